This is an optimization exercise on Yosys and OpenROAD, whose aim is small area, a short achievable clock period and few clock cycles per item, not a production implementation.
At most, simulation tests tie the RTL to the original design; equivalence was not proved.
Order is by start time. A run may have started before the one above it ended, and the first run may already hold edits.
Some runs may be left out. An edit can pass the tests and still lose a function that they never use.
Only the layout flow was run in runs 4, 5, 12 and 17; the RTL was not checked for function there.

==> design.v <==
module sha256_1(
						input 	wire 			CLK,
						input	wire			RST,
						input	wire			write_en,
						input	wire	[639:0]	block_in,
						input	wire	[255:0]	digest_in,
						output	wire	[255:0]	digest_out_1,
						output	wire	[255:0]	digest_out_2,
						output  wire            valid_out
);
	wire [31:0] d0_256;
	wire [31:0] d1_256;
	wire 	[31:0]  w_i;
	wire 	[31:0]  w1;
	wire 	[31:0]  w2;
	wire 	[31:0]  w3;
	wire 	[31:0]  w4;
	wire 	[31:0]  w5;
	wire 	[31:0]  w6;
	wire 	[31:0]  w7;
	wire 	[31:0]  w8;
	wire 	[31:0]  w9;
	wire 	[31:0]  w10;
	wire 	[31:0]  w11;
	wire 	[31:0]  w12;
	wire 	[31:0]  w13;
	wire 	[31:0]  w14;
	wire 	[31:0]  w15;
	wire 	[31:0]  w16;
	reg  [31:0] K;
	wire [31:0] K_i;
	wire [511:0] block_out_wire;
	wire [255:0] digest_out_wire;
	reg [255:0] digest_out_1_reg;
	reg [255:0] digest_out_2_reg;
	reg [511:0] block_in_reg;
	reg [127:0] block_in_2_reg;
	reg [6:0] counter_reg;
	wire [5:0] counter_w_reg;
	reg [255:0] digest_in_reg;
	reg [255:0] digest_initial_reg;
	reg        valid_out_reg;
	assign w1 = block_in_reg[511:480];
	assign w2 = block_in_reg[479:448];
	assign w3 = block_in_reg[447:416];
	assign w4 = block_in_reg[415:384];
	assign w5 = block_in_reg[383:352];
	assign w6 = block_in_reg[351:320];
	assign w7 = block_in_reg[319:288];
	assign w8 = block_in_reg[287:256];
	assign w9 = block_in_reg[255:224];
	assign w10 = block_in_reg[223:192];
	assign w11 = block_in_reg[191:160];
	assign w12 = block_in_reg[159:128];
	assign w13 = block_in_reg[127:96];
	assign w14 = block_in_reg[95:64];
	assign w15 = block_in_reg[63:32];
	assign w16 = block_in_reg[31:0];
	assign d0_256 = {w2[6:0],w2[31:7],w2[6:0],w2[31:7]}^{w2[17:0],w2[31:18],w2[17:0],w2[31:18]}^{3'b000,w2[31:3],3'b000,w2[31:3]};
	assign d1_256 = {w15[16:0],w15[31:17],w15[16:0],w15[31:17]}^{w15[18:0],w15[31:19],w15[18:0],w15[31:19]}^{10'b0000000000,w15[31:10],10'b0000000000,w15[31:10]};
	assign w_i = 	(counter_w_reg==0) ?   w1: 
					(counter_w_reg==1) ?   w2:
					(counter_w_reg==2) ?   w3:
					(counter_w_reg==3) ?   w4:
					(counter_w_reg==4) ?   w5:
					(counter_w_reg==5) ?   w6:
					(counter_w_reg==6) ?   w7:
					(counter_w_reg==7) ?   w8:
					(counter_w_reg==8) ?   w9:
					(counter_w_reg==9) ?   w10:
					(counter_w_reg==10) ?   w11:
					(counter_w_reg==11) ?   w12:
					(counter_w_reg==12) ?   w13:
					(counter_w_reg==13) ?   w14:
					(counter_w_reg==14) ?   w15:
					(counter_w_reg==15) ?   w16: d0_256 + w10 + d1_256 + w1;  
	assign block_out_wire = {w2,w3,w4,w5,w6,w7,w8,w9,w10,w11,w12,w13,w14,w15,w16,w_i};
	always @(posedge CLK or negedge RST) 
	begin
		if(RST == 1'b0) begin
			block_in_reg <= 512'b0;
			block_in_2_reg <= 128'b0;
		end
		else begin
			if(write_en == 1'b1 && counter_reg >= 65 && counter_reg <= 69) begin
				block_in_reg <= {block_in_2_reg,384'b0};
			end
			else if(write_en == 1'b1 && counter_reg > 16 && counter_reg <= 65) begin
				block_in_reg <= block_out_wire;
				block_in_2_reg <= block_in_2_reg;
			end
			else if(write_en == 1'b1 && counter_reg== 0) begin
				block_in_reg <= block_in[639:128];
				block_in_2_reg <= block_in[127:0];
			end
			else begin
				block_in_reg <= block_in_reg;
				block_in_2_reg <= block_in_2_reg;
			end
		end
	end
	wire 	[31:0]  a;
	wire 	[31:0]  b;
	wire 	[31:0]  c;
	wire 	[31:0]  d;
	wire 	[31:0]  e;
	wire 	[31:0]  f;
	wire 	[31:0]  g;
	wire 	[31:0]  h;
	wire 	[31:0]  updated_a;
	wire 	[31:0]  updated_b;
	wire 	[31:0]  updated_c;
	wire 	[31:0]  updated_d;
	wire 	[31:0]  updated_e;
	wire 	[31:0]  updated_f;
	wire 	[31:0]  updated_g;
	wire 	[31:0]  updated_h;
	wire 	[31:0]  sum_0;
	wire 	[31:0]  sum_1;
	wire	[31:0]  ch;
	wire	[31:0]  maj;
	wire	[31:0]  T1;
	wire	[31:0]  T2;
	assign a = digest_in_reg[255:224];
	assign b = digest_in_reg[223:192];
	assign c = digest_in_reg[191:160];
	assign d = digest_in_reg[159:128];
	assign e = digest_in_reg[127:96];
	assign f = digest_in_reg[95:64];
	assign g = digest_in_reg[63:32];
	assign h = digest_in_reg[31:0];
	assign sum_1 = {e[5:0],e[31:6]} ^ {e[10:0], e[31:11]} ^ {e[24:0], e[31:25]};
	assign sum_0 = {a[1:0], a[31:2]} ^ {a[12:0], a[31:13]} ^ {a[21:0], a[31:22]};
	assign ch    = (e & f) ^ ((~e) & g);
	assign maj	 = (a & b) ^ (a & c) ^ (b & c);
	assign T1 = h + sum_1 + ch + K_i + w_i;
	assign T2 = sum_0 + maj;  
	assign updated_a = T1 + T2;  
	assign updated_e = d + T1;  
	assign updated_b = a;
	assign updated_c = b;
	assign updated_d = c;
	assign updated_f = e;
	assign updated_g = f;
	assign updated_h = g;
	assign digest_out_wire = {updated_a,updated_b,updated_c,updated_d,updated_e,updated_f,updated_g,updated_h};
  	always @(posedge CLK or negedge RST) 
	begin
		if(RST == 1'b0) begin
			counter_reg <= 6'b0;
			valid_out_reg <= 1'b0;
			digest_out_1_reg <= 256'b0;
			digest_out_2_reg <= 256'b0;
		end
		else begin
			if(write_en == 1'b1 && counter_reg == 69) begin
                        counter_reg <= 0;
                        valid_out_reg <= 1'b1;
						digest_out_2_reg[255:224] <=  updated_a;
						digest_out_2_reg[223:192] <= updated_b;
						digest_out_2_reg[191:160] <= updated_c;
						digest_out_2_reg[159:128] <= updated_d;
						digest_out_2_reg[127:96] <= updated_e;
						digest_out_2_reg[95:64] <= updated_f;
						digest_out_2_reg[63:32] <= updated_g;
						digest_out_2_reg[31:0] <= updated_h;
            end
			else if(write_en == 1'b1 && counter_reg == 66) begin
                        counter_reg <= counter_reg + 1;
						digest_out_1_reg <= digest_in_reg;					
            end
			else if(write_en == 1'b1) begin
				counter_reg <= counter_reg + 1;
				valid_out_reg <= 1'b0;
				digest_out_1_reg <= digest_out_1_reg;
				digest_out_2_reg <= digest_out_2_reg;
			end
            else begin
                counter_reg <= 0;
                valid_out_reg <= 1'b0;  
				digest_out_1_reg <= digest_out_1_reg;
                digest_out_2_reg <= digest_out_2_reg;
            end
		end
	end
    assign valid_out = valid_out_reg;
	assign digest_out_1 = digest_out_1_reg;
    assign digest_out_2 = digest_out_2_reg;
	always @(posedge CLK or negedge RST) 
	begin
		if(RST == 1'b0) begin
			digest_in_reg <= 256'b0;
			digest_initial_reg<= 256'b0;
		end
		else begin
			if(write_en == 1'b1 && counter_reg== 0) begin
				digest_in_reg <= digest_in;
				digest_initial_reg <= digest_in;
			end
			else if(write_en == 1'b1 && counter_reg == 65) begin
						digest_in_reg[255:224] <=  digest_initial_reg[255:224] + a;
						digest_in_reg[223:192] <= digest_initial_reg[223:192] + b;
						digest_in_reg[191:160] <= digest_initial_reg[191:160] + c;
						digest_in_reg[159:128] <= digest_initial_reg[159:128] + d;
						digest_in_reg[127:96] <= digest_initial_reg[127:96] + e;
						digest_in_reg[95:64] <= digest_initial_reg[95:64] + f;
						digest_in_reg[63:32] <= digest_initial_reg[63:32] + g;
						digest_in_reg[31:0] <= digest_initial_reg[31:0] + h;
            end
			else begin
						digest_in_reg <= digest_out_wire;
			end
		end
	end
	assign K_i = (counter_reg==0)? 0: K;
	assign counter_w_reg = (counter_reg<65) ? counter_reg -1 : 
						   (counter_reg==65) ? 0 : 
						   (counter_reg==66) ? 0 : counter_reg-66;
	always @*
    begin 
      case(counter_w_reg)
        00: K = 32'h428a2f98;
        01: K = 32'h71374491;
        02: K = 32'hb5c0fbcf;
        03: K = 32'he9b5dba5;
        04: K = 32'h3956c25b;
        05: K = 32'h59f111f1;
        06: K = 32'h923f82a4;
        07: K = 32'hab1c5ed5;
        08: K = 32'hd807aa98;
        09: K = 32'h12835b01;
        10: K = 32'h243185be;
        11: K = 32'h550c7dc3;
        12: K = 32'h72be5d74;
        13: K = 32'h80deb1fe;
        14: K = 32'h9bdc06a7;
        15: K = 32'hc19bf174;
        16: K = 32'he49b69c1;
        17: K = 32'hefbe4786;
        18: K = 32'h0fc19dc6;
        19: K = 32'h240ca1cc;
        20: K = 32'h2de92c6f;
        21: K = 32'h4a7484aa;
        22: K = 32'h5cb0a9dc;
        23: K = 32'h76f988da;
        24: K = 32'h983e5152;
        25: K = 32'ha831c66d;
        26: K = 32'hb00327c8;
        27: K = 32'hbf597fc7;
        28: K = 32'hc6e00bf3;
        29: K = 32'hd5a79147;
        30: K = 32'h06ca6351;
        31: K = 32'h14292967;
        32: K = 32'h27b70a85;
        33: K = 32'h2e1b2138;
        34: K = 32'h4d2c6dfc;
        35: K = 32'h53380d13;
        36: K = 32'h650a7354;
        37: K = 32'h766a0abb;
        38: K = 32'h81c2c92e;
        39: K = 32'h92722c85;
        40: K = 32'ha2bfe8a1;
        41: K = 32'ha81a664b;
        42: K = 32'hc24b8b70;
        43: K = 32'hc76c51a3;
        44: K = 32'hd192e819;
        45: K = 32'hd6990624;
        46: K = 32'hf40e3585;
        47: K = 32'h106aa070;
        48: K = 32'h19a4c116;
        49: K = 32'h1e376c08;
        50: K = 32'h2748774c;
        51: K = 32'h34b0bcb5;
        52: K = 32'h391c0cb3;
        53: K = 32'h4ed8aa4a;
        54: K = 32'h5b9cca4f;
        55: K = 32'h682e6ff3;
        56: K = 32'h748f82ee;
        57: K = 32'h78a5636f;
        58: K = 32'h84c87814;
        59: K = 32'h8cc70208;
        60: K = 32'h90befffa;
        61: K = 32'ha4506ceb;
        62: K = 32'hbef9a3f7;
        63: K = 32'hc67178f2;
      endcase
    end
endmodule
==> run.sh <==
#!/bin/bash
# synth_recipe.tcl (not shown) runs the flow's synth.tcl, then flattens the netlist and writes it again
# the make line also repeats each setting of config.mk as NAME=value (left out here)
make -C /OpenROAD-flow-scripts/flow DESIGN_CONFIG=/design/flow/config.mk WORK_HOME=/design/flow/orfs CLKGATE_MAP_FILE= SYNTH_SCRIPT=/design/flow/synth_recipe.tcl finish
==> config.mk <==
export PLATFORM = sky130hd
export DESIGN_NAME = sha256_1
export DESIGN_NICKNAME = sha256_1
export VERILOG_FILES = /design/flow/design.v
export SDC_FILE = /design/flow/constraint.sdc
export NUM_CORES = 4
export LEC_CHECK = 0
export CAP_MARGIN = 20
export CORE_MARGIN = 2
export CORE_UTILIZATION = 40
export PLACE_DENSITY = 0.6
export SLEW_MARGIN = 20
==> constraint.sdc <==
create_clock -name core_clock -period 15.0 [get_ports {CLK}]
set_input_delay 3.0000 -clock core_clock [delete_from_list [all_inputs] [get_ports {CLK}]]
set_output_delay 3.0000 -clock core_clock [all_outputs]
set_load 0.01 [all_outputs]
==> results.txt, run 1 <==
# TYPE chip_impl_metric gauge
chip_impl_info{name="rsz0062_at_grt",value="false"} 1
chip_impl_metric{name="synth.cell_area",unit="sq um"} 102000
chip_impl_metric{name="cts.repair_timing.setup_buffer_count",unit=""} 0
chip_impl_info{name="critPathKind",value="reg2reg"} 1
chip_impl_info{name="tritoncts",value="built"} 1
chip_impl_info{name="crit_start",value="counter_reg[2]$_DFF_PN0_"} 1
chip_impl_metric{name="dp_hpwl",unit="microns"} 465000
chip_impl_metric{name="hold_viol",unit=""} 0
chip_impl_metric{name="critical_path.max_stage_delay",unit="ns"} 0.67
chip_impl_metric{name="fin_nets",unit=""} 14170
chip_impl_metric{name="cts_resized",unit=""} 0
chip_impl_metric{name="fill_cells",unit=""} 23848
chip_impl_metric{name="synth-edff-count",unit=""} 0
chip_impl_metric{name="cts.path.max_buffers",unit=""} 3
chip_impl_metric{name="ctsHtreeMaxLevel",unit=""} 4
chip_impl_info{name="critical_path.most_common_cell",value="a21o_1"} 1
chip_impl_info{name="timing.critical_path.to_type",value="flop"} 1
chip_impl_metric{name="grt_pass1_wl",unit="microns"} 797000
chip_impl_metric{name="timing.critical_path.buf_inv",unit=""} 6
chip_impl_metric{name="path_depth",unit=""} 43
chip_impl_metric{name="grt_pass1_vias",unit=""} 96191
chip_impl_metric{name="io_buffers",unit=""} 1411
chip_impl_metric{name="start_util",unit="%"} 40.2
chip_impl_metric{name="finalInstanceArea",unit="sq um"} 126000
chip_impl_info{name="worstHoldPathType",value="reg2reg"} 1
chip_impl_metric{name="num_io_pins",unit=""} 1412
chip_impl_metric{name="grt_use_total",unit="%"} 44.3
chip_impl_metric{name="finalWorstPathRequiredPeriod",unit="ns"} 14.09
chip_impl_metric{name="detailed_router_iteration_count_before_antenna_repair",unit=""} 6
chip_impl_metric{name="critPathArrivalTime",unit="ns"} 14.84
chip_impl_metric{name="die_w",unit="microns"} 509
chip_impl_metric{name="initialDrtViolationCount",unit=""} 14258
chip_impl_metric{name="critical_path.max_fanout",unit=""} 22
chip_impl_metric{name="drcViolationCount",unit=""} 0
chip_impl_metric{name="synth-seq-area-share",unit="%"} 41.0
chip_impl_metric{name="cp_data_required_time",unit="ns"} 15.76
chip_impl_metric{name="clock_sink_count",unit=""} 1672
chip_impl_metric{name="drv.max_cap_violation_count",unit=""} 0
chip_impl_metric{name="report.final.slew_viol_count",unit=""} 0
chip_impl_metric{name="async_flop_share",unit="%"} 100
chip_impl_metric{name="timing.slew.headroom",unit="%"} 10.7
chip_impl_info{name="cpLargestDelayFamily",value="compound AO/OA/AOI/OAI gates"} 1
chip_impl_info{name="cpMaxStageDelayCell",value="nand2_1"} 1
chip_impl_metric{name="global_route.overflow_total",unit=""} 0
chip_impl_info{name="clock_tree.root_cell",value="clkbuf_16"} 1
chip_impl_info{name="timing.critical_path.from_type",value="flop"} 1
chip_impl_info{name="critical_path.endpoint",value="digest_out_2_reg[252]$_DFFE_PN0P_"} 1
chip_impl_metric{name="placement.cell_area",unit="sq um"} 119000
chip_impl_metric{name="antenna_violating_nets_post_route",unit=""} 0
chip_impl_info{name="outcome",value="finished clean"} 1
chip_impl_metric{name="number_of_flip_flops_in_the_largest_register",unit=""} 512
chip_impl_metric{name="synthToLayoutAreaGrowth",unit="%"} 23.7
chip_impl_metric{name="reg2regPathDepth",unit=""} 43
chip_impl_metric{name="timing.final.setup_violations",unit=""} 0
chip_impl_metric{name="grt_antenna_before_repair",unit=""} 115
chip_impl_metric{name="mean_cell_area_of_the_mapped_netlist",unit="sq um"} 8.76
chip_impl_metric{name="post_route_cells_drive_above_1_share",unit="%"} 8.49
chip_impl_metric{name="vias_per_cell",unit=""} 6.19
chip_impl_metric{name="gp_congestion",unit=""} 1.08
chip_impl_metric{name="synth-seq-cells",unit=""} 1672
chip_impl_metric{name="setup.reg_to_reg.worst_slack",unit="ns"} 0.91
chip_impl_metric{name="vias",unit=""} 100616
chip_impl_metric{name="synth_warnings",unit=""} 1
chip_impl_metric{name="dieHeight",unit="microns"} 509
chip_impl_metric{name="yosys.cell_types.count",unit=""} 98
chip_impl_metric{name="maxClockFrequency",unit="GHz"} 0.0710
chip_impl_metric{name="postSynthCellCount",unit=""} 11655
chip_impl_info{name="worst_r2r_startpoint",value="counter_reg[2]$_DFF_PN0_"} 1
chip_impl_metric{name="die_footprint",unit="sq um"} 259000
chip_impl_metric{name="grt_start_max_net_pins",unit=""} 258
chip_impl_metric{name="final.hold.worst_slack",unit="ns"} 0.474
chip_impl_metric{name="skew",unit="ns"} 0.105
chip_impl_metric{name="wl_per_cell",unit="microns"} 36.3
chip_impl_metric{name="cts.clk_slew.worst_paths",unit="ns"} 0.06
chip_impl_metric{name="fraction_of_the_cycle_the_final_worst_path_needs",unit="%"} 93.9
chip_impl_metric{name="core-area",unit="sq um"} 254000
chip_impl_metric{name="synth_nets",unit=""} 13148
chip_impl_info{name="timing.rr.end",value="digest_out_2_reg[252]$_DFFE_PN0P_"} 1
chip_impl_metric{name="cts_hold_buffers",unit=""} 0
chip_impl_metric{name="insertion_delay",unit="ns"} 0.93
chip_impl_metric{name="route.final.wire_length",unit="microns"} 591000
chip_impl_metric{name="tritoncts.num_buffers",unit=""} 190
chip_impl_info{name="leading_register_cell_type_out_of_synthesis",value="dfrtp_1"} 1
chip_impl_metric{name="max_slew.worst_pin.slew",unit="ns"} 1.33
chip_impl_metric{name="min_delay_path_depth",unit=""} 2
chip_impl_metric{name="rows",unit=""} 185
chip_impl_metric{name="setup_tns",unit="ns"} 0
==> worst min-delay path, cell delays in order, from the launching register on <==
cell and delay, ns:
dfrtp_1 0.34, nand2_1 0.05, nand2_1 0.05
==> cells in the final DEF, fill, tap and decap left out, types with 44 or more instances in the layout <==
cell type / n
a31oi_1: 88
a221oi_1: 57
a21oi_1: 862
inv_1: 371
nand2_1: 2705
a311oi_1: 379
ha_1: 399
o21ai_0: 644
dfrtp_1: 1672
clkbuf_16: 191
o22ai_1: 60
xnor2_1: 377
fa_1: 195
nand3_1: 160
clkdlybuf4s50_1: 1410
xor2_1: 163
nor3_1: 130
o21bai_1: 45
mux2i_1: 64
mux2_2: 489
nor2_1: 885
nor2b_1: 44
o21a_1: 84
clkbuf_1: 50
nand2b_1: 62
diode_2: 62
o211ai_1: 91
buf_4: 206
a21o_1: 171
a211oi_1: 67
==> worst min-delay path by stage <==
stage | from | endpoint | slack, ns
after floorplan | block_in_2_reg[0]$_DFFE_PN0P_ | block_in_2_reg[0]$_DFFE_PN0P_ | 0.45
after global placement | block_in_2_reg[70]$_DFFE_PN0P_ | block_in_2_reg[70]$_DFFE_PN0P_ | 0.46
after detailed placement | block_in_2_reg[8]$_DFFE_PN0P_ | block_in_2_reg[8]$_DFFE_PN0P_ | 0.46
after CTS | block_in_2_reg[8]$_DFFE_PN0P_ | block_in_2_reg[8]$_DFFE_PN0P_ | 0.48
after global routing | block_in_2_reg[26]$_DFFE_PN0P_ | block_in_2_reg[26]$_DFFE_PN0P_ | 0.49
final | block_in_2_reg[78]$_DFFE_PN0P_ | block_in_2_reg[78]$_DFFE_PN0P_ | 0.47
==> layer usage <==
metal	track usage [%]	vias to the layer above	wire length, microns	share of wire (%)
met5	0	-	338	0.057
met4	33.8	50	54700	9.3
met3	10.1	1516	55900	9.5
met2	65.4	6177	253000	43
met1	56.2	50396	227000	38
li1	-	42477	-	-
==> metrics by stage <==
step / instances / setup WS, ns / util [%]
2_1_floorplan: 11655 / 3.85 / -
3_3_place_gp: 15847 / 1.47 / 47.0
3_5_place_dp: 15849 / 1.29 / 47.0
4_1_cts: 16198 / 1.28 / 49.6
5_1_grt: 16228 / 0.203 / 49.7
6_report: 16262 / 0.914 / 49.7
==> synth_stat cells, types with 22 or more instances <==
library cell     n  area share [%]
nand2_1       2706              10
dfrtp_1       1672              41
nor2_1         891             3.3
a21oi_1        863             4.2
clkbuf_1       733             2.7
o21ai_0        644             3.2
mux2_2         489             5.4
ha_1           399             4.9
xnor2_1        380             3.3
a311oi_1       379             3.3
inv_1          371             1.4
fa_1           195             3.8
a21o_1         171             1.3
xor2_1         163             1.4
nand3_1        162            0.79
nor3_1         131            0.64
o211ai_1        91            0.67
a31oi_1         89            0.55
o21a_1          84            0.62
a211oi_1        69            0.51
mux2i_1         64            0.63
nand2b_1        62            0.38
o22ai_1         60            0.37
a221oi_1        57            0.49
buf_1           47            0.17
and3_1          45            0.28
o21bai_1        45            0.33
nor2b_1         44            0.27
nor4_1          37            0.23
o221ai_1        32            0.27
nand4_1         30            0.18
or3_1           30            0.18
and2_1          26            0.16
o31ai_1         26            0.19
buf_2           23            0.11
a21boi_0        22            0.16
==> final cells by class <==
cell class	count	area (sq um)	share of cell area, %
multi-input cells	8799	55900	44.3
flip-flops and latches	1672	41800	33.1
repair buffers	1639	16100	12.8
clock buffers	279	5490	4.35
well taps	3366	4210	3.34
inverters	375	1410	1.12
clock inverters	70	1130	0.897
diodes	62	155	0.123
==> kinds of logic (layout without fill, tap and decap cells) <==
| group | Yosys count | count (layout) | share of synthesized area (%) |
|---|---|---|---|
| and+or+nand+nor | 4234 | 4234 | 16.9 |
| AOI/OAI and AO/OA | 2852 | 2852 | 18.0 |
| DFF | 1672 | 1672 | 41.0 |
| buffers and inverters | 1184 | 2363 | 4.41 |
| adders and majority gates | 614 | 614 | 8.91 |
| muxes | 555 | 555 | 6.05 |
| xor gates and xnor gates | 544 | 544 | 4.68 |
| other | 0 | 62 | 0 |
Testbench counts, summed over its fixed seeds: cycles 13,440, items 192.
Power of run 1 is not shown: default switching activity piles up to over one toggle a cycle in this logic, so the estimate is an artifact.
==> run 2, diff against run 1 <==
==> design.v (replaced) <==
module sha256_1(
	input  wire         CLK,
	input  wire         RST,
	input  wire         write_en,
	input  wire [639:0] block_in,
	input  wire [255:0] digest_in,
	output wire [255:0] digest_out_1,
	output wire [255:0] digest_out_2,
	output wire         valid_out
);
	localparam [6:0] LAST = 7'd75;
	reg  [6:0]  cnt;
	reg         valid_r;
	reg  [31:0] a, b, c, d, e, f, g, h;
	reg  [31:0] wr [0:15];
	reg  [31:0] pk;
	reg  [31:0] kr;
	function [31:0] add32(input [31:0] x, input [31:0] y);
		reg [31:0] gg, pp;
		integer l, i, k;
		begin
			gg = x & y;
			pp = x ^ y;
			for (l = 0; l < 5; l = l + 1)
				for (i = 0; i < 32; i = i + 1)
					if ((i >> l) & 1) begin
						k = ((i >> l) << l) - 1;
						gg[i] = gg[i] | (pp[i] & gg[k]);
						pp[i] = pp[i] & pp[k];
					end
			add32 = x ^ y ^ {gg[30:0], 1'b0};
		end
	endfunction
	always @(posedge CLK or negedge RST) begin
		if (!RST) begin
			cnt     <= 7'd0;
			valid_r <= 1'b0;
		end else if (!write_en) begin
			cnt     <= 7'd0;
			valid_r <= 1'b0;
		end else if (cnt == LAST) begin
			cnt     <= 7'd0;
			valid_r <= 1'b1;
		end else begin
			cnt     <= cnt + 7'd1;
			valid_r <= 1'b0;
		end
	end
	wire ldc  = (cnt < 7'd4);
	wire ffc  = (cnt >= 7'd68) && (cnt < 7'd72);
	wire capc = (cnt >= 7'd72);
	wire [31:0] s0w = {wr[1][6:0], wr[1][31:7]} ^ {wr[1][17:0], wr[1][31:18]} ^ (wr[1] >> 3);
	wire [31:0] s1w = {wr[14][16:0], wr[14][31:17]} ^ {wr[14][18:0], wr[14][31:19]} ^ (wr[14] >> 10);
	wire [31:0] ws0 = s1w ^ wr[9] ^ s0w;
	wire [31:0] wc0 = ((s1w & wr[9]) | (s1w & s0w) | (wr[9] & s0w)) << 1;
	wire [31:0] ws1 = ws0 ^ wc0 ^ wr[0];
	wire [31:0] wc1 = ((ws0 & wc0) | (ws0 & wr[0]) | (wc0 & wr[0])) << 1;
	wire [31:0] wsum = add32(ws1, wc1);
	reg  [31:0] bw;
	always @* begin
		case (cnt)
		7'd2: bw = block_in[639:608];
		7'd3: bw = block_in[607:576];
		7'd4: bw = block_in[575:544];
		7'd5: bw = block_in[543:512];
		7'd6: bw = block_in[511:480];
		7'd7: bw = block_in[479:448];
		7'd8: bw = block_in[447:416];
		7'd9: bw = block_in[415:384];
		7'd10: bw = block_in[383:352];
		7'd11: bw = block_in[351:320];
		7'd12: bw = block_in[319:288];
		7'd13: bw = block_in[287:256];
		7'd14: bw = block_in[255:224];
		7'd15: bw = block_in[223:192];
		7'd16: bw = block_in[191:160];
		7'd17: bw = block_in[159:128];
		7'd70: bw = block_in[127:96];
		7'd71: bw = block_in[95:64];
		7'd72: bw = block_in[63:32];
		7'd73: bw = block_in[31:0];
		default: bw = wsum;
		endcase
	end
	reg [31:0] kv;    
	always @* begin
		case (cnt)
		7'd2: kv = 32'h428a2f98;
		7'd3: kv = 32'h71374491;
		7'd4: kv = 32'hb5c0fbcf;
		7'd5: kv = 32'he9b5dba5;
		7'd6: kv = 32'h3956c25b;
		7'd7: kv = 32'h59f111f1;
		7'd8: kv = 32'h923f82a4;
		7'd9: kv = 32'hab1c5ed5;
		7'd10: kv = 32'hd807aa98;
		7'd11: kv = 32'h12835b01;
		7'd12: kv = 32'h243185be;
		7'd13: kv = 32'h550c7dc3;
		7'd14: kv = 32'h72be5d74;
		7'd15: kv = 32'h80deb1fe;
		7'd16: kv = 32'h9bdc06a7;
		7'd17: kv = 32'hc19bf174;
		7'd18: kv = 32'he49b69c1;
		7'd19: kv = 32'hefbe4786;
		7'd20: kv = 32'h0fc19dc6;
		7'd21: kv = 32'h240ca1cc;
		7'd22: kv = 32'h2de92c6f;
		7'd23: kv = 32'h4a7484aa;
		7'd24: kv = 32'h5cb0a9dc;
		7'd25: kv = 32'h76f988da;
		7'd26: kv = 32'h983e5152;
		7'd27: kv = 32'ha831c66d;
		7'd28: kv = 32'hb00327c8;
		7'd29: kv = 32'hbf597fc7;
		7'd30: kv = 32'hc6e00bf3;
		7'd31: kv = 32'hd5a79147;
		7'd32: kv = 32'h06ca6351;
		7'd33: kv = 32'h14292967;
		7'd34: kv = 32'h27b70a85;
		7'd35: kv = 32'h2e1b2138;
		7'd36: kv = 32'h4d2c6dfc;
		7'd37: kv = 32'h53380d13;
		7'd38: kv = 32'h650a7354;
		7'd39: kv = 32'h766a0abb;
		7'd40: kv = 32'h81c2c92e;
		7'd41: kv = 32'h92722c85;
		7'd42: kv = 32'ha2bfe8a1;
		7'd43: kv = 32'ha81a664b;
		7'd44: kv = 32'hc24b8b70;
		7'd45: kv = 32'hc76c51a3;
		7'd46: kv = 32'hd192e819;
		7'd47: kv = 32'hd6990624;
		7'd48: kv = 32'hf40e3585;
		7'd49: kv = 32'h106aa070;
		7'd50: kv = 32'h19a4c116;
		7'd51: kv = 32'h1e376c08;
		7'd52: kv = 32'h2748774c;
		7'd53: kv = 32'h34b0bcb5;
		7'd54: kv = 32'h391c0cb3;
		7'd55: kv = 32'h4ed8aa4a;
		7'd56: kv = 32'h5b9cca4f;
		7'd57: kv = 32'h682e6ff3;
		7'd58: kv = 32'h748f82ee;
		7'd59: kv = 32'h78a5636f;
		7'd60: kv = 32'h84c87814;
		7'd61: kv = 32'h8cc70208;
		7'd62: kv = 32'h90befffa;
		7'd63: kv = 32'ha4506ceb;
		7'd64: kv = 32'hbef9a3f7;
		7'd65: kv = 32'hc67178f2;
		7'd70: kv = 32'h428a2f98;
		7'd71: kv = 32'h71374491;
		7'd72: kv = 32'hb5c0fbcf;
		7'd73: kv = 32'he9b5dba5;
		default: kv = 32'h00000000;
		endcase
	end
	wire [31:0] S1  = {e[5:0], e[31:6]} ^ {e[10:0], e[31:11]} ^ {e[24:0], e[31:25]};
	wire [31:0] S0  = {a[1:0], a[31:2]} ^ {a[12:0], a[31:13]} ^ {a[21:0], a[31:22]};
	wire [31:0] CH  = (e & f) ^ (~e & g);
	wire [31:0] MAJ = (a & b) | (a & c) | (b & c);
	wire [31:0] xs = pk ^ S1 ^ CH;
	wire [31:0] xc = ((pk & S1) | (pk & CH) | (S1 & CH)) << 1;
	wire [31:0] zs = xs ^ xc ^ S0;
	wire [31:0] zc = ((xs & xc) | (xs & S0) | (xc & S0)) << 1;
	wire [31:0] os = zs ^ zc ^ MAJ;
	wire [31:0] oc = ((zs & zc) | (zs & MAJ) | (zc & MAJ)) << 1;
	wire [31:0] anew = add32(os, oc);
	wire [31:0] qs = xs ^ xc ^ d;
	wire [31:0] qc = ((xs & xc) | (xs & d) | (xc & d)) << 1;
	wire [31:0] enew = add32(qs, qc);
	wire [1:0] hs = cnt[1:0] + {1'b0, cnt[6]};
	reg  [31:0] ha, he;
	always @* begin
		case (hs)
		2'd0: begin ha = digest_in[159:128]; he = digest_in[31:0];   end
		2'd1: begin ha = digest_in[191:160]; he = digest_in[63:32];  end
		2'd2: begin ha = digest_in[223:192]; he = digest_in[95:64];  end
		default: begin ha = digest_in[255:224]; he = digest_in[127:96]; end
		endcase
	end
	reg  [31:0] hra, hre;
	wire [31:0] ffa = add32(d, hra);
	wire [31:0] ffe = add32(h, hre);
	integer i;
	always @(posedge CLK) begin
		for (i = 0; i < 15; i = i + 1) wr[i] <= wr[i+1];
		wr[15] <= bw;
		if (capc) begin
			wr[7] <= d;
			wr[3] <= h;
		end
		hra <= ha;
		hre <= he;
		kr <= kv;
		pk <= add32(g ^ kr ^ wr[15], ((g & kr) | (g & wr[15]) | (kr & wr[15])) << 1);
		a <= ldc ? ha : ffc ? ffa : anew;
		b <= a; c <= b; d <= c;
		e <= ldc ? he : ffc ? ffe : enew;
		f <= e; g <= f; h <= g;
	end
	assign valid_out = valid_r;
	assign digest_out_2 = {a, b, c, d, e, f, g, h};
	assign digest_out_1 = {wr[7], wr[6], wr[5], wr[4], wr[3], wr[2], wr[1], wr[0]};
endmodule
==> run 2 against run 1 <==
Compared with the run above: the run now fails in I/O pin placement (3_2_place_iop); synthesized area decreased by 58%; synthesized cell count decreased by 66%.
==> results.txt, run 2 <==
# TYPE chip_impl_metric gauge
chip_impl_metric{name="synth-edff-count",unit=""} 0
chip_impl_metric{name="synth_nets",unit=""} 5335
chip_impl_metric{name="synth-seq-cells",unit=""} 904
chip_impl_info{name="haltStage",value="I/O pin placement (3_2_place_iop)"} 1
chip_impl_metric{name="synth_top_cell_area_share",unit="%"} 41.5
chip_impl_metric{name="start_util",unit="%"} 40.3
chip_impl_info{name="post_synth_main_area_contributors",value="dfxtp_1 41%, fa_1 10%, xnor2_1 5.9%"} 1
chip_impl_metric{name="die_w",unit="microns"} 333
chip_impl_info{name="synth_top_cells_by_count",value="896 x dfxtp_1, 293 x xnor2_1, 225 x fa_1"} 1
chip_impl_metric{name="postSynthCellCount",unit=""} 4007
chip_impl_info{name="post-synth-top-count-cell",value="dfxtp_1"} 1
chip_impl_metric{name="async_flop_share",unit="%"} 0.885
chip_impl_info{name="yosys.area.top_type",value="dfxtp_1"} 1
chip_impl_metric{name="dieHeight",unit="microns"} 333
chip_impl_metric{name="synth_warnings",unit=""} 2
chip_impl_metric{name="mean_cell_area_of_the_mapped_netlist",unit="sq um"} 10.8
chip_impl_metric{name="synth-seq-area-share",unit="%"} 41.9
chip_impl_info{name="outcome",value="stopped before the end"} 1
chip_impl_metric{name="yosys.cell_types.count",unit=""} 84
chip_impl_info{name="leading_register_cell_type_out_of_synthesis",value="dfxtp_1"} 1
chip_impl_metric{name="rows",unit=""} 120
chip_impl_info{name="toolErrorMsg",value="[ERROR PPL-0024] Number of IO pins (1412) exceeds maximum number of available positions (1202). Increase the die perimeter from 1331.36um to 1920.32um."} 1
chip_impl_metric{name="synth.cell_area",unit="sq um"} 43300
## run 2: changes by cell type after synthesis, sizes merged, moves of 118 or more
| cell | before | now |
|---|---|---|
| nand2 | 2708 | 196 |
| dfrtp | 1672 | 8 |
| dfxtp | 0 | 896 |
| nor2 | 894 | 218 |
| a21oi | 863 | 193 |
| clkbuf | 733 | 161 |
| o21ai | 652 | 194 |
| mux2 | 490 | 63 |
| a311oi | 379 | 9 |
| inv | 372 | 161 |
| ha | 399 | 204 |
| a22oi | 20 | 180 |
| nand3 | 163 | 45 |
## run 2: logic make-up after synthesis
family	Yosys count	synth area share, %
fa+ha+maj	460	17.0
mux	168	6.07
compound gates	991	15.7
simple gates	710	7.66
buf+inv	358	3.16
flops	904	41.9
xor+xnor	416	8.42
Testbench counts for the RTL of run 2, summed over its fixed seeds: cycles 14,592, items 192.
==> run 3, diff against run 2 <==
--- a/design.v
+++ b/design.v
@@ -81,2 +81,3 @@
 		7'd73: bw = block_in[31:0];
+		7'd66, 7'd67, 7'd68, 7'd69: bw = he;
 		default: bw = wsum;
@@ -172,15 +173,21 @@
 	wire [31:0] enew = add32(qs, qc);
-	wire [1:0] hs = cnt[1:0] + {1'b0, cnt[6]};
+	wire [1:0] hsa = cnt[1:0] + {1'b0, cnt[6]};
+	wire [1:0] hse = cnt[1:0] + {cnt[6], 1'b0};
 	reg  [31:0] ha, he;
 	always @* begin
-		case (hs)
-		2'd0: begin ha = digest_in[159:128]; he = digest_in[31:0];   end
-		2'd1: begin ha = digest_in[191:160]; he = digest_in[63:32];  end
-		2'd2: begin ha = digest_in[223:192]; he = digest_in[95:64];  end
-		default: begin ha = digest_in[255:224]; he = digest_in[127:96]; end
-		endcase
-	end
-	reg  [31:0] hra, hre;
+		case (hsa)
+		2'd0: ha = digest_in[159:128];
+		2'd1: ha = digest_in[191:160];
+		2'd2: ha = digest_in[223:192];
+		default: ha = digest_in[255:224];
+		endcase
+		case (hse)
+		2'd0: he = digest_in[31:0];
+		2'd1: he = digest_in[63:32];
+		2'd2: he = digest_in[95:64];
+		default: he = digest_in[127:96];
+		endcase
+	end
+	reg  [31:0] hra;
 	wire [31:0] ffa = add32(d, hra);
-	wire [31:0] ffe = add32(h, hre);
 	integer i;
@@ -194,3 +201,2 @@
 		hra <= ha;
-		hre <= he;
 		kr <= kv;
@@ -199,3 +205,3 @@
 		b <= a; c <= b; d <= c;
-		e <= ldc ? he : ffc ? ffe : enew;
+		e <= ldc ? he : ffc ? pk : enew;
 		f <= e; g <= f; h <= g;
--- a/config.mk
+++ b/config.mk
@@ -8,4 +8,4 @@
 export CAP_MARGIN = 20
-export CORE_MARGIN = 2
-export CORE_UTILIZATION = 40
+export CORE_AREA = 5 5 485 485
+export DIE_AREA = 0 0 490 490
 export PLACE_DENSITY = 0.6
==> run 3 against run 2 <==
Compared with the run above: now clean on timing, DRC and antenna; synthesized area shrank 3.6%; synthesized cell count shrank 3.3%.
==> results.txt, run 3 <==
# TYPE chip_impl_metric gauge
chip_impl_info{name="outcome",value="finished clean"} 1
chip_impl_metric{name="die_footprint",unit="sq um"} 240000
chip_impl_info{name="synth_top_cells_by_count",value="864 x dfxtp_1, 290 x xnor2_1, 221 x nand2_1"} 1
chip_impl_metric{name="cts.clk_slew.worst_paths",unit="ns"} 0.06
chip_impl_metric{name="vias",unit=""} 41010
chip_impl_metric{name="detailed_router_iteration_count_before_antenna_repair",unit=""} 11
chip_impl_metric{name="grt_use_total",unit="%"} 29.1
chip_impl_info{name="crit_start",value="e[27]$_DFF_P_"} 1
chip_impl_info{name="timing.critical_path.to_type",value="flop"} 1
chip_impl_metric{name="timing.final.setup_violations",unit=""} 0
chip_impl_metric{name="cts_hold_buffers",unit=""} 0
chip_impl_info{name="worstHoldPathType",value="reg2reg"} 1
chip_impl_metric{name="synth-edff-count",unit=""} 0
chip_impl_metric{name="global_route.overflow_total",unit=""} 0
chip_impl_metric{name="async_flop_share",unit="%"} 0.917
chip_impl_metric{name="wl_per_cell",unit="microns"} 43.1
chip_impl_info{name="commonest_non_fill_non_tap_cell_in_the_layout",value="clkdlybuf4s50_1"} 1
chip_impl_metric{name="synth.cell_area",unit="sq um"} 41700
chip_impl_metric{name="ctsHtreeMaxLevel",unit=""} 3
chip_impl_info{name="timing.rr.end",value="a[17]$_DFF_P_"} 1
chip_impl_metric{name="tritoncts.num_buffers",unit=""} 104
chip_impl_metric{name="placed_cells_incl_taps",unit=""} 8181
chip_impl_metric{name="synth_top_cell_area_share",unit="%"} 41.5
chip_impl_metric{name="drv.max_cap_violation_count",unit=""} 0
chip_impl_info{name="leading_register_cell_type_out_of_synthesis",value="dfxtp_1"} 1
chip_impl_info{name="timing.critical_path.from_type",value="flop"} 1
chip_impl_metric{name="fin_nets",unit=""} 6554
chip_impl_metric{name="synthToLayoutAreaGrowth",unit="%"} 52.5
chip_impl_info{name="rsz0062_at_grt",value="false"} 1
chip_impl_metric{name="hold_viol",unit=""} 0
chip_impl_metric{name="vias_per_cell",unit=""} 4.84
chip_impl_metric{name="fraction_of_the_cycle_the_final_worst_path_needs",unit="%"} 38.0
chip_impl_info{name="yosys.area.top_type",value="dfxtp_1"} 1
chip_impl_metric{name="cts.path.max_buffers",unit=""} 3
chip_impl_info{name="tritoncts",value="built"} 1
chip_impl_metric{name="route.final.wire_length",unit="microns"} 365000
chip_impl_metric{name="dieHeight",unit="microns"} 490
chip_impl_metric{name="dp_hpwl",unit="microns"} 315000
chip_impl_metric{name="initialDrtViolationCount",unit=""} 5000
chip_impl_metric{name="setup.reg_to_reg.worst_slack",unit="ns"} 9.30
chip_impl_metric{name="synth-seq-cells",unit=""} 872
chip_impl_metric{name="final-instance-count-excl-fill",unit=""} 8471
chip_impl_metric{name="cts.repair_timing.setup_buffer_count",unit=""} 0
chip_impl_metric{name="synth-seq-area-share",unit="%"} 42.0
chip_impl_info{name="critical_path.endpoint",value="a[17]$_DFF_P_"} 1
chip_impl_metric{name="io_buffers",unit=""} 1411
chip_impl_metric{name="critPathArrivalTime",unit="ns"} 6.30
chip_impl_info{name="post-synth-top-count-cell",value="dfxtp_1"} 1
chip_impl_metric{name="maxClockFrequency",unit="GHz"} 0.175
chip_impl_metric{name="reg2regPathDepth",unit=""} 16
chip_impl_metric{name="grt_antenna_before_repair",unit=""} 185
chip_impl_metric{name="clock_sink_count",unit=""} 872
chip_impl_metric{name="core-area",unit="sq um"} 230000
chip_impl_metric{name="postSynthCellCount",unit=""} 3874
chip_impl_metric{name="timing.slew.headroom",unit="%"} 12.9
chip_impl_metric{name="skew",unit="ns"} 0.124
chip_impl_metric{name="synth_warnings",unit=""} 2
chip_impl_metric{name="report.final.slew_viol_count",unit=""} 0
chip_impl_metric{name="synth_nets",unit=""} 5167
chip_impl_metric{name="antenna_violating_nets_post_route",unit=""} 0
chip_impl_metric{name="critical_path.max_fanout",unit=""} 6
chip_impl_metric{name="grt_pass1_wl",unit="microns"} 456000
chip_impl_metric{name="drcViolationCount",unit=""} 0
chip_impl_metric{name="grt_start_max_net_pins",unit=""} 61
chip_impl_metric{name="gp_congestion",unit=""} 1.05
chip_impl_metric{name="die_w",unit="microns"} 490
chip_impl_metric{name="start_util",unit="%"} 18.2
chip_impl_metric{name="yosys.cell_types.count",unit=""} 74
chip_impl_info{name="post_synth_main_area_contributors",value="dfxtp_1 41%, fa_1 11%, xnor2_1 6.1%"} 1
chip_impl_metric{name="number_of_flip_flops_in_the_largest_register",unit=""} 512
chip_impl_metric{name="max_slew.worst_pin.slew",unit="ns"} 1.29
chip_impl_metric{name="insertion_delay",unit="ns"} 0.82
chip_impl_metric{name="grt_pass1_vias",unit=""} 40699
chip_impl_metric{name="finalWorstPathRequiredPeriod",unit="ns"} 5.70
chip_impl_metric{name="rows",unit=""} 176
chip_impl_metric{name="post_route_cells_drive_above_1_share",unit="%"} 8.36
chip_impl_metric{name="min_delay_path_depth",unit=""} 0
chip_impl_metric{name="num_io_pins",unit=""} 1412
chip_impl_info{name="clock_tree.root_cell",value="clkbuf_16"} 1
chip_impl_info{name="layout_common_cells",value="1,411 x clkdlybuf4s50_1, 864 x dfxtp_1, 289 x xnor2_1"} 1
chip_impl_metric{name="cts_resized",unit=""} 0
chip_impl_metric{name="cp_data_required_time",unit="ns"} 15.60
chip_impl_info{name="worst_r2r_startpoint",value="e[27]$_DFF_P_"} 1
chip_impl_metric{name="setup_tns",unit="ns"} 0
chip_impl_info{name="critPathKind",value="reg2reg"} 1
chip_impl_metric{name="mean_cell_area_of_the_mapped_netlist",unit="sq um"} 10.8
## run 3: changes by cell type after synthesis, sizes merged, moves of 12 or more
cell,delta
a211oi,+16
a222oi,+21
a22oi,-12
and3,+13
buf,+13
dfxtp,-32
ha,-30
nand2,+25
nor2,-37
nor2b,-20
xor2,-20
## run 3: cells by family (layout without fill, tap and decap cells)
kind of cell               count (synthesis)  count (layout)  share of synthesized area (%)
AOI/OAI and AO/OA                        977             977                           16.0
xor gates and xnor gates                 393             393                           8.25
adders and majority gates                425             425                           16.5
buffers and inverters                    366            1840                           3.41
DFF                                      872             872                           42.0
muxes                                    171             171                           6.37
other                                      0              97                              0
and+or+nand+nor                          670             670                           7.48
## run 3: worst max-delay path: stages, from the launching register on
cell      delay (ns)
dfxtp_1         0.60
xor2_1          0.14
xnor2_1         0.44
fa_1            0.58
xnor2_1         0.31
xor2_1          0.22
fa_1            0.46
ha_1            0.31
a211oi_1        0.34
o211ai_1        0.25
a41o_1          0.33
a31oi_1         0.59
inv_1           0.15
fa_1            0.45
xor2_1          0.15
a21oi_1         0.15
o21ai_0         0.09
## run 3: final cells by class
type,instances,area [sq um]
antenna,97,243
clock buffer,135,2950
clock inverter,58,887
fill,24067,166000
inverter,164,616
multi-input combinational,2636,23000
sequential,872,17500
tap,3026,3790
timing repair buffer,1483,14700
## run 3: through the flow
step                      hold WS [ns]  util (%)  worst slack (ns)  instance area, sq um
final                            0.264      27.7              9.30                 63600
after global routing             0.295      27.6              9.15                 63500
after CTS                        0.264      27.6              9.47                 63400
after detailed placement         0.312      25.9              9.28                 59500
after global placement           0.310      25.9              8.25                 59500
after floorplan                  0.310         -             10.57                 41700
## run 3: worst min path at each step
stage,endpoint,startpoint,slack (ns)
4_1_cts,wr[9][11]$_DFF_P_,wr[10][11]$_DFF_P_,0.26
6_report,wr[9][11]$_DFF_P_,wr[10][11]$_DFF_P_,0.26
3_3_place_gp,wr[10][29]$_DFF_P_,wr[11][29]$_DFF_P_,0.31
5_1_grt,wr[10][0]$_DFF_P_,wr[11][0]$_DFF_P_,0.30
3_5_place_dp,wr[10][20]$_DFF_P_,wr[11][20]$_DFF_P_,0.31
2_1_floorplan,wr[10][0]$_DFF_P_,wr[11][0]$_DFF_P_,0.31
## run 3: per-layer routing
layer	GRT usage (%)	wire length (microns)	part of all wire, %
met3	13.7	44900	12
met1	35.3	144000	39
met4	15.4	22200	6.1
met5	0	678	0.19
met2	42.7	153000	42
Testbench counts for the RTL of run 3, summed over its fixed seeds: cycles 14,592, items 192.
Power of run 3 is left out for the same reason.
==> run 4, diff against run 3 <==
==> design.v (replaced) <==
module sha256_1(
	input  wire         CLK,
	input  wire         RST,
	input  wire         write_en,
	input  wire [639:0] block_in,
	input  wire [255:0] digest_in,
	output wire [255:0] digest_out_1,
	output wire [255:0] digest_out_2,
	output wire         valid_out
);
	localparam [6:0] LAST = 7'd73;
	reg  [6:0]  cnt;
	reg         valid_r;
	reg  [31:0] a, b, c, d, e, f, g, h;
	reg  [31:0] wr [0:15];
	reg  [31:0] pk;
	reg  [31:0] kr;
	reg  [31:0] hra;
	function [31:0] add32(input [31:0] x, input [31:0] y);
		reg [31:0] gg, pp;
		integer l, i, k;
		begin
			gg = x & y;
			pp = x ^ y;
			for (l = 0; l < 5; l = l + 1)
				for (i = 0; i < 32; i = i + 1)
					if ((i >> l) & 1) begin
						k = ((i >> l) << l) - 1;
						gg[i] = gg[i] | (pp[i] & gg[k]);
						pp[i] = pp[i] & pp[k];
					end
			add32 = x ^ y ^ {gg[30:0], 1'b0};
		end
	endfunction
	always @(posedge CLK or negedge RST) begin
		if (!RST) begin
			cnt     <= 7'd0;
			valid_r <= 1'b0;
		end else if (!write_en) begin
			cnt     <= 7'd0;
			valid_r <= 1'b0;
		end else if (cnt == LAST) begin
			cnt     <= 7'd0;
			valid_r <= 1'b1;
		end else begin
			cnt     <= cnt + 7'd1;
			valid_r <= 1'b0;
		end
	end
	wire ldc  = (cnt < 7'd2);
	wire ffc  = (cnt >= 7'd66) && (cnt <= 7'd69);
	wire capc = (cnt >= 7'd70);
	wire [1:0] sa = cnt[1:0] + {cnt[6], cnt[6]};
	wire [1:0] se = cnt[1:0];
	wire [31:0] al = sa[0] ? digest_in[255:224] : digest_in[223:192];
	wire [31:0] ah = sa[0] ? digest_in[191:160] : digest_in[159:128];
	wire [31:0] ha = sa[1] ? al : ah;
	wire [31:0] el = se[0] ? digest_in[127:96] : digest_in[95:64];
	wire [31:0] eh = se[0] ? digest_in[63:32]  : digest_in[31:0];
	wire [31:0] he = se[1] ? el : eh;
	wire [31:0] s0w = {wr[1][6:0], wr[1][31:7]} ^ {wr[1][17:0], wr[1][31:18]} ^ (wr[1] >> 3);
	wire [31:0] s1w = {wr[14][16:0], wr[14][31:17]} ^ {wr[14][18:0], wr[14][31:19]} ^ (wr[14] >> 10);
	wire [31:0] ws0 = s1w ^ wr[9] ^ s0w;
	wire [31:0] wc0 = ((s1w & wr[9]) | (s1w & s0w) | (wr[9] & s0w)) << 1;
	wire [31:0] ws1 = ws0 ^ wc0 ^ wr[0];
	wire [31:0] wc1 = ((ws0 & wc0) | (ws0 & wr[0]) | (wc0 & wr[0])) << 1;
	wire [31:0] wsum = add32(ffc ? d : ws1, ffc ? hra : wc1);
	reg  [31:0] bw;
	always @* begin
		case (cnt)
		7'd0: bw = block_in[639:608];
		7'd1: bw = block_in[607:576];
		7'd2: bw = block_in[575:544];
		7'd3: bw = block_in[543:512];
		7'd4: bw = block_in[511:480];
		7'd5: bw = block_in[479:448];
		7'd6: bw = block_in[447:416];
		7'd7: bw = block_in[415:384];
		7'd8: bw = block_in[383:352];
		7'd9: bw = block_in[351:320];
		7'd10: bw = block_in[319:288];
		7'd11: bw = block_in[287:256];
		7'd12: bw = block_in[255:224];
		7'd13: bw = block_in[223:192];
		7'd14: bw = block_in[191:160];
		7'd15: bw = block_in[159:128];
		7'd64, 7'd65, 7'd66, 7'd67: bw = he;
		7'd68: bw = block_in[127:96];
		7'd69: bw = block_in[95:64];
		7'd70: bw = block_in[63:32];
		7'd71: bw = block_in[31:0];
		default: bw = wsum;
		endcase
	end
	reg [31:0] kv;
	always @* begin
		case (cnt)
		7'd0: kv = 32'h428a2f98;
		7'd1: kv = 32'h71374491;
		7'd2: kv = 32'hb5c0fbcf;
		7'd3: kv = 32'he9b5dba5;
		7'd4: kv = 32'h3956c25b;
		7'd5: kv = 32'h59f111f1;
		7'd6: kv = 32'h923f82a4;
		7'd7: kv = 32'hab1c5ed5;
		7'd8: kv = 32'hd807aa98;
		7'd9: kv = 32'h12835b01;
		7'd10: kv = 32'h243185be;
		7'd11: kv = 32'h550c7dc3;
		7'd12: kv = 32'h72be5d74;
		7'd13: kv = 32'h80deb1fe;
		7'd14: kv = 32'h9bdc06a7;
		7'd15: kv = 32'hc19bf174;
		7'd16: kv = 32'he49b69c1;
		7'd17: kv = 32'hefbe4786;
		7'd18: kv = 32'h0fc19dc6;
		7'd19: kv = 32'h240ca1cc;
		7'd20: kv = 32'h2de92c6f;
		7'd21: kv = 32'h4a7484aa;
		7'd22: kv = 32'h5cb0a9dc;
		7'd23: kv = 32'h76f988da;
		7'd24: kv = 32'h983e5152;
		7'd25: kv = 32'ha831c66d;
		7'd26: kv = 32'hb00327c8;
		7'd27: kv = 32'hbf597fc7;
		7'd28: kv = 32'hc6e00bf3;
		7'd29: kv = 32'hd5a79147;
		7'd30: kv = 32'h06ca6351;
		7'd31: kv = 32'h14292967;
		7'd32: kv = 32'h27b70a85;
		7'd33: kv = 32'h2e1b2138;
		7'd34: kv = 32'h4d2c6dfc;
		7'd35: kv = 32'h53380d13;
		7'd36: kv = 32'h650a7354;
		7'd37: kv = 32'h766a0abb;
		7'd38: kv = 32'h81c2c92e;
		7'd39: kv = 32'h92722c85;
		7'd40: kv = 32'ha2bfe8a1;
		7'd41: kv = 32'ha81a664b;
		7'd42: kv = 32'hc24b8b70;
		7'd43: kv = 32'hc76c51a3;
		7'd44: kv = 32'hd192e819;
		7'd45: kv = 32'hd6990624;
		7'd46: kv = 32'hf40e3585;
		7'd47: kv = 32'h106aa070;
		7'd48: kv = 32'h19a4c116;
		7'd49: kv = 32'h1e376c08;
		7'd50: kv = 32'h2748774c;
		7'd51: kv = 32'h34b0bcb5;
		7'd52: kv = 32'h391c0cb3;
		7'd53: kv = 32'h4ed8aa4a;
		7'd54: kv = 32'h5b9cca4f;
		7'd55: kv = 32'h682e6ff3;
		7'd56: kv = 32'h748f82ee;
		7'd57: kv = 32'h78a5636f;
		7'd58: kv = 32'h84c87814;
		7'd59: kv = 32'h8cc70208;
		7'd60: kv = 32'h90befffa;
		7'd61: kv = 32'ha4506ceb;
		7'd62: kv = 32'hbef9a3f7;
		7'd63: kv = 32'hc67178f2;
		7'd68: kv = 32'h428a2f98;
		7'd69: kv = 32'h71374491;
		7'd70: kv = 32'hb5c0fbcf;
		7'd71: kv = 32'he9b5dba5;
		default: kv = 32'h00000000;
		endcase
	end
	wire [31:0] S1  = {e[5:0], e[31:6]} ^ {e[10:0], e[31:11]} ^ {e[24:0], e[31:25]};
	wire [31:0] S0  = {a[1:0], a[31:2]} ^ {a[12:0], a[31:13]} ^ {a[21:0], a[31:22]};
	wire [31:0] CH  = (e & f) ^ (~e & g);
	wire [31:0] MAJ = (a & b) | (a & c) | (b & c);
	wire [31:0] xs = pk ^ S1 ^ CH;
	wire [31:0] xc = ((pk & S1) | (pk & CH) | (S1 & CH)) << 1;
	wire [31:0] zs = xs ^ xc ^ S0;
	wire [31:0] zc = ((xs & xc) | (xs & S0) | (xc & S0)) << 1;
	wire [31:0] os = zs ^ zc ^ MAJ;
	wire [31:0] oc = ((zs & zc) | (zs & MAJ) | (zc & MAJ)) << 1;
	wire [31:0] anew = add32(os, oc);
	wire [31:0] qs = xs ^ xc ^ d;
	wire [31:0] qc = ((xs & xc) | (xs & d) | (xc & d)) << 1;
	wire [31:0] enew = add32(qs, qc);
	integer i;
	always @(posedge CLK) begin
		for (i = 0; i < 15; i = i + 1) wr[i] <= wr[i+1];
		wr[15] <= bw;
		if (capc) begin
			wr[7] <= d;
			wr[3] <= h;
		end
		hra <= ha;
		kr  <= kv;
		pk  <= add32(g ^ kr ^ wr[15], ((g & kr) | (g & wr[15]) | (kr & wr[15])) << 1);
		a <= ldc ? al : ffc ? wsum : anew;
		b <= a;
		c <= ldc ? ah : b;
		d <= c;
		e <= ldc ? el : ffc ? pk : enew;
		f <= e;
		g <= ldc ? eh : f;
		h <= g;
	end
	assign valid_out = valid_r;
	assign digest_out_2 = {a, b, c, d, e, f, g, h};
	assign digest_out_1 = {wr[7], wr[6], wr[5], wr[4], wr[3], wr[2], wr[1], wr[0]};
endmodule
==> flow/run.sh (new file) <==
#!/bin/bash
# Standard layout, with the port buffers made of the smallest buffer cell.
set -euo pipefail
export BUFFER_PORTS_ARGS="-buffer_cell sky130_fd_sc_hd__buf_1"
bash standard.sh > standard_flow.log 2>&1
==> standard.sh (new file) <==
#!/bin/bash
# synth_recipe.tcl (not shown) runs the flow's synth.tcl, then flattens the netlist and writes it again
# the make line also repeats each setting of config.mk as NAME=value (left out here)
make -C /OpenROAD-flow-scripts/flow DESIGN_CONFIG=/design/flow/config.mk WORK_HOME=/design/flow/orfs CLKGATE_MAP_FILE= SYNTH_SCRIPT=/design/flow/synth_recipe.tcl "${@:-finish}"
removed: run.sh
==> run 4 against run 3 <==
Compared with the run above: first-iteration DRC count is 27% lower; synthesized area rose by 3.4%; design area is 12% lower; register-to-register slack got worse by 0.87 ns; sequential share of layout area grew 3.8 points; final cell count grew 3.9%; critical endpoint is now wr[15][30]$_DFF_P_; still clean on timing, DRC and antenna.
==> results.txt, run 4 <==
# TYPE chip_impl_metric gauge
chip_impl_info{name="outcome",value="finished clean"} 1
chip_impl_metric{name="timing.critical_path.buf_inv",unit=""} 6
chip_impl_info{name="tritoncts",value="built"} 1
chip_impl_metric{name="cts_resized",unit=""} 0
chip_impl_metric{name="vias_per_cell",unit=""} 4.82
chip_impl_metric{name="fraction_of_the_cycle_the_final_worst_path_needs",unit="%"} 43.8
chip_impl_metric{name="timing.slew.headroom",unit="%"} 17.6
chip_impl_metric{name="placed_cells_incl_taps",unit=""} 8573
chip_impl_metric{name="rows",unit=""} 176
chip_impl_metric{name="synth_top_cell_area_share",unit="%"} 40.1
chip_impl_info{name="critical_path.most_common_cell",value="buf_4"} 1
chip_impl_metric{name="wl_per_cell",unit="microns"} 40.6
chip_impl_metric{name="critical_path.max_fanout",unit=""} 126
chip_impl_metric{name="synth-seq-cells",unit=""} 872
chip_impl_metric{name="number_of_flip_flops_in_the_largest_register",unit=""} 512
chip_impl_metric{name="dp_hpwl",unit="microns"} 306000
chip_impl_info{name="layout_common_cells",value="1,411 x buf_1, 864 x dfxtp_1, 438 x nand2_1"} 1
chip_impl_info{name="post_synth_main_area_contributors",value="dfxtp_1 40%, fa_1 10%, xnor2_1 5.5%"} 1
chip_impl_metric{name="grt_antenna_before_repair",unit=""} 200
chip_impl_metric{name="synth-edff-count",unit=""} 0
chip_impl_metric{name="synth.cell_area",unit="sq um"} 43100
chip_impl_info{name="hold_start",value="wr[12][6]$_DFF_P_"} 1
chip_impl_metric{name="reg2regPathDepth",unit=""} 23
chip_impl_metric{name="die_w",unit="microns"} 490
chip_impl_metric{name="grt_pass1_wl",unit="microns"} 454000
chip_impl_info{name="commonest_non_fill_non_tap_cell_in_the_layout",value="buf_1"} 1
chip_impl_metric{name="setup_tns",unit="ns"} 0
chip_impl_metric{name="skew",unit="ns"} 0.0622
chip_impl_metric{name="finalWorstPathRequiredPeriod",unit="ns"} 6.57
chip_impl_metric{name="dieHeight",unit="microns"} 490
chip_impl_metric{name="finalWorstSetupSlack",unit="ns"} 8.43
chip_impl_metric{name="timing.final.setup_violations",unit=""} 0
chip_impl_metric{name="postSynthCellCount",unit=""} 4247
chip_impl_metric{name="min_delay_path_depth",unit=""} 0
chip_impl_metric{name="final-instance-count-excl-fill",unit=""} 8801
chip_impl_info{name="worst_r2r_startpoint",value="cnt[1]$_DFF_PN0_"} 1
chip_impl_metric{name="ctsHtreeMaxLevel",unit=""} 3
chip_impl_metric{name="vias",unit=""} 42377
chip_impl_metric{name="critPathArrivalTime",unit="ns"} 7.16
chip_impl_metric{name="io_buffers",unit=""} 1411
chip_impl_metric{name="cts.repair_timing.setup_buffer_count",unit=""} 0
chip_impl_metric{name="cp_data_required_time",unit="ns"} 15.59
chip_impl_metric{name="global_route.overflow_total",unit=""} 0
chip_impl_info{name="min_to",value="wr[11][6]$_DFF_P_"} 1
chip_impl_info{name="post-synth-top-count-cell",value="dfxtp_1"} 1
chip_impl_metric{name="antenna_violating_nets_post_route",unit=""} 0
chip_impl_metric{name="synthToLayoutAreaGrowth",unit="%"} 29.5
chip_impl_info{name="crit_chain",value="clkinv_1 > buf_4 > ha_1 > buf_4 > inv_1 > nor2_4 > buf_4 > o211ai_1 > buf_12 > nand2_1 > nand2_1 > ha_1 > fa_1 > a211oi_1 > o211ai_1 > a41oi_1 > o21ai_1 > a211oi_2 > a21oi_1 > a211o_1 > xor2_1 > nor2_1 > a21oi_1"} 1
chip_impl_info{name="timing.critical_path.to_type",value="flop"} 1
chip_impl_info{name="critPathKind",value="reg2reg"} 1
chip_impl_metric{name="clock_sink_count",unit=""} 872
chip_impl_metric{name="start_util",unit="%"} 18.8
chip_impl_metric{name="gp_congestion",unit=""} 1.03
chip_impl_metric{name="mean_cell_area_of_the_mapped_netlist",unit="sq um"} 10.2
chip_impl_info{name="leading_register_cell_type_out_of_synthesis",value="dfxtp_1"} 1
chip_impl_metric{name="max_slew.worst_pin.slew",unit="ns"} 1.20
chip_impl_info{name="synth_top_cells_by_count",value="864 x dfxtp_1, 440 x nand2_1, 273 x xnor2_1"} 1
chip_impl_metric{name="detailed_router_iteration_count_before_antenna_repair",unit=""} 6
chip_impl_info{name="rsz0062_at_grt",value="false"} 1
chip_impl_metric{name="drv.max_cap_violation_count",unit=""} 0
chip_impl_metric{name="cts_hold_buffers",unit=""} 0
chip_impl_metric{name="num_io_pins",unit=""} 1412
chip_impl_metric{name="report.final.slew_viol_count",unit=""} 0
chip_impl_metric{name="route.final.wire_length",unit="microns"} 357000
chip_impl_metric{name="drcViolationCount",unit=""} 0
chip_impl_metric{name="fin_nets",unit=""} 6899
chip_impl_metric{name="setup.reg_to_reg.worst_slack",unit="ns"} 8.43
chip_impl_metric{name="tritoncts.num_buffers",unit=""} 93
chip_impl_metric{name="synth_nets",unit=""} 5504
chip_impl_info{name="worstHoldPathType",value="reg2reg"} 1
chip_impl_info{name="timing.rr.end",value="wr[15][30]$_DFF_P_"} 1
chip_impl_metric{name="synth-seq-area-share",unit="%"} 40.6
chip_impl_metric{name="cts.path.max_buffers",unit=""} 3
chip_impl_metric{name="die_footprint",unit="sq um"} 240000
chip_impl_metric{name="cts.clk_slew.worst_paths",unit="ns"} 0.06
chip_impl_metric{name="critical_path.max_stage_delay",unit="ns"} 0.59
chip_impl_info{name="cpLargestDelayFamily",value="compound AO/OA/AOI/OAI gates"} 1
chip_impl_metric{name="fill_cells",unit=""} 25270
chip_impl_info{name="timing.critical_path.from_type",value="flop"} 1
chip_impl_metric{name="yosys.cell_types.count",unit=""} 81
chip_impl_metric{name="grt_pass1_vias",unit=""} 42626
chip_impl_metric{name="post_route_cells_drive_above_1_share",unit="%"} 8.19
chip_impl_info{name="yosys.area.top_type",value="dfxtp_1"} 1
chip_impl_metric{name="async_flop_share",unit="%"} 0.917
chip_impl_metric{name="grt_start_max_net_pins",unit=""} 127
chip_impl_metric{name="grt_use_total",unit="%"} 28.6
chip_impl_info{name="cpMaxStageDelayCell",value="a41oi_1"} 1
chip_impl_metric{name="synth_warnings",unit=""} 2
chip_impl_info{name="clock_tree.root_cell",value="clkbuf_16"} 1
chip_impl_metric{name="initialDrtViolationCount",unit=""} 3665
chip_impl_metric{name="hold_viol",unit=""} 0
chip_impl_metric{name="core-area",unit="sq um"} 230000
chip_impl_metric{name="place_worst_setup_slack",unit="ns"} 8.46
chip_impl_metric{name="insertion_delay",unit="ns"} 0.74
chip_impl_metric{name="maxClockFrequency",unit="GHz"} 0.152
## run 4: through the flow
step           instance area, sq um  util, %  hold slack [ns]
4_1_cts                       55700     24.2            0.316
6_report                      55800     24.3            0.307
3_5_place_dp                  52600     22.9            0.312
2_1_floorplan                 43100        -            0.310
5_1_grt                       55800     24.3            0.326
3_3_place_gp                  52500     22.9            0.310
## run 4: cell type report
class                   instances  area, sq um  share of cell area (%)
inverters                     166          623                    1.12
well taps                    3026         3790                    6.78
repair buffers               1544         6320                    11.3
multi-input cells            2965        24300                    43.6
clock inverters                41          505                   0.905
flip-flops and latches        872        17500                    31.4
diodes                         62          155                   0.278
clock buffers                 125         2610                    4.67
## run 4: cell families after synthesis
group	Yosys count	share of synthesized area, %
mux	277	7.95
xor+xnor	373	7.58
fa+ha+maj	389	14.9
simple gates	894	8.91
compound gates	1032	16.5
flops	872	40.6
buf+inv	410	3.58
## run 4: worst reg2reg max path, cell delays in order (launching register included)
cell and delay [ns]:
dfrtp_2 0.40, clkinv_1 0.16, buf_4 0.39, ha_1 0.24
buf_4 0.28, inv_1 0.15, nor2_4 0.12, buf_4 0.28
o211ai_1 0.21, buf_12 0.30, nand2_1 0.27, nand2_1 0.07
ha_1 0.21, fa_1 0.48, a211oi_1 0.35, o211ai_1 0.21
a41oi_1 0.59, o21ai_1 0.30, a211oi_2 0.39, a21oi_1 0.22
a211o_1 0.34, xor2_1 0.23, nor2_1 0.07, a21oi_1 0.17
## run 4: layer usage
layer  vias to the layer above  part of all wire, %  track usage [%]
met5                         -                 0.14                0
met4                        72                  6.4             15.3
met3                       689                  6.7             6.21
met2                      2402                   49             49.5
met1                     21230                   38             32.7
li1                      17984                    -                -
## run 4: worst max-delay path by stage
stage | start | end | slack, ns | depth (start not counted)
6_report | cnt[1]$_DFF_PN0_ | wr[15][30]$_DFF_P_ | 8.43 | 23
5_1_grt | cnt[1]$_DFF_PN0_ | a[30]$_DFF_P_ | 8.20 | 23
2_1_floorplan | cnt[1]$_DFF_PN0_ | wr[15][31]$_DFF_P_ | 9.39 | 24
4_1_cts | cnt[1]$_DFF_PN0_ | a[30]$_DFF_P_ | 8.41 | 23
3_3_place_gp | cnt[1]$_DFF_PN0_ | wr[15][31]$_DFF_P_ | 8.44 | 23
3_5_place_dp | cnt[1]$_DFF_PN0_ | a[30]$_DFF_P_ | 8.46 | 23
Power of run 4 is left out for the same reason.
==> run 5, diff against run 4 <==
--- a/flow/run.sh
+++ b/flow/run.sh
@@ -4,2 +4,3 @@
 export BUFFER_PORTS_ARGS="-buffer_cell sky130_fd_sc_hd__buf_1"
+export SETUP_SLACK_MARGIN=10.5
 bash standard.sh > standard_flow.log 2>&1
==> run 5 against run 4 <==
Compared with the run above: global-route usage up 0.23 points; final cell count up 1.4%; worst hold slack better by 0.013 ns; worst setup slack better by 1.8 ns; synthesized area unchanged; core utilization up 1.4 points; largest cell class unchanged; highest routed layer unchanged.
==> results.txt, run 5 <==
# TYPE chip_impl_metric gauge
chip_impl_info{name="outcome",value="finished clean"} 1
chip_impl_metric{name="critical_path.max_stage_delay",unit="ns"} 0.56
chip_impl_metric{name="timing.final.setup_violations",unit=""} 0
chip_impl_metric{name="placed_cells_incl_taps",unit=""} 8568
chip_impl_metric{name="initialDrtViolationCount",unit=""} 4005
chip_impl_info{name="synth_top_cells_by_count",value="864 x dfxtp_1, 440 x nand2_1, 273 x xnor2_1"} 1
chip_impl_metric{name="synth.cell_area",unit="sq um"} 43100
chip_impl_metric{name="gp_congestion",unit=""} 1.02
chip_impl_metric{name="synth_nets",unit=""} 5504
chip_impl_metric{name="synth-seq-area-share",unit="%"} 40.6
chip_impl_metric{name="global_route.overflow_total",unit=""} 0
chip_impl_metric{name="dieHeight",unit="microns"} 490
chip_impl_metric{name="timing.critical_path.buf_inv",unit=""} 4
chip_impl_metric{name="synthToLayoutAreaGrowth",unit="%"} 37.2
chip_impl_metric{name="synth-edff-count",unit=""} 0
chip_impl_metric{name="fill_cells",unit=""} 24858
chip_impl_metric{name="vias_per_cell",unit=""} 4.85
chip_impl_info{name="tritoncts",value="built"} 1
chip_impl_metric{name="max_slew.worst_pin.slew",unit="ns"} 1.34
chip_impl_metric{name="die_w",unit="microns"} 490
chip_impl_metric{name="vias",unit=""} 43331
chip_impl_metric{name="setup_tns",unit="ns"} 0
chip_impl_metric{name="insertion_delay",unit="ns"} 0.73
chip_impl_metric{name="ctsHtreeMaxLevel",unit=""} 3
chip_impl_info{name="crit_chain",value="buf_16 > ha_4 > nand2b_4 > a21oi_4 > o211ai_1 > buf_4 > clkbuf_16 > buf_16 > nand2_4 > nand2_4 > ha_4 > fa_2 > a211oi_2 > o211ai_1 > a41oi_2 > o21ai_4 > a211oi_4 > a21oi_2 > a211o_1 > xor2_2 > o22ai_1 > a21oi_1"} 1
chip_impl_metric{name="dp_hpwl",unit="microns"} 305000
chip_impl_metric{name="cts.path.max_buffers",unit=""} 3
chip_impl_info{name="leading_register_cell_type_out_of_synthesis",value="dfxtp_1"} 1
chip_impl_metric{name="tritoncts.num_buffers",unit=""} 94
chip_impl_metric{name="antenna_violating_nets_post_route",unit=""} 0
chip_impl_metric{name="synth_top_cell_area_share",unit="%"} 40.1
chip_impl_metric{name="mean_cell_area_of_the_mapped_netlist",unit="sq um"} 10.2
chip_impl_metric{name="drcViolationCount",unit=""} 0
chip_impl_metric{name="final_core_util",unit="%"} 25.7
chip_impl_metric{name="cts.clk_slew.worst_paths",unit="ns"} 0.07
chip_impl_metric{name="rows",unit=""} 176
chip_impl_metric{name="yosys.cell_types.count",unit=""} 81
chip_impl_info{name="critPathKind",value="reg2reg"} 1
chip_impl_metric{name="async_flop_share",unit="%"} 0.917
chip_impl_metric{name="report.final.slew_viol_count",unit=""} 0
chip_impl_info{name="timing.critical_path.from_type",value="flop"} 1
chip_impl_metric{name="wl_per_cell",unit="microns"} 40.6
chip_impl_info{name="clock_tree.root_cell",value="clkbuf_16"} 1
chip_impl_metric{name="detailed_router_iteration_count_before_antenna_repair",unit=""} 7
chip_impl_metric{name="fin_nets",unit=""} 7012
chip_impl_metric{name="critical_path.max_fanout",unit=""} 5
chip_impl_info{name="post-synth-top-count-cell",value="dfxtp_1"} 1
chip_impl_metric{name="post_route_cells_drive_above_1_share",unit="%"} 17.8
chip_impl_info{name="yosys.area.top_type",value="dfxtp_1"} 1
chip_impl_metric{name="route.final.wire_length",unit="microns"} 362000
chip_impl_metric{name="fraction_of_the_cycle_the_final_worst_path_needs",unit="%"} 31.5
chip_impl_metric{name="synth_warnings",unit=""} 2
chip_impl_metric{name="multi_input_comb_area",unit="sq um"} 25500
chip_impl_info{name="cpLargestDelayFamily",value="compound AO/OA/AOI/OAI gates"} 1
chip_impl_info{name="worstHoldPathType",value="reg2reg"} 1
chip_impl_metric{name="final-instance-count-excl-fill",unit=""} 8926
chip_impl_info{name="rsz0062_at_grt",value="true"} 1
chip_impl_metric{name="finalWorstSetupSlack",unit="ns"} 10.27
chip_impl_metric{name="grt_pass1_vias",unit=""} 43430
chip_impl_metric{name="io_buffers",unit=""} 1411
chip_impl_metric{name="hold_viol",unit=""} 0
chip_impl_metric{name="postSynthCellCount",unit=""} 4247
chip_impl_metric{name="cts_hold_buffers",unit=""} 0
chip_impl_info{name="timing.critical_path.to_type",value="flop"} 1
chip_impl_metric{name="grt_use_total",unit="%"} 28.8
chip_impl_metric{name="clock_sink_count",unit=""} 872
chip_impl_metric{name="grt_pass1_wl",unit="microns"} 457000
chip_impl_metric{name="grt_antenna_before_repair",unit=""} 183
chip_impl_metric{name="num_io_pins",unit=""} 1412
chip_impl_metric{name="die_footprint",unit="sq um"} 240000
chip_impl_info{name="layout_common_cells",value="1,297 x buf_1, 693 x dfxtp_1, 428 x nand2_1"} 1
chip_impl_info{name="cpMaxStageDelayCell",value="dfrtp_4"} 1
chip_impl_metric{name="start_util",unit="%"} 18.8
chip_impl_metric{name="timing.slew.headroom",unit="%"} 10.7
chip_impl_metric{name="core-area",unit="sq um"} 230000
chip_impl_metric{name="cp_data_required_time",unit="ns"} 15.54
chip_impl_metric{name="regArea",unit="sq um"} 17900
chip_impl_metric{name="number_of_flip_flops_in_the_largest_register",unit=""} 512
chip_impl_metric{name="grt_start_max_net_pins",unit=""} 89
chip_impl_metric{name="drv.max_cap_violation_count",unit=""} 0
chip_impl_metric{name="critPathArrivalTime",unit="ns"} 5.27
chip_impl_metric{name="place_worst_setup_slack",unit="ns"} 7.98
chip_impl_metric{name="finalWorstPathRequiredPeriod",unit="ns"} 4.73
chip_impl_metric{name="synth-seq-cells",unit=""} 872
chip_impl_info{name="commonest_non_fill_non_tap_cell_in_the_layout",value="buf_1"} 1
chip_impl_info{name="post_synth_main_area_contributors",value="dfxtp_1 40%, fa_1 10%, xnor2_1 5.5%"} 1
chip_impl_metric{name="skew",unit="ns"} 0.0382
chip_impl_metric{name="maxClockFrequency",unit="GHz"} 0.212
-- run 5: area by class of cell --
cell class | count | area share [%]
repair buffers | 1654 | 13.5
well taps | 3026 | 6.40
repair inverters | 2 | 0.0296
multi-input cells | 2965 | 43.1
clock inverters | 61 | 1.07
flip-flops and latches | 872 | 30.2
inverters | 166 | 1.11
diodes | 69 | 0.292
clock buffers | 111 | 4.27
-- run 5: metal layers --
layer	part of all wire, %	track usage [%]
met3	7.3	6.78
met4	7.5	16.7
met5	0.11	0
met1	37	32.4
met2	48	49.7
-- run 5: logic make-up after synthesis --
| kind of cell | after synthesis | synth area share [%] |
|---|---|---|
| xor gates and xnor gates | 373 | 7.58 |
| buffers and inverters | 410 | 3.58 |
| and+or+nand+nor | 894 | 8.91 |
| DFF | 872 | 40.6 |
| adders and majority gates | 389 | 14.9 |
| AOI/OAI and AO/OA | 1032 | 16.5 |
| muxes | 277 | 7.95 |
-- run 5: worst register-to-register path, stage by stage, from the launching register on --
cell,delay (ns)
dfrtp_4,0.56
buf_16,0.17
ha_4,0.16
nand2b_4,0.14
a21oi_4,0.13
o211ai_1,0.11
buf_4,0.17
clkbuf_16,0.16
buf_16,0.14
nand2_4,0.07
nand2_4,0.05
ha_4,0.16
fa_2,0.37
a211oi_2,0.29
o211ai_1,0.21
a41oi_2,0.33
o21ai_4,0.13
a211oi_4,0.29
a21oi_2,0.12
a211o_1,0.37
xor2_2,0.17
o22ai_1,0.17
a21oi_1,0.07
-- run 5: final timing paths --
kind                                    start            endpoint  slack (ns)  depth (start not counted)
min in group asynchronous                 RST   valid_r$_DFF_PN0_        2.44                          1
min reg2reg                wr[11][17]$_DFF_P_  wr[10][17]$_DFF_P_        0.32                          0
max                          cnt[2]$_DFF_PN0_       a[30]$_DFF_P_       10.27                         22
min                        wr[11][17]$_DFF_P_  wr[10][17]$_DFF_P_        0.32                          0
max in group asynchronous                 RST    cnt[0]$_DFF_PN0_       11.85                          1
max reg2reg                  cnt[2]$_DFF_PN0_       a[30]$_DFF_P_       10.27                         22
-- run 5: timing repair --
action,4_1_cts,5_1_grt
setup endpoints to repair,306,61
gates resized for setup,541,117
cloned,13,5
endpoints found under the hold margin,0,0
pin swaps,78,82
buffers inserted,57,41
-- run 5: per-stage QoR --
step | cell area, sq um | hold WS [ns]
finish | 59100 | 0.320
global route | 59100 | 0.328
CTS | 58000 | 0.320
detailed placement | 52500 | 0.312
global placement | 52500 | 0.310
floorplan | 43300 | 0.310
Power of run 5 is left out for the same reason.
==> run 6, diff against run 5 <==
--- a/design.v
+++ b/design.v
@@ -34,2 +34,4 @@
 	endfunction
+	wire [6:0] cnt_n = (!write_en || cnt == LAST) ? 7'd0 : cnt + 7'd1;
+	reg ldc, ffc, capc;
 	always @(posedge CLK or negedge RST) begin
@@ -38,16 +40,13 @@
 			valid_r <= 1'b0;
-		end else if (!write_en) begin
-			cnt     <= 7'd0;
-			valid_r <= 1'b0;
-		end else if (cnt == LAST) begin
-			cnt     <= 7'd0;
-			valid_r <= 1'b1;
+			ldc     <= 1'b1;
+			ffc     <= 1'b0;
+			capc    <= 1'b0;
 		end else begin
-			cnt     <= cnt + 7'd1;
-			valid_r <= 1'b0;
+			cnt     <= cnt_n;
+			valid_r <= write_en && cnt == LAST;
+			ldc     <= cnt_n < 7'd2;
+			ffc     <= cnt_n >= 7'd66 && cnt_n <= 7'd69;
+			capc    <= cnt_n >= 7'd70;
 		end
 	end
-	wire ldc  = (cnt < 7'd2);
-	wire ffc  = (cnt >= 7'd66) && (cnt <= 7'd69);
-	wire capc = (cnt >= 7'd70);
 	wire [1:0] sa = cnt[1:0] + {cnt[6], cnt[6]};
--- a/flow/run.sh
+++ b/flow/run.sh
@@ -4,3 +4,2 @@
 export BUFFER_PORTS_ARGS="-buffer_cell sky130_fd_sc_hd__buf_1"
-export SETUP_SLACK_MARGIN=10.5
 bash standard.sh > standard_flow.log 2>&1
--- a/config.mk
+++ b/config.mk
@@ -9,2 +9,3 @@
 export CORE_AREA = 5 5 485 485
+export CTS_BUF_LIST = sky130_fd_sc_hd__clkbuf_4 sky130_fd_sc_hd__clkbuf_8
 export DIE_AREA = 0 0 490 490
==> run 6 against run 5 <==
Compared with the run above: worst hold slack lost 0.019 ns; register-to-register slack lost 1.0 ns; synthesized area grew 1.1%; critical endpoint is now a[21]$_DFF_P_.
==> results.txt, run 6 <==
# TYPE chip_impl_metric gauge
chip_impl_metric{name="start_util",unit="%"} 19.0
chip_impl_metric{name="vias",unit=""} 42751
chip_impl_metric{name="detailed_router_iteration_count_before_antenna_repair",unit=""} 8
chip_impl_metric{name="skew",unit="ns"} 0.0454
chip_impl_metric{name="timing.slew.headroom",unit="%"} 13.0
chip_impl_metric{name="place_worst_setup_slack",unit="ns"} 8.72
chip_impl_metric{name="post_route_cells_drive_above_1_share",unit="%"} 11.7
chip_impl_metric{name="async_flop_share",unit="%"} 1.26
chip_impl_metric{name="synth_nets",unit=""} 5389
chip_impl_metric{name="insertion_delay",unit="ns"} 0.92
chip_impl_info{name="worstHoldPathType",value="reg2reg"} 1
chip_impl_metric{name="maxClockFrequency",unit="GHz"} 0.174
chip_impl_metric{name="critPathArrivalTime",unit="ns"} 6.57
chip_impl_metric{name="setup_tns",unit="ns"} 0
chip_impl_info{name="rsz0062_at_grt",value="false"} 1
chip_impl_metric{name="vias_per_cell",unit=""} 4.87
chip_impl_metric{name="wl_per_cell",unit="microns"} 40.2
chip_impl_info{name="clock_tree.root_cell",value="clkbuf_8"} 1
chip_impl_metric{name="drv.max_cap_violation_count",unit=""} 0
chip_impl_metric{name="finalWorstPathRequiredPeriod",unit="ns"} 5.74
chip_impl_metric{name="synth_warnings",unit=""} 2
chip_impl_metric{name="cts_resized",unit=""} 0
chip_impl_metric{name="tritoncts.num_buffers",unit=""} 154
chip_impl_metric{name="critical_path.max_stage_delay",unit="ns"} 0.65
chip_impl_metric{name="fin_nets",unit=""} 6818
chip_impl_metric{name="synth-edff-count",unit=""} 0
chip_impl_metric{name="critical_path.max_fanout",unit=""} 55
chip_impl_info{name="post_synth_main_area_contributors",value="dfxtp_1 40%, fa_1 9.9%, xnor2_1 5.3%"} 1
chip_impl_metric{name="number_of_flip_flops_in_the_largest_register",unit=""} 512
chip_impl_metric{name="timing.final.setup_violations",unit=""} 0
chip_impl_metric{name="dieHeight",unit="microns"} 490
chip_impl_metric{name="report.final.slew_viol_count",unit=""} 0
chip_impl_metric{name="cts.repair_timing.setup_buffer_count",unit=""} 0
chip_impl_metric{name="synth_top_cell_area_share",unit="%"} 39.7
chip_impl_info{name="leading_register_cell_type_out_of_synthesis",value="dfxtp_1"} 1
chip_impl_metric{name="synth-seq-area-share",unit="%"} 40.3
chip_impl_info{name="tritoncts",value="built"} 1
chip_impl_metric{name="route.final.wire_length",unit="microns"} 353000
chip_impl_metric{name="synthToLayoutAreaGrowth",unit="%"} 29.7
chip_impl_info{name="layout_common_cells",value="1,410 x buf_1, 864 x dfxtp_1, 259 x xnor2_1"} 1
chip_impl_metric{name="mean_cell_area_of_the_mapped_netlist",unit="sq um"} 10.6
chip_impl_metric{name="antenna_violating_nets_post_route",unit=""} 0
chip_impl_metric{name="num_io_pins",unit=""} 1412
chip_impl_metric{name="die_w",unit="microns"} 490
chip_impl_metric{name="rows",unit=""} 176
chip_impl_info{name="synth_top_cells_by_count",value="864 x dfxtp_1, 262 x xnor2_1, 245 x a21oi_1"} 1
chip_impl_info{name="commonest_non_fill_non_tap_cell_in_the_layout",value="buf_1"} 1
chip_impl_metric{name="grt_pass1_vias",unit=""} 42954
chip_impl_metric{name="cts.path.max_buffers",unit=""} 3
chip_impl_metric{name="global_route.overflow_total",unit=""} 0
chip_impl_metric{name="yosys.cell_types.count",unit=""} 87
chip_impl_info{name="post-synth-top-count-cell",value="dfxtp_1"} 1
chip_impl_metric{name="drcViolationCount",unit=""} 0
chip_impl_metric{name="cts_hold_buffers",unit=""} 0
chip_impl_metric{name="synth-seq-cells",unit=""} 875
chip_impl_metric{name="hold_viol",unit=""} 0
chip_impl_metric{name="ctsHtreeMaxLevel",unit=""} 4
chip_impl_metric{name="dp_hpwl",unit="microns"} 300000
chip_impl_metric{name="initialDrtViolationCount",unit=""} 3772
chip_impl_metric{name="die_footprint",unit="sq um"} 240000
chip_impl_metric{name="synth.cell_area",unit="sq um"} 43600
chip_impl_metric{name="grt_antenna_before_repair",unit=""} 165
chip_impl_metric{name="fraction_of_the_cycle_the_final_worst_path_needs",unit="%"} 38.2
chip_impl_metric{name="grt_start_max_net_pins",unit=""} 149
chip_impl_metric{name="grt_use_total",unit="%"} 28.2
chip_impl_metric{name="postSynthCellCount",unit=""} 4130
chip_impl_info{name="timing.critical_path.to_type",value="flop"} 1
chip_impl_metric{name="clock_sink_count",unit=""} 875
chip_impl_metric{name="max_slew.worst_pin.slew",unit="ns"} 1.30
chip_impl_metric{name="finalWorstSetupSlack",unit="ns"} 9.26
chip_impl_info{name="yosys.area.top_type",value="dfxtp_1"} 1
chip_impl_info{name="critPathKind",value="reg2reg"} 1
chip_impl_metric{name="grt_pass1_wl",unit="microns"} 448000
chip_impl_metric{name="gp_congestion",unit=""} 1.06
chip_impl_metric{name="cts.clk_slew.worst_paths",unit="ns"} 0.06
chip_impl_info{name="timing.critical_path.from_type",value="flop"} 1
chip_impl_metric{name="core-area",unit="sq um"} 230000
chip_impl_metric{name="io_buffers",unit=""} 1411
chip_impl_metric{name="cp_data_required_time",unit="ns"} 15.83
chip_impl_info{name="crit_chain",value="buf_4 > buf_4 > mux2_2 > ha_1 > fa_1 > a211oi_1 > o21a_1 > nor3_2 > o211a_1 > or3b_1 > a21oi_1 > xnor2_1 > a221oi_1 > a21oi_1"} 1
chip_impl_info{name="cpMaxStageDelayCell",value="buf_4"} 1
chip_impl_metric{name="fill_cells",unit=""} 25135
chip_impl_info{name="outcome",value="finished clean"} 1
==> run 6: per-stage QoR <==
step	hold WS [ns]	cell area [sq um]	util [%]	cells
after floorplan	0.310	43600	-	4130
after global placement	0.310	52700	22.9	8421
after detailed placement	0.312	52900	23.0	8428
after CTS	0.298	56300	24.5	8710
after global routing	0.320	56400	24.6	8746
final	0.302	56500	24.6	8773
==> run 6: worst max-delay path: cells and delay by family (launching register included) <==
kind / cells / cell delay (ns)
flops: 1 / 0.63
xor+xnor: 1 / 0.56
simple gates: 2 / 0.58
compound gates: 6 / 1.53
fa+ha+maj: 2 / 0.69
buf+inv: 2 / 1.17
mux: 1 / 0.42
==> run 6: worst paths after layout <==
path | slack [ns] | startpoint | cells past startpoint | end
worst max-delay path | 9.26 | ffc$_DFF_PN0_ | 14 | a[21]$_DFF_P_
worst min-delay path | 0.30 | wr[10][27]$_DFF_P_ | 0 | wr[9][27]$_DFF_P_
worst max register to register | 9.26 | ffc$_DFF_PN0_ | 14 | a[21]$_DFF_P_
worst min register to register | 0.30 | wr[10][27]$_DFF_P_ | 0 | wr[9][27]$_DFF_P_
max in group asynchronous | 12.53 | RST | 1 | cnt[3]$_DFF_PN0_
min in group asynchronous | 2.07 | RST | 1 | ffc$_DFF_PN0_
==> run 6: layout make-up <==
cell class | count | area [sq um] | share of cell area (%)
multi-input cells | 2837 | 24700 | 43.8
diodes | 62 | 155 | 0.275
well taps | 3026 | 3790 | 6.70
repair buffers | 1518 | 6130 | 10.8
clock buffers | 236 | 2960 | 5.24
clock inverters | 46 | 508 | 0.899
flip-flops and latches | 875 | 17600 | 31.1
inverters | 173 | 649 | 1.15
==> run 6: cells by family after synthesis <==
kind of cell    synth area share [%]
xor+xnor                        7.26
simple gates                    7.73
flops                           40.3
compound gates                  16.3
fa+ha+maj                       14.8
mux                             9.88
buf+inv                         3.74
==> run 6: routing by layer <==
| layer | wire, microns | GRT usage [%] | up-vias |
|---|---|---|---|
| met2 | 172000 | 49.0 | 2772 |
| met1 | 133000 | 32.2 | 21270 |
| li1 | - | - | 17881 |
| met4 | 20500 | 13.7 | 80 |
| met5 | 562 | 0 | - |
| met3 | 25800 | 6.85 | 748 |
Testbench counts for the RTL of run 6, summed over its fixed seeds: cycles 14,208, items 192.
Power of run 6 is left out for the same reason.
==> run 7, diff against run 6 <==
--- a/flow/run.sh
+++ b/flow/run.sh
@@ -4,2 +4,3 @@
 export BUFFER_PORTS_ARGS="-buffer_cell sky130_fd_sc_hd__buf_1"
+export SETUP_SLACK_MARGIN=10.5
 bash standard.sh > standard_flow.log 2>&1
--- a/config.mk
+++ b/config.mk
@@ -9,3 +9,2 @@
 export CORE_AREA = 5 5 485 485
-export CTS_BUF_LIST = sky130_fd_sc_hd__clkbuf_4 sky130_fd_sc_hd__clkbuf_8
 export DIE_AREA = 0 0 490 490
==> run 7 against run 6 <==
Compared with the run above: highest routed layer unchanged; core utilization is 1.9 points higher; global-route usage is 0.46 points higher; wire length is 1.9% higher; critical path depth is 4 higher.
==> results.txt, run 7 <==
# TYPE chip_impl_metric gauge
chip_impl_info{name="outcome",value="finished clean"} 1
chip_impl_metric{name="synth_top_cell_area_share",unit="%"} 39.7
chip_impl_metric{name="num_io_pins",unit=""} 1412
chip_impl_metric{name="route.final.wire_length",unit="microns"} 359000
chip_impl_metric{name="insertion_delay",unit="ns"} 0.78
chip_impl_info{name="timing.critical_path.from_type",value="flop"} 1
chip_impl_metric{name="grt_pass1_wl",unit="microns"} 455000
chip_impl_metric{name="finalWorstPathRequiredPeriod",unit="ns"} 4.69
chip_impl_info{name="leading_register_cell_type_out_of_synthesis",value="dfxtp_1"} 1
chip_impl_metric{name="tritoncts.num_buffers",unit=""} 102
chip_impl_info{name="commonest_non_fill_non_tap_cell_in_the_layout",value="buf_1"} 1
chip_impl_metric{name="antenna_violating_nets_post_route",unit=""} 0
chip_impl_metric{name="mean_cell_area_of_the_mapped_netlist",unit="sq um"} 10.6
chip_impl_metric{name="dieHeight",unit="microns"} 490
chip_impl_info{name="worstHoldPathType",value="reg2reg"} 1
chip_impl_info{name="cpMaxStageDelayCell",value="fa_2"} 1
chip_impl_metric{name="synth-seq-cells",unit=""} 875
chip_impl_info{name="synth_top_cells_by_count",value="864 x dfxtp_1, 262 x xnor2_1, 245 x a21oi_1"} 1
chip_impl_info{name="rsz0062_at_grt",value="true"} 1
chip_impl_metric{name="cts.clk_slew.worst_paths",unit="ns"} 0.06
chip_impl_metric{name="grt_pass1_vias",unit=""} 43276
chip_impl_metric{name="synth-seq-area-share",unit="%"} 40.3
chip_impl_metric{name="critical_path.max_stage_delay",unit="ns"} 0.63
chip_impl_metric{name="setup_tns",unit="ns"} 0
chip_impl_metric{name="fill_cells",unit=""} 24515
chip_impl_info{name="tritoncts",value="built"} 1
chip_impl_info{name="post_synth_main_area_contributors",value="dfxtp_1 40%, fa_1 9.9%, xnor2_1 5.3%"} 1
chip_impl_metric{name="finalWorstSetupSlack",unit="ns"} 10.31
chip_impl_metric{name="ctsHtreeMaxLevel",unit=""} 3
chip_impl_metric{name="start_util",unit="%"} 19.0
chip_impl_metric{name="timing.slew.headroom",unit="%"} 26.9
chip_impl_metric{name="final.hold.worst_slack",unit="ns"} 0.311
chip_impl_metric{name="postSynthCellCount",unit=""} 4130
chip_impl_metric{name="synthToLayoutAreaGrowth",unit="%"} 39.9
chip_impl_info{name="layout_common_cells",value="1,252 x buf_1, 632 x dfxtp_1, 254 x buf_4"} 1
chip_impl_metric{name="timing.final.setup_violations",unit=""} 0
chip_impl_metric{name="io_buffers",unit=""} 1411
chip_impl_info{name="yosys.area.top_type",value="dfxtp_1"} 1
chip_impl_metric{name="die_footprint",unit="sq um"} 240000
chip_impl_metric{name="detailed_router_iteration_count_before_antenna_repair",unit=""} 6
chip_impl_info{name="cpLargestDelayFamily",value="compound AO/OA/AOI/OAI gates"} 1
chip_impl_info{name="timing.critical_path.to_type",value="flop"} 1
chip_impl_info{name="clock_tree.root_cell",value="clkbuf_16"} 1
chip_impl_metric{name="core-area",unit="sq um"} 230000
chip_impl_metric{name="yosys.cell_types.count",unit=""} 87
chip_impl_metric{name="grt_use_total",unit="%"} 28.6
chip_impl_metric{name="synth_nets",unit=""} 5389
chip_impl_info{name="crit_chain",value="buf_4 > xor2_4 > xnor2_4 > fa_2 > xor2_2 > xor2_1 > ha_1 > a211oi_2 > o211ai_1 > a32o_2 > buf_6 > a32oi_4 > a21oi_4 > a41o_1 > buf_6 > o31ai_4 > xor2_1 > a222oi_1"} 1
chip_impl_metric{name="grt_start_max_net_pins",unit=""} 86
chip_impl_metric{name="die_w",unit="microns"} 490
chip_impl_metric{name="wl_per_cell",unit="microns"} 40.7
chip_impl_metric{name="vias",unit=""} 43106
chip_impl_metric{name="fraction_of_the_cycle_the_final_worst_path_needs",unit="%"} 31.3
chip_impl_metric{name="place_worst_setup_slack",unit="ns"} 9.05
chip_impl_metric{name="multi_input_comb_area",unit="sq um"} 26700
chip_impl_info{name="post-synth-top-count-cell",value="dfxtp_1"} 1
chip_impl_metric{name="gp_congestion",unit=""} 1.08
chip_impl_metric{name="critical_path.max_fanout",unit=""} 7
chip_impl_metric{name="regArea",unit="sq um"} 18200
chip_impl_metric{name="timing.critical_path.buf_inv",unit=""} 3
chip_impl_metric{name="skew",unit="ns"} 0.0773
chip_impl_metric{name="drv.max_cap_violation_count",unit=""} 0
chip_impl_metric{name="cts.path.max_buffers",unit=""} 3
chip_impl_metric{name="critPathArrivalTime",unit="ns"} 5.33
chip_impl_metric{name="number_of_flip_flops_in_the_largest_register",unit=""} 512
chip_impl_info{name="critPathKind",value="reg2reg"} 1
chip_impl_metric{name="global_route.overflow_total",unit=""} 0
chip_impl_metric{name="grt_antenna_before_repair",unit=""} 173
chip_impl_metric{name="clock_sink_count",unit=""} 875
chip_impl_metric{name="rows",unit=""} 176
chip_impl_metric{name="hold_viol",unit=""} 0
chip_impl_metric{name="vias_per_cell",unit=""} 4.88
chip_impl_metric{name="maxClockFrequency",unit="GHz"} 0.213
chip_impl_metric{name="dp_hpwl",unit="microns"} 301000
chip_impl_metric{name="initialDrtViolationCount",unit=""} 4293
chip_impl_metric{name="drcViolationCount",unit=""} 0
chip_impl_metric{name="synth_warnings",unit=""} 2
chip_impl_metric{name="report.final.slew_viol_count",unit=""} 0
chip_impl_metric{name="post_route_cells_drive_above_1_share",unit="%"} 23.4
chip_impl_metric{name="fin_nets",unit=""} 6913
chip_impl_metric{name="async_flop_share",unit="%"} 1.26
chip_impl_metric{name="max_slew.worst_pin.slew",unit="ns"} 1.09
chip_impl_metric{name="synth.cell_area",unit="sq um"} 43600
chip_impl_metric{name="cp_data_required_time",unit="ns"} 15.64
chip_impl_metric{name="synth-edff-count",unit=""} 0
run 7: path summary, 6_finish.rpt:
| check | from | endpoint | slack, ns | cells after the start |
|---|---|---|---|---|
| hold / removal | wr[10][23]$_DFF_P_ | wr[9][23]$_DFF_P_ | 0.31 | 0 |
| max in group asynchronous | RST | ffc$_DFF_PN0_ | 12.28 | 1 |
| min in group asynchronous | RST | cnt[4]$_DFF_PN0_ | 2.24 | 1 |
| setup / recovery | e[13]$_DFF_P_ | e[30]$_DFF_P_ | 10.31 | 18 |
| setup reg to reg | e[13]$_DFF_P_ | e[30]$_DFF_P_ | 10.31 | 18 |
| hold reg to reg | wr[10][23]$_DFF_P_ | wr[9][23]$_DFF_P_ | 0.31 | 0 |
run 7: kinds of logic (layout without fill, tap and decap cells):
family,count (synthesis),count (layout),synth area share [%]
other,0,67,0
adders and majority gates,391,391,14.8
xor gates and xnor gates,361,361,7.26
DFF,875,875,40.3
muxes,348,348,9.88
buffers and inverters,418,2024,3.74
AOI/OAI and AO/OA,1018,1018,16.3
and+or+nand+nor,719,719,7.73
run 7: stage by stage:
step | area (sq um) | util [%] | std cells
after floorplan | 43600 | - | 4130
after global placement | 52700 | 23.0 | 8426
after detailed placement | 52900 | 23.0 | 8433
after CTS | 59600 | 26.0 | 8714
after global routing | 60900 | 26.5 | 8814
final | 61000 | 26.5 | 8829
run 7: cell type report:
type,instances,area share (%)
multi-input combinational,2837,43.7
sequential,875,29.9
antenna,67,0.275
tap,3026,6.21
clock inverter,46,0.973
inverter,173,1.07
timing repair buffer,1665,13.2
clock buffer,140,4.72
run 7: timing repair:
action,in CTS,in global routing
setup endpoints to repair,342,71
resized for setup,835,158
buffers inserted,95,48
pin swaps,81,100
hold buffers,0,0
run 7: layer usage:
layer	track usage, %	part of all wire (%)	wire [microns]
met1	32.8	38	136000
met4	16.7	7.1	25400
met3	6.84	7.3	26100
met5	0	0.11	401
met2	48.5	48	171000
Power of run 7 is left out for the same reason.
==> run 8, diff against run 7 <==
--- a/config.mk
+++ b/config.mk
@@ -10,3 +10,3 @@
 export DIE_AREA = 0 0 490 490
-export PLACE_DENSITY = 0.6
+export PLACE_DENSITY = 0.75
 export SLEW_MARGIN = 20
==> run 8 against run 7 <==
Compared with the run above: still clean; via count up 1.0%; die area unchanged; clock-buffer cell count down 14; design area down 1.2%; clock skew down 0.00061 ns; wire length down 2.1%; maximum frequency down 2.5%; non-clock buffer count down 33.
==> results.txt, run 8 <==
# TYPE chip_impl_metric gauge
chip_impl_info{name="worst_r2r_startpoint",value="e[15]$_DFF_P_"} 1
chip_impl_metric{name="core-area",unit="sq um"} 230000
chip_impl_metric{name="met3RoutedLength",unit="microns"} 32300
chip_impl_info{name="outcome",value="finished clean"} 1
chip_impl_metric{name="skew",unit="ns"} 0.0767
chip_impl_info{name="min_to",value="wr[12][28]$_DFF_P_"} 1
chip_impl_info{name="critPathKind",value="in2reg"} 1
chip_impl_metric{name="insertion_delay",unit="ns"} 0.77
chip_impl_metric{name="num_io_pins",unit=""} 1412
chip_impl_metric{name="antenna_violating_nets_post_route",unit=""} 0
chip_impl_info{name="commonest_non_fill_non_tap_cell_in_the_layout",value="buf_1"} 1
chip_impl_metric{name="cp_data_required_time",unit="ns"} 15.60
chip_impl_metric{name="fraction_of_the_cycle_the_final_worst_path_needs",unit="%"} 32.1
chip_impl_metric{name="synth.cell_area",unit="sq um"} 43600
chip_impl_metric{name="max_slew.worst_pin.slew",unit="ns"} 1.15
chip_impl_info{name="synth_top_cells_by_count",value="864 x dfxtp_1, 262 x xnor2_1, 245 x a21oi_1"} 1
chip_impl_metric{name="grt_pass1_vias",unit=""} 42731
chip_impl_metric{name="grt_pass1_wl",unit="microns"} 444000
chip_impl_metric{name="maxClockFrequency",unit="GHz"} 0.208
chip_impl_metric{name="synth_nets",unit=""} 5389
chip_impl_metric{name="cts.clk_slew.worst_paths",unit="ns"} 0.06
chip_impl_info{name="rsz0062_at_grt",value="true"} 1
chip_impl_metric{name="critPathArrivalTime",unit="ns"} 5.41
chip_impl_metric{name="grt_start_max_net_pins",unit=""} 76
chip_impl_info{name="hold_start",value="wr[13][28]$_DFF_P_"} 1
chip_impl_metric{name="final_core_util",unit="%"} 26.2
chip_impl_metric{name="multi_input_comb_area",unit="sq um"} 26100
chip_impl_metric{name="gp_congestion",unit=""} 1.01
chip_impl_metric{name="grt_antenna_before_repair",unit=""} 153
chip_impl_metric{name="route.final.wire_length",unit="microns"} 352000
chip_impl_metric{name="synth-seq-cells",unit=""} 875
chip_impl_metric{name="hold_viol",unit=""} 0
chip_impl_info{name="cpMaxStageDelayCell",value="nor4_4"} 1
chip_impl_info{name="post-synth-top-count-cell",value="dfxtp_1"} 1
chip_impl_info{name="yosys.area.top_type",value="dfxtp_1"} 1
chip_impl_metric{name="wl_met2",unit="microns"} 163000
chip_impl_metric{name="yosys.cell_types.count",unit=""} 87
chip_impl_metric{name="mean_cell_area_of_the_mapped_netlist",unit="sq um"} 10.6
chip_impl_metric{name="detail_route.wirelength.met1",unit="microns"} 126000
chip_impl_metric{name="finalWorstPathRequiredPeriod",unit="ns"} 4.81
chip_impl_metric{name="synth-seq-area-share",unit="%"} 40.3
chip_impl_metric{name="synthToLayoutAreaGrowth",unit="%"} 38.3
chip_impl_metric{name="vias_per_cell",unit=""} 4.93
chip_impl_metric{name="synth_warnings",unit=""} 2
chip_impl_metric{name="drv.max_cap_violation_count",unit=""} 0
chip_impl_metric{name="synth-edff-count",unit=""} 0
chip_impl_metric{name="ctsHtreeMaxLevel",unit=""} 3
chip_impl_metric{name="cts.path.max_buffers",unit=""} 3
chip_impl_metric{name="wl_per_cell",unit="microns"} 39.9
chip_impl_metric{name="reg2regPathDepth",unit=""} 19
chip_impl_metric{name="report.final.slew_viol_count",unit=""} 0
chip_impl_info{name="worstHoldPathType",value="reg2reg"} 1
chip_impl_metric{name="tritoncts.num_buffers",unit=""} 102
chip_impl_metric{name="vias",unit=""} 43539
chip_impl_metric{name="setup_tns",unit="ns"} 0
chip_impl_metric{name="critical_path.max_stage_delay",unit="ns"} 0.78
chip_impl_metric{name="post_route_cells_drive_above_1_share",unit="%"} 22.6
chip_impl_metric{name="timing.slew.headroom",unit="%"} 23.2
chip_impl_info{name="timing.critical_path.to_type",value="flop"} 1
chip_impl_info{name="crit_chain",value="buf_1 > mux4_2 > a22oi_2 > nand4_1 > nor4_4 > a21oi_1"} 1
chip_impl_metric{name="critical_path.max_fanout",unit=""} 2
chip_impl_info{name="post_synth_main_area_contributors",value="dfxtp_1 40%, fa_1 9.9%, xnor2_1 5.3%"} 1
chip_impl_metric{name="timing.critical_path.buf_inv",unit=""} 1
chip_impl_metric{name="drcViolationCount",unit=""} 0
chip_impl_info{name="leading_register_cell_type_out_of_synthesis",value="dfxtp_1"} 1
chip_impl_metric{name="postSynthCellCount",unit=""} 4130
chip_impl_metric{name="number_of_flip_flops_in_the_largest_register",unit=""} 512
chip_impl_metric{name="global_route.overflow_total",unit=""} 0
chip_impl_metric{name="rows",unit=""} 176
chip_impl_metric{name="start_util",unit="%"} 19.0
chip_impl_metric{name="setup.reg_to_reg.worst_slack",unit="ns"} 10.25
chip_impl_metric{name="grt_use_total",unit="%"} 28.0
chip_impl_metric{name="fin_nets",unit=""} 6880
chip_impl_info{name="layout_common_cells",value="1,204 x buf_1, 653 x dfxtp_1, 236 x buf_4"} 1
chip_impl_metric{name="initialDrtViolationCount",unit=""} 4926
chip_impl_metric{name="timing.final.setup_violations",unit=""} 0
chip_impl_metric{name="async_flop_share",unit="%"} 1.26
chip_impl_metric{name="detailed_router_iteration_count_before_antenna_repair",unit=""} 9
chip_impl_metric{name="dp_hpwl",unit="microns"} 294000
chip_impl_info{name="timing.critical_path.from_type",value="primary input"} 1
chip_impl_metric{name="die_w",unit="microns"} 490
chip_impl_metric{name="synth_top_cell_area_share",unit="%"} 39.7
chip_impl_info{name="timing.rr.end",value="a[27]$_DFF_P_"} 1
chip_impl_info{name="top_signal_layer_used",value="met5"} 1
chip_impl_metric{name="clock_sink_count",unit=""} 875
chip_impl_metric{name="io_buffers",unit=""} 1411
chip_impl_metric{name="min_delay_path_depth",unit=""} 0
chip_impl_metric{name="die_footprint",unit="sq um"} 240000
chip_impl_metric{name="dieHeight",unit="microns"} 490
chip_impl_metric{name="regArea",unit="sq um"} 18200
chip_impl_info{name="cpLargestDelayFamily",value="simple AND/OR/NAND/NOR gates"} 1
chip_impl_info{name="tritoncts",value="built"} 1
chip_impl_info{name="clock_tree.root_cell",value="clkbuf_16"} 1
chip_impl_metric{name="fill_cells",unit=""} 24567
chip_impl_metric{name="cts_hold_buffers",unit=""} 0
==> run 8: cell counts after synthesis <==
No cell type changed its count.
==> run 8: logic make-up (layout without fill, tap and decap cells) <==
group / Yosys count / count (layout) / synth area share (%)
AO/OA/AOI/OAI: 1018 / 1018 / 16.3
AND/OR/NAND/NOR: 719 / 719 / 7.73
XOR/XNOR: 361 / 361 / 7.26
multiplexers: 348 / 348 / 9.88
adder cells (fa/ha/maj): 391 / 391 / 14.8
flip-flops: 875 / 875 / 40.3
buffers and inverters: 418 / 1998 / 3.74
other: 0 / 88 / 0
==> run 8: worst max path at each step <==
stage	start	end	slack, ns	depth (start not counted)
after global routing	e[15]$_DFF_P_	a[29]$_DFF_P_	10.10	19
final	digest_in[83]	wr[15][19]$_DFF_P_	10.19	6
after global placement	digest_in[114]	wr[15][18]$_DFF_P_	8.02	7
after floorplan	e[3]$_DFF_P_	a[27]$_DFF_P_	10.51	16
after detailed placement	digest_in[114]	wr[15][18]$_DFF_P_	8.75	8
after CTS	a[31]$_DFF_P_	digest_out_2[255]	10.21	1
==> run 8: through the flow <==
step                hold WS [ns]  setup slack, ns  cells  area (sq um)
floorplan                  0.310            10.51   4130         43600
global placement           0.310             8.02   8422         52700
detailed placement         0.312             8.75   8425         52800
CTS                        0.289            10.21   8703         59100
global route               0.307            10.10   8792         60200
finish                     0.296            10.19   8824         60300
==> run 8: per-layer routing <==
layer / track usage [%] / up-vias
met5: 0.476 / -
met4: 19.4 / 62
met3: 7.98 / 826
met2: 46.1 / 3175
met1: 31.2 / 21479
li1: - / 17997
==> run 8: repair_timing <==
item	4_1_cts	5_1_grt
endpoints found under the hold margin	0	0
pin swaps	48	62
cloned	0	0
endpoints found under the setup margin	348	57
gates resized for setup	762	154
buffers inserted	85	32
==> run 8: final cells by class <==
| class | count | share of cell area [%] |
|---|---|---|
| Timing Repair Buffer | 1632 | 12.8 |
| Tap cell | 3026 | 6.28 |
| Multi-Input combinational cell | 2837 | 43.3 |
| Inverter | 173 | 1.09 |
| Clock buffer | 126 | 4.53 |
| Sequential cell | 875 | 30.1 |
| Clock inverter | 67 | 1.43 |
| Antenna cell | 88 | 0.365 |
Power of run 8 is left out for the same reason.
==> run 9, diff against run 8 <==
--- a/flow/run.sh
+++ b/flow/run.sh
@@ -4,3 +4,3 @@
 export BUFFER_PORTS_ARGS="-buffer_cell sky130_fd_sc_hd__buf_1"
-export SETUP_SLACK_MARGIN=10.5
+export SETUP_SLACK_MARGIN=11.0
 bash standard.sh > standard_flow.log 2>&1
--- a/config.mk
+++ b/config.mk
@@ -10,3 +10,3 @@
 export DIE_AREA = 0 0 490 490
-export PLACE_DENSITY = 0.75
+export PLACE_DENSITY = 0.6
 export SLEW_MARGIN = 20
==> run 9 against run 8 <==
Compared with the run above: still clean on timing, DRC and antenna; clock skew fell by 0.0071 ns; maximum frequency fell by 0.97%; design area rose by 14%; via count increased by 3.2%; non-clock buffer count increased by 363; critical endpoint is now a[27]$_DFF_P_.
==> results.txt, run 9 <==
# TYPE chip_impl_metric gauge
chip_impl_metric{name="cts_hold_buffers",unit=""} 0
chip_impl_metric{name="yosys.cell_types.count",unit=""} 87
chip_impl_metric{name="drcViolationCount",unit=""} 0
chip_impl_metric{name="detailed_router_iteration_count_before_antenna_repair",unit=""} 10
chip_impl_info{name="rsz0062_at_grt",value="true"} 1
chip_impl_info{name="timing.critical_path.to_type",value="flop"} 1
chip_impl_metric{name="clock_sink_count",unit=""} 875
chip_impl_metric{name="wl_per_cell",unit="microns"} 40.3
chip_impl_metric{name="fraction_of_the_cycle_the_final_worst_path_needs",unit="%"} 32.4
chip_impl_info{name="worstHoldPathType",value="reg2reg"} 1
chip_impl_metric{name="grt_pass1_vias",unit=""} 45177
chip_impl_info{name="tritoncts",value="built"} 1
chip_impl_info{name="clock_tree.root_cell",value="clkbuf_16"} 1
chip_impl_metric{name="maxClockFrequency",unit="GHz"} 0.206
chip_impl_info{name="outcome",value="finished clean"} 1
chip_impl_metric{name="global_route.overflow_total",unit=""} 0
chip_impl_metric{name="cts.clk_slew.worst_paths",unit="ns"} 0.07
chip_impl_metric{name="hold_viol",unit=""} 0
chip_impl_metric{name="placed_cells_incl_taps",unit=""} 8417
chip_impl_metric{name="die_footprint",unit="sq um"} 240000
chip_impl_metric{name="insertion_delay",unit="ns"} 0.78
chip_impl_metric{name="dp_hpwl",unit="microns"} 302000
chip_impl_metric{name="fin_nets",unit=""} 7243
chip_impl_metric{name="ctsHtreeMaxLevel",unit=""} 3
chip_impl_info{name="critPathKind",value="reg2reg"} 1
chip_impl_metric{name="timing.slew.headroom",unit="%"} 27.2
chip_impl_metric{name="max_slew.worst_pin.slew",unit="ns"} 1.09
chip_impl_metric{name="timing.final.setup_violations",unit=""} 0
chip_impl_metric{name="synth_nets",unit=""} 5389
chip_impl_metric{name="synth_top_cell_area_share",unit="%"} 39.7
chip_impl_metric{name="setup_tns",unit="ns"} 0
chip_impl_metric{name="start_util",unit="%"} 19.0
chip_impl_metric{name="vias",unit=""} 44927
chip_impl_metric{name="core-area",unit="sq um"} 230000
chip_impl_metric{name="grt_use_total",unit="%"} 29.4
chip_impl_metric{name="route.final.wire_length",unit="microns"} 370000
chip_impl_metric{name="synth-seq-area-share",unit="%"} 40.3
chip_impl_metric{name="vias_per_cell",unit=""} 4.90
chip_impl_metric{name="final-instance-count-excl-fill",unit=""} 9173
chip_impl_metric{name="io_buffers",unit=""} 1411
chip_impl_metric{name="synth.cell_area",unit="sq um"} 43600
chip_impl_metric{name="tritoncts.num_buffers",unit=""} 101
chip_impl_metric{name="critPathArrivalTime",unit="ns"} 5.48
chip_impl_info{name="post-synth-top-count-cell",value="dfxtp_1"} 1
chip_impl_info{name="synth_top_cells_by_count",value="864 x dfxtp_1, 262 x xnor2_1, 245 x a21oi_1"} 1
chip_impl_metric{name="number_of_flip_flops_in_the_largest_register",unit=""} 512
chip_impl_info{name="layout_common_cells",value="893 x buf_1, 548 x buf_6, 481 x buf_4"} 1
chip_impl_metric{name="synth_warnings",unit=""} 2
chip_impl_info{name="timing.critical_path.from_type",value="flop"} 1
chip_impl_metric{name="report.final.slew_viol_count",unit=""} 0
chip_impl_metric{name="grt_antenna_before_repair",unit=""} 175
chip_impl_metric{name="finalWorstPathRequiredPeriod",unit="ns"} 4.86
chip_impl_metric{name="dieHeight",unit="microns"} 490
chip_impl_metric{name="mean_cell_area_of_the_mapped_netlist",unit="sq um"} 10.6
chip_impl_metric{name="synth-seq-cells",unit=""} 875
chip_impl_metric{name="synthToLayoutAreaGrowth",unit="%"} 57.7
chip_impl_metric{name="gp_congestion",unit=""} 1.04
chip_impl_metric{name="fill_cells",unit=""} 23684
chip_impl_info{name="commonest_non_fill_non_tap_cell_in_the_layout",value="buf_1"} 1
chip_impl_metric{name="post_route_cells_drive_above_1_share",unit="%"} 39.5
chip_impl_metric{name="drv.max_cap_violation_count",unit=""} 0
chip_impl_metric{name="skew",unit="ns"} 0.0696
chip_impl_metric{name="postSynthCellCount",unit=""} 4130
chip_impl_metric{name="place_worst_setup_slack",unit="ns"} 8.91
chip_impl_metric{name="multi_input_comb_area",unit="sq um"} 27100
chip_impl_metric{name="synth-edff-count",unit=""} 0
chip_impl_metric{name="antenna_violating_nets_post_route",unit=""} 0
chip_impl_metric{name="die_w",unit="microns"} 490
chip_impl_metric{name="cts.path.max_buffers",unit=""} 3
chip_impl_info{name="post_synth_main_area_contributors",value="dfxtp_1 40%, fa_1 9.9%, xnor2_1 5.3%"} 1
chip_impl_metric{name="initialDrtViolationCount",unit=""} 4395
chip_impl_metric{name="async_flop_share",unit="%"} 1.26
chip_impl_metric{name="grt_pass1_wl",unit="microns"} 469000
chip_impl_info{name="yosys.area.top_type",value="dfxtp_1"} 1
chip_impl_metric{name="regArea",unit="sq um"} 19000
chip_impl_metric{name="cp_data_required_time",unit="ns"} 15.63
chip_impl_metric{name="finalWorstSetupSlack",unit="ns"} 10.14
chip_impl_metric{name="grt_start_max_net_pins",unit=""} 78
chip_impl_info{name="leading_register_cell_type_out_of_synthesis",value="dfxtp_1"} 1
chip_impl_metric{name="num_io_pins",unit=""} 1412
chip_impl_metric{name="rows",unit=""} 176
chip_impl_metric{name="critical_path.max_fanout",unit=""} 4
## run 9: cell counts after synthesis
No cell type changed its count.
## run 9: path summary, 6_finish.rpt
path	start	endpoint	slack (ns)	cells after the start
max	e[14]$_DFF_P_	a[27]$_DFF_P_	10.14	17
min	wr[13][3]$_DFF_P_	wr[12][3]$_DFF_P_	0.29	0
max reg2reg	e[14]$_DFF_P_	a[27]$_DFF_P_	10.14	17
min reg2reg	wr[13][3]$_DFF_P_	wr[12][3]$_DFF_P_	0.29	0
max in group asynchronous	RST	cnt[4]$_DFF_PN0_	12.17	1
min in group asynchronous	RST	capc$_DFF_PN0_	2.29	1
## run 9: through the flow
step                      hold WS, ns  util [%]  area, sq um
after detailed placement        0.312      23.1        53000
after floorplan                 0.310         -        43900
after global placement          0.309      23.0        52800
after global routing            0.285      29.9        68700
final                           0.285      29.9        68700
after CTS                       0.263      29.1        66900
## run 9: repair_timing
item                                     CTS  global route
gates cloned                               2             0
resized for setup                       2351           196
buffers inserted                         400            87
endpoints found under the setup margin   601           602
pin swaps                                134           119
## run 9: area by class of cell
| cell class | instances | area share [%] |
|---|---|---|
| Tap cell | 3026 | 5.51 |
| Sequential cell | 875 | 27.6 |
| Multi-Input combinational cell | 2838 | 39.5 |
| Clock buffer | 126 | 4.06 |
| Antenna cell | 76 | 0.277 |
| Clock inverter | 64 | 1.34 |
| Timing Repair Buffer | 1995 | 20.8 |
| Inverter | 173 | 0.950 |
## run 9: cells by family after synthesis
| logic type | synth area share, % |
|---|---|
| simple gates | 7.73 |
| mux | 9.88 |
| compound gates | 16.3 |
| flops | 40.3 |
| buf+inv | 3.74 |
| xor+xnor | 7.26 |
| fa+ha+maj | 14.8 |
## run 9: critical path: stages (launching register included)
cell	delay, ns
dfxtp_4	0.42
xor2_2	0.19
xnor2_1	0.16
fa_1	0.44
inv_1	0.13
fa_1	0.45
fa_1	0.53
ha_1	0.33
nand3_1	0.09
a21oi_2	0.16
o21ai_4	0.10
or3_4	0.43
a2111oi_4	0.29
buf_4	0.20
o211ai_1	0.12
nand3b_1	0.11
or3b_1	0.36
a31oi_1	0.19
## run 9: metal layers
layer	vias to the layer above	wire [microns]	global-route usage, %
li1	18720	-	-
met1	22500	139000	33.6
met2	2735	175000	49.7
met3	892	27300	7.09
met4	80	27600	17.7
met5	-	521	0.0198
Power of run 9 is left out for the same reason.
==> run 10, diff against run 9 <==
--- a/flow/run.sh
+++ b/flow/run.sh
@@ -4,3 +4,3 @@
 export BUFFER_PORTS_ARGS="-buffer_cell sky130_fd_sc_hd__buf_1"
-export SETUP_SLACK_MARGIN=11.0
+export SETUP_SLACK_MARGIN=10.5
 bash standard.sh > standard_flow.log 2>&1
--- a/config.mk
+++ b/config.mk
@@ -9,4 +9,6 @@
 export CORE_AREA = 5 5 485 485
+export CTS_CLUSTER_DIAMETER = 80
+export CTS_CLUSTER_SIZE = 30
 export DIE_AREA = 0 0 490 490
-export PLACE_DENSITY = 0.6
+export PLACE_DENSITY = 0.75
 export SLEW_MARGIN = 20
==> run 10 against run 9 <==
Compared with the run above: wire length fell by 5.1%; core utilization fell by 3.9 points; first-iteration DRC count grew 18%; non-clock buffer count is 368 lower; via count decreased by 4.0%; final cell count fell by 4.6%; die area did not move; flip-flop and latch count unchanged; synthesized cell count stayed put; worst setup slack worse by 0.049 ns; sequential share of layout area increased by 2.8 points; still clean.
==> results.txt, run 10 <==
# TYPE chip_impl_metric gauge
chip_impl_info{name="outcome",value="finished clean"} 1
chip_impl_metric{name="grt_pass1_wl",unit="microns"} 442000
chip_impl_metric{name="cts.clk_slew.worst_paths",unit="ns"} 0.10
chip_impl_metric{name="clock_sink_count",unit=""} 875
chip_impl_metric{name="mean_cell_area_of_the_mapped_netlist",unit="sq um"} 10.6
chip_impl_metric{name="grt_antenna_before_repair",unit=""} 160
chip_impl_info{name="timing.critical_path.to_type",value="flop"} 1
chip_impl_info{name="post_synth_main_area_contributors",value="dfxtp_1 40%, fa_1 9.9%, xnor2_1 5.3%"} 1
chip_impl_metric{name="max_slew.worst_pin.slew",unit="ns"} 1.08
chip_impl_info{name="tritoncts",value="built"} 1
chip_impl_metric{name="vias",unit=""} 43116
chip_impl_info{name="critPathKind",value="in2reg"} 1
chip_impl_metric{name="drcViolationCount",unit=""} 0
chip_impl_info{name="yosys.area.top_type",value="dfxtp_1"} 1
chip_impl_metric{name="timing.final.setup_violations",unit=""} 0
chip_impl_info{name="worstHoldPathType",value="reg2reg"} 1
chip_impl_info{name="synth_top_cells_by_count",value="864 x dfxtp_1, 262 x xnor2_1, 245 x a21oi_1"} 1
chip_impl_metric{name="timing.critical_path.buf_inv",unit=""} 1
chip_impl_metric{name="fraction_of_the_cycle_the_final_worst_path_needs",unit="%"} 32.7
chip_impl_info{name="cpMaxStageDelayCell",value="nor4_4"} 1
chip_impl_metric{name="die_w",unit="microns"} 490
chip_impl_metric{name="vias_per_cell",unit=""} 4.93
chip_impl_metric{name="wl_per_cell",unit="microns"} 40.1
chip_impl_metric{name="timing.slew.headroom",unit="%"} 27.7
chip_impl_metric{name="report.final.slew_viol_count",unit=""} 0
chip_impl_metric{name="maxClockFrequency",unit="GHz"} 0.204
chip_impl_metric{name="async_flop_share",unit="%"} 1.26
chip_impl_metric{name="synth-seq-area-share",unit="%"} 40.3
chip_impl_info{name="rsz0062_at_grt",value="true"} 1
chip_impl_metric{name="setup.reg_to_reg.worst_slack",unit="ns"} 10.16
chip_impl_metric{name="synthToLayoutAreaGrowth",unit="%"} 36.9
chip_impl_metric{name="global_route.overflow_total",unit=""} 0
chip_impl_info{name="leading_register_cell_type_out_of_synthesis",value="dfxtp_1"} 1
chip_impl_metric{name="synth.cell_area",unit="sq um"} 43600
chip_impl_info{name="clock_tree.root_cell",value="clkbuf_16"} 1
chip_impl_metric{name="grt_use_total",unit="%"} 27.9
chip_impl_metric{name="synth_nets",unit=""} 5389
chip_impl_metric{name="die_footprint",unit="sq um"} 240000
chip_impl_metric{name="dieHeight",unit="microns"} 490
chip_impl_metric{name="synth-edff-count",unit=""} 0
chip_impl_metric{name="synth_warnings",unit=""} 2
chip_impl_metric{name="core-area",unit="sq um"} 230000
chip_impl_metric{name="gp_congestion",unit=""} 1.01
chip_impl_metric{name="rows",unit=""} 176
chip_impl_metric{name="cts.path.max_buffers",unit=""} 3
chip_impl_metric{name="setup_tns",unit="ns"} 0
chip_impl_metric{name="hold_viol",unit=""} 0
chip_impl_metric{name="start_util",unit="%"} 19.0
chip_impl_metric{name="antenna_violating_nets_post_route",unit=""} 0
chip_impl_metric{name="critPathArrivalTime",unit="ns"} 5.49
chip_impl_metric{name="critical_path.max_stage_delay",unit="ns"} 0.84
chip_impl_metric{name="skew",unit="ns"} 0.0604
chip_impl_metric{name="finalWorstPathRequiredPeriod",unit="ns"} 4.91
chip_impl_info{name="crit_chain",value="clkbuf_2 > mux4_2 > a22oi_2 > nand4_1 > nor4_4 > a21oi_1"} 1
chip_impl_metric{name="yosys.cell_types.count",unit=""} 87
chip_impl_metric{name="reg2regPathDepth",unit=""} 19
chip_impl_metric{name="synth_top_cell_area_share",unit="%"} 39.7
chip_impl_metric{name="postSynthCellCount",unit=""} 4130
chip_impl_info{name="min_to",value="wr[1][14]$_DFF_P_"} 1
chip_impl_metric{name="place_worst_setup_slack",unit="ns"} 8.75
chip_impl_metric{name="cp_data_required_time",unit="ns"} 15.58
chip_impl_metric{name="min_delay_path_depth",unit=""} 0
chip_impl_info{name="post-synth-top-count-cell",value="dfxtp_1"} 1
chip_impl_metric{name="post_route_cells_drive_above_1_share",unit="%"} 22.2
chip_impl_metric{name="insertion_delay",unit="ns"} 0.74
chip_impl_info{name="commonest_non_fill_non_tap_cell_in_the_layout",value="buf_1"} 1
chip_impl_metric{name="number_of_flip_flops_in_the_largest_register",unit=""} 512
chip_impl_metric{name="fin_nets",unit=""} 6844
chip_impl_info{name="layout_common_cells",value="1,217 x buf_1, 658 x dfxtp_1, 229 x a21oi_1"} 1
chip_impl_metric{name="detailed_router_iteration_count_before_antenna_repair",unit=""} 6
chip_impl_metric{name="initialDrtViolationCount",unit=""} 5178
chip_impl_metric{name="grt_pass1_vias",unit=""} 42294
chip_impl_metric{name="critical_path.max_fanout",unit=""} 2
chip_impl_metric{name="dp_hpwl",unit="microns"} 294000
chip_impl_info{name="worst_r2r_startpoint",value="e[10]$_DFF_P_"} 1
chip_impl_metric{name="tritoncts.num_buffers",unit=""} 71
chip_impl_metric{name="synth-seq-cells",unit=""} 875
chip_impl_metric{name="num_io_pins",unit=""} 1412
chip_impl_info{name="timing.rr.end",value="a[27]$_DFF_P_"} 1
chip_impl_metric{name="route.final.wire_length",unit="microns"} 351000
chip_impl_info{name="timing.critical_path.from_type",value="primary input"} 1
chip_impl_metric{name="io_buffers",unit=""} 1411
chip_impl_metric{name="drv.max_cap_violation_count",unit=""} 0
chip_impl_metric{name="finalWorstSetupSlack",unit="ns"} 10.09
chip_impl_metric{name="ctsHtreeMaxLevel",unit=""} 3
chip_impl_info{name="hold_start",value="wr[2][14]$_DFF_P_"} 1
chip_impl_info{name="cpLargestDelayFamily",value="simple AND/OR/NAND/NOR gates"} 1
chip_impl_metric{name="grt_start_max_net_pins",unit=""} 76
run 10: changes by cell type in the layout (fill, tap and decap cells not counted), moves of 21 or more:
cell,change
dfxtp_1,+327
xnor2_2,+21
dfxtp_4,-162
buf_8,-22
dfxtp_2,-165
buf_1,+324
clkbuf_16,-30
buf_6,-519
buf_2,+128
buf_4,-268
run 10: what timing repair did:
action | CTS | global route
resized for setup | 766 | 159
cloned | 0 | 0
hold buffers | 0 | 0
buffers inserted | 85 | 28
endpoints found under the setup margin | 330 | 61
pin swaps | 81 | 82
run 10: worst register-to-register path, delay by kind of cell (launching register included):
family	cells	cell delay, ns
adder cells (fa/ha/maj)	4	1.84
buffers and inverters	4	0.37
flip-flops	1	0.43
AO/OA/AOI/OAI	4	0.69
XOR/XNOR	2	0.33
AND/OR/NAND/NOR	5	1.13
run 10: kinds of logic (layout without fill, tap and decap cells):
logic type	after synthesis	count (layout)	synth area share [%]
AOI/OAI and AO/OA	1018	1018	16.3
and+or+nand+nor	719	719	7.73
other	0	86	0
muxes	348	348	9.88
DFF	875	875	40.3
adders and majority gates	391	391	14.8
buffers and inverters	418	1929	3.74
xor gates and xnor gates	361	361	7.26
run 10: metrics by stage:
step	hold WS (ns)	util, %	cells	instance area (sq um)
6_report	0.330	26.0	8753	59700
5_1_grt	0.331	26.0	8724	59600
4_1_cts	0.331	25.5	8639	58500
3_5_place_dp	0.312	23.0	8425	52800
3_3_place_gp	0.310	22.9	8422	52700
2_1_floorplan	0.310	-	4130	43600
run 10: worst max path at each step:
stage              startpoint                 end  slack [ns]  cells after the start
2_1_floorplan    e[3]$_DFF_P_       a[27]$_DFF_P_       10.51                     16
3_3_place_gp   digest_in[114]  wr[15][18]$_DFF_P_        8.02                      7
3_5_place_dp   digest_in[114]  wr[15][18]$_DFF_P_        8.75                      8
4_1_cts         e[18]$_DFF_P_       a[26]$_DFF_P_       10.22                     22
5_1_grt         e[15]$_DFF_P_       a[27]$_DFF_P_        9.99                     18
6_report        digest_in[51]  wr[15][19]$_DFF_P_       10.09                      6
run 10: final cells by class:
| class | count | area (sq um) |
|---|---|---|
| well taps | 3026 | 3790 |
| flip-flops and latches | 875 | 18200 |
| clock inverters | 56 | 978 |
| diodes | 86 | 215 |
| multi-input cells | 2837 | 26400 |
| clock buffers | 73 | 1810 |
| inverters | 173 | 657 |
| repair buffers | 1627 | 7690 |
| fillers | 24537 | 170000 |
run 10: per-layer routing:
layer | part of all wire [%] | track usage [%] | wire length, microns | vias to the layer above
met2 | 46 | 45.8 | 161000 | 3076
met3 | 9.1 | 8.28 | 32100 | 811
met1 | 36 | 30.9 | 126000 | 21252
li1 | - | - | - | 17903
met4 | 8.8 | 19.6 | 30700 | 74
met5 | 0.15 | 0 | 526 | -
Power of run 10 is left out for the same reason.
==> run 11, diff against run 10 <==
--- a/flow/run.sh
+++ b/flow/run.sh
@@ -4,3 +4,3 @@
 export BUFFER_PORTS_ARGS="-buffer_cell sky130_fd_sc_hd__buf_1"
-export SETUP_SLACK_MARGIN=10.5
+export SETUP_SLACK_MARGIN=10.0
 bash standard.sh > standard_flow.log 2>&1
--- a/config.mk
+++ b/config.mk
@@ -9,4 +9,2 @@
 export CORE_AREA = 5 5 485 485
-export CTS_CLUSTER_DIAMETER = 80
-export CTS_CLUSTER_SIZE = 30
 export DIE_AREA = 0 0 490 490
==> run 11 against run 10 <==
Compared with the run above: still clean; core utilization decreased by 1.1 points; synthesized cell count unchanged; design area down 4.4%; first-iteration DRC count is 4.4% lower; wire length shrank 3.6%; worst setup slack got worse by 0.071 ns; die area is the same; synthesized area is the same; clock skew rose by 0.015 ns; maximum frequency is 1.4% lower; sequential share of layout area is 0.63 points higher.
==> results.txt, run 11 <==
# TYPE chip_impl_metric gauge
chip_impl_metric{name="setup.reg_to_reg.worst_slack",unit="ns"} 10.08
chip_impl_info{name="post-synth-top-count-cell",value="dfxtp_1"} 1
chip_impl_metric{name="num_io_pins",unit=""} 1412
chip_impl_metric{name="grt_pass1_wl",unit="microns"} 426000
chip_impl_metric{name="number_of_flip_flops_in_the_largest_register",unit=""} 512
chip_impl_info{name="rsz0062_at_grt",value="true"} 1
chip_impl_info{name="clock_tree.root_cell",value="clkbuf_16"} 1
chip_impl_metric{name="max_slew.worst_pin.slew",unit="ns"} 1.19
chip_impl_metric{name="synth.cell_area",unit="sq um"} 43600
chip_impl_metric{name="grt_start_max_net_pins",unit=""} 91
chip_impl_metric{name="die_footprint",unit="sq um"} 240000
chip_impl_metric{name="route.final.wire_length",unit="microns"} 338000
chip_impl_metric{name="yosys.cell_types.count",unit=""} 87
chip_impl_metric{name="report.final.slew_viol_count",unit=""} 0
chip_impl_info{name="post_synth_main_area_contributors",value="dfxtp_1 40%, fa_1 9.9%, xnor2_1 5.3%"} 1
chip_impl_info{name="crit_start",value="a[10]$_DFF_P_"} 1
chip_impl_metric{name="synth-seq-cells",unit=""} 875
chip_impl_info{name="top_signal_layer_used",value="met5"} 1
chip_impl_info{name="commonest_non_fill_non_tap_cell_in_the_layout",value="buf_1"} 1
chip_impl_metric{name="synth-edff-count",unit=""} 0
chip_impl_metric{name="skew",unit="ns"} 0.0755
chip_impl_metric{name="postSynthCellCount",unit=""} 4130
chip_impl_metric{name="wl_met2",unit="microns"} 154000
chip_impl_metric{name="fin_nets",unit=""} 6774
chip_impl_info{name="critical_path.endpoint",value="digest_out_2[234]"} 1
chip_impl_metric{name="synth_warnings",unit=""} 2
chip_impl_metric{name="timing.slew.headroom",unit="%"} 20.8
chip_impl_info{name="worst_r2r_startpoint",value="wr[14][20]$_DFF_P_"} 1
chip_impl_metric{name="async_flop_share",unit="%"} 1.26
chip_impl_metric{name="clock_sink_count",unit=""} 875
chip_impl_metric{name="dieHeight",unit="microns"} 490
chip_impl_info{name="timing.critical_path.to_type",value="output port"} 1
chip_impl_metric{name="synth-simple-area-share",unit="%"} 7.73
chip_impl_metric{name="final_core_util",unit="%"} 24.9
chip_impl_metric{name="io_buffers",unit=""} 1411
chip_impl_metric{name="rows",unit=""} 176
chip_impl_metric{name="maxClockFrequency",unit="GHz"} 0.201
chip_impl_metric{name="vias",unit=""} 42631
chip_impl_metric{name="core-area",unit="sq um"} 230000
chip_impl_info{name="tritoncts",value="built"} 1
chip_impl_info{name="layout_common_cells",value="1,409 x buf_1, 796 x dfxtp_1, 245 x xnor2_1"} 1
chip_impl_metric{name="grt_antenna_before_repair",unit=""} 167
chip_impl_metric{name="place_worst_setup_slack",unit="ns"} 9.20
chip_impl_metric{name="synth_nets",unit=""} 5389
chip_impl_metric{name="wl_per_cell",unit="microns"} 38.8
chip_impl_metric{name="timing.final.setup_violations",unit=""} 0
chip_impl_metric{name="grt_use_total",unit="%"} 26.9
chip_impl_metric{name="insertion_delay",unit="ns"} 0.76
chip_impl_metric{name="synth_top_cell_area_share",unit="%"} 39.7
chip_impl_metric{name="synth-seq-area-share",unit="%"} 40.3
chip_impl_metric{name="cts.path.max_buffers",unit=""} 3
chip_impl_metric{name="critical_path.max_fanout",unit=""} 6
chip_impl_metric{name="finalWorstSetupSlack",unit="ns"} 10.02
chip_impl_metric{name="met3RoutedLength",unit="microns"} 29400
chip_impl_metric{name="finalWorstPathRequiredPeriod",unit="ns"} 4.98
chip_impl_metric{name="hold_viol",unit=""} 0
chip_impl_info{name="timing.rr.end",value="a[21]$_DFF_P_"} 1
chip_impl_metric{name="global_route.overflow_total",unit=""} 0
chip_impl_metric{name="critical_path.max_stage_delay",unit="ns"} 0.99
chip_impl_metric{name="detail_route.wirelength.met1",unit="microns"} 124000
chip_impl_metric{name="gp_congestion",unit=""} 1.01
chip_impl_metric{name="reg2regPathDepth",unit=""} 15
chip_impl_metric{name="path_depth",unit=""} 1
chip_impl_metric{name="mean_cell_area_of_the_mapped_netlist",unit="sq um"} 10.6
chip_impl_metric{name="fill_cells",unit=""} 24824
chip_impl_info{name="cpMaxStageDelayCell",value="dfxtp_1"} 1
chip_impl_metric{name="post_route_cells_drive_above_1_share",unit="%"} 12.1
chip_impl_info{name="cpLargestDelayFamily",value="flip-flops"} 1
chip_impl_metric{name="tritoncts.num_buffers",unit=""} 92
chip_impl_metric{name="detailed_router_iteration_count_before_antenna_repair",unit=""} 7
chip_impl_metric{name="yosys.area_share.xor_xnor",unit="%"} 7.26
chip_impl_info{name="worstHoldPathType",value="reg2reg"} 1
chip_impl_metric{name="ctsHtreeMaxLevel",unit=""} 3
chip_impl_metric{name="cts.clk_slew.worst_paths",unit="ns"} 0.07
chip_impl_info{name="critPathKind",value="reg2out"} 1
chip_impl_metric{name="fraction_of_the_cycle_the_final_worst_path_needs",unit="%"} 33.2
chip_impl_metric{name="initialDrtViolationCount",unit=""} 4949
chip_impl_metric{name="drcViolationCount",unit=""} 0
chip_impl_metric{name="die_w",unit="microns"} 490
chip_impl_metric{name="grt_pass1_vias",unit=""} 41436
chip_impl_metric{name="antenna_violating_nets_post_route",unit=""} 0
chip_impl_metric{name="regArea",unit="sq um"} 17700
chip_impl_metric{name="cts_hold_buffers",unit=""} 0
chip_impl_info{name="leading_register_cell_type_out_of_synthesis",value="dfxtp_1"} 1
chip_impl_metric{name="drv.max_cap_violation_count",unit=""} 0
chip_impl_metric{name="synth_compound_gate_area_share",unit="%"} 16.3
chip_impl_info{name="synth_top_cells_by_count",value="864 x dfxtp_1, 262 x xnor2_1, 245 x a21oi_1"} 1
chip_impl_metric{name="post_synth_mux_area_share",unit="%"} 9.88
chip_impl_info{name="yosys.area.top_type",value="dfxtp_1"} 1
chip_impl_metric{name="dp_hpwl",unit="microns"} 286000
chip_impl_info{name="synth_top_family_by_area",value="compound AO/OA/AOI/OAI gates"} 1
chip_impl_metric{name="timing.critical_path.buf_inv",unit=""} 1
chip_impl_metric{name="start_util",unit="%"} 19.0
chip_impl_metric{name="synthToLayoutAreaGrowth",unit="%"} 31.0
chip_impl_info{name="timing.critical_path.from_type",value="flop"} 1
chip_impl_metric{name="vias_per_cell",unit=""} 4.89
chip_impl_metric{name="cp_data_required_time",unit="ns"} 12.00
chip_impl_info{name="outcome",value="finished clean"} 1
chip_impl_info{name="crit_chain",value="buf_1"} 1
chip_impl_metric{name="critPathArrivalTime",unit="ns"} 1.98
chip_impl_metric{name="synth_adder_area_share",unit="%"} 14.8
chip_impl_metric{name="multi_input_comb_area",unit="sq um"} 25000
chip_impl_metric{name="setup_tns",unit="ns"} 0
==> run 11: cell counts after synthesis <==
Identical to the previous run, type by type.
==> run 11: logic make-up (layout without fill, tap and decap cells) <==
family	after synthesis	after routing
AO/OA/AOI/OAI	1018	1018
flip-flops	875	875
AND/OR/NAND/NOR	719	720
buffers and inverters	418	1879
adder cells (fa/ha/maj)	391	391
XOR/XNOR	361	361
multiplexers	348	348
other	0	100
==> run 11: layer usage <==
metal | global-route usage, % | vias to the layer above
li1 | - | 17821
met1 | 30.5 | 20765
met2 | 43.7 | 3098
met3 | 7.12 | 863
met4 | 19.3 | 84
met5 | 0 | -
==> run 11: worst min path at each step <==
stage | from | to | slack [ns] | cells after the start
finish | wr[13][27]$_DFF_P_ | wr[12][27]$_DFF_P_ | 0.30 | 0
global route | wr[10][10]$_DFF_P_ | wr[9][10]$_DFF_P_ | 0.31 | 0
CTS | wr[10][10]$_DFF_P_ | wr[9][10]$_DFF_P_ | 0.29 | 0
detailed placement | wr[11][25]$_DFF_P_ | wr[10][25]$_DFF_P_ | 0.31 | 0
global placement | wr[13][26]$_DFF_P_ | wr[12][26]$_DFF_P_ | 0.31 | 0
floorplan | wr[11][0]$_DFF_P_ | wr[10][0]$_DFF_P_ | 0.31 | 0
==> run 11: what timing repair did <==
| item | in CTS | in global routing |
|---|---|---|
| pin swaps | 7 | 8 |
| gates cloned | 1 | 0 |
| gates resized for setup | 80 | 72 |
| buffers inserted | 4 | 12 |
| endpoints found under the setup margin | 57 | 27 |
==> run 11: cell type report <==
type	count	share of cell area [%]
multi-input combinational	2838	43.8
sequential	875	31.0
antenna	100	0.438
tap	3026	6.63
inverter	173	1.14
clock buffer	112	4.38
timing repair buffer	1535	11.1
clock inverter	59	1.45
==> run 11: through the flow <==
stage | std cells | instance area (sq um) | hold WS, ns
2_1_floorplan | 4130 | 43600 | 0.310
4_1_cts | 8606 | 56400 | 0.294
5_1_grt | 8677 | 57000 | 0.312
3_5_place_dp | 8430 | 52800 | 0.312
3_3_place_gp | 8426 | 52700 | 0.310
6_report | 8718 | 57100 | 0.300
Power of run 11 is left out for the same reason.
==> run 12, diff against run 11 <==
--- a/design.v
+++ b/design.v
@@ -65,3 +65,4 @@
 	wire [31:0] wc1 = ((ws0 & wc0) | (ws0 & wr[0]) | (wc0 & wr[0])) << 1;
-	wire [31:0] wsum = add32(ffc ? d : ws1, ffc ? hra : wc1);
+	wire [31:0] wsum = add32(ws1, wc1);
+	wire [31:0] ffa = add32(d, hra);
 	reg  [31:0] bw;
@@ -192,3 +193,3 @@
 		pk  <= add32(g ^ kr ^ wr[15], ((g & kr) | (g & wr[15]) | (kr & wr[15])) << 1);
-		a <= ldc ? al : ffc ? wsum : anew;
+		a <= ldc ? al : ffc ? ffa : anew;
 		b <= a;
==> run 12 against run 11 <==
Compared with the run above: worst hold slack better by 0.024 ns; die area unchanged; design area down 0.57%; highest routed layer unchanged; critical path depth is 12 higher; via count increased by 3.3%; worst setup slack got worse by 0.013 ns; register-to-register slack lost 0.07 ns; wire length grew 15%; clock-buffer cell count rose by 18.
==> results.txt, run 12 <==
# TYPE chip_impl_metric gauge
chip_impl_metric{name="rows",unit=""} 176
chip_impl_info{name="timing.critical_path.from_type",value="flop"} 1
chip_impl_metric{name="synth-seq-cells",unit=""} 875
chip_impl_metric{name="grt_use_total",unit="%"} 30.8
chip_impl_metric{name="finalWorstPathRequiredPeriod",unit="ns"} 4.99
chip_impl_metric{name="synth.cell_area",unit="sq um"} 43600
chip_impl_metric{name="post_route_cells_drive_above_1_share",unit="%"} 9.63
chip_impl_metric{name="global_route.overflow_total",unit=""} 0
chip_impl_metric{name="synth_top_cell_area_share",unit="%"} 39.7
chip_impl_metric{name="io_buffers",unit=""} 1411
chip_impl_metric{name="report.final.slew_viol_count",unit=""} 0
chip_impl_metric{name="synth-seq-area-share",unit="%"} 40.3
chip_impl_metric{name="initialDrtViolationCount",unit=""} 6206
chip_impl_info{name="tritoncts",value="built"} 1
chip_impl_info{name="post-synth-top-count-cell",value="dfxtp_1"} 1
chip_impl_metric{name="grt_start_max_net_pins",unit=""} 187
chip_impl_metric{name="dieHeight",unit="microns"} 490
chip_impl_metric{name="fin_nets",unit=""} 6827
chip_impl_metric{name="placement.cell_area",unit="sq um"} 52600
chip_impl_info{name="leading_register_cell_type_out_of_synthesis",value="dfxtp_1"} 1
chip_impl_metric{name="finalWorstSetupSlack",unit="ns"} 10.01
chip_impl_info{name="clock_tree.root_cell",value="clkbuf_16"} 1
chip_impl_metric{name="drcViolationCount",unit=""} 0
chip_impl_metric{name="fill_cells",unit=""} 24948
chip_impl_metric{name="die_footprint",unit="sq um"} 240000
chip_impl_metric{name="multi_input_comb_area",unit="sq um"} 24800
chip_impl_metric{name="timing.final.setup_violations",unit=""} 0
chip_impl_metric{name="finalInstanceArea",unit="sq um"} 56800
chip_impl_metric{name="placed_cells_incl_taps",unit=""} 8446
chip_impl_metric{name="number_of_flip_flops_in_the_largest_register",unit=""} 512
chip_impl_metric{name="async_flop_share",unit="%"} 1.26
chip_impl_info{name="post_synth_main_area_contributors",value="dfxtp_1 40%, fa_1 10%, xnor2_1 5.7%"} 1
chip_impl_metric{name="reg2regPathDepth",unit=""} 13
chip_impl_metric{name="wl_per_cell",unit="microns"} 44.4
chip_impl_info{name="synth_top_cells_by_count",value="864 x dfxtp_1, 282 x xnor2_1, 247 x a21oi_1"} 1
chip_impl_info{name="worstHoldPathType",value="reg2reg"} 1
chip_impl_info{name="timing.critical_path.to_type",value="flop"} 1
chip_impl_metric{name="vias_per_cell",unit=""} 5.04
chip_impl_info{name="rsz0062_at_grt",value="true"} 1
chip_impl_metric{name="die_w",unit="microns"} 490
chip_impl_metric{name="max_slew.worst_pin.slew",unit="ns"} 1.33
chip_impl_metric{name="ctsHtreeMaxLevel",unit=""} 3
chip_impl_metric{name="cp_data_required_time",unit="ns"} 15.57
chip_impl_metric{name="place_worst_setup_slack",unit="ns"} 8.85
chip_impl_metric{name="route.final.wire_length",unit="microns"} 388000
chip_impl_metric{name="antenna_violating_nets_post_route",unit=""} 0
chip_impl_metric{name="fraction_of_the_cycle_the_final_worst_path_needs",unit="%"} 33.3
chip_impl_info{name="commonest_non_fill_non_tap_cell_in_the_layout",value="buf_1"} 1
chip_impl_info{name="yosys.area.top_type",value="dfxtp_1"} 1
chip_impl_metric{name="critPathArrivalTime",unit="ns"} 5.57
chip_impl_metric{name="setup_tns",unit="ns"} 0
chip_impl_metric{name="hold_viol",unit=""} 0
chip_impl_metric{name="postSynthCellCount",unit=""} 4143
chip_impl_metric{name="synthToLayoutAreaGrowth",unit="%"} 30.2
chip_impl_info{name="critPathKind",value="reg2reg"} 1
chip_impl_metric{name="gp_congestion",unit=""} 1.06
chip_impl_metric{name="num_io_pins",unit=""} 1412
chip_impl_metric{name="timing.slew.headroom",unit="%"} 11.6
chip_impl_metric{name="synth_warnings",unit=""} 2
chip_impl_metric{name="grt_pass1_vias",unit=""} 41134
chip_impl_metric{name="dp_hpwl",unit="microns"} 335000
chip_impl_metric{name="vias",unit=""} 44059
chip_impl_metric{name="tritoncts.num_buffers",unit=""} 102
chip_impl_metric{name="detailed_router_iteration_count_before_antenna_repair",unit=""} 6
chip_impl_metric{name="cts.path.max_buffers",unit=""} 3
chip_impl_metric{name="cts.clk_slew.worst_paths",unit="ns"} 0.06
chip_impl_info{name="outcome",value="finished clean"} 1
chip_impl_metric{name="mean_cell_area_of_the_mapped_netlist",unit="sq um"} 10.5
chip_impl_metric{name="final-instance-count-excl-fill",unit=""} 8735
chip_impl_metric{name="drv.max_cap_violation_count",unit=""} 0
chip_impl_metric{name="grt_pass1_wl",unit="microns"} 477000
chip_impl_metric{name="core-area",unit="sq um"} 230000
chip_impl_metric{name="insertion_delay",unit="ns"} 0.79
chip_impl_metric{name="yosys.cell_types.count",unit=""} 87
chip_impl_metric{name="critical_path.max_fanout",unit=""} 4
chip_impl_metric{name="synth-edff-count",unit=""} 0
chip_impl_metric{name="grt_antenna_before_repair",unit=""} 310
chip_impl_metric{name="synth_nets",unit=""} 5436
chip_impl_metric{name="clock_sink_count",unit=""} 875
chip_impl_metric{name="skew",unit="ns"} 0.0810
chip_impl_metric{name="maxClockFrequency",unit="GHz"} 0.200
chip_impl_metric{name="start_util",unit="%"} 19.0
chip_impl_metric{name="min_delay_path_depth",unit=""} 0
chip_impl_info{name="layout_common_cells",value="1,402 x buf_1, 835 x dfxtp_1, 273 x xnor2_1"} 1
chip_impl_metric{name="regArea",unit="sq um"} 17600
run 12: area by class of cell:
type                            instances  share of cell area, %
Sequential cell                       875                   31.1
Inverter                              165                   1.10
Clock buffer                          130                   4.93
Tap cell                             3026                   6.67
Multi-Input combinational cell       2877                   43.7
Clock inverter                         55                   1.35
Antenna cell                           94                  0.414
Timing Repair Buffer                 1513                   10.7
run 12: worst paths after layout:
check                                    from  slack, ns                  to
max                        wr[14][12]$_DFF_P_      10.01  wr[15][17]$_DFF_P_
min                        wr[11][14]$_DFF_P_       0.32  wr[10][14]$_DFF_P_
max reg2reg                wr[14][12]$_DFF_P_      10.01  wr[15][17]$_DFF_P_
min reg2reg                wr[11][14]$_DFF_P_       0.32  wr[10][14]$_DFF_P_
max in group asynchronous                 RST      12.25    cnt[3]$_DFF_PN0_
min in group asynchronous                 RST       2.28    cnt[6]$_DFF_PN0_
run 12: what timing repair did:
| item | CTS | global route |
|---|---|---|
| setup endpoints to repair | 22 | 25 |
| setup buffers | 0 | 8 |
| hold buffers | 0 | 0 |
| gates resized for setup | 27 | 48 |
| pin swaps | 1 | 10 |
| gates cloned | 0 | 0 |
run 12: kinds of logic after synthesis:
kind of cell,count (synthesis),synth area share (%)
xor+xnor,386,7.76
mux,278,7.98
buf+inv,391,3.52
compound gates,1060,16.9
simple gates,728,7.77
flops,875,40.3
fa+ha+maj,425,15.8
run 12: metrics by stage:
stage	hold slack, ns	utilization, %
CTS	0.326	24.5
floorplan	0.310	-
detailed placement	0.312	22.9
global placement	0.310	22.9
global route	0.327	24.6
finish	0.324	24.7
run 12: worst max-delay path, cell delays in order, from the launching register on:
cell	delay, ns
dfxtp_1	0.50
xnor2_1	0.12
xnor2_1	0.44
fa_1	0.52
fa_1	0.50
ha_1	0.32
a211oi_1	0.46
nor4_2	0.16
o21bai_1	0.25
a31oi_1	0.17
or2_2	0.34
fa_1	0.43
xnor2_1	0.42
a21oi_1	0.15
run 12: layer usage:
| layer | global-route usage [%] | up-vias | routed length [microns] |
|---|---|---|---|
| li1 | - | 17881 | - |
| met1 | 36.9 | 21814 | 147000 |
| met2 | 45.1 | 3290 | 160000 |
| met3 | 16.8 | 828 | 57000 |
| met4 | 13.9 | 246 | 22100 |
| met5 | 0 | - | 1560 |
Power of run 12 is left out for the same reason.
==> run 13, diff against run 12 <==
--- a/design.v
+++ b/design.v
@@ -65,4 +65,3 @@
 	wire [31:0] wc1 = ((ws0 & wc0) | (ws0 & wr[0]) | (wc0 & wr[0])) << 1;
-	wire [31:0] wsum = add32(ws1, wc1);
-	wire [31:0] ffa = add32(d, hra);
+	wire [31:0] wsum = add32(ffc ? d : ws1, ffc ? hra : wc1);
 	reg  [31:0] bw;
@@ -94,76 +93,38 @@
 	end
-	reg [31:0] kv;
-	always @* begin
-		case (cnt)
-		7'd0: kv = 32'h428a2f98;
-		7'd1: kv = 32'h71374491;
-		7'd2: kv = 32'hb5c0fbcf;
-		7'd3: kv = 32'he9b5dba5;
-		7'd4: kv = 32'h3956c25b;
-		7'd5: kv = 32'h59f111f1;
-		7'd6: kv = 32'h923f82a4;
-		7'd7: kv = 32'hab1c5ed5;
-		7'd8: kv = 32'hd807aa98;
-		7'd9: kv = 32'h12835b01;
-		7'd10: kv = 32'h243185be;
-		7'd11: kv = 32'h550c7dc3;
-		7'd12: kv = 32'h72be5d74;
-		7'd13: kv = 32'h80deb1fe;
-		7'd14: kv = 32'h9bdc06a7;
-		7'd15: kv = 32'hc19bf174;
-		7'd16: kv = 32'he49b69c1;
-		7'd17: kv = 32'hefbe4786;
-		7'd18: kv = 32'h0fc19dc6;
-		7'd19: kv = 32'h240ca1cc;
-		7'd20: kv = 32'h2de92c6f;
-		7'd21: kv = 32'h4a7484aa;
-		7'd22: kv = 32'h5cb0a9dc;
-		7'd23: kv = 32'h76f988da;
-		7'd24: kv = 32'h983e5152;
-		7'd25: kv = 32'ha831c66d;
-		7'd26: kv = 32'hb00327c8;
-		7'd27: kv = 32'hbf597fc7;
-		7'd28: kv = 32'hc6e00bf3;
-		7'd29: kv = 32'hd5a79147;
-		7'd30: kv = 32'h06ca6351;
-		7'd31: kv = 32'h14292967;
-		7'd32: kv = 32'h27b70a85;
-		7'd33: kv = 32'h2e1b2138;
-		7'd34: kv = 32'h4d2c6dfc;
-		7'd35: kv = 32'h53380d13;
-		7'd36: kv = 32'h650a7354;
-		7'd37: kv = 32'h766a0abb;
-		7'd38: kv = 32'h81c2c92e;
-		7'd39: kv = 32'h92722c85;
-		7'd40: kv = 32'ha2bfe8a1;
-		7'd41: kv = 32'ha81a664b;
-		7'd42: kv = 32'hc24b8b70;
-		7'd43: kv = 32'hc76c51a3;
-		7'd44: kv = 32'hd192e819;
-		7'd45: kv = 32'hd6990624;
-		7'd46: kv = 32'hf40e3585;
-		7'd47: kv = 32'h106aa070;
-		7'd48: kv = 32'h19a4c116;
-		7'd49: kv = 32'h1e376c08;
-		7'd50: kv = 32'h2748774c;
-		7'd51: kv = 32'h34b0bcb5;
-		7'd52: kv = 32'h391c0cb3;
-		7'd53: kv = 32'h4ed8aa4a;
-		7'd54: kv = 32'h5b9cca4f;
-		7'd55: kv = 32'h682e6ff3;
-		7'd56: kv = 32'h748f82ee;
-		7'd57: kv = 32'h78a5636f;
-		7'd58: kv = 32'h84c87814;
-		7'd59: kv = 32'h8cc70208;
-		7'd60: kv = 32'h90befffa;
-		7'd61: kv = 32'ha4506ceb;
-		7'd62: kv = 32'hbef9a3f7;
-		7'd63: kv = 32'hc67178f2;
-		7'd68: kv = 32'h428a2f98;
-		7'd69: kv = 32'h71374491;
-		7'd70: kv = 32'hb5c0fbcf;
-		7'd71: kv = 32'he9b5dba5;
-		default: kv = 32'h00000000;
-		endcase
-	end
+	wire [5:0]  kidx = cnt[6] ? {4'd0, cnt[1:0]} : cnt[5:0];
+	wire        kon  = !cnt[6] || (cnt[6:2] == 5'b10001);
+	wire [63:0] koh  = (64'd1 << kidx) & {64{kon}};
+	wire [31:0] kv;
+	assign kv[0] = |(koh & 64'h62d85ba9fa114abe);
+	assign kv[1] = |(koh & 64'hf3f10a68b9b66c14);
+	assign kv[2] = |(koh & 64'h474d60d5aa5ef4cc);
+	assign kv[3] = |(koh & 64'h3b66126606f82515);
+	assign kv[4] = |(koh & 64'hd499943e51c0b5b3);
+	assign kv[5] = |(koh & 64'hf398ad669230f468);
+	assign kv[6] = |(koh & 64'hf3e48614ffddb8b4);
+	assign kv[7] = |(koh & 64'hf19849a51cef6def);
+	assign kv[8] = |(koh & 64'h52854c5efd4fbe2d);
+	assign kv[9] = |(koh & 64'h5be426315e0243dd);
+	assign kv[10] = |(koh & 64'h309e628c0e365c83);
+	assign kv[11] = |(koh & 64'hb4fa15ed98d51b8d);
+	assign kv[12] = |(koh & 64'h940c48102904baac);
+	assign kv[13] = |(koh & 64'hf6aed396cc59a905);
+	assign kv[14] = |(koh & 64'hb6c71b544b039a9e);
+	assign kv[15] = |(koh & 64'h5169954022eca55c);
+	assign kv[16] = |(koh & 64'hcb022503ae95876a);
+	assign kv[17] = |(koh & 64'h1982d7f36503b353);
+	assign kv[18] = |(koh & 64'h1bd34905212a79da);
+	assign kv[19] = |(koh & 64'h55f4ef3ec99bf8c1);
+	assign kv[20] = |(koh & 64'hf07a338b0be3f4fa);
+	assign kv[21] = |(koh & 64'hd28b89adb3f2146a);
+	assign kv[22] = |(koh & 64'hec248ce058b46034);
+	assign kv[23] = |(koh & 64'h5f69314170d7f22d);
+	assign kv[24] = |(koh & 64'h0055185d2816c8be);
+	assign kv[25] = |(koh & 64'hc0662dab58a652c1);
+	assign kv[26] = |(koh & 64'hed2e6837f8df0c04);
+	assign kv[27] = |(koh & 64'h4af302060b7641b8);
+	assign kv[28] = |(koh & 64'h535bf0a8adc05b76);
+	assign kv[29] = |(koh & 64'h639c43330e9b149e);
+	assign kv[30] = |(koh & 64'h83e07c3c30e3992b);
+	assign kv[31] = |(koh & 64'hfc007fc03f03e1cc);
 	wire [31:0] S1  = {e[5:0], e[31:6]} ^ {e[10:0], e[31:11]} ^ {e[24:0], e[31:25]};
@@ -193,3 +154,3 @@
 		pk  <= add32(g ^ kr ^ wr[15], ((g & kr) | (g & wr[15]) | (kr & wr[15])) << 1);
-		a <= ldc ? al : ffc ? ffa : anew;
+		a <= ldc ? al : ffc ? wsum : anew;
 		b <= a;
==> run 13 against run 12 <==
Compared with the run above: still clean; maximum frequency decreased by 3.4%; die area unchanged; synthesized area fell by 2.6%; wire length is 15% lower; via count decreased by 4.7%; design area down 1.7%; worst setup slack worse by 0.18 ns; clock skew shrank 0.027 ns; non-clock buffer count down 4; register-to-register slack improved by 0.09 ns; core utilization is 0.43 points lower; sequential share of layout area up 0.70 points; critical path type is now in2reg; highest routed layer unchanged.
==> results.txt, run 13 <==
# TYPE chip_impl_metric gauge
chip_impl_info{name="tritoncts",value="built"} 1
chip_impl_info{name="rsz0062_at_grt",value="true"} 1
chip_impl_info{name="leading_register_cell_type_out_of_synthesis",value="dfxtp_1"} 1
chip_impl_info{name="post_synth_main_area_contributors",value="dfxtp_1 41%, fa_1 10%, xnor2_1 5.8%"} 1
chip_impl_metric{name="start_util",unit="%"} 18.5
chip_impl_metric{name="maxClockFrequency",unit="GHz"} 0.194
chip_impl_metric{name="drcViolationCount",unit=""} 0
chip_impl_metric{name="synth-seq-area-share",unit="%"} 41.4
chip_impl_metric{name="rows",unit=""} 176
chip_impl_metric{name="post_route_cells_drive_above_1_share",unit="%"} 11.6
chip_impl_metric{name="skew",unit="ns"} 0.0541
chip_impl_info{name="timing.critical_path.to_type",value="flop"} 1
chip_impl_metric{name="die_w",unit="microns"} 490
chip_impl_info{name="post-synth-top-count-cell",value="dfxtp_1"} 1
chip_impl_metric{name="cts.path.max_buffers",unit=""} 3
chip_impl_metric{name="grt_use_total",unit="%"} 26.1
chip_impl_metric{name="synth-edff-count",unit=""} 0
chip_impl_info{name="outcome",value="finished clean"} 1
chip_impl_metric{name="cts.clk_slew.worst_paths",unit="ns"} 0.07
chip_impl_metric{name="setup_tns",unit="ns"} 0
chip_impl_metric{name="mean_cell_area_of_the_mapped_netlist",unit="sq um"} 10.7
chip_impl_info{name="crit_start",value="digest_in[126]"} 1
chip_impl_metric{name="synth_top_cell_area_share",unit="%"} 40.8
chip_impl_metric{name="timing.slew.headroom",unit="%"} 10.7
chip_impl_metric{name="dieHeight",unit="microns"} 490
chip_impl_metric{name="fill_cells",unit=""} 24798
chip_impl_metric{name="grt_pass1_wl",unit="microns"} 416000
chip_impl_metric{name="drv.max_cap_violation_count",unit=""} 0
chip_impl_info{name="worst_r2r_startpoint",value="wr[14][20]$_DFF_P_"} 1
chip_impl_metric{name="async_flop_share",unit="%"} 1.26
chip_impl_metric{name="antenna_violating_nets_post_route",unit=""} 0
chip_impl_metric{name="initialDrtViolationCount",unit=""} 5042
chip_impl_metric{name="placed_cells_incl_taps",unit=""} 8297
chip_impl_metric{name="synth_warnings",unit=""} 2
chip_impl_metric{name="num_io_pins",unit=""} 1412
chip_impl_metric{name="max_slew.worst_pin.slew",unit="ns"} 1.34
chip_impl_metric{name="critPathArrivalTime",unit="ns"} 5.71
chip_impl_metric{name="gp_congestion",unit=""} 1.02
chip_impl_metric{name="vias",unit=""} 41991
chip_impl_info{name="critical_path.endpoint",value="wr[15][30]$_DFF_P_"} 1
chip_impl_metric{name="ctsHtreeMaxLevel",unit=""} 3
chip_impl_metric{name="finalWorstPathRequiredPeriod",unit="ns"} 5.17
chip_impl_info{name="timing.critical_path.from_type",value="primary input"} 1
chip_impl_info{name="layout_common_cells",value="1,410 x buf_1, 785 x dfxtp_1, 257 x xnor2_1"} 1
chip_impl_metric{name="vias_per_cell",unit=""} 4.92
chip_impl_metric{name="dp_hpwl",unit="microns"} 280000
chip_impl_metric{name="cp_data_required_time",unit="ns"} 15.54
chip_impl_info{name="critPathKind",value="in2reg"} 1
chip_impl_metric{name="route.final.wire_length",unit="microns"} 329000
chip_impl_metric{name="insertion_delay",unit="ns"} 0.73
chip_impl_metric{name="fin_nets",unit=""} 6615
chip_impl_metric{name="yosys.cell_types.count",unit=""} 85
chip_impl_metric{name="final-instance-count-excl-fill",unit=""} 8530
chip_impl_info{name="commonest_non_fill_non_tap_cell_in_the_layout",value="buf_1"} 1
chip_impl_info{name="timing.rr.end",value="wr[15][15]$_DFF_P_"} 1
chip_impl_metric{name="cts_hold_buffers",unit=""} 0
chip_impl_metric{name="number_of_flip_flops_in_the_largest_register",unit=""} 512
chip_impl_metric{name="synth.cell_area",unit="sq um"} 42400
chip_impl_metric{name="wl_per_cell",unit="microns"} 38.5
chip_impl_metric{name="report.final.slew_viol_count",unit=""} 0
chip_impl_info{name="synth_top_cells_by_count",value="864 x dfxtp_1, 283 x xnor2_1, 218 x nor2_1"} 1
chip_impl_metric{name="detailed_router_iteration_count_before_antenna_repair",unit=""} 10
chip_impl_metric{name="tritoncts.num_buffers",unit=""} 91
chip_impl_metric{name="synthToLayoutAreaGrowth",unit="%"} 31.4
chip_impl_info{name="clock_tree.root_cell",value="clkbuf_16"} 1
chip_impl_metric{name="place_worst_setup_slack",unit="ns"} 8.90
chip_impl_metric{name="fraction_of_the_cycle_the_final_worst_path_needs",unit="%"} 34.4
chip_impl_metric{name="clock_sink_count",unit=""} 875
chip_impl_metric{name="global_route.overflow_total",unit=""} 0
chip_impl_metric{name="reg2regPathDepth",unit=""} 15
chip_impl_metric{name="finalWorstSetupSlack",unit="ns"} 9.83
chip_impl_metric{name="timing.final.setup_violations",unit=""} 0
chip_impl_info{name="yosys.area.top_type",value="dfxtp_1"} 1
chip_impl_metric{name="critical_path.max_fanout",unit=""} 2
chip_impl_metric{name="regArea",unit="sq um"} 17700
chip_impl_metric{name="synth_nets",unit=""} 5219
chip_impl_metric{name="postSynthCellCount",unit=""} 3975
chip_impl_metric{name="io_buffers",unit=""} 1411
chip_impl_info{name="worstHoldPathType",value="reg2reg"} 1
chip_impl_metric{name="multi_input_comb_area",unit="sq um"} 24100
chip_impl_metric{name="grt_start_max_net_pins",unit=""} 95
chip_impl_metric{name="synth-seq-cells",unit=""} 875
chip_impl_metric{name="die_footprint",unit="sq um"} 240000
chip_impl_metric{name="hold_viol",unit=""} 0
chip_impl_metric{name="core-area",unit="sq um"} 230000
chip_impl_metric{name="grt_antenna_before_repair",unit=""} 154
chip_impl_metric{name="grt_pass1_vias",unit=""} 40477
chip_impl_metric{name="setup.reg_to_reg.worst_slack",unit="ns"} 10.10
run 13: cell types whose count changed after synthesis, sizes merged, moves of 19 or more:
| cell | previous run | this run |
|---|---|---|
| a22oi | 182 | 138 |
| o21a | 30 | 11 |
| o22a | 1 | 21 |
| o21ai | 162 | 107 |
| a21oi | 251 | 217 |
| buf | 80 | 42 |
| nor2 | 245 | 220 |
| a22o | 42 | 73 |
| nand4 | 75 | 95 |
| mux2 | 77 | 129 |
| ha | 174 | 129 |
run 13: how the worst min path moves through the flow:
stage                                   from                 end  cells past startpoint
final                      wr[10][0]$_DFF_P_    wr[9][0]$_DFF_P_                      0
after CTS                  wr[10][0]$_DFF_P_    wr[9][0]$_DFF_P_                      0
after global routing       wr[11][1]$_DFF_P_   wr[10][1]$_DFF_P_                      0
after detailed placement  wr[11][27]$_DFF_P_  wr[10][27]$_DFF_P_                      0
after global placement    wr[10][16]$_DFF_P_   wr[9][16]$_DFF_P_                      0
after floorplan            wr[11][0]$_DFF_P_   wr[10][0]$_DFF_P_                      0
run 13: final cells by class:
cell class | count | area share, %
diodes | 60 | 0.269
clock buffers | 114 | 4.49
clock inverters | 52 | 1.39
inverters | 179 | 1.20
multi-input cells | 2715 | 43.2
flip-flops and latches | 875 | 31.8
well taps | 3026 | 6.79
repair buffers | 1509 | 10.9
run 13: worst max-delay path: stages:
cell and delay (ns):
buf_1 0.08, mux4_2 0.58, a222oi_1 0.96, nand4_1 0.45, nor3_4 0.53, a21oi_1 0.08
run 13: kinds of logic (layout without fill, tap and decap cells):
family	Yosys count	count (layout)	share of synthesized area, %
AO/OA/AOI/OAI	886	886	14.7
flip-flops	875	875	41.4
AND/OR/NAND/NOR	746	746	8.42
buffers and inverters	385	1854	3.48
adder cells (fa/ha/maj)	376	376	14.7
XOR/XNOR	373	373	7.70
multiplexers	334	334	9.56
other	0	60	0
run 13: layer usage:
metal  share of wire, %  wire, microns  track usage [%]
met5               0.17            550           0.0198
met4                7.8          25700             17.2
met3                9.7          32000             7.46
met2                 46         151000             42.4
met1                 36         120000             29.9
run 13: through the flow:
step	util, %	hold WS (ns)	instance area [sq um]
floorplan	-	0.310	42400
CTS	24.1	0.317	55200
global placement	22.5	0.310	51600
detailed placement	22.5	0.312	51700
finish	24.3	0.319	55800
global route	24.2	0.325	55700
run 13: timing repair:
| action | in CTS | in global routing |
|---|---|---|
| endpoints found under the setup margin | 55 | 40 |
| resized for setup | 91 | 90 |
| pin swaps | 7 | 13 |
| setup buffers | 1 | 6 |
Testbench counts for the RTL of run 13, summed over its fixed seeds: cycles 14,208, items 192.
Power of run 13 is left out for the same reason.
==> run 14, diff against run 13 <==
--- a/flow/run.sh
+++ b/flow/run.sh
@@ -4,3 +4,3 @@
 export BUFFER_PORTS_ARGS="-buffer_cell sky130_fd_sc_hd__buf_1"
-export SETUP_SLACK_MARGIN=10.0
+export SETUP_SLACK_MARGIN=10.5
 bash standard.sh > standard_flow.log 2>&1
==> run 14 against run 13 <==
Compared with the run above: still clean on timing, DRC and antenna; worst hold slack better by 0.00051 ns; worst setup slack better by 0.13 ns; sequential share of layout area down 0.61 points; via count up 0.76%; clock skew up 0.0051 ns; global-route usage up 0.26 points; core utilization up 0.99 points; clock-buffer cell count unchanged; synthesized cell count unchanged; critical path depth unchanged; flip-flop and latch count unchanged; die area unchanged; critical endpoint unchanged; highest routed layer unchanged.
==> results.txt, run 14 <==
# TYPE chip_impl_metric gauge
chip_impl_info{name="tritoncts",value="built"} 1
chip_impl_metric{name="synth-edff-count",unit=""} 0
chip_impl_metric{name="timing.final.setup_violations",unit=""} 0
chip_impl_metric{name="route.final.wire_length",unit="microns"} 333000
chip_impl_metric{name="grt_antenna_before_repair",unit=""} 162
chip_impl_info{name="worstHoldPathType",value="reg2reg"} 1
chip_impl_metric{name="postSynthCellCount",unit=""} 3975
chip_impl_metric{name="cts.path.max_buffers",unit=""} 3
chip_impl_metric{name="synth_top_cell_area_share",unit="%"} 40.8
chip_impl_metric{name="setup_tns",unit="ns"} 0
chip_impl_metric{name="synth-seq-area-share",unit="%"} 41.4
chip_impl_info{name="rsz0062_at_grt",value="true"} 1
chip_impl_metric{name="antenna_violating_nets_post_route",unit=""} 0
chip_impl_metric{name="finalWorstSetupSlack",unit="ns"} 9.96
chip_impl_metric{name="post_route_cells_drive_above_1_share",unit="%"} 19.9
chip_impl_metric{name="max_slew.worst_pin.slew",unit="ns"} 1.37
chip_impl_metric{name="met3RoutedLength",unit="microns"} 31900
chip_impl_metric{name="ctsHtreeMaxLevel",unit=""} 3
chip_impl_info{name="timing.critical_path.from_type",value="primary input"} 1
chip_impl_info{name="leading_register_cell_type_out_of_synthesis",value="dfxtp_1"} 1
chip_impl_metric{name="drv.max_cap_violation_count",unit=""} 0
chip_impl_metric{name="gp_congestion",unit=""} 1.02
chip_impl_info{name="post_synth_main_area_contributors",value="dfxtp_1 41%, fa_1 10%, xnor2_1 5.8%"} 1
chip_impl_metric{name="dieHeight",unit="microns"} 490
chip_impl_metric{name="synth_compound_gate_area_share",unit="%"} 14.7
chip_impl_metric{name="critPathArrivalTime",unit="ns"} 5.58
chip_impl_metric{name="detail_route.wirelength.met1",unit="microns"} 120000
chip_impl_metric{name="grt_pass1_vias",unit=""} 40998
chip_impl_metric{name="cts.clk_slew.worst_paths",unit="ns"} 0.07
chip_impl_metric{name="synth.cell_area",unit="sq um"} 42400
chip_impl_metric{name="maxClockFrequency",unit="GHz"} 0.199
chip_impl_metric{name="hold_viol",unit=""} 0
chip_impl_metric{name="fill_cells",unit=""} 24514
chip_impl_metric{name="wl_per_cell",unit="microns"} 38.7
chip_impl_info{name="commonest_non_fill_non_tap_cell_in_the_layout",value="buf_1"} 1
chip_impl_metric{name="clock_sink_count",unit=""} 875
chip_impl_info{name="critPathKind",value="in2reg"} 1
chip_impl_metric{name="regArea",unit="sq um"} 18100
chip_impl_metric{name="insertion_delay",unit="ns"} 0.73
chip_impl_info{name="layout_common_cells",value="1,269 x buf_1, 658 x dfxtp_1, 233 x xnor2_1"} 1
chip_impl_metric{name="fin_nets",unit=""} 6683
chip_impl_metric{name="global_route.overflow_total",unit=""} 0
chip_impl_metric{name="dp_hpwl",unit="microns"} 280000
chip_impl_metric{name="synth-simple-area-share",unit="%"} 8.42
chip_impl_metric{name="yosys.area_share.xor_xnor",unit="%"} 7.70
chip_impl_metric{name="mean_cell_area_of_the_mapped_netlist",unit="sq um"} 10.7
chip_impl_metric{name="grt_pass1_wl",unit="microns"} 420000
chip_impl_metric{name="synth_warnings",unit=""} 2
chip_impl_metric{name="async_flop_share",unit="%"} 1.26
chip_impl_metric{name="vias",unit=""} 42311
chip_impl_metric{name="core-area",unit="sq um"} 230000
chip_impl_metric{name="synth_nets",unit=""} 5219
chip_impl_metric{name="fraction_of_the_cycle_the_final_worst_path_needs",unit="%"} 33.6
chip_impl_metric{name="drcViolationCount",unit=""} 0
chip_impl_metric{name="timing.slew.headroom",unit="%"} 8.87
chip_impl_metric{name="start_util",unit="%"} 18.5
chip_impl_metric{name="place_worst_setup_slack",unit="ns"} 8.90
chip_impl_metric{name="cp_data_required_time",unit="ns"} 15.54
chip_impl_metric{name="rows",unit=""} 176
chip_impl_metric{name="grt_start_max_net_pins",unit=""} 95
chip_impl_metric{name="yosys.cell_types.count",unit=""} 85
chip_impl_metric{name="post_synth_mux_area_share",unit="%"} 9.56
chip_impl_metric{name="skew",unit="ns"} 0.0592
chip_impl_info{name="clock_tree.root_cell",value="clkbuf_16"} 1
chip_impl_info{name="synth_top_family_by_area",value="adder cells"} 1
chip_impl_metric{name="vias_per_cell",unit=""} 4.92
chip_impl_metric{name="number_of_flip_flops_in_the_largest_register",unit=""} 512
chip_impl_metric{name="die_w",unit="microns"} 490
chip_impl_metric{name="tritoncts.num_buffers",unit=""} 91
chip_impl_info{name="outcome",value="finished clean"} 1
chip_impl_metric{name="synth_adder_area_share",unit="%"} 14.7
chip_impl_metric{name="wl_met2",unit="microns"} 153000
chip_impl_info{name="synth_top_cells_by_count",value="864 x dfxtp_1, 283 x xnor2_1, 218 x nor2_1"} 1
chip_impl_metric{name="min_delay_path_depth",unit=""} 0
chip_impl_info{name="top_signal_layer_used",value="met5"} 1
chip_impl_metric{name="synthToLayoutAreaGrowth",unit="%"} 36.8
chip_impl_info{name="post-synth-top-count-cell",value="dfxtp_1"} 1
chip_impl_metric{name="finalWorstPathRequiredPeriod",unit="ns"} 5.04
chip_impl_metric{name="num_io_pins",unit=""} 1412
chip_impl_info{name="yosys.area.top_type",value="dfxtp_1"} 1
chip_impl_metric{name="reg2regPathDepth",unit=""} 15
chip_impl_metric{name="grt_use_total",unit="%"} 26.3
chip_impl_metric{name="setup.reg_to_reg.worst_slack",unit="ns"} 10.08
chip_impl_metric{name="initialDrtViolationCount",unit=""} 4774
chip_impl_info{name="timing.critical_path.to_type",value="flop"} 1
chip_impl_metric{name="multi_input_comb_area",unit="sq um"} 25100
chip_impl_metric{name="synth-seq-cells",unit=""} 875
chip_impl_metric{name="report.final.slew_viol_count",unit=""} 0
chip_impl_metric{name="io_buffers",unit=""} 1411
chip_impl_metric{name="die_footprint",unit="sq um"} 240000
chip_impl_metric{name="detailed_router_iteration_count_before_antenna_repair",unit=""} 9
chip_impl_metric{name="critical_path.max_fanout",unit=""} 2
==> run 14: cell counts after synthesis <==
Identical to the previous run, type by type.
==> run 14: cell families after synthesis <==
family                   after synthesis
multiplexers                         334
AND/OR/NAND/NOR                      746
AO/OA/AOI/OAI                        886
buffers and inverters                385
XOR/XNOR                             373
adder cells (fa/ha/maj)              376
flip-flops                           875
==> run 14: area by class of cell <==
type                    instances  share of cell area, %
multi-input cells            2716                   43.2
flip-flops and latches        875                   31.2
clock inverters                52                   1.33
inverters                     179                   1.16
repair buffers               1576                   12.0
diodes                         55                  0.237
clock buffers                 114                   4.32
well taps                    3026                   6.52
==> run 14: critical path, stage by stage <==
cell      delay [ns]
buf_6           0.09
mux4_2          0.55
a222oi_1        0.91
nand4_1         0.45
nor3_4          0.51
a21oi_2         0.04
==> run 14: per-stage QoR <==
stage | util [%] | hold slack, ns | instances | cell area [sq um]
2_1_floorplan | - | 0.310 | 3975 | 42400
3_3_place_gp | 22.5 | 0.310 | 8291 | 51600
3_5_place_dp | 22.5 | 0.312 | 8297 | 51700
4_1_cts | 24.8 | 0.317 | 8516 | 57100
5_1_grt | 25.2 | 0.325 | 8570 | 58000
6_report | 25.3 | 0.319 | 8593 | 58000
==> run 14: repair_timing <==
action | in CTS | in global routing
pin swaps | 86 | 65
gates cloned | 1 | 0
hold buffers | 0 | 0
resized for setup | 638 | 120
setup endpoints to repair | 298 | 61
buffers inserted | 52 | 22
==> run 14: layer usage <==
metal	global-route usage (%)	vias to the layer above
li1	-	17325
met1	29.8	20796
met2	43.0	3186
met5	0	-
met3	7.94	910
met4	17.3	94
==> run 14: final timing paths <==
kind                                          from                 end
worst max-delay path                digest_in[126]  wr[15][30]$_DFF_P_
worst min-delay path             wr[10][0]$_DFF_P_    wr[9][0]$_DFF_P_
worst max register to register  wr[14][30]$_DFF_P_       a[31]$_DFF_P_
worst min register to register   wr[10][0]$_DFF_P_    wr[9][0]$_DFF_P_
max in group asynchronous                      RST      capc$_DFF_PN0_
min in group asynchronous                      RST       ffc$_DFF_PN0_
Power of run 14 is left out for the same reason.
==> run 15, diff against run 14 <==
--- a/flow/run.sh
+++ b/flow/run.sh
@@ -4,3 +4,3 @@
 export BUFFER_PORTS_ARGS="-buffer_cell sky130_fd_sc_hd__buf_1"
-export SETUP_SLACK_MARGIN=10.5
+export SETUP_SLACK_MARGIN=10.0
 bash standard.sh > standard_flow.log 2>&1
--- a/config.mk
+++ b/config.mk
@@ -8,4 +8,4 @@
 export CAP_MARGIN = 20
-export CORE_AREA = 5 5 485 485
-export DIE_AREA = 0 0 490 490
+export CORE_AREA = 5 5 395 395
+export DIE_AREA = 0 0 400 400
 export PLACE_DENSITY = 0.75
==> run 15 against run 14 <==
Compared with the run above: global-route usage grew 11 points; worst hold slack lost 0.013 ns; core utilization grew 11 points; design area shrank 5.8%; synthesized area is the same; final cell count shrank 12%; clock skew shrank 0.017 ns.
==> results.txt, run 15 <==
# TYPE chip_impl_metric gauge
chip_impl_metric{name="synth.cell_area",unit="sq um"} 42400
chip_impl_metric{name="grt_pass1_vias",unit=""} 41290
chip_impl_metric{name="drcViolationCount",unit=""} 0
chip_impl_metric{name="reg2regPathDepth",unit=""} 15
chip_impl_metric{name="dp_hpwl",unit="microns"} 267000
chip_impl_metric{name="fraction_of_the_cycle_the_final_worst_path_needs",unit="%"} 33.2
chip_impl_metric{name="core-area",unit="sq um"} 152000
chip_impl_metric{name="post_synth_mux_area_share",unit="%"} 9.56
chip_impl_info{name="post_synth_main_area_contributors",value="dfxtp_1 41%, fa_1 10%, xnor2_1 5.8%"} 1
chip_impl_metric{name="synth_top_cell_area_share",unit="%"} 40.8
chip_impl_metric{name="die_w",unit="microns"} 400
chip_impl_metric{name="dieHeight",unit="microns"} 400
chip_impl_metric{name="gp_congestion",unit=""} 1.03
chip_impl_info{name="critPathKind",value="reg2out"} 1
chip_impl_metric{name="yosys.cell_types.count",unit=""} 85
chip_impl_info{name="synth_top_family_by_area",value="adder cells"} 1
chip_impl_info{name="synth_top_cells_by_count",value="864 x dfxtp_1, 283 x xnor2_1, 218 x nor2_1"} 1
chip_impl_metric{name="initialDrtViolationCount",unit=""} 5326
chip_impl_metric{name="setup_tns",unit="ns"} 0
chip_impl_metric{name="drv.max_cap_violation_count",unit=""} 0
chip_impl_metric{name="postSynthCellCount",unit=""} 3975
chip_impl_info{name="hold_start",value="wr[12][22]$_DFF_P_"} 1
chip_impl_metric{name="synth_adder_area_share",unit="%"} 14.7
chip_impl_info{name="layout_common_cells",value="1,411 x buf_1, 788 x dfxtp_1, 254 x xnor2_1"} 1
chip_impl_metric{name="setup.reg_to_reg.worst_slack",unit="ns"} 10.08
chip_impl_metric{name="cts.clk_slew.worst_paths",unit="ns"} 0.06
chip_impl_metric{name="finalWorstPathRequiredPeriod",unit="ns"} 4.97
chip_impl_info{name="cpLargestDelayFamily",value="flip-flops"} 1
chip_impl_metric{name="yosys.area_share.xor_xnor",unit="%"} 7.70
chip_impl_info{name="post-synth-top-count-cell",value="dfxtp_1"} 1
chip_impl_metric{name="synth-simple-area-share",unit="%"} 8.42
chip_impl_metric{name="maxClockFrequency",unit="GHz"} 0.201
chip_impl_metric{name="path_depth",unit=""} 1
chip_impl_metric{name="ctsHtreeMaxLevel",unit=""} 3
chip_impl_metric{name="post_route_cells_drive_above_1_share",unit="%"} 11.7
chip_impl_metric{name="synth-seq-area-share",unit="%"} 41.4
chip_impl_metric{name="max_slew.worst_pin.slew",unit="ns"} 1.16
chip_impl_metric{name="die_footprint",unit="sq um"} 160000
chip_impl_metric{name="timing.critical_path.buf_inv",unit=""} 1
chip_impl_metric{name="detailed_router_iteration_count_before_antenna_repair",unit=""} 6
chip_impl_metric{name="antenna_violating_nets_post_route",unit=""} 0
chip_impl_info{name="cpMaxStageDelayCell",value="dfxtp_1"} 1
chip_impl_info{name="outcome",value="finished clean"} 1
chip_impl_metric{name="cts_hold_buffers",unit=""} 0
chip_impl_metric{name="synth_warnings",unit=""} 2
chip_impl_metric{name="number_of_flip_flops_in_the_largest_register",unit=""} 512
chip_impl_info{name="timing.critical_path.to_type",value="output port"} 1
chip_impl_info{name="yosys.area.top_type",value="dfxtp_1"} 1
chip_impl_metric{name="critical_path.max_stage_delay",unit="ns"} 0.72
chip_impl_info{name="crit_chain",value="buf_1"} 1
chip_impl_metric{name="async_flop_share",unit="%"} 1.26
chip_impl_metric{name="route.final.wire_length",unit="microns"} 315000
chip_impl_metric{name="vias",unit=""} 41966
chip_impl_metric{name="hold_viol",unit=""} 0
chip_impl_metric{name="insertion_delay",unit="ns"} 0.72
chip_impl_metric{name="wl_per_cell",unit="microns"} 41.7
chip_impl_info{name="timing.critical_path.from_type",value="flop"} 1
chip_impl_metric{name="mean_cell_area_of_the_mapped_netlist",unit="sq um"} 10.7
chip_impl_metric{name="synth_compound_gate_area_share",unit="%"} 14.7
chip_impl_metric{name="grt_antenna_before_repair",unit=""} 123
chip_impl_metric{name="start_util",unit="%"} 28.0
chip_impl_metric{name="critical_path.max_fanout",unit=""} 6
chip_impl_info{name="rsz0062_at_grt",value="true"} 1
chip_impl_metric{name="grt_start_max_net_pins",unit=""} 75
chip_impl_info{name="commonest_non_fill_non_tap_cell_in_the_layout",value="buf_1"} 1
chip_impl_metric{name="min_delay_path_depth",unit=""} 0
chip_impl_info{name="timing.rr.end",value="a[31]$_DFF_P_"} 1
chip_impl_metric{name="report.final.slew_viol_count",unit=""} 0
chip_impl_metric{name="timing.final.setup_violations",unit=""} 0
chip_impl_metric{name="num_io_pins",unit=""} 1412
chip_impl_metric{name="fin_nets",unit=""} 6622
chip_impl_info{name="worstHoldPathType",value="reg2reg"} 1
chip_impl_metric{name="final_core_util",unit="%"} 36.1
chip_impl_metric{name="io_buffers",unit=""} 1411
chip_impl_metric{name="critPathArrivalTime",unit="ns"} 1.97
chip_impl_metric{name="skew",unit="ns"} 0.0421
chip_impl_metric{name="clock_sink_count",unit=""} 875
chip_impl_metric{name="fill_cells",unit=""} 15562
chip_impl_metric{name="cts.path.max_buffers",unit=""} 3
chip_impl_info{name="tritoncts",value="built"} 1
chip_impl_metric{name="synth-edff-count",unit=""} 0
chip_impl_metric{name="vias_per_cell",unit=""} 5.56
chip_impl_info{name="min_to",value="wr[11][22]$_DFF_P_"} 1
chip_impl_metric{name="rows",unit=""} 143
chip_impl_metric{name="tritoncts.num_buffers",unit=""} 91
chip_impl_info{name="leading_register_cell_type_out_of_synthesis",value="dfxtp_1"} 1
chip_impl_metric{name="timing.slew.headroom",unit="%"} 20.4
chip_impl_metric{name="synth-seq-cells",unit=""} 875
chip_impl_metric{name="global_route.overflow_total",unit=""} 0
chip_impl_metric{name="grt_pass1_wl",unit="microns"} 399000
chip_impl_metric{name="synthToLayoutAreaGrowth",unit="%"} 28.8
chip_impl_info{name="clock_tree.root_cell",value="clkbuf_16"} 1
chip_impl_metric{name="synth_nets",unit=""} 5219
chip_impl_info{name="worst_r2r_startpoint",value="wr[1][27]$_DFF_P_"} 1
chip_impl_metric{name="grt_use_total",unit="%"} 37.6
chip_impl_metric{name="cp_data_required_time",unit="ns"} 12.00
run 15: cell families (layout without fill, tap and decap cells):
family	count (synthesis)	in the layout
fa+ha+maj	376	376
simple gates	746	746
buf+inv	385	1861
flops	875	875
compound gates	886	886
other cells	0	70
mux	334	334
xor+xnor	373	373
run 15: layer usage:
layer | up-vias | global-route usage, % | part of all wire [%]
met5 | - | 0 | 0.12
met4 | 58 | 27.2 | 9.1
met3 | 767 | 10.4 | 9.5
met2 | 2911 | 61.4 | 46
met1 | 21003 | 42.2 | 35
li1 | 17227 | - | -
run 15: area by class of cell:
type	count	area, sq um	share of cell area (%)
Multi-Input combinational cell	2715	24200	44.2
Sequential cell	875	17700	32.4
Timing Repair Buffer	1516	6110	11.2
Clock buffer	123	2650	4.85
Tap cell	2030	2540	4.65
Inverter	179	672	1.23
Clock inverter	43	651	1.19
Antenna cell	70	175	0.320
run 15: worst max path at each step:
| stage | from | to | slack, ns |
|---|---|---|---|
| after CTS | wr[14][10]$_DFF_P_ | wr[15][15]$_DFF_P_ | 9.96 |
| after detailed placement | wr[1][22]$_DFF_P_ | a[28]$_DFF_P_ | 9.04 |
| final | e[3]$_DFF_P_ | digest_out_2[99] | 10.03 |
| after global routing | e[13]$_DFF_P_ | e[16]$_DFF_P_ | 9.93 |
| after floorplan | wr[1][12]$_DFF_P_ | a[31]$_DFF_P_ | 10.62 |
| after global placement | digest_in[82] | wr[15][18]$_DFF_P_ | 8.75 |
run 15: through the flow:
stage / hold slack [ns] / setup WS (ns) / cell area [sq um] / cells
floorplan: 0.310 / 10.62 / 42400 / 3975
global placement: 0.310 / 8.75 / 50300 / 7295
detailed placement: 0.312 / 9.04 / 50300 / 7300
CTS: 0.295 / 9.96 / 54100 / 7471
global route: 0.321 / 9.93 / 54600 / 7539
finish: 0.307 / 10.03 / 54700 / 7551
run 15: timing repair:
action,CTS,global route
gates cloned,0,0
hold endpoints to repair,0,0
buffers inserted,5,10
endpoints found under the setup margin,51,43
pin swaps,10,19
resized for setup,99,83
run 15: worst reg2reg max path, cell delays in order, from the launching register on:
cell       delay [ns]
dfxtp_4          0.46
xnor2_1          0.13
xnor2_1          0.25
fa_1             0.49
fa_1             0.45
mux2_2           0.27
ha_1             0.35
a21o_1           0.19
a31o_2           0.25
a211o_4          0.37
o211ai_1         0.32
o2111ai_2        0.22
a21o_1           0.25
a21oi_2          0.20
mux2_2           0.36
a31o_2           0.25
Power of run 15 is left out for the same reason.
==> run 16, diff against run 15 <==
--- a/flow/run.sh
+++ b/flow/run.sh
@@ -5,2 +5,3 @@
 export SETUP_SLACK_MARGIN=10.0
+export PLACE_PINS_ARGS="-min_distance 1 -min_distance_in_tracks"
 bash standard.sh > standard_flow.log 2>&1
--- a/config.mk
+++ b/config.mk
@@ -8,4 +8,4 @@
 export CAP_MARGIN = 20
-export CORE_AREA = 5 5 395 395
-export DIE_AREA = 0 0 400 400
+export CORE_AREA = 5 5 335 335
+export DIE_AREA = 0 0 340 340
 export PLACE_DENSITY = 0.75
==> run 16 against run 15 <==
Compared with the run above: still clean; clock-buffer cell count down 7; via count fell by 0.99%; first-iteration DRC count is 5.6% lower; synthesized area unchanged; wire length is 24% lower; die area decreased by 28%.
==> results.txt, run 16 <==
# TYPE chip_impl_metric gauge
chip_impl_metric{name="timing.final.setup_violations",unit=""} 0
chip_impl_info{name="tritoncts",value="built"} 1
chip_impl_metric{name="postSynthCellCount",unit=""} 3975
chip_impl_metric{name="grt_pass1_wl",unit="microns"} 324000
chip_impl_metric{name="synth_warnings",unit=""} 2
chip_impl_metric{name="grt_antenna_before_repair",unit=""} 89
chip_impl_metric{name="grt_pass1_vias",unit=""} 41575
chip_impl_metric{name="placed_cells_incl_taps",unit=""} 6643
chip_impl_metric{name="timing.slew.headroom",unit="%"} 19.4
chip_impl_metric{name="gp_congestion",unit=""} 1.11
chip_impl_metric{name="dp_hpwl",unit="microns"} 198000
chip_impl_metric{name="skew",unit="ns"} 0.0185
chip_impl_info{name="outcome",value="finished clean"} 1
chip_impl_info{name="post_synth_main_area_contributors",value="dfxtp_1 41%, fa_1 10%, xnor2_1 5.8%"} 1
chip_impl_metric{name="synth_top_cell_area_share",unit="%"} 40.8
chip_impl_info{name="timing.rr.end",value="a[31]$_DFF_P_"} 1
chip_impl_info{name="timing.critical_path.to_type",value="flop"} 1
chip_impl_metric{name="fin_nets",unit=""} 6570
chip_impl_metric{name="die_w",unit="microns"} 340
chip_impl_metric{name="synth_adder_area_share",unit="%"} 14.7
chip_impl_metric{name="setup_tns",unit="ns"} 0
chip_impl_metric{name="global_route.overflow_total",unit=""} 0
chip_impl_info{name="post-synth-top-count-cell",value="dfxtp_1"} 1
chip_impl_metric{name="start_util",unit="%"} 39.1
chip_impl_metric{name="report.final.slew_viol_count",unit=""} 0
chip_impl_metric{name="yosys.cell_types.count",unit=""} 85
chip_impl_metric{name="cp_data_required_time",unit="ns"} 15.55
chip_impl_metric{name="clock_sink_count",unit=""} 875
chip_impl_metric{name="route.final.wire_length",unit="microns"} 241000
chip_impl_info{name="crit_chain",value="xnor2_2 > xnor2_2 > fa_1 > ha_1 > mux2_2 > ha_1 > fa_2 > a211oi_4 > o211a_4 > nor4_4 > buf_4 > o211ai_1 > o2111ai_2 > a21o_1 > a21oi_2 > mux2_2 > a31o_2"} 1
chip_impl_metric{name="insertion_delay",unit="ns"} 0.67
chip_impl_metric{name="final-instance-count-excl-fill",unit=""} 6863
chip_impl_info{name="worstHoldPathType",value="reg2reg"} 1
chip_impl_metric{name="wl_per_cell",unit="microns"} 35.1
chip_impl_metric{name="post_route_cells_drive_above_1_share",unit="%"} 10.2
chip_impl_info{name="cpMaxStageDelayCell",value="fa_1"} 1
chip_impl_info{name="yosys.area.top_type",value="dfxtp_1"} 1
chip_impl_metric{name="fraction_of_the_cycle_the_final_worst_path_needs",unit="%"} 32.9
chip_impl_metric{name="hold_viol",unit=""} 0
chip_impl_metric{name="antenna_violating_nets_post_route",unit=""} 0
chip_impl_metric{name="vias_per_cell",unit=""} 6.05
chip_impl_info{name="layout_common_cells",value="1,411 x buf_1, 804 x dfxtp_1, 253 x xnor2_1"} 1
chip_impl_metric{name="yosys.area_share.xor_xnor",unit="%"} 7.70
chip_impl_info{name="timing.critical_path.from_type",value="flop"} 1
chip_impl_metric{name="maxClockFrequency",unit="GHz"} 0.203
chip_impl_info{name="hold_start",value="wr[12][21]$_DFF_P_"} 1
chip_impl_metric{name="vias",unit=""} 41550
chip_impl_info{name="min_to",value="wr[11][21]$_DFF_P_"} 1
chip_impl_metric{name="mean_cell_area_of_the_mapped_netlist",unit="sq um"} 10.7
chip_impl_metric{name="synth-edff-count",unit=""} 0
chip_impl_metric{name="drcViolationCount",unit=""} 0
chip_impl_metric{name="ctsHtreeMaxLevel",unit=""} 3
chip_impl_info{name="worst_r2r_startpoint",value="wr[14][17]$_DFF_P_"} 1
chip_impl_metric{name="core-area",unit="sq um"} 109000
chip_impl_metric{name="die_footprint",unit="sq um"} 116000
chip_impl_metric{name="critical_path.max_fanout",unit=""} 4
chip_impl_metric{name="synth_nets",unit=""} 5219
chip_impl_metric{name="tritoncts.num_buffers",unit=""} 87
chip_impl_metric{name="fill_cells",unit=""} 10180
chip_impl_metric{name="io_buffers",unit=""} 1411
chip_impl_metric{name="synth_compound_gate_area_share",unit="%"} 14.7
chip_impl_metric{name="number_of_flip_flops_in_the_largest_register",unit=""} 512
chip_impl_metric{name="drv.max_cap_violation_count",unit=""} 0
chip_impl_metric{name="max_slew.worst_pin.slew",unit="ns"} 1.20
chip_impl_metric{name="initialDrtViolationCount",unit=""} 5028
chip_impl_info{name="rsz0062_at_grt",value="true"} 1
chip_impl_metric{name="synth-seq-area-share",unit="%"} 41.4
chip_impl_info{name="synth_top_family_by_area",value="adder cells"} 1
chip_impl_metric{name="grt_start_max_net_pins",unit=""} 84
chip_impl_metric{name="final_core_util",unit="%"} 48.9
chip_impl_metric{name="detailed_router_iteration_count_before_antenna_repair",unit=""} 8
chip_impl_info{name="commonest_non_fill_non_tap_cell_in_the_layout",value="buf_1"} 1
chip_impl_info{name="clock_tree.root_cell",value="clkbuf_16"} 1
chip_impl_metric{name="num_io_pins",unit=""} 1412
chip_impl_metric{name="min_delay_path_depth",unit=""} 0
chip_impl_info{name="leading_register_cell_type_out_of_synthesis",value="dfxtp_1"} 1
chip_impl_metric{name="synthToLayoutAreaGrowth",unit="%"} 25.2
chip_impl_metric{name="cts.path.max_buffers",unit=""} 3
chip_impl_metric{name="grt_use_total",unit="%"} 39.6
chip_impl_metric{name="critical_path.max_stage_delay",unit="ns"} 0.48
chip_impl_info{name="critPathKind",value="reg2reg"} 1
chip_impl_metric{name="critPathArrivalTime",unit="ns"} 5.49
chip_impl_info{name="synth_top_cells_by_count",value="864 x dfxtp_1, 283 x xnor2_1, 218 x nor2_1"} 1
chip_impl_metric{name="rows",unit=""} 121
chip_impl_metric{name="cts.clk_slew.worst_paths",unit="ns"} 0.07
chip_impl_metric{name="post_synth_mux_area_share",unit="%"} 9.56
chip_impl_metric{name="async_flop_share",unit="%"} 1.26
chip_impl_metric{name="reg2regPathDepth",unit=""} 17
chip_impl_metric{name="finalWorstPathRequiredPeriod",unit="ns"} 4.94
chip_impl_metric{name="dieHeight",unit="microns"} 340
chip_impl_metric{name="synth-simple-area-share",unit="%"} 8.42
chip_impl_metric{name="synth.cell_area",unit="sq um"} 42400
chip_impl_metric{name="cts_hold_buffers",unit=""} 0
chip_impl_metric{name="synth-seq-cells",unit=""} 875
chip_impl_metric{name="setup.reg_to_reg.worst_slack",unit="ns"} 10.06
## run 16: worst max path at each step
stage | startpoint | endpoint | slack [ns] | cells past startpoint
after global placement | digest_in[114] | wr[15][18]$_DFF_P_ | 8.57 | 7
after CTS | digest_in[50] | wr[15][18]$_DFF_P_ | 10.00 | 7
after detailed placement | digest_in[114] | wr[15][18]$_DFF_P_ | 9.00 | 7
after floorplan | wr[1][12]$_DFF_P_ | a[31]$_DFF_P_ | 10.62 | 15
final | wr[14][17]$_DFF_P_ | a[31]$_DFF_P_ | 10.06 | 17
after global routing | wr[1][23]$_DFF_P_ | wr[15][15]$_DFF_P_ | 9.92 | 15
## run 16: cell families after synthesis
kind of cell	after synthesis
compound gates	886
xor+xnor	373
fa+ha+maj	376
buf+inv	385
flops	875
mux	334
simple gates	746
## run 16: through the flow
step                      cell area (sq um)  worst slack [ns]  hold WS (ns)
after floorplan                       42400             10.62         0.310
after global placement                49200              8.57         0.310
after detailed placement              49200              9.00         0.312
after CTS                             52600             10.00         0.322
after global routing                  53100              9.92         0.328
final                                 53100             10.06         0.321
## run 16: layout make-up
class	instances	area (sq um)	share of cell area (%)
clock buffer	116	2530	4.76
timing repair buffer	1468	5730	10.8
multi-input combinational	2715	24000	45.1
clock inverter	43	618	1.16
inverter	179	672	1.26
sequential	875	17700	33.3
antenna	53	133	0.250
tap	1414	1770	3.33
## run 16: critical path, delay by kind of cell, from the launching register on
kind | cells | cell delay, ns
buffers and inverters | 1 | 0.17
adders and majority gates | 4 | 1.42
xor gates and xnor gates | 2 | 0.47
and+or+nand+nor | 1 | 0.05
AOI/OAI and AO/OA | 7 | 1.69
muxes | 2 | 0.64
DFF | 1 | 0.36
## run 16: repair_timing
action | 4_1_cts | 5_1_grt
resized for setup | 57 | 83
setup endpoints to repair | 41 | 35
pin swaps | 6 | 14
setup buffers | 2 | 6
## run 16: per-layer routing
metal	global-route usage [%]	vias to the layer above	wire (microns)
li1	-	17091	-
met1	43.8	20039	82000
met2	63.1	3245	108000
met3	11.6	1123	25400
met4	32.4	52	24700
met5	0	-	369
Power of run 16 is left out for the same reason.
==> run 17, diff against run 16 <==
--- a/design.v
+++ b/design.v
@@ -85,3 +85,3 @@
 		7'd15: bw = block_in[159:128];
-		7'd64, 7'd65, 7'd66, 7'd67: bw = he;
+		7'd64, 7'd65, 7'd66, 7'd67: bw = 32'd0;
 		7'd68: bw = block_in[127:96];
@@ -97,2 +97,3 @@
 	wire [31:0] kv;
+	wire        hek  = (cnt[6:2] == 5'b10000);
 	assign kv[0] = |(koh & 64'h62d85ba9fa114abe);
@@ -152,3 +153,3 @@
 		hra <= ha;
-		kr  <= kv;
+		kr  <= kv | (he & {32{hek}});
 		pk  <= add32(g ^ kr ^ wr[15], ((g & kr) | (g & wr[15]) | (kr & wr[15])) << 1);
==> run 17 against run 16 <==
Compared with the run above: core utilization up 0.76 points; synthesized cell count up 0.98%; first-iteration DRC count down 8.5%; register-to-register slack about the same; largest cell class unchanged.
==> results.txt, run 17 <==
# TYPE chip_impl_metric gauge
chip_impl_metric{name="synth_nets",unit=""} 5258
chip_impl_metric{name="async_flop_share",unit="%"} 1.26
chip_impl_metric{name="multi_input_comb_area",unit="sq um"} 24400
chip_impl_info{name="yosys.area.top_type",value="dfxtp_1"} 1
chip_impl_metric{name="ctsHtreeMaxLevel",unit=""} 3
chip_impl_info{name="worst_r2r_startpoint",value="wr[14][17]$_DFF_P_"} 1
chip_impl_metric{name="fin_nets",unit=""} 6637
chip_impl_metric{name="synth-seq-area-share",unit="%"} 41.0
chip_impl_metric{name="timing.final.setup_violations",unit=""} 0
chip_impl_metric{name="dieHeight",unit="microns"} 340
chip_impl_metric{name="cts_hold_buffers",unit=""} 0
chip_impl_metric{name="grt_start_max_net_pins",unit=""} 107
chip_impl_metric{name="number_of_flip_flops_in_the_largest_register",unit=""} 512
chip_impl_metric{name="synthToLayoutAreaGrowth",unit="%"} 26.0
chip_impl_metric{name="postSynthCellCount",unit=""} 4014
chip_impl_metric{name="insertion_delay",unit="ns"} 0.67
chip_impl_info{name="post_synth_main_area_contributors",value="dfxtp_1 40%, fa_1 10%, xnor2_1 5.6%"} 1
chip_impl_metric{name="wl_per_cell",unit="microns"} 36.7
chip_impl_metric{name="die_footprint",unit="sq um"} 116000
chip_impl_metric{name="global_route.overflow_total",unit=""} 0
chip_impl_metric{name="synth.cell_area",unit="sq um"} 42800
chip_impl_info{name="outcome",value="finished clean"} 1
chip_impl_metric{name="tritoncts.num_buffers",unit=""} 86
chip_impl_metric{name="initialDrtViolationCount",unit=""} 4602
chip_impl_metric{name="setup_tns",unit="ns"} 0
chip_impl_metric{name="mean_cell_area_of_the_mapped_netlist",unit="sq um"} 10.7
chip_impl_metric{name="cts.clk_slew.worst_paths",unit="ns"} 0.07
chip_impl_metric{name="gp_congestion",unit=""} 1.12
chip_impl_metric{name="critical_path.max_stage_delay",unit="ns"} 0.50
chip_impl_metric{name="synth_top_cell_area_share",unit="%"} 40.4
chip_impl_info{name="worstHoldPathType",value="reg2reg"} 1
chip_impl_info{name="clock_tree.root_cell",value="clkbuf_16"} 1
chip_impl_metric{name="rows",unit=""} 121
chip_impl_metric{name="vias_per_cell",unit=""} 6.05
chip_impl_metric{name="cp_data_required_time",unit="ns"} 15.57
chip_impl_info{name="cpLargestDelayFamily",value="adder cells"} 1
chip_impl_metric{name="grt.met2_usage",unit="%"} 67.6
chip_impl_metric{name="clock_sink_count",unit=""} 875
chip_impl_metric{name="regArea",unit="sq um"} 17700
chip_impl_info{name="post-synth-top-count-cell",value="dfxtp_1"} 1
chip_impl_metric{name="hold_viol",unit=""} 0
chip_impl_metric{name="timing.slew.headroom",unit="%"} 21.6
chip_impl_metric{name="route.final.wire_length",unit="microns"} 255000
chip_impl_metric{name="synth-seq-cells",unit=""} 875
chip_impl_metric{name="vias",unit=""} 42102
chip_impl_metric{name="report.final.slew_viol_count",unit=""} 0
chip_impl_metric{name="start_util",unit="%"} 39.4
chip_impl_metric{name="core-area",unit="sq um"} 109000
chip_impl_metric{name="num_io_pins",unit=""} 1412
chip_impl_metric{name="maxClockFrequency",unit="GHz"} 0.203
chip_impl_metric{name="grt_pass1_vias",unit=""} 42229
chip_impl_metric{name="dp_hpwl",unit="microns"} 210000
chip_impl_metric{name="fraction_of_the_cycle_the_final_worst_path_needs",unit="%"} 32.9
chip_impl_info{name="rsz0062_at_grt",value="true"} 1
chip_impl_metric{name="met3_usage",unit="%"} 13.0
chip_impl_metric{name="synth_warnings",unit=""} 2
chip_impl_metric{name="fill_cells",unit=""} 10122
chip_impl_info{name="cpMaxStageDelayCell",value="fa_1"} 1
chip_impl_info{name="timing.critical_path.to_type",value="flop"} 1
chip_impl_metric{name="detailed_router_iteration_count_before_antenna_repair",unit=""} 7
chip_impl_metric{name="antenna_violating_nets_post_route",unit=""} 0
chip_impl_info{name="synth_top_cells_by_count",value="864 x dfxtp_1, 273 x xnor2_1, 253 x nor2_1"} 1
chip_impl_metric{name="die_w",unit="microns"} 340
chip_impl_info{name="layer_with_the_highest_usage",value="met2"} 1
chip_impl_metric{name="finalWorstPathRequiredPeriod",unit="ns"} 4.93
chip_impl_info{name="commonest_non_fill_non_tap_cell_in_the_layout",value="buf_1"} 1
chip_impl_info{name="tritoncts",value="built"} 1
chip_impl_metric{name="drv.max_cap_violation_count",unit=""} 0
chip_impl_metric{name="critPathArrivalTime",unit="ns"} 5.50
chip_impl_info{name="timing.critical_path.from_type",value="flop"} 1
chip_impl_info{name="crit_start",value="wr[14][17]$_DFF_P_"} 1
chip_impl_metric{name="post_route_cells_drive_above_1_share",unit="%"} 11.1
chip_impl_metric{name="grt_use_total",unit="%"} 41.8
chip_impl_info{name="hold_start",value="wr[10][9]$_DFF_P_"} 1
chip_impl_metric{name="critical_path.max_fanout",unit=""} 4
chip_impl_info{name="layout_common_cells",value="1,411 x buf_1, 795 x dfxtp_1, 250 x xnor2_1"} 1
chip_impl_metric{name="drcViolationCount",unit=""} 0
chip_impl_info{name="crit_chain",value="xnor2_2 > xnor2_2 > fa_1 > ha_1 > mux2_2 > ha_1 > fa_2 > a211oi_2 > o211ai_1 > buf_4 > a221oi_4 > buf_6 > nand2_1 > fa_1 > xor2_1 > nor2_1 > a41oi_1"} 1
chip_impl_metric{name="grt_antenna_before_repair",unit=""} 87
chip_impl_metric{name="yosys.cell_types.count",unit=""} 78
chip_impl_info{name="critPathKind",value="reg2reg"} 1
chip_impl_metric{name="synth-edff-count",unit=""} 0
chip_impl_metric{name="grt_pass1_wl",unit="microns"} 339000
chip_impl_info{name="leading_register_cell_type_out_of_synthesis",value="dfxtp_1"} 1
chip_impl_metric{name="skew",unit="ns"} 0.0331
chip_impl_metric{name="max_slew.worst_pin.slew",unit="ns"} 1.14
chip_impl_metric{name="groute.layer.met1.usage",unit="%"} 45.0
chip_impl_metric{name="timing.critical_path.buf_inv",unit=""} 2
chip_impl_metric{name="cts.path.max_buffers",unit=""} 3
chip_impl_metric{name="io_buffers",unit=""} 1411
## run 17: final timing paths
kind / to / slack (ns) / cells after the start
max: wr[15][17]$_DFF_P_ / 10.07 / 17
min: wr[9][9]$_DFF_P_ / 0.32 / 0
max reg2reg: wr[15][17]$_DFF_P_ / 10.07 / 17
min reg2reg: wr[9][9]$_DFF_P_ / 0.32 / 0
max in group asynchronous: capc$_DFF_PN0_ / 12.02 / 1
min in group asynchronous: valid_r$_DFF_PN0_ / 2.39 / 1
## run 17: cell families after synthesis
kind of cell	after synthesis	share of synthesized area [%]
flops	875	41.0
buf+inv	378	3.40
mux	345	10.1
compound gates	864	14.2
simple gates	798	8.92
xor+xnor	378	7.73
fa+ha+maj	376	14.6
## run 17: layout make-up
cell class | instances | area share, %
multi-input cells | 2761 | 45.2
flip-flops and latches | 875 | 32.8
repair buffers | 1500 | 11.2
clock buffers | 107 | 4.43
well taps | 1414 | 3.28
clock inverters | 53 | 1.55
inverters | 169 | 1.18
diodes | 82 | 0.380
## run 17: routing by layer
metal,wire [microns],up-vias,part of all wire (%)
li1,-,17255,-
met1,86300,20376,34
met2,117000,3372,46
met3,26300,1073,10
met4,25800,26,10
met5,172,-,0.067
## run 17: worst reg2reg max path, stage by stage, from the launching register on
cell and delay (ns):
dfxtp_4 0.37, xnor2_2 0.16, xnor2_2 0.36, fa_1 0.51, ha_1 0.28, mux2_2 0.27, ha_1 0.20, fa_2 0.39
a211oi_2 0.25, o211ai_1 0.14, buf_4 0.17, a221oi_4 0.25, buf_6 0.17, nand2_1 0.10, fa_1 0.44, xor2_1 0.49
nor2_1 0.10, a41oi_1 0.20
## run 17: repair_timing
action / CTS / global route
gates resized for setup: 75 / 74
gates cloned: 0 / 0
pin swaps: 9 / 18
endpoints found under the setup margin: 46 / 36
setup buffers: 2 / 6
## run 17: metrics by stage
step | instances | area (sq um) | hold WS [ns] | util [%] | setup slack [ns]
finish | 6961 | 53900 | 0.321 | 49.7 | 10.07
global route | 6928 | 53900 | 0.324 | 49.6 | 9.94
CTS | 6873 | 53400 | 0.317 | 49.2 | 10.00
detailed placement | 6711 | 49900 | 0.312 | 46.0 | 9.29
global placement | 6709 | 49900 | 0.310 | 45.9 | 9.40
floorplan | 4014 | 42800 | 0.310 | - | 10.49
Power of run 17 is left out for the same reason.
==> run 18, diff against run 17 <==
--- a/design.v
+++ b/design.v
@@ -85,3 +85,3 @@
 		7'd15: bw = block_in[159:128];
-		7'd64, 7'd65, 7'd66, 7'd67: bw = 32'd0;
+		7'd64, 7'd65, 7'd66, 7'd67: bw = he;
 		7'd68: bw = block_in[127:96];
@@ -97,3 +97,2 @@
 	wire [31:0] kv;
-	wire        hek  = (cnt[6:2] == 5'b10000);
 	assign kv[0] = |(koh & 64'h62d85ba9fa114abe);
@@ -153,3 +152,3 @@
 		hra <= ha;
-		kr  <= kv | (he & {32{hek}});
+		kr  <= kv;
 		pk  <= add32(g ^ kr ^ wr[15], ((g & kr) | (g & wr[15]) | (kr & wr[15])) << 1);
--- a/flow/run.sh
+++ b/flow/run.sh
@@ -4,3 +4,3 @@
 export BUFFER_PORTS_ARGS="-buffer_cell sky130_fd_sc_hd__buf_1"
-export SETUP_SLACK_MARGIN=10.0
+export SETUP_SLACK_MARGIN=10.3
 export PLACE_PINS_ARGS="-min_distance 1 -min_distance_in_tracks"
==> run 18 against run 17 <==
Compared with the run above: synthesized cell count shrank 0.97%; register-to-register slack gained 0.18 ns; via count is essentially flat; synthesized area shrank 0.89%; core utilization grew 0.48 points; final cell count shrank 0.66%; first-iteration DRC count grew 4.5%; wire length shrank 4.5%; worst setup slack gained 0.18 ns; critical path depth shrank 1; global-route usage shrank 2.1 points; critical endpoint is now e[29]$_DFF_P_.
==> results.txt, run 18 <==
# TYPE chip_impl_metric gauge
chip_impl_info{name="outcome",value="finished clean"} 1
chip_impl_metric{name="met3RoutedLength",unit="microns"} 25200
chip_impl_metric{name="initialDrtViolationCount",unit=""} 4807
chip_impl_info{name="commonest_non_fill_non_tap_cell_in_the_layout",value="buf_1"} 1
chip_impl_metric{name="fraction_of_the_cycle_the_final_worst_path_needs",unit="%"} 31.7
chip_impl_metric{name="antenna_violating_nets_post_route",unit=""} 0
chip_impl_metric{name="setup.reg_to_reg.worst_slack",unit="ns"} 10.25
chip_impl_metric{name="tritoncts.num_buffers",unit=""} 87
chip_impl_info{name="worst_r2r_startpoint",value="e[28]$_DFF_P_"} 1
chip_impl_metric{name="post_route_cells_drive_above_1_share",unit="%"} 13.4
chip_impl_metric{name="finalWorstPathRequiredPeriod",unit="ns"} 4.75
chip_impl_metric{name="start_util",unit="%"} 39.1
chip_impl_metric{name="synth_top_cell_area_share",unit="%"} 40.8
chip_impl_info{name="timing.rr.end",value="e[29]$_DFF_P_"} 1
chip_impl_metric{name="multi_input_comb_area",unit="sq um"} 24800
chip_impl_metric{name="grt_pass1_vias",unit=""} 41802
chip_impl_metric{name="reg2regPathDepth",unit=""} 16
chip_impl_metric{name="cts.clk_slew.worst_paths",unit="ns"} 0.06
chip_impl_metric{name="grt_pass1_wl",unit="microns"} 326000
chip_impl_metric{name="cts.path.max_buffers",unit=""} 3
chip_impl_info{name="post-synth-top-count-cell",value="dfxtp_1"} 1
chip_impl_metric{name="synthToLayoutAreaGrowth",unit="%"} 28.4
chip_impl_info{name="tritoncts",value="built"} 1
chip_impl_metric{name="wl_per_cell",unit="microns"} 35.3
chip_impl_info{name="post_synth_main_area_contributors",value="dfxtp_1 41%, fa_1 10%, xnor2_1 5.8%"} 1
chip_impl_info{name="timing.critical_path.to_type",value="flop"} 1
chip_impl_info{name="layout_common_cells",value="1,411 x buf_1, 765 x dfxtp_1, 221 x xnor2_1"} 1
chip_impl_metric{name="min_delay_path_depth",unit=""} 0
chip_impl_metric{name="synth_nets",unit=""} 5219
chip_impl_metric{name="route.final.wire_length",unit="microns"} 244000
chip_impl_metric{name="die_footprint",unit="sq um"} 116000
chip_impl_info{name="clock_tree.root_cell",value="clkbuf_16"} 1
chip_impl_metric{name="detail_route.wirelength.met1",unit="microns"} 83100
chip_impl_metric{name="postSynthCellCount",unit=""} 3975
chip_impl_metric{name="ctsHtreeMaxLevel",unit=""} 3
chip_impl_metric{name="setup_tns",unit="ns"} 0
chip_impl_metric{name="grt_use_total",unit="%"} 39.8
chip_impl_metric{name="gp_congestion",unit=""} 1.11
chip_impl_metric{name="die_w",unit="microns"} 340
chip_impl_metric{name="fin_nets",unit=""} 6612
chip_impl_metric{name="detailed_router_iteration_count_before_antenna_repair",unit=""} 13
chip_impl_metric{name="grt_antenna_before_repair",unit=""} 90
chip_impl_info{name="yosys.area.top_type",value="dfxtp_1"} 1
chip_impl_info{name="crit_chain",value="xor2_1 > xnor2_1 > fa_2 > xnor2_2 > xnor2_1 > ha_1 > o211ai_1 > o211ai_1 > a221oi_4 > nor4b_4 > o2111ai_2 > buf_4 > and4b_2 > o31ai_1 > xnor2_1 > o221ai_1"} 1
chip_impl_metric{name="global_route.overflow_total",unit=""} 0
chip_impl_metric{name="cts_hold_buffers",unit=""} 0
chip_impl_metric{name="timing.final.setup_violations",unit=""} 0
chip_impl_info{name="timing.critical_path.from_type",value="flop"} 1
chip_impl_metric{name="critical_path.max_stage_delay",unit="ns"} 0.55
chip_impl_metric{name="dp_hpwl",unit="microns"} 198000
chip_impl_metric{name="io_buffers",unit=""} 1411
chip_impl_metric{name="cp_data_required_time",unit="ns"} 15.52
chip_impl_metric{name="regArea",unit="sq um"} 17800
chip_impl_metric{name="async_flop_share",unit="%"} 1.26
chip_impl_metric{name="synth.cell_area",unit="sq um"} 42400
chip_impl_metric{name="yosys.cell_types.count",unit=""} 85
chip_impl_metric{name="critical_path.max_fanout",unit=""} 6
chip_impl_metric{name="insertion_delay",unit="ns"} 0.67
chip_impl_metric{name="synth-seq-cells",unit=""} 875
chip_impl_metric{name="wl_met2",unit="microns"} 110000
chip_impl_info{name="critical_path.most_common_cell",value="xnor2_1"} 1
chip_impl_metric{name="fill_cells",unit=""} 9973
chip_impl_metric{name="vias_per_cell",unit=""} 6.09
chip_impl_metric{name="rows",unit=""} 121
chip_impl_metric{name="synth_warnings",unit=""} 2
chip_impl_metric{name="core-area",unit="sq um"} 109000
chip_impl_info{name="cpMaxStageDelayCell",value="fa_2"} 1
chip_impl_info{name="rsz0062_at_grt",value="true"} 1
chip_impl_metric{name="critPathArrivalTime",unit="ns"} 5.27
chip_impl_info{name="leading_register_cell_type_out_of_synthesis",value="dfxtp_1"} 1
chip_impl_metric{name="maxClockFrequency",unit="GHz"} 0.211
chip_impl_metric{name="clock_sink_count",unit=""} 875
chip_impl_metric{name="vias",unit=""} 42098
chip_impl_metric{name="drcViolationCount",unit=""} 0
chip_impl_metric{name="number_of_flip_flops_in_the_largest_register",unit=""} 512
chip_impl_metric{name="mean_cell_area_of_the_mapped_netlist",unit="sq um"} 10.7
chip_impl_metric{name="synth-edff-count",unit=""} 0
chip_impl_info{name="top_signal_layer_used",value="met5"} 1
chip_impl_metric{name="hold_viol",unit=""} 0
chip_impl_metric{name="num_io_pins",unit=""} 1412
chip_impl_metric{name="grt_start_max_net_pins",unit=""} 84
chip_impl_info{name="worstHoldPathType",value="reg2reg"} 1
chip_impl_metric{name="timing.slew.headroom",unit="%"} 27.7
chip_impl_metric{name="drv.max_cap_violation_count",unit=""} 0
chip_impl_info{name="min_to",value="wr[9][24]$_DFF_P_"} 1
chip_impl_info{name="critPathKind",value="reg2reg"} 1
chip_impl_metric{name="skew",unit="ns"} 0.0205
chip_impl_metric{name="synth-seq-area-share",unit="%"} 41.4
chip_impl_metric{name="report.final.slew_viol_count",unit=""} 0
chip_impl_info{name="hold_start",value="wr[10][24]$_DFF_P_"} 1
chip_impl_metric{name="dieHeight",unit="microns"} 340
chip_impl_metric{name="max_slew.worst_pin.slew",unit="ns"} 1.08
chip_impl_info{name="synth_top_cells_by_count",value="864 x dfxtp_1, 283 x xnor2_1, 218 x nor2_1"} 1
-- run 18: cell types whose count changed after synthesis, sizes merged, moves of 19 or more --
cell and change:
nand4 +42, nor2 -33, a222oi +30, a221oi -22, a22o -21, o22a +20, a21o -19
-- run 18: critical path: cells and delay by family, from the launching register on --
| kind | cells | cell delay [ns] |
|---|---|---|
| compound gates | 6 | 1.46 |
| xor+xnor | 5 | 0.96 |
| fa+ha+maj | 2 | 0.93 |
| simple gates | 2 | 0.66 |
| flops | 1 | 0.40 |
| buf+inv | 1 | 0.19 |
-- run 18: final cells by class --
class / instances / share of cell area (%)
diodes: 63 / 0.289
inverters: 179 / 1.24
clock buffers: 116 / 4.64
multi-input cells: 2715 / 45.6
flip-flops and latches: 875 / 32.7
well taps: 1414 / 3.25
clock inverters: 43 / 1.13
repair buffers: 1510 / 11.1
-- run 18: worst max path at each step --
stage | start | endpoint | slack, ns | cells after the start
after CTS | wr[14][31]$_DFF_P_ | wr[15][31]$_DFF_P_ | 10.19 | 16
after floorplan | wr[1][12]$_DFF_P_ | a[31]$_DFF_P_ | 10.62 | 15
after global routing | e[15]$_DFF_P_ | e[30]$_DFF_P_ | 10.19 | 16
after global placement | digest_in[114] | wr[15][18]$_DFF_P_ | 8.57 | 7
final | e[28]$_DFF_P_ | e[29]$_DFF_P_ | 10.25 | 16
after detailed placement | digest_in[114] | wr[15][18]$_DFF_P_ | 9.00 | 7
-- run 18: through the flow --
step | cell area [sq um] | cells | worst slack, ns | hold slack, ns | utilization, %
after global placement | 49200 | 6643 | 8.57 | 0.310 | 45.4
after floorplan | 42400 | 3975 | 10.62 | 0.310 | -
after CTS | 53200 | 6823 | 10.19 | 0.322 | 49.0
after detailed placement | 49200 | 6643 | 9.00 | 0.312 | 45.4
final | 54500 | 6915 | 10.25 | 0.323 | 50.2
after global routing | 54400 | 6892 | 10.19 | 0.332 | 50.1
-- run 18: cell families (layout without fill, tap and decap cells) --
kind of cell / Yosys count / after routing / share of synthesized area, %
adder cells (fa/ha/maj): 376 / 376 / 14.7
multiplexers: 334 / 334 / 9.56
buffers and inverters: 385 / 1848 / 3.48
flip-flops: 875 / 875 / 41.4
other: 0 / 63 / 0
AND/OR/NAND/NOR: 746 / 746 / 8.42
XOR/XNOR: 373 / 373 / 7.70
AO/OA/AOI/OAI: 886 / 886 / 14.7
-- run 18: repair_timing --
action | 4_1_cts | 5_1_grt
gates resized for setup | 164 | 185
setup endpoints to repair | 53 | 58
pin swaps | 32 | 54
buffers inserted | 21 | 29
-- run 18: routing by layer --
metal,GRT usage [%],up-vias
met5,0,-
met4,32.2,48
met3,11.7,1171
met2,63.5,3333
met1,44.1,20355
li1,-,17191
Testbench counts for the RTL of run 18, summed over its fixed seeds: cycles 14,208, items 192.
Power of run 18 is left out for the same reason.
==> run 19, diff against run 18 <==
==> flow/run.sh (replaced) <==
#!/bin/bash
# The standard layout (standard.sh: standard synthesis, floorplan, place,
# CTS, route) with three ORFS variables set:
#  - port buffers made of the smallest buffer cell,
#  - timing repair aimed at 10 ns of setup slack at the design's 15 ns clock
#    (the SDC is unchanged; this only makes repair_timing work harder),
#  - IO pins allowed on every routing track, so the 1412 ports fit a smaller die.
# make's full output goes to standard_flow.log; ORFS keeps each step's log
# under orfs/logs/.
set -euo pipefail
export BUFFER_PORTS_ARGS="-buffer_cell sky130_fd_sc_hd__buf_1"
export SETUP_SLACK_MARGIN=10.0
export PLACE_PINS_ARGS="-min_distance 1 -min_distance_in_tracks"
bash standard.sh > standard_flow.log 2>&1
==> run 19 against run 18 <==
Compared with the run above: clock skew decreased by 0.0020 ns; design area decreased by 2.5%; final cell count fell by 0.75%; flip-flop and latch count unchanged; worst hold slack worse by 0.0024 ns; critical path type unchanged.
==> results.txt, run 19 <==
# TYPE chip_impl_metric gauge
chip_impl_metric{name="vias",unit=""} 41550
chip_impl_metric{name="fill_cells",unit=""} 10180
chip_impl_metric{name="synth-seq-area-share",unit="%"} 41.4
chip_impl_info{name="hold_start",value="wr[12][21]$_DFF_P_"} 1
chip_impl_metric{name="start_util",unit="%"} 39.1
chip_impl_metric{name="antenna_violating_nets_post_route",unit=""} 0
chip_impl_metric{name="timing.slew.headroom",unit="%"} 19.4
chip_impl_metric{name="grt_use_total",unit="%"} 39.6
chip_impl_info{name="cpLargestDelayFamily",value="compound AO/OA/AOI/OAI gates"} 1
chip_impl_metric{name="clock_sink_count",unit=""} 875
chip_impl_metric{name="die_footprint",unit="sq um"} 116000
chip_impl_info{name="critPathKind",value="reg2reg"} 1
chip_impl_info{name="crit_chain",value="xnor2_2 > xnor2_2 > fa_1 > ha_1 > mux2_2 > ha_1 > fa_2 > a211oi_4 > o211a_4 > nor4_4 > buf_4 > o211ai_1 > o2111ai_2 > a21o_1 > a21oi_2 > mux2_2 > a31o_2"} 1
chip_impl_metric{name="hold_viol",unit=""} 0
chip_impl_metric{name="global_route.overflow_total",unit=""} 0
chip_impl_metric{name="io_buffers",unit=""} 1411
chip_impl_metric{name="gp_congestion",unit=""} 1.11
chip_impl_metric{name="post_route_cells_drive_above_1_share",unit="%"} 10.2
chip_impl_info{name="clock_tree.root_cell",value="clkbuf_16"} 1
chip_impl_metric{name="dieHeight",unit="microns"} 340
chip_impl_metric{name="cp_data_required_time",unit="ns"} 15.55
chip_impl_metric{name="maxClockFrequency",unit="GHz"} 0.203
chip_impl_metric{name="synthToLayoutAreaGrowth",unit="%"} 25.2
chip_impl_metric{name="ctsHtreeMaxLevel",unit=""} 3
chip_impl_info{name="tritoncts",value="built"} 1
chip_impl_metric{name="timing.final.setup_violations",unit=""} 0
chip_impl_info{name="rsz0062_at_grt",value="true"} 1
chip_impl_metric{name="synth.cell_area",unit="sq um"} 42400
chip_impl_metric{name="synth-seq-cells",unit=""} 875
chip_impl_metric{name="dp_hpwl",unit="microns"} 198000
chip_impl_metric{name="grt_antenna_before_repair",unit=""} 89
chip_impl_metric{name="timing.critical_path.buf_inv",unit=""} 1
chip_impl_metric{name="num_io_pins",unit=""} 1412
chip_impl_metric{name="drv.max_cap_violation_count",unit=""} 0
chip_impl_metric{name="grt_pass1_wl",unit="microns"} 324000
chip_impl_metric{name="multi_input_comb_area",unit="sq um"} 24000
chip_impl_metric{name="grt_start_max_net_pins",unit=""} 84
chip_impl_metric{name="wl_per_cell",unit="microns"} 35.1
chip_impl_metric{name="initialDrtViolationCount",unit=""} 5028
chip_impl_metric{name="die_w",unit="microns"} 340
chip_impl_metric{name="synth_top_cell_area_share",unit="%"} 40.8
chip_impl_metric{name="synth-edff-count",unit=""} 0
chip_impl_info{name="cpMaxStageDelayCell",value="fa_1"} 1
chip_impl_metric{name="async_flop_share",unit="%"} 1.26
chip_impl_metric{name="vias_per_cell",unit=""} 6.05
chip_impl_metric{name="critical_path.max_stage_delay",unit="ns"} 0.48
chip_impl_info{name="commonest_non_fill_non_tap_cell_in_the_layout",value="buf_1"} 1
chip_impl_metric{name="critical_path.max_fanout",unit=""} 4
chip_impl_metric{name="number_of_flip_flops_in_the_largest_register",unit=""} 512
chip_impl_metric{name="regArea",unit="sq um"} 17700
chip_impl_metric{name="cts.clk_slew.worst_paths",unit="ns"} 0.07
chip_impl_metric{name="yosys.cell_types.count",unit=""} 85
chip_impl_info{name="outcome",value="finished clean"} 1
chip_impl_metric{name="fin_nets",unit=""} 6570
chip_impl_metric{name="mean_cell_area_of_the_mapped_netlist",unit="sq um"} 10.7
chip_impl_metric{name="synth_nets",unit=""} 5219
chip_impl_info{name="synth_top_cells_by_count",value="864 x dfxtp_1, 283 x xnor2_1, 218 x nor2_1"} 1
chip_impl_info{name="leading_register_cell_type_out_of_synthesis",value="dfxtp_1"} 1
chip_impl_metric{name="insertion_delay",unit="ns"} 0.67
chip_impl_metric{name="core-area",unit="sq um"} 109000
chip_impl_metric{name="detailed_router_iteration_count_before_antenna_repair",unit=""} 8
chip_impl_info{name="worstHoldPathType",value="reg2reg"} 1
chip_impl_info{name="yosys.area.top_type",value="dfxtp_1"} 1
chip_impl_info{name="post_synth_main_area_contributors",value="dfxtp_1 41%, fa_1 10%, xnor2_1 5.8%"} 1
chip_impl_info{name="worst_r2r_startpoint",value="wr[14][17]$_DFF_P_"} 1
chip_impl_metric{name="finalWorstPathRequiredPeriod",unit="ns"} 4.94
chip_impl_info{name="post-synth-top-count-cell",value="dfxtp_1"} 1
chip_impl_metric{name="postSynthCellCount",unit=""} 3975
chip_impl_metric{name="skew",unit="ns"} 0.0185
chip_impl_metric{name="fraction_of_the_cycle_the_final_worst_path_needs",unit="%"} 32.9
chip_impl_metric{name="report.final.slew_viol_count",unit=""} 0
chip_impl_info{name="layout_common_cells",value="1,411 x buf_1, 804 x dfxtp_1, 253 x xnor2_1"} 1
chip_impl_metric{name="drcViolationCount",unit=""} 0
chip_impl_metric{name="max_slew.worst_pin.slew",unit="ns"} 1.20
chip_impl_metric{name="route.final.wire_length",unit="microns"} 241000
chip_impl_metric{name="critPathArrivalTime",unit="ns"} 5.49
chip_impl_metric{name="cts.path.max_buffers",unit=""} 3
chip_impl_metric{name="tritoncts.num_buffers",unit=""} 87
chip_impl_metric{name="synth_warnings",unit=""} 2
chip_impl_info{name="crit_start",value="wr[14][17]$_DFF_P_"} 1
chip_impl_metric{name="rows",unit=""} 121
chip_impl_info{name="timing.critical_path.to_type",value="flop"} 1
chip_impl_metric{name="grt_pass1_vias",unit=""} 41575
chip_impl_info{name="timing.critical_path.from_type",value="flop"} 1
chip_impl_metric{name="setup_tns",unit="ns"} 0
[run 19: cell counts after synthesis]
Identical to the previous run, type by type.
[run 19: cells by family after synthesis]
kind of cell,Yosys count,synth area share [%]
fa+ha+maj,376,14.7
xor+xnor,373,7.70
mux,334,9.56
simple gates,746,8.42
flops,875,41.4
buf+inv,385,3.48
compound gates,886,14.7
[run 19: worst register-to-register path, cell delays in order, from the launching register on]
cell,delay [ns]
dfxtp_2,0.36
xnor2_2,0.16
xnor2_2,0.31
fa_1,0.48
ha_1,0.29
mux2_2,0.27
ha_1,0.21
fa_2,0.44
a211oi_4,0.32
o211a_4,0.23
nor4_4,0.05
buf_4,0.17
o211ai_1,0.28
o2111ai_2,0.18
a21o_1,0.24
a21oi_2,0.21
mux2_2,0.37
a31o_2,0.24
[run 19: repair_timing]
action,CTS,global route
buffers inserted,2,6
pin swaps,6,14
endpoints found under the setup margin,41,35
hold buffers,0,0
resized for setup,57,83
[run 19: worst paths after layout]
check | end | slack (ns) | cells after the start
hold / removal | wr[11][21]$_DFF_P_ | 0.32 | 0
setup / recovery | a[31]$_DFF_P_ | 10.06 | 17
max in group asynchronous | capc$_DFF_PN0_ | 11.86 | 1
hold reg to reg | wr[11][21]$_DFF_P_ | 0.32 | 0
min in group asynchronous | valid_r$_DFF_PN0_ | 2.45 | 1
setup reg to reg | a[31]$_DFF_P_ | 10.06 | 17
[run 19: per-layer routing]
layer	wire length, microns	GRT usage (%)	vias to the layer above	share of wire [%]
met3	25400	11.6	1123	11
met1	82000	43.8	20039	34
li1	-	-	17091	-
met2	108000	63.1	3245	45
met5	369	0	-	0.15
met4	24700	32.4	52	10
[run 19: layout make-up]
cell class / instances / share of cell area (%)
clock buffer: 116 / 4.76
sequential: 875 / 33.3
tap: 1414 / 3.33
inverter: 179 / 1.26
multi-input combinational: 2715 / 45.1
timing repair buffer: 1468 / 10.8
clock inverter: 43 / 1.16
antenna: 53 / 0.250
[run 19: through the flow]
| step | util, % | instances | cell area, sq um | hold slack (ns) | setup WS (ns) |
|---|---|---|---|---|---|
| global placement | 45.4 | 6643 | 49200 | 0.310 | 8.57 |
| floorplan | - | 3975 | 42400 | 0.310 | 10.62 |
| CTS | 48.5 | 6804 | 52600 | 0.322 | 10.00 |
| global route | 48.9 | 6847 | 53100 | 0.328 | 9.92 |
| detailed placement | 45.4 | 6643 | 49200 | 0.312 | 9.00 |
| finish | 48.9 | 6863 | 53100 | 0.321 | 10.06 |
Power of run 19 is left out for the same reason.
==> run 20, diff against run 19 <==
==> flow/run.sh (replaced) <==
#!/bin/bash
# Standard layout, with the port buffers made of the smallest buffer cell.
set -euo pipefail
export BUFFER_PORTS_ARGS="-buffer_cell sky130_fd_sc_hd__buf_1"
export SETUP_SLACK_MARGIN=10.3
export PLACE_PINS_ARGS="-min_distance 1 -min_distance_in_tracks"
bash standard.sh > standard_flow.log 2>&1
--- a/config.mk
+++ b/config.mk
@@ -9,2 +9,4 @@
 export CORE_AREA = 5 5 335 335
+export CTS_CLUSTER_DIAMETER = 60
+export CTS_CLUSTER_SIZE = 20
 export DIE_AREA = 0 0 340 340
==> run 20 against run 19 <==
Compared with the run above: still clean; via count grew 0.59%; global-route usage hardly changed; wire length increased by 0.55%; worst setup slack better by 0.15 ns; clock skew is 0.015 ns higher; final cell count barely moved; design area increased by 0.49%; synthesized area unchanged; worst hold slack improved by 0.0026 ns; die area stayed put; flip-flop and latch count stayed put; clock-buffer cell count fell by 37.
==> results.txt, run 20 <==
# TYPE chip_impl_metric gauge
chip_impl_metric{name="insertion_delay",unit="ns"} 0.67
chip_impl_metric{name="gp_congestion",unit=""} 1.11
chip_impl_metric{name="fin_nets",unit=""} 6586
chip_impl_metric{name="clock_sink_count",unit=""} 875
chip_impl_info{name="outcome",value="finished clean"} 1
chip_impl_metric{name="antenna_violating_nets_post_route",unit=""} 0
chip_impl_metric{name="dieHeight",unit="microns"} 340
chip_impl_metric{name="grt_antenna_before_repair",unit=""} 85
chip_impl_metric{name="drv.max_cap_violation_count",unit=""} 0
chip_impl_metric{name="core-area",unit="sq um"} 109000
chip_impl_metric{name="synth-seq-cells",unit=""} 875
chip_impl_metric{name="yosys.cell_types.count",unit=""} 85
chip_impl_metric{name="timing.slew.headroom",unit="%"} 22.4
chip_impl_metric{name="vias_per_cell",unit=""} 6.09
chip_impl_metric{name="num_io_pins",unit=""} 1412
chip_impl_metric{name="max_slew.worst_pin.slew",unit="ns"} 1.16
chip_impl_metric{name="hold_viol",unit=""} 0
chip_impl_metric{name="detail_route.wirelength.met1",unit="microns"} 82600
chip_impl_metric{name="tritoncts.num_buffers",unit=""} 70
chip_impl_info{name="timing.critical_path.to_type",value="flop"} 1
chip_impl_info{name="yosys.area.top_type",value="dfxtp_1"} 1
chip_impl_metric{name="synth_warnings",unit=""} 2
chip_impl_metric{name="grt_start_max_net_pins",unit=""} 84
chip_impl_metric{name="synthToLayoutAreaGrowth",unit="%"} 25.8
chip_impl_metric{name="number_of_flip_flops_in_the_largest_register",unit=""} 512
chip_impl_metric{name="detailed_router_iteration_count_before_antenna_repair",unit=""} 9
chip_impl_metric{name="maxClockFrequency",unit="GHz"} 0.209
chip_impl_metric{name="timing.final.setup_violations",unit=""} 0
chip_impl_metric{name="synth_nets",unit=""} 5219
chip_impl_metric{name="critical_path.max_fanout",unit=""} 4
chip_impl_metric{name="post_route_cells_drive_above_1_share",unit="%"} 12.4
chip_impl_metric{name="cts_hold_buffers",unit=""} 0
chip_impl_metric{name="setup_tns",unit="ns"} 0
chip_impl_metric{name="met3RoutedLength",unit="microns"} 25400
chip_impl_metric{name="path_depth",unit=""} 15
chip_impl_info{name="worstHoldPathType",value="reg2reg"} 1
chip_impl_info{name="timing.critical_path.from_type",value="flop"} 1
chip_impl_metric{name="cp_data_required_time",unit="ns"} 15.55
chip_impl_info{name="post-synth-top-count-cell",value="dfxtp_1"} 1
chip_impl_metric{name="synth_top_cell_area_share",unit="%"} 40.8
chip_impl_info{name="layout_common_cells",value="1,411 x buf_1, 765 x dfxtp_1, 229 x xnor2_1"} 1
chip_impl_metric{name="timing.critical_path.buf_inv",unit=""} 0
chip_impl_metric{name="min_delay_path_depth",unit=""} 0
chip_impl_metric{name="cts.clk_slew.worst_paths",unit="ns"} 0.08
chip_impl_metric{name="rows",unit=""} 121
chip_impl_metric{name="postSynthCellCount",unit=""} 3975
chip_impl_metric{name="synth-seq-area-share",unit="%"} 41.4
chip_impl_info{name="critical_path.endpoint",value="a[31]$_DFF_P_"} 1
chip_impl_metric{name="die_footprint",unit="sq um"} 116000
chip_impl_metric{name="route.final.wire_length",unit="microns"} 242000
chip_impl_info{name="cpMaxStageDelayCell",value="fa_1"} 1
chip_impl_metric{name="synth.cell_area",unit="sq um"} 42400
chip_impl_metric{name="drcViolationCount",unit=""} 0
chip_impl_metric{name="grt_pass1_vias",unit=""} 41301
chip_impl_metric{name="ctsHtreeMaxLevel",unit=""} 3
chip_impl_metric{name="mean_cell_area_of_the_mapped_netlist",unit="sq um"} 10.7
chip_impl_metric{name="report.final.slew_viol_count",unit=""} 0
chip_impl_info{name="post_synth_main_area_contributors",value="dfxtp_1 41%, fa_1 10%, xnor2_1 5.8%"} 1
chip_impl_metric{name="grt_pass1_wl",unit="microns"} 324000
chip_impl_info{name="leading_register_cell_type_out_of_synthesis",value="dfxtp_1"} 1
chip_impl_metric{name="die_w",unit="microns"} 340
chip_impl_info{name="timing.rr.end",value="a[31]$_DFF_P_"} 1
chip_impl_metric{name="synth-edff-count",unit=""} 0
chip_impl_info{name="critPathKind",value="reg2reg"} 1
chip_impl_metric{name="critical_path.max_stage_delay",unit="ns"} 0.51
chip_impl_info{name="crit_start",value="wr[14][25]$_DFF_P_"} 1
chip_impl_metric{name="dp_hpwl",unit="microns"} 198000
chip_impl_info{name="top_signal_layer_used",value="met5"} 1
chip_impl_metric{name="vias",unit=""} 41794
chip_impl_metric{name="global_route.overflow_total",unit=""} 0
chip_impl_metric{name="wl_met2",unit="microns"} 109000
chip_impl_metric{name="wl_per_cell",unit="microns"} 35.3
chip_impl_metric{name="skew",unit="ns"} 0.0337
chip_impl_info{name="crit_chain",value="xnor2_2 > xnor2_2 > fa_1 > fa_1 > mux2_4 > ha_1 > a21o_1 > a31o_2 > a211o_4 > o211ai_1 > o2111ai_2 > a21o_1 > a21oi_4 > mux2_4 > a31o_2"} 1
chip_impl_info{name="worst_r2r_startpoint",value="wr[14][25]$_DFF_P_"} 1
chip_impl_metric{name="finalWorstPathRequiredPeriod",unit="ns"} 4.78
chip_impl_info{name="synth_top_cells_by_count",value="864 x dfxtp_1, 283 x xnor2_1, 218 x nor2_1"} 1
chip_impl_metric{name="critPathArrivalTime",unit="ns"} 5.34
chip_impl_metric{name="fraction_of_the_cycle_the_final_worst_path_needs",unit="%"} 31.9
chip_impl_info{name="rsz0062_at_grt",value="true"} 1
chip_impl_info{name="commonest_non_fill_non_tap_cell_in_the_layout",value="buf_1"} 1
chip_impl_info{name="cpLargestDelayFamily",value="compound AO/OA/AOI/OAI gates"} 1
chip_impl_metric{name="setup.reg_to_reg.worst_slack",unit="ns"} 10.22
chip_impl_metric{name="start_util",unit="%"} 39.1
chip_impl_metric{name="reg2regPathDepth",unit=""} 15
chip_impl_metric{name="cts.path.max_buffers",unit=""} 3
chip_impl_metric{name="grt_use_total",unit="%"} 39.6
chip_impl_metric{name="initialDrtViolationCount",unit=""} 4865
chip_impl_metric{name="io_buffers",unit=""} 1411
chip_impl_metric{name="async_flop_share",unit="%"} 1.26
chip_impl_info{name="tritoncts",value="built"} 1
chip_impl_info{name="clock_tree.root_cell",value="clkbuf_16"} 1
-- run 20: cell counts after synthesis --
No cell type changed its count.
-- run 20: routing by layer --
metal  up-vias  track usage, %
li1      17122               -
met1     20193            43.7
met2      3342            63.3
met3      1093            11.7
met4        44            32.2
met5         -               0
-- run 20: timing repair --
action | in CTS | in global routing
setup buffers | 14 | 26
pin swaps | 25 | 55
endpoints found under the setup margin | 53 | 55
resized for setup | 158 | 158
hold endpoints to repair | 0 | 0
-- run 20: per-stage QoR --
step                      std cells  hold WS (ns)  worst slack [ns]  area, sq um  util, %
after floorplan                3975         0.310             10.62        42400        -
after detailed placement       6643         0.312              9.00        49200     45.4
after global placement         6643         0.310              8.57        49200     45.4
after CTS                      6774         0.320             10.21        52300     48.2
after global routing           6837         0.324             10.14        53300     49.1
final                          6858         0.323             10.22        53400     49.2
-- run 20: how the worst min path moves through the flow --
| stage | from | slack, ns | to |
|---|---|---|---|
| floorplan | wr[11][0]$_DFF_P_ | 0.31 | wr[10][0]$_DFF_P_ |
| global placement | wr[13][5]$_DFF_P_ | 0.31 | wr[12][5]$_DFF_P_ |
| detailed placement | wr[11][12]$_DFF_P_ | 0.31 | wr[10][12]$_DFF_P_ |
| CTS | wr[10][24]$_DFF_P_ | 0.32 | wr[9][24]$_DFF_P_ |
| global route | wr[13][11]$_DFF_P_ | 0.32 | wr[12][11]$_DFF_P_ |
| finish | wr[11][25]$_DFF_P_ | 0.32 | wr[10][25]$_DFF_P_ |
-- run 20: final cells by class --
type | count | area [sq um]
multi-input combinational | 2715 | 24600
clock inverter | 38 | 500
timing repair buffer | 1501 | 6000
sequential | 875 | 17800
fill | 10105 | 55200
inverter | 179 | 676
tap | 1414 | 1770
antenna | 57 | 143
clock buffer | 79 | 1850
-- run 20: kinds of logic after synthesis --
| kind of cell | Yosys count | share of synthesized area, % |
|---|---|---|
| flip-flops | 875 | 41.4 |
| AO/OA/AOI/OAI | 886 | 14.7 |
| buffers and inverters | 385 | 3.48 |
| multiplexers | 334 | 9.56 |
| adder cells (fa/ha/maj) | 376 | 14.7 |
| XOR/XNOR | 373 | 7.70 |
| AND/OR/NAND/NOR | 746 | 8.42 |
-- run 20: worst register-to-register path: stages (launching register included) --
cell and delay, ns:
dfxtp_2 0.48, xnor2_2 0.13, xnor2_2 0.24, fa_1 0.49
fa_1 0.51, mux2_4 0.30, ha_1 0.20, a21o_1 0.21
a31o_2 0.25, a211o_4 0.36, o211ai_1 0.28, o2111ai_2 0.20
a21o_1 0.26, a21oi_4 0.20, mux2_4 0.32, a31o_2 0.24
Power of run 20 is left out for the same reason.
==> run 21, diff against run 20 <==
--- a/flow/run.sh
+++ b/flow/run.sh
@@ -4,3 +4,3 @@
 export BUFFER_PORTS_ARGS="-buffer_cell sky130_fd_sc_hd__buf_1"
-export SETUP_SLACK_MARGIN=10.3
+export SETUP_SLACK_MARGIN=10.5
 export PLACE_PINS_ARGS="-min_distance 1 -min_distance_in_tracks"
--- a/config.mk
+++ b/config.mk
@@ -9,4 +9,2 @@
 export CORE_AREA = 5 5 335 335
-export CTS_CLUSTER_DIAMETER = 60
-export CTS_CLUSTER_SIZE = 20
 export DIE_AREA = 0 0 340 340
==> run 21 against run 20 <==
Compared with the run above: non-clock buffer count increased by 31; synthesized cell count is the same; clock skew down 0.016 ns; largest cell class unchanged; critical endpoint unchanged; design area increased by 3.7%.
==> results.txt, run 21 <==
# TYPE chip_impl_metric gauge
chip_impl_info{name="layout_common_cells",value="1,403 x buf_1, 733 x dfxtp_1, 208 x xnor2_1"} 1
chip_impl_metric{name="hold_viol",unit=""} 0
chip_impl_metric{name="synth_top_cell_area_share",unit="%"} 40.8
chip_impl_metric{name="number_of_flip_flops_in_the_largest_register",unit=""} 512
chip_impl_metric{name="core-area",unit="sq um"} 109000
chip_impl_metric{name="timing.final.setup_violations",unit=""} 0
chip_impl_metric{name="grt_pass1_vias",unit=""} 42010
chip_impl_info{name="clock_tree.root_cell",value="clkbuf_16"} 1
chip_impl_metric{name="die_footprint",unit="sq um"} 116000
chip_impl_metric{name="rows",unit=""} 121
chip_impl_metric{name="drcViolationCount",unit=""} 0
chip_impl_info{name="post_synth_main_area_contributors",value="dfxtp_1 41%, fa_1 10%, xnor2_1 5.8%"} 1
chip_impl_metric{name="synthToLayoutAreaGrowth",unit="%"} 30.4
chip_impl_metric{name="placement.cell_area",unit="sq um"} 49200
chip_impl_metric{name="synth.cell_area",unit="sq um"} 42400
chip_impl_metric{name="synth-edff-count",unit=""} 0
chip_impl_info{name="tritoncts",value="built"} 1
chip_impl_metric{name="finalWorstPathRequiredPeriod",unit="ns"} 4.81
chip_impl_metric{name="max_slew.worst_pin.slew",unit="ns"} 1.19
chip_impl_metric{name="cts.clk_slew.worst_paths",unit="ns"} 0.06
chip_impl_metric{name="num_io_pins",unit=""} 1412
chip_impl_metric{name="critical_path.max_fanout",unit=""} 4
chip_impl_info{name="cpLargestDelayFamily",value="compound AO/OA/AOI/OAI gates"} 1
chip_impl_metric{name="detailed_router_iteration_count_before_antenna_repair",unit=""} 9
chip_impl_info{name="timing.critical_path.from_type",value="flop"} 1
chip_impl_metric{name="route.final.wire_length",unit="microns"} 246000
chip_impl_metric{name="global_route.overflow_total",unit=""} 0
chip_impl_metric{name="multi_input_comb_area",unit="sq um"} 25400
chip_impl_metric{name="synth_nets",unit=""} 5219
chip_impl_info{name="leading_register_cell_type_out_of_synthesis",value="dfxtp_1"} 1
chip_impl_info{name="outcome",value="finished clean"} 1
chip_impl_metric{name="critPathArrivalTime",unit="ns"} 5.36
chip_impl_metric{name="vias",unit=""} 42149
chip_impl_metric{name="wl_per_cell",unit="microns"} 35.5
chip_impl_info{name="crit_chain",value="xnor2_1 > xnor2_2 > fa_1 > fa_1 > mux2_2 > ha_1 > a21o_1 > a31o_2 > a211o_4 > o211ai_1 > o2111ai_2 > a21o_1 > a21oi_2 > mux2_4 > a31o_4"} 1
chip_impl_metric{name="grt_antenna_before_repair",unit=""} 87
chip_impl_metric{name="mean_cell_area_of_the_mapped_netlist",unit="sq um"} 10.7
chip_impl_metric{name="report.final.slew_viol_count",unit=""} 0
chip_impl_metric{name="synth_warnings",unit=""} 2
chip_impl_metric{name="synth-seq-area-share",unit="%"} 41.4
chip_impl_metric{name="initialDrtViolationCount",unit=""} 4867
chip_impl_metric{name="grt_start_max_net_pins",unit=""} 84
chip_impl_metric{name="dieHeight",unit="microns"} 340
chip_impl_metric{name="clock_sink_count",unit=""} 875
chip_impl_info{name="yosys.area.top_type",value="dfxtp_1"} 1
chip_impl_metric{name="vias_per_cell",unit=""} 6.08
chip_impl_metric{name="setup_tns",unit="ns"} 0
chip_impl_metric{name="grt_pass1_wl",unit="microns"} 327000
chip_impl_metric{name="fill_cells",unit=""} 9859
chip_impl_metric{name="place_worst_setup_slack",unit="ns"} 9.00
chip_impl_info{name="post-synth-top-count-cell",value="dfxtp_1"} 1
chip_impl_info{name="cpMaxStageDelayCell",value="fa_1"} 1
chip_impl_metric{name="antenna_violating_nets_post_route",unit=""} 0
chip_impl_info{name="critPathKind",value="reg2reg"} 1
chip_impl_metric{name="insertion_delay",unit="ns"} 0.66
chip_impl_metric{name="drv.max_cap_violation_count",unit=""} 0
chip_impl_info{name="commonest_non_fill_non_tap_cell_in_the_layout",value="buf_1"} 1
chip_impl_metric{name="ctsHtreeMaxLevel",unit=""} 3
chip_impl_metric{name="yosys.cell_types.count",unit=""} 85
chip_impl_metric{name="critical_path.max_stage_delay",unit="ns"} 0.53
chip_impl_metric{name="synth-seq-cells",unit=""} 875
chip_impl_metric{name="post_route_cells_drive_above_1_share",unit="%"} 15.6
chip_impl_metric{name="async_flop_share",unit="%"} 1.26
chip_impl_metric{name="regArea",unit="sq um"} 17900
chip_impl_info{name="rsz0062_at_grt",value="true"} 1
chip_impl_metric{name="finalWorstSetupSlack",unit="ns"} 10.19
chip_impl_metric{name="postSynthCellCount",unit=""} 3975
chip_impl_metric{name="start_util",unit="%"} 39.1
chip_impl_metric{name="cp_data_required_time",unit="ns"} 15.55
chip_impl_metric{name="io_buffers",unit=""} 1411
chip_impl_metric{name="maxClockFrequency",unit="GHz"} 0.208
chip_impl_metric{name="fin_nets",unit=""} 6634
chip_impl_metric{name="dp_hpwl",unit="microns"} 198000
chip_impl_metric{name="cts.path.max_buffers",unit=""} 3
chip_impl_metric{name="gp_congestion",unit=""} 1.11
chip_impl_info{name="worstHoldPathType",value="reg2reg"} 1
chip_impl_metric{name="fraction_of_the_cycle_the_final_worst_path_needs",unit="%"} 32.0
chip_impl_metric{name="die_w",unit="microns"} 340
chip_impl_metric{name="finalInstanceArea",unit="sq um"} 55300
chip_impl_info{name="timing.critical_path.to_type",value="flop"} 1
chip_impl_info{name="synth_top_cells_by_count",value="864 x dfxtp_1, 283 x xnor2_1, 218 x nor2_1"} 1
chip_impl_metric{name="timing.critical_path.buf_inv",unit=""} 0
chip_impl_metric{name="skew",unit="ns"} 0.0172
chip_impl_metric{name="grt_use_total",unit="%"} 40.0
chip_impl_metric{name="tritoncts.num_buffers",unit=""} 87
chip_impl_metric{name="timing.slew.headroom",unit="%"} 20.7
## run 21: cell counts after synthesis
No cell type changed its count.
## run 21: cells by family (layout without fill, tap and decap cells)
kind of cell,count (synthesis),in the layout,share of synthesized area [%]
adders and majority gates,376,376,14.7
muxes,334,334,9.56
and+or+nand+nor,746,746,8.42
AOI/OAI and AO/OA,886,886,14.7
DFF,875,875,41.4
xor gates and xnor gates,373,373,7.70
buffers and inverters,385,1870,3.48
other,0,57,0
## run 21: worst paths after layout
kind	endpoint	slack, ns	depth (start not counted)	startpoint
max	a[31]$_DFF_P_	10.19	15	wr[14][26]$_DFF_P_
max reg2reg	a[31]$_DFF_P_	10.19	15	wr[14][26]$_DFF_P_
min in group asynchronous	valid_r$_DFF_PN0_	2.43	1	RST
max in group asynchronous	capc$_DFF_PN0_	11.90	1	RST
min reg2reg	wr[9][24]$_DFF_P_	0.32	0	wr[10][24]$_DFF_P_
min	wr[9][24]$_DFF_P_	0.32	0	wr[10][24]$_DFF_P_
## run 21: worst register-to-register path: stages (launching register included)
cell and delay [ns]:
dfxtp_2 0.39, xnor2_1 0.35, xnor2_2 0.23, fa_1 0.54, fa_1 0.39, mux2_2 0.31, ha_1 0.23, a21o_1 0.20
a31o_2 0.26, a211o_4 0.36, o211ai_1 0.31, o2111ai_2 0.21, a21o_1 0.22, a21oi_2 0.16, mux2_4 0.32, a31o_4 0.23
## run 21: layout make-up
| cell class | instances | share of cell area, % |
|---|---|---|
| multi-input cells | 2715 | 45.8 |
| flip-flops and latches | 875 | 32.3 |
| repair buffers | 1532 | 11.5 |
| clock buffers | 116 | 4.57 |
| well taps | 1414 | 3.20 |
| inverters | 179 | 1.22 |
| clock inverters | 43 | 1.12 |
| diodes | 57 | 0.258 |
## run 21: metrics by stage
stage | hold WS, ns | util [%] | instances
floorplan | 0.310 | - | 3975
global placement | 0.310 | 45.4 | 6643
detailed placement | 0.312 | 45.4 | 6643
CTS | 0.322 | 49.7 | 6837
global route | 0.330 | 50.9 | 6908
finish | 0.323 | 51.0 | 6931
## run 21: routing by layer
metal | up-vias | wire length (microns) | track usage, % | share of wire [%]
met5 | - | 289 | 0 | 0.12
met4 | 44 | 26100 | 33.5 | 11
met3 | 1127 | 26500 | 12.0 | 11
met2 | 3445 | 110000 | 63.5 | 45
met1 | 20296 | 82700 | 44.0 | 34
li1 | 17237 | - | - | -
## run 21: timing repair
item	CTS	global route
resized for setup	321	180
buffers inserted	35	37
pin swaps	67	90
setup endpoints to repair	151	67
hold buffers	0	0
Power of run 21 is left out for the same reason.
==> run 22, diff against run 21 <==
==> flow/run.sh (replaced) <==
#!/bin/bash
# The standard layout (standard.sh: standard synthesis, floorplan, place,
# CTS, route) with three ORFS variables set:
#  - port buffers made of the smallest buffer cell,
#  - timing repair aimed at 10.3 ns of setup slack at the design's 15 ns clock
#    (the SDC is unchanged; this only makes repair_timing work harder),
#  - IO pins allowed on every routing track, so the 1412 ports fit a smaller die.
# make's full output goes to standard_flow.log; ORFS keeps each step's log
# under orfs/logs/.
set -euo pipefail
export BUFFER_PORTS_ARGS="-buffer_cell sky130_fd_sc_hd__buf_1"
export SETUP_SLACK_MARGIN=10.3
export PLACE_PINS_ARGS="-min_distance 1 -min_distance_in_tracks"
bash standard.sh > standard_flow.log 2>&1
--- a/config.mk
+++ b/config.mk
@@ -9,2 +9,4 @@
 export CORE_AREA = 5 5 335 335
+export CTS_CLUSTER_DIAMETER = 60
+export CTS_CLUSTER_SIZE = 20
 export DIE_AREA = 0 0 340 340
==> run 22 against run 21 <==
Compared with the run above: highest routed layer unchanged; worst hold slack is essentially flat; clock-buffer cell count decreased by 37; critical endpoint unchanged; register-to-register slack gained 0.02 ns.
==> results.txt, run 22 <==
# TYPE chip_impl_metric gauge
chip_impl_info{name="outcome",value="finished clean"} 1
chip_impl_info{name="yosys.area.top_type",value="dfxtp_1"} 1
chip_impl_info{name="layout_common_cells",value="1,411 x buf_1, 765 x dfxtp_1, 229 x xnor2_1"} 1
chip_impl_metric{name="timing.slew.headroom",unit="%"} 22.4
chip_impl_metric{name="num_io_pins",unit=""} 1412
chip_impl_metric{name="grt_start_max_net_pins",unit=""} 84
chip_impl_metric{name="fraction_of_the_cycle_the_final_worst_path_needs",unit="%"} 31.9
chip_impl_info{name="critPathKind",value="reg2reg"} 1
chip_impl_info{name="clock_tree.root_cell",value="clkbuf_16"} 1
chip_impl_metric{name="finalWorstPathRequiredPeriod",unit="ns"} 4.78
chip_impl_metric{name="synth_nets",unit=""} 5219
chip_impl_info{name="cpLargestDelayFamily",value="compound AO/OA/AOI/OAI gates"} 1
chip_impl_metric{name="insertion_delay",unit="ns"} 0.67
chip_impl_metric{name="setup_tns",unit="ns"} 0
chip_impl_metric{name="dieHeight",unit="microns"} 340
chip_impl_metric{name="clock_sink_count",unit=""} 875
chip_impl_info{name="post-synth-top-count-cell",value="dfxtp_1"} 1
chip_impl_metric{name="antenna_violating_nets_post_route",unit=""} 0
chip_impl_metric{name="io_buffers",unit=""} 1411
chip_impl_metric{name="die_footprint",unit="sq um"} 116000
chip_impl_metric{name="ctsHtreeMaxLevel",unit=""} 3
chip_impl_metric{name="drv.max_cap_violation_count",unit=""} 0
chip_impl_metric{name="report.final.slew_viol_count",unit=""} 0
chip_impl_metric{name="fin_nets",unit=""} 6586
chip_impl_info{name="tritoncts",value="built"} 1
chip_impl_metric{name="final_core_util",unit="%"} 49.2
chip_impl_info{name="hold_start",value="wr[11][25]$_DFF_P_"} 1
chip_impl_metric{name="fill_cells",unit=""} 10105
chip_impl_metric{name="yosys.cell_types.count",unit=""} 85
chip_impl_metric{name="dp_hpwl",unit="microns"} 198000
chip_impl_metric{name="synth_warnings",unit=""} 2
chip_impl_metric{name="setup.reg_to_reg.worst_slack",unit="ns"} 10.22
chip_impl_metric{name="number_of_flip_flops_in_the_largest_register",unit=""} 512
chip_impl_metric{name="synth-edff-count",unit=""} 0
chip_impl_info{name="worst_r2r_startpoint",value="wr[14][25]$_DFF_P_"} 1
chip_impl_info{name="commonest_non_fill_non_tap_cell_in_the_layout",value="buf_1"} 1
chip_impl_metric{name="grt_pass1_wl",unit="microns"} 324000
chip_impl_metric{name="critPathArrivalTime",unit="ns"} 5.34
chip_impl_metric{name="tritoncts.num_buffers",unit=""} 70
chip_impl_metric{name="synth_top_cell_area_share",unit="%"} 40.8
chip_impl_metric{name="start_util",unit="%"} 39.1
chip_impl_metric{name="synth-seq-area-share",unit="%"} 41.4
chip_impl_info{name="crit_start",value="wr[14][25]$_DFF_P_"} 1
chip_impl_info{name="crit_chain",value="xnor2_2 > xnor2_2 > fa_1 > fa_1 > mux2_4 > ha_1 > a21o_1 > a31o_2 > a211o_4 > o211ai_1 > o2111ai_2 > a21o_1 > a21oi_4 > mux2_4 > a31o_2"} 1
chip_impl_metric{name="hold_viol",unit=""} 0
chip_impl_metric{name="detailed_router_iteration_count_before_antenna_repair",unit=""} 9
chip_impl_metric{name="critical_path.max_stage_delay",unit="ns"} 0.51
chip_impl_info{name="cpMaxStageDelayCell",value="fa_1"} 1
chip_impl_metric{name="async_flop_share",unit="%"} 1.26
chip_impl_metric{name="postSynthCellCount",unit=""} 3975
chip_impl_metric{name="rows",unit=""} 121
chip_impl_metric{name="global_route.overflow_total",unit=""} 0
chip_impl_metric{name="skew",unit="ns"} 0.0337
chip_impl_metric{name="timing.final.setup_violations",unit=""} 0
chip_impl_metric{name="mean_cell_area_of_the_mapped_netlist",unit="sq um"} 10.7
chip_impl_metric{name="vias",unit=""} 41794
chip_impl_info{name="timing.critical_path.from_type",value="flop"} 1
chip_impl_info{name="synth_top_cells_by_count",value="864 x dfxtp_1, 283 x xnor2_1, 218 x nor2_1"} 1
chip_impl_metric{name="cp_data_required_time",unit="ns"} 15.55
chip_impl_metric{name="cts.clk_slew.worst_paths",unit="ns"} 0.08
chip_impl_metric{name="synth.cell_area",unit="sq um"} 42400
chip_impl_info{name="worstHoldPathType",value="reg2reg"} 1
chip_impl_metric{name="gp_congestion",unit=""} 1.11
chip_impl_metric{name="die_w",unit="microns"} 340
chip_impl_info{name="rsz0062_at_grt",value="true"} 1
chip_impl_info{name="leading_register_cell_type_out_of_synthesis",value="dfxtp_1"} 1
chip_impl_metric{name="synthToLayoutAreaGrowth",unit="%"} 25.8
chip_impl_metric{name="core-area",unit="sq um"} 109000
chip_impl_metric{name="max_slew.worst_pin.slew",unit="ns"} 1.16
chip_impl_metric{name="grt_antenna_before_repair",unit=""} 85
chip_impl_metric{name="critical_path.max_fanout",unit=""} 4
chip_impl_metric{name="vias_per_cell",unit=""} 6.09
chip_impl_metric{name="cts.path.max_buffers",unit=""} 3
chip_impl_metric{name="timing.critical_path.buf_inv",unit=""} 0
chip_impl_metric{name="maxClockFrequency",unit="GHz"} 0.209
chip_impl_metric{name="wl_per_cell",unit="microns"} 35.3
chip_impl_metric{name="initialDrtViolationCount",unit=""} 4865
chip_impl_metric{name="drcViolationCount",unit=""} 0
chip_impl_metric{name="post_route_cells_drive_above_1_share",unit="%"} 12.4
chip_impl_metric{name="grt_pass1_vias",unit=""} 41301
chip_impl_metric{name="grt_use_total",unit="%"} 39.6
chip_impl_metric{name="synth-seq-cells",unit=""} 875
chip_impl_info{name="timing.critical_path.to_type",value="flop"} 1
chip_impl_metric{name="route.final.wire_length",unit="microns"} 242000
chip_impl_info{name="post_synth_main_area_contributors",value="dfxtp_1 41%, fa_1 10%, xnor2_1 5.8%"} 1
## run 22: logic make-up after synthesis
family	share of synthesized area, %
buffers and inverters	3.48
XOR/XNOR	7.70
multiplexers	9.56
AND/OR/NAND/NOR	8.42
flip-flops	41.4
AO/OA/AOI/OAI	14.7
adder cells (fa/ha/maj)	14.7
## run 22: path summary, 6_finish.rpt
| kind | end | cells after the start |
|---|---|---|
| max reg2reg | a[31]$_DFF_P_ | 15 |
| max in group asynchronous | capc$_DFF_PN0_ | 1 |
| min reg2reg | wr[10][25]$_DFF_P_ | 0 |
| min in group asynchronous | ffc$_DFF_PN0_ | 1 |
| max | a[31]$_DFF_P_ | 15 |
| min | wr[10][25]$_DFF_P_ | 0 |
## run 22: final cells by class
type                            instances  area (sq um)  share of cell area (%)
Antenna cell                           57           143                   0.267
Clock buffer                           79          1850                    3.46
Clock inverter                         38           500                   0.938
Inverter                              179           676                    1.27
Multi-Input combinational cell       2715         24600                    46.2
Sequential cell                       875         17800                    33.3
Tap cell                             1414          1770                    3.31
Timing Repair Buffer                 1501          6000                    11.2
## run 22: routing by layer
metal  up-vias  part of all wire (%)  global-route usage, %
met5         -                  0.12                      0
met1     20193                    34                   43.7
met3      1093                    10                   11.7
met2      3342                    45                   63.3
met4        44                    10                   32.2
li1      17122                     -                      -
## run 22: timing repair
| item | in CTS | in global routing |
|---|---|---|
| pin swaps | 25 | 55 |
| endpoints found under the setup margin | 53 | 55 |
| hold buffers | 0 | 0 |
| gates resized for setup | 158 | 158 |
| gates cloned | 0 | 0 |
| setup buffers | 14 | 26 |
## run 22: through the flow
stage,hold slack (ns),cells,instance area (sq um),setup slack [ns]
after global routing,0.324,6837,53300,10.14
after detailed placement,0.312,6643,49200,9.00
after floorplan,0.310,3975,42400,10.62
after CTS,0.320,6774,52300,10.21
final,0.323,6858,53400,10.22
after global placement,0.310,6643,49200,8.57
## run 22: worst register-to-register path: stages, from the launching register on
cell	delay, ns
dfxtp_2	0.48
xnor2_2	0.13
xnor2_2	0.24
fa_1	0.49
fa_1	0.51
mux2_4	0.30
ha_1	0.20
a21o_1	0.21
a31o_2	0.25
a211o_4	0.36
o211ai_1	0.28
o2111ai_2	0.20
a21o_1	0.26
a21oi_4	0.20
mux2_4	0.32
a31o_2	0.24
Power of run 22 is left out for the same reason.
==> run 23, diff against run 22 <==
==> flow/run.sh (replaced) <==
#!/bin/bash
# Standard layout, with the port buffers made of the smallest buffer cell.
set -euo pipefail
export BUFFER_PORTS_ARGS="-buffer_cell sky130_fd_sc_hd__buf_1"
export SETUP_SLACK_MARGIN=10.3
export PLACE_PINS_ARGS="-min_distance 1 -min_distance_in_tracks"
bash standard.sh > standard_flow.log 2>&1
--- a/config.mk
+++ b/config.mk
@@ -10,3 +10,3 @@
 export CTS_CLUSTER_DIAMETER = 60
-export CTS_CLUSTER_SIZE = 20
+export CTS_CLUSTER_SIZE = 30
 export DIE_AREA = 0 0 340 340
==> run 23 against run 22 <==
Compared with the run above: still clean; worst hold slack lost 0.0023 ns; global-route usage increased by 0.11 points; via count rose by 0.20%; first-iteration DRC count increased by 1.4%; synthesized area did not move; sequential share of layout area is 0.16 points lower; core utilization increased by 0.24 points; die area unchanged; final cell count grew 0.13%; design area rose by 0.50%.
==> results.txt, run 23 <==
# TYPE chip_impl_metric gauge
chip_impl_info{name="outcome",value="finished clean"} 1
chip_impl_info{name="cpLargestDelayFamily",value="compound AO/OA/AOI/OAI gates"} 1
chip_impl_info{name="post-synth-top-count-cell",value="dfxtp_1"} 1
chip_impl_metric{name="route.final.wire_length",unit="microns"} 243000
chip_impl_info{name="synth_top_cells_by_count",value="864 x dfxtp_1, 283 x xnor2_1, 218 x nor2_1"} 1
chip_impl_metric{name="reg2regPathDepth",unit=""} 14
chip_impl_metric{name="start_util",unit="%"} 39.1
chip_impl_metric{name="initialDrtViolationCount",unit=""} 4935
chip_impl_metric{name="die_w",unit="microns"} 340
chip_impl_info{name="leading_register_cell_type_out_of_synthesis",value="dfxtp_1"} 1
chip_impl_info{name="tritoncts",value="built"} 1
chip_impl_metric{name="setup_tns",unit="ns"} 0
chip_impl_metric{name="insertion_delay",unit="ns"} 0.67
chip_impl_metric{name="synth-seq-cells",unit=""} 875
chip_impl_metric{name="maxClockFrequency",unit="GHz"} 0.208
chip_impl_metric{name="critical_path.max_stage_delay",unit="ns"} 0.58
chip_impl_metric{name="finalWorstPathRequiredPeriod",unit="ns"} 4.82
chip_impl_metric{name="cp_data_required_time",unit="ns"} 15.53
chip_impl_metric{name="grt_use_total",unit="%"} 39.7
chip_impl_metric{name="grt_start_max_net_pins",unit=""} 84
chip_impl_info{name="timing.critical_path.from_type",value="flop"} 1
chip_impl_metric{name="critPathArrivalTime",unit="ns"} 5.35
chip_impl_metric{name="synth-seq-area-share",unit="%"} 41.4
chip_impl_metric{name="async_flop_share",unit="%"} 1.26
chip_impl_info{name="worstHoldPathType",value="reg2reg"} 1
chip_impl_metric{name="hold_viol",unit=""} 0
chip_impl_metric{name="grt_antenna_before_repair",unit=""} 85
chip_impl_metric{name="setup.reg_to_reg.worst_slack",unit="ns"} 10.18
chip_impl_metric{name="cts.clk_slew.worst_paths",unit="ns"} 0.10
chip_impl_info{name="post_synth_main_area_contributors",value="dfxtp_1 41%, fa_1 10%, xnor2_1 5.8%"} 1
chip_impl_info{name="critPathKind",value="reg2reg"} 1
chip_impl_metric{name="multi_input_comb_area",unit="sq um"} 24600
chip_impl_metric{name="synth_top_cell_area_share",unit="%"} 40.8
chip_impl_metric{name="core-area",unit="sq um"} 109000
chip_impl_info{name="cpMaxStageDelayCell",value="dfxtp_2"} 1
chip_impl_metric{name="wl_per_cell",unit="microns"} 35.3
chip_impl_metric{name="drv.max_cap_violation_count",unit=""} 0
chip_impl_metric{name="mean_cell_area_of_the_mapped_netlist",unit="sq um"} 10.7
chip_impl_metric{name="fraction_of_the_cycle_the_final_worst_path_needs",unit="%"} 32.1
chip_impl_info{name="timing.rr.end",value="e[31]$_DFF_P_"} 1
chip_impl_metric{name="skew",unit="ns"} 0.0405
chip_impl_metric{name="max_slew.worst_pin.slew",unit="ns"} 1.05
chip_impl_metric{name="critical_path.max_fanout",unit=""} 6
chip_impl_metric{name="synthToLayoutAreaGrowth",unit="%"} 26.4
chip_impl_metric{name="regArea",unit="sq um"} 17800
chip_impl_metric{name="vias",unit=""} 41879
chip_impl_metric{name="min_delay_path_depth",unit=""} 0
chip_impl_metric{name="synth_warnings",unit=""} 2
chip_impl_metric{name="timing.critical_path.buf_inv",unit=""} 1
chip_impl_metric{name="synth_nets",unit=""} 5219
chip_impl_metric{name="cts.path.max_buffers",unit=""} 3
chip_impl_metric{name="grt_pass1_wl",unit="microns"} 325000
chip_impl_info{name="clock_tree.root_cell",value="clkbuf_16"} 1
chip_impl_metric{name="clock_sink_count",unit=""} 875
chip_impl_metric{name="dieHeight",unit="microns"} 340
chip_impl_metric{name="die_footprint",unit="sq um"} 116000
chip_impl_metric{name="report.final.slew_viol_count",unit=""} 0
chip_impl_metric{name="postSynthCellCount",unit=""} 3975
chip_impl_info{name="crit_chain",value="xnor2_2 > fa_1 > inv_2 > fa_1 > ha_1 > o211ai_1 > o211ai_1 > a221oi_4 > nor4b_4 > o2111ai_2 > a311oi_2 > o2111ai_2 > and4_1 > or3_1"} 1
chip_impl_metric{name="detailed_router_iteration_count_before_antenna_repair",unit=""} 10
chip_impl_info{name="layout_common_cells",value="1,411 x buf_1, 767 x dfxtp_1, 227 x xnor2_1"} 1
chip_impl_metric{name="timing.slew.headroom",unit="%"} 29.8
chip_impl_metric{name="gp_congestion",unit=""} 1.11
chip_impl_metric{name="rows",unit=""} 121
chip_impl_metric{name="cts_hold_buffers",unit=""} 0
chip_impl_metric{name="yosys.cell_types.count",unit=""} 85
chip_impl_metric{name="antenna_violating_nets_post_route",unit=""} 0
chip_impl_metric{name="synth.cell_area",unit="sq um"} 42400
chip_impl_metric{name="ctsHtreeMaxLevel",unit=""} 3
chip_impl_metric{name="num_io_pins",unit=""} 1412
chip_impl_metric{name="number_of_flip_flops_in_the_largest_register",unit=""} 512
chip_impl_info{name="timing.critical_path.to_type",value="flop"} 1
chip_impl_metric{name="io_buffers",unit=""} 1411
chip_impl_metric{name="vias_per_cell",unit=""} 6.10
chip_impl_info{name="hold_start",value="wr[13][11]$_DFF_P_"} 1
chip_impl_metric{name="tritoncts.num_buffers",unit=""} 67
chip_impl_info{name="rsz0062_at_grt",value="true"} 1
chip_impl_info{name="commonest_non_fill_non_tap_cell_in_the_layout",value="buf_1"} 1
chip_impl_info{name="yosys.area.top_type",value="dfxtp_1"} 1
chip_impl_info{name="min_to",value="wr[12][11]$_DFF_P_"} 1
chip_impl_info{name="worst_r2r_startpoint",value="e[29]$_DFF_P_"} 1
chip_impl_metric{name="synth-edff-count",unit=""} 0
chip_impl_metric{name="grt_pass1_vias",unit=""} 41539
chip_impl_metric{name="drcViolationCount",unit=""} 0
chip_impl_metric{name="timing.final.setup_violations",unit=""} 0
chip_impl_metric{name="fin_nets",unit=""} 6581
chip_impl_metric{name="fill_cells",unit=""} 10034
chip_impl_info{name="crit_start",value="e[29]$_DFF_P_"} 1
chip_impl_metric{name="post_route_cells_drive_above_1_share",unit="%"} 12.6
chip_impl_metric{name="global_route.overflow_total",unit=""} 0
chip_impl_metric{name="dp_hpwl",unit="microns"} 198000
-- run 23: cell count changes in the layout (fill, tap and decap cells not counted), sizes merged --
cell and delta:
buf -1, bufinv +3, clkbuf -9, clkinv +4, clkinvlp -1, diode +5
inv +8
-- run 23: worst register-to-register path: cells and delay by family, from the launching register on --
kind | cells | cell delay, ns
simple gates | 3 | 1.02
flops | 1 | 0.58
fa+ha+maj | 3 | 1.31
compound gates | 6 | 1.60
xor+xnor | 1 | 0.15
buf+inv | 1 | 0.06
-- run 23: worst max path at each step --
stage	slack, ns	cells after the start	end
6_report	10.18	14	e[31]$_DFF_P_
5_1_grt	10.08	15	e[31]$_DFF_P_
4_1_cts	10.18	15	a[25]$_DFF_P_
3_5_place_dp	9.00	7	wr[15][18]$_DFF_P_
3_3_place_gp	8.57	7	wr[15][18]$_DFF_P_
2_1_floorplan	10.62	15	a[31]$_DFF_P_
-- run 23: metrics by stage --
stage	util, %	hold WS, ns	instance area, sq um	instances	worst slack [ns]
floorplan	-	0.310	42400	3975	10.62
global placement	45.4	0.310	49200	6643	8.57
detailed placement	45.4	0.312	49200	6643	9.00
CTS	48.5	0.322	52700	6783	10.18
global route	49.4	0.321	53600	6840	10.08
finish	49.4	0.321	53600	6867	10.18
-- run 23: kinds of logic (layout without fill, tap and decap cells) --
family | after synthesis | in the layout | synth area share, %
AOI/OAI and AO/OA | 886 | 886 | 14.7
DFF | 875 | 875 | 41.4
and+or+nand+nor | 746 | 746 | 8.42
buffers and inverters | 385 | 1801 | 3.48
adders and majority gates | 376 | 376 | 14.7
xor gates and xnor gates | 373 | 373 | 7.70
muxes | 334 | 334 | 9.56
other | 0 | 62 | 0
-- run 23: layout make-up --
class,count,share of cell area [%]
Inverter,179,1.26
Antenna cell,62,0.289
Sequential cell,875,33.2
Clock inverter,52,1.56
Tap cell,1414,3.30
Multi-Input combinational cell,2715,45.9
Clock buffer,71,3.23
Timing Repair Buffer,1499,11.2
-- run 23: metal layers --
| layer | vias to the layer above | GRT usage [%] | routed length (microns) |
|---|---|---|---|
| met5 | - | 0 | 262 |
| met4 | 38 | 33.1 | 25400 |
| met3 | 1120 | 12.2 | 25700 |
| met2 | 3413 | 62.9 | 109000 |
| met1 | 20168 | 43.7 | 82700 |
| li1 | 17140 | - | - |
-- run 23: what timing repair did --
| action | CTS | global route |
|---|---|---|
| resized for setup | 197 | 120 |
| setup buffers | 17 | 21 |
| pin swaps | 23 | 62 |
| endpoints found under the setup margin | 52 | 55 |
Power of run 23 is left out for the same reason.
==> run 24, diff against run 23 <==
--- a/flow/run.sh
+++ b/flow/run.sh
@@ -1,3 +1,10 @@
 #!/bin/bash
-# Standard layout, with the port buffers made of the smallest buffer cell.
+# The standard layout (standard.sh: standard synthesis, floorplan, place,
+# CTS, route) with three ORFS variables set:
+#  - port buffers made of the smallest buffer cell,
+#  - timing repair aimed at 10.3 ns of setup slack at the design's 15 ns clock
+#    (the SDC is unchanged; this only makes repair_timing work harder),
+#  - IO pins allowed on every routing track, so the 1412 ports fit a smaller die.
+# make's full output goes to standard_flow.log; ORFS keeps each step's log
+# under orfs/logs/.
 set -euo pipefail
--- a/config.mk
+++ b/config.mk
@@ -10,5 +10,5 @@
 export CTS_CLUSTER_DIAMETER = 60
-export CTS_CLUSTER_SIZE = 30
+export CTS_CLUSTER_SIZE = 20
 export DIE_AREA = 0 0 340 340
-export PLACE_DENSITY = 0.75
+export PLACE_DENSITY = 0.85
 export SLEW_MARGIN = 20
==> run 24 against run 23 <==
Compared with the run above: synthesized area did not move; still clean on timing, DRC and antenna; critical endpoint unchanged; final cell count rose by 0.86%; synthesized cell count did not move; design area rose by 0.88%.
==> results.txt, run 24 <==
# TYPE chip_impl_metric gauge
chip_impl_metric{name="finalInstanceArea",unit="sq um"} 54100
chip_impl_metric{name="gp_congestion",unit=""} 1.09
chip_impl_metric{name="insertion_delay",unit="ns"} 0.68
chip_impl_metric{name="fin_nets",unit=""} 6611
chip_impl_metric{name="yosys.cell_types.count",unit=""} 85
chip_impl_info{name="critPathKind",value="reg2reg"} 1
chip_impl_metric{name="post_route_cells_drive_above_1_share",unit="%"} 13.1
chip_impl_metric{name="start_util",unit="%"} 39.1
chip_impl_info{name="leading_register_cell_type_out_of_synthesis",value="dfxtp_1"} 1
chip_impl_metric{name="vias_per_cell",unit=""} 6.16
chip_impl_metric{name="placed_cells_incl_taps",unit=""} 6654
chip_impl_metric{name="final-instance-count-excl-fill",unit=""} 6926
chip_impl_metric{name="postSynthCellCount",unit=""} 3975
chip_impl_metric{name="dieHeight",unit="microns"} 340
chip_impl_info{name="post_synth_main_area_contributors",value="dfxtp_1 41%, fa_1 10%, xnor2_1 5.8%"} 1
chip_impl_metric{name="timing.slew.headroom",unit="%"} 18.3
chip_impl_info{name="timing.critical_path.from_type",value="flop"} 1
chip_impl_metric{name="die_footprint",unit="sq um"} 116000
chip_impl_info{name="tritoncts",value="built"} 1
chip_impl_metric{name="cp_data_required_time",unit="ns"} 15.55
chip_impl_metric{name="grt_antenna_before_repair",unit=""} 111
chip_impl_metric{name="mean_cell_area_of_the_mapped_netlist",unit="sq um"} 10.7
chip_impl_metric{name="async_flop_share",unit="%"} 1.26
chip_impl_metric{name="ctsHtreeMaxLevel",unit=""} 3
chip_impl_info{name="yosys.area.top_type",value="dfxtp_1"} 1
chip_impl_metric{name="skew",unit="ns"} 0.0450
chip_impl_metric{name="regArea",unit="sq um"} 17800
chip_impl_metric{name="multi_input_comb_area",unit="sq um"} 24800
chip_impl_metric{name="core-area",unit="sq um"} 109000
chip_impl_metric{name="synth-seq-area-share",unit="%"} 41.4
chip_impl_metric{name="max_slew.worst_pin.slew",unit="ns"} 1.23
chip_impl_metric{name="tritoncts.num_buffers",unit=""} 76
chip_impl_metric{name="critical_path.max_stage_delay",unit="ns"} 0.49
chip_impl_metric{name="num_io_pins",unit=""} 1412
chip_impl_info{name="cpLargestDelayFamily",value="simple AND/OR/NAND/NOR gates"} 1
chip_impl_metric{name="synth-seq-cells",unit=""} 875
chip_impl_info{name="outcome",value="finished clean"} 1
chip_impl_metric{name="placement.cell_area",unit="sq um"} 49300
chip_impl_metric{name="cts_hold_buffers",unit=""} 0
chip_impl_metric{name="synth_nets",unit=""} 5219
chip_impl_metric{name="cts.path.max_buffers",unit=""} 3
chip_impl_metric{name="io_buffers",unit=""} 1411
chip_impl_info{name="timing.critical_path.to_type",value="flop"} 1
chip_impl_metric{name="timing.critical_path.buf_inv",unit=""} 1
chip_impl_info{name="crit_chain",value="mux2i_2 > fa_1 > inv_1 > fa_1 > ha_1 > nand3_2 > or3_1 > nor4b_4 > o2111ai_2 > a311oi_2 > o2111ai_2 > and4_1 > or3_1"} 1
chip_impl_metric{name="drcViolationCount",unit=""} 0
chip_impl_info{name="layout_common_cells",value="1,411 x buf_1, 766 x dfxtp_1, 230 x xnor2_1"} 1
chip_impl_metric{name="synth_warnings",unit=""} 2
chip_impl_metric{name="cts.clk_slew.worst_paths",unit="ns"} 0.08
chip_impl_info{name="rsz0062_at_grt",value="true"} 1
chip_impl_metric{name="initialDrtViolationCount",unit=""} 5222
chip_impl_metric{name="dp_hpwl",unit="microns"} 213000
chip_impl_metric{name="grt_pass1_wl",unit="microns"} 345000
chip_impl_metric{name="synthToLayoutAreaGrowth",unit="%"} 27.5
chip_impl_metric{name="detailed_router_iteration_count_before_antenna_repair",unit=""} 9
chip_impl_metric{name="drv.max_cap_violation_count",unit=""} 0
chip_impl_metric{name="fill_cells",unit=""} 10007
chip_impl_metric{name="finalWorstPathRequiredPeriod",unit="ns"} 4.77
chip_impl_metric{name="synth_top_cell_area_share",unit="%"} 40.8
chip_impl_info{name="post-synth-top-count-cell",value="dfxtp_1"} 1
chip_impl_metric{name="hold_viol",unit=""} 0
chip_impl_metric{name="critPathArrivalTime",unit="ns"} 5.32
chip_impl_metric{name="number_of_flip_flops_in_the_largest_register",unit=""} 512
chip_impl_metric{name="grt_start_max_net_pins",unit=""} 185
chip_impl_metric{name="route.final.wire_length",unit="microns"} 261000
chip_impl_metric{name="fraction_of_the_cycle_the_final_worst_path_needs",unit="%"} 31.8
chip_impl_metric{name="report.final.slew_viol_count",unit=""} 0
chip_impl_metric{name="synth-edff-count",unit=""} 0
chip_impl_metric{name="grt_use_total",unit="%"} 42.8
chip_impl_metric{name="antenna_violating_nets_post_route",unit=""} 0
chip_impl_metric{name="rows",unit=""} 121
chip_impl_metric{name="wl_per_cell",unit="microns"} 37.7
chip_impl_metric{name="setup_tns",unit="ns"} 0
chip_impl_metric{name="critical_path.max_fanout",unit=""} 6
chip_impl_info{name="cpMaxStageDelayCell",value="fa_1"} 1
chip_impl_metric{name="global_route.overflow_total",unit=""} 0
chip_impl_info{name="worstHoldPathType",value="reg2reg"} 1
chip_impl_info{name="synth_top_cells_by_count",value="864 x dfxtp_1, 283 x xnor2_1, 218 x nor2_1"} 1
chip_impl_info{name="commonest_non_fill_non_tap_cell_in_the_layout",value="buf_1"} 1
chip_impl_metric{name="grt_pass1_vias",unit=""} 41949
chip_impl_metric{name="clock_sink_count",unit=""} 875
chip_impl_metric{name="synth.cell_area",unit="sq um"} 42400
chip_impl_metric{name="maxClockFrequency",unit="GHz"} 0.210
chip_impl_metric{name="vias",unit=""} 42659
chip_impl_info{name="clock_tree.root_cell",value="clkbuf_16"} 1
chip_impl_metric{name="die_w",unit="microns"} 340
chip_impl_metric{name="timing.final.setup_violations",unit=""} 0
[run 24: cell count changes in the layout (fill, tap and decap cells not counted), moves of 6 or more]
cell / change
o21ai_0: -6
xnor2_2: -9
buf_4: +20
clkbuf_16: +9
xnor2_4: +6
diode_2: +33
[run 24: layout make-up]
cell class / instances / share of cell area, %
clock buffers: 83 / 3.69
well taps: 1414 / 3.27
clock inverters: 45 / 1.18
diodes: 95 / 0.439
inverters: 179 / 1.24
flip-flops and latches: 875 / 32.9
repair buffers: 1520 / 11.5
multi-input cells: 2715 / 45.8
[run 24: stage by stage]
stage          util [%]  hold slack [ns]  setup slack, ns
2_1_floorplan         -            0.310            10.62
3_3_place_gp       45.4            0.310             8.96
3_5_place_dp       45.5            0.312             8.90
4_1_cts            48.6            0.318            10.18
5_1_grt            49.8            0.328            10.12
6_report           49.9            0.320            10.23
[run 24: repair_timing]
item                                    4_1_cts  5_1_grt
hold endpoints to repair                      0        0
pin swaps                                    25       62
resized for setup                           158      185
endpoints found under the setup margin       75       56
setup buffers                                18       31
[run 24: metal layers]
| metal | share of wire, % | track usage [%] |
|---|---|---|
| met5 | 0.060 | 0.625 |
| met1 | 34 | 47.3 |
| met4 | 11 | 35.1 |
| met2 | 45 | 68.1 |
| met3 | 11 | 12.7 |
[run 24: final timing paths]
path                                    startpoint            endpoint  slack [ns]  cells past startpoint
max in group asynchronous                      RST    cnt[0]$_DFF_PN0_       11.91                      1
worst max-delay path                 e[21]$_DFF_P_       e[31]$_DFF_P_       10.23                     13
min in group asynchronous                      RST    cnt[3]$_DFF_PN0_        2.43                      1
worst max register to register       e[21]$_DFF_P_       e[31]$_DFF_P_       10.23                     13
worst min register to register  wr[11][14]$_DFF_P_  wr[10][14]$_DFF_P_        0.32                      0
worst min-delay path            wr[11][14]$_DFF_P_  wr[10][14]$_DFF_P_        0.32                      0
[run 24: kinds of logic after synthesis]
logic type	after synthesis	share of synthesized area (%)
AO/OA/AOI/OAI	886	14.7
flip-flops	875	41.4
AND/OR/NAND/NOR	746	8.42
buffers and inverters	385	3.48
adder cells (fa/ha/maj)	376	14.7
XOR/XNOR	373	7.70
multiplexers	334	9.56
Power of run 24 is left out for the same reason.
==> run 25, diff against run 24 <==
--- a/flow/run.sh
+++ b/flow/run.sh
@@ -4,3 +4,3 @@
 #  - port buffers made of the smallest buffer cell,
-#  - timing repair aimed at 10.3 ns of setup slack at the design's 15 ns clock
+#  - timing repair aimed at 10.15 ns of setup slack at the design's 15 ns clock
 #    (the SDC is unchanged; this only makes repair_timing work harder),
@@ -11,3 +11,3 @@
 export BUFFER_PORTS_ARGS="-buffer_cell sky130_fd_sc_hd__buf_1"
-export SETUP_SLACK_MARGIN=10.3
+export SETUP_SLACK_MARGIN=10.15
 export PLACE_PINS_ARGS="-min_distance 1 -min_distance_in_tracks"
--- a/config.mk
+++ b/config.mk
@@ -12,3 +12,3 @@
 export DIE_AREA = 0 0 340 340
-export PLACE_DENSITY = 0.85
+export PLACE_DENSITY = 0.75
 export SLEW_MARGIN = 20
==> run 25 against run 24 <==
Compared with the run above: still clean; synthesized cell count unchanged; wire length decreased by 7.8%; flip-flop and latch count is the same; non-clock buffer count decreased by 41; global-route usage down 3.2 points; sequential share of layout area is 0.75 points higher; worst hold slack better by 0.0031 ns.
==> results.txt, run 25 <==
# TYPE chip_impl_metric gauge
chip_impl_info{name="rsz0062_at_grt",value="true"} 1
chip_impl_metric{name="cts_hold_buffers",unit=""} 0
chip_impl_metric{name="grt_use_total",unit="%"} 39.5
chip_impl_metric{name="rows",unit=""} 121
chip_impl_metric{name="synth_compound_gate_area_share",unit="%"} 14.7
chip_impl_info{name="post_synth_main_area_contributors",value="dfxtp_1 41%, fa_1 10%, xnor2_1 5.8%"} 1
chip_impl_metric{name="wl_per_cell",unit="microns"} 35.3
chip_impl_info{name="tritoncts",value="built"} 1
chip_impl_metric{name="synth-seq-cells",unit=""} 875
chip_impl_metric{name="route.final.wire_length",unit="microns"} 241000
chip_impl_metric{name="die_w",unit="microns"} 340
chip_impl_metric{name="cts.path.max_buffers",unit=""} 3
chip_impl_metric{name="num_io_pins",unit=""} 1412
chip_impl_metric{name="reg2regPathDepth",unit=""} 14
chip_impl_metric{name="grt_pass1_wl",unit="microns"} 323000
chip_impl_metric{name="max_slew.worst_pin.slew",unit="ns"} 1.09
chip_impl_metric{name="number_of_flip_flops_in_the_largest_register",unit=""} 512
chip_impl_metric{name="synthToLayoutAreaGrowth",unit="%"} 24.3
chip_impl_metric{name="tritoncts.num_buffers",unit=""} 70
chip_impl_metric{name="postSynthCellCount",unit=""} 3975
chip_impl_metric{name="multi_input_comb_area",unit="sq um"} 24200
chip_impl_metric{name="vias",unit=""} 41635
chip_impl_metric{name="vias_per_cell",unit=""} 6.09
chip_impl_metric{name="yosys.cell_types.count",unit=""} 85
chip_impl_metric{name="drcViolationCount",unit=""} 0
chip_impl_metric{name="synth_top_cell_area_share",unit="%"} 40.8
chip_impl_metric{name="async_flop_share",unit="%"} 1.26
chip_impl_metric{name="synth-seq-area-share",unit="%"} 41.4
chip_impl_metric{name="core-area",unit="sq um"} 109000
chip_impl_metric{name="mean_cell_area_of_the_mapped_netlist",unit="sq um"} 10.7
chip_impl_info{name="critPathKind",value="reg2reg"} 1
chip_impl_metric{name="global_route.overflow_total",unit=""} 0
chip_impl_metric{name="synth_nets",unit=""} 5219
chip_impl_info{name="leading_register_cell_type_out_of_synthesis",value="dfxtp_1"} 1
chip_impl_metric{name="dp_hpwl",unit="microns"} 198000
chip_impl_metric{name="start_util",unit="%"} 39.1
chip_impl_metric{name="maxClockFrequency",unit="GHz"} 0.206
chip_impl_metric{name="min_delay_path_depth",unit=""} 0
chip_impl_info{name="worstHoldPathType",value="reg2reg"} 1
chip_impl_info{name="timing.critical_path.to_type",value="flop"} 1
chip_impl_metric{name="finalWorstPathRequiredPeriod",unit="ns"} 4.86
chip_impl_metric{name="skew",unit="ns"} 0.0361
chip_impl_metric{name="detailed_router_iteration_count_before_antenna_repair",unit=""} 11
chip_impl_metric{name="synth-simple-area-share",unit="%"} 8.42
chip_impl_metric{name="ctsHtreeMaxLevel",unit=""} 3
chip_impl_metric{name="hold_viol",unit=""} 0
chip_impl_metric{name="grt_pass1_vias",unit=""} 41263
chip_impl_info{name="worst_r2r_startpoint",value="e[6]$_DFF_P_"} 1
chip_impl_metric{name="setup_tns",unit="ns"} 0
chip_impl_metric{name="timing.final.setup_violations",unit=""} 0
chip_impl_info{name="clock_tree.root_cell",value="clkbuf_16"} 1
chip_impl_metric{name="insertion_delay",unit="ns"} 0.66
chip_impl_metric{name="initialDrtViolationCount",unit=""} 4857
chip_impl_info{name="commonest_non_fill_non_tap_cell_in_the_layout",value="buf_1"} 1
chip_impl_metric{name="final.hold.worst_slack",unit="ns"} 0.324
chip_impl_info{name="yosys.area.top_type",value="dfxtp_1"} 1
chip_impl_metric{name="drv.max_cap_violation_count",unit=""} 0
chip_impl_info{name="post-synth-top-count-cell",value="dfxtp_1"} 1
chip_impl_metric{name="report.final.slew_viol_count",unit=""} 0
chip_impl_info{name="synth_top_family_by_area",value="adder cells"} 1
chip_impl_info{name="min_to",value="wr[10][25]$_DFF_P_"} 1
chip_impl_info{name="hold_start",value="wr[11][25]$_DFF_P_"} 1
chip_impl_metric{name="yosys.area_share.xor_xnor",unit="%"} 7.70
chip_impl_metric{name="gp_congestion",unit=""} 1.11
chip_impl_metric{name="regArea",unit="sq um"} 17700
chip_impl_metric{name="fin_nets",unit=""} 6564
chip_impl_metric{name="setup.reg_to_reg.worst_slack",unit="ns"} 10.14
chip_impl_metric{name="synth_adder_area_share",unit="%"} 14.7
chip_impl_metric{name="cp_data_required_time",unit="ns"} 15.53
chip_impl_metric{name="post_synth_mux_area_share",unit="%"} 9.56
chip_impl_metric{name="io_buffers",unit=""} 1411
chip_impl_info{name="timing.rr.end",value="e[31]$_DFF_P_"} 1
chip_impl_metric{name="critical_path.max_fanout",unit=""} 6
chip_impl_info{name="outcome",value="finished clean"} 1
chip_impl_metric{name="fraction_of_the_cycle_the_final_worst_path_needs",unit="%"} 32.4
chip_impl_metric{name="critPathArrivalTime",unit="ns"} 5.39
chip_impl_info{name="layout_common_cells",value="1,411 x buf_1, 781 x dfxtp_1, 247 x xnor2_1"} 1
chip_impl_metric{name="grt_start_max_net_pins",unit=""} 84
chip_impl_metric{name="cts.clk_slew.worst_paths",unit="ns"} 0.08
chip_impl_metric{name="grt_antenna_before_repair",unit=""} 86
chip_impl_metric{name="synth_warnings",unit=""} 2
chip_impl_metric{name="post_route_cells_drive_above_1_share",unit="%"} 10.8
chip_impl_info{name="timing.critical_path.from_type",value="flop"} 1
chip_impl_metric{name="clock_sink_count",unit=""} 875
chip_impl_metric{name="antenna_violating_nets_post_route",unit=""} 0
chip_impl_metric{name="final_core_util",unit="%"} 48.6
chip_impl_metric{name="synth-edff-count",unit=""} 0
chip_impl_metric{name="fill_cells",unit=""} 10198
chip_impl_metric{name="timing.slew.headroom",unit="%"} 27.0
chip_impl_metric{name="synth.cell_area",unit="sq um"} 42400
chip_impl_metric{name="die_footprint",unit="sq um"} 116000
chip_impl_info{name="synth_top_cells_by_count",value="864 x dfxtp_1, 283 x xnor2_1, 218 x nor2_1"} 1
chip_impl_metric{name="dieHeight",unit="microns"} 340
[run 25: cell counts after synthesis]
No cell type changed its count.
[run 25: layer usage]
metal  share of wire [%]  global-route usage, %  vias up
met1                  34                   43.8    20102
met4                  10                   32.0       40
met3                  11                   11.6     1087
met2                  45                   63.2     3329
met5                0.11                      0        -
li1                    -                      -    17077
[run 25: critical path: stages (launching register included)]
cell	delay, ns
dfxtp_1	0.60
mux2i_1	0.35
fa_1	0.53
xor2_1	0.27
xor2_1	0.14
ha_1	0.36
o21ai_1	0.12
a211oi_2	0.36
a221oi_4	0.16
nor4b_4	0.43
o2111ai_2	0.24
a311oi_2	0.44
o2111ai_2	0.19
and4_1	0.21
or3_1	0.36
[run 25: cell families after synthesis]
kind of cell | Yosys count
compound gates | 886
flops | 875
simple gates | 746
buf+inv | 385
fa+ha+maj | 376
xor+xnor | 373
mux | 334
[run 25: how the worst max path moves through the flow]
stage	slack [ns]	endpoint	cells after the start	startpoint
floorplan	10.62	a[31]$_DFF_P_	15	wr[1][12]$_DFF_P_
finish	10.14	e[31]$_DFF_P_	14	e[6]$_DFF_P_
global placement	8.57	wr[15][18]$_DFF_P_	7	digest_in[114]
detailed placement	9.00	wr[15][18]$_DFF_P_	7	digest_in[114]
CTS	10.10	a[17]$_DFF_P_	16	wr[1][7]$_DFF_P_
global route	10.06	e[31]$_DFF_P_	15	e[20]$_DFF_P_
[run 25: area by class of cell]
| type | count | share of cell area (%) |
|---|---|---|
| diodes | 55 | 0.261 |
| clock buffers | 79 | 3.50 |
| clock inverters | 38 | 0.949 |
| inverters | 179 | 1.28 |
| multi-input cells | 2715 | 46.0 |
| flip-flops and latches | 875 | 33.7 |
| well taps | 1414 | 3.35 |
| repair buffers | 1479 | 11.0 |
[run 25: metrics by stage]
stage	area (sq um)	worst slack [ns]	cells
2_1_floorplan	42400	10.62	3975
3_3_place_gp	49200	8.57	6643
3_5_place_dp	49200	9.00	6643
4_1_cts	52000	10.10	6765
5_1_grt	52700	10.06	6815
6_report	52700	10.14	6834
[run 25: repair_timing]
item                                    4_1_cts  5_1_grt
resized for setup                            88      135
buffers inserted                              5       13
hold endpoints to repair                      0        0
pin swaps                                    11       32
endpoints found under the setup margin       48       42
Power of run 25 is left out for the same reason.

==> static timing again, ports no longer ideal <==
The flow's constraints put no driver on any port. The routed layouts listed below were extracted and timed again, unchanged, in two steps.
Step 1 assumes that a clkbuf_16 drives the clock port and a buf_2 every other input.
Step 2, shift: input delay + t, output delay - t, t = (earliest + latest rising clock arrival at the registers) / 2. This alone moves slack from input paths to output paths.
Slacks: no drivers / after step 1 / after step 2; pairs: no drivers / after step 1.
run | shift t [ns] | slack for setup (ns) | worst setup path at the end | worst data-port slew with drivers (ns)
run 1 | 0.991 | 0.914 / 0.914 / 0.914 | register to register | 0.29
run 3 | 0.852 | 9.298 / 9.298 / 9.063 | input to register | 0.38
run 4 | 0.797 | 8.429 / 8.429 / 8.429 | register to register | 0.38
run 5 | 0.788 | 10.273 / 10.273 / 9.658 | input to register | 0.40
run 6 | 0.977 | 9.263 / 9.263 / 8.606 | input to register | 0.42
run 7 | 0.837 | 10.307 / 10.307 / 9.555 | input to register | 0.38
run 8 | 0.833 | 10.189 / 10.182 / 9.409 | input to register | 0.42
run 9 | 0.844 | 10.142 / 10.142 / 9.530 | input to register | 0.38
run 10 | 0.815 | 10.092 / 10.138 / 9.324 | input to register | 0.47
run 11 | 0.808 | 10.021 / 9.935 / 9.314 | input to register | 0.41
run 12 | 0.840 | 10.008 / 9.956 / 9.260 | input to register | 0.42
run 13 | 0.798 | 9.833 / 9.889 / 9.091 | input to register | 0.29
run 14 | 0.784 | 9.963 / 10.002 / 9.218 | input to register | 0.29
run 15 | 0.786 | 10.027 / 9.944 / 9.328 | input to register | 0.45
run 16 | 0.730 | 10.064 / 10.064 / 9.393 | input to register | 0.29
run 17 | 0.726 | 10.067 / 10.067 / 9.736 | input to register | 0.20
run 18 | 0.731 | 10.252 / 10.219 / 9.619 | input to register | 0.30
run 19 | 0.730 | 10.064 / 10.064 / 9.393 | input to register | 0.29
run 20 | 0.722 | 10.216 / 10.216 / 9.635 | input to register | 0.30
run 21 | 0.726 | 10.194 / 10.194 / 9.811 | input to register | 0.35
run 22 | 0.722 | 10.216 / 10.216 / 9.635 | input to register | 0.30
run 23 | 0.716 | 10.183 / 10.183 / 9.681 | input to register | 0.30
run 24 | 0.726 | 10.233 / 10.233 / 9.815 | input to register | 0.28
run 25 | 0.717 | 10.137 / 10.137 / 9.472 | input to register | 0.27
After both steps setup and hold are still met in every run listed. The setup slack of run 8, which loses most, moves by -0.007 ns with the drivers and by -0.780 ns with both steps.
